This design comes from an exercise in tuning for small area and a short achievable clock period on the open sky130 flow, not from production work. At most, simulation tests tie the RTL to the original design; equivalence was not proved. Order is by start time. A run may have started before the one above it ended, and the first run may already hold edits. Not every run is shown, and edits may drop behaviour that the tests do not exercise. The RTL of runs 2, 4 to 6, 8, 12 and 20 was laid out without a check of its function.

<file path="design/flow/design.v">
module mult #(
    parameter DATA_WIDTH      = 6,
    parameter TAP_COEFF_WIDTH = 6
)(
    input  signed [DATA_WIDTH-1:0]      in,
    output signed [DATA_WIDTH-1:0]      out,
    input  signed [TAP_COEFF_WIDTH-1:0] tap_coeff
);
logic signed [TAP_COEFF_WIDTH + DATA_WIDTH - 2 : 0] mult_out;  
assign mult_out = ($signed(in) * $signed(tap_coeff));
assign out = $signed(mult_out[TAP_COEFF_WIDTH + DATA_WIDTH - 2 : TAP_COEFF_WIDTH - 1]);
endmodule
module add_sat #(
    parameter DATA_WIDTH = 6,
    parameter NUM_TAPS   = 2
)(
    input         [NUM_TAPS-1:0][DATA_WIDTH-1:0] in,
    output signed [DATA_WIDTH-1:0] out
);
localparam PAD_WIDTH = $clog2(NUM_TAPS);
logic signed [PAD_WIDTH+DATA_WIDTH-1:0] sum;
logic signed [DATA_WIDTH-1:0] sum_sat;
always @(*) begin
	sum = '0;
	for (integer i=0; i<NUM_TAPS; i+=1) begin
		sum += $signed(in[i]);
	end  
end  
always @(*) begin
	if      (sum >= $signed(  'b1 << (DATA_WIDTH-1)))  sum_sat = $signed(~('b1 << (DATA_WIDTH-1)));
	else if (sum <  $signed(-('b1 << (DATA_WIDTH-1)))) sum_sat = $signed(  'b1 << (DATA_WIDTH-1) );
	else                                               sum_sat = $signed(sum[DATA_WIDTH-1:0]);
end  
assign out = sum_sat;
endmodule
module fir_transpose_nom #(
    parameter DATA_WIDTH      = 5,
    parameter TAP_COEFF_WIDTH = 5,
    parameter NUM_TAPS        = 50
)(
    input                               clk,
    input                               rst,
    input  signed [DATA_WIDTH-1:0]      in,
    output signed [DATA_WIDTH-1:0]      out,
    input  [NUM_TAPS*TAP_COEFF_WIDTH-1:0] tap_coeffs
);
logic signed [DATA_WIDTH-1:0] in_flopped;
logic [NUM_TAPS-1:0][DATA_WIDTH-1:0] part_flopped;  
logic [NUM_TAPS-1:0][DATA_WIDTH-1:0] mult_out;
logic [NUM_TAPS-2:0][DATA_WIDTH-1:0] add_sat_out;
logic [NUM_TAPS-1:0][TAP_COEFF_WIDTH-1:0] tap_coeffs_flopped;
always @ (posedge clk or posedge rst) begin
    if (rst) begin
        in_flopped  <= '0;
        for (integer i=0; i<NUM_TAPS; i+=1) begin
            tap_coeffs_flopped[i] <= '0;
            part_flopped[i]       <= '0;
        end  
    end  
    else begin
        in_flopped                     <= in;
        tap_coeffs_flopped[NUM_TAPS-1] <= tap_coeffs[TAP_COEFF_WIDTH*(NUM_TAPS-1) +: TAP_COEFF_WIDTH];
        part_flopped[NUM_TAPS-1]       <= mult_out[NUM_TAPS-1];
        for (integer i=0; i<NUM_TAPS-1; i+=1) begin
            tap_coeffs_flopped[i] <= tap_coeffs[TAP_COEFF_WIDTH*i +: TAP_COEFF_WIDTH];
            part_flopped[i]       <= add_sat_out[i];
        end  
    end  
end  
assign out = part_flopped[0];
genvar i;
for (i=0; i<NUM_TAPS; i=i+1) begin: mult
    mult #(
        .DATA_WIDTH(DATA_WIDTH),
        .TAP_COEFF_WIDTH(TAP_COEFF_WIDTH)
    ) mult (
        .in(in_flopped),
        .out(mult_out[i]),
        .tap_coeff(tap_coeffs_flopped[i])
    );
end  
for (i=0; i<NUM_TAPS-1; i=i+1) begin: add_sat
    wire [2*DATA_WIDTH-1:0] adder_in;
    assign adder_in[DATA_WIDTH +: DATA_WIDTH] = mult_out[i];
    assign adder_in[0 +: DATA_WIDTH]          = part_flopped[i+1];
    add_sat #(
        .DATA_WIDTH(DATA_WIDTH),
        .NUM_TAPS(2)
    ) add_sat (
        .in(adder_in),
        .out(add_sat_out[i])
    );
end  
endmodule
</file>
<file path="design/flow/run.sh">
#!/bin/bash
# synth_recipe.tcl (not shown) runs the flow's synth.tcl, then flattens the netlist and writes it again
# the make line also repeats each setting of config.mk as NAME=value (left out here)
make -C /OpenROAD-flow-scripts/flow DESIGN_CONFIG=/design/flow/config.mk WORK_HOME=/design/flow/orfs CLKGATE_MAP_FILE= SYNTH_SCRIPT=/design/flow/synth_recipe.tcl finish
</file>
<file path="design/flow/config.mk">
export PLATFORM = sky130hd
export DESIGN_NAME = fir_transpose_nom
export DESIGN_NICKNAME = fir_transpose_nom
export VERILOG_FILES = /design/flow/design.v
export SDC_FILE = /design/flow/constraint.sdc
export NUM_CORES = 4
export LEC_CHECK = 0
export CAP_MARGIN = 20
export CORE_MARGIN = 2
export CORE_UTILIZATION = 40
export SLEW_MARGIN = 20
</file>
<file path="design/flow/constraint.sdc">
create_clock -name core_clock -period 6.0 [get_ports {clk}]
set_input_delay 1.2000 -clock core_clock [delete_from_list [all_inputs] [get_ports {clk}]]
set_output_delay 1.2000 -clock core_clock [all_outputs]
set_load 0.01 [all_outputs]
</file>
==> metrics.md, run 1 <==
| Metric | Value |
|---|---|
| Outcome | `timing/DRC/antenna clean` |
| Required time worst endpoint | `6560 ps` |
| Max FO, Critical Path | `21` |
| Layout cells sized above 1 | `0.03419` |
| Initial drt markers | `1431` |
| Clock Tree Buf Depth | `3` |
| Routed length per instance | `15.23 um` |
| DR vias/cell | `4.814` |
| GRT Total Usage | `0.1758` |
| FP Rows | `144` |
| Largest stage delay, worst path | `750 ps` |
| Synth Area in Adders | `0.4059` |
| Synth Warn # | `2` |
| Die area | `159100 um2` |
| HP Class | `reg2reg` |
| Synthesized instance count | `6328` |
| DR pass1 iterations | `5` |
| CORE AREA | `154400 um2` |
| Post_cts resized | `0` |
| Max Fclk | `0.1849 GHz` |
| Worst r2r path cells | `17` |
| Fraction of the mapped netlist area in compound gates | `0.08435` |
| Hold Crit Depth | `3` |
| Largest family of logic cells by synthesized area | `adder cells` |
| Bufs and invs on worst path | `3` |
| Area of the mapped netlist | `62380 um2` |
| Critical Path Source Type | `flip-flop` |
| Vias | `41818` |
| Post-CTS setup buffer count | `0` |
| Kind of cell adding the most delay to the critical path | `adder cells` |
| Vias in the first global route | `45708` |
| Worst hold endpoint | `part_flopped[225]` |
| Post-synthesis mux area share | `0` |
| Max H-tree Level | `3` |
| CTS Hold Bufs | `0` |
| Non-Filler Instances | `8686` |
| CP cell instances | `buf_4 > nor2b_1 > fa_1 > inv_1 > fa_1 > inv_1 > fa_1 > ha_1 > nand4_1 > o21ai_0 > xor2_1 > ha_1 > nor2b_1 > o21a_1 > or3_1 > a22oi_1 > o21ai_0` |
| First-pass GRT wire length | `226300 um` |
| HPWL Detailed | `105400 um` |
| Fin util | `0.4556` |
| Worst Path Class, Setup | `reg2reg` |
| Mean Syn Cell Area | `9.857 um2` |
| I/O Pins | `262` |
| Simple logic cell fraction of the synthesized area | `0.1420` |
| Num CTS Buffers | `72` |
| Slew @ Worst Pin | `899.5 ps` |
| Reg2reg start | `in_flopped[1]` |
| TritonCTS clock tree | `built` |
| Fin. max-slew vios | `0` |
| Nets | `8386` |
| Hold_sp | `part_flopped[230]` |
| Starting Density | `0.4040` |
| Post-route ant nets | `0` |
| GR Overflow Total | `0` |
| Gpl congestion | `0.8125` |
| CP max stage cell | `dfrtp_4` |
| Final hold violation count | `0` |
| # setup viols final | `0` |
| Initial antenna violation count | `7` |
| Post-layout min period | `5408 ps` |
| Clock sinks | `505` |
| Setup WS pre-CTS | `561.7 ps` |
| #FFs+latches synth | `505` |
| Pin count of the biggest net entering global routing | `138` |
| Worst setup EP type | `flip-flop` |
| CTS Root Cell | `clkbuf_16` |
| Worst slew margin relative to its limit | `0.4004` |
| Clk_skew | `36.42 ps` |
| Period utilization | `0.9014` |
| Detailed-route DRC error count | `0` |
| FF-to-FF End | `part_flopped[0]` |
| Clock transition at path regs | `60 ps` |
| Crit path top cell by count | `fa_1` |
| Max-Cap Viols | `0` |
| Arrival time at the worst endpoint | `5970 ps` |
| Worst setup margin | `591.5 ps` |
| Die Y | `398.9 um` |
| Width of the die | `398.9 um` |
| Clk latency of the worst-skew pair | `680 ps` |
| Post-synthesis sequential area ratio | `0.2026` |
| DP Cell Count | `8555` |
| Area Overhead vs Synth | `12.77%` |
| Post-synth net total | `8129` |
| Synth cell types | `33` |
| R2R setup slack | `590 ps` |
| RSZ-0062 raised after global routing | `false` |
| IO buf count | `261` |
| Post-synthesis xor/xnor area fraction | `0.08439` |
| Final WL | `132300 um` |
[metal layers]
metal	global-route usage	vias up	wire, um
li1	-	20386	-
met1	0.2281	20840	59440
met2	0.3066	440	65640
met3	0.02449	148	3913
met4	0.04609	4	3254
met5	0	-	24
[flip-flops by register name (all words and copies together), names as in the netlist]
register            flops
tap_coeffs_flopped    250
part_flopped          250
in_flopped              5
[how the worst max path moves through the flow]
stage,from,to,slack [ps],cells past startpoint
finish,in_flopped[1],part_flopped[0],590,17
global route,in_flopped[1],part_flopped[15],220,18
CTS,in_flopped[2],part_flopped[125],580,17
floorplan,rst,in_flopped[0],-2050,1
global placement,in_flopped[2],part_flopped[125],670,17
detailed placement,in_flopped[1],part_flopped[20],560,17
[per-stage QoR]
stage	TNS (ps)	area (um2)	hold WS, ps
after floorplan	-1037480	62380	587.4
after global placement	0	67740	647.9
after detailed placement	0	67740	650.8
after CTS	0	70340	648.6
after global routing	0	70340	699.9
final	0	70340	637.2
[cell families (layout without fill, tap and decap cells)]
logic type,after synthesis,after routing
adders and majority gates,1544,1544
DFF,505,505
buffers and inverters,1331,1642
other,0,3
AOI/OAI and AO/OA,840,840
xor gates and xnor gates,601,601
and+or+nand+nor,1507,1507
[Yosys cell counts, drive strengths merged]
| cell type | n | share of area |
|---|---|---|
| nand4b | 1 | 0.00014 |
| o211ai | 30 | 0.0036 |
| xnor2 | 505 | 0.071 |
| xor2 | 96 | 0.013 |
| fa | 799 | 0.26 |
| nand2b | 102 | 0.010 |
| a21oi | 311 | 0.027 |
| and4 | 35 | 0.0049 |
| o21a | 46 | 0.0055 |
| nor3b | 19 | 0.0023 |
| or2 | 13 | 0.0013 |
| or3 | 46 | 0.0046 |
| a22oi | 46 | 0.0055 |
| clkbuf | 127 | 0.0076 |
| o21ai | 185 | 0.015 |
| a41o | 35 | 0.0056 |
| dfrtp | 505 | 0.20 |
| inv | 1191 | 0.072 |
| nand3 | 5 | 0.00040 |
| nor2 | 30 | 0.0018 |
| nand2 | 242 | 0.015 |
| and2 | 744 | 0.075 |
| buf | 13 | 0.0015 |
| nand4 | 75 | 0.0075 |
| and3 | 2 | 0.00020 |
| a21o | 187 | 0.023 |
| ha | 745 | 0.15 |
| nor2b | 193 | 0.019 |
[layout by cell type (no fill, tap or decap), drive strengths merged, types with 35 or more instances in the layout]
cell	count
clkdlybuf4s50	261
or3	46
o21ai	185
and4	35
a21oi	311
dfrtp	505
nand2	242
nand2b	102
xnor2	505
a41o	35
clkbuf	99
xor2	96
fa	799
nor2b	193
buf	62
o21a	46
inv	1192
a21o	187
ha	745
nand4	75
and2	744
a22oi	46
[worst register-to-register path, delay by kind of cell (launching register included)]
kind,cells,cell delay [ps]
AOI/OAI and AO/OA,4,940
xor gates and xnor gates,1,200
adders and majority gates,5,2170
buffers and inverters,3,540
DFF,1,750
and+or+nand+nor,4,720
[area by class of cell]
type                       count  area [um2]
antenna                        3       7.507
clock buffer                  99        2087
tap                         2044        2557
fill                       14604       84070
timing repair buffer         323        3353
multi-input combinational   4492       44700
inverter                    1191        4474
sequential                   505       12660
clock inverter                29       508.0
Power of run 1 is not shown: the default activity estimate is doubtful for this run.
==> inputs of run 2 (changes only) <==
--- a/design/flow/design.v
+++ b/design/flow/design.v
@@ -45,28 +45,21 @@
     input  [NUM_TAPS*TAP_COEFF_WIDTH-1:0] tap_coeffs
 );
-logic signed [DATA_WIDTH-1:0] in_flopped;
-logic [NUM_TAPS-1:0][DATA_WIDTH-1:0] part_flopped;  
+logic [NUM_TAPS-1:0][DATA_WIDTH-1:0] part_next;  
 logic [NUM_TAPS-1:0][DATA_WIDTH-1:0] mult_out;
 logic [NUM_TAPS-2:0][DATA_WIDTH-1:0] add_sat_out;
-logic [NUM_TAPS-1:0][TAP_COEFF_WIDTH-1:0] tap_coeffs_flopped;
+logic [DATA_WIDTH-1:0]               out_q;
 always @ (posedge clk or posedge rst) begin
     if (rst) begin
-        in_flopped  <= '0;
-        for (integer i=0; i<NUM_TAPS; i+=1) begin
-            tap_coeffs_flopped[i] <= '0;
-            part_flopped[i]       <= '0;
-        end  
-    end  
+        out_q     <= '0;
+        part_next <= '0;
+    end
     else begin
-        in_flopped                     <= in;
-        tap_coeffs_flopped[NUM_TAPS-1] <= tap_coeffs[TAP_COEFF_WIDTH*(NUM_TAPS-1) +: TAP_COEFF_WIDTH];
-        part_flopped[NUM_TAPS-1]       <= mult_out[NUM_TAPS-1];
-        for (integer i=0; i<NUM_TAPS-1; i+=1) begin
-            tap_coeffs_flopped[i] <= tap_coeffs[TAP_COEFF_WIDTH*i +: TAP_COEFF_WIDTH];
-            part_flopped[i]       <= add_sat_out[i];
-        end  
-    end  
-end  
-assign out = part_flopped[0];
+        out_q                 <= part_next[0];
+        part_next[NUM_TAPS-1] <= mult_out[NUM_TAPS-1];
+        for (integer i=0; i<NUM_TAPS-1; i+=1)
+            part_next[i] <= add_sat_out[i];
+    end
+end
+assign out = out_q;
 genvar i;
 for (i=0; i<NUM_TAPS; i=i+1) begin: mult
@@ -75,13 +68,13 @@
         .TAP_COEFF_WIDTH(TAP_COEFF_WIDTH)
     ) mult (
-        .in(in_flopped),
+        .in(in),
         .out(mult_out[i]),
-        .tap_coeff(tap_coeffs_flopped[i])
+        .tap_coeff(tap_coeffs[TAP_COEFF_WIDTH*i +: TAP_COEFF_WIDTH])
     );
-end  
+end
 for (i=0; i<NUM_TAPS-1; i=i+1) begin: add_sat
     wire [2*DATA_WIDTH-1:0] adder_in;
     assign adder_in[DATA_WIDTH +: DATA_WIDTH] = mult_out[i];
-    assign adder_in[0 +: DATA_WIDTH]          = part_flopped[i+1];
+    assign adder_in[0 +: DATA_WIDTH]          = part_next[i+1];
     add_sat #(
         .DATA_WIDTH(DATA_WIDTH),
@@ -91,4 +84,4 @@
         .out(add_sat_out[i])
     );
-end  
+end
 endmodule
==> run 2 against run 1 <==
Compared with the run above: still clean; area after synthesis decreased by 10%; via count decreased by 1.5%; worst hold slack got worse by 290 ps; utilization increased by 2.0 points; clock skew decreased by 23 ps; cell count about the same; non-clock buffer count increased by 462; die area decreased by 9.9%; first-iteration DRC count decreased by 16%; register-to-register slack improved by 3300 ps; setup slack got worse by 220 ps; largest cell class unchanged.
==> metrics.md, run 2 <==
| Metric | Value |
|---|---|
| Clock transition at path regs | `60 ps (about the same)` |
| Clk latency of the worst-skew pair | `560 ps (-120 ps)` |
| Clock Tree Buf Depth | `3 (unchanged)` |
| Area Overhead vs Synth | `18.01%` |
| Hold_sp | `part_next[3]` |
| Final hold violation count | `0 (unchanged)` |
| Dominant synthesized flop cell | `dfrtp_1` |
| I/O Pins | `262 (unchanged)` |
| Synthesized instance count | `6086 (-3.8%)` |
| Detailed-route DRC error count | `0 (unchanged)` |
| Max H-tree Level | `2 (-1)` |
| Area of the mapped netlist | `56130 um2 (-10%)` |
| Max Fclk | `0.1777 GHz (-3.9%)` |
| Crit path launch | `tap_coeffs[108]` |
| GR Overflow Total | `0 (unchanged)` |
| Post-synthesis sequential area ratio | `0.1137 (-0.08890)` |
| Post-synth net total | `7887 (-3.0%)` |
| CTS Root Cell | `clkbuf_16` |
| Clock sinks | `255 (-50%)` |
| Worst setup margin | `371.3 ps (-220.2 ps)` |
| Gpl congestion | `0.8374 (+3.1%)` |
| Critical Path Source Type | `input port` |
| Setup WS pre-CTS | `-168.5 ps (-730.3 ps)` |
| Initial drt markers | `1198 (-16%)` |
| FP Rows | `137 (-4.9%)` |
| HPWL Detailed | `106900 um (+1.4%)` |
| Synth cell types | `32 (-3.0%)` |
| Clk_skew | `13.17 ps (-23.25 ps)` |
| Post-layout min period | `5629 ps (+220.2 ps)` |
| Most frequent cells in the layout | `1194 x inv_1, 799 x fa_1, 745 x ha_1` |
| Hold_ws | `346.5 ps (-290.7 ps)` |
| Top Registers | `part_next x250, out_q x5` |
| Leading area contributor after synthesis | `fa_1` |
| DR pass1 iterations | `5 (unchanged)` |
| Final WL | `125000 um (-5.5%)` |
| Outcome | `timing/DRC/antenna clean` |
| CORE AREA | `139400 um2 (-9.7%)` |
| Mean Syn Cell Area | `9.222 um2 (-6.4%)` |
| # setup viols final | `0 (unchanged)` |
| Post-synth ARST share | `1.000 (unchanged)` |
| GRT Total Usage | `0.1825 (+0.006701)` |
| Max-Cap Viols | `0 (unchanged)` |
| Most frequent cell after synthesis | `inv_1` |
| FILL cells | `13269 (-9.1%)` |
| Post-route ant nets | `0 (unchanged)` |
| CTS Hold Bufs | `0 (unchanged)` |
| TritonCTS clock tree | `built` |
| Vias in the first global route | `44573 (-2.5%)` |
| Worst slew margin relative to its limit | `0.4507 (+0.05037)` |
| Layout cells sized above 1 | `0.09415 (+0.05995)` |
| Post_cts resized | `0 (unchanged)` |
| Multi-input combinational cell area | `44690 um2 (about the same)` |
| Routed length per instance | `14.40 um (-5.4%)` |
| Period utilization | `0.9381 (+0.03671)` |
| IO buf count | `261 (unchanged)` |
| Most common cell after layout, fill and taps aside | `inv_1` |
| Arrival time at the worst endpoint | `6060 ps (+90 ps)` |
| Initial antenna violation count | `25 (+18)` |
| Post-CTS setup buffer count | `0 (unchanged)` |
| DR vias/cell | `4.746 (-1.4%)` |
| HP Class | `reg2reg` |
| Max FO, Critical Path | `6 (-71%)` |
| Reg2reg start | `part_next[80]` |
| Required time worst endpoint | `6430 ps (-130 ps)` |
| Synth Warn # | `2 (unchanged)` |
| Worst setup EP type | `flip-flop` |
| #FFs+latches synth | `255 (-50%)` |
| Die area | `143300 um2 (-9.9%)` |
| Slew @ Worst Pin | `823.9 ps (-75.56 ps)` |
| Largest register FFs | `250` |
| Pin count of the biggest net entering global routing | `124 (-10%)` |
| RSZ-0062 raised after global routing | `false` |
| Top post-synthesis cells by area | `fa_1 28%, ha_1 17%, dfrtp_1 11%` |
| Register area | `6381 um2 (-50%)` |
| Nets | `8571 (+2.2%)` |
| Die Y | `378.6 um (-5.1%)` |
| Worst Path Class, Setup | `in2reg` |
| Top reg by flops | `part_next` |
| Num CTS Buffers | `37 (-49%)` |
| Share of the synthesized area in the top cell type | `0.2850 (+0.02856)` |
| Width of the die | `378.6 um (-5.1%)` |
| First-pass GRT wire length | `215000 um (-5.0%)` |
| Post-synth top cells | `1195 x inv_1, 799 x fa_1, 745 x ha_1` |
| Fin. max-slew vios | `0 (unchanged)` |
| Vias | `41200 (-1.5%)` |
| Number of synthesized flops with an enable pin | `0 (unchanged)` |
| Starting Density | `0.4027 (-0.001234)` |
-- run 2: cell types whose count changed after synthesis, sizes merged, moves of 5 or more --
| cell | delta |
|---|---|
| dfrtp | -250 |
| nand4 | +10 |
| a21o | -6 |
| or2 | +6 |
| o21ai | +5 |
-- run 2: final cells by class --
cell class	instances	area share
Timing Repair Buffer	785	0.1049
Tap cell	1876	0.03544
Antenna cell	7	0.0002645
Clock buffer	53	0.01704
Clock inverter	14	0.003457
Inverter	1195	0.06778
Multi-Input combinational cell	4496	0.6748
Sequential cell	255	0.09634
-- run 2: critical path: stages --
cell and delay, ps:
clkdlybuf4s50_1 510, and2_1 230, fa_1 530, inv_1 60, fa_1 510, inv_1 60, fa_1 490, ha_1 340
nand4_1 100, o21ai_0 400, a21o_1 180, a21oi_1 70, xnor2_1 130, buf_4 140, ha_1 280, or3_1 400
a22oi_1 320, o21ai_0 120
-- run 2: final timing paths --
path	depth (start not counted)	to	slack (ps)
worst min register to register	0	out_q[3]	350
worst max register to register	8	part_next[75]	3940
max in group asynchronous	3	part_next[233]	3910
worst min-delay path	0	out_q[3]	350
worst max-delay path	18	part_next[105]	370
min in group asynchronous	2	part_next[134]	1000
-- run 2: cells by family after synthesis --
logic type / count (synthesis) / share of synthesized area
compound gates: 840 / 0.09296
fa+ha+maj: 1544 / 0.4511
buf+inv: 1335 / 0.09002
xor+xnor: 599 / 0.09347
flops: 255 / 0.1137
simple gates: 1513 / 0.1588
-- run 2: routing by layer --
metal,share of wire,global-route usage
met4,0.014,0.02909
met2,0.50,0.3262
met5,0.0018,0
met3,0.033,0.02510
met1,0.45,0.2371
-- run 2: stage by stage --
step | cell area, um2 | utilization | setup TNS (ps) | instances
6_report | 66230 | 0.4753 | 0 | 8681
4_1_cts | 66220 | 0.4752 | 0 | 8674
3_3_place_gp | 64860 | 0.4654 | -488.1 | 8607
3_5_place_dp | 64860 | 0.4654 | -2506 | 8607
5_1_grt | 66220 | 0.4752 | 0 | 8676
2_1_floorplan | 56130 | - | -521.2 | 6086
Power of run 2 is not shown: the default activity estimate is doubtful for this run.
==> inputs of run 3 (changes only) <==
==> design/flow/design.v (replaced) <==
module mult (
    input  [4:0] x,
    input  [4:0] c,
    input  [4:0] s,
    output [5:0] t
);
    wire p0 = (x[0] & c[0]);
    wire p1 = (x[0] & c[1]);
    wire p2 = (x[1] & c[0]);
    wire p3 = (x[0] & c[2]);
    wire p4 = (x[1] & c[1]);
    wire p5 = (x[2] & c[0]);
    wire p6 = (x[0] & c[3]);
    wire p7 = (x[1] & c[2]);
    wire p8 = (x[2] & c[1]);
    wire p9 = (x[3] & c[0]);
    wire p10 = (x[1] & c[3]);
    wire p11 = (x[2] & c[2]);
    wire p12 = (x[3] & c[1]);
    wire p13 = ~(x[4] & c[0]);
    wire p14 = ~(x[0] & c[4]);
    wire p15 = s[0];
    wire p16 = (x[2] & c[3]);
    wire p17 = (x[3] & c[2]);
    wire p18 = ~(x[4] & c[1]);
    wire p19 = ~(x[1] & c[4]);
    wire p20 = s[1];
    wire p21 = (x[3] & c[3]);
    wire p22 = ~(x[4] & c[2]);
    wire p23 = ~(x[2] & c[4]);
    wire p24 = s[2];
    wire p25 = ~(x[4] & c[3]);
    wire p26 = ~(x[3] & c[4]);
    wire p27 = s[3];
    wire p28 = (x[4] & c[4]);
    wire p29 = ~s[4];
    wire s30 = p3 ^ p4 ^ p5;
    wire c31 = (p3 & p4) | (p3 & p5) | (p4 & p5);
    wire s32 = p6 ^ p7 ^ p8;
    wire c33 = (p6 & p7) | (p6 & p8) | (p7 & p8);
    wire s34 = p10 ^ p11 ^ p12;
    wire c35 = (p10 & p11) | (p10 & p12) | (p11 & p12);
    wire s36 = p13 ^ p14 ^ p15;
    wire c37 = (p13 & p14) | (p13 & p15) | (p14 & p15);
    wire s38 = p16 ^ p17 ^ p18;
    wire c39 = (p16 & p17) | (p16 & p18) | (p17 & p18);
    wire s40 = p19 ^ p20 ^ 1'b1;
    wire c41 = (p19 & p20) | (p19 & 1'b1) | (p20 & 1'b1);
    wire s42 = p21 ^ p22 ^ p23;
    wire c43 = (p21 & p22) | (p21 & p23) | (p22 & p23);
    wire s44 = p25 ^ p26 ^ p27;
    wire c45 = (p25 & p26) | (p25 & p27) | (p26 & p27);
    wire s46 = p28 ^ p29 ^ 1'b1;
    wire c47 = (p28 & p29) | (p28 & 1'b1) | (p29 & 1'b1);
    wire s48 = c31 ^ s32 ^ p9;
    wire c49 = (c31 & s32) | (c31 & p9) | (s32 & p9);
    wire s50 = c33 ^ s34 ^ s36;
    wire c51 = (c33 & s34) | (c33 & s36) | (s34 & s36);
    wire s52 = c35 ^ c37 ^ s38;
    wire c53 = (c35 & c37) | (c35 & s38) | (c37 & s38);
    wire s54 = c39 ^ c41 ^ s42;
    wire c55 = (c39 & c41) | (c39 & s42) | (c41 & s42);
    wire s56 = c51 ^ s52 ^ s40;
    wire c57 = (c51 & s52) | (c51 & s40) | (s52 & s40);
    wire s58 = c53 ^ s54 ^ p24;
    wire c59 = (c53 & s54) | (c53 & p24) | (s54 & p24);
    wire s60 = c55 ^ c43 ^ s44;
    wire c61 = (c55 & c43) | (c55 & s44) | (c43 & s44);
    wire s62 = c61 ^ c45 ^ s46;
    wire c63 = (c61 & c45) | (c61 & s46) | (c45 & s46);
    wire c64 = p1 & p2;
    wire c65 = s30 & c64;
    wire c66 = s48 & c65;
    wire [5:0] ra = {c63, s62, c59, c57, s56, c49};
    wire [5:0] rb = {c47, 1'b0, s60, s58, 1'b0, s50};
    assign t = ra + rb + {5'b0, c66};
endmodule
module add_sat (
    input  [5:0] t,      
    input        flip,   
    output [4:0] out
);
    wire t5 = t[5] ^ flip;
    wire ovf = t5 ^ t[4];
    assign out = ovf ? {t5, {4{~t5}}} : t[4:0];
endmodule
module fir_transpose_nom #(
    parameter DATA_WIDTH      = 5,
    parameter TAP_COEFF_WIDTH = 5,
    parameter NUM_TAPS        = 50
)(
    input                               clk,
    input                               rst,
    input  signed [DATA_WIDTH-1:0]      in,
    output signed [DATA_WIDTH-1:0]      out,
    input  [NUM_TAPS*TAP_COEFF_WIDTH-1:0] tap_coeffs
);
logic [NUM_TAPS-1:0][4:0] part_next;
logic [NUM_TAPS-1:0][4:0] tap_out;
logic [4:0]               out_q;
wire                      x_min = in[4] & ~|in[3:0];
always @ (posedge clk or posedge rst) begin
    if (rst) begin
        out_q     <= '0;
        part_next <= '0;
    end
    else begin
        out_q     <= part_next[0];
        part_next <= tap_out;
    end
end
assign out = out_q;
genvar i;
for (i=0; i<NUM_TAPS; i=i+1) begin: tap
    wire [4:0] c = tap_coeffs[5*i +: 5];
    wire [4:0] s = (i == NUM_TAPS-1) ? 5'b0 : part_next[(i+1)%NUM_TAPS];
    wire [5:0] t;
    mult mult (.x(in), .c(c), .s(s), .t(t));
    add_sat add_sat (.t(t), .flip(x_min & c[4] & ~|c[3:0]), .out(tap_out[i]));
end
endmodule
==> run 3 against run 2 <==
Compared with the run above: register-to-register slack lost 1300 ps; die area down 22%; design area decreased by 25%; largest cell class unchanged.
==> metrics.md, run 3 <==
| Metric | Value |
|---|---|
| Outcome | `timing/DRC/antenna clean` |
| Post-CTS setup buffer count | `0 (unchanged)` |
| Fraction of the mapped netlist area in compound gates | `0.04474 (-0.04822)` |
| Most frequent cells in the layout | `1049 x inv_1, 797 x fa_1, 683 x and2_1` |
| Largest family of logic cells by synthesized area | `adder cells` |
| Max Fclk | `0.2105 GHz (+18%)` |
| Post_cts resized | `0 (unchanged)` |
| Post-route ant nets | `0 (unchanged)` |
| Crit path launch | `in[3]` |
| Top reg by flops | `part_next` |
| Post-synthesis sequential area ratio | `0.1454 (+0.03175)` |
| Setup TNS | `0 ps (unchanged)` |
| Synthesized instance count | `4639 (-24%)` |
| Hold_sp | `part_next[2]` |
| Post-synth ARST share | `1.000 (unchanged)` |
| Die area | `112400 um2 (-22%)` |
| First-pass GRT wire length | `177000 um (-18%)` |
| Num CTS Buffers | `41 (+11%)` |
| RSZ-0062 raised after global routing | `false` |
| Post-synth top cells | `1050 x inv_1, 797 x fa_1, 684 x and2_1` |
| Max-Cap Viols | `0 (unchanged)` |
| Synth cell types | `41 (+28%)` |
| Initial drt markers | `1148 (-4.2%)` |
| #FFs+latches synth | `255 (unchanged)` |
| Detailed-route DRC error count | `0 (unchanged)` |
| Bufs and invs on worst path | `3 (-1)` |
| CORE AREA | `108900 um2 (-22%)` |
| Max H-tree Level | `2 (unchanged)` |
| FP Rows | `121 (-12%)` |
| Setup WS pre-CTS | `646.5 ps (+815.0 ps)` |
| GRT Total Usage | `0.1976 (+0.01510)` |
| Largest register FFs | `250 (unchanged)` |
| Max FO, Critical Path | `59 (+53)` |
| Post-route cell area | `49760 um2 (-25%)` |
| Most frequent cell after synthesis | `inv_1` |
| Mean Syn Cell Area | `9.458 um2 (+2.6%)` |
| Synth Warn # | `1 (-1)` |
| Synth Area in Adders | `0.4400 (-0.01105)` |
| Nets | `6177 (-28%)` |
| Cell count along the critical path | `13 (-5)` |
| Area of the mapped netlist | `43870 um2 (-22%)` |
| Layout cells sized above 1 | `0.05424 (-0.03990)` |
| # setup viols final | `0 (unchanged)` |
| Worst slew margin relative to its limit | `0.2426 (-0.2082)` |
| Period utilization | `0.7917 (-0.1464)` |
| Crit path top cell by count | `fa_1` |
| Worst setup EP type | `flip-flop` |
| Kind of cell adding the most delay to the critical path | `adder cells` |
| Critical Path Source Type | `input port` |
| HP Class | `reg2reg` |
| CP cell instances | `clkbuf_8 > buf_4 > nand2_1 > fa_1 > fa_1 > inv_1 > fa_1 > ha_1 > and4b_1 > o21ai_0 > xnor3_1 > or2_4 > a21oi_1` |
| Area Overhead vs Synth | `13.41%` |
| Final hold violation count | `0 (unchanged)` |
| Post-synthesis mux area share | `0 (unchanged)` |
| Fin. max-slew vios | `0 (unchanged)` |
| Post-layout min period | `4750 ps (-878.4 ps)` |
| Clk latency of the worst-skew pair | `610 ps (+50 ps)` |
| DP Area | `48400 um2 (-25%)` |
| Clock Tree Buf Depth | `3 (unchanged)` |
| Final WL | `105800 um (-15%)` |
| CP max stage cell | `fa_1` |
| FF-to-FF End | `part_next[215]` |
| Arrival time at the worst endpoint | `5260 ps (-800 ps)` |
| GR Overflow Total | `0 (unchanged)` |
| Top post-synthesis cells by area | `fa_1 36%, dfrtp_1 15%, and2_1 9.8%` |
| Post-synth net total | `5944 (-25%)` |
| R2R setup slack | `2630 ps (-1310 ps)` |
| Simple logic cell fraction of the synthesized area | `0.2014 (+0.04259)` |
| DR vias/cell | `4.849 (+2.2%)` |
| Die Y | `335.2 um (-11%)` |
| Worst Path Class, Setup | `in2reg` |
| Top Registers | `part_next x250, out_q x5` |
| Dominant synthesized flop cell | `dfrtp_1` |
| I/O Pins | `262 (unchanged)` |
| Gpl congestion | `0.8295 (-0.94%)` |
| TritonCTS clock tree | `built` |
| Number of synthesized flops with an enable pin | `0 (unchanged)` |
| Clk_skew | `22.62 ps (+9.452 ps)` |
| Vias | `30706 (-25%)` |
| FILL cells | `10375 (-22%)` |
| CTS Root Cell | `clkbuf_16` |
| CP Capture Point | `part_next[26]` |
| Starting Density | `0.4031 (about the same)` |
| Worst setup margin | `1250 ps (+878.4 ps)` |
| Largest stage delay, worst path | `500 ps (-30 ps)` |
| DR pass1 iterations | `6 (+1)` |
| Reg2reg start | `part_next[220]` |
| Clock transition at path regs | `50 ps (about the same)` |
| Most common cell after layout, fill and taps aside | `inv_1` |
| Clock sinks | `255 (unchanged)` |
| Required time worst endpoint | `6510 ps (+80 ps)` |
| Width of the die | `335.2 um (-11%)` |
| Slew @ Worst Pin | `1136 ps (+312.2 ps)` |
| Routed length per instance | `16.70 um (+16%)` |
| CTS Hold Bufs | `0 (unchanged)` |
| Post-synthesis xor/xnor area fraction | `0.06533 (-0.02814)` |
| HPWL Detailed | `80610 um (-25%)` |
| IO buf count | `261 (unchanged)` |
| Initial antenna violation count | `24 (-4.0%)` |
| Pin count of the biggest net entering global routing | `102 (-18%)` |
| Vias in the first global route | `33190 (-26%)` |
| Leading area contributor after synthesis | `fa_1` |
| Share of the synthesized area in the top cell type | `0.3637 (+0.07866)` |
| Worst r2r path cells | `9 (+1)` |
-- run 3: cell type report --
type	count	area, um2	share of cell area
Clock buffer	58	1232	0.02477
Tap cell	1414	1769	0.03556
Clock inverter	17	93.84	0.001886
Multi-Input combinational cell	3195	32980	0.6628
Antenna cell	14	35.03	0.0007041
Sequential cell	255	6381	0.1282
Timing Repair Buffer	329	3324	0.06681
Inverter	1050	3945	0.07928
-- run 3: how the worst min path moves through the flow --
stage,to,slack (ps),cells past startpoint
CTS,out_q[2],350,0
finish,out_q[2],340,0
global placement,out_q[2],340,0
global route,out_q[2],360,0
floorplan,out_q[0],330,0
detailed placement,out_q[1],340,0
-- run 3: cell families (layout without fill, tap and decap cells) --
logic type,count (synthesis),count (layout)
simple gates,1529,1529
compound gates,343,343
buf+inv,1189,1454
flops,255,255
fa+ha+maj,1069,1069
other cells,0,14
xor+xnor,254,254
-- run 3: per-stage QoR --
stage                     std cells    util  hold slack [ps]
final                          6332  0.4571            343.7
after detailed placement       6243  0.4446            337.9
after floorplan                4639       -            331.2
after CTS                      6318  0.4568            349.0
after global routing           6329  0.4571            356.9
after global placement         6243  0.4446            335.5
-- run 3: metal layers --
layer | GRT usage | share of wire | vias up
li1 | - | - | 14465
met1 | 0.2711 | 0.46 | 15638
met2 | 0.3270 | 0.48 | 454
met3 | 0.02928 | 0.043 | 127
met4 | 0.05209 | 0.022 | 22
met5 | 0 | 0.0013 | -
Power of run 3 is not shown: the default activity estimate is doubtful for this run.
==> inputs of run 4 (changes only) <==
--- a/design/flow/design.v
+++ b/design/flow/design.v
@@ -96,25 +96,28 @@
     input  [NUM_TAPS*TAP_COEFF_WIDTH-1:0] tap_coeffs
 );
-logic [NUM_TAPS-1:0][4:0] part_next;
+logic [4:0]               in_flopped;
+logic [NUM_TAPS-1:0][4:0] tap_coeffs_flopped;
+logic [NUM_TAPS-1:0][4:0] part_flopped;
 logic [NUM_TAPS-1:0][4:0] tap_out;
-logic [4:0]               out_q;
-wire                      x_min = in[4] & ~|in[3:0];
+wire                      x_min = in_flopped[4] & ~|in_flopped[3:0];
 always @ (posedge clk or posedge rst) begin
     if (rst) begin
-        out_q     <= '0;
-        part_next <= '0;
+        in_flopped   <= '0;
+        part_flopped <= '0;
     end
     else begin
-        out_q     <= part_next[0];
-        part_next <= tap_out;
+        in_flopped   <= in;
+        part_flopped <= tap_out;
     end
 end
-assign out = out_q;
+always @ (posedge clk)
+    tap_coeffs_flopped <= tap_coeffs;
+assign out = part_flopped[0];
 genvar i;
 for (i=0; i<NUM_TAPS; i=i+1) begin: tap
-    wire [4:0] c = tap_coeffs[5*i +: 5];
-    wire [4:0] s = (i == NUM_TAPS-1) ? 5'b0 : part_next[(i+1)%NUM_TAPS];
+    wire [4:0] c = tap_coeffs_flopped[i];
+    wire [4:0] s = (i == NUM_TAPS-1) ? 5'b0 : part_flopped[(i+1)%NUM_TAPS];
     wire [5:0] t;
-    mult mult (.x(in), .c(c), .s(s), .t(t));
+    mult mult (.x(in_flopped), .c(c), .s(s), .t(t));
     add_sat add_sat (.t(t), .flip(x_min & c[4] & ~|c[3:0]), .out(tap_out[i]));
 end
==> run 4 against run 3 <==
Compared with the run above: still clean; via count increased by 6.2%; sequential share of layout area increased by 7.6 points; synthesized cell count increased by 5.5%; area after synthesis increased by 12%; non-clock buffer count decreased by 31; global-route usage decreased by 0.60 points; critical path depth decreased by 1; maximum frequency increased by 1.5%; worst hold slack improved by 370 ps; design area increased by 12%; setup slack improved by 68 ps; critical endpoint is now part_flopped[106].
==> metrics.md, run 4 <==
| Metric | Value |
|---|---|
| Initial antenna violation count | `6 (-75%)` |
| Post-synthesis sequential area ratio | `0.2326 (+0.08714)` |
| Area Overhead vs Synth | `13.86%` |
| Vias | `32606 (+6.2%)` |
| FF-to-FF End | `part_flopped[106]` |
| Worst setup margin | `1318 ps (+68.44 ps)` |
| Max Fclk | `0.2136 GHz (+1.5%)` |
| Top post-synthesis cells by area | `fa_1 33%, dfrtp_1 13%, dfxtp_1 10%` |
| Number of synthesized flops with an enable pin | `0 (unchanged)` |
| Outcome | `timing/DRC/antenna clean` |
| TritonCTS clock tree | `built` |
| Clock Tree Buf Depth | `3 (unchanged)` |
| First-pass GRT wire length | `191100 um (+8.0%)` |
| HPWL Detailed | `83720 um (+3.9%)` |
| Starting Density | `0.4027 (about the same)` |
| R2R setup slack | `1320 ps (-1310 ps)` |
| Num CTS Buffers | `68 (+66%)` |
| Cell count along the critical path | `12 (-1)` |
| Arrival time at the worst endpoint | `5250 ps (about the same)` |
| Setup TNS | `0 ps (unchanged)` |
| Worst setup EP type | `flip-flop` |
| Non-Filler Instances | `6801 (+7.4%)` |
| CTS Hold Bufs | `0 (unchanged)` |
| I/O Pins | `262 (unchanged)` |
| Share of the synthesized area in the top cell type | `0.3259 (-0.03774)` |
| RSZ-0062 raised after global routing | `false` |
| Hold_ws | `716.4 ps (+372.7 ps)` |
| Period utilization | `0.7803 (-0.01141)` |
| DR pass1 iterations | `5 (-1)` |
| Clk_skew | `23.04 ps (+0.4193 ps)` |
| # setup viols final | `0 (unchanged)` |
| FILL cells | `11453 (+10%)` |
| Layout cells sized above 1 | `0.05415 (-0.00009330)` |
| Mean Syn Cell Area | `10.01 um2 (+5.8%)` |
| Post_cts resized | `0 (unchanged)` |
| Met2 Use GR | `0.3170 (-0.009987)` |
| Post-synth ARST share | `0.5050 (-0.4950)` |
| Synth cell types | `43 (+4.9%)` |
| Worst r2r path cells | `12 (+3)` |
| Leading area contributor after synthesis | `fa_1` |
| M3 GR Usage | `0.03129 (+0.002009)` |
| Crit path launch | `in_flopped[2]` |
| GR Overflow Total | `0 (unchanged)` |
| Setup WS pre-CTS | `1345 ps (+698.6 ps)` |
| Clk latency of the worst-skew pair | `660 ps (+50 ps)` |
| Max H-tree Level | `3 (+1)` |
| Most frequent cell after synthesis | `inv_1` |
| Critical Path Source Type | `flip-flop` |
| CP Capture Point | `part_flopped[106]` |
| Final hold violation count | `0 (unchanged)` |
| Top Registers | `part_flopped x250, tap_coeffs_flopped x250, in_flopped x5` |
| Post-layout min period | `4682 ps (-68.44 ps)` |
| Post-CTS setup buffer count | `0 (unchanged)` |
| Routed length per instance | `16.64 um (-0.40%)` |
| Post-synth top cells | `1046 x inv_1, 797 x fa_1, 693 x and2_1` |
| Crit path top cell by count | `fa_1` |
| Required time worst endpoint | `6570 ps (+60 ps)` |
| Clock sinks | `505 (+98%)` |
| HP Class | `reg2reg` |
| FP Rows | `128 (+5.8%)` |
| CTS Root Cell | `clkbuf_16` |
| Synth Warn # | `1 (unchanged)` |
| Dominant synthesized flop cell | `dfrtp_1` |
| Worst Path Class, Setup | `reg2reg` |
| Max-Cap Viols | `0 (unchanged)` |
| Width of the die | `353.8 um (+5.6%)` |
| GRT Total Usage | `0.1916 (-0.006010)` |
| Most common cell after layout, fill and taps aside | `inv_1` |
| CP max stage cell | `dfrtp_4` |
| DR vias/cell | `4.794 (-1.1%)` |
| Die Y | `353.8 um (+5.6%)` |
| Die area | `125200 um2 (+11%)` |
| Synthesized instance count | `4893 (+5.5%)` |
| CORE AREA | `121600 um2 (+12%)` |
| #FFs+latches synth | `505 (+98%)` |
| Kind of cell adding the most delay to the critical path | `adder cells` |
| CP cell instances | `buf_12 > and2_1 > fa_1 > fa_1 > inv_1 > fa_1 > ha_1 > nand4b_1 > a21boi_0 > xnor3_1 > or2_4 > a21oi_1` |
| DP Cell Count | `6672 (+6.9%)` |
| Initial drt markers | `1334 (+16%)` |
| Max FO, Critical Path | `79 (+34%)` |
| Clock transition at path regs | `60 ps (about the same)` |
| Worst slew margin relative to its limit | `0.3435 (+0.1009)` |
| Gpl congestion | `0.8305 (+0.12%)` |
| Most frequent cells in the layout | `1045 x inv_1, 797 x fa_1, 692 x and2_1` |
| Area of the mapped netlist | `48960 um2 (+12%)` |
| Detailed-route DRC error count | `0 (unchanged)` |
| Pin count of the biggest net entering global routing | `155 (+52%)` |
| Bufs and invs on worst path | `2 (-1)` |
| Reg2reg start | `in_flopped[2]` |
| Vias in the first global route | `36164 (+9.0%)` |
| GR Util met1 | `0.2582 (-0.01289)` |
| Post-synth net total | `6198 (+4.3%)` |
| Nets | `6422 (+4.0%)` |
| Gr busiest metal | `met2` |
| Largest stage delay, worst path | `850 ps (+350 ps)` |
| Post-route ant nets | `0 (unchanged)` |
| Fin. max-slew vios | `0 (unchanged)` |
| Slew @ Worst Pin | `984.8 ps (-151.3 ps)` |
| IO buf count | `261 (unchanged)` |
| Final WL | `113200 um (+7.0%)` |
## run 4: cell types whose count changed after synthesis, sizes merged, moves of 5 or more
cell	change
o21ai	-12
maj3	-13
dfxtp	+250
a21o	-5
a21oi	+21
## run 4: final cells by class
type / instances / area (um2) / area share
clock buffers: 99 / 2058 / 0.03692
well taps: 1625 / 2033 / 0.03648
multi-input cells: 3198 / 33020 / 0.5923
repair buffers: 298 / 3078 / 0.05522
clock inverters: 25 / 209.0 / 0.003749
flip-flops and latches: 505 / 11400 / 0.2046
diodes: 5 / 12.51 / 0.0002245
inverters: 1046 / 3930 / 0.07050
## run 4: kinds of logic (layout without fill, tap and decap cells)
group	after synthesis	after routing	share of synthesized area
and+or+nand+nor	1543	1543	0.1829
buffers and inverters	1190	1468	0.09316
xor gates and xnor gates	251	251	0.05873
adders and majority gates	1056	1056	0.3917
DFF	505	505	0.2326
AOI/OAI and AO/OA	348	348	0.04094
other	0	5	0
## run 4: stage by stage
| step | utilization | instance area (um2) |
|---|---|---|
| 2_1_floorplan | - | 48960 |
| 3_3_place_gp | 0.4398 | 53460 |
| 3_5_place_dp | 0.4398 | 53460 |
| 4_1_cts | 0.4585 | 55730 |
| 5_1_grt | 0.4585 | 55730 |
| 6_report | 0.4586 | 55740 |
## run 4: how the worst min path moves through the flow
stage | from | end | slack (ps) | depth (start not counted)
finish | tap_coeffs_flopped[61] | part_flopped[60] | 720 | 3
global route | tap_coeffs_flopped[6] | part_flopped[5] | 770 | 3
CTS | tap_coeffs_flopped[106] | part_flopped[105] | 730 | 3
detailed placement | tap_coeffs_flopped[11] | part_flopped[10] | 720 | 3
global placement | tap_coeffs_flopped[66] | part_flopped[65] | 720 | 3
floorplan | tap_coeffs_flopped[16] | part_flopped[15] | 640 | 3
## run 4: worst min-delay path, delay by kind of cell (launching register included)
| family | cells | cell delay (ps) |
|---|---|---|
| AO/OA/AOI/OAI | 1 | 60 |
| adder cells (fa/ha/maj) | 1 | 170 |
| flip-flops | 1 | 350 |
| AND/OR/NAND/NOR | 1 | 100 |
## run 4: routing by layer
layer	vias up	wire length (um)
li1	15241	-
met1	16700	51590
met2	525	53830
met3	140	5036
met4	0	2692
met5	-	0
Power of run 4 is not shown: the default activity estimate is doubtful for this run.
==> inputs of run 5 (changes only) <==
==> design/flow/design.v (replaced) <==
module mult (
    input  [7:0] m1,
    input  [7:0] m2,
    input  [7:0] m3,
    input  [7:0] m4,
    input  [7:0] m5,
    input  [7:0] m6,
    input  [7:0] m7,
    input  [6:0] n1,
    input  [6:0] n2,
    input  [4:0] c,
    input  [4:0] s,
    output [5:0] t
);
    wire sel0 = c[2:0] == 3'd1;
    wire sel1 = c[2:0] == 3'd2;
    wire sel2 = c[2:0] == 3'd3;
    wire sel3 = c[2:0] == 3'd4;
    wire sel4 = c[2:0] == 3'd5;
    wire sel5 = c[2:0] == 3'd6;
    wire sel6 = c[2:0] == 3'd7;
    wire R7 = (sel0 & m1[3]) | (sel1 & m2[3]) | (sel2 & m3[3]) | (sel3 & m4[3]) | (sel4 & m5[3]) | (sel5 & m6[3]) | (sel6 & m7[3]);
    wire R8 = (sel0 & m1[4]) | (sel1 & m2[4]) | (sel2 & m3[4]) | (sel3 & m4[4]) | (sel4 & m5[4]) | (sel5 & m6[4]) | (sel6 & m7[4]);
    wire R9 = (sel0 & m1[5]) | (sel1 & m2[5]) | (sel2 & m3[5]) | (sel3 & m4[5]) | (sel4 & m5[5]) | (sel5 & m6[5]) | (sel6 & m7[5]);
    wire R10 = (sel0 & m1[6]) | (sel1 & m2[6]) | (sel2 & m3[6]) | (sel3 & m4[6]) | (sel4 & m5[6]) | (sel5 & m6[6]) | (sel6 & m7[6]);
    wire R11 = (sel0 & m1[7]) | (sel1 & m2[7]) | (sel2 & m3[7]) | (sel3 & m4[7]) | (sel4 & m5[7]) | (sel5 & m6[7]) | (sel6 & m7[7]);
    wire R12 = ~R11;
    wire e13 = ~c[4] & c[3];
    wire e14 = c[4] & c[3];
    wire e15 = c[4] & ~c[3];
    wire Q16 = (e13 & m1[0]) | (e14 & n1[0]) | (e15 & n2[0]);
    wire Q17 = (e13 & m1[1]) | (e14 & n1[1]) | (e15 & n2[1]);
    wire Q18 = (e13 & m1[2]) | (e14 & n1[2]) | (e15 & n2[2]);
    wire Q19 = (e13 & m1[3]) | (e14 & n1[3]) | (e15 & n2[3]);
    wire Q20 = (e13 & m1[4]) | (e14 & n1[4]) | (e15 & n2[4]);
    wire Q21 = (e13 & m1[5]) | (e14 & n1[5]) | (e15 & n2[5]);
    wire Q22 = (e13 & m1[6]) | (e14 & n1[6]) | (e15 & n2[6]);
    wire Q23 = ~Q22;
    wire s24 = R8 ^ Q17 ^ s[0];
    wire c25 = (R8 & Q17) | (R8 & s[0]) | (Q17 & s[0]);
    wire s26 = R9 ^ Q18 ^ s[1];
    wire c27 = (R9 & Q18) | (R9 & s[1]) | (Q18 & s[1]);
    wire s28 = R10 ^ Q19 ^ s[2];
    wire c29 = (R10 & Q19) | (R10 & s[2]) | (Q19 & s[2]);
    wire s30 = R12 ^ Q20 ^ s[3];
    wire c31 = (R12 & Q20) | (R12 & s[3]) | (Q20 & s[3]);
    wire s32 = c29 ^ s30 ^ 1'b1;
    wire c33 = (c29 & s30) | (c29 & 1'b1) | (s30 & 1'b1);
    wire s34 = c31 ^ Q21 ^ ~s[4];
    wire c35 = (c31 & Q21) | (c31 & ~s[4]) | (Q21 & ~s[4]);
    wire c36 = R7 & Q16;
    wire [5:0] ra = {c35, c33, s32, c27, c25, s24};
    wire [5:0] rb = {Q23, s34, 1'b0, s28, s26, 1'b0};
    assign t = ra + rb + {5'b0, c36};
endmodule
module add_sat (
    input  [5:0] t,      
    input        flip,   
    output [4:0] out
);
    wire t5 = t[5] ^ flip;
    wire ovf = t5 ^ t[4];
    assign out = ovf ? {t5, {4{~t5}}} : t[4:0];
endmodule
module fir_transpose_nom #(
    parameter DATA_WIDTH      = 5,
    parameter TAP_COEFF_WIDTH = 5,
    parameter NUM_TAPS        = 50
)(
    input                               clk,
    input                               rst,
    input  signed [DATA_WIDTH-1:0]      in,
    output signed [DATA_WIDTH-1:0]      out,
    input  [NUM_TAPS*TAP_COEFF_WIDTH-1:0] tap_coeffs
);
logic [NUM_TAPS-1:0][4:0] part_next;
logic [NUM_TAPS-1:0][4:0] tap_out;
logic [4:0]               out_q;
wire                      x_min = in[4] & ~|in[3:0];
logic [7:0] m1;
logic [7:0] m2;
logic [7:0] m3;
logic [7:0] m4;
logic [7:0] m5;
logic [7:0] m6;
logic [7:0] m7;
logic [6:0] n1, n2;
always @(*) begin
    case (in)
    5'd0: begin m1 = 8'd0; m2 = 8'd0; m3 = 8'd0; m4 = 8'd0; m5 = 8'd0; m6 = 8'd0; m7 = 8'd0; n1 = 7'd0; n2 = 7'd0; end
    5'd1: begin m1 = 8'd1; m2 = 8'd2; m3 = 8'd3; m4 = 8'd4; m5 = 8'd5; m6 = 8'd6; m7 = 8'd7; n1 = 7'd127; n2 = 7'd126; end
    5'd2: begin m1 = 8'd2; m2 = 8'd4; m3 = 8'd6; m4 = 8'd8; m5 = 8'd10; m6 = 8'd12; m7 = 8'd14; n1 = 7'd126; n2 = 7'd124; end
    5'd3: begin m1 = 8'd3; m2 = 8'd6; m3 = 8'd9; m4 = 8'd12; m5 = 8'd15; m6 = 8'd18; m7 = 8'd21; n1 = 7'd125; n2 = 7'd122; end
    5'd4: begin m1 = 8'd4; m2 = 8'd8; m3 = 8'd12; m4 = 8'd16; m5 = 8'd20; m6 = 8'd24; m7 = 8'd28; n1 = 7'd124; n2 = 7'd120; end
    5'd5: begin m1 = 8'd5; m2 = 8'd10; m3 = 8'd15; m4 = 8'd20; m5 = 8'd25; m6 = 8'd30; m7 = 8'd35; n1 = 7'd123; n2 = 7'd118; end
    5'd6: begin m1 = 8'd6; m2 = 8'd12; m3 = 8'd18; m4 = 8'd24; m5 = 8'd30; m6 = 8'd36; m7 = 8'd42; n1 = 7'd122; n2 = 7'd116; end
    5'd7: begin m1 = 8'd7; m2 = 8'd14; m3 = 8'd21; m4 = 8'd28; m5 = 8'd35; m6 = 8'd42; m7 = 8'd49; n1 = 7'd121; n2 = 7'd114; end
    5'd8: begin m1 = 8'd8; m2 = 8'd16; m3 = 8'd24; m4 = 8'd32; m5 = 8'd40; m6 = 8'd48; m7 = 8'd56; n1 = 7'd120; n2 = 7'd112; end
    5'd9: begin m1 = 8'd9; m2 = 8'd18; m3 = 8'd27; m4 = 8'd36; m5 = 8'd45; m6 = 8'd54; m7 = 8'd63; n1 = 7'd119; n2 = 7'd110; end
    5'd10: begin m1 = 8'd10; m2 = 8'd20; m3 = 8'd30; m4 = 8'd40; m5 = 8'd50; m6 = 8'd60; m7 = 8'd70; n1 = 7'd118; n2 = 7'd108; end
    5'd11: begin m1 = 8'd11; m2 = 8'd22; m3 = 8'd33; m4 = 8'd44; m5 = 8'd55; m6 = 8'd66; m7 = 8'd77; n1 = 7'd117; n2 = 7'd106; end
    5'd12: begin m1 = 8'd12; m2 = 8'd24; m3 = 8'd36; m4 = 8'd48; m5 = 8'd60; m6 = 8'd72; m7 = 8'd84; n1 = 7'd116; n2 = 7'd104; end
    5'd13: begin m1 = 8'd13; m2 = 8'd26; m3 = 8'd39; m4 = 8'd52; m5 = 8'd65; m6 = 8'd78; m7 = 8'd91; n1 = 7'd115; n2 = 7'd102; end
    5'd14: begin m1 = 8'd14; m2 = 8'd28; m3 = 8'd42; m4 = 8'd56; m5 = 8'd70; m6 = 8'd84; m7 = 8'd98; n1 = 7'd114; n2 = 7'd100; end
    5'd15: begin m1 = 8'd15; m2 = 8'd30; m3 = 8'd45; m4 = 8'd60; m5 = 8'd75; m6 = 8'd90; m7 = 8'd105; n1 = 7'd113; n2 = 7'd98; end
    5'd16: begin m1 = 8'd240; m2 = 8'd224; m3 = 8'd208; m4 = 8'd192; m5 = 8'd176; m6 = 8'd160; m7 = 8'd144; n1 = 7'd16; n2 = 7'd32; end
    5'd17: begin m1 = 8'd241; m2 = 8'd226; m3 = 8'd211; m4 = 8'd196; m5 = 8'd181; m6 = 8'd166; m7 = 8'd151; n1 = 7'd15; n2 = 7'd30; end
    5'd18: begin m1 = 8'd242; m2 = 8'd228; m3 = 8'd214; m4 = 8'd200; m5 = 8'd186; m6 = 8'd172; m7 = 8'd158; n1 = 7'd14; n2 = 7'd28; end
    5'd19: begin m1 = 8'd243; m2 = 8'd230; m3 = 8'd217; m4 = 8'd204; m5 = 8'd191; m6 = 8'd178; m7 = 8'd165; n1 = 7'd13; n2 = 7'd26; end
    5'd20: begin m1 = 8'd244; m2 = 8'd232; m3 = 8'd220; m4 = 8'd208; m5 = 8'd196; m6 = 8'd184; m7 = 8'd172; n1 = 7'd12; n2 = 7'd24; end
    5'd21: begin m1 = 8'd245; m2 = 8'd234; m3 = 8'd223; m4 = 8'd212; m5 = 8'd201; m6 = 8'd190; m7 = 8'd179; n1 = 7'd11; n2 = 7'd22; end
    5'd22: begin m1 = 8'd246; m2 = 8'd236; m3 = 8'd226; m4 = 8'd216; m5 = 8'd206; m6 = 8'd196; m7 = 8'd186; n1 = 7'd10; n2 = 7'd20; end
    5'd23: begin m1 = 8'd247; m2 = 8'd238; m3 = 8'd229; m4 = 8'd220; m5 = 8'd211; m6 = 8'd202; m7 = 8'd193; n1 = 7'd9; n2 = 7'd18; end
    5'd24: begin m1 = 8'd248; m2 = 8'd240; m3 = 8'd232; m4 = 8'd224; m5 = 8'd216; m6 = 8'd208; m7 = 8'd200; n1 = 7'd8; n2 = 7'd16; end
    5'd25: begin m1 = 8'd249; m2 = 8'd242; m3 = 8'd235; m4 = 8'd228; m5 = 8'd221; m6 = 8'd214; m7 = 8'd207; n1 = 7'd7; n2 = 7'd14; end
    5'd26: begin m1 = 8'd250; m2 = 8'd244; m3 = 8'd238; m4 = 8'd232; m5 = 8'd226; m6 = 8'd220; m7 = 8'd214; n1 = 7'd6; n2 = 7'd12; end
    5'd27: begin m1 = 8'd251; m2 = 8'd246; m3 = 8'd241; m4 = 8'd236; m5 = 8'd231; m6 = 8'd226; m7 = 8'd221; n1 = 7'd5; n2 = 7'd10; end
    5'd28: begin m1 = 8'd252; m2 = 8'd248; m3 = 8'd244; m4 = 8'd240; m5 = 8'd236; m6 = 8'd232; m7 = 8'd228; n1 = 7'd4; n2 = 7'd8; end
    5'd29: begin m1 = 8'd253; m2 = 8'd250; m3 = 8'd247; m4 = 8'd244; m5 = 8'd241; m6 = 8'd238; m7 = 8'd235; n1 = 7'd3; n2 = 7'd6; end
    5'd30: begin m1 = 8'd254; m2 = 8'd252; m3 = 8'd250; m4 = 8'd248; m5 = 8'd246; m6 = 8'd244; m7 = 8'd242; n1 = 7'd2; n2 = 7'd4; end
    5'd31: begin m1 = 8'd255; m2 = 8'd254; m3 = 8'd253; m4 = 8'd252; m5 = 8'd251; m6 = 8'd250; m7 = 8'd249; n1 = 7'd1; n2 = 7'd2; end
    endcase
end
always @ (posedge clk or posedge rst) begin
    if (rst) begin
        out_q     <= '0;
        part_next <= '0;
    end
    else begin
        out_q     <= part_next[0];
        part_next <= tap_out;
    end
end
assign out = out_q;
genvar i;
for (i=0; i<NUM_TAPS; i=i+1) begin: tap
    wire [4:0] c = tap_coeffs[5*i +: 5];
    wire [4:0] s = (i == NUM_TAPS-1) ? 5'b0 : part_next[(i+1)%NUM_TAPS];
    wire [5:0] t;
    mult mult (.m1(m1), .m2(m2), .m3(m3), .m4(m4), .m5(m5), .m6(m6), .m7(m7), .n1(n1), .n2(n2), .c(c), .s(s), .t(t));
    add_sat add_sat (.t(t), .flip(x_min & c[4] & ~|c[3:0]), .out(tap_out[i]));
end
endmodule
==> run 5 against run 4 <==
Compared with the run above: still clean on timing, DRC and antenna; routed wire length is 36% higher; maximum frequency decreased by 12%; sequential share of layout area fell by 7.3 points; cell count grew 1.7%; register-to-register slack better by 2000 ps; clock-buffer cell count decreased by 40; first-iteration DRC count grew to 2.9 times the previous value; critical path type is now in2reg; critical endpoint is now part_next[233].
==> metrics.md, run 5 <==
| Metric | Value |
|---|---|
| Num CTS Buffers | `38 (-44%)` |
| Dominant synthesized flop cell | `dfrtp_1` |
| Max-Cap Viols | `0 (unchanged)` |
| #FFs+latches synth | `255 (-50%)` |
| IO buf count | `261 (unchanged)` |
| Synthesized instance count | `5564 (+14%)` |
| Vias in the first global route | `38415 (+6.2%)` |
| Vias | `40491 (+24%)` |
| Required time worst endpoint | `6510 ps (-60 ps)` |
| Die Y | `333.4 um (-5.8%)` |
| Post-synth top cells | `644 x inv_1, 574 x o21ai_0, 551 x nand2_1` |
| Post-route cell area | `48410 um2 (-13%)` |
| Post-synth ARST share | `1.000 (+0.4950)` |
| CTS Root Cell | `clkbuf_16` |
| First-pass GRT wire length | `234000 um (+22%)` |
| Clock Tree Buf Depth | `3 (unchanged)` |
| Post-route ant nets | `0 (unchanged)` |
| Share of the synthesized area in the top cell type | `0.1470 (-0.1789)` |
| Clk latency of the worst-skew pair | `620 ps (-40 ps)` |
| Max H-tree Level | `2 (-1)` |
| Nets | `6284 (-2.1%)` |
| Post-synth net total | `6381 (+3.0%)` |
| I/O Pins | `262 (unchanged)` |
| Starting Density | `0.4043 (+0.001607)` |
| Number of synthesized flops with an enable pin | `0 (unchanged)` |
| CTS Hold Bufs | `0 (unchanged)` |
| Synth cell types | `81 (+88%)` |
| Outcome | `timing/DRC/antenna clean` |
| HP Class | `reg2reg` |
| Most frequent cell after synthesis | `inv_1` |
| FP Rows | `120 (-6.3%)` |
| Max Fclk | `0.1873 GHz (-12%)` |
| Critical Path Source Type | `input port` |
| Period utilization | `0.8900 (+0.1097)` |
| Detailed-route DRC error count | `0 (unchanged)` |
| Top reg by flops | `part_next` |
| Post_cts resized | `0 (unchanged)` |
| Initial antenna violation count | `47 (+41)` |
| Post-CTS setup buffer count | `0 (unchanged)` |
| Clk_skew | `27.23 ps (+4.193 ps)` |
| Top Registers | `part_next x250, out_q x5` |
| Leading area contributor after synthesis | `dfrtp_1` |
| Most common cell after layout, fill and taps aside | `inv_1` |
| TritonCTS clock tree | `built` |
| DR vias/cell | `5.851 (+22%)` |
| Post-synthesis sequential area ratio | `0.1470 (-0.08557)` |
| DP Area | `47110 um2 (-12%)` |
| Mean Syn Cell Area | `7.802 um2 (-22%)` |
| Hold_ws | `349.9 ps (-366.5 ps)` |
| Post-layout min period | `5340 ps (+658.3 ps)` |
| Clock transition at path regs | `50 ps (about the same)` |
| RSZ-0062 raised after global routing | `false` |
| Max FO, Critical Path | `18 (-77%)` |
| DR pass1 iterations | `7 (+2)` |
| Most frequent cells in the layout | `641 x inv_1, 573 x o21ai_0, 550 x nand2_1` |
| CORE AREA | `107400 um2 (-12%)` |
| Slew @ Worst Pin | `1075 ps (+90.61 ps)` |
| Final WL | `154200 um (+36%)` |
| Initial drt markers | `3881 (+190%)` |
| Area of the mapped netlist | `43410 um2 (-11%)` |
| Layout cells sized above 1 | `0.06133 (+0.007180)` |
| Worst setup EP type | `flip-flop` |
| # setup viols final | `0 (unchanged)` |
| Setup TNS | `0 ps (unchanged)` |
| Worst slew margin relative to its limit | `0.2831 (-0.06041)` |
| Clock sinks | `255 (-50%)` |
| Largest register FFs | `250` |
| Worst Path Class, Setup | `in2reg` |
| Gpl congestion | `0.8726 (+5.1%)` |
| GR Overflow Total | `0 (unchanged)` |
| Width of the die | `333.4 um (-5.8%)` |
| Fin. max-slew vios | `0 (unchanged)` |
| Arrival time at the worst endpoint | `5850 ps (+600 ps)` |
| Final hold violation count | `0 (unchanged)` |
| GRT Total Usage | `0.2724 (+0.08084)` |
| Routed length per instance | `22.29 um (+34%)` |
| Pin count of the biggest net entering global routing | `95 (-39%)` |
| Synth Warn # | `1 (unchanged)` |
| HPWL Detailed | `105800 um (+26%)` |
| Die area | `111200 um2 (-11%)` |
| Top post-synthesis cells by area | `dfrtp_1 15%, fa_1 14%, ha_1 7.6%` |
| Area Overhead vs Synth | `11.52%` |
-- run 5: cell types whose count changed after synthesis, moves of 97 or more --
| cell | delta |
|---|---|
| a21oi_1 | +247 |
| o21ai_0 | +515 |
| inv_1 | -402 |
| dfxtp_1 | -250 |
| clkbuf_1 | +297 |
| nor2b_1 | +135 |
| fa_1 | -502 |
| nor2_1 | +197 |
| and2_1 | -653 |
| a22o_1 | +97 |
-- run 5: routing by layer --
layer	global-route usage	up-vias	routed length, um	part of all wire
met5	0	-	339	0.0022
met4	0.09185	48	5164	0.033
met3	0.06163	344	13960	0.090
met2	0.4374	1615	70210	0.46
met1	0.3611	19545	64570	0.42
li1	-	18939	-	-
-- run 5: layout make-up --
cell class / count / area, um2
fill: 10460 / 58940
multi-input combinational: 4153 / 32840
sequential: 255 / 6381
timing repair buffer: 374 / 3699
inverter: 645 / 2432
tap: 1403 / 1755
clock buffer: 59 / 1151
clock inverter: 9 / 96.34
antenna: 22 / 55.05
-- run 5: path summary, 6_finish.rpt --
path	cells past startpoint	start	end	slack (ps)
max	19	in[2]	part_next[233]	660
min	0	part_next[4]	out_q[4]	350
max reg2reg	9	part_next[163]	part_next[156]	3280
min reg2reg	0	part_next[4]	out_q[4]	350
max in group asynchronous	3	rst	part_next[234]	3740
min in group asynchronous	2	rst	part_next[49]	1050
-- run 5: metrics by stage --
stage               worst slack [ps]  instances    util
CTS                            761.3       6898  0.4504
global placement               185.3       6829  0.4386
global route                   475.7       6915  0.4508
detailed placement             125.1       6830  0.4388
finish                         659.8       6920  0.4509
floorplan                      471.9       5564       -
-- run 5: logic make-up after synthesis --
logic type,count (synthesis),share of synthesized area
compound gates,1765,0.2603
simple gates,1348,0.1494
buf+inv,1156,0.1021
fa+ha+maj,564,0.2134
xor+xnor,369,0.09123
flops,255,0.1470
mux,107,0.03655
-- run 5: critical path: stages --
cell	delay (ps)
clkbuf_8	200
clkinv_1	140
buf_4	220
ha_1	280
nand2b_1	140
o311a_1	170
a21oi_4	480
buf_4	430
mux4_2	300
nand2_1	50
o21ai_0	130
fa_1	480
ha_1	280
a21o_1	170
a21oi_1	240
o21bai_1	120
xnor3_1	370
or2_2	310
o21ai_0	90
Power of run 5 is not shown: the default activity estimate is doubtful for this run.
==> inputs of run 6 (changes only) <==
==> design/flow/design.v (replaced) <==
module mult (
    input  [6:0] x1,    
    input  [6:0] x3,
    input  [5:0] nx,    
    input  [4:0] c,
    input  [4:0] s,
    output [5:0] t
);
    wire sa0 = c[1:0] == 2'd1;
    wire sa1 = c[1:0] == 2'd2;
    wire sa2 = c[1:0] == 2'd3;
    wire sb3 = c[3:2] == 2'd1;
    wire sb4 = c[3:2] == 2'd2;
    wire sb5 = c[3:2] == 2'd3;
    wire A6 = (sa0 & x1[2]) | (sa1 & x1[1]) | (sa2 & x3[2]);
    wire A7 = (sa0 & x1[3]) | (sa1 & x1[2]) | (sa2 & x3[3]);
    wire A8 = (sa0 & x1[4]) | (sa1 & x1[3]) | (sa2 & x3[4]);
    wire A9 = (sa0 & x1[5]) | (sa1 & x1[4]) | (sa2 & x3[5]);
    wire A10 = (sa0 & x1[6]) | (sa1 & x1[5]) | (sa2 & x3[6]);
    wire B11 = (sb3 & x1[0]) | (sb4 & 1'b0) | (sb5 & x3[0]);
    wire B12 = (sb3 & x1[1]) | (sb4 & x1[0]) | (sb5 & x3[1]);
    wire B13 = (sb3 & x1[2]) | (sb4 & x1[1]) | (sb5 & x3[2]);
    wire B14 = (sb3 & x1[3]) | (sb4 & x1[2]) | (sb5 & x3[3]);
    wire B15 = (sb3 & x1[4]) | (sb4 & x1[3]) | (sb5 & x3[4]);
    wire B16 = (sb3 & x1[5]) | (sb4 & x1[4]) | (sb5 & x3[5]);
    wire B17 = (sb3 & x1[6]) | (sb4 & x1[5]) | (sb5 & x3[6]);
    wire D18 = c[4] & nx[0];
    wire D19 = c[4] & nx[1];
    wire D20 = c[4] & nx[2];
    wire D21 = c[4] & nx[3];
    wire D22 = c[4] & nx[4];
    wire D23 = c[4] & nx[5];
    wire ci24 = (A7 & B12) | ((A7 | B12) & A6 & B11);
    wire A25 = ~A10;
    wire B26 = ~B17;
    wire D27 = ~D23;
    wire s28 = A8 ^ B13 ^ D18;
    wire c29 = (A8 & B13) | (A8 & D18) | (B13 & D18);
    wire s30 = A9 ^ B14 ^ D19;
    wire c31 = (A9 & B14) | (A9 & D19) | (B14 & D19);
    wire s32 = A25 ^ B15 ^ D20;
    wire c33 = (A25 & B15) | (A25 & D20) | (B15 & D20);
    wire s34 = B16 ^ D21 ^ s[3];
    wire c35 = (B16 & D21) | (B16 & s[3]) | (D21 & s[3]);
    wire s36 = B26 ^ D22 ^ ~s[4];
    wire c37 = (B26 & D22) | (B26 & ~s[4]) | (D22 & ~s[4]);
    wire s38 = s28 ^ s[0] ^ ci24;
    wire c39 = (s28 & s[0]) | (s28 & ci24) | (s[0] & ci24);
    wire s40 = c29 ^ s30 ^ s[1];
    wire c41 = (c29 & s30) | (c29 & s[1]) | (s30 & s[1]);
    wire s42 = c31 ^ s32 ^ s[2];
    wire c43 = (c31 & s32) | (c31 & s[2]) | (s32 & s[2]);
    wire s44 = c33 ^ s34 ^ 1'b1;
    wire c45 = (c33 & s34) | (c33 & 1'b1) | (s34 & 1'b1);
    wire s46 = c35 ^ s36 ^ 1'b1;
    wire c47 = (c35 & s36) | (c35 & 1'b1) | (s36 & 1'b1);
    wire s48 = c37 ^ D27 ^ 1'b1;
    wire c49 = (c37 & D27) | (c37 & 1'b1) | (D27 & 1'b1);
    wire s50 = c41 ^ s42 ^ 1'b1;
    wire c51 = (c41 & s42) | (c41 & 1'b1) | (s42 & 1'b1);
    wire s52 = c51 ^ c43 ^ s44;
    wire c53 = (c51 & c43) | (c51 & s44) | (c43 & s44);
    wire s54 = c53 ^ c45 ^ s46;
    wire c55 = (c53 & c45) | (c53 & s46) | (c45 & s46);
    wire s56 = c55 ^ c47 ^ s48;
    wire c57 = (c55 & c47) | (c55 & s48) | (c47 & s48);
    wire g58 = s38 & 1'b0;
    wire g59 = c39 & s40;
    wire g60 = s50 & 1'b0;
    wire g61 = s52 & 1'b0;
    wire g62 = s54 & 1'b0;
    wire g63 = s56 & 1'b0;
    wire p64 = s38 ^ 1'b0;
    wire p65 = c39 ^ s40;
    wire p66 = s50 ^ 1'b0;
    wire p67 = s52 ^ 1'b0;
    wire p68 = s54 ^ 1'b0;
    wire p69 = s56 ^ 1'b0;
    wire G70 = g59 | (p65 & g58);
    wire P71 = p65 & p64;
    wire G72 = g61 | (p67 & g60);
    wire P73 = p67 & p66;
    wire G74 = g63 | (p69 & g62);
    wire P75 = p69 & p68;
    wire G76 = g60 | (p66 & G70);
    wire P77 = p66 & P71;
    wire G78 = G72 | (P73 & G70);
    wire P79 = P73 & P71;
    wire G80 = g62 | (p68 & G78);
    wire P81 = p68 & P79;
    wire G82 = G74 | (P75 & G78);
    wire P83 = P75 & P79;
    wire y84 = p65 ^ g58;
    wire y85 = p66 ^ G70;
    wire y86 = p67 ^ G76;
    wire y87 = p68 ^ G78;
    wire y88 = p69 ^ G80;
    assign t = {y88, y87, y86, y85, y84, p64};
endmodule
module add_sat (
    input  [5:0] t,      
    input        flip,   
    output [4:0] out
);
    wire t5 = t[5] ^ flip;
    wire ovf = t5 ^ t[4];
    assign out = ovf ? {t5, {4{~t5}}} : t[4:0];
endmodule
module fir_transpose_nom #(
    parameter DATA_WIDTH      = 5,
    parameter TAP_COEFF_WIDTH = 5,
    parameter NUM_TAPS        = 50
)(
    input                               clk,
    input                               rst,
    input  signed [DATA_WIDTH-1:0]      in,
    output signed [DATA_WIDTH-1:0]      out,
    input  [NUM_TAPS*TAP_COEFF_WIDTH-1:0] tap_coeffs
);
logic [NUM_TAPS-1:0][4:0] part_next;
logic [NUM_TAPS-1:0][4:0] tap_out;
logic [4:0]               out_q;
wire                      x_min = in[4] & ~|in[3:0];
logic [6:0] x1, x3;
logic [5:0] nx;
always @(*) begin
    case (in)
    5'd0: begin x1 = 7'd0; x3 = 7'd0; nx = 6'd0; end
    5'd1: begin x1 = 7'd1; x3 = 7'd3; nx = 6'd63; end
    5'd2: begin x1 = 7'd2; x3 = 7'd6; nx = 6'd62; end
    5'd3: begin x1 = 7'd3; x3 = 7'd9; nx = 6'd61; end
    5'd4: begin x1 = 7'd4; x3 = 7'd12; nx = 6'd60; end
    5'd5: begin x1 = 7'd5; x3 = 7'd15; nx = 6'd59; end
    5'd6: begin x1 = 7'd6; x3 = 7'd18; nx = 6'd58; end
    5'd7: begin x1 = 7'd7; x3 = 7'd21; nx = 6'd57; end
    5'd8: begin x1 = 7'd8; x3 = 7'd24; nx = 6'd56; end
    5'd9: begin x1 = 7'd9; x3 = 7'd27; nx = 6'd55; end
    5'd10: begin x1 = 7'd10; x3 = 7'd30; nx = 6'd54; end
    5'd11: begin x1 = 7'd11; x3 = 7'd33; nx = 6'd53; end
    5'd12: begin x1 = 7'd12; x3 = 7'd36; nx = 6'd52; end
    5'd13: begin x1 = 7'd13; x3 = 7'd39; nx = 6'd51; end
    5'd14: begin x1 = 7'd14; x3 = 7'd42; nx = 6'd50; end
    5'd15: begin x1 = 7'd15; x3 = 7'd45; nx = 6'd49; end
    5'd16: begin x1 = 7'd112; x3 = 7'd80; nx = 6'd16; end
    5'd17: begin x1 = 7'd113; x3 = 7'd83; nx = 6'd15; end
    5'd18: begin x1 = 7'd114; x3 = 7'd86; nx = 6'd14; end
    5'd19: begin x1 = 7'd115; x3 = 7'd89; nx = 6'd13; end
    5'd20: begin x1 = 7'd116; x3 = 7'd92; nx = 6'd12; end
    5'd21: begin x1 = 7'd117; x3 = 7'd95; nx = 6'd11; end
    5'd22: begin x1 = 7'd118; x3 = 7'd98; nx = 6'd10; end
    5'd23: begin x1 = 7'd119; x3 = 7'd101; nx = 6'd9; end
    5'd24: begin x1 = 7'd120; x3 = 7'd104; nx = 6'd8; end
    5'd25: begin x1 = 7'd121; x3 = 7'd107; nx = 6'd7; end
    5'd26: begin x1 = 7'd122; x3 = 7'd110; nx = 6'd6; end
    5'd27: begin x1 = 7'd123; x3 = 7'd113; nx = 6'd5; end
    5'd28: begin x1 = 7'd124; x3 = 7'd116; nx = 6'd4; end
    5'd29: begin x1 = 7'd125; x3 = 7'd119; nx = 6'd3; end
    5'd30: begin x1 = 7'd126; x3 = 7'd122; nx = 6'd2; end
    5'd31: begin x1 = 7'd127; x3 = 7'd125; nx = 6'd1; end
    endcase
end
always @ (posedge clk or posedge rst) begin
    if (rst) begin
        out_q     <= '0;
        part_next <= '0;
    end
    else begin
        out_q     <= part_next[0];
        part_next <= tap_out;
    end
end
assign out = out_q;
genvar i;
for (i=0; i<NUM_TAPS; i=i+1) begin: tap
    wire [4:0] c = tap_coeffs[5*i +: 5];
    wire [4:0] s = (i == NUM_TAPS-1) ? 5'b0 : part_next[(i+1)%NUM_TAPS];
    wire [5:0] t;
    mult mult (.x1(x1), .x3(x3), .nx(nx), .c(c), .s(s), .t(t));
    add_sat add_sat (.t(t), .flip(x_min & c[4] & ~|c[3:0]), .out(tap_out[i]));
end
endmodule
==> design/flow/flow/run.sh (new file) <==
#!/bin/bash
# The standard layout, with one change: synthesis leaves the adders to ABC
# instead of mapping them onto the library's full/half-adder cells, which are
# slow and which ABC cannot restructure. Registers are untouched.
set -euo pipefail
bash standard.sh ADDER_MAP_FILE= finish > standard_flow.log 2>&1
==> design/flow/standard.sh (new file) <==
#!/bin/bash
# synth_recipe.tcl (not shown) runs the flow's synth.tcl, then flattens the netlist and writes it again
# the make line also repeats each setting of config.mk as NAME=value (left out here)
make -C /OpenROAD-flow-scripts/flow DESIGN_CONFIG=/design/flow/config.mk WORK_HOME=/design/flow/orfs CLKGATE_MAP_FILE= SYNTH_SCRIPT=/design/flow/synth_recipe.tcl "${@:-finish}"
--- a/design/flow/config.mk
+++ b/design/flow/config.mk
@@ -6,4 +6,5 @@
 export NUM_CORES = 4
 export LEC_CHECK = 0
+export ABC_AREA = 1
 export CAP_MARGIN = 20
 export CORE_MARGIN = 2
removed: design/flow/run.sh
==> run 6 against run 5 <==
Compared with the run above: cell count up 56%; worst hold slack got worse by 5.3 ps; design area is 9.3% higher; still clean on timing, DRC and antenna; setup slack better by 660 ps; utilization decreased by 0.16 points; sequential cell count stayed put; first-iteration DRC count rose by 22%; global-route usage increased by 0.23 points; non-clock buffer count is 57 lower; via count rose by 39%; clock-buffer cell count fell by 4; sequential share of layout area shrank 1.1 points.
==> metrics.md, run 6 <==
| Metric | Value |
|---|---|
| DP Area | `51460 um2 (+9.2%)` |
| Gpl congestion | `0.8958 (+2.7%)` |
| Clock transition at path regs | `50 ps (about the same)` |
| Worst slew margin relative to its limit | `0.3289 (+0.04582)` |
| Initial antenna violation count | `30 (-36%)` |
| Most common cell after layout, fill and taps aside | `nand2_1` |
| Clk_skew | `23.12 ps (-4.111 ps)` |
| Routed length per instance | `15.93 um (-29%)` |
| Setup TNS | `0 ps (unchanged)` |
| FILL cells | `12640 (+21%)` |
| Top post-synthesis cells by area | `nand2_1 28%, dfrtp_1 13%, inv_1 11%` |
| Critical Path Source Type | `input port` |
| Post-synthesis xor/xnor area fraction | `0.08456 (-0.006665)` |
| Max FO, Critical Path | `33 (+15)` |
| FP Rows | `126 (+5.0%)` |
| CP max stage cell | `inv_4` |
| Initial drt markers | `4717 (+22%)` |
| Vias in the first global route | `50134 (+31%)` |
| Slew @ Worst Pin | `1007 ps (-68.72 ps)` |
| Outcome | `timing/DRC/antenna clean` |
| Die area | `121200 um2 (+9.0%)` |
| Largest register FFs | `250 (unchanged)` |
| DR pass1 iterations | `5 (-2)` |
| Width of the die | `348.1 um (+4.4%)` |
| HPWL Detailed | `123700 um (+17%)` |
| CORE AREA | `117800 um2 (+9.7%)` |
| Post-synth ARST share | `1.000 (unchanged)` |
| Largest stage delay, worst path | `560 ps (+80 ps)` |
| IO buf count | `261 (unchanged)` |
| Kind of cell adding the most delay to the critical path | `simple AND/OR/NAND/NOR gates` |
| Nets | `9483 (+51%)` |
| Worst Path Class, Setup | `in2reg` |
| Clock sinks | `255 (unchanged)` |
| Largest family of logic cells by synthesized area | `simple AND/OR/NAND/NOR gates` |
| Top reg by flops | `part_next` |
| HP Class | `reg2reg` |
| Dominant synthesized flop cell | `dfrtp_1` |
| Worst setup EP type | `flip-flop` |
| Synth Area in Adders | `0.001083 (-0.2123)` |
| Post_cts resized | `0 (unchanged)` |
| Most frequent cell after synthesis | `nand2_1` |
| Max H-tree Level | `2 (unchanged)` |
| Area Overhead vs Synth | `11.74%` |
| Pin count of the biggest net entering global routing | `117 (+23%)` |
| Post-route cell area | `52920 um2 (+9.3%)` |
| Top Registers | `part_next x250, out_q x5` |
| Starting Density | `0.4022 (-0.002178)` |
| Vias | `56374 (+39%)` |
| GRT Total Usage | `0.2748 (+0.002321)` |
| Final WL | `172200 um (+12%)` |
| Layout cells sized above 1 | `0.04237 (-0.01895)` |
| Fin. max-slew vios | `0 (unchanged)` |
| Synth cell types | `63 (-22%)` |
| GR Overflow Total | `0 (unchanged)` |
| Die Y | `348.1 um (+4.4%)` |
| Post-synthesis mux area share | `0 (-0.03655)` |
| CTS Hold Bufs | `0 (unchanged)` |
| Period utilization | `0.7794 (-0.1106)` |
| Register area | `6381 um2 (unchanged)` |
| Clock Tree Buf Depth | `3 (unchanged)` |
| Area of the mapped netlist | `47360 um2 (+9.1%)` |
| Max Fclk | `0.2138 GHz (+14%)` |
| Fraction of the mapped netlist area in compound gates | `0.1447 (-0.1156)` |
| Most frequent cells in the layout | `3551 x nand2_1, 1353 x inv_1, 853 x nand3_1` |
| #FFs+latches synth | `255 (unchanged)` |
| Leading area contributor after synthesis | `nand2_1` |
| Max-Cap Viols | `0 (unchanged)` |
| Synthesized instance count | `9063 (+63%)` |
| Bufs and invs on worst path | `4 (unchanged)` |
| RSZ-0062 raised after global routing | `false` |
| TritonCTS clock tree | `built` |
| Fin util | `0.4494 (-0.001570)` |
| Post-synthesis sequential area ratio | `0.1347 (-0.01227)` |
| Post-CTS setup buffer count | `0 (unchanged)` |
| DR vias/cell | `5.217 (-11%)` |
| Required time worst endpoint | `6480 ps (-30 ps)` |
| Final hold violation count | `0 (unchanged)` |
| Simple logic cell fraction of the synthesized area | `0.5008 (+0.3514)` |
| Post-synth net total | `9320 (+46%)` |
| Share of the synthesized area in the top cell type | `0.2816 (+0.1346)` |
| Clk latency of the worst-skew pair | `620 ps (about the same)` |
| Post-layout min period | `4676 ps (-663.8 ps)` |
| Number of synthesized flops with an enable pin | `0 (unchanged)` |
| Post-route ant nets | `0 (unchanged)` |
| Post-synth top cells | `3553 x nand2_1, 1355 x inv_1, 853 x nand3_1` |
| Synth Warn # | `1 (unchanged)` |
| Detailed-route DRC error count | `0 (unchanged)` |
| # setup viols final | `0 (unchanged)` |
| I/O Pins | `262 (unchanged)` |
| First-pass GRT wire length | `265700 um (+14%)` |
| Arrival time at the worst endpoint | `5160 ps (-690 ps)` |
| Multi-input combinational cell area | `34680 um2 (+5.6%)` |
| Mean Syn Cell Area | `5.226 um2 (-33%)` |
| Crit path top cell by count | `nand2_1` |
| CTS Root Cell | `clkbuf_16` |
| Num CTS Buffers | `41 (+7.9%)` |
run 6: changes by cell type after synthesis, sizes merged, moves of 118 or more:
cell,delta
o22ai,+118
a21oi,-238
o21ai,-119
fa,-295
nand3,+824
nor2b,-135
nor2,+542
inv,+757
ha,-265
clkbuf,-362
xor2,+172
nand2,+3060
run 6: path summary, 6_finish.rpt:
path | slack, ps | cells after the start | from | to
setup / recovery | 1320 | 27 | in[2] | part_next[186]
hold / removal | 340 | 0 | part_next[0] | out_q[0]
setup reg to reg | 3880 | 14 | part_next[63] | part_next[57]
hold reg to reg | 340 | 0 | part_next[0] | out_q[0]
max in group asynchronous | 3750 | 3 | rst | part_next[142]
min in group asynchronous | 1060 | 2 | rst | part_next[98]
run 6: layout make-up:
cell class / count / area share
Antenna cell: 18 / 0.0008511
Sequential cell: 255 / 0.1206
Inverter: 1407 / 0.1002
Clock buffer: 55 / 0.02289
Multi-Input combinational cell: 7204 / 0.6553
Tap cell: 1536 / 0.03632
Timing Repair Buffer: 317 / 0.05998
Clock inverter: 13 / 0.003806
run 6: logic make-up (layout without fill, tap and decap cells):
logic type               Yosys count  after routing
buffers and inverters           1604           1792
AO/OA/AOI/OAI                   1113           1113
XOR/XNOR                         453            453
AND/OR/NAND/NOR                 5633           5633
adder cells (fa/ha/maj)            5              5
flip-flops                       255            255
other                              0             18
run 6: stage by stage:
step	setup WS (ps)	instances	hold slack, ps
2_1_floorplan	1442	9063	331.2
3_3_place_gp	884.8	10719	338.0
3_5_place_dp	790.3	10719	340.4
4_1_cts	1433	10787	345.6
5_1_grt	1022	10793	351.3
6_report	1324	10805	344.6
run 6: per-layer routing:
metal / vias up / share of wire / global-route usage
met5: - / 0.00076 / 0
met4: 24 / 0.038 / 0.1065
met3: 363 / 0.081 / 0.04210
met2: 1835 / 0.44 / 0.4521
met1: 25096 / 0.44 / 0.3600
li1: 29056 / - / -
Power of run 6 is not shown: the default activity estimate is doubtful for this run.
==> inputs of run 7 (changes only) <==
==> design/flow/design.v: back to that of run 3 <==
==> design/flow/run.sh (new file) <==
#!/bin/bash
# synth_recipe.tcl (not shown) runs the flow's synth.tcl, then flattens the netlist and writes it again
# the make line also repeats each setting of config.mk as NAME=value (left out here)
make -C /OpenROAD-flow-scripts/flow DESIGN_CONFIG=/design/flow/config.mk WORK_HOME=/design/flow/orfs CLKGATE_MAP_FILE= SYNTH_SCRIPT=/design/flow/synth_recipe.tcl finish
--- a/design/flow/config.mk
+++ b/design/flow/config.mk
@@ -6,7 +6,7 @@
 export NUM_CORES = 4
 export LEC_CHECK = 0
-export ABC_AREA = 1
 export CAP_MARGIN = 20
 export CORE_MARGIN = 2
-export CORE_UTILIZATION = 40
+export CORE_UTILIZATION = 55
+export SETUP_SLACK_MARGIN = 3.0
 export SLEW_MARGIN = 20
removed: design/flow/flow/run.sh
removed: design/flow/standard.sh
==> run 7 against run 6 <==
Compared with the run above: still clean on timing, DRC and antenna; die area shrank 32%; area after synthesis shrank 7.4%; register-to-register slack worse by 1000 ps; largest cell class unchanged.
==> metrics.md, run 7 <==
| Metric | Value |
|---|---|
| Hold_ws | `348.5 ps (+3.899 ps)` |
| Clock Tree Buf Depth | `3 (unchanged)` |
| DP Cell Count | `5857 (-45%)` |
| Largest register FFs | `250 (unchanged)` |
| Post-synthesis sequential area ratio | `0.1454 (+0.01071)` |
| DR vias/cell | `5.336 (+2.3%)` |
| Vias | `32921 (-42%)` |
| CTS Root Cell | `clkbuf_16` |
| Synthesized instance count | `4639 (-49%)` |
| Number of synthesized flops with an enable pin | `0 (unchanged)` |
| HPWL Detailed | `77150 um (-38%)` |
| Max Fclk | `0.2363 GHz (+11%)` |
| Arrival time at the worst endpoint | `4730 ps (-430 ps)` |
| Max FO, Critical Path | `5 (-85%)` |
| Worst r2r path cells | `10 (-4)` |
| Top Registers | `part_next x250, out_q x5` |
| Area Overhead vs Synth | `24.96%` |
| CP cell instances | `clkbuf_16 > buf_16 > clkbuf_16 > buf_12 > and2_4 > fa_1 > fa_1 > inv_1 > fa_1 > ha_4 > nand4b_1 > a21boi_1 > xnor3_1 > or2_4 > a21oi_2` |
| Clk_skew | `30.71 ps (+7.585 ps)` |
| Crit path top cell by count | `fa_1` |
| Width of the die | `286.4 um (-18%)` |
| Fin. max-slew vios | `0 (unchanged)` |
| I/O Pins | `262 (unchanged)` |
| Setup WS pre-CTS | `687.1 ps (-103.2 ps)` |
| CP max stage cell | `fa_1` |
| Worst setup margin | `1769 ps (+445.1 ps)` |
| Kind of cell adding the most delay to the critical path | `adder cells` |
| Period utilization | `0.7052 (-0.07419)` |
| Setup TNS | `0 ps (unchanged)` |
| Layout cells sized above 1 | `0.2224 (+0.1800)` |
| GRT Total Usage | `0.3055 (+0.03075)` |
| Initial antenna violation count | `32 (+6.7%)` |
| Top post-synthesis cells by area | `fa_1 36%, dfrtp_1 15%, and2_1 9.8%` |
| Worst slew margin relative to its limit | `0.2764 (-0.05246)` |
| CORE AREA | `79000 um2 (-33%)` |
| Clock sinks | `255 (unchanged)` |
| Final hold violation count | `0 (unchanged)` |
| Detailed-route DRC error count | `0 (unchanged)` |
| Outcome | `timing/DRC/antenna clean` |
| RSZ-0062 raised after global routing | `true` |
| FF-to-FF End | `part_next[243]` |
| Clock transition at path regs | `60 ps (about the same)` |
| TritonCTS clock tree | `built` |
| Worst setup EP type | `flip-flop` |
| Post-route ant nets | `0 (unchanged)` |
| Starting Density | `0.5554 (+0.1532)` |
| Routed length per instance | `20.11 um (+26%)` |
| First-pass GRT wire length | `193400 um (-27%)` |
| Mean Syn Cell Area | `9.458 um2 (+81%)` |
| Num CTS Buffers | `37 (-9.8%)` |
| HP Class | `reg2reg` |
| Most frequent cell after synthesis | `inv_1` |
| Initial drt markers | `1478 (-69%)` |
| Hold Crit Depth | `0 (unchanged)` |
| Gpl congestion | `0.8415 (-6.1%)` |
| Leading area contributor after synthesis | `fa_1` |
| Share of the synthesized area in the top cell type | `0.3637 (+0.08207)` |
| IO buf count | `261 (unchanged)` |
| Final WL | `124100 um (-28%)` |
| R2R setup slack | `2880 ps (-1000 ps)` |
| Die Y | `286.4 um (-18%)` |
| Vias in the first global route | `35070 (-30%)` |
| Reg2reg start | `part_next[245]` |
| Post-synth top cells | `1050 x inv_1, 797 x fa_1, 684 x and2_1` |
| FP Rows | `103 (-18%)` |
| Slew @ Worst Pin | `1085 ps (+78.69 ps)` |
| Pin count of the biggest net entering global routing | `118 (+0.85%)` |
| DR pass1 iterations | `5 (unchanged)` |
| CTS Hold Bufs | `0 (unchanged)` |
| Largest stage delay, worst path | `510 ps (-50 ps)` |
| Area of the mapped netlist | `43870 um2 (-7.4%)` |
| Worst hold endpoint | `out_q[0]` |
| #FFs+latches synth | `255 (unchanged)` |
| Non-Filler Instances | `6170 (-43%)` |
| Top reg by flops | `part_next` |
| Clk latency of the worst-skew pair | `580 ps (-40 ps)` |
| Die area | `82050 um2 (-32%)` |
| Max-Cap Viols | `0 (unchanged)` |
| Bufs and invs on worst path | `5 (+1)` |
| Nets | `6379 (-33%)` |
| Synth cell types | `41 (-35%)` |
| Dominant synthesized flop cell | `dfrtp_1` |
| Max H-tree Level | `2 (unchanged)` |
| Synth Warn # | `1 (unchanged)` |
| Most frequent cells in the layout | `972 x inv_1, 679 x fa_1, 582 x and2_1` |
| Most common cell after layout, fill and taps aside | `inv_1` |
| GR Overflow Total | `0 (unchanged)` |
| Hold_sp | `part_next[0]` |
| Post-layout min period | `4231 ps (-445.1 ps)` |
| Worst Path Class, Setup | `in2reg` |
| Post-synth ARST share | `1.000 (unchanged)` |
| Critical Path Source Type | `input port` |
| Post-synth net total | `5944 (-36%)` |
| # setup viols final | `0 (unchanged)` |
| Required time worst endpoint | `6500 ps (+20 ps)` |
==> run 7: cell count changes in the layout (fill, tap and decap cells not counted), moves of 302 or more <==
cell,change
nand2_1,-3071
nor2_1,-697
inv_1,-381
nand3_1,-811
and2_1,+570
fa_1,+679
o21ai_0,-302
==> run 7: through the flow <==
step	instance area (um2)	util
after floorplan	45250	-
after global placement	48700	0.6165
after detailed placement	48700	0.6165
after CTS	52700	0.6671
after global routing	54800	0.6937
final	54820	0.6940
==> run 7: per-layer routing <==
| layer | routed length, um | vias up | track usage |
|---|---|---|---|
| li1 | - | 14918 | - |
| met2 | 61100 | 817 | 0.5184 |
| met3 | 7012 | 206 | 0.05072 |
| met1 | 52090 | 16962 | 0.4084 |
| met4 | 3781 | 18 | 0.07997 |
| met5 | 123 | - | 0.0005814 |
==> run 7: cell type report <==
class                   instances  area [um2]
multi-input cells            3196       35710
flip-flops and latches        255        6381
clock buffers                  52        1064
repair buffers                534        6102
diodes                         20       50.05
clock inverters                13       254.0
inverters                    1050        3945
fillers                      6250       24180
well taps                    1050        1314
==> run 7: timing repair <==
| action | in CTS | in global routing |
|---|---|---|
| gates resized for setup | 489 | 444 |
| endpoints found under the setup margin | 250 | 250 |
| cloned | 37 | 14 |
| setup buffers | 112 | 65 |
| pin swaps | 195 | 300 |
==> run 7: worst max path at each step <==
stage / start / end / depth (start not counted)
finish: in[4] / part_next[178] / 15
global placement: in[2] / part_next[145] / 13
CTS: in[4] / part_next[225] / 15
detailed placement: in[2] / part_next[140] / 13
global route: in[4] / part_next[50] / 17
floorplan: rst / out_q[0] / 1
==> run 7: cells by family (layout without fill, tap and decap cells) <==
group                      after synthesis  count (layout)  synth area share
AOI/OAI and AO/OA                      343             343           0.04474
adders and majority gates             1069            1069            0.4400
DFF                                    255             255            0.1454
xor gates and xnor gates               254             254           0.06533
and+or+nand+nor                       1529            1530            0.2014
buffers and inverters                 1189            1649            0.1031
other                                    0              20                 0
Power of run 7 is not shown: the default activity estimate is doubtful for this run.
==> inputs of run 8 (changes only) <==
==> design/flow/design.v (replaced) <==
module mult (
    input  [6:0] x1,    
    input  [6:0] x3,
    input  [5:0] nx,    
    input  [4:0] c,
    input  [4:0] s,
    output [5:0] t
);
    wire sa0 = c[1:0] == 2'd1;
    wire sa1 = c[1:0] == 2'd2;
    wire sa2 = c[1:0] == 2'd3;
    wire sb3 = c[3:2] == 2'd1;
    wire sb4 = c[3:2] == 2'd2;
    wire sb5 = c[3:2] == 2'd3;
    wire A6 = (sa0 & x1[2]) | (sa1 & x1[1]) | (sa2 & x3[2]);
    wire A7 = (sa0 & x1[3]) | (sa1 & x1[2]) | (sa2 & x3[3]);
    wire A8 = (sa0 & x1[4]) | (sa1 & x1[3]) | (sa2 & x3[4]);
    wire A9 = (sa0 & x1[5]) | (sa1 & x1[4]) | (sa2 & x3[5]);
    wire A10 = (sa0 & x1[6]) | (sa1 & x1[5]) | (sa2 & x3[6]);
    wire B11 = (sb3 & x1[0]) | (sb4 & 1'b0) | (sb5 & x3[0]);
    wire B12 = (sb3 & x1[1]) | (sb4 & x1[0]) | (sb5 & x3[1]);
    wire B13 = (sb3 & x1[2]) | (sb4 & x1[1]) | (sb5 & x3[2]);
    wire B14 = (sb3 & x1[3]) | (sb4 & x1[2]) | (sb5 & x3[3]);
    wire B15 = (sb3 & x1[4]) | (sb4 & x1[3]) | (sb5 & x3[4]);
    wire B16 = (sb3 & x1[5]) | (sb4 & x1[4]) | (sb5 & x3[5]);
    wire B17 = (sb3 & x1[6]) | (sb4 & x1[5]) | (sb5 & x3[6]);
    wire D18 = c[4] & nx[0];
    wire D19 = c[4] & nx[1];
    wire D20 = c[4] & nx[2];
    wire D21 = c[4] & nx[3];
    wire D22 = c[4] & nx[4];
    wire D23 = c[4] & nx[5];
    wire ci24 = (A7 & B12) | ((A7 | B12) & A6 & B11);
    wire A25 = ~A10;
    wire B26 = ~B17;
    wire D27 = ~D23;
    wire s28 = A8 ^ B13 ^ D18;
    wire c29 = (A8 & B13) | (A8 & D18) | (B13 & D18);
    wire s30 = A9 ^ B14 ^ D19;
    wire c31 = (A9 & B14) | (A9 & D19) | (B14 & D19);
    wire s32 = A25 ^ B15 ^ D20;
    wire c33 = (A25 & B15) | (A25 & D20) | (B15 & D20);
    wire s34 = B16 ^ D21 ^ s[3];
    wire c35 = (B16 & D21) | (B16 & s[3]) | (D21 & s[3]);
    wire s36 = B26 ^ D22 ^ ~s[4];
    wire c37 = (B26 & D22) | (B26 & ~s[4]) | (D22 & ~s[4]);
    wire s38 = s28 ^ s[0] ^ ci24;
    wire c39 = (s28 & s[0]) | (s28 & ci24) | (s[0] & ci24);
    wire s40 = c29 ^ s30 ^ s[1];
    wire c41 = (c29 & s30) | (c29 & s[1]) | (s30 & s[1]);
    wire s42 = c31 ^ s32 ^ s[2];
    wire c43 = (c31 & s32) | (c31 & s[2]) | (s32 & s[2]);
    wire s44 = c33 ^ s34 ^ 1'b1;
    wire c45 = (c33 & s34) | (c33 & 1'b1) | (s34 & 1'b1);
    wire s46 = c35 ^ s36 ^ 1'b1;
    wire c47 = (c35 & s36) | (c35 & 1'b1) | (s36 & 1'b1);
    wire s48 = c37 ^ D27 ^ 1'b1;
    wire c49 = (c37 & D27) | (c37 & 1'b1) | (D27 & 1'b1);
    wire s50 = c41 ^ s42 ^ 1'b1;
    wire c51 = (c41 & s42) | (c41 & 1'b1) | (s42 & 1'b1);
    wire s52 = c51 ^ c43 ^ s44;
    wire c53 = (c51 & c43) | (c51 & s44) | (c43 & s44);
    wire s54 = c53 ^ c45 ^ s46;
    wire c55 = (c53 & c45) | (c53 & s46) | (c45 & s46);
    wire s56 = c55 ^ c47 ^ s48;
    wire c57 = (c55 & c47) | (c55 & s48) | (c47 & s48);
    wire g58 = s38 & 1'b0;
    wire g59 = c39 & s40;
    wire g60 = s50 & 1'b0;
    wire g61 = s52 & 1'b0;
    wire g62 = s54 & 1'b0;
    wire g63 = s56 & 1'b0;
    wire p64 = s38 ^ 1'b0;
    wire p65 = c39 ^ s40;
    wire p66 = s50 ^ 1'b0;
    wire p67 = s52 ^ 1'b0;
    wire p68 = s54 ^ 1'b0;
    wire p69 = s56 ^ 1'b0;
    wire G70 = g59 | (p65 & g58);
    wire P71 = p65 & p64;
    wire G72 = g61 | (p67 & g60);
    wire P73 = p67 & p66;
    wire G74 = g63 | (p69 & g62);
    wire P75 = p69 & p68;
    wire G76 = g60 | (p66 & G70);
    wire P77 = p66 & P71;
    wire G78 = G72 | (P73 & G70);
    wire P79 = P73 & P71;
    wire G80 = g62 | (p68 & G78);
    wire P81 = p68 & P79;
    wire G82 = G74 | (P75 & G78);
    wire P83 = P75 & P79;
    wire y84 = p65 ^ g58;
    wire y85 = p66 ^ G70;
    wire y86 = p67 ^ G76;
    wire y87 = p68 ^ G78;
    wire y88 = p69 ^ G80;
    assign t = {y88, y87, y86, y85, y84, p64};
endmodule
module add_sat (
    input  [4:0] a,
    input  [4:0] b,
    output [4:0] out
);
    wire [5:0] t = {a[4], a} + {b[4], b};
    assign out = (t[5] ^ t[4]) ? {t[5], {4{~t[5]}}} : t[4:0];
endmodule
module fir_transpose_nom #(
    parameter DATA_WIDTH      = 5,
    parameter TAP_COEFF_WIDTH = 5,
    parameter NUM_TAPS        = 50
)(
    input                               clk,
    input                               rst,
    input  signed [DATA_WIDTH-1:0]      in,
    output signed [DATA_WIDTH-1:0]      out,
    input  [NUM_TAPS*TAP_COEFF_WIDTH-1:0] tap_coeffs
);
logic [NUM_TAPS-1:0][4:0] prod_q;
logic [NUM_TAPS-1:0][4:0] prod_d;
logic [NUM_TAPS-1:0][4:0] part_flopped;
logic [NUM_TAPS-1:0][4:0] sum_d;
logic [6:0] x1, x3;
logic [5:0] nx;
always @(*) begin
    case (in)
    5'd0: begin x1 = 7'd0; x3 = 7'd0; nx = 6'd0; end
    5'd1: begin x1 = 7'd1; x3 = 7'd3; nx = 6'd63; end
    5'd2: begin x1 = 7'd2; x3 = 7'd6; nx = 6'd62; end
    5'd3: begin x1 = 7'd3; x3 = 7'd9; nx = 6'd61; end
    5'd4: begin x1 = 7'd4; x3 = 7'd12; nx = 6'd60; end
    5'd5: begin x1 = 7'd5; x3 = 7'd15; nx = 6'd59; end
    5'd6: begin x1 = 7'd6; x3 = 7'd18; nx = 6'd58; end
    5'd7: begin x1 = 7'd7; x3 = 7'd21; nx = 6'd57; end
    5'd8: begin x1 = 7'd8; x3 = 7'd24; nx = 6'd56; end
    5'd9: begin x1 = 7'd9; x3 = 7'd27; nx = 6'd55; end
    5'd10: begin x1 = 7'd10; x3 = 7'd30; nx = 6'd54; end
    5'd11: begin x1 = 7'd11; x3 = 7'd33; nx = 6'd53; end
    5'd12: begin x1 = 7'd12; x3 = 7'd36; nx = 6'd52; end
    5'd13: begin x1 = 7'd13; x3 = 7'd39; nx = 6'd51; end
    5'd14: begin x1 = 7'd14; x3 = 7'd42; nx = 6'd50; end
    5'd15: begin x1 = 7'd15; x3 = 7'd45; nx = 6'd49; end
    5'd16: begin x1 = 7'd112; x3 = 7'd80; nx = 6'd16; end
    5'd17: begin x1 = 7'd113; x3 = 7'd83; nx = 6'd15; end
    5'd18: begin x1 = 7'd114; x3 = 7'd86; nx = 6'd14; end
    5'd19: begin x1 = 7'd115; x3 = 7'd89; nx = 6'd13; end
    5'd20: begin x1 = 7'd116; x3 = 7'd92; nx = 6'd12; end
    5'd21: begin x1 = 7'd117; x3 = 7'd95; nx = 6'd11; end
    5'd22: begin x1 = 7'd118; x3 = 7'd98; nx = 6'd10; end
    5'd23: begin x1 = 7'd119; x3 = 7'd101; nx = 6'd9; end
    5'd24: begin x1 = 7'd120; x3 = 7'd104; nx = 6'd8; end
    5'd25: begin x1 = 7'd121; x3 = 7'd107; nx = 6'd7; end
    5'd26: begin x1 = 7'd122; x3 = 7'd110; nx = 6'd6; end
    5'd27: begin x1 = 7'd123; x3 = 7'd113; nx = 6'd5; end
    5'd28: begin x1 = 7'd124; x3 = 7'd116; nx = 6'd4; end
    5'd29: begin x1 = 7'd125; x3 = 7'd119; nx = 6'd3; end
    5'd30: begin x1 = 7'd126; x3 = 7'd122; nx = 6'd2; end
    5'd31: begin x1 = 7'd127; x3 = 7'd125; nx = 6'd1; end
    endcase
end
always @ (posedge clk or posedge rst) begin
    if (rst) begin
        prod_q       <= '0;
        part_flopped <= '0;
    end
    else begin
        prod_q       <= prod_d;
        part_flopped <= sum_d;
    end
end
assign out = part_flopped[0];
genvar i;
for (i=0; i<NUM_TAPS; i=i+1) begin: tap
    wire [4:0] c = tap_coeffs[5*i +: 5];
    wire [4:0] s = 5'b0;
    wire [5:0] t;
    mult mult (.x1(x1), .x3(x3), .nx(nx), .c(c), .s(s), .t(t));
    assign prod_d[i] = t[4:0];   
    if (i == NUM_TAPS-1) begin: last
        assign sum_d[i] = prod_q[i];
    end else begin: add
        add_sat add_sat (.a(prod_q[i]), .b(part_flopped[(i+1)%NUM_TAPS]), .out(sum_d[i]));
    end
end
endmodule
==> design/flow/flow/run.sh (new file) <==
#!/bin/bash
# The standard layout, with one change: synthesis leaves the adders to ABC
# instead of mapping them onto the library's full/half-adder cells, which are
# slow and which ABC cannot restructure. Registers are untouched.
set -euo pipefail
bash standard.sh ADDER_MAP_FILE= finish > standard_flow.log 2>&1
==> design/flow/standard.sh (new file) <==
#!/bin/bash
# synth_recipe.tcl (not shown) runs the flow's synth.tcl, then flattens the netlist and writes it again
# the make line also repeats each setting of config.mk as NAME=value (left out here)
make -C /OpenROAD-flow-scripts/flow DESIGN_CONFIG=/design/flow/config.mk WORK_HOME=/design/flow/orfs CLKGATE_MAP_FILE= SYNTH_SCRIPT=/design/flow/synth_recipe.tcl "${@:-finish}"
--- a/design/flow/config.mk
+++ b/design/flow/config.mk
@@ -6,7 +6,8 @@
 export NUM_CORES = 4
 export LEC_CHECK = 0
+export ABC_AREA = 1
 export CAP_MARGIN = 20
 export CORE_MARGIN = 2
-export CORE_UTILIZATION = 55
-export SETUP_SLACK_MARGIN = 3.0
+export CORE_UTILIZATION = 45
+export SETUP_SLACK_MARGIN = 3.5
 export SLEW_MARGIN = 20
removed: design/flow/run.sh
==> run 8 against run 7 <==
Compared with the run above: synthesized cell count increased by 86%; maximum frequency increased by 49%; critical endpoint is now prod_q[244]; register-to-register slack improved by 700 ps; utilization decreased by 6.3 points; worst hold slack got worse by 0.57 ps; non-clock buffer count increased by 113; critical path depth increased by 4; global-route usage increased by 2.3 points; routed wire length increased by 68%; sequential cell count increased by 245; via count increased by 77%.
==> metrics.md, run 8 <==
| Metric | Value |
|---|---|
| Outcome | `timing/DRC/antenna clean` |
| DP Cell Count | `10214 (+74%)` |
| Hold Crit Depth | `0 (unchanged)` |
| Die area | `114500 um2 (+40%)` |
| GRT Total Usage | `0.3285 (+0.02300)` |
| CP max stage cell | `buf_12` |
| Share of the synthesized area in the top cell type | `0.2486 (-0.1150)` |
| HPWL Detailed | `115500 um (+50%)` |
| Clock transition at path regs | `60 ps (about the same)` |
| Area of the mapped netlist | `50330 um2 (+15%)` |
| Die Y | `338.4 um (+18%)` |
| Non-Filler Instances | `10682 (+73%)` |
| IO buf count | `261 (unchanged)` |
| Slew @ Worst Pin | `1046 ps (-38.89 ps)` |
| Post-synth ARST share | `1.000 (unchanged)` |
| Dominant synthesized flop cell | `dfrtp_1` |
| Mean Syn Cell Area | `5.845 um2 (-38%)` |
| Most frequent cell after synthesis | `nand2_1` |
| Post-synthesis sequential area ratio | `0.2486 (+0.1032)` |
| Worst hold endpoint | `part_flopped[246]` |
| Max FO, Critical Path | `7 (+2)` |
| CORE AREA | `110800 um2 (+40%)` |
| CTS Hold Bufs | `0 (unchanged)` |
| DR vias/cell | `5.452 (+2.2%)` |
| Reg2reg start | `part_flopped[131]` |
| Top Registers | `part_flopped x250, prod_q x250` |
| Top post-synthesis cells by area | `dfrtp_1 25%, nand2_1 24%, nand3_1 9.9%` |
| Post-synth top cells | `3270 x nand2_1, 1256 x inv_1, 994 x nand3_1` |
| Routed length per instance | `19.54 um (-2.8%)` |
| Clk_skew | `13.34 ps (-17.36 ps)` |
| Nets | `9391 (+47%)` |
| FF-to-FF End | `part_flopped[128]` |
| Largest stage delay, worst path | `180 ps (-330 ps)` |
| Worst r2r path cells | `6 (-4)` |
| HP Class | `reg2reg` |
| R2R setup slack | `3580 ps (+700 ps)` |
| Post-synthesis xor/xnor area fraction | `0.1070 (+0.04169)` |
| Final hold violation count | `0 (unchanged)` |
| I/O Pins | `262 (unchanged)` |
| Vias in the first global route | `51769 (+48%)` |
| Largest family of logic cells by synthesized area | `simple AND/OR/NAND/NOR gates` |
| GR Overflow Total | `0 (unchanged)` |
| Initial drt markers | `4774 (+220%)` |
| Post-synthesis mux area share | `0 (unchanged)` |
| Synth Area in Adders | `0.01889 (-0.4211)` |
| Hold_sp | `prod_q[246]` |
| Pin count of the biggest net entering global routing | `156 (+32%)` |
| Clock Tree Buf Depth | `3 (unchanged)` |
| Worst slew margin relative to its limit | `0.3023 (+0.02593)` |
| FP Rows | `122 (+18%)` |
| Worst Path Class, Setup | `in2reg` |
| Worst setup EP type | `flip-flop` |
| Initial antenna violation count | `21 (-34%)` |
| DR pass1 iterations | `7 (+2)` |
| Area Overhead vs Synth | `38.94%` |
| TritonCTS clock tree | `built` |
| First-pass GRT wire length | `292500 um (+51%)` |
| Num CTS Buffers | `58 (+57%)` |
| Period utilization | `0.4746 (-0.2306)` |
| Post-layout min period | `2848 ps (-1384 ps)` |
| Fin. max-slew vios | `0 (unchanged)` |
| Detailed-route DRC error count | `0 (unchanged)` |
| CTS Root Cell | `clkbuf_16` |
| Critical Path Source Type | `input port` |
| Width of the die | `338.4 um (+18%)` |
| Post-route ant nets | `0 (unchanged)` |
| Fraction of the mapped netlist area in compound gates | `0.1088 (+0.06402)` |
| Most common cell after layout, fill and taps aside | `nand2_1` |
| #FFs+latches synth | `500 (+96%)` |
| Required time worst endpoint | `6580 ps (+80 ps)` |
| Layout cells sized above 1 | `0.2175 (-0.004839)` |
| Leading area contributor after synthesis | `dfrtp_1` |
| Max-Cap Viols | `0 (unchanged)` |
| Synth Warn # | `1 (unchanged)` |
| Max H-tree Level | `2 (unchanged)` |
| Simple logic cell fraction of the synthesized area | `0.4055 (+0.2041)` |
| CP cell instances | `buf_16 > buf_16 > nand2_8 > a21oi_4 > buf_12 > nand2_8 > buf_12 > buf_8 > nand3_1 > nand3b_1 > nand3_1 > nand2_4 > nor2_1 > nand2_2 > nand2_1 > nand2_2 > nand2_2 > nor2_1 > nor2_1` |
| # setup viols final | `0 (unchanged)` |
| Synth cell types | `37 (-9.8%)` |
| Final WL | `208700 um (+68%)` |
| Most frequent cells in the layout | `2680 x nand2_1, 1182 x inv_1, 596 x nand3_1` |
| Clock sinks | `500 (+96%)` |
| Synthesized instance count | `8610 (+86%)` |
| Number of synthesized flops with an enable pin | `0 (unchanged)` |
| Clk latency of the worst-skew pair | `650 ps (+70 ps)` |
| Gpl congestion | `0.8830 (+4.9%)` |
| Max Fclk | `0.3512 GHz (+49%)` |
| Vias | `58234 (+77%)` |
| Arrival time at the worst endpoint | `3430 ps (-1300 ps)` |
| Starting Density | `0.4541 (-0.1013)` |
| RSZ-0062 raised after global routing | `true` |
| Post-synth net total | `8867 (+49%)` |
run 8: changes by cell type in the layout (fill, tap and decap cells not counted), sizes merged, moves of 245 or more:
cell / before / now
fa: 797 / 0
and2: 689 / 4
dfrtp: 255 / 500
nand3: 42 / 994
ha: 251 / 0
o21ai: 83 / 530
nor2: 52 / 581
nand2: 499 / 3279
xnor2: 114 / 376
run 8: what timing repair did:
item / 4_1_cts / 5_1_grt
gates cloned: 57 / 26
setup endpoints to repair: 255 / 225
setup buffers: 144 / 121
gates resized for setup: 860 / 1235
pin swaps: 215 / 350
run 8: cell families (layout without fill, tap and decap cells):
| family | after synthesis | count (layout) |
|---|---|---|
| flops | 500 | 500 |
| xor+xnor | 615 | 615 |
| simple gates | 4990 | 4997 |
| fa+ha+maj | 95 | 95 |
| other cells | 0 | 13 |
| buf+inv | 1459 | 2023 |
| compound gates | 951 | 951 |
run 8: metal layers:
metal | GRT usage | wire length [um] | vias to the layer above | part of all wire
met1 | 0.4241 | 81990 | 26927 | 0.39
met3 | 0.06177 | 20910 | 716 | 0.10
li1 | - | - | 28189 | -
met4 | 0.1557 | 14710 | 16 | 0.070
met2 | 0.5292 | 91040 | 2386 | 0.44
met5 | 0 | 103 | - | 0.00049
run 8: worst max path at each step:
stage	slack, ps	end	cells after the start	start
2_1_floorplan	-1980	part_flopped[0]	1	rst
3_3_place_gp	1100	prod_q[4]	14	in[1]
3_5_place_dp	1030	prod_q[4]	14	in[1]
4_1_cts	3310	prod_q[229]	18	in[1]
5_1_grt	3070	prod_q[114]	20	in[2]
6_report	3150	prod_q[244]	19	in[2]
run 8: layout make-up:
class / count / area (um2)
timing repair inverter: 5 / 48.80
inverter: 1264 / 4871
sequential: 500 / 12510
timing repair buffer: 647 / 8577
fill: 10031 / 40900
tap: 1488 / 1862
antenna: 13 / 32.53
clock buffer: 71 / 1612
clock inverter: 36 / 524.3
multi-input combinational: 6658 / 39880
run 8: critical path: cells and delay by family:
kind | cells | cell delay [ps]
and+or+nand+nor | 13 | 1310
buffers and inverters | 5 | 720
AOI/OAI and AO/OA | 1 | 160
run 8: stage by stage:
stage	setup WS [ps]	utilization	hold WS, ps	cell area, um2	TNS [ps]
4_1_cts	3308	0.5727	350.0	63470	0
3_5_place_dp	1028	0.5002	336.2	55440	0
3_3_place_gp	1098	0.5002	332.7	55440	0
6_report	3152	0.6309	348.0	69920	0
5_1_grt	3071	0.6308	353.9	69900	0
2_1_floorplan	-1984	-	331.2	51580	-992240
Power of run 8 is not shown: the default activity estimate is doubtful for this run.
==> inputs of run 9 (changes only) <==
==> design/flow/design.v: back to that of run 3 <==
==> design/flow/run.sh (new file) <==
#!/bin/bash
# synth_recipe.tcl (not shown) runs the flow's synth.tcl, then flattens the netlist and writes it again
# the make line also repeats each setting of config.mk as NAME=value (left out here)
make -C /OpenROAD-flow-scripts/flow DESIGN_CONFIG=/design/flow/config.mk WORK_HOME=/design/flow/orfs CLKGATE_MAP_FILE= SYNTH_SCRIPT=/design/flow/synth_recipe.tcl finish
--- a/design/flow/config.mk
+++ b/design/flow/config.mk
@@ -6,8 +6,7 @@
 export NUM_CORES = 4
 export LEC_CHECK = 0
-export ABC_AREA = 1
 export CAP_MARGIN = 20
 export CORE_MARGIN = 2
-export CORE_UTILIZATION = 45
-export SETUP_SLACK_MARGIN = 3.5
+export CORE_UTILIZATION = 60
+export SETUP_SLACK_MARGIN = 2.5
 export SLEW_MARGIN = 20
removed: design/flow/flow/run.sh
removed: design/flow/standard.sh
==> run 9 against run 8 <==
Compared with the run above: still clean; utilization increased by 13 points; die area decreased by 34%; non-clock buffer count decreased by 109; critical path type unchanged.
==> metrics.md, run 9 <==
| Metric | Value |
|---|---|
| Outcome | `timing/DRC/antenna clean` |
| Worst slew margin relative to its limit | `0.3414 (+0.03903)` |
| FILL cells | `5139 (-49%)` |
| Max FO, Critical Path | `6 (-1)` |
| IO buf count | `261 (unchanged)` |
| Kind of cell adding the most delay to the critical path | `adder cells` |
| Period utilization | `0.6887 (+0.2141)` |
| RSZ-0062 raised after global routing | `true` |
| Bufs and invs on worst path | `4 (-1)` |
| Share of the synthesized area in the top cell type | `0.3637 (+0.1150)` |
| DR pass1 iterations | `5 (-2)` |
| TritonCTS clock tree | `built` |
| CP max stage cell | `fa_2` |
| Max Fclk | `0.2420 GHz (-31%)` |
| Final hold violation count | `0 (unchanged)` |
| Slew @ Worst Pin | `987.9 ps (-58.55 ps)` |
| Fin. max-slew vios | `0 (unchanged)` |
| Critical Path Source Type | `input port` |
| Post-synthesis sequential area ratio | `0.1454 (-0.1032)` |
| Mean Syn Cell Area | `9.458 um2 (+62%)` |
| GRT Total Usage | `0.3404 (+0.01185)` |
| FF-to-FF End | `part_next[212]` |
| Required time worst endpoint | `6470 ps (-110 ps)` |
| Width of the die | `274.4 um (-19%)` |
| Worst r2r path cells | `10 (+4)` |
| #FFs+latches synth | `255 (-49%)` |
| Fin util | `0.7601 (+0.1291)` |
| Clock Tree Buf Depth | `3 (unchanged)` |
| Pin count of the biggest net entering global routing | `101 (-35%)` |
| Post-synth ARST share | `1.000 (unchanged)` |
| Synthesized instance count | `4639 (-46%)` |
| Detailed-route DRC error count | `0 (unchanged)` |
| Final WL | `127900 um (-39%)` |
| Dominant synthesized flop cell | `dfrtp_1` |
| Top Registers | `part_next x250, out_q x5` |
| FP Rows | `99 (-19%)` |
| Hold_sp | `part_next[0]` |
| CTS Root Cell | `clkbuf_16` |
| Worst Path Class, Setup | `in2reg` |
| Post-synth net total | `5944 (-33%)` |
| Layout cells sized above 1 | `0.2391 (+0.02160)` |
| Leading area contributor after synthesis | `fa_1` |
| Max H-tree Level | `2 (unchanged)` |
| DP Area | `48530 um2 (-12%)` |
| Crit path top cell by count | `fa_1` |
| # setup viols final | `0 (unchanged)` |
| Initial drt markers | `2010 (-58%)` |
| Arrival time at the worst endpoint | `4600 ps (+1170 ps)` |
| Largest register FFs | `250` |
| CP cell instances | `clkbuf_16 > buf_12 > buf_16 > and2_4 > fa_1 > fa_2 > inv_2 > fa_1 > ha_4 > nand4b_1 > a21boi_1 > xnor3_1 > or2_4 > a21oi_2` |
| Initial antenna violation count | `30 (+43%)` |
| Hold Crit Depth | `0 (unchanged)` |
| Post-route cell area | `55260 um2 (-21%)` |
| Area Overhead vs Synth | `25.96%` |
| Reg2reg start | `part_next[215]` |
| Most common cell after layout, fill and taps aside | `inv_1` |
| Clock sinks | `255 (-49%)` |
| Setup TNS | `0 ps (unchanged)` |
| CORE AREA | `72710 um2 (-34%)` |
| Post-synth top cells | `1050 x inv_1, 797 x fa_1, 684 x and2_1` |
| Post-layout min period | `4132 ps (+1285 ps)` |
| Routed length per instance | `21.04 um (+7.6%)` |
| Starting Density | `0.6034 (+0.1493)` |
| Synth cell types | `41 (+11%)` |
| Worst hold endpoint | `out_q[0]` |
| Num CTS Buffers | `36 (-38%)` |
| Die area | `75300 um2 (-34%)` |
| Synth Warn # | `1 (unchanged)` |
| Most frequent cell after synthesis | `inv_1` |
| DR vias/cell | `5.547 (+1.7%)` |
| CTS Hold Bufs | `0 (unchanged)` |
| Post-route ant nets | `0 (unchanged)` |
| I/O Pins | `262 (unchanged)` |
| Clk_skew | `26.38 ps (+13.03 ps)` |
| Number of synthesized flops with an enable pin | `0 (unchanged)` |
| Nets | `6381 (-32%)` |
| Clock transition at path regs | `60 ps (about the same)` |
| Gpl congestion | `0.8505 (-3.7%)` |
| Most frequent cells in the layout | `961 x inv_1, 663 x fa_1, 564 x and2_1` |
| Clk latency of the worst-skew pair | `560 ps (-90 ps)` |
| Top reg by flops | `part_next` |
| GR Overflow Total | `0 (unchanged)` |
| Max-Cap Viols | `0 (unchanged)` |
| Die Y | `274.4 um (-19%)` |
| Worst setup EP type | `flip-flop` |
| HP Class | `reg2reg` |
| Vias | `33712 (-42%)` |
| Largest stage delay, worst path | `550 ps (+370 ps)` |
| Top post-synthesis cells by area | `fa_1 36%, dfrtp_1 15%, and2_1 9.8%` |
| Area of the mapped netlist | `43870 um2 (-13%)` |
| HPWL Detailed | `76250 um (-34%)` |
| First-pass GRT wire length | `196000 um (-33%)` |
| Vias in the first global route | `35446 (-32%)` |
| R2R setup slack | `2790 ps (-790 ps)` |
run 9: cell count changes after synthesis, sizes merged, moves of 212 or more:
| cell | change |
|---|---|
| nand2 | -2773 |
| inv | -212 |
| and2 | +685 |
| xnor2 | -262 |
| nand3 | -952 |
| nor2 | -529 |
| o21ai | -447 |
| dfrtp | -245 |
| fa | +797 |
| ha | +251 |
run 9: cell families (layout without fill, tap and decap cells):
family          count (synthesis)  after routing  share of synthesized area
compound gates                343            343                    0.04474
xor+xnor                      254            254                    0.06533
fa+ha+maj                    1069           1069                     0.4400
buf+inv                      1189           1648                     0.1031
flops                         255            255                     0.1454
other cells                     0             21                          0
simple gates                 1529           1529                     0.2014
run 9: how the worst max path moves through the flow:
stage,from,endpoint,depth (start not counted)
after floorplan,rst,out_q[0],1
after global placement,in[2],part_next[115],13
after detailed placement,in[2],part_next[116],13
after CTS,in[4],part_next[247],17
after global routing,in[4],part_next[67],14
final,in[4],part_next[85],14
run 9: per-stage QoR:
stage	hold slack (ps)	std cells	setup WS (ps)
floorplan	331.2	4639	1442
CTS	349.1	6004	1891
detailed placement	339.7	5759	816.6
global route	355.1	6068	1784
global placement	332.8	5759	893.7
finish	347.6	6078	1868
run 9: cell type report:
cell class | count | area (um2) | share of cell area
antenna | 21 | 52.55 | 0.0009509
clock buffer | 45 | 985.9 | 0.01784
clock inverter | 15 | 212.7 | 0.003849
inverter | 1050 | 3945 | 0.07138
multi-input combinational | 3195 | 35850 | 0.6487
sequential | 255 | 6381 | 0.1155
tap | 959 | 1200 | 0.02171
timing repair buffer | 538 | 6636 | 0.1201
run 9: repair_timing:
item                       in CTS  in global routing
gates resized for setup       667                394
cloned                         56                 15
setup buffers                 129                 38
pin swaps                     234                266
setup endpoints to repair     250                250
run 9: routing by layer:
layer	up-vias	wire, um	track usage	part of all wire
met3	277	8228	0.05141	0.064
met5	-	85	0	0.00066
met2	1047	63030	0.5770	0.49
li1	14947	-	-	-
met1	17427	51990	0.4547	0.41
met4	14	4524	0.1018	0.035
Power of run 9 is not shown: the default activity estimate is doubtful for this run.
==> inputs of run 10 (changes only) <==
==> design/flow/design.v (replaced) <==
module mult (
    input  [7:0] m1,
    input  [7:0] m2,
    input  [7:0] m3,
    input  [7:0] m4,
    input  [7:0] m5,
    input  [7:0] m6,
    input  [7:0] m7,
    input  [6:0] n1,
    input  [6:0] n2,
    input  [4:0] c,
    input  [4:0] s,
    output [5:0] t
);
    wire sel0 = c[2:0] == 3'd1;
    wire sel1 = c[2:0] == 3'd2;
    wire sel2 = c[2:0] == 3'd3;
    wire sel3 = c[2:0] == 3'd4;
    wire sel4 = c[2:0] == 3'd5;
    wire sel5 = c[2:0] == 3'd6;
    wire sel6 = c[2:0] == 3'd7;
    wire R7 = (sel0 & m1[3]) | (sel1 & m2[3]) | (sel2 & m3[3]) | (sel3 & m4[3]) | (sel4 & m5[3]) | (sel5 & m6[3]) | (sel6 & m7[3]);
    wire R8 = (sel0 & m1[4]) | (sel1 & m2[4]) | (sel2 & m3[4]) | (sel3 & m4[4]) | (sel4 & m5[4]) | (sel5 & m6[4]) | (sel6 & m7[4]);
    wire R9 = (sel0 & m1[5]) | (sel1 & m2[5]) | (sel2 & m3[5]) | (sel3 & m4[5]) | (sel4 & m5[5]) | (sel5 & m6[5]) | (sel6 & m7[5]);
    wire R10 = (sel0 & m1[6]) | (sel1 & m2[6]) | (sel2 & m3[6]) | (sel3 & m4[6]) | (sel4 & m5[6]) | (sel5 & m6[6]) | (sel6 & m7[6]);
    wire R11 = (sel0 & m1[7]) | (sel1 & m2[7]) | (sel2 & m3[7]) | (sel3 & m4[7]) | (sel4 & m5[7]) | (sel5 & m6[7]) | (sel6 & m7[7]);
    wire R12 = ~R11;
    wire e13 = ~c[4] & c[3];
    wire e14 = c[4] & c[3];
    wire e15 = c[4] & ~c[3];
    wire Q16 = (e13 & m1[0]) | (e14 & n1[0]) | (e15 & n2[0]);
    wire Q17 = (e13 & m1[1]) | (e14 & n1[1]) | (e15 & n2[1]);
    wire Q18 = (e13 & m1[2]) | (e14 & n1[2]) | (e15 & n2[2]);
    wire Q19 = (e13 & m1[3]) | (e14 & n1[3]) | (e15 & n2[3]);
    wire Q20 = (e13 & m1[4]) | (e14 & n1[4]) | (e15 & n2[4]);
    wire Q21 = (e13 & m1[5]) | (e14 & n1[5]) | (e15 & n2[5]);
    wire Q22 = (e13 & m1[6]) | (e14 & n1[6]) | (e15 & n2[6]);
    wire Q23 = ~Q22;
    wire s24 = R8 ^ Q17 ^ s[0];
    wire c25 = (R8 & Q17) | (R8 & s[0]) | (Q17 & s[0]);
    wire s26 = R9 ^ Q18 ^ s[1];
    wire c27 = (R9 & Q18) | (R9 & s[1]) | (Q18 & s[1]);
    wire s28 = R10 ^ Q19 ^ s[2];
    wire c29 = (R10 & Q19) | (R10 & s[2]) | (Q19 & s[2]);
    wire s30 = R12 ^ Q20 ^ s[3];
    wire c31 = (R12 & Q20) | (R12 & s[3]) | (Q20 & s[3]);
    wire s32 = c29 ^ s30 ^ 1'b1;
    wire c33 = (c29 & s30) | (c29 & 1'b1) | (s30 & 1'b1);
    wire s34 = c31 ^ Q21 ^ ~s[4];
    wire c35 = (c31 & Q21) | (c31 & ~s[4]) | (Q21 & ~s[4]);
    wire c36 = R7 & Q16;
    wire [5:0] ra = {c35, c33, s32, c27, c25, s24};
    wire [5:0] rb = {Q23, s34, 1'b0, s28, s26, 1'b0};
    assign t = ra + rb + {5'b0, c36};
endmodule
module add_sat (
    input  [4:0] a,
    input  [4:0] b,
    output [4:0] out
);
    wire [5:0] t = {a[4], a} + {b[4], b};
    assign out = (t[5] ^ t[4]) ? {t[5], {4{~t[5]}}} : t[4:0];
endmodule
module fir_transpose_nom #(
    parameter DATA_WIDTH      = 5,
    parameter TAP_COEFF_WIDTH = 5,
    parameter NUM_TAPS        = 50
)(
    input                               clk,
    input                               rst,
    input  signed [DATA_WIDTH-1:0]      in,
    output signed [DATA_WIDTH-1:0]      out,
    input  [NUM_TAPS*TAP_COEFF_WIDTH-1:0] tap_coeffs
);
logic [NUM_TAPS-1:0][4:0] prod_q;
logic [NUM_TAPS-1:0][4:0] prod_d;
logic [NUM_TAPS-1:0][4:0] part_flopped;
logic [NUM_TAPS-1:0][4:0] sum_d;
logic [7:0] m1;
logic [7:0] m2;
logic [7:0] m3;
logic [7:0] m4;
logic [7:0] m5;
logic [7:0] m6;
logic [7:0] m7;
logic [6:0] n1, n2;
always @(*) begin
    case (in)
    5'd0: begin m1 = 8'd0; m2 = 8'd0; m3 = 8'd0; m4 = 8'd0; m5 = 8'd0; m6 = 8'd0; m7 = 8'd0; n1 = 7'd0; n2 = 7'd0; end
    5'd1: begin m1 = 8'd1; m2 = 8'd2; m3 = 8'd3; m4 = 8'd4; m5 = 8'd5; m6 = 8'd6; m7 = 8'd7; n1 = 7'd127; n2 = 7'd126; end
    5'd2: begin m1 = 8'd2; m2 = 8'd4; m3 = 8'd6; m4 = 8'd8; m5 = 8'd10; m6 = 8'd12; m7 = 8'd14; n1 = 7'd126; n2 = 7'd124; end
    5'd3: begin m1 = 8'd3; m2 = 8'd6; m3 = 8'd9; m4 = 8'd12; m5 = 8'd15; m6 = 8'd18; m7 = 8'd21; n1 = 7'd125; n2 = 7'd122; end
    5'd4: begin m1 = 8'd4; m2 = 8'd8; m3 = 8'd12; m4 = 8'd16; m5 = 8'd20; m6 = 8'd24; m7 = 8'd28; n1 = 7'd124; n2 = 7'd120; end
    5'd5: begin m1 = 8'd5; m2 = 8'd10; m3 = 8'd15; m4 = 8'd20; m5 = 8'd25; m6 = 8'd30; m7 = 8'd35; n1 = 7'd123; n2 = 7'd118; end
    5'd6: begin m1 = 8'd6; m2 = 8'd12; m3 = 8'd18; m4 = 8'd24; m5 = 8'd30; m6 = 8'd36; m7 = 8'd42; n1 = 7'd122; n2 = 7'd116; end
    5'd7: begin m1 = 8'd7; m2 = 8'd14; m3 = 8'd21; m4 = 8'd28; m5 = 8'd35; m6 = 8'd42; m7 = 8'd49; n1 = 7'd121; n2 = 7'd114; end
    5'd8: begin m1 = 8'd8; m2 = 8'd16; m3 = 8'd24; m4 = 8'd32; m5 = 8'd40; m6 = 8'd48; m7 = 8'd56; n1 = 7'd120; n2 = 7'd112; end
    5'd9: begin m1 = 8'd9; m2 = 8'd18; m3 = 8'd27; m4 = 8'd36; m5 = 8'd45; m6 = 8'd54; m7 = 8'd63; n1 = 7'd119; n2 = 7'd110; end
    5'd10: begin m1 = 8'd10; m2 = 8'd20; m3 = 8'd30; m4 = 8'd40; m5 = 8'd50; m6 = 8'd60; m7 = 8'd70; n1 = 7'd118; n2 = 7'd108; end
    5'd11: begin m1 = 8'd11; m2 = 8'd22; m3 = 8'd33; m4 = 8'd44; m5 = 8'd55; m6 = 8'd66; m7 = 8'd77; n1 = 7'd117; n2 = 7'd106; end
    5'd12: begin m1 = 8'd12; m2 = 8'd24; m3 = 8'd36; m4 = 8'd48; m5 = 8'd60; m6 = 8'd72; m7 = 8'd84; n1 = 7'd116; n2 = 7'd104; end
    5'd13: begin m1 = 8'd13; m2 = 8'd26; m3 = 8'd39; m4 = 8'd52; m5 = 8'd65; m6 = 8'd78; m7 = 8'd91; n1 = 7'd115; n2 = 7'd102; end
    5'd14: begin m1 = 8'd14; m2 = 8'd28; m3 = 8'd42; m4 = 8'd56; m5 = 8'd70; m6 = 8'd84; m7 = 8'd98; n1 = 7'd114; n2 = 7'd100; end
    5'd15: begin m1 = 8'd15; m2 = 8'd30; m3 = 8'd45; m4 = 8'd60; m5 = 8'd75; m6 = 8'd90; m7 = 8'd105; n1 = 7'd113; n2 = 7'd98; end
    5'd16: begin m1 = 8'd240; m2 = 8'd224; m3 = 8'd208; m4 = 8'd192; m5 = 8'd176; m6 = 8'd160; m7 = 8'd144; n1 = 7'd16; n2 = 7'd32; end
    5'd17: begin m1 = 8'd241; m2 = 8'd226; m3 = 8'd211; m4 = 8'd196; m5 = 8'd181; m6 = 8'd166; m7 = 8'd151; n1 = 7'd15; n2 = 7'd30; end
    5'd18: begin m1 = 8'd242; m2 = 8'd228; m3 = 8'd214; m4 = 8'd200; m5 = 8'd186; m6 = 8'd172; m7 = 8'd158; n1 = 7'd14; n2 = 7'd28; end
    5'd19: begin m1 = 8'd243; m2 = 8'd230; m3 = 8'd217; m4 = 8'd204; m5 = 8'd191; m6 = 8'd178; m7 = 8'd165; n1 = 7'd13; n2 = 7'd26; end
    5'd20: begin m1 = 8'd244; m2 = 8'd232; m3 = 8'd220; m4 = 8'd208; m5 = 8'd196; m6 = 8'd184; m7 = 8'd172; n1 = 7'd12; n2 = 7'd24; end
    5'd21: begin m1 = 8'd245; m2 = 8'd234; m3 = 8'd223; m4 = 8'd212; m5 = 8'd201; m6 = 8'd190; m7 = 8'd179; n1 = 7'd11; n2 = 7'd22; end
    5'd22: begin m1 = 8'd246; m2 = 8'd236; m3 = 8'd226; m4 = 8'd216; m5 = 8'd206; m6 = 8'd196; m7 = 8'd186; n1 = 7'd10; n2 = 7'd20; end
    5'd23: begin m1 = 8'd247; m2 = 8'd238; m3 = 8'd229; m4 = 8'd220; m5 = 8'd211; m6 = 8'd202; m7 = 8'd193; n1 = 7'd9; n2 = 7'd18; end
    5'd24: begin m1 = 8'd248; m2 = 8'd240; m3 = 8'd232; m4 = 8'd224; m5 = 8'd216; m6 = 8'd208; m7 = 8'd200; n1 = 7'd8; n2 = 7'd16; end
    5'd25: begin m1 = 8'd249; m2 = 8'd242; m3 = 8'd235; m4 = 8'd228; m5 = 8'd221; m6 = 8'd214; m7 = 8'd207; n1 = 7'd7; n2 = 7'd14; end
    5'd26: begin m1 = 8'd250; m2 = 8'd244; m3 = 8'd238; m4 = 8'd232; m5 = 8'd226; m6 = 8'd220; m7 = 8'd214; n1 = 7'd6; n2 = 7'd12; end
    5'd27: begin m1 = 8'd251; m2 = 8'd246; m3 = 8'd241; m4 = 8'd236; m5 = 8'd231; m6 = 8'd226; m7 = 8'd221; n1 = 7'd5; n2 = 7'd10; end
    5'd28: begin m1 = 8'd252; m2 = 8'd248; m3 = 8'd244; m4 = 8'd240; m5 = 8'd236; m6 = 8'd232; m7 = 8'd228; n1 = 7'd4; n2 = 7'd8; end
    5'd29: begin m1 = 8'd253; m2 = 8'd250; m3 = 8'd247; m4 = 8'd244; m5 = 8'd241; m6 = 8'd238; m7 = 8'd235; n1 = 7'd3; n2 = 7'd6; end
    5'd30: begin m1 = 8'd254; m2 = 8'd252; m3 = 8'd250; m4 = 8'd248; m5 = 8'd246; m6 = 8'd244; m7 = 8'd242; n1 = 7'd2; n2 = 7'd4; end
    5'd31: begin m1 = 8'd255; m2 = 8'd254; m3 = 8'd253; m4 = 8'd252; m5 = 8'd251; m6 = 8'd250; m7 = 8'd249; n1 = 7'd1; n2 = 7'd2; end
    endcase
end
always @ (posedge clk or posedge rst) begin
    if (rst) begin
        prod_q       <= '0;
        part_flopped <= '0;
    end
    else begin
        prod_q       <= prod_d;
        part_flopped <= sum_d;
    end
end
assign out = part_flopped[0];
genvar i;
for (i=0; i<NUM_TAPS; i=i+1) begin: tap
    wire [4:0] c = tap_coeffs[5*i +: 5];
    wire [4:0] s = 5'b0;
    wire [5:0] t;
    mult mult (.m1(m1), .m2(m2), .m3(m3), .m4(m4), .m5(m5), .m6(m6), .m7(m7), .n1(n1), .n2(n2), .c(c), .s(s), .t(t));
    assign prod_d[i] = t[4:0];   
    if (i == NUM_TAPS-1) begin: last
        assign sum_d[i] = prod_q[i];
    end else begin: add
        add_sat add_sat (.a(prod_q[i]), .b(part_flopped[(i+1)%NUM_TAPS]), .out(sum_d[i]));
    end
end
endmodule
==> design/flow/flow/run.sh (new file) <==
#!/bin/bash
# The standard layout (standard.sh), with two changes to synthesis only:
# adders are left to ABC instead of being mapped onto the library's full- and
# half-adder cells, and ABC maps with flow/abc.script. Registers are untouched.
set -euo pipefail
W=$(pwd)
export FLOW_SYNTH_TCL=$W/synth_recipe.tcl
bash standard.sh SYNTH_SCRIPT=$W/flow/my_synth.tcl ADDER_MAP_FILE= \
  ABC_SCRIPT_OVERRIDE=$W/flow/abc.script finish > standard_flow.log 2>&1
==> design/flow/flow/abc.script (new file) <==
strash
dch -f
amap
topo
stime -c
buffer -c
upsize -c
dnsize -c
==> design/flow/flow/my_synth.tcl (new file) <==
# The standard flow's synthesis script (synth_recipe.tcl in the flow's work folder, sourced
# unchanged), with ABC's mapping script replaced by the file named in
# ABC_SCRIPT_OVERRIDE. Only the combinational mapping changes; registers are
# mapped exactly as in the standard synthesis.
proc abc {args} {
  if { [info exists ::env(ABC_SCRIPT_OVERRIDE)] && $::env(ABC_SCRIPT_OVERRIDE) ne "" } {
    set i [lsearch -exact $args -script]
    if { $i >= 0 } { lset args [expr { $i + 1 }] $::env(ABC_SCRIPT_OVERRIDE) }
  }
  yosys abc {*}$args
}
source $::env(FLOW_SYNTH_TCL)
==> design/flow/standard.sh (new file) <==
#!/bin/bash
# synth_recipe.tcl (not shown) runs the flow's synth.tcl, then flattens the netlist and writes it again
# the make line also repeats each setting of config.mk as NAME=value (left out here)
make -C /OpenROAD-flow-scripts/flow DESIGN_CONFIG=/design/flow/config.mk WORK_HOME=/design/flow/orfs CLKGATE_MAP_FILE= SYNTH_SCRIPT=/design/flow/synth_recipe.tcl "${@:-finish}"
--- a/design/flow/config.mk
+++ b/design/flow/config.mk
@@ -8,5 +8,5 @@
 export CAP_MARGIN = 20
 export CORE_MARGIN = 2
-export CORE_UTILIZATION = 60
-export SETUP_SLACK_MARGIN = 2.5
+export CORE_UTILIZATION = 45
+export SETUP_SLACK_MARGIN = 3.0
 export SLEW_MARGIN = 20
removed: design/flow/run.sh
==> run 10 against run 9 <==
Compared with the run above: still clean; via count is 47% higher; design area up 4.1%; setup slack improved by 470 ps; register-to-register slack improved by 1100 ps; clock skew increased by 3.7 ps; global-route usage is 0.73 points higher; first-iteration DRC count rose to 2.6 times the previous value; die area increased by 23%; sequential share of layout area up 10 points; critical path depth grew 6; utilization decreased by 12 points; critical endpoint is now prod_q[59]; largest cell class unchanged.
==> metrics.md, run 10 <==
| Metric | Value |
|---|---|
| Outcome | `timing/DRC/antenna clean` |
| Detailed-route DRC error count | `0 (unchanged)` |
| Vias in the first global route | `44195 (+25%)` |
| Clock Tree Buf Depth | `3 (unchanged)` |
| Max H-tree Level | `2 (unchanged)` |
| Vias | `49441 (+47%)` |
| Critical Path Source Type | `input port` |
| RSZ-0062 raised after global routing | `true` |
| Number of synthesized flops with an enable pin | `0 (unchanged)` |
| Worst r2r path cells | `8 (-2)` |
| Layout cells sized above 1 | `0.2349 (-0.004216)` |
| HPWL Detailed | `94690 um (+24%)` |
| Fin util | `0.6410 (-0.1190)` |
| Synth Warn # | `1 (unchanged)` |
| Nets | `7179 (+13%)` |
| Fraction of the mapped netlist area in compound gates | `0.3419 (+0.2971)` |
| CTS Root Cell | `clkbuf_16` |
| Clk latency of the worst-skew pair | `650 ps (+90 ps)` |
| Leading area contributor after synthesis | `dfrtp_1` |
| GR Overflow Total | `0 (unchanged)` |
| First-pass GRT wire length | `252200 um (+29%)` |
| Area of the mapped netlist | `40620 um2 (-7.4%)` |
| Worst setup EP type | `flip-flop` |
| Required time worst endpoint | `6540 ps (+70 ps)` |
| Top post-synthesis cells by area | `dfrtp_1 31%, o21ai_0 13%, nor2_1 12%` |
| Final WL | `176900 um (+38%)` |
| Num CTS Buffers | `58 (+61%)` |
| Worst slew margin relative to its limit | `0.3586 (+0.01725)` |
| Post-synth net total | `6424 (+8.1%)` |
| Hold Crit Depth | `0 (unchanged)` |
| Post-synth top cells | `1269 x nor2_1, 1023 x o21ai_0, 971 x nand2_1` |
| Reg2reg start | `prod_q[146]` |
| Starting Density | `0.4527 (-0.1507)` |
| Worst Path Class, Setup | `in2reg` |
| Clock sinks | `500 (+96%)` |
| Final hold violation count | `0 (unchanged)` |
| Synth Area in Adders | `0 (-0.4400)` |
| Dominant synthesized flop cell | `dfrtp_1` |
| Top Registers | `part_flopped x250, prod_q x250` |
| R2R setup slack | `3930 ps (+1140 ps)` |
| Width of the die | `304.5 um (+11%)` |
| HP Class | `reg2reg` |
| Largest family of logic cells by synthesized area | `compound AO/OA/AOI/OAI gates` |
| Share of the synthesized area in the top cell type | `0.3080 (-0.05565)` |
| Crit path launch | `in[0]` |
| IO buf count | `261 (unchanged)` |
| #FFs+latches synth | `500 (+96%)` |
| Clock transition at path regs | `60 ps (about the same)` |
| Post-synthesis xor/xnor area fraction | `0.002156 (-0.06318)` |
| Post-route ant nets | `0 (unchanged)` |
| Mean Syn Cell Area | `6.587 um2 (-30%)` |
| Slew @ Worst Pin | `962.1 ps (-25.88 ps)` |
| Die Y | `304.5 um (+11%)` |
| Initial drt markers | `5255 (+160%)` |
| DR vias/cell | `6.063 (+9.3%)` |
| CORE AREA | `89740 um2 (+23%)` |
| Arrival time at the worst endpoint | `4200 ps (-400 ps)` |
| Fin. max-slew vios | `0 (unchanged)` |
| Most common cell after layout, fill and taps aside | `nor2_1` |
| Max-Cap Viols | `0 (unchanged)` |
| Synth cell types | `47 (+15%)` |
| Post-synthesis sequential area ratio | `0.3080 (+0.1626)` |
| Die area | `92690 um2 (+23%)` |
| DR pass1 iterations | `8 (+3)` |
| Routed length per instance | `21.70 um (+3.2%)` |
| Area Overhead vs Synth | `41.60%` |
| Period utilization | `0.6103 (-0.07845)` |
| Hold_ws | `348.3 ps (+0.7260 ps)` |
| Simple logic cell fraction of the synthesized area | `0.3004 (+0.09903)` |
| # setup viols final | `0 (unchanged)` |
| CP Capture Point | `prod_q[59]` |
| Pin count of the biggest net entering global routing | `169 (+67%)` |
| FF-to-FF End | `part_flopped[147]` |
| TritonCTS clock tree | `built` |
| GRT Total Usage | `0.3477 (+0.007338)` |
| Post-synthesis mux area share | `0 (unchanged)` |
| Post-layout min period | `3662 ps (-470.7 ps)` |
| Most frequent cell after synthesis | `nor2_1` |
| Most frequent cells in the layout | `1113 x nor2_1, 911 x o21ai_0, 843 x nand2_1` |
| FP Rows | `110 (+11%)` |
| I/O Pins | `262 (unchanged)` |
| Initial antenna violation count | `20 (-33%)` |
| Max FO, Critical Path | `5 (-1)` |
| Clk_skew | `30.08 ps (+3.708 ps)` |
| Gpl congestion | `0.8962 (+5.4%)` |
| Post-synth ARST share | `1.000 (unchanged)` |
| Max Fclk | `0.2731 GHz (+13%)` |
| FILL cells | `7675 (+49%)` |
| Synthesized instance count | `6167 (+33%)` |
[run 10: cell count changes in the layout (fill, tap and decap cells not counted), moves of 233 or more]
cell	before	now
and2_1	564	9
buf_4	134	386
clkdlybuf4s50_1	18	254
dfrtp_1	255	500
fa_1	663	0
inv_1	961	233
nand2_1	471	843
nand3_1	42	331
nor2_1	50	1113
o21a_1	0	233
o21ai_0	1	911
o22ai_1	0	238
[run 10: area by class of cell]
cell class              count  area, um2  area share
clock inverters            31      447.9    0.007787
flip-flops and latches    500      12510      0.2175
repair inverters            4      35.03   0.0006090
multi-input cells        5211      30500      0.5302
inverters                 249       1039     0.01805
clock buffers              76       1650     0.02869
diodes                      9      22.52   0.0003915
repair buffers            898       9844      0.1711
well taps                1176       1471     0.02558
[run 10: per-layer routing]
layer  share of wire  wire length, um  up-vias  global-route usage
met1            0.39            68520    22440              0.4419
li1                -                -    23558                   -
met5         0.00070              123        -                   0
met2            0.44            77460     2628              0.5553
met3            0.11            18670      797             0.07267
met4           0.069            12170       18              0.1856
[run 10: cells by family (layout without fill, tap and decap cells)]
family	count (synthesis)	after routing
AND/OR/NAND/NOR	2924	2930
buffers and inverters	465	1258
flip-flops	500	500
other	0	9
AO/OA/AOI/OAI	2268	2271
XOR/XNOR	10	10
[run 10: critical path, stage by stage]
cell	delay (ps)
buf_16	120
inv_12	30
nor2_4	180
buf_4	160
nor2_4	40
buf_4	150
inv_6	110
a21oi_4	110
buf_4	160
o21ai_4	260
buf_6	190
buf_4	130
nor2_1	40
nor3_1	230
nor3_1	140
nand2_2	170
a21oi_4	90
and2_4	160
or2_4	280
a221oi_2	230
[run 10: worst min path at each step]
stage | start | end | slack, ps
final | prod_q[249] | part_flopped[249] | 350
after global routing | prod_q[249] | part_flopped[249] | 360
after CTS | prod_q[249] | part_flopped[249] | 350
after detailed placement | prod_q[249] | part_flopped[249] | 340
after global placement | prod_q[245] | part_flopped[245] | 330
after floorplan | prod_q[245] | part_flopped[245] | 330
[run 10: stage by stage]
stage	std cells	cell area [um2]	setup TNS, ps	setup WS, ps
finish	8154	57520	0	2338
global placement	7461	45230	0	499.8
CTS	7981	53880	0	2593
floorplan	6167	41460	-992240	-1984
global route	8147	57510	0	2261
detailed placement	7461	45230	0	482.2
[run 10: repair_timing]
| item | 4_1_cts | 5_1_grt |
|---|---|---|
| pin swaps | 286 | 203 |
| buffers inserted | 369 | 157 |
| cloned | 44 | 7 |
| gates resized for setup | 646 | 502 |
| endpoints found under the hold margin | 0 | 0 |
| endpoints found under the setup margin | 250 | 250 |
| hold buffers | 0 | 0 |
Power of run 10 is not shown: the default activity estimate is doubtful for this run.
==> inputs of run 11 (changes only) <==
==> design/flow/flow/abc.script (replaced) <==
&get -n
&st
&dch -f
&nf -R 1000
&put
topo
stime -c
buffer -c
upsize -c
dnsize -c
==> run 11 against run 10 <==
Compared with the run above: non-clock buffer count is 179 lower; via count is 12% lower; clock skew increased by 10 ps; clock-buffer cell count is 8 higher; routed wire length decreased by 5.0%; register-to-register slack got worse by 250 ps; sequential cell count stayed put; area after synthesis rose by 5.1%; setup slack better by 350 ps; critical path depth is 5 lower; cell count decreased by 13%; first-iteration DRC count fell by 15%.
==> metrics.md, run 11 <==
| Metric | Value |
|---|---|
| Outcome | `timing/DRC/antenna clean` |
| Initial drt markers | `4449 (-15%)` |
| GR Overflow Total | `0 (unchanged)` |
| Fin. max-slew vios | `0 (unchanged)` |
| FP Rows | `112 (+1.8%)` |
| Vias | `43491 (-12%)` |
| Multi-input combinational cell area | `31650 um2 (+3.8%)` |
| GRT Total Usage | `0.3257 (-0.02202)` |
| Clk latency of the worst-skew pair | `710 ps (+60 ps)` |
| Most common cell after layout, fill and taps aside | `nand2_1` |
| Period utilization | `0.5519 (-0.05840)` |
| Top post-synthesis cells by area | `dfrtp_1 29%, xnor2_1 11%, xor2_1 8.0%` |
| CORE AREA | `93610 um2 (+4.3%)` |
| Required time worst endpoint | `6550 ps (about the same)` |
| Slew @ Worst Pin | `906.0 ps (-56.08 ps)` |
| TritonCTS clock tree | `built` |
| Vias in the first global route | `40901 (-7.5%)` |
| Clock transition at path regs | `60 ps (about the same)` |
| CP max stage cell | `o32a_1` |
| Num CTS Buffers | `61 (+5.2%)` |
| HP Class | `reg2reg` |
| Final WL | `168100 um (-5.0%)` |
| Final hold violation count | `0 (unchanged)` |
| Most frequent cell after synthesis | `nand2_1` |
| HPWL Detailed | `97760 um (+3.2%)` |
| Hold_ws | `350.9 ps (+2.649 ps)` |
| Width of the die | `312.0 um (+2.5%)` |
| Max H-tree Level | `2 (unchanged)` |
| Post-layout min period | `3311 ps (-350.4 ps)` |
| Synth cell types | `73 (+55%)` |
| Max-Cap Viols | `0 (unchanged)` |
| CTS Root Cell | `clkbuf_16` |
| Clk_skew | `40.49 ps (+10.41 ps)` |
| I/O Pins | `262 (unchanged)` |
| FILL cells | `8240 (+7.4%)` |
| Area of the mapped netlist | `42690 um2 (+5.1%)` |
| DR pass1 iterations | `8 (unchanged)` |
| DR vias/cell | `6.107 (+0.73%)` |
| CP cell instances | `buf_16 > buf_16 > a21oi_4 > a21oi_2 > o21ai_2 > xor2_4 > buf_12 > buf_12 > buf_8 > o221ai_4 > o21ai_2 > xor2_1 > o32a_1 > maj3_2 > xor2_1` |
| Register area | `12510 um2 (unchanged)` |
| Starting Density | `0.4561 (+0.003361)` |
| Dominant synthesized flop cell | `dfrtp_1` |
| First-pass GRT wire length | `244000 um (-3.3%)` |
| Critical Path Source Type | `input port` |
| Number of synthesized flops with an enable pin | `0 (unchanged)` |
| Nets | `6051 (-16%)` |
| Post-synth top cells | `661 x nand2_1, 556 x nor2_1, 525 x xnor2_1` |
| Layout cells sized above 1 | `0.2004 (-0.03449)` |
| Post-synth net total | `5590 (-13%)` |
| Largest stage delay, worst path | `340 ps (+60 ps)` |
| IO buf count | `261 (unchanged)` |
| Leading area contributor after synthesis | `dfrtp_1` |
| Die area | `97350 um2 (+5.0%)` |
| Clock sinks | `500 (unchanged)` |
| Gpl congestion | `0.8613 (-3.9%)` |
| Post-route ant nets | `0 (unchanged)` |
| Post-synthesis sequential area ratio | `0.2931 (-0.01492)` |
| Top Registers | `part_flopped x250, prod_q x250` |
| Routed length per instance | `23.60 um (+8.8%)` |
| Arrival time at the worst endpoint | `3860 ps (-340 ps)` |
| Max FO, Critical Path | `8 (+3)` |
| Area Overhead vs Synth | `32.00%` |
| CTS Hold Bufs | `0 (unchanged)` |
| Pin count of the biggest net entering global routing | `120 (-29%)` |
| Worst setup EP type | `flip-flop` |
| Most frequent cells in the layout | `635 x nand2_1, 500 x dfrtp_1, 496 x nor2_1` |
| Post-synth ARST share | `1.000 (unchanged)` |
| Non-Filler Instances | `7121 (-13%)` |
| Setup TNS | `0 ps (unchanged)` |
| Clock Tree Buf Depth | `3 (unchanged)` |
| Worst slew margin relative to its limit | `0.3960 (+0.03739)` |
| Detailed-route DRC error count | `0 (unchanged)` |
| Worst Path Class, Setup | `in2reg` |
| Synthesized instance count | `5333 (-14%)` |
| Mean Syn Cell Area | `8.005 um2 (+22%)` |
| Max Fclk | `0.3020 GHz (+11%)` |
| #FFs+latches synth | `500 (unchanged)` |
| DP Cell Count | `6593 (-12%)` |
| Synth Warn # | `1 (unchanged)` |
| Initial antenna violation count | `37 (+85%)` |
| RSZ-0062 raised after global routing | `true` |
| # setup viols final | `0 (unchanged)` |
| Share of the synthesized area in the top cell type | `0.2931 (-0.01492)` |
| Die Y | `312.0 um (+2.5%)` |
-- run 11: cell count changes after synthesis, sizes merged, moves of 138 or more --
cell | before | now
nand2 | 971 | 662
o22ai | 246 | 108
o21a | 236 | 18
xnor2 | 2 | 527
inv | 248 | 92
nor2 | 1289 | 557
xor2 | 8 | 395
o21ai | 1140 | 499
nand3 | 331 | 102
-- run 11: cells by family after synthesis --
| logic type | Yosys count | share of synthesized area |
|---|---|---|
| and+or+nand+nor | 1941 | 0.2201 |
| adders and majority gates | 123 | 0.02931 |
| AOI/OAI and AO/OA | 1428 | 0.2257 |
| DFF | 500 | 0.2931 |
| xor gates and xnor gates | 922 | 0.1903 |
| buffers and inverters | 419 | 0.04144 |
-- run 11: metal layers --
metal / global-route usage / vias to the layer above / share of wire
li1: - / 19969 / -
met1: 0.4211 / 20658 / 0.40
met2: 0.5093 / 2237 / 0.44
met3: 0.06828 / 609 / 0.098
met4: 0.1784 / 18 / 0.060
met5: 0 / - / 0.00065
-- run 11: worst paths after layout --
kind,cells after the start,startpoint,end,slack (ps)
min in group asynchronous,2,rst,part_flopped[119],1040
min,0,prod_q[248],part_flopped[248],350
max in group asynchronous,4,rst,prod_q[3],3790
max reg2reg,6,part_flopped[171],part_flopped[167],3680
min reg2reg,0,prod_q[248],part_flopped[248],350
max,15,in[0],prod_q[168],2690
-- run 11: per-stage QoR --
| step | cell area [um2] | worst slack [ps] | utilization |
|---|---|---|---|
| final | 56350 | 2689 | 0.6020 |
| after global routing | 56330 | 2609 | 0.6018 |
| after CTS | 53850 | 2796 | 0.5753 |
| after detailed placement | 47250 | 760.0 | 0.5048 |
| after global placement | 47240 | 811.4 | 0.5046 |
| after floorplan | 43950 | -1984 | - |
-- run 11: critical path: cells and delay by family --
kind	cells	cell delay, ps
buf+inv	5	710
fa+ha+maj	1	320
compound gates	6	1110
xor+xnor	3	500
-- run 11: what timing repair did --
| action | CTS | global route |
|---|---|---|
| resized for setup | 428 | 320 |
| setup buffers | 251 | 98 |
| gates cloned | 37 | 6 |
| pin swaps | 205 | 204 |
| endpoints found under the hold margin | 0 | 0 |
| endpoints found under the setup margin | 250 | 169 |
-- run 11: cell type report --
| cell class | instances | area share |
|---|---|---|
| sequential | 500 | 0.2220 |
| clock buffer | 84 | 0.03182 |
| multi-input combinational | 4420 | 0.5616 |
| clock inverter | 28 | 0.005173 |
| antenna | 24 | 0.001066 |
| tap | 1254 | 0.02784 |
| timing repair buffer | 719 | 0.1441 |
| inverter | 92 | 0.006328 |
Power of run 11 is not shown: the default activity estimate is doubtful for this run.
==> inputs of run 12 (changes only) <==
==> design/flow/design.v (replaced) <==
module mult (
    input  [6:0] x1,    
    input  [6:0] x3,
    input  [5:0] nx,    
    input  [4:0] c,
    input  [4:0] s,
    output [5:0] t
);
    wire sa0 = c[1:0] == 2'd1;
    wire sa1 = c[1:0] == 2'd2;
    wire sa2 = c[1:0] == 2'd3;
    wire sb3 = c[3:2] == 2'd1;
    wire sb4 = c[3:2] == 2'd2;
    wire sb5 = c[3:2] == 2'd3;
    wire A6 = (sa0 & x1[2]) | (sa1 & x1[1]) | (sa2 & x3[2]);
    wire A7 = (sa0 & x1[3]) | (sa1 & x1[2]) | (sa2 & x3[3]);
    wire A8 = (sa0 & x1[4]) | (sa1 & x1[3]) | (sa2 & x3[4]);
    wire A9 = (sa0 & x1[5]) | (sa1 & x1[4]) | (sa2 & x3[5]);
    wire A10 = (sa0 & x1[6]) | (sa1 & x1[5]) | (sa2 & x3[6]);
    wire B11 = (sb3 & x1[0]) | (sb4 & 1'b0) | (sb5 & x3[0]);
    wire B12 = (sb3 & x1[1]) | (sb4 & x1[0]) | (sb5 & x3[1]);
    wire B13 = (sb3 & x1[2]) | (sb4 & x1[1]) | (sb5 & x3[2]);
    wire B14 = (sb3 & x1[3]) | (sb4 & x1[2]) | (sb5 & x3[3]);
    wire B15 = (sb3 & x1[4]) | (sb4 & x1[3]) | (sb5 & x3[4]);
    wire B16 = (sb3 & x1[5]) | (sb4 & x1[4]) | (sb5 & x3[5]);
    wire B17 = (sb3 & x1[6]) | (sb4 & x1[5]) | (sb5 & x3[6]);
    wire D18 = c[4] & nx[0];
    wire D19 = c[4] & nx[1];
    wire D20 = c[4] & nx[2];
    wire D21 = c[4] & nx[3];
    wire D22 = c[4] & nx[4];
    wire D23 = c[4] & nx[5];
    wire ci24 = (A7 & B12) | ((A7 | B12) & A6 & B11);
    wire A25 = ~A10;
    wire B26 = ~B17;
    wire D27 = ~D23;
    wire s28 = A8 ^ B13 ^ D18;
    wire c29 = (A8 & B13) | (A8 & D18) | (B13 & D18);
    wire s30 = A9 ^ B14 ^ D19;
    wire c31 = (A9 & B14) | (A9 & D19) | (B14 & D19);
    wire s32 = A25 ^ B15 ^ D20;
    wire c33 = (A25 & B15) | (A25 & D20) | (B15 & D20);
    wire s34 = B16 ^ D21 ^ s[3];
    wire c35 = (B16 & D21) | (B16 & s[3]) | (D21 & s[3]);
    wire s36 = B26 ^ D22 ^ ~s[4];
    wire c37 = (B26 & D22) | (B26 & ~s[4]) | (D22 & ~s[4]);
    wire s38 = s28 ^ s[0] ^ ci24;
    wire c39 = (s28 & s[0]) | (s28 & ci24) | (s[0] & ci24);
    wire s40 = c29 ^ s30 ^ s[1];
    wire c41 = (c29 & s30) | (c29 & s[1]) | (s30 & s[1]);
    wire s42 = c31 ^ s32 ^ s[2];
    wire c43 = (c31 & s32) | (c31 & s[2]) | (s32 & s[2]);
    wire s44 = c33 ^ s34 ^ 1'b1;
    wire c45 = (c33 & s34) | (c33 & 1'b1) | (s34 & 1'b1);
    wire s46 = c35 ^ s36 ^ 1'b1;
    wire c47 = (c35 & s36) | (c35 & 1'b1) | (s36 & 1'b1);
    wire s48 = c37 ^ D27 ^ 1'b1;
    wire c49 = (c37 & D27) | (c37 & 1'b1) | (D27 & 1'b1);
    wire s50 = c41 ^ s42 ^ 1'b1;
    wire c51 = (c41 & s42) | (c41 & 1'b1) | (s42 & 1'b1);
    wire s52 = c51 ^ c43 ^ s44;
    wire c53 = (c51 & c43) | (c51 & s44) | (c43 & s44);
    wire s54 = c53 ^ c45 ^ s46;
    wire c55 = (c53 & c45) | (c53 & s46) | (c45 & s46);
    wire s56 = c55 ^ c47 ^ s48;
    wire c57 = (c55 & c47) | (c55 & s48) | (c47 & s48);
    wire g58 = s38 & 1'b0;
    wire g59 = c39 & s40;
    wire g60 = s50 & 1'b0;
    wire g61 = s52 & 1'b0;
    wire g62 = s54 & 1'b0;
    wire g63 = s56 & 1'b0;
    wire p64 = s38 ^ 1'b0;
    wire p65 = c39 ^ s40;
    wire p66 = s50 ^ 1'b0;
    wire p67 = s52 ^ 1'b0;
    wire p68 = s54 ^ 1'b0;
    wire p69 = s56 ^ 1'b0;
    wire G70 = g59 | (p65 & g58);
    wire P71 = p65 & p64;
    wire G72 = g61 | (p67 & g60);
    wire P73 = p67 & p66;
    wire G74 = g63 | (p69 & g62);
    wire P75 = p69 & p68;
    wire G76 = g60 | (p66 & G70);
    wire P77 = p66 & P71;
    wire G78 = G72 | (P73 & G70);
    wire P79 = P73 & P71;
    wire G80 = g62 | (p68 & G78);
    wire P81 = p68 & P79;
    wire G82 = G74 | (P75 & G78);
    wire P83 = P75 & P79;
    wire y84 = p65 ^ g58;
    wire y85 = p66 ^ G70;
    wire y86 = p67 ^ G76;
    wire y87 = p68 ^ G78;
    wire y88 = p69 ^ G80;
    assign t = {y88, y87, y86, y85, y84, p64};
endmodule
module add_sat (
    input  [4:0] a,
    input  [4:0] b,
    output [4:0] out
);
    wire [5:0] t = {a[4], a} + {b[4], b};
    assign out = (t[5] ^ t[4]) ? {t[5], {4{~t[5]}}} : t[4:0];
endmodule
module fir_transpose_nom #(
    parameter DATA_WIDTH      = 5,
    parameter TAP_COEFF_WIDTH = 5,
    parameter NUM_TAPS        = 50
)(
    input                               clk,
    input                               rst,
    input  signed [DATA_WIDTH-1:0]      in,
    output signed [DATA_WIDTH-1:0]      out,
    input  [NUM_TAPS*TAP_COEFF_WIDTH-1:0] tap_coeffs
);
logic [NUM_TAPS-1:0][4:0] prod_q;
logic [NUM_TAPS-1:0][4:0] prod_d;
logic [NUM_TAPS-1:0][4:0] part_flopped;
logic [NUM_TAPS-1:0][4:0] sum_d;
always @ (posedge clk or posedge rst) begin
    if (rst) begin
        prod_q       <= '0;
        part_flopped <= '0;
    end
    else begin
        prod_q       <= prod_d;
        part_flopped <= sum_d;
    end
end
assign out = part_flopped[0];
genvar i;
for (i=0; i<NUM_TAPS; i=i+1) begin: tap
    wire [4:0] c = tap_coeffs[5*i +: 5];
    wire [4:0] s = 5'b0;
    wire [5:0] t;
    logic [6:0] c1, c3;
    logic [5:0] nc;
    always @(*) begin
        case (c)
        5'd0: begin c1 = 7'd0; c3 = 7'd0; nc = 6'd0; end
        5'd1: begin c1 = 7'd1; c3 = 7'd3; nc = 6'd63; end
        5'd2: begin c1 = 7'd2; c3 = 7'd6; nc = 6'd62; end
        5'd3: begin c1 = 7'd3; c3 = 7'd9; nc = 6'd61; end
        5'd4: begin c1 = 7'd4; c3 = 7'd12; nc = 6'd60; end
        5'd5: begin c1 = 7'd5; c3 = 7'd15; nc = 6'd59; end
        5'd6: begin c1 = 7'd6; c3 = 7'd18; nc = 6'd58; end
        5'd7: begin c1 = 7'd7; c3 = 7'd21; nc = 6'd57; end
        5'd8: begin c1 = 7'd8; c3 = 7'd24; nc = 6'd56; end
        5'd9: begin c1 = 7'd9; c3 = 7'd27; nc = 6'd55; end
        5'd10: begin c1 = 7'd10; c3 = 7'd30; nc = 6'd54; end
        5'd11: begin c1 = 7'd11; c3 = 7'd33; nc = 6'd53; end
        5'd12: begin c1 = 7'd12; c3 = 7'd36; nc = 6'd52; end
        5'd13: begin c1 = 7'd13; c3 = 7'd39; nc = 6'd51; end
        5'd14: begin c1 = 7'd14; c3 = 7'd42; nc = 6'd50; end
        5'd15: begin c1 = 7'd15; c3 = 7'd45; nc = 6'd49; end
        5'd16: begin c1 = 7'd112; c3 = 7'd80; nc = 6'd16; end
        5'd17: begin c1 = 7'd113; c3 = 7'd83; nc = 6'd15; end
        5'd18: begin c1 = 7'd114; c3 = 7'd86; nc = 6'd14; end
        5'd19: begin c1 = 7'd115; c3 = 7'd89; nc = 6'd13; end
        5'd20: begin c1 = 7'd116; c3 = 7'd92; nc = 6'd12; end
        5'd21: begin c1 = 7'd117; c3 = 7'd95; nc = 6'd11; end
        5'd22: begin c1 = 7'd118; c3 = 7'd98; nc = 6'd10; end
        5'd23: begin c1 = 7'd119; c3 = 7'd101; nc = 6'd9; end
        5'd24: begin c1 = 7'd120; c3 = 7'd104; nc = 6'd8; end
        5'd25: begin c1 = 7'd121; c3 = 7'd107; nc = 6'd7; end
        5'd26: begin c1 = 7'd122; c3 = 7'd110; nc = 6'd6; end
        5'd27: begin c1 = 7'd123; c3 = 7'd113; nc = 6'd5; end
        5'd28: begin c1 = 7'd124; c3 = 7'd116; nc = 6'd4; end
        5'd29: begin c1 = 7'd125; c3 = 7'd119; nc = 6'd3; end
        5'd30: begin c1 = 7'd126; c3 = 7'd122; nc = 6'd2; end
        5'd31: begin c1 = 7'd127; c3 = 7'd125; nc = 6'd1; end
        endcase
    end
    mult mult (.x1(c1), .x3(c3), .nx(nc), .c(in), .s(s), .t(t));
    assign prod_d[i] = t[4:0];   
    if (i == NUM_TAPS-1) begin: last
        assign sum_d[i] = prod_q[i];
    end else begin: add
        add_sat add_sat (.a(prod_q[i]), .b(part_flopped[(i+1)%NUM_TAPS]), .out(sum_d[i]));
    end
end
endmodule
==> run 12 against run 11 <==
Compared with the run above: still clean on timing, DRC and antenna; global-route usage shrank 4.5 points; first-iteration DRC count shrank 17%; worst hold slack lost 5.6 ps; critical path type unchanged; largest cell class unchanged.
==> metrics.md, run 12 <==
| Metric | Value |
|---|---|
| HPWL Detailed | `90140 um (-7.8%)` |
| Max FO, Critical Path | `8 (unchanged)` |
| Worst slew margin relative to its limit | `0.3601 (-0.03592)` |
| Fin util | `0.5883 (-0.01370)` |
| Period utilization | `0.5532 (+0.001328)` |
| Most frequent cell after synthesis | `nand2_1` |
| Clock sinks | `500 (unchanged)` |
| Outcome | `timing/DRC/antenna clean` |
| Hold_ws | `345.3 ps (-5.631 ps)` |
| Multi-input combinational cell area | `37100 um2 (+17%)` |
| FILL cells | `9117 (+11%)` |
| Routed length per instance | `20.25 um (-14%)` |
| Max Fclk | `0.3013 GHz (-0.24%)` |
| Critical Path Source Type | `input port` |
| Max-Cap Viols | `0 (unchanged)` |
| Detailed-route DRC error count | `0 (unchanged)` |
| #FFs+latches synth | `500 (unchanged)` |
| Pin count of the biggest net entering global routing | `140 (+17%)` |
| # setup viols final | `0 (unchanged)` |
| GRT Total Usage | `0.2805 (-0.04520)` |
| Leading area contributor after synthesis | `dfrtp_1` |
| Worst Path Class, Setup | `in2reg` |
| Worst setup EP type | `flip-flop` |
| Gpl congestion | `0.8302 (-3.6%)` |
| Initial drt markers | `3677 (-17%)` |
| Layout cells sized above 1 | `0.2236 (+0.02321)` |
| First-pass GRT wire length | `234600 um (-3.9%)` |
| Synth Warn # | `1 (unchanged)` |
| Clock Tree Buf Depth | `3 (unchanged)` |
| FP Rows | `118 (+5.4%)` |
| Setup WS pre-CTS | `1152 ps (+391.8 ps)` |
| Fin. max-slew vios | `0 (unchanged)` |
| Initial antenna violation count | `38 (+2.7%)` |
| Final WL | `161900 um (-3.7%)` |
| HP Class | `reg2reg` |
| Setup TNS | `0 ps (unchanged)` |
| GR Overflow Total | `0 (unchanged)` |
| Share of the synthesized area in the top cell type | `0.2667 (-0.02636)` |
| Area of the mapped netlist | `46910 um2 (+9.9%)` |
| DR pass1 iterations | `8 (unchanged)` |
| CORE AREA | `103500 um2 (+11%)` |
| Top post-synthesis cells by area | `dfrtp_1 27%, xnor2_1 14%, xor2_1 10%` |
| Number of synthesized flops with an enable pin | `0 (unchanged)` |
| Required time worst endpoint | `6520 ps (-30 ps)` |
| Post-synthesis sequential area ratio | `0.2667 (-0.02636)` |
| Max H-tree Level | `2 (unchanged)` |
| Die area | `106800 um2 (+9.8%)` |
| Register area | `12510 um2 (unchanged)` |
| Post-route ant nets | `0 (unchanged)` |
| Most frequent cells in the layout | `1005 x nand2_1, 651 x xnor2_1, 621 x nor2_1` |
| I/O Pins | `262 (unchanged)` |
| Nets | `6808 (+13%)` |
| Post-synth net total | `6476 (+16%)` |
| Post-synth ARST share | `1.000 (unchanged)` |
| Vias | `45448 (+4.5%)` |
| Arrival time at the worst endpoint | `3840 ps (-20 ps)` |
| Synth cell types | `47 (-36%)` |
| Die Y | `326.9 um (+4.8%)` |
| Mean Syn Cell Area | `7.543 um2 (-5.8%)` |
| Most common cell after layout, fill and taps aside | `nand2_1` |
| Clk_skew | `15.85 ps (-24.64 ps)` |
| CTS Hold Bufs | `0 (unchanged)` |
| IO buf count | `261 (unchanged)` |
| Synthesized instance count | `6219 (+17%)` |
| Vias in the first global route | `41164 (+0.64%)` |
| Top Registers | `part_flopped x250, prod_q x250` |
| DR vias/cell | `5.685 (-6.9%)` |
| TritonCTS clock tree | `built` |
| Final hold violation count | `0 (unchanged)` |
| CTS Root Cell | `clkbuf_16` |
| Num CTS Buffers | `58 (-4.9%)` |
| Dominant synthesized flop cell | `dfrtp_1` |
| RSZ-0062 raised after global routing | `true` |
| Clk latency of the worst-skew pair | `640 ps (-70 ps)` |
| Slew @ Worst Pin | `957.6 ps (+51.61 ps)` |
| Worst setup margin | `2681 ps (-7.970 ps)` |
| Clock transition at path regs | `60 ps (about the same)` |
| Post-layout min period | `3319 ps (+7.970 ps)` |
| Post-synth top cells | `1058 x nand2_1, 726 x xnor2_1, 698 x nor2_1` |
| Area Overhead vs Synth | `29.80%` |
| Width of the die | `326.9 um (+4.8%)` |
| Starting Density | `0.4533 (-0.002801)` |
[run 12: cell families (layout without fill, tap and decap cells)]
group	Yosys count	after routing	share of synthesized area
AOI/OAI and AO/OA	1432	1432	0.1920
buffers and inverters	460	830	0.04198
DFF	500	500	0.2667
and+or+nand+nor	2358	2365	0.2196
other	0	19	0
muxes	45	45	0.009602
xor gates and xnor gates	1275	1275	0.2382
adders and majority gates	149	149	0.03182
[run 12: metrics by stage]
step                cell area (um2)  instances
floorplan                     47880       6219
global placement              50520       7461
detailed placement            50520       7461
CTS                           56280       7773
global route                  60860       7984
finish                        60890       7995
[run 12: worst paths after layout]
path	from	end	slack [ps]	depth (start not counted)
worst max register to register	part_flopped[6]	part_flopped[1]	3650	6
min in group asynchronous	rst	part_flopped[34]	950	2
max in group asynchronous	rst	prod_q[66]	3550	4
worst min-delay path	prod_q[248]	part_flopped[248]	350	0
worst min register to register	prod_q[248]	part_flopped[248]	350	0
worst max-delay path	in[3]	prod_q[98]	2680	15
[run 12: worst max-delay path, cell delays in order]
cell,delay (ps)
buf_12,110
nor2b_4,140
buf_12,150
buf_16,160
buf_16,160
a222oi_1,420
and3_1,260
nor2_2,70
xor2_2,270
and3_4,260
nor2_2,50
xor2_1,180
buf_4,160
nor3_4,140
nor2_1,80
[run 12: area by class of cell]
type                    count  share of cell area
repair buffers            716              0.1221
flip-flops and latches    500              0.2055
diodes                     19           0.0007809
multi-input cells        5266              0.6094
clock buffers              69             0.02569
clock inverters            36            0.007603
well taps                1380             0.02836
inverters                   9           0.0006165
[run 12: layer usage]
layer / track usage / share of wire / vias up
met3: 0.05240 / 0.083 / 403
met5: 0 / 0.0012 / -
li1: - / - / 21745
met1: 0.3816 / 0.43 / 21716
met4: 0.09035 / 0.041 / 30
met2: 0.4491 / 0.45 / 1554
[run 12: what timing repair did]
item,CTS,global route
cloned,41,10
endpoints found under the setup margin,250,148
pin swaps,259,574
setup buffers,166,193
gates resized for setup,1238,688
Power of run 12 is not shown: the default activity estimate is doubtful for this run.
==> inputs of run 13 (changes only) <==
==> design/flow/design.v: back to that of run 10 <==
--- a/design/flow/config.mk
+++ b/design/flow/config.mk
@@ -9,4 +9,4 @@
 export CORE_MARGIN = 2
 export CORE_UTILIZATION = 45
-export SETUP_SLACK_MARGIN = 3.0
+export SETUP_SLACK_MARGIN = 3.5
 export SLEW_MARGIN = 20
==> run 13 against run 12 <==
Compared with the run above: worst hold slack improved by 3.4 ps; sequential cell count did not move; global-route usage rose by 5.1 points; still clean on timing, DRC and antenna; clock-buffer cell count rose by 15; area after synthesis fell by 9.0%; critical path type unchanged; setup slack got worse by 200 ps.
==> metrics.md, run 13 <==
| Metric | Value |
|---|---|
| Dominant synthesized flop cell | `dfrtp_1` |
| Max Fclk | `0.2844 GHz (-5.6%)` |
| Non-Filler Instances | `7199 (-10%)` |
| Nets | `6130 (-10%)` |
| Slew @ Worst Pin | `890.3 ps (-67.25 ps)` |
| Final WL | `172600 um (+6.6%)` |
| Post-layout min period | `3516 ps (+196.6 ps)` |
| CTS Root Cell | `clkbuf_16` |
| HP Class | `reg2reg` |
| Num CTS Buffers | `61 (+5.2%)` |
| Clock Tree Buf Depth | `3 (unchanged)` |
| Max FO, Critical Path | `8 (unchanged)` |
| Vias in the first global route | `41531 (+0.89%)` |
| Worst setup EP type | `flip-flop` |
| Post-synth ARST share | `1.000 (unchanged)` |
| FP Rows | `112 (-5.1%)` |
| #FFs+latches synth | `500 (unchanged)` |
| First-pass GRT wire length | `248200 um (+5.8%)` |
| Area Overhead vs Synth | `36.92%` |
| Post-synth top cells | `661 x nand2_1, 556 x nor2_1, 525 x xnor2_1` |
| Worst setup margin | `2484 ps (-196.6 ps)` |
| Required time worst endpoint | `6550 ps (+30 ps)` |
| Kind of cell adding the most delay to the critical path | `compound AO/OA/AOI/OAI gates` |
| Max H-tree Level | `2 (unchanged)` |
| CORE AREA | `93610 um2 (-9.6%)` |
| Area of the mapped netlist | `42690 um2 (-9.0%)` |
| FILL cells | `7911 (-13%)` |
| Routed length per instance | `23.98 um (+18%)` |
| Final hold violation count | `0 (unchanged)` |
| DR vias/cell | `6.144 (+8.1%)` |
| Clock transition at path regs | `60 ps (about the same)` |
| Setup WS pre-CTS | `760.0 ps (-391.8 ps)` |
| Largest stage delay, worst path | `650 ps (+230 ps)` |
| Synthesized instance count | `5333 (-14%)` |
| Leading area contributor after synthesis | `dfrtp_1` |
| CP max stage cell | `clkdlybuf4s50_1` |
| Initial drt markers | `4699 (+28%)` |
| Synth cell types | `73 (+55%)` |
| I/O Pins | `262 (unchanged)` |
| Die Y | `312.0 um (-4.5%)` |
| Starting Density | `0.4561 (+0.002801)` |
| Max-Cap Viols | `0 (unchanged)` |
| IO buf count | `261 (unchanged)` |
| Gpl congestion | `0.8613 (+3.7%)` |
| Worst Path Class, Setup | `in2reg` |
| Mean Syn Cell Area | `8.005 um2 (+6.1%)` |
| DR pass1 iterations | `10 (+2)` |
| Bufs and invs on worst path | `1 (-4)` |
| Width of the die | `312.0 um (-4.5%)` |
| Clk latency of the worst-skew pair | `710 ps (+70 ps)` |
| Crit path top cell by count | `nor2_1` |
| Worst slew margin relative to its limit | `0.4052 (+0.04510)` |
| Setup TNS | `0 ps (unchanged)` |
| HPWL Detailed | `97760 um (+8.4%)` |
| Period utilization | `0.5860 (+0.03277)` |
| Clock sinks | `500 (unchanged)` |
| RSZ-0062 raised after global routing | `true` |
| Vias | `44234 (-2.7%)` |
| Critical Path Source Type | `input port` |
| Post-route ant nets | `0 (unchanged)` |
| Share of the synthesized area in the top cell type | `0.2931 (+0.02636)` |
| Number of synthesized flops with an enable pin | `0 (unchanged)` |
| TritonCTS clock tree | `built` |
| Clk_skew | `41.07 ps (+25.22 ps)` |
| Post-synth net total | `5590 (-14%)` |
| Most frequent cells in the layout | `629 x nand2_1, 500 x dfrtp_1, 464 x nor2_1` |
| Initial antenna violation count | `33 (-13%)` |
| Pin count of the biggest net entering global routing | `120 (-14%)` |
| Top post-synthesis cells by area | `dfrtp_1 29%, xnor2_1 11%, xor2_1 8.0%` |
| Fin. max-slew vios | `0 (unchanged)` |
| GRT Total Usage | `0.3319 (+0.05143)` |
| DP Cell Count | `6593 (-12%)` |
| Detailed-route DRC error count | `0 (unchanged)` |
| Fin util | `0.6244 (+0.03614)` |
| Arrival time at the worst endpoint | `4070 ps (+230 ps)` |
| # setup viols final | `0 (unchanged)` |
| CP cell instances | `clkdlybuf4s50_1 > nor2_1 > nand3_1 > nand2_1 > a21oi_1 > o221a_2 > o221ai_2 > nor2_1 > nor2_4 > xor2_2 > o32a_1 > maj3_2 > xor2_1` |
| GR Overflow Total | `0 (unchanged)` |
| Post-synthesis sequential area ratio | `0.2931 (+0.02636)` |
| Synth Warn # | `1 (unchanged)` |
| Layout cells sized above 1 | `0.2329 (+0.009240)` |
| Most frequent cell after synthesis | `nand2_1` |
| Most common cell after layout, fill and taps aside | `nand2_1` |
| Die area | `97350 um2 (-8.9%)` |
| Outcome | `timing/DRC/antenna clean` |
| Top Registers | `part_flopped x250, prod_q x250` |
## run 13: cells by family (layout without fill, tap and decap cells)
family	after synthesis	in the layout	share of synthesized area
simple gates	1941	1946	0.2201
xor+xnor	922	922	0.1903
other cells	0	23	0
flops	500	500	0.2931
fa+ha+maj	123	123	0.02931
compound gates	1428	1429	0.2257
buf+inv	419	1002	0.04144
## run 13: per-layer routing
layer,routed length [um],global-route usage,vias to the layer above
li1,-,-,20126
met5,101,0,-
met1,66360,0.4261,21003
met4,11200,0.1794,16
met2,77130,0.5244,2344
met3,17820,0.06894,745
## run 13: worst reg2reg max path: cells and delay by family, from the launching register on
family | cells | cell delay (ps)
XOR/XNOR | 1 | 220
AND/OR/NAND/NOR | 1 | 200
AO/OA/AOI/OAI | 2 | 470
flip-flops | 1 | 400
adder cells (fa/ha/maj) | 2 | 830
## run 13: metrics by stage
stage | hold slack [ps] | instance area (um2)
final | 348.7 | 58450
after global placement | 333.3 | 47240
after CTS | 350.6 | 55120
after global routing | 351.9 | 58430
after detailed placement | 337.1 | 47250
after floorplan | 331.2 | 43950
## run 13: layout make-up
| type | instances | area (um2) | area share |
|---|---|---|---|
| Sequential cell | 500 | 12510 | 0.2141 |
| Tap cell | 1254 | 1569 | 0.02684 |
| Timing Repair Buffer | 798 | 9220 | 0.1577 |
| Multi-Input combinational cell | 4420 | 32650 | 0.5586 |
| Inverter | 92 | 359.1 | 0.006143 |
| Clock inverter | 28 | 291.5 | 0.004987 |
| Antenna cell | 23 | 57.56 | 0.0009846 |
| Clock buffer | 84 | 1793 | 0.03067 |
## run 13: repair_timing
action	in CTS	in global routing
pin swaps	275	259
gates cloned	40	5
hold buffers	0	0
buffers inserted	304	121
setup endpoints to repair	255	250
resized for setup	634	440
## run 13: path summary, 6_finish.rpt
check / depth (start not counted) / start / slack (ps) / end
max in group asynchronous: 4 / rst / 3770 / prod_q[3]
min reg2reg: 0 / prod_q[248] / 350 / part_flopped[248]
max reg2reg: 6 / part_flopped[171] / 3660 / part_flopped[167]
min: 0 / prod_q[248] / 350 / part_flopped[248]
max: 13 / tap_coeffs[175] / 2480 / prod_q[178]
min in group asynchronous: 2 / rst / 1040 / part_flopped[119]
Power of run 13 is not shown: the default activity estimate is doubtful for this run.
==> inputs of run 14 (changes only) <==
--- a/design/flow/config.mk
+++ b/design/flow/config.mk
@@ -8,5 +8,5 @@
 export CAP_MARGIN = 20
 export CORE_MARGIN = 2
-export CORE_UTILIZATION = 45
-export SETUP_SLACK_MARGIN = 3.5
+export CORE_UTILIZATION = 50
+export SETUP_SLACK_MARGIN = 2.5
 export SLEW_MARGIN = 20
==> run 14 against run 13 <==
Compared with the run above: still clean on timing, DRC and antenna; first-iteration DRC count shrank 14%; critical path depth is the same; setup slack gained 20 ps; global-route usage shrank 1.4 points; via count shrank 8.1%; non-clock buffer count shrank 397; utilization shrank 3.0 points.
==> metrics.md, run 14 <==
| Metric | Value |
|---|---|
| Outcome | `timing/DRC/antenna clean` |
| Vias in the first global route | `37086 (-11%)` |
| Routed length per instance | `22.28 um (-7.1%)` |
| Highest metal used | `met5` |
| GR Overflow Total | `0 (unchanged)` |
| Layout cells sized above 1 | `0.09323 (-0.1396)` |
| Nets | `5730 (-6.5%)` |
| Gpl congestion | `0.8882 (+3.1%)` |
| Number of synthesized flops with an enable pin | `0 (unchanged)` |
| Worst slew margin relative to its limit | `0.3167 (-0.08852)` |
| Setup TNS | `0 ps (unchanged)` |
| Pin count of the biggest net entering global routing | `134 (+12%)` |
| Area of the mapped netlist | `42690 um2 (unchanged)` |
| Mean Syn Cell Area | `8.005 um2 (unchanged)` |
| Post-synthesis sequential area ratio | `0.2931 (unchanged)` |
| Max-Cap Viols | `0 (unchanged)` |
| DP Cell Count | `6476 (-1.8%)` |
| Kind of cell adding the most delay to the critical path | `compound AO/OA/AOI/OAI gates` |
| Synth Warn # | `1 (unchanged)` |
| Clock transition at path regs | `60 ps (about the same)` |
| Non-Filler Instances | `6676 (-7.3%)` |
| Period utilization | `0.5826 (-0.003375)` |
| Max FO, Critical Path | `21 (+13)` |
| First-pass GRT wire length | `215800 um (-13%)` |
| Max H-tree Level | `2 (unchanged)` |
| IO buf count | `261 (unchanged)` |
| Post-synth ARST share | `1.000 (unchanged)` |
| Required time worst endpoint | `6580 ps (+30 ps)` |
| CP max stage cell | `o22a_2` |
| Largest stage delay, worst path | `660 ps (about the same)` |
| Post-synth net total | `5590 (unchanged)` |
| Clock sinks | `500 (unchanged)` |
| Leading area contributor after synthesis | `dfrtp_1` |
| Worst setup EP type | `flip-flop` |
| Fin util | `0.5941 (-0.03030)` |
| Post-Route M1 WL | `64350 um (-3.0%)` |
| I/O Pins | `262 (unchanged)` |
| Crit path top cell by count | `xor2_1` |
| Critical Path Source Type | `input port` |
| Area Overhead vs Synth | `18.13%` |
| Clock Tree Buf Depth | `3 (unchanged)` |
| FP Rows | `107 (-4.5%)` |
| Starting Density | `0.5030 (+0.04691)` |
| CTS Root Cell | `clkbuf_16` |
| Wire length on met2 | `65970 um (-14%)` |
| Max Fclk | `0.2861 GHz (+0.58%)` |
| Dominant synthesized flop cell | `dfrtp_1` |
| Share of the synthesized area in the top cell type | `0.2931 (unchanged)` |
| Die area | `87730 um2 (-9.9%)` |
| DR pass1 iterations | `9 (-1)` |
| Post-synth top cells | `661 x nand2_1, 556 x nor2_1, 525 x xnor2_1` |
| TritonCTS clock tree | `built` |
| DR vias/cell | `6.087 (-0.93%)` |
| Slew @ Worst Pin | `1019 ps (+128.7 ps)` |
| Num CTS Buffers | `59 (-3.3%)` |
| Detailed-route DRC error count | `0 (unchanged)` |
| Routed wl met3 | `13100 um (-26%)` |
| RSZ-0062 raised after global routing | `true` |
| Clk_skew | `19.92 ps (-21.15 ps)` |
| Bufs and invs on worst path | `2 (+1)` |
| #FFs+latches synth | `500 (unchanged)` |
| Initial drt markers | `4021 (-14%)` |
| Die Y | `296.2 um (-5.1%)` |
| Top Registers | `part_flopped x250, prod_q x250` |
| CP cell instances | `buf_16 > nand2_2 > nand2_2 > a21oi_4 > buf_12 > o22a_2 > a21oi_1 > o221ai_1 > xor2_1 > xor2_1 > o32a_1 > o21ai_2 > xor2_1` |
| Vias | `40637 (-8.1%)` |
| Top post-synthesis cells by area | `dfrtp_1 29%, xnor2_1 11%, xor2_1 8.0%` |
| Final hold violation count | `0 (unchanged)` |
| GRT Total Usage | `0.3184 (-0.01353)` |
| Arrival time at the worst endpoint | `4080 ps (about the same)` |
| Most frequent cell after synthesis | `nand2_1` |
| Post-route ant nets | `0 (unchanged)` |
| Fin. max-slew vios | `0 (unchanged)` |
| Synth cell types | `73 (unchanged)` |
| Initial antenna violation count | `17 (-48%)` |
| Most common cell after layout, fill and taps aside | `nand2_1` |
| CORE AREA | `84880 um2 (-9.3%)` |
| # setup viols final | `0 (unchanged)` |
| Width of the die | `296.2 um (-5.1%)` |
| CTS Hold Bufs | `0 (unchanged)` |
| Post-layout min period | `3496 ps (-20.25 ps)` |
| Worst Path Class, Setup | `in2reg` |
| Most frequent cells in the layout | `650 x nand2_1, 539 x nor2_1, 517 x xnor2_1` |
| HP Class | `reg2reg` |
| Final WL | `148800 um (-14%)` |
| Synthesized instance count | `5333 (unchanged)` |
| Clk latency of the worst-skew pair | `660 ps (-50 ps)` |
| HPWL Detailed | `95800 um (-2.0%)` |
run 14: what timing repair did:
item                                    CTS  global route
gates resized for setup                  38           105
pin swaps                                11            14
hold endpoints to repair                  0             0
endpoints found under the setup margin  169           101
cloned                                    5            14
buffers inserted                         40            21
run 14: metrics by stage:
stage | setup slack [ps] | cell area (um2) | hold WS, ps
final | 2504 | 50430 | 349.2
after floorplan | -1984 | 43480 | 331.2
after CTS | 2392 | 49530 | 350.5
after detailed placement | 1241 | 46830 | 336.4
after global routing | 2479 | 50420 | 356.9
after global placement | 1266 | 46830 | 332.4
run 14: path summary, 6_finish.rpt:
| kind | startpoint | endpoint | slack (ps) | depth (start not counted) |
|---|---|---|---|---|
| min in group asynchronous | rst | part_flopped[54] | 990 | 2 |
| max in group asynchronous | rst | prod_q[135] | 3810 | 3 |
| hold / removal | prod_q[249] | part_flopped[249] | 350 | 0 |
| setup reg to reg | part_flopped[151] | part_flopped[146] | 3590 | 6 |
| setup / recovery | in[2] | prod_q[73] | 2500 | 13 |
| hold reg to reg | prod_q[249] | part_flopped[249] | 350 | 0 |
run 14: logic make-up after synthesis:
kind of cell             count (synthesis)  synth area share
flip-flops                             500            0.2931
AO/OA/AOI/OAI                         1428            0.2257
AND/OR/NAND/NOR                       1941            0.2201
XOR/XNOR                               922            0.1903
buffers and inverters                  419           0.04144
adder cells (fa/ha/maj)                123           0.02931
run 14: final cells by class:
class	count	area (um2)
Fill cell	7663	34450
Multi-Input combinational cell	4419	29480
Sequential cell	500	12510
Timing Repair Buffer	401	4564
Clock buffer	84	1710
Tap cell	1144	1431
Clock inverter	28	357.8
Inverter	92	354.1
Antenna cell	8	20.02
run 14: routing by layer:
metal  up-vias  GRT usage
met3       357    0.05381
met4        16     0.1051
met2      1775     0.5042
met1     19190     0.4409
met5         -          0
li1      19299          -
Power of run 14 is not shown: the default activity estimate is doubtful for this run.
==> inputs of run 15 (changes only) <==
--- a/design/flow/config.mk
+++ b/design/flow/config.mk
@@ -9,4 +9,4 @@
 export CORE_MARGIN = 2
 export CORE_UTILIZATION = 50
-export SETUP_SLACK_MARGIN = 2.5
+export SETUP_SLACK_MARGIN = 2.0
 export SLEW_MARGIN = 20
==> run 15 against run 14 <==
Compared with the run above: still clean; utilization fell by 1.9 points; clock-buffer cell count rose by 2; global-route usage fell by 0.78 points; maximum frequency fell by 9.2%; routed wire length fell by 5.5%; cell count fell by 0.60%; highest routed layer unchanged.
==> metrics.md, run 15 <==
| Metric | Value |
|---|---|
| CP max stage cell | `xor2_4` |
| Most frequent cell after synthesis | `nand2_1` |
| Worst Path Class, Setup | `in2reg` |
| Clk latency of the worst-skew pair | `650 ps (about the same)` |
| Vias | `40099 (-1.3%)` |
| Area Overhead vs Synth | `14.27%` |
| Post-synthesis sequential area ratio | `0.2931 (unchanged)` |
| Top Registers | `part_flopped x250, prod_q x250` |
| Outcome | `timing/DRC/antenna clean` |
| Synth cell types | `73 (unchanged)` |
| Die area | `87730 um2 (unchanged)` |
| Detailed-route DRC error count | `0 (unchanged)` |
| Number of synthesized flops with an enable pin | `0 (unchanged)` |
| Synthesized instance count | `5333 (unchanged)` |
| Width of the die | `296.2 um (unchanged)` |
| # setup viols final | `0 (unchanged)` |
| Non-Filler Instances | `6636 (-0.60%)` |
| Dominant synthesized flop cell | `dfrtp_1` |
| FP Rows | `107 (unchanged)` |
| Die Y | `296.2 um (unchanged)` |
| Clock transition at path regs | `50 ps (about the same)` |
| Routed length per instance | `21.19 um (-4.9%)` |
| Clock sinks | `500 (unchanged)` |
| Arrival time at the worst endpoint | `4380 ps (+300 ps)` |
| DR pass1 iterations | `8 (-1)` |
| Clock Tree Buf Depth | `3 (unchanged)` |
| Layout cells sized above 1 | `0.06290 (-0.03033)` |
| Share of the synthesized area in the top cell type | `0.2931 (unchanged)` |
| DR vias/cell | `6.043 (-0.73%)` |
| Most frequent cells in the layout | `655 x nand2_1, 556 x nor2_1, 521 x xnor2_1` |
| #FFs+latches synth | `500 (unchanged)` |
| Final hold violation count | `0 (unchanged)` |
| HPWL Detailed | `95640 um (-0.16%)` |
| Max FO, Critical Path | `44 (+110%)` |
| CP cell instances | `buf_12 > nand2_1 > nand2b_1 > nand2_2 > nand2_2 > xor2_4 > buf_12 > o22ai_1 > nor3_1 > xnor2_1 > and2_1 > inv_1 > maj3_2 > maj3_2 > xor2_1` |
| Mean Syn Cell Area | `8.005 um2 (unchanged)` |
| Largest stage delay, worst path | `330 ps (-330 ps)` |
| Max-Cap Viols | `0 (unchanged)` |
| Initial drt markers | `3841 (-4.5%)` |
| Nets | `5692 (-0.66%)` |
| GRT Total Usage | `0.3106 (-0.007807)` |
| Vias in the first global route | `36997 (-0.24%)` |
| GR Overflow Total | `0 (unchanged)` |
| Synth Warn # | `1 (unchanged)` |
| Top post-synthesis cells by area | `dfrtp_1 29%, xnor2_1 11%, xor2_1 8.0%` |
| Area of the mapped netlist | `42690 um2 (unchanged)` |
| FILL cells | `7875 (+2.8%)` |
| Gpl congestion | `0.8952 (+0.79%)` |
| Num CTS Buffers | `59 (unchanged)` |
| Worst slew margin relative to its limit | `0.2927 (-0.02400)` |
| Post-synth net total | `5590 (unchanged)` |
| Initial antenna violation count | `16 (-1)` |
| Post-layout min period | `3850 ps (+354.1 ps)` |
| DP Cell Count | `6488 (+0.19%)` |
| I/O Pins | `262 (unchanged)` |
| Critical Path Source Type | `input port` |
| Post-route ant nets | `0 (unchanged)` |
| RSZ-0062 raised after global routing | `false` |
| IO buf count | `261 (unchanged)` |
| Max Fclk | `0.2598 GHz (-9.2%)` |
| Starting Density | `0.5030 (unchanged)` |
| Setup TNS | `0 ps (unchanged)` |
| First-pass GRT wire length | `211300 um (-2.1%)` |
| HP Class | `reg2reg` |
| Final WL | `140600 um (-5.5%)` |
| Post-synth ARST share | `1.000 (unchanged)` |
| Clk_skew | `26.12 ps (+6.209 ps)` |
| Pin count of the biggest net entering global routing | `132 (-1.5%)` |
| CORE AREA | `84880 um2 (unchanged)` |
| Worst setup EP type | `flip-flop` |
| Fin. max-slew vios | `0 (unchanged)` |
| Leading area contributor after synthesis | `dfrtp_1` |
| Most common cell after layout, fill and taps aside | `nand2_1` |
| TritonCTS clock tree | `built` |
| CTS Root Cell | `clkbuf_16` |
| Required time worst endpoint | `6530 ps (-50 ps)` |
| Slew @ Worst Pin | `1056 ps (+36.77 ps)` |
| Post-synth top cells | `661 x nand2_1, 556 x nor2_1, 525 x xnor2_1` |
| Period utilization | `0.6416 (+0.05901)` |
| Max H-tree Level | `2 (unchanged)` |
run 15: changes by cell type in the layout (fill, tap and decap cells not counted), moves of 10 or more:
cell	previous run	this run
o21ai_2	17	7
o221ai_2	11	1
dlymetal6s2s_1	37	0
a21oi_1	167	189
o21ai_0	458	470
nor2_1	539	556
and2_4	16	2
o221ai_1	191	202
and2_1	36	50
a21oi_2	23	4
clkbuf_16	71	61
clkdlybuf4s50_1	218	256
run 15: per-stage QoR:
step                hold slack, ps  instance area, um2  utilization  setup WS, ps
floorplan                    331.2               42690            -         -1984
global placement             333.2               46290       0.5454          1023
detailed placement           341.1               46290       0.5454         972.5
CTS                          349.9               48550       0.5720          1958
global route                 357.2               48780       0.5746          1991
finish                       347.5               48780       0.5747          2150
run 15: path summary, 6_finish.rpt:
path / from / depth (start not counted) / end / slack (ps)
max in group asynchronous: rst / 3 / part_flopped[3] / 3650
hold / removal: prod_q[247] / 0 / part_flopped[247] / 350
min in group asynchronous: rst / 2 / part_flopped[56] / 1140
hold reg to reg: prod_q[247] / 0 / part_flopped[247] / 350
setup reg to reg: part_flopped[116] / 6 / part_flopped[111] / 3630
setup / recovery: in[1] / 15 / prod_q[113] / 2150
run 15: layout make-up:
type                    instances  area [um2]  area share
repair buffers                364        3707     0.07600
clock inverters                25       285.3    0.005848
well taps                    1144        1431     0.02934
clock buffers                  86        1749     0.03586
diodes                          7       17.52   0.0003591
flip-flops and latches        500       12510      0.2565
multi-input cells            4418       28730      0.5890
inverters                      92       349.1    0.007156
run 15: routing by layer:
| metal | up-vias | wire (um) | GRT usage |
|---|---|---|---|
| met5 | - | 126 | 0 |
| met4 | 22 | 4341 | 0.09596 |
| met3 | 306 | 13590 | 0.06138 |
| met2 | 1763 | 61240 | 0.4839 |
| met1 | 18796 | 61290 | 0.4336 |
| li1 | 19212 | - | - |
run 15: cells by family (layout without fill, tap and decap cells):
family,Yosys count,after routing,synth area share
XOR/XNOR,922,923,0.1903
buffers and inverters,419,567,0.04144
AND/OR/NAND/NOR,1941,1944,0.2201
AO/OA/AOI/OAI,1428,1428,0.2257
adder cells (fa/ha/maj),123,123,0.02931
flip-flops,500,500,0.2931
other,0,7,0
run 15: what timing repair did:
action	CTS	global route
endpoints found under the setup margin	85	107
gates cloned	1	4
buffers inserted	19	6
resized for setup	7	34
hold buffers	0	0
pin swaps	6	2
run 15: critical path, delay by kind of cell:
| family | cells | cell delay, ps |
|---|---|---|
| fa+ha+maj | 2 | 650 |
| xor+xnor | 3 | 650 |
| buf+inv | 3 | 570 |
| compound gates | 1 | 90 |
| simple gates | 6 | 1160 |
Power of run 15 is not shown: the default activity estimate is doubtful for this run.
==> inputs of run 16 (changes only) <==
==> design/flow/flow/abc.script (replaced) <==
strash
dch
map -B 0.9
topo
stime -c
buffer -c
upsize -c
dnsize -c
--- a/design/flow/config.mk
+++ b/design/flow/config.mk
@@ -9,4 +9,4 @@
 export CORE_MARGIN = 2
 export CORE_UTILIZATION = 50
-export SETUP_SLACK_MARGIN = 2.0
+export SETUP_SLACK_MARGIN = 2.5
 export SLEW_MARGIN = 20
==> run 16 against run 15 <==
Compared with the run above: cell count up 44%; worst hold slack better by 5.6 ps; register-to-register slack got worse by 30 ps; die area increased by 14%; area after synthesis rose by 14%; clock-buffer cell count shrank 7; sequential share of layout area fell by 3.0 points; highest routed layer unchanged.
==> metrics.md, run 16 <==
| Metric | Value |
|---|---|
| Outcome | `timing/DRC/antenna clean` |
| #FFs+latches synth | `500 (unchanged)` |
| Number of synthesized flops with an enable pin | `0 (unchanged)` |
| Die Y | `315.8 um (+6.6%)` |
| Num CTS Buffers | `60 (+1.7%)` |
| DR vias/cell | `5.633 (-6.8%)` |
| Die area | `99700 um2 (+14%)` |
| IO buf count | `261 (unchanged)` |
| Most frequent cell after synthesis | `nand2_1` |
| Max FO, Critical Path | `32 (-27%)` |
| CP max stage cell | `buf_12` |
| Clock sinks | `500 (unchanged)` |
| Detailed-route DRC error count | `0 (unchanged)` |
| Leading area contributor after synthesis | `dfrtp_1` |
| Post-layout min period | `3446 ps (-403.8 ps)` |
| Clk_skew | `34.15 ps (+8.024 ps)` |
| Arrival time at the worst endpoint | `4030 ps (-350 ps)` |
| First-pass GRT wire length | `274800 um (+30%)` |
| HPWL Detailed | `126100 um (+32%)` |
| Most common cell after layout, fill and taps aside | `nand2_1` |
| Clock transition at path regs | `60 ps (about the same)` |
| Share of the synthesized area in the top cell type | `0.2575 (-0.03560)` |
| Gpl congestion | `0.9414 (+5.2%)` |
| GRT Total Usage | `0.3563 (+0.04568)` |
| Area Overhead vs Synth | `13.88%` |
| Clk latency of the worst-skew pair | `690 ps (+40 ps)` |
| Post-synth ARST share | `1.000 (unchanged)` |
| Post-synthesis sequential area ratio | `0.2575 (-0.03560)` |
| Clock Tree Buf Depth | `3 (unchanged)` |
| Synth Warn # | `1 (unchanged)` |
| Required time worst endpoint | `6580 ps (+50 ps)` |
| Area of the mapped netlist | `48590 um2 (+14%)` |
| CTS Root Cell | `clkbuf_16` |
| Synthesized instance count | `8013 (+50%)` |
| Dominant synthesized flop cell | `dfrtp_1` |
| DR pass1 iterations | `6 (-2)` |
| Worst setup EP type | `flip-flop` |
| Routed length per instance | `19.43 um (-8.3%)` |
| GR Overflow Total | `0 (unchanged)` |
| Starting Density | `0.5032 (about the same)` |
| Post-route ant nets | `0 (unchanged)` |
| Crit path top cell by count | `nand2_1` |
| Post-route cell area | `55340 um2 (+13%)` |
| Crit path launch | `in[3]` |
| I/O Pins | `262 (unchanged)` |
| Initial drt markers | `5466 (+42%)` |
| Width of the die | `315.8 um (+6.6%)` |
| Post-synth net total | `8270 (+48%)` |
| # setup viols final | `0 (unchanged)` |
| Max-Cap Viols | `0 (unchanged)` |
| Synth cell types | `45 (-38%)` |
| Nets | `8460 (+49%)` |
| CTS Hold Bufs | `0 (unchanged)` |
| DP Area | `52460 um2 (+13%)` |
| Period utilization | `0.5743 (-0.06731)` |
| Final hold violation count | `0 (unchanged)` |
| Critical Path Source Type | `input port` |
| Top Registers | `part_flopped x250, prod_q x250` |
| CORE AREA | `96570 um2 (+14%)` |
| RSZ-0062 raised after global routing | `true` |
| Most frequent cells in the layout | `2388 x nand2_1, 1036 x nor2_1, 858 x inv_1` |
| TritonCTS clock tree | `built` |
| Layout cells sized above 1 | `0.03755 (-0.02535)` |
| Vias in the first global route | `48429 (+31%)` |
| Max Fclk | `0.2902 GHz (+12%)` |
| Post-synth top cells | `2404 x nand2_1, 1037 x nor2_1, 860 x inv_1` |
| Max H-tree Level | `2 (unchanged)` |
| Pin count of the biggest net entering global routing | `129 (-2.3%)` |
| Mean Syn Cell Area | `6.064 um2 (-24%)` |
| Top post-synthesis cells by area | `dfrtp_1 26%, nand2_1 19%, nand3_1 8.4%` |
| HP Class | `reg2reg` |
| Fin. max-slew vios | `0 (unchanged)` |
| Hold_sp | `prod_q[247]` |
| FP Rows | `114 (+6.5%)` |
| CP cell instances | `buf_12 > inv_12 > nand3_2 > buf_4 > nand2_4 > nand2_4 > buf_12 > buf_16 > nand2_1 > nand3_1 > xor2_1 > inv_1 > nand2_1 > nand2_1 > or2_2 > nand2_1 > nor2_1` |
| Vias | `53748 (+34%)` |
| Largest stage delay, worst path | `300 ps (-30 ps)` |
| Initial antenna violation count | `18 (+2)` |
| Final WL | `185400 um (+32%)` |
| Reg2reg start | `part_flopped[71]` |
| Slew @ Worst Pin | `976.2 ps (-79.62 ps)` |
| Worst Path Class, Setup | `in2reg` |
| Fin util | `0.5731 (-0.001646)` |
| Worst slew margin relative to its limit | `0.3492 (+0.05654)` |
-- run 16: stage by stage --
step	worst slack, ps	cells	hold WS (ps)	setup TNS, ps
after floorplan	-1984	8013	331.2	-992240
after global placement	788.1	9402	341.1	0
after detailed placement	747.0	9402	341.0	0
after CTS	2471	9516	356.8	0
after global routing	2441	9536	366.3	0
final	2554	9542	353.1	0
-- run 16: cell families after synthesis --
family                     after synthesis  share of synthesized area
buffers and inverters                 1118                    0.09177
AOI/OAI and AO/OA                      846                    0.09625
muxes                                    5                   0.001030
xor gates and xnor gates               642                     0.1159
adders and majority gates               98                    0.02019
DFF                                    500                     0.2575
and+or+nand+nor                       4804                     0.4174
-- run 16: final timing paths --
check,depth (start not counted),slack (ps),endpoint
setup / recovery,17,2550,prod_q[244]
hold / removal,0,350,part_flopped[247]
max in group asynchronous,3,3600,prod_q[98]
min in group asynchronous,2,1020,prod_q[157]
setup reg to reg,6,3600,part_flopped[68]
hold reg to reg,0,350,part_flopped[247]
-- run 16: what timing repair did --
action                     in CTS  in global routing
buffers inserted                0                  8
pin swaps                       0                  4
cloned                          0                  7
gates resized for setup        64                 69
setup endpoints to repair     250                190
-- run 16: metal layers --
metal  GRT usage  vias to the layer above  share of wire
met4      0.1545                       14          0.047
met3     0.06218                      554           0.10
met2      0.5725                     2537           0.44
met1      0.4712                    24440           0.41
met5           0                        -        0.00050
li1            -                    26203              -
-- run 16: cell type report --
class / count / area [um2]
Antenna cell: 11 / 27.53
Clock buffer: 79 / 1613
Clock inverter: 35 / 516.7
Fill cell: 9482 / 41220
Inverter: 887 / 3418
Multi-Input combinational cell: 6398 / 31930
Sequential cell: 500 / 12510
Tap cell: 1276 / 1597
Timing Repair Buffer: 355 / 3722
Timing Repair inverter: 1 / 8.758
-- run 16: worst max-delay path: cells and delay by family --
kind                   cells  cell delay [ps]
XOR/XNOR                   1              240
AND/OR/NAND/NOR           10             1280
buffers and inverters      6             1220
Power of run 16 is not shown: the default activity estimate is doubtful for this run.
==> inputs of run 17 (changes only) <==
==> design/flow/flow/abc.script (replaced) <==
&get -n
&st
&dch -f
&nf -R 0
&put
topo
stime -c
buffer -c
upsize -c
dnsize -c
--- a/design/flow/config.mk
+++ b/design/flow/config.mk
@@ -8,5 +8,5 @@
 export CAP_MARGIN = 20
 export CORE_MARGIN = 2
-export CORE_UTILIZATION = 50
+export CORE_UTILIZATION = 60
 export SETUP_SLACK_MARGIN = 2.5
 export SLEW_MARGIN = 20
==> run 17 against run 16 <==
Compared with the run above: still clean on timing, DRC and antenna; non-clock buffer count increased by 28; clock skew fell by 9.4 ps; setup slack got worse by 42 ps; clock-buffer cell count shrank 3; global-route usage increased by 3.9 points; synthesized cell count shrank 34%; die area decreased by 25%; via count is 21% lower; utilization rose by 13 points; critical path type unchanged.
==> metrics.md, run 17 <==
| Metric | Value |
|---|---|
| Initial antenna violation count | `19 (+1)` |
| Reg2reg start | `part_flopped[176]` |
| CP Capture Point | `prod_q[248]` |
| Clk latency of the worst-skew pair | `660 ps (-30 ps)` |
| Post-synthesis sequential area ratio | `0.2888 (+0.03134)` |
| Initial drt markers | `4794 (-12%)` |
| Pin count of the biggest net entering global routing | `170 (+32%)` |
| Worst r2r path cells | `6 (unchanged)` |
| DR vias/cell | `6.704 (+19%)` |
| Required time worst endpoint | `6520 ps (-60 ps)` |
| DP Cell Count | `6184 (-34%)` |
| CTS Hold Bufs | `0 (unchanged)` |
| Hold_ws | `346.6 ps (-6.475 ps)` |
| Most common cell after layout, fill and taps aside | `nand2_1` |
| Largest stage delay, worst path | `520 ps (+220 ps)` |
| CP max stage cell | `or4_1` |
| Mean Syn Cell Area | `8.234 um2 (+36%)` |
| Critical Path Source Type | `input port` |
| Fin. max-slew vios | `0 (unchanged)` |
| Period utilization | `0.5814 (+0.007063)` |
| Area of the mapped netlist | `43320 um2 (-11%)` |
| Setup WS pre-CTS | `958.6 ps (+211.7 ps)` |
| Nets | `5606 (-34%)` |
| CTS Root Cell | `clkbuf_16` |
| # setup viols final | `0 (unchanged)` |
| Post-route cell area | `50360 um2 (-9.0%)` |
| Worst setup EP type | `flip-flop` |
| Post-synth net total | `5518 (-33%)` |
| CP cell instances | `clkbuf_16 > inv_4 > o211ai_1 > and2_4 > buf_4 > buf_12 > o22ai_1 > or4_1 > nand3b_1 > maj3_2 > o21ai_2 > xor2_1` |
| #FFs+latches synth | `500 (unchanged)` |
| Most frequent cells in the layout | `588 x nand2_1, 500 x dfrtp_1, 490 x xnor2_1` |
| HPWL Detailed | `98780 um (-22%)` |
| Outcome | `timing/DRC/antenna clean` |
| GR Overflow Total | `0 (unchanged)` |
| GRT Total Usage | `0.3957 (+0.03943)` |
| Worst slew margin relative to its limit | `0.3075 (-0.04167)` |
| Max FO, Critical Path | `36 (+13%)` |
| Clock sinks | `500 (unchanged)` |
| First-pass GRT wire length | `228000 um (-17%)` |
| Max Fclk | `0.2867 GHz (-1.2%)` |
| Die area | `74370 um2 (-25%)` |
| Width of the die | `272.7 um (-14%)` |
| DP Area | `47410 um2 (-9.6%)` |
| HP Class | `reg2reg` |
| Max-Cap Viols | `0 (unchanged)` |
| Clock transition at path regs | `60 ps (about the same)` |
| Number of synthesized flops with an enable pin | `0 (unchanged)` |
| Top Registers | `part_flopped x250, prod_q x250` |
| Layout cells sized above 1 | `0.1064 (+0.06888)` |
| FF-to-FF End | `part_flopped[172]` |
| Most frequent cell after synthesis | `nand2_1` |
| Vias in the first global route | `39815 (-18%)` |
| Final hold violation count | `0 (unchanged)` |
| Routed length per instance | `24.14 um (+24%)` |
| Arrival time at the worst endpoint | `4010 ps (-20 ps)` |
| Post-route ant nets | `0 (unchanged)` |
| I/O Pins | `262 (unchanged)` |
| Share of the synthesized area in the top cell type | `0.2888 (+0.03134)` |
| FP Rows | `98 (-14%)` |
| R2R setup slack | `3680 ps (+80 ps)` |
| Leading area contributor after synthesis | `dfrtp_1` |
| Gpl congestion | `0.9237 (-1.9%)` |
| Max H-tree Level | `2 (unchanged)` |
| Detailed-route DRC error count | `0 (unchanged)` |
| IO buf count | `261 (unchanged)` |
| RSZ-0062 raised after global routing | `true` |
| Vias | `42622 (-21%)` |
| Synth Warn # | `1 (unchanged)` |
| Num CTS Buffers | `55 (-8.3%)` |
| Starting Density | `0.6060 (+0.1028)` |
| Post-synth ARST share | `1.000 (unchanged)` |
| Slew @ Worst Pin | `1039 ps (+62.51 ps)` |
| Die Y | `272.7 um (-14%)` |
| CORE AREA | `71490 um2 (-26%)` |
| Clk_skew | `24.73 ps (-9.423 ps)` |
| TritonCTS clock tree | `built` |
| Non-Filler Instances | `6358 (-33%)` |
| DR pass1 iterations | `8 (+2)` |
| Worst Path Class, Setup | `in2reg` |
| Post-layout min period | `3488 ps (+42.38 ps)` |
| Worst setup margin | `2512 ps (-42.38 ps)` |
| Post-synth top cells | `592 x nand2_1, 500 x dfrtp_1, 497 x xnor2_1` |
| Final WL | `153500 um (-17%)` |
| Clock Tree Buf Depth | `3 (unchanged)` |
| Synthesized instance count | `5261 (-34%)` |
| Synth cell types | `99 (+120%)` |
| Crit path launch | `in[3]` |
| Area Overhead vs Synth | `16.25%` |
| Top post-synthesis cells by area | `dfrtp_1 29%, xnor2_1 10%, xor2_1 7.7%` |
| Dominant synthesized flop cell | `dfrtp_1` |
==> run 17: changes by cell type in the layout (fill, tap and decap cells not counted), sizes merged, moves of 92 or more <==
cell | previous run | this run
nand2 | 2420 | 594
inv | 882 | 46
nand3 | 818 | 92
nor2 | 1046 | 415
nand4 | 210 | 10
xnor2 | 321 | 502
nor3b | 2 | 152
o22ai | 15 | 153
nor3 | 194 | 65
nand3b | 47 | 157
o221ai | 82 | 174
==> run 17: timing repair <==
action                                  CTS  global route
gates cloned                             10             5
endpoints found under the setup margin  248           103
resized for setup                        43            58
setup buffers                            31            12
pin swaps                                 9            13
==> run 17: kinds of logic (layout without fill, tap and decap cells) <==
kind of cell,after synthesis,in the layout,share of synthesized area
AND/OR/NAND/NOR,1860,1867,0.2190
AO/OA/AOI/OAI,1489,1489,0.2391
XOR/XNOR,883,884,0.1800
flip-flops,500,500,0.2888
buffers and inverters,405,529,0.04344
adder cells (fa/ha/maj),122,122,0.02868
multiplexers,2,2,0.001040
other,0,15,0
==> run 17: metal layers <==
layer	part of all wire	track usage	vias up
met3	0.11	0.07574	617
met2	0.44	0.6310	2402
li1	-	-	19415
met4	0.062	0.2079	10
met5	0.00052	0	-
met1	0.38	0.5106	20178
==> run 17: how the worst min path moves through the flow <==
| stage | endpoint | depth (start not counted) | start | slack [ps] |
|---|---|---|---|---|
| floorplan | part_flopped[245] | 0 | prod_q[245] | 330 |
| global placement | part_flopped[247] | 0 | prod_q[247] | 330 |
| detailed placement | part_flopped[247] | 0 | prod_q[247] | 340 |
| CTS | part_flopped[247] | 0 | prod_q[247] | 350 |
| global route | part_flopped[245] | 0 | prod_q[245] | 360 |
| finish | part_flopped[247] | 0 | prod_q[247] | 350 |
==> run 17: final cells by class <==
type / count / area [um2]
clock buffers: 76 / 1575
repair buffers: 383 / 4064
clock inverters: 25 / 287.8
inverters: 45 / 182.7
flip-flops and latches: 500 / 12510
well taps: 950 / 1189
multi-input cells: 4364 / 30510
fillers: 5729 / 21120
diodes: 15 / 37.54
==> run 17: through the flow <==
step / util / TNS [ps]
floorplan: - / -992240
global placement: 0.6632 / 0
detailed placement: 0.6632 / 0
CTS: 0.6979 / 0
global route: 0.7042 / 0
finish: 0.7045 / 0
==> run 17: worst max-delay path, delay by kind of cell <==
family | cells | cell delay (ps)
AOI/OAI and AO/OA | 3 | 540
adders and majority gates | 1 | 230
and+or+nand+nor | 3 | 970
xor gates and xnor gates | 1 | 140
buffers and inverters | 4 | 820
Power of run 17 is not shown: the default activity estimate is doubtful for this run.
==> inputs of run 18 (changes only) <==
==> design/flow/flow/abc.script (replaced) <==
&get -n
&st
&dch -f
&nf -R 1000
&put
topo
stime -c
buffer -c
upsize -c
dnsize -c
==> run 18 against run 17 <==
Compared with the run above: clock skew shrank 3.9 ps; maximum frequency grew 1.0%; critical path depth shrank 2; utilization grew 0.33 points; design area shrank 1.2%; die area shrank 1.4%; synthesized cell count grew 1.4%; sequential cell count is the same; sequential share of layout area grew 0.31 points; area after synthesis shrank 1.5%; still clean; via count shrank 3.3%; critical endpoint is now prod_q[103].
==> metrics.md, run 18 <==
| Metric | Value |
|---|---|
| Initial drt markers | `3973 (-17%)` |
| Slew @ Worst Pin | `1174 ps (+135.2 ps)` |
| #FFs+latches synth | `500 (unchanged)` |
| Final WL | `140500 um (-8.4%)` |
| Most frequent cell after synthesis | `nand2_1` |
| CP cell instances | `buf_16 > xnor2_4 > a21oi_2 > xnor2_2 > buf_6 > o22ai_1 > o311ai_0 > o32a_1 > o21ai_2 > xor2_1` |
| Starting Density | `0.6075 (+0.001503)` |
| Detailed-route DRC error count | `0 (unchanged)` |
| IO buf count | `261 (unchanged)` |
| Post-layout min period | `3452 ps (-36.16 ps)` |
| CTS Root Cell | `clkbuf_16` |
| # setup viols final | `0 (unchanged)` |
| Max H-tree Level | `2 (unchanged)` |
| Top post-synthesis cells by area | `dfrtp_1 29%, xnor2_1 11%, xor2_1 8.0%` |
| CORE AREA | `70270 um2 (-1.7%)` |
| Arrival time at the worst endpoint | `3970 ps (-40 ps)` |
| Clock transition at path regs | `60 ps (about the same)` |
| Synth cell types | `73 (-26%)` |
| DP Area | `46450 um2 (-2.0%)` |
| HP Class | `reg2reg` |
| Synth Warn # | `1 (unchanged)` |
| Post-route ant nets | `0 (unchanged)` |
| Post-synth top cells | `661 x nand2_1, 556 x nor2_1, 525 x xnor2_1` |
| Worst Path Class, Setup | `in2reg` |
| Most frequent cells in the layout | `652 x nand2_1, 542 x nor2_1, 516 x xnor2_1` |
| Post-synthesis sequential area ratio | `0.2931 (+0.004266)` |
| Vias | `41222 (-3.3%)` |
| GR Overflow Total | `0 (unchanged)` |
| Setup WS pre-CTS | `1080 ps (+121.6 ps)` |
| Leading area contributor after synthesis | `dfrtp_1` |
| Post-synth net total | `5590 (+1.3%)` |
| Top Registers | `part_flopped x250, prod_q x250` |
| Synthesized instance count | `5333 (+1.4%)` |
| Setup TNS | `0 ps (unchanged)` |
| Routed length per instance | `21.80 um (-9.7%)` |
| DR vias/cell | `6.395 (-4.6%)` |
| Die area | `73300 um2 (-1.4%)` |
| Required time worst endpoint | `6510 ps (about the same)` |
| Outcome | `timing/DRC/antenna clean` |
| First-pass GRT wire length | `211600 um (-7.2%)` |
| Final hold violation count | `0 (unchanged)` |
| Largest stage delay, worst path | `830 ps (+310 ps)` |
| Most common cell after layout, fill and taps aside | `nand2_1` |
| HPWL Detailed | `89980 um (-8.9%)` |
| Nets | `5706 (+1.8%)` |
| Vias in the first global route | `38436 (-3.5%)` |
| Share of the synthesized area in the top cell type | `0.2931 (+0.004266)` |
| GRT Total Usage | `0.3658 (-0.02986)` |
| Mean Syn Cell Area | `8.005 um2 (-2.8%)` |
| Clock sinks | `500 (unchanged)` |
| FP Rows | `97 (-1.0%)` |
| I/O Pins | `262 (unchanged)` |
| Post-synth ARST share | `1.000 (unchanged)` |
| Width of the die | `270.7 um (-0.72%)` |
| Layout cells sized above 1 | `0.08719 (-0.01925)` |
| Worst slew margin relative to its limit | `0.2145 (-0.09304)` |
| Dominant synthesized flop cell | `dfrtp_1` |
| Max FO, Critical Path | `17 (-53%)` |
| CP max stage cell | `o311ai_0` |
| Fin util | `0.7079 (+0.003348)` |
| Number of synthesized flops with an enable pin | `0 (unchanged)` |
| Critical Path Source Type | `input port` |
| Die Y | `270.7 um (-0.72%)` |
| Initial antenna violation count | `16 (-3)` |
| RSZ-0062 raised after global routing | `false` |
| Area of the mapped netlist | `42690 um2 (-1.5%)` |
| Max-Cap Viols | `0 (unchanged)` |
| Area Overhead vs Synth | `16.52%` |
| Clk_skew | `20.87 ps (-3.853 ps)` |
| Gpl congestion | `0.9050 (-2.0%)` |
| Period utilization | `0.5753 (-0.006027)` |
| TritonCTS clock tree | `built` |
| Clk latency of the worst-skew pair | `640 ps (-20 ps)` |
| Pin count of the biggest net entering global routing | `128 (-25%)` |
| Post-route cell area | `49740 um2 (-1.2%)` |
| DR pass1 iterations | `8 (unchanged)` |
| Fin. max-slew vios | `0 (unchanged)` |
| Clock Tree Buf Depth | `3 (unchanged)` |
| Worst setup margin | `2548 ps (+36.16 ps)` |
| Worst setup EP type | `flip-flop` |
| Max Fclk | `0.2897 GHz (+1.0%)` |
| Num CTS Buffers | `56 (+1.8%)` |
==> run 18: cell types whose count changed after synthesis, sizes merged, moves of 30 or more <==
cell,before,now
buf,238,194
o22ai,153,108
a221oi,81,37
a32oi,6,40
nor2,415,557
nor3b,152,121
a21oi,150,193
o221ai,174,204
nand2,592,662
inv,45,92
o21a,62,18
nand2b,69,107
nand3b,157,113
==> run 18: area by class of cell <==
| cell class | count | area [um2] |
|---|---|---|
| clock inverter | 30 | 385.4 |
| fill | 5630 | 20530 |
| antenna | 12 | 30.03 |
| timing repair buffer | 381 | 4309 |
| inverter | 92 | 354.1 |
| tap | 940 | 1176 |
| sequential | 500 | 12510 |
| clock buffer | 73 | 1577 |
| multi-input combinational | 4418 | 29400 |
==> run 18: path summary, 6_finish.rpt <==
kind / from / to / slack [ps] / cells after the start
max in group asynchronous: rst / part_flopped[128] / 3680 / 3
max: in[1] / prod_q[103] / 2550 / 10
min reg2reg: prod_q[246] / part_flopped[246] / 350 / 0
max reg2reg: part_flopped[31] / part_flopped[26] / 3610 / 6
min in group asynchronous: rst / prod_q[84] / 1120 / 2
min: prod_q[246] / part_flopped[246] / 350 / 0
==> run 18: per-layer routing <==
| layer | track usage | vias to the layer above | wire length, um |
|---|---|---|---|
| met3 | 0.07118 | 453 | 14430 |
| met5 | 0 | - | 43 |
| met1 | 0.4830 | 19346 | 56600 |
| met2 | 0.5794 | 2164 | 62510 |
| met4 | 0.1711 | 8 | 6925 |
| li1 | - | 19251 | - |
==> run 18: cells by family (layout without fill, tap and decap cells) <==
kind of cell / count (synthesis) / count (layout) / share of synthesized area
AOI/OAI and AO/OA: 1428 / 1429 / 0.2257
xor gates and xnor gates: 922 / 922 / 0.1903
adders and majority gates: 123 / 123 / 0.02931
buffers and inverters: 419 / 576 / 0.04144
DFF: 500 / 500 / 0.2931
other: 0 / 12 / 0
and+or+nand+nor: 1941 / 1944 / 0.2201
==> run 18: critical path: cells and delay by family <==
| family | cells | cell delay (ps) |
|---|---|---|
| compound gates | 5 | 1780 |
| xor+xnor | 3 | 500 |
| buf+inv | 2 | 440 |
==> run 18: per-stage QoR <==
step           hold slack [ps]  std cells
2_1_floorplan            331.2       5333
6_report                 347.2       6446
3_3_place_gp             331.7       6268
3_5_place_dp             334.7       6268
4_1_cts                  348.0       6401
5_1_grt                  353.6       6443
==> run 18: what timing repair did <==
action                                  in CTS  in global routing
buffers inserted                            24                 22
pin swaps                                   12                 11
hold buffers                                 0                  0
endpoints found under the setup margin     234                 95
gates resized for setup                     40                 98
gates cloned                                 6                 11
Power of run 18 is not shown: the default activity estimate is doubtful for this run.
==> inputs of run 19 (changes only) <==
==> design/flow/flow/run.sh (replaced) <==
#!/bin/bash
# The standard layout (standard.sh), with these changes:
# - synthesis leaves adders to ABC instead of mapping them onto the library's
#   full- and half-adder cells, and ABC maps with flow/abc.script (registers are
#   mapped exactly as in the standard synthesis);
# - every input and output port still gets its own buffer, but a plain buf_1
#   instead of the delay buffer the default picks (timing repair upsizes the
#   ones that need it).
set -euo pipefail
W=$(pwd)
export FLOW_SYNTH_TCL=$W/synth_recipe.tcl
bash standard.sh SYNTH_SCRIPT=$W/flow/my_synth.tcl ADDER_MAP_FILE= \
  ABC_SCRIPT_OVERRIDE=$W/flow/abc.script \
  "BUFFER_PORTS_ARGS=-buffer_cell sky130_fd_sc_hd__buf_1" finish > standard_flow.log 2>&1
==> run 19 against run 18 <==
Compared with the run above: design area shrank 2.8%; still clean; critical path type unchanged; global-route usage increased by 0.18 points; highest routed layer unchanged; first-iteration DRC count up 14%; sequential cell count unchanged; maximum frequency down 0.23%; sequential share of layout area increased by 0.72 points.
==> metrics.md, run 19 <==
| Metric | Value |
|---|---|
| Outcome | `timing/DRC/antenna clean` |
| Gpl congestion | `0.9248 (+2.2%)` |
| Required time worst endpoint | `6540 ps (+30 ps)` |
| Final hold violation count | `0 (unchanged)` |
| Mean Syn Cell Area | `8.005 um2 (unchanged)` |
| I/O Pins | `262 (unchanged)` |
| Pin count of the biggest net entering global routing | `166 (+30%)` |
| Worst r2r path cells | `6 (unchanged)` |
| CORE AREA | `70270 um2 (unchanged)` |
| Vias in the first global route | `38293 (-0.37%)` |
| DR vias/cell | `6.379 (-0.25%)` |
| HPWL Detailed | `91390 um (+1.6%)` |
| Number of synthesized flops with an enable pin | `0 (unchanged)` |
| CTS Root Cell | `clkbuf_16` |
| TritonCTS clock tree | `built` |
| Clock transition at path regs | `60 ps (about the same)` |
| DR pass1 iterations | `9 (+1)` |
| Post-route ant nets | `0 (unchanged)` |
| Period utilization | `0.5767 (+0.001348)` |
| Dominant synthesized flop cell | `dfrtp_1` |
| Vias | `41427 (+0.50%)` |
| Reg2reg start | `part_flopped[31]` |
| CP Capture Point | `prod_q[8]` |
| Most frequent cell after synthesis | `nand2_1` |
| Clk latency of the worst-skew pair | `630 ps (about the same)` |
| First-pass GRT wire length | `212500 um (+0.39%)` |
| Crit path launch | `in[2]` |
| Initial drt markers | `4527 (+14%)` |
| FF-to-FF End | `part_flopped[25]` |
| GR Overflow Total | `0 (unchanged)` |
| R2R setup slack | `3670 ps (+60 ps)` |
| Detailed-route DRC error count | `0 (unchanged)` |
| Synth cell types | `73 (unchanged)` |
| Share of the synthesized area in the top cell type | `0.2931 (unchanged)` |
| Final WL | `142200 um (+1.2%)` |
| Clock Tree Buf Depth | `3 (unchanged)` |
| Critical Path Source Type | `input port` |
| Non-Filler Instances | `6494 (+0.74%)` |
| Num CTS Buffers | `56 (unchanged)` |
| Initial antenna violation count | `33 (+17)` |
| Synth Warn # | `1 (unchanged)` |
| Setup WS pre-CTS | `1001 ps (-79.32 ps)` |
| GRT Total Usage | `0.3676 (+0.001803)` |
| Width of the die | `270.7 um (unchanged)` |
| Max Fclk | `0.2890 GHz (-0.23%)` |
| Layout cells sized above 1 | `0.09183 (+0.004643)` |
| Post-synthesis sequential area ratio | `0.2931 (unchanged)` |
| #FFs+latches synth | `500 (unchanged)` |
| Worst setup EP type | `flip-flop` |
| Clk_skew | `14.95 ps (-5.918 ps)` |
| FP Rows | `97 (unchanged)` |
| Area Overhead vs Synth | `13.26%` |
| Top Registers | `part_flopped x250, prod_q x250` |
| Post-synth net total | `5590 (unchanged)` |
| Top post-synthesis cells by area | `dfrtp_1 29%, xnor2_1 11%, xor2_1 8.0%` |
| Post-synth top cells | `661 x nand2_1, 556 x nor2_1, 525 x xnor2_1` |
| DP Cell Count | `6281 (+0.21%)` |
| Area of the mapped netlist | `42690 um2 (unchanged)` |
| Arrival time at the worst endpoint | `4000 ps (+30 ps)` |
| Nets | `5742 (+0.63%)` |
| Setup TNS | `0 ps (unchanged)` |
| Starting Density | `0.6075 (unchanged)` |
| # setup viols final | `0 (unchanged)` |
| Max H-tree Level | `2 (unchanged)` |
| Leading area contributor after synthesis | `dfrtp_1` |
| Synthesized instance count | `5333 (unchanged)` |
| IO buf count | `261 (unchanged)` |
| Die area | `73300 um2 (unchanged)` |
| HP Class | `reg2reg` |
| Post-layout min period | `3460 ps (+8.090 ps)` |
| RSZ-0062 raised after global routing | `true` |
| Most common cell after layout, fill and taps aside | `nand2_1` |
| Max-Cap Viols | `0 (unchanged)` |
| Worst Path Class, Setup | `in2reg` |
| Clock sinks | `500 (unchanged)` |
| Max FO, Critical Path | `23 (+6)` |
| Slew @ Worst Pin | `1198 ps (+23.95 ps)` |
| Routed length per instance | `21.90 um (+0.47%)` |
| Worst slew margin relative to its limit | `0.1985 (-0.01603)` |
| Post-synth ARST share | `1.000 (unchanged)` |
| Worst setup margin | `2540 ps (-8.090 ps)` |
| Most frequent cells in the layout | `652 x nand2_1, 538 x nor2_1, 517 x xnor2_1` |
| Fin. max-slew vios | `0 (unchanged)` |
| Die Y | `270.7 um (unchanged)` |
[run 19: cell counts after synthesis]
No cell type changed its count.
[run 19: critical path: stages]
cell	delay (ps)
clkbuf_16	180
nand2_8	130
nand2b_4	90
nand2_2	150
and2_2	890
o22ai_1	130
nor2_1	220
xor2_1	290
xnor2_1	130
or2_0	240
and3_1	170
nor2_1	150
[run 19: metrics by stage]
stage | hold WS, ps | area [um2] | utilization
2_1_floorplan | 331.2 | 43480 | -
3_3_place_gp | 335.8 | 44980 | 0.6400
3_5_place_dp | 338.7 | 44980 | 0.6400
4_1_cts | 352.2 | 47670 | 0.6784
5_1_grt | 352.6 | 48340 | 0.6878
6_report | 349.7 | 48350 | 0.6881
[run 19: layout make-up]
class / count / area [um2]
Sequential cell: 500 / 12510
Fill cell: 5832 / 21920
Inverter: 92 / 354.1
Multi-Input combinational cell: 4419 / 29390
Timing Repair Buffer: 416 / 2915
Antenna cell: 22 / 55.05
Clock buffer: 74 / 1549
Clock inverter: 31 / 394.1
Tap cell: 940 / 1176
[run 19: logic make-up (layout without fill, tap and decap cells)]
family                     after synthesis  in the layout  share of synthesized area
and+or+nand+nor                       1941           1945                     0.2201
other                                    0             22                          0
buffers and inverters                  419            613                    0.04144
adders and majority gates              123            123                    0.02931
DFF                                    500            500                     0.2931
AOI/OAI and AO/OA                     1428           1428                     0.2257
xor gates and xnor gates               922            923                     0.1903
[run 19: worst min path at each step]
stage,start,endpoint,slack (ps),cells past startpoint
6_report,prod_q[245],part_flopped[245],350,0
5_1_grt,prod_q[245],part_flopped[245],350,0
4_1_cts,prod_q[245],part_flopped[245],350,0
3_5_place_dp,prod_q[245],part_flopped[245],340,0
3_3_place_gp,prod_q[247],part_flopped[247],340,0
2_1_floorplan,prod_q[245],part_flopped[245],330,0
[run 19: metal layers]
metal | share of wire | GRT usage | up-vias
li1 | - | - | 19344
met1 | 0.40 | 0.4823 | 19385
met2 | 0.44 | 0.5852 | 2139
met3 | 0.11 | 0.07828 | 529
met4 | 0.050 | 0.1620 | 30
met5 | 0.0015 | 0 | -
[run 19: what timing repair did]
action | CTS | global route
buffers inserted | 40 | 31
hold buffers | 0 | 0
endpoints found under the setup margin | 233 | 89
pin swaps | 13 | 10
gates cloned | 8 | 7
resized for setup | 44 | 42
Power of run 19 is not shown: the default activity estimate is doubtful for this run.
==> inputs of run 20 (changes only) <==
--- a/design/flow/design.v
+++ b/design/flow/design.v
@@ -10,6 +10,7 @@
     input  [6:0] n2,
     input  [4:0] c,
-    input  [4:0] s,
-    output [5:0] t
+    output [3:0] r0,     
+    output [4:0] r1,     
+    output       cy      
 );
     wire sel0 = c[2:0] == 3'd1;
@@ -25,40 +26,34 @@
     wire R10 = (sel0 & m1[6]) | (sel1 & m2[6]) | (sel2 & m3[6]) | (sel3 & m4[6]) | (sel4 & m5[6]) | (sel5 & m6[6]) | (sel6 & m7[6]);
     wire R11 = (sel0 & m1[7]) | (sel1 & m2[7]) | (sel2 & m3[7]) | (sel3 & m4[7]) | (sel4 & m5[7]) | (sel5 & m6[7]) | (sel6 & m7[7]);
-    wire R12 = ~R11;
-    wire e13 = ~c[4] & c[3];
-    wire e14 = c[4] & c[3];
-    wire e15 = c[4] & ~c[3];
-    wire Q16 = (e13 & m1[0]) | (e14 & n1[0]) | (e15 & n2[0]);
-    wire Q17 = (e13 & m1[1]) | (e14 & n1[1]) | (e15 & n2[1]);
-    wire Q18 = (e13 & m1[2]) | (e14 & n1[2]) | (e15 & n2[2]);
-    wire Q19 = (e13 & m1[3]) | (e14 & n1[3]) | (e15 & n2[3]);
-    wire Q20 = (e13 & m1[4]) | (e14 & n1[4]) | (e15 & n2[4]);
-    wire Q21 = (e13 & m1[5]) | (e14 & n1[5]) | (e15 & n2[5]);
-    wire Q22 = (e13 & m1[6]) | (e14 & n1[6]) | (e15 & n2[6]);
-    wire Q23 = ~Q22;
-    wire s24 = R8 ^ Q17 ^ s[0];
-    wire c25 = (R8 & Q17) | (R8 & s[0]) | (Q17 & s[0]);
-    wire s26 = R9 ^ Q18 ^ s[1];
-    wire c27 = (R9 & Q18) | (R9 & s[1]) | (Q18 & s[1]);
-    wire s28 = R10 ^ Q19 ^ s[2];
-    wire c29 = (R10 & Q19) | (R10 & s[2]) | (Q19 & s[2]);
-    wire s30 = R12 ^ Q20 ^ s[3];
-    wire c31 = (R12 & Q20) | (R12 & s[3]) | (Q20 & s[3]);
-    wire s32 = c29 ^ s30 ^ 1'b1;
-    wire c33 = (c29 & s30) | (c29 & 1'b1) | (s30 & 1'b1);
-    wire s34 = c31 ^ Q21 ^ ~s[4];
-    wire c35 = (c31 & Q21) | (c31 & ~s[4]) | (Q21 & ~s[4]);
-    wire c36 = R7 & Q16;
-    wire [5:0] ra = {c35, c33, s32, c27, c25, s24};
-    wire [5:0] rb = {Q23, s34, 1'b0, s28, s26, 1'b0};
-    assign t = ra + rb + {5'b0, c36};
+    wire e12 = ~c[4] & c[3];
+    wire e13 = c[4] & c[3];
+    wire e14 = c[4] & ~c[3];
+    wire Q15 = (e12 & m1[0]) | (e13 & n1[0]) | (e14 & n2[0]);
+    wire Q16 = (e12 & m1[1]) | (e13 & n1[1]) | (e14 & n2[1]);
+    wire Q17 = (e12 & m1[2]) | (e13 & n1[2]) | (e14 & n2[2]);
+    wire Q18 = (e12 & m1[3]) | (e13 & n1[3]) | (e14 & n2[3]);
+    wire Q19 = (e12 & m1[4]) | (e13 & n1[4]) | (e14 & n2[4]);
+    wire Q20 = (e12 & m1[5]) | (e13 & n1[5]) | (e14 & n2[5]);
+    assign r0 = {R11, R10, R9, R8};
+    assign r1 = {Q20, Q19, Q18, Q17, Q16};
+    assign cy = R7 & Q15;
 endmodule
 module add_sat (
-    input  [4:0] a,
-    input  [4:0] b,
+    input  [3:0] r0,    
+    input  [4:0] r1,    
+    input        cy,    
+    input  [4:0] s,     
     output [4:0] out
 );
-    wire [5:0] t = {a[4], a} + {b[4], b};
-    assign out = (t[5] ^ t[4]) ? {t[5], {4{~t[5]}}} : t[4:0];
+    wire        r1_32 = (r1 == 5'b10000);
+    wire        r1_6  = r1[4] & ~r1_32;
+    wire [5:0]  a = {{2{r0[3]}}, r0};
+    wire [5:0]  b = {r1_6, r1};
+    wire [5:0]  c = {s[4], s};
+    wire [5:0]  t = a + b + c + {5'b0, cy};
+    wire        flip = r1_32 & ~|r0;
+    wire        t5 = t[5] ^ flip;
+    wire        ovf = t5 ^ t[4];
+    assign out = ovf ? {t5, {4{~t5}}} : t[4:0];
 endmodule
 module fir_transpose_nom #(
@@ -73,6 +68,6 @@
     input  [NUM_TAPS*TAP_COEFF_WIDTH-1:0] tap_coeffs
 );
-logic [NUM_TAPS-1:0][4:0] prod_q;
-logic [NUM_TAPS-1:0][4:0] prod_d;
+logic [NUM_TAPS-1:0][9:0] row_q;
+logic [NUM_TAPS-1:0][9:0] row_d;
 logic [NUM_TAPS-1:0][4:0] part_flopped;
 logic [NUM_TAPS-1:0][4:0] sum_d;
@@ -123,9 +118,9 @@
 always @ (posedge clk or posedge rst) begin
     if (rst) begin
-        prod_q       <= '0;
+        row_q        <= '0;
         part_flopped <= '0;
     end
     else begin
-        prod_q       <= prod_d;
+        row_q        <= row_d;
         part_flopped <= sum_d;
     end
@@ -135,13 +130,8 @@
 for (i=0; i<NUM_TAPS; i=i+1) begin: tap
     wire [4:0] c = tap_coeffs[5*i +: 5];
-    wire [4:0] s = 5'b0;
-    wire [5:0] t;
-    mult mult (.m1(m1), .m2(m2), .m3(m3), .m4(m4), .m5(m5), .m6(m6), .m7(m7), .n1(n1), .n2(n2), .c(c), .s(s), .t(t));
-    assign prod_d[i] = t[4:0];   
-    if (i == NUM_TAPS-1) begin: last
-        assign sum_d[i] = prod_q[i];
-    end else begin: add
-        add_sat add_sat (.a(prod_q[i]), .b(part_flopped[(i+1)%NUM_TAPS]), .out(sum_d[i]));
-    end
+    wire [4:0] s = (i == NUM_TAPS-1) ? 5'b0 : part_flopped[(i+1)%NUM_TAPS];
+    mult mult (.m1(m1), .m2(m2), .m3(m3), .m4(m4), .m5(m5), .m6(m6), .m7(m7),
+               .n1(n1), .n2(n2), .c(c), .r0(row_d[i][3:0]), .r1(row_d[i][8:4]), .cy(row_d[i][9]));
+    add_sat add_sat (.r0(row_q[i][3:0]), .r1(row_q[i][8:4]), .cy(row_q[i][9]), .s(s), .out(sum_d[i]));
 end
 endmodule
--- a/design/flow/config.mk
+++ b/design/flow/config.mk
@@ -9,4 +9,4 @@
 export CORE_MARGIN = 2
 export CORE_UTILIZATION = 60
-export SETUP_SLACK_MARGIN = 2.5
+export SETUP_SLACK_MARGIN = 3.3
 export SLEW_MARGIN = 20
==> run 20 against run 19 <==
Compared with the run above: still clean; design area is 23% higher; die area is 24% higher; first-iteration DRC count is 16% higher; clock skew is 4.2 ps higher; clock-buffer cell count is 49 higher; largest cell class unchanged; highest routed layer unchanged.
==> metrics.md, run 20 <==
| Metric | Value |
|---|---|
| HPWL Detailed | `109900 um (+20%)` |
| Slew @ Worst Pin | `1109 ps (-88.89 ps)` |
| Layout cells sized above 1 | `0.07979 (-0.01204)` |
| CTS Hold Bufs | `0 (unchanged)` |
| Starting Density | `0.6027 (-0.004843)` |
| Clk latency of the worst-skew pair | `660 ps (+30 ps)` |
| DP Area | `55120 um2 (+23%)` |
| Nets | `6382 (+11%)` |
| Fraction of the mapped netlist area in compound gates | `0.1662 (-0.05956)` |
| Reg2reg start | `row_q[100]` |
| Leading area contributor after synthesis | `dfrtp_1` |
| Max Fclk | `0.3689 GHz (+28%)` |
| Vias in the first global route | `44359 (+16%)` |
| GR Overflow Total | `0 (unchanged)` |
| Outcome | `timing/DRC/antenna clean` |
| Die area | `90750 um2 (+24%)` |
| HP Class | `reg2reg` |
| Hold_sp | `row_q[419]` |
| Top reg by flops | `row_q` |
| Synth Area in Adders | `0.04911 (+0.01981)` |
| Area Overhead vs Synth | `11.98%` |
| Die Y | `301.3 um (+11%)` |
| Synth cell types | `60 (-18%)` |
| Required time worst endpoint | `6510 ps (-30 ps)` |
| Worst hold endpoint | `part_flopped[205]` |
| CTS Root Cell | `clkbuf_16` |
| GRT Total Usage | `0.3678 (about the same)` |
| Clk_skew | `19.11 ps (+4.152 ps)` |
| Dominant synthesized flop cell | `dfrtp_1` |
| Critical Path Source Type | `input port` |
| Routed length per instance | `23.13 um (+5.6%)` |
| Final WL | `171300 um (+20%)` |
| Top post-synthesis cells by area | `dfrtp_1 35%, xnor2_1 11%, xor2_1 5.9%` |
| Post-route ant nets | `0 (unchanged)` |
| R2R setup slack | `3380 ps (-290 ps)` |
| #FFs+latches synth | `750 (+50%)` |
| Most common cell after layout, fill and taps aside | `nand2_1` |
| Clock Tree Buf Depth | `3 (unchanged)` |
| Crit path top cell by count | `a21oi_1` |
| Worst r2r path cells | `8 (+2)` |
| Post-synth ARST share | `1.000 (unchanged)` |
| Synthesized instance count | `5974 (+12%)` |
| TritonCTS clock tree | `built` |
| Post-synthesis mux area share | `0 (unchanged)` |
| Final hold violation count | `0 (unchanged)` |
| Period utilization | `0.4518 (-0.1249)` |
| Area of the mapped netlist | `53010 um2 (+24%)` |
| FP Rows | `109 (+12%)` |
| First-pass GRT wire length | `257200 um (+21%)` |
| Most frequent cell after synthesis | `nand2_1` |
| IO buf count | `261 (unchanged)` |
| Detailed-route DRC error count | `0 (unchanged)` |
| DR vias/cell | `6.393 (+0.22%)` |
| Arrival time at the worst endpoint | `3220 ps (-780 ps)` |
| Post-synth net total | `6231 (+11%)` |
| I/O Pins | `262 (unchanged)` |
| # setup viols final | `0 (unchanged)` |
| Mean Syn Cell Area | `8.874 um2 (+11%)` |
| CP cell instances | `clkbuf_8 > buf_16 > a21oi_1 > nor2_2 > buf_4 > xnor2_2 > buf_8 > nor2_1 > a211oi_1 > a21oi_1` |
| Fin. max-slew vios | `0 (unchanged)` |
| Post-synthesis xor/xnor area fraction | `0.1786 (-0.01171)` |
| Number of synthesized flops with an enable pin | `0 (unchanged)` |
| Max FO, Critical Path | `38 (+65%)` |
| CP max stage cell | `buf_8` |
| Worst slew margin relative to its limit | `0.2599 (+0.06142)` |
| Post-synthesis sequential area ratio | `0.3540 (+0.06093)` |
| Worst setup EP type | `flip-flop` |
| Top Registers | `row_q x500, part_flopped x250` |
| Initial drt markers | `5260 (+16%)` |
| Num CTS Buffers | `88 (+57%)` |
| Pin count of the biggest net entering global routing | `137 (-17%)` |
| Hold Crit Depth | `2 (+2)` |
| Share of the synthesized area in the top cell type | `0.3540 (+0.06093)` |
| Largest stage delay, worst path | `380 ps (-510 ps)` |
| Vias | `47347 (+14%)` |
| Gpl congestion | `0.9447 (+2.2%)` |
| Clock transition at path regs | `50 ps (about the same)` |
| Initial antenna violation count | `57 (+73%)` |
| Most frequent cells in the layout | `766 x nand2_1, 749 x dfrtp_1, 661 x xnor2_1` |
| FF-to-FF End | `part_flopped[50]` |
| DR pass1 iterations | `10 (+1)` |
| Post-synth top cells | `776 x nand2_1, 750 x dfrtp_1, 673 x xnor2_1` |
| Post-route cell area | `59360 um2 (+23%)` |
| Clock sinks | `750 (+50%)` |
| CORE AREA | `87970 um2 (+25%)` |
| RSZ-0062 raised after global routing | `true` |
| Largest register FFs | `500` |
| Max-Cap Viols | `0 (unchanged)` |
| Width of the die | `301.3 um (+11%)` |
| Worst Path Class, Setup | `in2reg` |
| Largest family of logic cells by synthesized area | `simple AND/OR/NAND/NOR gates` |
| Synth Warn # | `1 (unchanged)` |
| Post-layout min period | `2711 ps (-749.1 ps)` |
| Simple logic cell fraction of the synthesized area | `0.2237 (+0.003580)` |
| Max H-tree Level | `3 (+1)` |
## run 20: cell types whose count changed in the layout (fill, tap and decap cells not counted), moves of 114 or more
cell      before  now
nor2_1       538  124
nand3_1      102  406
dfrtp_1      500  749
o221ai_1     195   42
maj3_1       100  250
xnor2_1      517  661
nand2_1      652  766
## run 20: how the worst max path moves through the flow
stage,startpoint,endpoint,slack (ps),cells after the start
after floorplan,rst,part_flopped[0],-5480,1
after global placement,in[0],row_q[329],1410,9
after detailed placement,in[0],row_q[409],1380,8
after CTS,part_flopped[140],part_flopped[136],3280,8
after global routing,part_flopped[205],part_flopped[202],3250,8
final,in[1],row_q[189],3290,10
## run 20: metal layers
metal | share of wire | track usage | up-vias
li1 | - | - | 21822
met1 | 0.40 | 0.4766 | 22747
met2 | 0.45 | 0.5802 | 2229
met3 | 0.10 | 0.09502 | 515
met4 | 0.045 | 0.1637 | 34
met5 | 0.0012 | 0 | -
## run 20: metrics by stage
| step | hold slack [ps] | setup TNS (ps) | util | std cells | setup slack (ps) |
|---|---|---|---|---|---|
| 3_3_place_gp | 593.7 | 0 | 0.6266 | 7141 | 1407 |
| 6_report | 606.5 | 0 | 0.6749 | 7406 | 3289 |
| 4_1_cts | 610.5 | 0 | 0.6681 | 7338 | 3278 |
| 5_1_grt | 637.6 | 0 | 0.6742 | 7383 | 3253 |
| 2_1_floorplan | 552.0 | -4111020 | - | 5974 | -5481 |
| 3_5_place_dp | 591.5 | 0 | 0.6266 | 7141 | 1382 |
## run 20: what timing repair did
action,CTS,global route
gates resized for setup,62,67
setup endpoints to repair,404,190
setup buffers,30,15
pin swaps,15,18
cloned,11,3
## run 20: cells by family after synthesis
logic type | Yosys count
flops | 750
compound gates | 1259
buf+inv | 386
simple gates | 2263
fa+ha+maj | 259
xor+xnor | 1057
## run 20: final cells by class
type	count	area (um2)
timing repair buffer	377	2307
tap	1165	1458
sequential	750	18770
inverter	61	232.7
multi-input combinational	4847	33560
fill	7204	28600
clock inverter	33	314.1
clock buffer	123	2597
antenna	50	125.1
## run 20: critical path: cells and delay by family
kind,cells,cell delay (ps)
xor gates and xnor gates,1,180
buffers and inverters,4,920
AOI/OAI and AO/OA,3,700
and+or+nand+nor,2,200
Power of run 20 is not shown: the default activity estimate is doubtful for this run.
==> inputs of run 21 (changes only) <==
--- a/design/flow/design.v
+++ b/design/flow/design.v
@@ -72,4 +72,5 @@
 logic [NUM_TAPS-1:0][4:0] part_flopped;
 logic [NUM_TAPS-1:0][4:0] sum_d;
+logic                     live;
 logic [7:0] m1;
 logic [7:0] m2;
@@ -118,12 +119,14 @@
 always @ (posedge clk or posedge rst) begin
     if (rst) begin
-        row_q        <= '0;
+        live         <= 1'b0;
         part_flopped <= '0;
     end
     else begin
-        row_q        <= row_d;
+        live         <= 1'b1;
         part_flopped <= sum_d;
     end
 end
+always @ (posedge clk)
+    row_q <= row_d;
 assign out = part_flopped[0];
 genvar i;
@@ -131,7 +134,9 @@
     wire [4:0] c = tap_coeffs[5*i +: 5];
     wire [4:0] s = (i == NUM_TAPS-1) ? 5'b0 : part_flopped[(i+1)%NUM_TAPS];
+    wire [4:0] sum;
     mult mult (.m1(m1), .m2(m2), .m3(m3), .m4(m4), .m5(m5), .m6(m6), .m7(m7),
                .n1(n1), .n2(n2), .c(c), .r0(row_d[i][3:0]), .r1(row_d[i][8:4]), .cy(row_d[i][9]));
-    add_sat add_sat (.r0(row_q[i][3:0]), .r1(row_q[i][8:4]), .cy(row_q[i][9]), .s(s), .out(sum_d[i]));
+    add_sat add_sat (.r0(row_q[i][3:0]), .r1(row_q[i][8:4]), .cy(row_q[i][9]), .s(s), .out(sum));
+    assign sum_d[i] = live ? sum : 5'b0;
 end
 endmodule
==> design/flow/flow/abc.script (replaced) <==
&get -n
&st
&dch -f
&nf -R 0
&put
topo
stime -c
buffer -c
upsize -c
dnsize -c
==> run 21 against run 20 <==
Compared with the run above: still clean; first-iteration DRC count fell by 4.8%; register-to-register slack is essentially flat; critical path depth fell by 2; clock-buffer cell count up 3; die area up 2.6%; sequential share of layout area decreased by 4.5 points; via count increased by 2.8%; maximum frequency decreased by 0.18%; synthesized cell count rose by 2.6%; design area increased by 1.3%; critical path type unchanged; highest routed layer unchanged.
==> metrics.md, run 21 <==
| Metric | Value |
|---|---|
| Setup WS pre-CTS | `1530 ps (+147.3 ps)` |
| Kind of cell adding the most delay to the critical path | `simple AND/OR/NAND/NOR gates` |
| #FFs+latches synth | `751 (+0.13%)` |
| Final WL | `177400 um (+3.6%)` |
| Top Registers | `row_q x500, part_flopped x250, live x1` |
| FP Rows | `110 (+0.92%)` |
| CP cell instances | `clkbuf_16 > nand2_2 > nand2_2 > a21oi_4 > or2_4 > buf_4 > o221a_2 > o21ai_0` |
| GRT Total Usage | `0.3692 (+0.001468)` |
| Dominant synthesized flop cell | `dfxtp_1` |
| Gpl congestion | `0.9028 (-4.4%)` |
| Worst setup margin | `3284 ps (-4.850 ps)` |
| Mean Syn Cell Area | `8.880 um2 (about the same)` |
| RSZ-0062 raised after global routing | `true` |
| Area Overhead vs Synth | `10.49%` |
| Fin. max-slew vios | `0 (unchanged)` |
| Slew @ Worst Pin | `1233 ps (+124.0 ps)` |
| Pin count of the biggest net entering global routing | `138 (+0.73%)` |
| Max FO, Critical Path | `47 (+24%)` |
| Starting Density | `0.6047 (+0.002010)` |
| Die area | `93140 um2 (+2.6%)` |
| I/O Pins | `262 (unchanged)` |
| Largest register FFs | `500 (unchanged)` |
| Post-route ant nets | `0 (unchanged)` |
| DR vias/cell | `6.489 (+1.5%)` |
| TritonCTS clock tree | `built` |
| Synthesized instance count | `6129 (+2.6%)` |
| Setup TNS | `0 ps (unchanged)` |
| Max H-tree Level | `3 (unchanged)` |
| Share of the synthesized area in the top cell type | `0.1839 (-0.1701)` |
| CORE AREA | `90010 um2 (+2.3%)` |
| FILL cells | `7492 (+4.0%)` |
| IO buf count | `261 (unchanged)` |
| Worst slew margin relative to its limit | `0.1780 (-0.08189)` |
| Leading area contributor after synthesis | `dfxtp_1` |
| Vias | `48664 (+2.8%)` |
| Worst Path Class, Setup | `in2reg` |
| Vias in the first global route | `45756 (+3.1%)` |
| Post-synth top cells | `802 x nand2_1, 500 x dfxtp_1, 381 x nand3_1` |
| Initial drt markers | `5008 (-4.8%)` |
| Crit path top cell by count | `nand2_2` |
| HP Class | `reg2reg` |
| Multi-input combinational cell area | `36760 um2 (+9.5%)` |
| Post-synth ARST share | `0.3342 (-0.6658)` |
| Synth cell types | `70 (+17%)` |
| # setup viols final | `0 (unchanged)` |
| CP max stage cell | `a21oi_4` |
| Clk_skew | `23.02 ps (+3.909 ps)` |
| Largest stage delay, worst path | `400 ps (+20 ps)` |
| Period utilization | `0.4526 (+0.0008083)` |
| Top post-synthesis cells by area | `dfxtp_1 18%, dfrtp_1 12%, xnor3_1 6.8%` |
| Initial antenna violation count | `49 (-14%)` |
| Top reg by flops | `row_q` |
| Number of synthesized flops with an enable pin | `0 (unchanged)` |
| First-pass GRT wire length | `268500 um (+4.4%)` |
| Max-Cap Viols | `0 (unchanged)` |
| Nets | `6477 (+1.5%)` |
| HPWL Detailed | `116200 um (+5.7%)` |
| Final hold violation count | `0 (unchanged)` |
| Area of the mapped netlist | `54430 um2 (+2.7%)` |
| Most frequent cell after synthesis | `nand2_1` |
| Most common cell after layout, fill and taps aside | `nand2_1` |
| Clock transition at path regs | `60 ps (about the same)` |
| Register area | `16290 um2 (-13%)` |
| Clock Tree Buf Depth | `3 (unchanged)` |
| Die Y | `305.2 um (+1.3%)` |
| Post-layout min period | `2716 ps (+4.850 ps)` |
| Layout cells sized above 1 | `0.06601 (-0.01378)` |
| Arrival time at the worst endpoint | `3200 ps (-20 ps)` |
| Width of the die | `305.2 um (+1.3%)` |
| Critical Path Source Type | `input port` |
| Post-synth net total | `6386 (+2.5%)` |
| Detailed-route DRC error count | `0 (unchanged)` |
| Clock sinks | `751 (+0.13%)` |
| Worst setup EP type | `flip-flop` |
| DR pass1 iterations | `7 (-3)` |
| Most frequent cells in the layout | `798 x nand2_1, 500 x dfxtp_1, 381 x nand3_1` |
| Required time worst endpoint | `6480 ps (-30 ps)` |
| Max Fclk | `0.3682 GHz (-0.18%)` |
| GR Overflow Total | `0 (unchanged)` |
| Bufs and invs on worst path | `2 (-2)` |
| Synth Warn # | `1 (unchanged)` |
| CTS Root Cell | `clkbuf_16` |
| Num CTS Buffers | `85 (-3.4%)` |
| Outcome | `timing/DRC/antenna clean` |
| Routed length per instance | `23.65 um (+2.3%)` |
| Clk latency of the worst-skew pair | `670 ps (about the same)` |
| Post-synthesis sequential area ratio | `0.2993 (-0.05471)` |
==> run 21: tightest hold or removal path, delay by kind of cell (launching register included) <==
kind                   cells  cell delay (ps)
DFF                        1              300
AOI/OAI and AO/OA          1               60
buffers and inverters      1               50
and+or+nand+nor            2              100
==> run 21: path summary, 6_finish.rpt <==
path                            start                end  slack (ps)  cells after the start
setup / recovery                in[1]         row_q[472]        3280                      8
hold / removal             row_q[109]   part_flopped[50]         550                      4
setup reg to reg           row_q[276]  part_flopped[137]        3370                      7
hold reg to reg            row_q[109]   part_flopped[50]         550                      4
max in group asynchronous         rst  part_flopped[118]        4230                      3
min in group asynchronous         rst   part_flopped[29]         570                      2
==> run 21: layout make-up <==
type / instances / share of cell area
inverter: 162 / 0.01022
tap: 1176 / 0.02447
timing repair buffer: 348 / 0.03410
multi-input combinational: 4872 / 0.6112
antenna: 37 / 0.001540
clock buffer: 126 / 0.04203
sequential: 751 / 0.2709
clock inverter: 28 / 0.005472
==> run 21: cells by family (layout without fill, tap and decap cells) <==
| family | Yosys count | after routing | share of synthesized area |
|---|---|---|---|
| AO/OA/AOI/OAI | 1441 | 1443 | 0.1899 |
| XOR/XNOR | 795 | 796 | 0.2037 |
| adder cells (fa/ha/maj) | 267 | 267 | 0.04938 |
| buffers and inverters | 515 | 664 | 0.03660 |
| flip-flops | 751 | 751 | 0.2993 |
| multiplexers | 1 | 1 | 0.0002069 |
| other | 1 | 38 | 0.00006890 |
| AND/OR/NAND/NOR | 2358 | 2364 | 0.2208 |
==> run 21: what timing repair did <==
action,4_1_cts,5_1_grt
gates resized for setup,47,27
buffers inserted,31,8
cloned,7,3
pin swaps,13,7
endpoints found under the hold margin,0,0
endpoints found under the setup margin,434,192
hold buffers,0,0
==> run 21: metrics by stage <==
stage               utilization  cell area (um2)  instances  hold slack, ps
floorplan                     -            54810       6129           513.6
global placement         0.6257            56320       7260           544.5
detailed placement       0.6257            56320       7260           538.6
CTS                      0.6647            59830       7452           556.3
global route             0.6677            60100       7484           580.8
finish                   0.6681            60140       7500           545.8
==> run 21: layer usage <==
layer	up-vias	share of wire	track usage	wire length [um]
met5	-	0.0017	0	307
met1	23307	0.42	0.4997	74590
met3	511	0.10	0.08964	17670
li1	22600	-	-	-
met4	44	0.041	0.1571	7329
met2	2202	0.44	0.5652	77510
Power of run 21 is not shown: the default activity estimate is doubtful for this run.
==> inputs of run 22 (changes only) <==
==> design/flow/flow/abc.script (replaced) <==
&get -n
&st
&dch -f
&nf -R 1000
&put
topo
stime -c
buffer -c
upsize -c
dnsize -c
==> run 22 against run 21 <==
Compared with the run above: first-iteration DRC count down 3.0%; clock skew down 7.5 ps; setup slack worse by 38 ps; utilization up 0.79 points; sequential cell count unchanged.
==> metrics.md, run 22 <==
| Metric | Value |
|---|---|
| Outcome | `timing/DRC/antenna clean` |
| Width of the die | `294.3 um (-3.6%)` |
| HP Class | `in2async` |
| Detailed-route DRC error count | `0 (unchanged)` |
| GRT Total Usage | `0.3651 (-0.004138)` |
| Most common cell after layout, fill and taps aside | `nand2_1` |
| Worst setup margin | `3246 ps (-38.32 ps)` |
| Pin count of the biggest net entering global routing | `95 (-31%)` |
| R2R setup slack | `3380 ps (about the same)` |
| Post-route ant nets | `0 (unchanged)` |
| Dominant synthesized flop cell | `dfxtp_1` |
| Setup TNS | `0 ps (unchanged)` |
| Post-synthesis xor/xnor area fraction | `0.1749 (-0.02880)` |
| RSZ-0062 raised after global routing | `true` |
| Arrival time at the worst endpoint | `3230 ps (+30 ps)` |
| Max FO, Critical Path | `13 (-72%)` |
| Synthesized instance count | `6258 (+2.1%)` |
| Area Overhead vs Synth | `11.72%` |
| Max-Cap Viols | `0 (unchanged)` |
| Clock Tree Buf Depth | `3 (unchanged)` |
| CTS Root Cell | `clkbuf_16` |
| Simple logic cell fraction of the synthesized area | `0.2445 (+0.02374)` |
| Worst setup EP type | `flip-flop` |
| Post-synthesis mux area share | `0 (-0.0002069)` |
| Vias | `47426 (-2.5%)` |
| Post-synthesis sequential area ratio | `0.3222 (+0.02286)` |
| Gpl congestion | `0.9096 (+0.75%)` |
| Nets | `6620 (+2.2%)` |
| Top reg by flops | `row_q` |
| Final WL | `162900 um (-8.2%)` |
| DR pass1 iterations | `9 (+2)` |
| Post-synth top cells | `869 x nand2_1, 720 x xnor2_1, 500 x dfxtp_1` |
| Starting Density | `0.6052 (about the same)` |
| Share of the synthesized area in the top cell type | `0.1980 (+0.01405)` |
| Vias in the first global route | `44079 (-3.7%)` |
| Largest family of logic cells by synthesized area | `simple AND/OR/NAND/NOR gates` |
| Largest register FFs | `500 (unchanged)` |
| Clk latency of the worst-skew pair | `640 ps (-30 ps)` |
| GR Overflow Total | `0 (unchanged)` |
| Max Fclk | `0.3631 GHz (-1.4%)` |
| # setup viols final | `0 (unchanged)` |
| Post-layout min period | `2754 ps (+38.32 ps)` |
| Mean Syn Cell Area | `8.080 um2 (-9.0%)` |
| Num CTS Buffers | `85 (unchanged)` |
| Setup WS pre-CTS | `1517 ps (-12.36 ps)` |
| Slew @ Worst Pin | `1109 ps (-123.6 ps)` |
| Worst Path Class, Setup | `in2reg` |
| Clock sinks | `751 (unchanged)` |
| Area of the mapped netlist | `50570 um2 (-7.1%)` |
| Die area | `86620 um2 (-7.0%)` |
| Synth Area in Adders | `0.04461 (-0.004765)` |
| Die Y | `294.3 um (-3.6%)` |
| FP Rows | `106 (-3.6%)` |
| IO buf count | `261 (unchanged)` |
| DR vias/cell | `6.283 (-3.2%)` |
| Worst slew margin relative to its limit | `0.2604 (+0.08240)` |
| Synth cell types | `64 (-8.6%)` |
| Period utilization | `0.4590 (+0.006387)` |
| Most frequent cells in the layout | `864 x nand2_1, 704 x xnor2_1, 500 x dfxtp_1` |
| Final hold violation count | `0 (unchanged)` |
| Fin. max-slew vios | `0 (unchanged)` |
| Number of synthesized flops with an enable pin | `0 (unchanged)` |
| Critical Path Source Type | `input port` |
| Clk_skew | `15.48 ps (-7.534 ps)` |
| FILL cells | `7055 (-5.8%)` |
| DP Cell Count | `7304 (+0.61%)` |
| #FFs+latches synth | `751 (unchanged)` |
| Top post-synthesis cells by area | `dfxtp_1 20%, xnor2_1 12%, dfrtp_1 12%` |
| I/O Pins | `262 (unchanged)` |
| Synth Warn # | `1 (unchanged)` |
| Top Registers | `row_q x500, part_flopped x250, live x1` |
| Leading area contributor after synthesis | `dfxtp_1` |
| First-pass GRT wire length | `248000 um (-7.6%)` |
| CORE AREA | `83560 um2 (-7.2%)` |
| Initial antenna violation count | `35 (-29%)` |
| Max H-tree Level | `3 (unchanged)` |
| Non-Filler Instances | `7548 (+0.64%)` |
| Routed length per instance | `21.59 um (-8.7%)` |
| Worst r2r path cells | `8 (+1)` |
| Initial drt markers | `4857 (-3.0%)` |
| Fraction of the mapped netlist area in compound gates | `0.1815 (-0.008405)` |
| Most frequent cell after synthesis | `nand2_1` |
| Post-synth ARST share | `0.3342 (unchanged)` |
| Required time worst endpoint | `6470 ps (about the same)` |
| CTS Hold Bufs | `0 (unchanged)` |
| TritonCTS clock tree | `built` |
| Post-synth net total | `6515 (+2.0%)` |
| HPWL Detailed | `105100 um (-9.5%)` |
| Layout cells sized above 1 | `0.05190 (-0.01411)` |
| Clock transition at path regs | `60 ps (about the same)` |
[run 22: cell count changes after synthesis, moves of 47 or more]
cell     previous run  this run
xnor3_1           165         0
a21oi_1           236       335
o21ai_0           244       351
and2_1             42       121
o211a_1            47         0
xnor2_1           235       720
inv_1             162        71
o21ai_1            89         2
a31oi_1            65       127
xor3_1            108         0
nand2_1           802       869
[run 22: through the flow]
stage / util / hold WS (ps) / cell area, um2
after floorplan: - / 521.4 / 51000
after global placement: 0.6271 / 560.1 / 52400
after detailed placement: 0.6271 / 564.5 / 52400
after CTS: 0.6707 / 502.7 / 56040
after global routing: 0.6756 / 524.6 / 56450
final: 0.6761 / 518.9 / 56490
[run 22: repair_timing]
action                                 CTS  global route
gates resized for setup                 52            54
setup endpoints to repair              419           216
cloned                                  10             0
buffers inserted                        28            14
endpoints found under the hold margin    0             0
pin swaps                               13            17
[run 22: logic make-up after synthesis]
kind of cell / after synthesis
other cells: 1
fa+ha+maj: 225
compound gates: 1406
xor+xnor: 1009
buf+inv: 424
simple gates: 2442
flops: 751
[run 22: final timing paths]
| check | start | end |
|---|---|---|
| setup / recovery | in[0] | row_q[410] |
| hold / removal | rst | part_flopped[6] |
| setup reg to reg | part_flopped[145] | part_flopped[140] |
| hold reg to reg | row_q[429] | part_flopped[210] |
| max in group asynchronous | rst | part_flopped[235] |
| min in group core_clock | row_q[429] | part_flopped[210] |
[run 22: final cells by class]
class | count | area, um2 | share of cell area
multi-input combinational | 5088 | 33280 | 0.5891
antenna | 32 | 80.08 | 0.001418
timing repair buffer | 366 | 2281 | 0.04038
clock buffer | 133 | 2575 | 0.04558
clock inverter | 27 | 362.8 | 0.006423
tap | 1080 | 1351 | 0.02392
inverter | 71 | 270.3 | 0.004784
sequential | 751 | 16290 | 0.2884
[run 22: critical path, stage by stage]
cell and delay [ps]:
clkbuf_16 170, buf_16 180, nand2_2 130, nand2_4 90, o21ai_2 360, xnor2_2 200, buf_8 250, nor2_1 70
a311oi_1 310, o221ai_1 230
[run 22: per-layer routing]
layer | vias up | track usage | wire length (um)
li1 | 22586 | - | -
met5 | - | 0 | 159
met4 | 24 | 0.1562 | 6875
met1 | 22229 | 0.4635 | 65820
met3 | 482 | 0.07699 | 15560
met2 | 2105 | 0.6004 | 74540
Power of run 22 is not shown: the default activity estimate is doubtful for this run.
==> inputs of run 23 (changes only) <==
--- a/design/flow/config.mk
+++ b/design/flow/config.mk
@@ -9,4 +9,4 @@
 export CORE_MARGIN = 2
 export CORE_UTILIZATION = 60
-export SETUP_SLACK_MARGIN = 3.3
+export SETUP_SLACK_MARGIN = 3.0
 export SLEW_MARGIN = 20
==> run 23 against run 22 <==
Compared with the run above: clock-buffer cell count decreased by 9; global-route usage down 0.92 points; via count down 0.55%; critical endpoint is now row_q[492]; critical path type unchanged.
==> metrics.md, run 23 <==
| Metric | Value |
|---|---|
| Outcome | `timing/DRC/antenna clean` |
| Final hold violation count | `0 (unchanged)` |
| Worst hold endpoint | `part_flopped[210]` |
| Synth Area in Adders | `0.04461 (unchanged)` |
| Gpl congestion | `0.9014 (-0.90%)` |
| Number of synthesized flops with an enable pin | `0 (unchanged)` |
| Post-synth ARST share | `0.3342 (unchanged)` |
| RSZ-0062 raised after global routing | `true` |
| Worst Path Class, Setup | `in2reg` |
| Post-route ant nets | `0 (unchanged)` |
| IO buf count | `261 (unchanged)` |
| TritonCTS clock tree | `built` |
| Layout cells sized above 1 | `0.04295 (-0.008947)` |
| Hold_sp | `row_q[429]` |
| CTS Root Cell | `clkbuf_16` |
| Share of the synthesized area in the top cell type | `0.1980 (unchanged)` |
| DR vias/cell | `6.277 (-0.10%)` |
| Top post-synthesis cells by area | `dfxtp_1 20%, xnor2_1 12%, dfrtp_1 12%` |
| Area of the mapped netlist | `50570 um2 (unchanged)` |
| # setup viols final | `0 (unchanged)` |
| DP Cell Count | `7300 (-0.055%)` |
| Synth Warn # | `1 (unchanged)` |
| Die Y | `294.3 um (unchanged)` |
| Period utilization | `0.5004 (+0.04135)` |
| Dominant synthesized flop cell | `dfxtp_1` |
| Detailed-route DRC error count | `0 (unchanged)` |
| CORE AREA | `83560 um2 (unchanged)` |
| FP Rows | `106 (unchanged)` |
| Simple logic cell fraction of the synthesized area | `0.2445 (unchanged)` |
| GRT Total Usage | `0.3559 (-0.009179)` |
| Most frequent cells in the layout | `866 x nand2_1, 712 x xnor2_1, 500 x dfxtp_1` |
| Clk latency of the worst-skew pair | `650 ps (about the same)` |
| Starting Density | `0.6052 (unchanged)` |
| Worst r2r path cells | `10 (+2)` |
| Nets | `6588 (-0.48%)` |
| Initial drt markers | `4305 (-11%)` |
| Clk_skew | `23.45 ps (+7.967 ps)` |
| Fin. max-slew vios | `0 (unchanged)` |
| Crit path top cell by count | `buf_8` |
| Final WL | `159300 um (-2.2%)` |
| Largest family of logic cells by synthesized area | `simple AND/OR/NAND/NOR gates` |
| Kind of cell adding the most delay to the critical path | `simple AND/OR/NAND/NOR gates` |
| Post-layout min period | `3002 ps (+248.1 ps)` |
| CTS Hold Bufs | `0 (unchanged)` |
| HP Class | `reg2reg` |
| Synthesized instance count | `6258 (unchanged)` |
| Vias | `47164 (-0.55%)` |
| GR Overflow Total | `0 (unchanged)` |
| Vias in the first global route | `43569 (-1.2%)` |
| Initial antenna violation count | `40 (+14%)` |
| Post-synth top cells | `869 x nand2_1, 720 x xnor2_1, 500 x dfxtp_1` |
| Post-synthesis mux area share | `0 (unchanged)` |
| First-pass GRT wire length | `243200 um (-1.9%)` |
| Largest stage delay, worst path | `800 ps (+440 ps)` |
| Max FO, Critical Path | `29 (+16)` |
| Most frequent cell after synthesis | `nand2_1` |
| R2R setup slack | `3330 ps (-50 ps)` |
| Bufs and invs on worst path | `2 (-1)` |
| DR pass1 iterations | `7 (-2)` |
| Max Fclk | `0.3331 GHz (-8.3%)` |
| Largest register FFs | `500 (unchanged)` |
| Top reg by flops | `row_q` |
| Worst slew margin relative to its limit | `0.2366 (-0.02382)` |
| CP cell instances | `buf_8 > buf_8 > nand2_1 > nand2_2 > a21oi_2 > nor2_4 > a22oi_1 > o211ai_1` |
| Non-Filler Instances | `7514 (-0.45%)` |
| Arrival time at the worst endpoint | `3530 ps (+300 ps)` |
| Pin count of the biggest net entering global routing | `146 (+54%)` |
| Die area | `86620 um2 (unchanged)` |
| Hold Crit Depth | `2` |
| Area Overhead vs Synth | `10.07%` |
| Max H-tree Level | `3 (unchanged)` |
| Clock Tree Buf Depth | `3 (unchanged)` |
| FILL cells | `7105 (+0.71%)` |
| Width of the die | `294.3 um (unchanged)` |
| HPWL Detailed | `105200 um (about the same)` |
| Mean Syn Cell Area | `8.080 um2 (unchanged)` |
| Required time worst endpoint | `6530 ps (+60 ps)` |
| Post-synthesis xor/xnor area fraction | `0.1749 (unchanged)` |
| Leading area contributor after synthesis | `dfxtp_1` |
| CP max stage cell | `nor2_4` |
| Slew @ Worst Pin | `1145 ps (+35.58 ps)` |
| Reg2reg start | `part_flopped[50]` |
| Post-synth net total | `6515 (unchanged)` |
| Routed length per instance | `21.20 um (-1.8%)` |
| Critical Path Source Type | `input port` |
| Num CTS Buffers | `84 (-1.2%)` |
| Clock sinks | `751 (unchanged)` |
| Post-synthesis sequential area ratio | `0.3222 (unchanged)` |
| Max-Cap Viols | `0 (unchanged)` |
| Setup TNS | `0 ps (unchanged)` |
| FF-to-FF End | `part_flopped[47]` |
| Most common cell after layout, fill and taps aside | `nand2_1` |
| Fraction of the mapped netlist area in compound gates | `0.1815 (unchanged)` |
| Clock transition at path regs | `60 ps (about the same)` |
| I/O Pins | `262 (unchanged)` |
| Top Registers | `row_q x500, part_flopped x250, live x1` |
| #FFs+latches synth | `751 (unchanged)` |
| Synth cell types | `64 (unchanged)` |
| Worst setup EP type | `flip-flop` |
[run 23: cell count changes in the layout (fill, tap and decap cells not counted), moves of 8 or more]
| cell | before | now |
|---|---|---|
| a21boi_0 | 15 | 26 |
| a21boi_1 | 11 | 0 |
| buf_4 | 65 | 55 |
| o21ai_0 | 339 | 347 |
| xnor2_1 | 704 | 712 |
| xnor2_2 | 14 | 6 |
| xor2_1 | 272 | 281 |
| xor2_2 | 10 | 1 |
[run 23: tightest hold or removal path: cells and delay by family (launching register included)]
kind / cells / cell delay, ps
flip-flops: 1 / 340
AO/OA/AOI/OAI: 1 / 70
XOR/XNOR: 1 / 120
[run 23: area by class of cell]
cell class | count | area [um2] | area share
Antenna cell | 31 | 77.57 | 0.001394
Tap cell | 1080 | 1351 | 0.02428
Timing Repair Buffer | 337 | 1789 | 0.03215
Clock inverter | 34 | 365.4 | 0.006564
Clock buffer | 124 | 2500 | 0.04491
Sequential cell | 751 | 16290 | 0.2928
Inverter | 71 | 270.3 | 0.004856
Multi-Input combinational cell | 5086 | 33010 | 0.5931
[run 23: cells by family after synthesis]
| family | after synthesis |
|---|---|
| xor+xnor | 1009 |
| simple gates | 2442 |
| compound gates | 1406 |
| other cells | 1 |
| fa+ha+maj | 225 |
| buf+inv | 424 |
| flops | 751 |
[run 23: worst max path at each step]
stage	start	end	slack, ps	cells after the start
6_report	in[1]	row_q[492]	3000	8
3_5_place_dp	in[0]	row_q[411]	1530	9
4_1_cts	in[2]	row_q[220]	2980	10
3_3_place_gp	in[0]	row_q[411]	1580	9
2_1_floorplan	rst	live	1500	1
5_1_grt	in[2]	row_q[490]	2890	8
[run 23: stage by stage]
| step | area, um2 | util | setup WS [ps] | hold slack [ps] |
|---|---|---|---|---|
| after detailed placement | 52330 | 0.6263 | 1528 | 551.9 |
| after global placement | 52330 | 0.6263 | 1575 | 555.0 |
| after floorplan | 50620 | - | 1498 | 521.4 |
| final | 55660 | 0.6661 | 2998 | 565.4 |
| after CTS | 55460 | 0.6638 | 2975 | 567.6 |
| after global routing | 55630 | 0.6658 | 2890 | 603.1 |
[run 23: timing repair]
item	4_1_cts	5_1_grt
setup endpoints to repair	389	172
cloned	2	1
pin swaps	8	2
buffers inserted	20	2
gates resized for setup	23	20
[run 23: per-layer routing]
layer | track usage | vias to the layer above | share of wire
met3 | 0.06862 | 469 | 0.092
li1 | - | 22542 | -
met1 | 0.4645 | 22093 | 0.42
met4 | 0.1644 | 38 | 0.047
met2 | 0.5694 | 2022 | 0.44
met5 | 0 | - | 0.0016
Power of run 23 is not shown: the default activity estimate is doubtful for this run.
==> inputs of run 24 (changes only) <==
--- a/design/flow/config.mk
+++ b/design/flow/config.mk
@@ -9,4 +9,4 @@
 export CORE_MARGIN = 2
 export CORE_UTILIZATION = 60
-export SETUP_SLACK_MARGIN = 3.0
+export SETUP_SLACK_MARGIN = 3.6
 export SLEW_MARGIN = 20
==> run 24 against run 23 <==
Compared with the run above: critical path type is now reg2reg; utilization increased by 6.9 points; critical endpoint is now part_flopped[63]; worst hold slack got worse by 3.4 ps; die area unchanged; critical path depth unchanged; clock-buffer cell count increased by 2; design area increased by 10%; routed wire length increased by 11%; maximum frequency increased by 15%; still clean; via count increased by 4.8%; setup slack improved by 400 ps.
==> metrics.md, run 24 <==
| Metric | Value |
|---|---|
| Post-synth ARST share | `0.3342 (unchanged)` |
| FILL cells | `6303 (-11%)` |
| CTS Root Cell | `clkbuf_16` |
| Post-synth net total | `6515 (unchanged)` |
| Arrival time at the worst endpoint | `3110 ps (-420 ps)` |
| Reg2reg start | `part_flopped[66]` |
| Crit path top cell by count | `a21oi_1` |
| Die area | `86620 um2 (unchanged)` |
| I/O Pins | `262 (unchanged)` |
| Post-route ant nets | `0 (unchanged)` |
| First-pass GRT wire length | `252500 um (+3.8%)` |
| Register area | `16330 um2 (+0.21%)` |
| Area of the mapped netlist | `50570 um2 (unchanged)` |
| Most frequent cell after synthesis | `nand2_1` |
| Area Overhead vs Synth | `21.49%` |
| DP Cell Count | `7299 (-0.014%)` |
| Vias in the first global route | `44386 (+1.9%)` |
| DP Area | `52900 um2 (+1.1%)` |
| Routed length per instance | `22.98 um (+8.4%)` |
| Non-Filler Instances | `7725 (+2.8%)` |
| Hold_sp | `row_q[99]` |
| Nets | `6800 (+3.2%)` |
| HP Class | `reg2reg` |
| Clock transition at path regs | `60 ps (about the same)` |
| Post-layout min period | `2605 ps (-397.0 ps)` |
| DR vias/cell | `6.400 (+2.0%)` |
| Dominant synthesized flop cell | `dfxtp_1` |
| Initial drt markers | `5032 (+17%)` |
| Fin. max-slew vios | `0 (unchanged)` |
| Share of the synthesized area in the top cell type | `0.1980 (unchanged)` |
| Bufs and invs on worst path | `1 (-1)` |
| Pin count of the biggest net entering global routing | `122 (-16%)` |
| Detailed-route DRC error count | `0 (unchanged)` |
| Leading area contributor after synthesis | `dfxtp_1` |
| Worst setup EP type | `flip-flop` |
| Number of synthesized flops with an enable pin | `0 (unchanged)` |
| Largest register FFs | `500 (unchanged)` |
| Max FO, Critical Path | `4 (-86%)` |
| # setup viols final | `0 (unchanged)` |
| R2R setup slack | `3390 ps (+60 ps)` |
| CP max stage cell | `nor2_1` |
| Top Registers | `row_q x500, part_flopped x250, live x1` |
| Hold Crit Depth | `2 (unchanged)` |
| Mean Syn Cell Area | `8.080 um2 (unchanged)` |
| FP Rows | `106 (unchanged)` |
| #FFs+latches synth | `751 (unchanged)` |
| Most common cell after layout, fill and taps aside | `nand2_1` |
| Clk latency of the worst-skew pair | `650 ps (about the same)` |
| Clock sinks | `751 (unchanged)` |
| IO buf count | `261 (unchanged)` |
| Num CTS Buffers | `85 (+1.2%)` |
| Synth Warn # | `1 (unchanged)` |
| GR Overflow Total | `0 (unchanged)` |
| Starting Density | `0.6052 (unchanged)` |
| Synthesized instance count | `6258 (unchanged)` |
| Final WL | `177500 um (+11%)` |
| Multi-input combinational cell area | `36260 um2 (+9.8%)` |
| Slew @ Worst Pin | `1072 ps (-72.49 ps)` |
| GRT Total Usage | `0.3736 (+0.01768)` |
| Max H-tree Level | `3 (unchanged)` |
| Top post-synthesis cells by area | `dfxtp_1 20%, xnor2_1 12%, dfrtp_1 12%` |
| Top reg by flops | `row_q` |
| Most frequent cells in the layout | `833 x nand2_1, 599 x xnor2_1, 474 x dfxtp_1` |
| Largest stage delay, worst path | `430 ps (-370 ps)` |
| CORE AREA | `83560 um2 (unchanged)` |
| Max Fclk | `0.3838 GHz (+15%)` |
| FF-to-FF End | `part_flopped[63]` |
| Required time worst endpoint | `6500 ps (-30 ps)` |
| Outcome | `timing/DRC/antenna clean` |
| Initial antenna violation count | `46 (+15%)` |
| DR pass1 iterations | `9 (+2)` |
| Synth cell types | `64 (unchanged)` |
| TritonCTS clock tree | `built` |
| Critical Path Source Type | `flip-flop` |
| Worst slew margin relative to its limit | `0.2850 (+0.04843)` |
| Die Y | `294.3 um (unchanged)` |
| Setup TNS | `0 ps (unchanged)` |
| Period utilization | `0.4342 (-0.06616)` |
| Worst r2r path cells | `8 (-2)` |
| Gpl congestion | `0.9194 (+2.0%)` |
| Final hold violation count | `0 (unchanged)` |
| Post-synth top cells | `869 x nand2_1, 720 x xnor2_1, 500 x dfxtp_1` |
| Vias | `49437 (+4.8%)` |
| Clk_skew | `19.21 ps (-4.238 ps)` |
| Width of the die | `294.3 um (unchanged)` |
| Clock Tree Buf Depth | `3 (unchanged)` |
| CP cell instances | `maj3_1 > nor2_1 > a31oi_4 > a21oi_1 > xor2_1 > buf_4 > xor2_2 > a21oi_1` |
| Max-Cap Viols | `0 (unchanged)` |
| Worst hold endpoint | `part_flopped[45]` |
| Worst Path Class, Setup | `reg2reg` |
| Layout cells sized above 1 | `0.1504 (+0.1074)` |
| RSZ-0062 raised after global routing | `true` |
| Post-synthesis sequential area ratio | `0.3222 (unchanged)` |
| Post-route cell area | `61430 um2 (+10%)` |
| Kind of cell adding the most delay to the critical path | `compound AO/OA/AOI/OAI gates` |
| HPWL Detailed | `103800 um (-1.3%)` |
-- run 24: per-layer routing --
layer | routed length [um] | global-route usage | part of all wire | vias up
li1 | - | - | - | 22913
met1 | 70380 | 0.4911 | 0.40 | 23380
met2 | 78440 | 0.5882 | 0.44 | 2466
met3 | 18060 | 0.07352 | 0.10 | 646
met4 | 10440 | 0.1811 | 0.059 | 32
met5 | 209 | 0 | 0.0012 | -
-- run 24: through the flow --
| stage | hold slack, ps | setup slack [ps] | util |
|---|---|---|---|
| after floorplan | 521.4 | 1498 | - |
| after global placement | 564.6 | 1666 | 0.6332 |
| after detailed placement | 548.5 | 1577 | 0.6332 |
| after CTS | 547.4 | 3582 | 0.6922 |
| after global routing | 586.1 | 3408 | 0.7349 |
| final | 562.0 | 3395 | 0.7352 |
-- run 24: worst max path at each step --
stage                     startpoint                to  slack, ps  depth (start not counted)
floorplan                        rst              live       1500                          1
global placement               in[1]         row_q[80]       1670                          8
detailed placement             in[1]        row_q[250]       1580                          8
CTS                            in[0]        row_q[259]       3580                         10
global route        part_flopped[66]  part_flopped[63]       3410                          8
finish              part_flopped[66]  part_flopped[63]       3390                          8
-- run 24: worst min-delay path, cell delays in order (launching register included) --
cell and delay, ps:
dfxtp_1 340, xnor2_1 120, a21oi_1 60
-- run 24: repair_timing --
item	in CTS	in global routing
setup endpoints to repair	597	423
setup buffers	104	109
hold buffers	0	0
cloned	17	7
gates resized for setup	149	513
pin swaps	86	175
-- run 24: area by class of cell --
| cell class | count | share of cell area |
|---|---|---|
| multi-input combinational | 5089 | 0.5903 |
| sequential | 751 | 0.2658 |
| timing repair buffer | 545 | 0.06996 |
| clock buffer | 126 | 0.04082 |
| tap | 1080 | 0.02200 |
| clock inverter | 29 | 0.005357 |
| inverter | 71 | 0.004399 |
| antenna | 34 | 0.001385 |
-- run 24: kinds of logic (layout without fill, tap and decap cells) --
| family | Yosys count | in the layout | synth area share |
|---|---|---|---|
| AOI/OAI and AO/OA | 1406 | 1407 | 0.1815 |
| xor gates and xnor gates | 1009 | 1009 | 0.1749 |
| adders and majority gates | 225 | 225 | 0.04461 |
| buffers and inverters | 424 | 771 | 0.03217 |
| DFF | 751 | 751 | 0.3222 |
| other | 1 | 35 | 0.00007416 |
| and+or+nand+nor | 2442 | 2447 | 0.2445 |
Power of run 24 is not shown: the default activity estimate is doubtful for this run.
==> inputs of run 25 (changes only) <==
--- a/design/flow/config.mk
+++ b/design/flow/config.mk
@@ -8,5 +8,5 @@
 export CAP_MARGIN = 20
 export CORE_MARGIN = 2
-export CORE_UTILIZATION = 60
-export SETUP_SLACK_MARGIN = 3.6
+export CORE_UTILIZATION = 68
+export SETUP_SLACK_MARGIN = 3.3
 export SLEW_MARGIN = 20
==> run 25 against run 24 <==
Compared with the run above: clock-buffer cell count decreased by 11; register-to-register slack about the same; critical endpoint is now row_q[309]; critical path type is now in2reg; worst hold slack improved by 14 ps; cell count decreased by 3.8%; non-clock buffer count decreased by 171; sequential share of layout area increased by 2.3 points; utilization increased by 3.5 points; sequential cell count unchanged; via count decreased by 1.2%; highest routed layer unchanged; critical path depth decreased by 1; still clean; design area decreased by 8.0%; global-route usage increased by 3.3 points.
==> metrics.md, run 25 <==
| Metric | Value |
|---|---|
| Max Fclk | `0.3658 GHz (-4.7%)` |
| Worst setup EP type | `flip-flop` |
| Initial antenna violation count | `44 (-4.3%)` |
| Most frequent cells in the layout | `865 x nand2_1, 699 x xnor2_1, 500 x dfxtp_1` |
| Max FO, Critical Path | `35 (+31)` |
| Area Overhead vs Synth | `11.73%` |
| Initial drt markers | `5579 (+11%)` |
| I/O Pins | `262 (unchanged)` |
| FP Rows | `99 (-6.6%)` |
| Max-Cap Viols | `0 (unchanged)` |
| Synth cell types | `64 (unchanged)` |
| Clock Tree Buf Depth | `3 (unchanged)` |
| Vias in the first global route | `45790 (+3.2%)` |
| Pin count of the biggest net entering global routing | `151 (+24%)` |
| Max H-tree Level | `3 (unchanged)` |
| Post-route cell area | `56500 um2 (-8.0%)` |
| Share of the synthesized area in the top cell type | `0.1980 (unchanged)` |
| First-pass GRT wire length | `248100 um (-1.7%)` |
| Post-synth top cells | `869 x nand2_1, 720 x xnor2_1, 500 x dfxtp_1` |
| Nets | `6623 (-2.6%)` |
| Arrival time at the worst endpoint | `3320 ps (+210 ps)` |
| Width of the die | `276.7 um (-6.0%)` |
| Synth Warn # | `1 (unchanged)` |
| Mean Syn Cell Area | `8.080 um2 (unchanged)` |
| Post-synthesis sequential area ratio | `0.3222 (unchanged)` |
| Number of synthesized flops with an enable pin | `0 (unchanged)` |
| Largest register FFs | `500 (unchanged)` |
| Outcome | `timing/DRC/antenna clean` |
| Setup TNS | `0 ps (unchanged)` |
| Worst Path Class, Setup | `in2reg` |
| Final WL | `166200 um (-6.4%)` |
| IO buf count | `261 (unchanged)` |
| Post-route ant nets | `0 (unchanged)` |
| Num CTS Buffers | `81 (-4.7%)` |
| TritonCTS clock tree | `built` |
| Fin. max-slew vios | `0 (unchanged)` |
| FILL cells | `5497 (-13%)` |
| HPWL Detailed | `103600 um (-0.24%)` |
| Worst slew margin relative to its limit | `0.3088 (+0.02374)` |
| Clock sinks | `751 (unchanged)` |
| Synthesized instance count | `6258 (unchanged)` |
| Post-synth ARST share | `0.3342 (unchanged)` |
| Period utilization | `0.4556 (+0.02142)` |
| Multi-input combinational cell area | `33390 um2 (-7.9%)` |
| Slew @ Worst Pin | `1037 ps (-35.60 ps)` |
| Area of the mapped netlist | `50570 um2 (unchanged)` |
| GR Overflow Total | `0 (unchanged)` |
| Final hold violation count | `0 (unchanged)` |
| Register area | `16290 um2 (-0.21%)` |
| #FFs+latches synth | `751 (unchanged)` |
| HP Class | `reg2reg` |
| Routed length per instance | `22.36 um (-2.7%)` |
| DP Area | `52250 um2 (-1.2%)` |
| RSZ-0062 raised after global routing | `true` |
| Clock transition at path regs | `70 ps (about the same)` |
| Required time worst endpoint | `6590 ps (+90 ps)` |
| Top Registers | `row_q x500, part_flopped x250, live x1` |
| Most frequent cell after synthesis | `nand2_1` |
| Dominant synthesized flop cell | `dfxtp_1` |
| Clk latency of the worst-skew pair | `670 ps (+20 ps)` |
| Critical Path Source Type | `input port` |
| Leading area contributor after synthesis | `dfxtp_1` |
| Most common cell after layout, fill and taps aside | `nand2_1` |
| Post-layout min period | `2734 ps (+128.5 ps)` |
| Die Y | `276.7 um (-6.0%)` |
| CTS Root Cell | `clkbuf_16` |
| Clk_skew | `26.47 ps (+7.258 ps)` |
| Top post-synthesis cells by area | `dfxtp_1 20%, xnor2_1 12%, dfrtp_1 12%` |
| CP cell instances | `clkbuf_16 > and2_4 > nor2_2 > xor2_4 > buf_4 > a21oi_1 > a21oi_1` |
| Crit path top cell by count | `a21oi_1` |
| CTS Hold Bufs | `0 (unchanged)` |
| Starting Density | `0.6896 (+0.08438)` |
| GRT Total Usage | `0.4063 (+0.03269)` |
| CP max stage cell | `xor2_4` |
| Largest stage delay, worst path | `530 ps (+100 ps)` |
| Post-synth net total | `6515 (unchanged)` |
| Die area | `76560 um2 (-12%)` |
| Layout cells sized above 1 | `0.05455 (-0.09580)` |
| Top reg by flops | `row_q` |
| DR pass1 iterations | `10 (+1)` |
| Gpl congestion | `0.9178 (-0.17%)` |
| Detailed-route DRC error count | `0 (unchanged)` |
| # setup viols final | `0 (unchanged)` |
| Vias | `48833 (-1.2%)` |
| DR vias/cell | `6.569 (+2.6%)` |
| CORE AREA | `73330 um2 (-12%)` |
==> run 25: final timing paths <==
| check | start | end | slack (ps) | depth (start not counted) |
|---|---|---|---|---|
| max | in[1] | row_q[309] | 3270 | 7 |
| min in group asynchronous | rst | part_flopped[0] | 670 | 3 |
| min | row_q[99] | part_flopped[45] | 580 | 2 |
| min reg2reg | row_q[99] | part_flopped[45] | 580 | 2 |
| max in group asynchronous | rst | live | 4300 | 3 |
| max reg2reg | part_flopped[60] | part_flopped[55] | 3390 | 8 |
==> run 25: cells by family after synthesis <==
group,share of synthesized area
AOI/OAI and AO/OA,0.1815
xor gates and xnor gates,0.1749
adders and majority gates,0.04461
buffers and inverters,0.03217
DFF,0.3222
other,0.00007416
and+or+nand+nor,0.2445
==> run 25: cell type report <==
cell class / count / area share
Multi-Input combinational cell: 5087 / 0.5909
Sequential cell: 751 / 0.2884
Timing Repair Buffer: 374 / 0.04281
Clock buffer: 115 / 0.04232
Tap cell: 959 / 0.02124
Clock inverter: 36 / 0.007685
Inverter: 71 / 0.004784
Antenna cell: 41 / 0.001816
==> run 25: timing repair <==
action | in CTS | in global routing
resized for setup | 48 | 89
endpoints found under the setup margin | 416 | 318
pin swaps | 11 | 33
setup buffers | 30 | 22
gates cloned | 5 | 8
==> run 25: worst max-delay path, delay by kind of cell <==
kind	cells	cell delay [ps]
AND/OR/NAND/NOR	2	520
buffers and inverters	2	700
AO/OA/AOI/OAI	2	300
XOR/XNOR	1	530
==> run 25: routing by layer <==
layer,track usage,routed length [um],vias up
li1,-,-,22566
met1,0.5010,62760,22947
met2,0.6636,74660,2645
met3,0.09609,19360,655
met4,0.2096,9288,20
met5,0,124,-
==> run 25: through the flow <==
step,std cells,worst slack [ps],hold WS [ps],util
after global routing,7416,3235,609.5,0.7698
after CTS,7363,3237,581.9,0.7589
after floorplan,6258,1498,521.4,-
final,7434,3266,576.1,0.7705
after global placement,7176,1529,546.7,0.7121
after detailed placement,7177,1404,544.2,0.7125
Power of run 25 is not shown: the default activity estimate is doubtful for this run.
==> inputs of run 26 (changes only) <==
--- a/design/flow/config.mk
+++ b/design/flow/config.mk
@@ -8,5 +8,5 @@
 export CAP_MARGIN = 20
 export CORE_MARGIN = 2
-export CORE_UTILIZATION = 68
+export CORE_UTILIZATION = 50
 export SETUP_SLACK_MARGIN = 3.3
 export SLEW_MARGIN = 20
==> run 26 against run 25 <==
Compared with the run above: area after synthesis is the same; register-to-register slack gained 40 ps; routed wire length grew 3.2%; via count shrank 3.9%; non-clock buffer count shrank 14; global-route usage shrank 9.1 points; critical path type unchanged; critical endpoint is now row_q[321]; largest cell class unchanged.
==> metrics.md, run 26 <==
| Metric | Value |
|---|---|
| Post-synth top cells | `869 x nand2_1, 720 x xnor2_1, 500 x dfxtp_1` |
| Top reg by flops | `row_q` |
| Worst setup margin | `3296 ps (+29.54 ps)` |
| # setup viols final | `0 (unchanged)` |
| Post-synthesis mux area share | `0 (unchanged)` |
| Detailed-route DRC error count | `0 (unchanged)` |
| Final WL | `171400 um (+3.2%)` |
| Mean Syn Cell Area | `8.080 um2 (unchanged)` |
| Hold_ws | `561.4 ps (-14.76 ps)` |
| CP cell instances | `buf_8 > nand2_1 > nand2_2 > a21oi_2 > a22oi_2 > clkbuf_8 > o22ai_1 > or3b_2` |
| HP Class | `reg2reg` |
| Required time worst endpoint | `6550 ps (-40 ps)` |
| GR Util met1 | `0.4157 (-0.08528)` |
| Max Fclk | `0.3698 GHz (+1.1%)` |
| CP max stage cell | `or3b_2` |
| Post-layout min period | `2704 ps (-29.54 ps)` |
| Synth Area in Adders | `0.04461 (unchanged)` |
| Initial antenna violation count | `42 (-4.5%)` |
| Vias in the first global route | `43404 (-5.2%)` |
| Synthesized instance count | `6258 (unchanged)` |
| Leading area contributor after synthesis | `dfxtp_1` |
| Post-synthesis sequential area ratio | `0.3222 (unchanged)` |
| Top post-synthesis cells by area | `dfxtp_1 20%, xnor2_1 12%, dfrtp_1 12%` |
| IO buf count | `261 (unchanged)` |
| HPWL Detailed | `112700 um (+8.9%)` |
| Die area | `103700 um2 (+35%)` |
| Clock Tree Buf Depth | `3 (unchanged)` |
| FP Rows | `116 (+17%)` |
| TritonCTS clock tree | `built` |
| CTS Root Cell | `clkbuf_16` |
| Post-route cell area | `56880 um2 (+0.68%)` |
| #FFs+latches synth | `751 (unchanged)` |
| Top Registers | `row_q x500, part_flopped x250, live x1` |
| Gr busiest metal | `met2` |
| Number of synthesized flops with an enable pin | `0 (unchanged)` |
| Bufs and invs on worst path | `2 (unchanged)` |
| Initial drt markers | `4396 (-21%)` |
| M3 GR Usage | `0.06344 (-0.03265)` |
| Max H-tree Level | `3 (unchanged)` |
| Final hold violation count | `0 (unchanged)` |
| Dominant synthesized flop cell | `dfxtp_1` |
| Post-synthesis xor/xnor area fraction | `0.1749 (unchanged)` |
| Clk_skew | `26.20 ps (-0.2658 ps)` |
| Register area | `16290 um2 (unchanged)` |
| Clock transition at path regs | `60 ps (about the same)` |
| Most common cell after layout, fill and taps aside | `nand2_1` |
| Nets | `6619 (-0.060%)` |
| Vias | `46905 (-3.9%)` |
| Post-synth ARST share | `0.3342 (unchanged)` |
| Synth cell types | `64 (unchanged)` |
| Fraction of the mapped netlist area in compound gates | `0.1815 (unchanged)` |
| Share of the synthesized area in the top cell type | `0.1980 (unchanged)` |
| RSZ-0062 raised after global routing | `true` |
| Worst setup EP type | `flip-flop` |
| Period utilization | `0.4507 (-0.004923)` |
| Setup TNS | `0 ps (unchanged)` |
| Setup WS pre-CTS | `1683 ps (+279.5 ps)` |
| Largest stage delay, worst path | `470 ps (-60 ps)` |
| Fin. max-slew vios | `0 (unchanged)` |
| CTS Hold Bufs | `0 (unchanged)` |
| Gpl congestion | `0.8980 (-2.2%)` |
| I/O Pins | `262 (unchanged)` |
| FILL cells | `9294 (+69%)` |
| Most frequent cells in the layout | `865 x nand2_1, 704 x xnor2_1, 500 x dfxtp_1` |
| DR vias/cell | `6.042 (-8.0%)` |
| Multi-input combinational cell area | `33340 um2 (-0.13%)` |
| Routed length per instance | `22.08 um (-1.2%)` |
| Slew @ Worst Pin | `1110 ps (+73.58 ps)` |
| GRT Total Usage | `0.3155 (-0.09080)` |
| Post-route ant nets | `0 (unchanged)` |
| Worst Path Class, Setup | `in2reg` |
| Clock sinks | `751 (unchanged)` |
| Worst slew margin relative to its limit | `0.2589 (-0.04985)` |
| Simple logic cell fraction of the synthesized area | `0.2445 (unchanged)` |
| Width of the die | `322.0 um (+16%)` |
| Starting Density | `0.5049 (-0.1846)` |
| CORE AREA | `100100 um2 (+37%)` |
| Num CTS Buffers | `90 (+11%)` |
| Die Y | `322.0 um (+16%)` |
| Max-Cap Viols | `0 (unchanged)` |
| Largest family of logic cells by synthesized area | `simple AND/OR/NAND/NOR gates` |
| DR pass1 iterations | `14 (+4)` |
| Clk latency of the worst-skew pair | `670 ps (about the same)` |
| DP Area | `52730 um2 (+0.92%)` |
| Kind of cell adding the most delay to the critical path | `simple AND/OR/NAND/NOR gates` |
| Layout cells sized above 1 | `0.05482 (+0.0002682)` |
| Outcome | `timing/DRC/antenna clean` |
| Post-synth net total | `6515 (unchanged)` |
| Critical Path Source Type | `input port` |
| Area Overhead vs Synth | `12.50%` |
| Largest register FFs | `500 (unchanged)` |
| Met2 Use GR | `0.5149 (-0.1487)` |
| Area of the mapped netlist | `50570 um2 (unchanged)` |
| Synth Warn # | `1 (unchanged)` |
| Pin count of the biggest net entering global routing | `134 (-11%)` |
| GR Overflow Total | `0 (unchanged)` |
| First-pass GRT wire length | `253900 um (+2.3%)` |
| Max FO, Critical Path | `33 (-5.7%)` |
| Most frequent cell after synthesis | `nand2_1` |
| Arrival time at the worst endpoint | `3250 ps (-70 ps)` |
-- run 26: final timing paths --
| check | start | cells past startpoint | slack, ps | to |
|---|---|---|---|---|
| min in group asynchronous | rst | 3 | 630 | part_flopped[9] |
| setup / recovery | in[2] | 8 | 3300 | row_q[321] |
| hold reg to reg | row_q[429] | 2 | 560 | part_flopped[210] |
| hold / removal | row_q[429] | 2 | 560 | part_flopped[210] |
| setup reg to reg | part_flopped[195] | 8 | 3430 | part_flopped[190] |
| max in group asynchronous | rst | 4 | 4280 | part_flopped[128] |
-- run 26: through the flow --
| step | std cells | utilization |
|---|---|---|
| 6_report | 7763 | 0.5680 |
| 5_1_grt | 7751 | 0.5677 |
| 4_1_cts | 7717 | 0.5622 |
| 3_5_place_dp | 7526 | 0.5265 |
| 3_3_place_gp | 7524 | 0.5261 |
| 2_1_floorplan | 6258 | - |
-- run 26: logic make-up (layout without fill, tap and decap cells) --
group | Yosys count | after routing
adder cells (fa/ha/maj) | 225 | 225
flip-flops | 751 | 751
AND/OR/NAND/NOR | 2442 | 2446
buffers and inverters | 424 | 600
other | 1 | 27
AO/OA/AOI/OAI | 1406 | 1407
XOR/XNOR | 1009 | 1009
-- run 26: layout make-up --
class	count	area share
Inverter	71	0.004751
Tap cell	1298	0.02855
Multi-Input combinational cell	5088	0.5862
Clock inverter	30	0.005719
Sequential cell	751	0.2864
Clock buffer	139	0.04947
Antenna cell	26	0.001144
Timing Repair Buffer	360	0.03774
-- run 26: layer usage --
metal / routed length (um) / vias up
met3: 15180 / 361
met4: 5091 / 34
li1: - / 22520
met2: 78010 / 1776
met5: 219 / -
met1: 72940 / 22214
-- run 26: worst reg2reg max path, cell delays in order (launching register included) --
cell     delay [ps]
dfrtp_1         400
maj3_1          400
xnor2_1         260
nand3_1         130
a31oi_1         280
a21oi_1         120
xnor2_1         310
xor2_1          330
a21oi_1         170
-- run 26: repair_timing --
item                                    4_1_cts  5_1_grt
setup buffers                                20       11
pin swaps                                     9       20
gates cloned                                  2        9
endpoints found under the setup margin      420      307
resized for setup                            46       65
Power of run 26 is not shown: the default activity estimate is doubtful for this run.
==> inputs of run 27 (changes only) <==
--- a/design/flow/config.mk
+++ b/design/flow/config.mk
@@ -8,5 +8,5 @@
 export CAP_MARGIN = 20
 export CORE_MARGIN = 2
-export CORE_UTILIZATION = 50
+export CORE_UTILIZATION = 45
 export SETUP_SLACK_MARGIN = 3.3
 export SLEW_MARGIN = 20
==> run 27 against run 26 <==
Compared with the run above: sequential cell count did not move; register-to-register slack better by 20 ps; critical path depth increased by 1; critical path type unchanged; largest cell class unchanged; highest routed layer unchanged.
==> metrics.md, run 27 <==
| Metric | Value |
|---|---|
| Most common cell after layout, fill and taps aside | `nand2_1` |
| Clock transition at path regs | `60 ps (about the same)` |
| Top post-synthesis cells by area | `dfxtp_1 20%, xnor2_1 12%, dfrtp_1 12%` |
| RSZ-0062 raised after global routing | `true` |
| Detailed-route DRC error count | `0 (unchanged)` |
| Die area | `115100 um2 (+11%)` |
| Initial drt markers | `4784 (+8.8%)` |
| Largest stage delay, worst path | `460 ps (about the same)` |
| IO buf count | `261 (unchanged)` |
| DR pass1 iterations | `9 (-5)` |
| Final hold violation count | `0 (unchanged)` |
| Post-route ant nets | `0 (unchanged)` |
| Clk_skew | `33.20 ps (+7.001 ps)` |
| DR vias/cell | `5.947 (-1.6%)` |
| Setup TNS | `0 ps (unchanged)` |
| FP Rows | `122 (+5.2%)` |
| Num CTS Buffers | `87 (-3.3%)` |
| Share of the synthesized area in the top cell type | `0.1980 (unchanged)` |
| Gpl congestion | `0.8703 (-3.1%)` |
| Synth Warn # | `1 (unchanged)` |
| Non-Filler Instances | `7976 (+2.7%)` |
| Fin. max-slew vios | `0 (unchanged)` |
| Leading area contributor after synthesis | `dfxtp_1` |
| Top reg by flops | `row_q` |
| Max Fclk | `0.3707 GHz (+0.26%)` |
| # setup viols final | `0 (unchanged)` |
| I/O Pins | `262 (unchanged)` |
| Dominant synthesized flop cell | `dfxtp_1` |
| Worst r2r path cells | `8 (unchanged)` |
| Max H-tree Level | `3 (unchanged)` |
| Vias | `47435 (+1.1%)` |
| Hold_ws | `467.7 ps (-93.60 ps)` |
| Reg2reg start | `part_flopped[210]` |
| Post-synth ARST share | `0.3342 (unchanged)` |
| DP Cell Count | `7709 (+2.4%)` |
| Post-synth net total | `6515 (unchanged)` |
| Worst slew margin relative to its limit | `0.3324 (+0.07349)` |
| Max FO, Critical Path | `16 (-52%)` |
| Crit path top cell by count | `buf_8` |
| Synth cell types | `64 (unchanged)` |
| Routed length per instance | `22.00 um (-0.37%)` |
| FILL cells | `10672 (+15%)` |
| HP Class | `in2async` |
| Max-Cap Viols | `0 (unchanged)` |
| Clock Tree Buf Depth | `3 (unchanged)` |
| TritonCTS clock tree | `built` |
| Post-layout min period | `2697 ps (-7.030 ps)` |
| Final WL | `175500 um (+2.4%)` |
| Arrival time at the worst endpoint | `3250 ps (about the same)` |
| Die Y | `339.2 um (+5.3%)` |
| Critical Path Source Type | `input port` |
| FF-to-FF End | `part_flopped[208]` |
| Top Registers | `row_q x500, part_flopped x250, live x1` |
| Post-synth top cells | `869 x nand2_1, 720 x xnor2_1, 500 x dfxtp_1` |
| First-pass GRT wire length | `260200 um (+2.5%)` |
| Most frequent cell after synthesis | `nand2_1` |
| CP cell instances | `buf_8 > buf_16 > nand2_2 > nand2_4 > a21oi_2 > a22oi_2 > buf_8 > o22ai_1 > or3b_2` |
| Worst setup margin | `3303 ps (+7.030 ps)` |
| Initial antenna violation count | `62 (+48%)` |
| Slew @ Worst Pin | `1001 ps (-109.0 ps)` |
| Pin count of the biggest net entering global routing | `114 (-15%)` |
| Mean Syn Cell Area | `8.080 um2 (unchanged)` |
| CP max stage cell | `or3b_2` |
| Worst setup EP type | `flip-flop` |
| Area Overhead vs Synth | `13.65%` |
| CTS Root Cell | `clkbuf_16` |
| Period utilization | `0.4495 (-0.001172)` |
| Clk latency of the worst-skew pair | `700 ps (+30 ps)` |
| Layout cells sized above 1 | `0.05741 (+0.002587)` |
| R2R setup slack | `3450 ps (+20 ps)` |
| CORE AREA | `111100 um2 (+11%)` |
| Required time worst endpoint | `6550 ps (about the same)` |
| Post-synthesis sequential area ratio | `0.3222 (unchanged)` |
| Worst Path Class, Setup | `in2reg` |
| Outcome | `timing/DRC/antenna clean` |
| GR Overflow Total | `0 (unchanged)` |
| GRT Total Usage | `0.2891 (-0.02635)` |
| Area of the mapped netlist | `50570 um2 (unchanged)` |
| Synthesized instance count | `6258 (unchanged)` |
| Clock sinks | `751 (unchanged)` |
| Nets | `6628 (+0.14%)` |
| Width of the die | `339.2 um (+5.3%)` |
| Starting Density | `0.4550 (-0.04989)` |
| #FFs+latches synth | `751 (unchanged)` |
| Number of synthesized flops with an enable pin | `0 (unchanged)` |
| HPWL Detailed | `114600 um (+1.6%)` |
| Setup WS pre-CTS | `1604 ps (-79.23 ps)` |
| Largest register FFs | `500 (unchanged)` |
| Vias in the first global route | `44022 (+1.4%)` |
| Most frequent cells in the layout | `866 x nand2_1, 698 x xnor2_1, 500 x dfxtp_1` |
## run 27: cells by family after synthesis
family                     count (synthesis)  share of synthesized area
and+or+nand+nor                         2442                     0.2445
AOI/OAI and AO/OA                       1406                     0.1815
xor gates and xnor gates                1009                     0.1749
DFF                                      751                     0.3222
buffers and inverters                    424                    0.03217
adders and majority gates                225                    0.04461
other                                      1                 0.00007416
## run 27: timing repair
action | 4_1_cts | 5_1_grt
hold buffers | 0 | 0
pin swaps | 12 | 26
setup buffers | 37 | 12
gates resized for setup | 56 | 61
endpoints found under the setup margin | 423 | 204
cloned | 7 | 5
## run 27: worst max path at each step
stage | from | end | slack [ps] | cells past startpoint
CTS | in[4] | row_q[220] | 3300 | 8
global placement | in[0] | row_q[139] | 1620 | 11
detailed placement | in[0] | row_q[139] | 1600 | 11
global route | row_q[483] | part_flopped[243] | 3280 | 10
floorplan | rst | live | 1500 | 1
finish | in[1] | row_q[321] | 3300 | 9
## run 27: per-layer routing
metal  part of all wire  global-route usage
met5             0.0016                   0
met4              0.037              0.1056
met3               0.10             0.07723
met1               0.41              0.3731
met2               0.45              0.4635
## run 27: layout make-up
| class | instances | area (um2) | share of cell area |
|---|---|---|---|
| Multi-Input combinational cell | 5088 | 33400 | 0.5812 |
| Sequential cell | 751 | 16290 | 0.2835 |
| Antenna cell | 43 | 107.6 | 0.001872 |
| Inverter | 71 | 270.3 | 0.004703 |
| Clock inverter | 46 | 566.8 | 0.009862 |
| Timing Repair Buffer | 372 | 2410 | 0.04193 |
| Tap cell | 1488 | 1862 | 0.03240 |
| Clock buffer | 117 | 2557 | 0.04450 |
## run 27: worst max-delay path: cells and delay by family
family          cells  cell delay, ps
simple gates        3             780
compound gates      3             600
buf+inv             3             610
## run 27: per-stage QoR
step / cell area, um2 / utilization
5_1_grt: 57400 / 0.5166
3_5_place_dp: 52930 / 0.4763
4_1_cts: 56850 / 0.5116
3_3_place_gp: 52910 / 0.4761
2_1_floorplan: 51000 / -
6_report: 57470 / 0.5172
Power of run 27 is not shown: the default activity estimate is doubtful for this run.
==> inputs of run 28 (changes only) <==
--- a/design/flow/config.mk
+++ b/design/flow/config.mk
@@ -8,5 +8,5 @@
 export CAP_MARGIN = 20
 export CORE_MARGIN = 2
-export CORE_UTILIZATION = 45
-export SETUP_SLACK_MARGIN = 3.3
+export CORE_UTILIZATION = 50
+export SETUP_SLACK_MARGIN = 3.45
 export SLEW_MARGIN = 20
==> run 28 against run 27 <==
Compared with the run above: critical path type unchanged; largest cell class unchanged; first-iteration DRC count shrank 7.8%; area after synthesis did not move; critical endpoint is now row_q[450]; routed wire length shrank 1.9%; design area up 2.5%; sequential cell count stayed put.
==> metrics.md, run 28 <==
| Metric | Value |
|---|---|
| #FFs+latches synth | `751 (unchanged)` |
| CTS Root Cell | `clkbuf_16` |
| Max FO, Critical Path | `39 (+23)` |
| Leading area contributor after synthesis | `dfxtp_1` |
| Setup TNS | `0 ps (unchanged)` |
| Outcome | `timing/DRC/antenna clean` |
| IO buf count | `261 (unchanged)` |
| Layout cells sized above 1 | `0.09120 (+0.03379)` |
| Max H-tree Level | `3 (unchanged)` |
| Max-Cap Viols | `0 (unchanged)` |
| Nets | `6685 (+0.86%)` |
| TritonCTS clock tree | `built` |
| HP Class | `reg2reg` |
| Num CTS Buffers | `88 (+1.1%)` |
| Initial drt markers | `4409 (-7.8%)` |
| FP Rows | `116 (-4.9%)` |
| Max Fclk | `0.3933 GHz (+6.1%)` |
| Starting Density | `0.5049 (+0.04989)` |
| GR Overflow Total | `0 (unchanged)` |
| Share of the synthesized area in the top cell type | `0.1980 (unchanged)` |
| GRT Total Usage | `0.3180 (+0.02891)` |
| RSZ-0062 raised after global routing | `true` |
| DR pass1 iterations | `9 (unchanged)` |
| Worst setup EP type | `flip-flop` |
| Post-synth ARST share | `0.3342 (unchanged)` |
| Number of synthesized flops with an enable pin | `0 (unchanged)` |
| Synthesized instance count | `6258 (unchanged)` |
| Most frequent cell after synthesis | `nand2_1` |
| Area of the mapped netlist | `50570 um2 (unchanged)` |
| Dominant synthesized flop cell | `dfxtp_1` |
| CP cell instances | `clkbuf_16 > buf_16 > a21oi_4 > buf_12 > nor2_4 > xnor2_4 > buf_8 > o21ai_0 > or3_1` |
| Clk_skew | `19.95 ps (-13.26 ps)` |
| Fin util | `0.5883 (+0.07115)` |
| Vias | `47354 (-0.17%)` |
| Final WL | `172100 um (-1.9%)` |
| Arrival time at the worst endpoint | `3100 ps (-150 ps)` |
| Worst slew margin relative to its limit | `0.1787 (-0.1537)` |
| Clock sinks | `751 (unchanged)` |
| Period utilization | `0.4237 (-0.02581)` |
| Fin. max-slew vios | `0 (unchanged)` |
| Die Y | `322.0 um (-5.1%)` |
| DR vias/cell | `6.042 (+1.6%)` |
| Kind of cell adding the most delay to the critical path | `buffers and inverters` |
| Required time worst endpoint | `6560 ps (about the same)` |
| Most frequent cells in the layout | `859 x nand2_1, 665 x xnor2_1, 497 x dfxtp_1` |
| R2R setup slack | `3480 ps (+30 ps)` |
| Area Overhead vs Synth | `16.51%` |
| I/O Pins | `262 (unchanged)` |
| Post-layout min period | `2542 ps (-154.8 ps)` |
| Routed length per instance | `21.96 um (-0.20%)` |
| Synth Warn # | `1 (unchanged)` |
| Top Registers | `row_q x500, part_flopped x250, live x1` |
| Post-synth top cells | `869 x nand2_1, 720 x xnor2_1, 500 x dfxtp_1` |
| Top reg by flops | `row_q` |
| Post-route cell area | `58920 um2 (+2.5%)` |
| Largest stage delay, worst path | `390 ps (-70 ps)` |
| Clock transition at path regs | `60 ps (about the same)` |
| Bufs and invs on worst path | `4 (+1)` |
| First-pass GRT wire length | `255200 um (-1.9%)` |
| Vias in the first global route | `43762 (-0.59%)` |
| DP Area | `53170 um2 (+0.45%)` |
| Width of the die | `322.0 um (-5.1%)` |
| Clk latency of the worst-skew pair | `680 ps (-20 ps)` |
| CP max stage cell | `buf_8` |
| Most common cell after layout, fill and taps aside | `nand2_1` |
| Post-synth net total | `6515 (unchanged)` |
| Largest register FFs | `500 (unchanged)` |
| Mean Syn Cell Area | `8.080 um2 (unchanged)` |
| Post-route ant nets | `0 (unchanged)` |
| Top post-synthesis cells by area | `dfxtp_1 20%, xnor2_1 12%, dfrtp_1 12%` |
| Die area | `103700 um2 (-9.9%)` |
| # setup viols final | `0 (unchanged)` |
| HPWL Detailed | `109900 um (-4.1%)` |
| CTS Hold Bufs | `0 (unchanged)` |
| Slew @ Worst Pin | `1226 ps (+224.5 ps)` |
| Detailed-route DRC error count | `0 (unchanged)` |
| Gpl congestion | `0.8950 (+2.8%)` |
| Critical Path Source Type | `input port` |
| Post-synthesis sequential area ratio | `0.3222 (unchanged)` |
| Synth cell types | `64 (unchanged)` |
| Final hold violation count | `0 (unchanged)` |
| Clock Tree Buf Depth | `3 (unchanged)` |
| Pin count of the biggest net entering global routing | `128 (+12%)` |
| CORE AREA | `100100 um2 (-9.9%)` |
| Initial antenna violation count | `53 (-15%)` |
| Worst Path Class, Setup | `in2reg` |
run 28: cell types whose count changed in the layout (fill, tap and decap cells not counted), sizes merged, moves of 2 or more:
| cell | delta |
|---|---|
| clkbuf | +9 |
| buf | +53 |
| diode | -5 |
| clkinv | -2 |
| bufbuf | +3 |
| clkinvlp | -4 |
| inv | -3 |
run 28: stage by stage:
| stage | hold slack [ps] | setup slack, ps | cells |
|---|---|---|---|
| 4_1_cts | 548.8 | 3457 | 7760 |
| 2_1_floorplan | 521.4 | 1498 | 6258 |
| 6_report | 556.7 | 3458 | 7838 |
| 3_3_place_gp | 551.1 | 1667 | 7527 |
| 3_5_place_dp | 545.9 | 1608 | 7527 |
| 5_1_grt | 586.2 | 3375 | 7822 |
run 28: timing repair:
action,in CTS,in global routing
gates cloned,11,6
setup endpoints to repair,422,345
pin swaps,22,81
resized for setup,81,177
setup buffers,58,34
hold endpoints to repair,0,0
run 28: cell families after synthesis:
family | Yosys count | synth area share
flops | 751 | 0.3222
simple gates | 2442 | 0.2445
compound gates | 1406 | 0.1815
buf+inv | 424 | 0.03217
xor+xnor | 1009 | 0.1749
other cells | 1 | 0.00007416
fa+ha+maj | 225 | 0.04461
run 28: final cells by class:
type | instances | area [um2]
clock buffer | 126 | 2663
sequential | 751 | 16300
fill | 9079 | 41230
clock inverter | 38 | 509.2
multi-input combinational | 5088 | 34530
timing repair buffer | 428 | 2930
tap | 1298 | 1624
antenna | 38 | 95.09
inverter | 71 | 270.3
run 28: worst paths after layout:
check	from	end	cells past startpoint
min in group asynchronous	rst	part_flopped[88]	3
max in group asynchronous	rst	part_flopped[37]	4
hold reg to reg	row_q[429]	part_flopped[210]	2
hold / removal	row_q[429]	part_flopped[210]	2
setup / recovery	in[0]	row_q[450]	9
setup reg to reg	row_q[499]	part_flopped[246]	7
run 28: per-layer routing:
layer | routed length (um) | vias to the layer above | GRT usage
met4 | 7035 | 40 | 0.1321
li1 | - | 22715 | -
met2 | 78580 | 1725 | 0.5151
met5 | 272 | - | 0
met1 | 71740 | 22441 | 0.4101
met3 | 14480 | 433 | 0.06791
run 28: tightest hold or removal path: stages (launching register included):
cell and delay (ps):
dfxtp_1 340, xnor2_1 120, a21oi_1 60
Power of run 28 is not shown: the default activity estimate is doubtful for this run.

## re-timing with driven ports
The results above use ideal ports. As a check the final layouts listed here were re-extracted and re-timed, cells and wires unchanged.
Step 1 (the two cells are an assumption about what drives the block):
set clk [get_ports {clk}]
set_driving_cell -lib_cell sky130_fd_sc_hd__clkbuf_16 $clk
set_driving_cell -lib_cell sky130_fd_sc_hd__buf_2 [delete_from_list [all_inputs] $clk]
Step 2, shift: input delay + t, output delay - t, t = (earliest + latest rising clock arrival at the registers) / 2. This alone moves slack from input paths to output paths.
Slacks: no drivers / after step 1 / after step 2; pairs: no drivers / after step 1.
| run | t (ns) | slack for setup (ns) | worst register clock-pin slew, ns |
|---|---|---|---|
| run 1 | 0.744 | 0.592 / 0.592 / 0.592 | 0.06 / 0.06 |
| run 2 | 0.626 | 0.371 / 0.421 / -0.205 | 0.06 / 0.06 |
| run 3 | 0.659 | 1.250 / 1.278 / 0.619 | 0.06 / 0.06 |
| run 4 | 0.727 | 1.318 / 1.318 / 1.318 | 0.07 / 0.07 |
| run 5 | 0.683 | 0.660 / 0.629 / -0.055 | 0.06 / 0.06 |
| run 6 | 0.684 | 1.324 / 1.233 / 0.548 | 0.06 / 0.06 |
| run 7 | 0.633 | 1.769 / 1.681 / 1.048 | 0.06 / 0.06 |
| run 8 | 0.719 | 3.152 / 2.967 / 2.248 | 0.07 / 0.07 |
| run 9 | 0.617 | 1.868 / 1.422 / 0.806 | 0.06 / 0.06 |
| run 10 | 0.708 | 2.338 / 2.171 / 1.464 | 0.08 / 0.08 |
| run 11 | 0.759 | 2.689 / 2.474 / 1.715 | 0.07 / 0.07 |
| run 12 | 0.712 | 2.681 / 2.608 / 1.896 | 0.07 / 0.07 |
| run 13 | 0.764 | 2.484 / 2.450 / 1.686 | 0.07 / 0.07 |
| run 14 | 0.720 | 2.504 / 2.289 / 1.569 | 0.07 / 0.07 |
| run 15 | 0.708 | 2.150 / 2.158 / 1.450 | 0.06 / 0.06 |
| run 16 | 0.755 | 2.554 / 2.563 / 1.808 | 0.07 / 0.07 |
| run 17 | 0.716 | 2.512 / 2.272 / 1.556 | 0.07 / 0.07 |
| run 18 | 0.695 | 2.548 / 2.337 / 1.642 | 0.06 / 0.06 |
| run 19 | 0.690 | 2.540 / 2.338 / 1.648 | 0.07 / 0.07 |
| run 20 | 0.721 | 3.289 / 3.139 / 2.418 | 0.07 / 0.07 |
| run 21 | 0.738 | 3.284 / 3.309 / 2.571 | 0.07 / 0.07 |
| run 22 | 0.708 | 3.246 / 3.138 / 2.430 | 0.06 / 0.06 |
| run 23 | 0.711 | 2.998 / 2.998 / 2.287 | 0.07 / 0.07 |
| run 24 | 0.714 | 3.395 / 3.220 / 2.506 | 0.06 / 0.06 |
| run 25 | 0.726 | 3.266 / 3.141 / 2.415 | 0.07 / 0.07 |
| run 26 | 0.734 | 3.296 / 3.128 / 2.394 | 0.07 / 0.07 |
| run 27 | 0.754 | 3.303 / 3.136 / 2.382 | 0.07 / 0.07 |
| run 28 | 0.742 | 3.458 / 3.201 / 2.460 | 0.07 / 0.07 |
With both steps, setup timing fails in run 2 and run 5, where it was met with ideal ports. The setup slack of run 9, which loses most, moves by -0.446 ns with the drivers and by -1.062 ns with both steps.
